Source: an optimization exercise on an open RTL-to-GDS flow (aim: small area and a short achievable clock period). Production flows keep margins and buffers that such runs may drop.
Where RTL was checked, it was by simulation tests only, not by an equivalence proof against the original.
Order is by start time. A run may have started before the one above it ended, and the first run may already hold edits.
Some runs may be left out. An edit can pass the tests and still lose a function that they never use.
Only the layout flow was run in runs 2 to 7, 13 to 23, 25, 26, 28, 30, 48, 50, 52, 54, 57, 62, 68, 69, 71 and 72; the RTL was not checked for function there.
Power and IR drop assume default switching activity.

`design.v`:
```
`timescale 1ns / 1ps
module fixedFloatConversion(
  input wire clk, 
  input wire rst , 
  input wire[31:0] targetnumber, 
  input wire[4:0] fixpointpos , 
  input wire opcode , 
  output reg[31:0] result );
reg [31:0] floatresult ; 
reg [31:0] fixresult ; 
reg [1:0] signBit;
reg [31:0] targetnumberCopy;
reg[7:0] exponent; 
integer index;
integer first1Pos;
reg [22:0] fraction; 
integer foundFirstOne;
reg sign;
integer exp2;
reg [31:0] temp; 
always @(*) begin 
	floatresult= 32'h0;
	fixresult=32'h0;
	signBit = 2'b0;
	targetnumberCopy = 32'h0;
	exponent = 8'h0;
	index = 0;
	first1Pos = 0;
	fraction = 23'h0;
	foundFirstOne = 0;
	sign = 1'b0;
	exp2 = 0;
	temp = 32'h0;
	case (opcode) 
	1'b00: begin
		foundFirstOne = 0;
		first1Pos = 999;
		targetnumberCopy = targetnumber;
		signBit = targetnumberCopy[31];
		if (signBit == 1) begin
			targetnumberCopy = (~targetnumberCopy) + 1;
		end
		for(index = 30; index >= 0; index = index - 1) begin
			if (targetnumberCopy[index] == 1 && foundFirstOne == 0) begin
				exponent = index - fixpointpos + 127;
				first1Pos = index;
				foundFirstOne = 1;
			end
		end
		if(first1Pos == 999) begin
			signBit = 0;
			exponent = 0;
			fraction = 0;
		end
		else begin
			targetnumberCopy = targetnumberCopy << (31-first1Pos);
			fraction = targetnumberCopy[31:8];		
		end
		floatresult = {signBit, exponent, fraction};
	end
	1'b01: begin 
		sign = targetnumber[31];
		exp2 = targetnumber[30:23] - 127;
		temp = 1;
		temp[23] = 1;
		temp[22:0] = targetnumber[22:0];
		temp = temp >> (23 - (fixpointpos + exp2));
		if (sign == 1'b1) begin 
			temp=-temp;
		end
		fixresult= temp; 
  end 
  endcase
  end
always @ ( posedge clk ) begin 
    result <= opcode == 1 ?  fixresult : floatresult ;
end 
endmodule
```
`run.sh`:
```
#!/bin/bash
# synth_recipe.tcl (not shown) runs the flow's synth.tcl, then flattens the netlist and writes it again
# the make line also repeats each setting of config.mk as NAME=value (left out here)
make -C /OpenROAD-flow-scripts/flow DESIGN_CONFIG=/design/flow/config.mk WORK_HOME=/design/flow/orfs CLKGATE_MAP_FILE= SYNTH_SCRIPT=/design/flow/synth_recipe.tcl finish
```
`config.mk`:
```
export PLATFORM = sky130hd
export DESIGN_NAME = fixedFloatConversion
export DESIGN_NICKNAME = fixedFloatConversion
export VERILOG_FILES = /design/flow/design.v
export SDC_FILE = /design/flow/constraint.sdc
export NUM_CORES = 4
export LEC_CHECK = 0
export CAP_MARGIN = 20
export CORE_MARGIN = 2
export CORE_UTILIZATION = 40
export SLEW_MARGIN = 20
```
`constraint.sdc`:
```
create_clock -name core_clock -period 9.0 [get_ports {clk}]
set_input_delay 1.8000 -clock core_clock [delete_from_list [all_inputs] [get_ports {clk}]]
set_output_delay 1.8000 -clock core_clock [all_outputs]
set_load 0.01 [all_outputs]
```
==> flow_summary.toml, run 1 <==
[status]
result_of_the_run = "timing/DRC/antenna clean"

[placement]
place.gp.congestion = 1.017
buffers_added_on_ports = 70
post-dp-hpwl_um = 41360

[floorplan]
core_area_um2 = 28550
fp-row-count = 62
io_pins = 72
die_height_um = 173.7
floorplan.die_area_um2 = 30170
chip_width_um = 173.7
start_util_pct = 40.35

[critical_path]
start_kind = "input port"
critical_path.max_fanout = 15
critical_path_required_ns = 9.13
cp.arrival_ns = 8.46
crit_start = "targetnumber[23]"
critical_path.endpoint = "result[17]"
worstSetupEndpointType = "flip-flop"
cell_type_of_the_slowest_stage_on_the_worst_timing_path = "sky130_fd_sc_hd__clkdlybuf4s50_1"
timing.setup.critical_path_class = "input port to flip-flop"
cp_slowest_stage_delay_ns = 0.69

[synth]
synth_seq_cells = 32
total_standard_cell_area_after_synthesis_um2 = 11520
fraction_of_the_yosys_area_taken_by_sequential_cells_pct = 5.561
postSynthAreaPerCell_um2 = 6.780
yosys.area.top_type = "sky130_fd_sc_hd__nand2_1"
synth_edf_count = 0
synthesis.nets = 1787
synth-main-ff-cell = "sky130_fd_sc_hd__dfxtp_1"
synthesis.yosys.warnings = 1
synth.lib_cells_used.distinct = 97
synth.area.top_cells = "sky130_fd_sc_hd__nand2_1 (7.2%), sky130_fd_sc_hd__xnor2_1 (6.4%), sky130_fd_sc_hd__mux2i_1 (6.3%), sky130_fd_sc_hd__dfxtp_1 (5.6%), sky130_fd_sc_hd__ha_1 (5.0%)"
ys_async_sr_fraction_pct = 0
synth_largest_type_area_fraction_pct = 7.201
synthCells = 1699

[sta]
period_share_pct = 92.57
slew_headroom_pct = 29.12
report.final.hold_viol_count = 0
final.hold.worst_slack_ns = 2.305
finalCriticalPeriod_ns = 8.332
worst-slew-pin-transition_ns = 1.063
fmaxAchievable_ghz = 0.1200
rsz0062_at_grt = "false"
setup_violations = 0
finalSetupTns_ns = 0
timing.final.max_slew_violations = 0

[global_routing]
grt_pass1_vias = 12700
use_met3_pct = 6.360
grt_first_pass_wirelength_um = 78110
number_of_antenna_violations_at_the_first_check_in_global_routing = 0
grt_overflow = 0
grt_start_max_net_pins = 74
gr-usage-met1_pct = 47.60
grt-busiest-layer = "met2"
globalRouteTotalUtil_pct = 32.94
globalRouteMet2Util_pct = 48.75

[detailed_routing]
remaining_drc_errors = 0
dr_total_vias = 14240
routed_wirelength_um = 51680
detail_route.wl_per_cell_um = 24.55
drtAntennaViolNets = 0
drtIter0Drc = 2134
drtPass1Iterations = 6
via_count_normalized_by_instance_count = 6.765

[cells_and_area]
area.growth.synth_to_final_pct = 11.72
finalNetCount = 1808
antenna_cells = 0
layout_top_registers = "result (32)"
largest_register_ff_count = 32
post_route_cells_drive_above_1_share_pct = 9.123
max_flop_register = "result"

[flow_run]
drv.max_cap_violation_count = 0

[power_and_ir_drop]
peakVddDrop_uv = 65.67
power_report.internal_total_w = 0.0007100
p_switching_w = 0.0007543
pwr-share-clk_pct = 12.9
fraction_of_power_consumed_by_sequential_logic_pct = 12.0
power_per_cell_area_nw_per_um2 = 113.8
leakagePower_nw = 4.662
comb_power_share_pct = 75.1
switching_share_pct = 51.51

[worst_hold_path]
hold_path_class = "input port to flip-flop"

[clocking]
clock_path_buffers = 2
clock_edge_transition_at_the_registers_on_the_reported_setup_and_hold_paths_ns = 0.05
cts_buffers = 5
post_cts_resized = 0
clock-root-buffer = "sky130_fd_sc_hd__clkbuf_16"
ctsHoldBuffers = 0
post_cts.repair.setup_buffers = 0
cts_tree = "yes"
clock_tree.htree_level_count = 2
clock_sinks = 32
[power by group through the flow]
stage | sequential, W | combinational, W | clock, W
2_1_floorplan | 0.000195 | 0.000691 | 0
3_3_place_gp | 0.000179 | 0.00106 | 0
3_5_place_dp | 0.000180 | 0.00106 | 0
4_1_cts | 0.000177 | 0.00106 | 0.000193
5_1_grt | 0.000180 | 0.00117 | 0.000200
6_report | 0.000176 | 0.00110 | 0.000189
[routing by layer]
layer	vias to the layer above	part of all wire [%]
met5	-	0
met4	0	3.9
met3	125	11
met2	909	41
met1	6755	44
li1	6451	-
[logic make-up (layout without fill, tap and decap cells)]
| family | count (synthesis) | after routing | synth area share [%] |
|---|---|---|---|
| AO/OA/AOI/OAI | 503 | 503 | 29.95 |
| XOR/XNOR | 135 | 135 | 10.33 |
| adder cells (fa/ha/maj) | 48 | 48 | 5.344 |
| buffers and inverters | 170 | 192 | 6.267 |
| flip-flops | 32 | 32 | 5.561 |
| multiplexers | 105 | 105 | 11.33 |
| AND/OR/NAND/NOR | 706 | 706 | 31.23 |
[through the flow]
step | instances | power [W] | util [%] | instance area, um^2 | worst slack (ns)
global placement | 2097 | 0.001236 | 44.46 | 12690 | 0.5219
finish | 2105 | 0.001464 | 45.08 | 12870 | 0.6684
CTS | 2105 | 0.001431 | 45.05 | 12860 | 0.6997
detailed placement | 2097 | 0.001237 | 44.46 | 12690 | 0.4211
floorplan | 1699 | 0.0008857 | - | 11520 | 1.730
global route | 2105 | 0.001549 | 45.08 | 12870 | 0.1983
[worst max-delay path: cells and delay by family]
family / cells / cell delay (ns)
adders and majority gates: 4 / 1.38
AOI/OAI and AO/OA: 11 / 2.10
muxes: 1 / 0.26
buffers and inverters: 3 / 1.01
and+or+nand+nor: 8 / 1.72
xor gates and xnor gates: 1 / 0.15
[cell type report]
type | count | area [um^2]
Clock buffer | 5 | 125.1
Clock inverter | 3 | 42.54
Fill cell | 3059 | 15680
Inverter | 45 | 168.9
Multi-Input combinational cell | 1497 | 10170
Sequential cell | 32 | 640.6
Tap cell | 384 | 480.5
Timing Repair Buffer | 139 | 1239
[synth_stat cells, drive strengths merged, types with 18 or more instances]
cell and n:
nand2 221, a31oi 27, and3 18, mux2i 73
dfxtp 32, xnor2 84, nand2b 19, o211ai 23
inv 42, a211oi 20, nor2 138, o21ai 105
a21oi 102, o31ai 24, nor2b 22, nand4 28
nand3 66, buf 41, mux4 19, ha 46
or3 27, xor2 51, clkbuf 84, nor4 32
nor3 64, o22ai 21
[worst min-delay path by stage]
stage,startpoint,to,cells past startpoint
6_report,targetnumber[31],result[31],3
5_1_grt,targetnumber[31],result[31],3
4_1_cts,targetnumber[31],result[31],3
3_5_place_dp,result[17],result[17],1
3_3_place_gp,result[20],result[20],1
2_1_floorplan,opcode,result[11],2
[layout by cell type, fill, tap and decap left out, types with 25 or more instances in the layout]
cell type and instances:
sky130_fd_sc_hd__nor4_1 25, sky130_fd_sc_hd__nor3_1 61, sky130_fd_sc_hd__buf_4 67, sky130_fd_sc_hd__a21oi_1 102, sky130_fd_sc_hd__clkdlybuf4s50_1 69, sky130_fd_sc_hd__or3_1 27
sky130_fd_sc_hd__xor2_1 50, sky130_fd_sc_hd__ha_1 45, sky130_fd_sc_hd__nand3_1 66, sky130_fd_sc_hd__nand2_1 221, sky130_fd_sc_hd__dfxtp_1 32, sky130_fd_sc_hd__nor2_1 136
sky130_fd_sc_hd__inv_1 42, sky130_fd_sc_hd__o21ai_0 96, sky130_fd_sc_hd__mux2i_1 73, sky130_fd_sc_hd__a31oi_1 27, sky130_fd_sc_hd__nand4_1 27, sky130_fd_sc_hd__xnor2_1 83
==> run 2, diff against run 1 <==
==> design.v (replaced) <==
`timescale 1ns / 1ps
module fixedFloatConversion(
  input wire clk,
  input wire rst,
  input wire[31:0] targetnumber,
  input wire[4:0] fixpointpos,
  input wire opcode,
  output reg[31:0] result);
wire        s  = targetnumber[31];
wire [30:0] t  = targetnumber[30:0];
wire [30:0] mag = s ? (~t + 31'd1) : t;
wire        nz  = |t;
wire [9:0] d     = 10'd150 - {5'd0, fixpointpos} - {2'd0, targetnumber[30:23]};
wire       valid = (d[9:5] == 5'd0);
wire [4:0] amt   = d[4:0];
wire [23:0] m = {1'b1, targetnumber[22:0]};
wire [30:0] revm;
genvar g;
generate
  for (g = 0; g < 24; g = g + 1) begin : rv
    assign revm[30-g] = m[g];
  end
endgenerate
assign revm[6:0] = 7'd0;
wire [30:0] x0 = opcode ? revm : mag;
wire z16 = opcode ? amt[4] : ~|x0[30:15];
wire [30:0] x1 = z16 ? {x0[14:0], 16'd0} : x0;
wire z8  = opcode ? amt[3] : ~|x1[30:23];
wire [30:0] x2 = z8 ? {x1[22:0], 8'd0} : x1;
wire z4  = opcode ? amt[2] : ~|x2[30:27];
wire [30:0] x3 = z4 ? {x2[26:0], 4'd0} : x2;
wire z2  = opcode ? amt[1] : ~|x3[30:29];
wire [30:0] x4 = z2 ? {x3[28:0], 2'd0} : x3;
wire z1  = opcode ? amt[0] : ~x4[30];
wire [30:0] y  = z1 ? {x4[29:0], 1'd0} : x4;
wire [4:0]  lz = {z16, z8, z4, z2, z1};
wire [7:0]  e  = 8'd157 - {3'd0, lz} - {3'd0, fixpointpos};
wire [31:0] fres = nz ? {s, e, y[29:7]} : 32'd0;
wire [23:0] v;
generate
  for (g = 0; g < 24; g = g + 1) begin : rb
    assign v[g] = y[30-g] & valid;
  end
endgenerate
wire [31:0] xres = s ? -{8'd0, v} : {8'd0, v};
always @(posedge clk) begin
  result <= opcode ? xres : fres;
end
endmodule
==> run 2 against run 1 <==
Die area down 48%. Sequential cell count unchanged. Power decreased by 5.3%. Cell count is 50% lower. Sequential power increased by 19%. Global-route usage is 4.3 points lower. Largest cell class unchanged. Highest routed layer unchanged.
==> flow_summary.toml, run 2 <==
[critical_path]
critical_path_required_ns = 9.17
crit_start = "targetnumber[15]"
cp_slowest_stage_delay_ns = 0.67
start_kind = "input port"
worstSetupEndpointType = "flip-flop"
critical_path_buf_inv_count = 6

[sta]
finalCriticalPeriod_ns = 8.391
finalSetupTns_ns = 0
timing.final.max_slew_violations = 0
setup_violations = 0
worst-slew-pin-transition_ns = 0.9176
slew_headroom_pct = 38.42

[synth]
total_standard_cell_area_after_synthesis_um2 = 5858
synth_seq_cells = 32
postSynthAreaPerCell_um2 = 7.259
synth.area.top_cells = "sky130_fd_sc_hd__dfxtp_1 (11%), sky130_fd_sc_hd__mux2_2 (5.8%), sky130_fd_sc_hd__mux2i_1 (5.6%), sky130_fd_sc_hd__o21ai_0 (4.5%), sky130_fd_sc_hd__nand2_1 (4.2%)"

[detailed_routing]
remaining_drc_errors = 0
drtPass1Iterations = 6
dr_total_vias = 6861

[placement]
post-dp-hpwl_um = 18200
place.gp.congestion = 0.9801
buffers_added_on_ports = 70
dpl-instance-area_um2 = 6888

[cells_and_area]
num-fill-cells = 1453
layout.cells.largest_class = "multi-input combinational cells"
area.growth.synth_to_final_pct = 20.44
buf_share_pct = 15.32
antenna_cells = 0
layout_top_registers = "result (32)"
seq-cell-share_pct = 9.080
post_route_cells_drive_above_1_share_pct = 14.74
multi_input_area_um2 = 4822

[clocking]
cts_buffers = 5
clock-root-buffer = "sky130_fd_sc_hd__clkbuf_16"
clock_edge_transition_at_the_registers_on_the_reported_setup_and_hold_paths_ns = 0.05

[power_and_ir_drop]
leakagePower_nw = 2.718
comb_cell_power_w = 0.000981
comb_power_share_pct = 70.7
power_report.internal_total_w = 0.0007503
power.largest_group = "combinational logic"

[floorplan]
floorplan.die_area_um2 = 15630
io_pins = 72
die_height_um = 125.0

[status]
result_of_the_run = "timing/DRC/antenna clean"

[global_routing]
grt-busiest-layer = "met2"
globalRouteMet2Util_pct = 44.88
grt_start_max_net_pins = 52
number_of_antenna_violations_at_the_first_check_in_global_routing = 0
grt_pass1_vias = 6486
## run 2: cell families after synthesis
| family | synth area share [%] |
|---|---|
| mux | 12.28 |
| fa+ha+maj | 4.742 |
| flops | 10.94 |
| compound gates | 31.91 |
| xor+xnor | 6.130 |
| simple gates | 27.08 |
| buf+inv | 6.920 |
## run 2: per-stage QoR
step | utilization, % | cells | worst slack (ns) | total power (W) | hold slack [ns]
after floorplan | - | 807 | 1.371 | 0.0008322 | 2.032
after global placement | 47.75 | 1051 | 0.5079 | 0.001156 | 2.473
after detailed placement | 47.75 | 1051 | 0.4227 | 0.001171 | 2.437
after CTS | 48.92 | 1059 | 0.7109 | 0.001373 | 2.164
after global routing | 48.92 | 1059 | 0.2668 | 0.001476 | 2.202
final | 48.92 | 1059 | 0.6092 | 0.001386 | 2.177
## run 2: layer usage
layer / share of wire [%] / vias to the layer above / wire length (um)
li1: - / 3214 / -
met1: 47 / 3239 / 10610
met2: 44 / 374 / 9974
met3: 8.0 / 34 / 1819
met4: 1.6 / 0 / 360
met5: 0 / - / 0
## run 2: worst min-delay path by stage
stage | to | slack, ns | depth (start not counted) | from
floorplan | result[23] | 2.03 | 2 | fixpointpos[0]
global placement | result[31] | 2.47 | 3 | targetnumber[31]
global route | result[31] | 2.20 | 3 | targetnumber[31]
CTS | result[31] | 2.16 | 3 | targetnumber[31]
detailed placement | result[31] | 2.44 | 3 | targetnumber[31]
finish | result[31] | 2.18 | 3 | targetnumber[31]
==> run 3, diff against run 2 <==
--- a/config.mk
+++ b/config.mk
@@ -7,2 +7,3 @@
 export LEC_CHECK = 0
+export ABC_AREA = 1
 export CAP_MARGIN = 20
@@ -10,2 +11,3 @@
 export CORE_UTILIZATION = 40
+export SETUP_SLACK_MARGIN = 4
 export SLEW_MARGIN = 20
==> run 3 against run 2 <==
Still clean on timing, DRC and antenna. Setup slack gained 1.9 ns. Power grew 26%. Critical path depth grew 19. Critical path type unchanged. Largest cell class unchanged. Highest routed layer unchanged.
==> flow_summary.toml, run 3 <==
[status]
result_of_the_run = "timing/DRC/antenna clean"

[worst_hold_path]
hold_depth = 4

[critical_path]
timing.setup.critical_path_class = "input port to flip-flop"
cp_slowest_stage_delay_ns = 0.28
worstSetupEndpointType = "flip-flop"
cp.arrival_ns = 6.72
critical_path.max_fanout = 8

[sta]
setup_violations = 0
rsz0062_at_grt = "true"
finalCriticalPeriod_ns = 6.501
slew_headroom_pct = 30.21
smallest_setup_slack_after_layout_ns = 2.499
worst-slew-pin-transition_ns = 1.040
timing.final.max_slew_violations = 0
report.final.hold_viol_count = 0

[synth]
synth_top_family_by_area = "simple AND/OR/NAND/NOR gates"
synth_largest_type_area_fraction_pct = 24.78
synth.lib_cells_used.distinct = 44
synth_mux_area_share_pct = 1.643
yosys.cell_count.top_type = "sky130_fd_sc_hd__nand2_1"
yosys.area.top_type = "sky130_fd_sc_hd__nand2_1"
synth-main-ff-cell = "sky130_fd_sc_hd__dfxtp_1"
synth-compound-area-share_pct = 13.40

[power_and_ir_drop]
power_per_cell_area_nw_per_um2 = 195.9
power.sequential.total_w = 0.000210
comb_cell_power_w = 0.00136
switching_share_pct = 51.24
power_report.internal_total_w = 0.0008490
fraction_of_power_consumed_by_sequential_logic_pct = 12.0
comb_power_share_pct = 78.0
fin_total_pwr_w = 0.001741

[cells_and_area]
antenna_cells = 0
finalInstanceArea_um2 = 8886
layout.cells.most_common = "sky130_fd_sc_hd__nand2_1"

[placement]
buffers_added_on_ports = 70

[global_routing]
grt_start_max_net_pins = 43
grt_pass1_vias = 6769
grt_overflow = 0

[clocking]
clock_sinks = 32
cts_tree = "yes"
clock_path_buffers = 2

[floorplan]
floorplan.die_area_um2 = 14660
start_util_pct = 41.24
die_height_um = 121.1

[detailed_routing]
drtPass1Iterations = 5
drtIter0Drc = 870
via_count_normalized_by_instance_count = 5.620
dr_total_vias = 7694
detail_route.wl_per_cell_um = 16.82
-- run 3: layer usage --
| metal | GRT usage (%) | wire length, um | part of all wire [%] | vias up |
|---|---|---|---|---|
| met4 | 5.233 | 626 | 2.7 | 0 |
| met1 | 42.59 | 10040 | 44 | 3526 |
| li1 | - | - | - | 3699 |
| met2 | 45.15 | 10160 | 44 | 396 |
| met3 | 7.284 | 2187 | 9.5 | 73 |
| met5 | 0 | 0 | 0 | - |
-- run 3: final cells by class --
cell class,count,area share [%]
flip-flops and latches,32,7.209
repair buffers,187,18.25
inverters,93,4.280
multi-input cells,873,66.09
clock inverters,1,0.08448
well taps,176,2.478
clock buffers,7,1.605
-- run 3: timing repair --
action,4_1_cts,5_1_grt
pin swaps,102,66
cloned,11,2
setup buffers,74,35
resized for setup,275,195
setup endpoints to repair,32,32
-- run 3: worst paths after layout --
| kind | startpoint | endpoint | slack [ns] |
|---|---|---|---|
| setup / recovery | targetnumber[1] | result[8] | 2.50 |
| hold / removal | fixpointpos[0] | result[23] | 2.02 |
-- run 3: critical path, delay by kind of cell --
family	cells	cell delay, ns
adder cells (fa/ha/maj)	1	0.14
AND/OR/NAND/NOR	31	3.37
AO/OA/AOI/OAI	4	0.65
buffers and inverters	6	0.72
==> run 4, diff against run 3 <==
--- a/config.mk
+++ b/config.mk
@@ -11,3 +11,2 @@
 export CORE_UTILIZATION = 40
-export SETUP_SLACK_MARGIN = 4
 export SLEW_MARGIN = 20
==> run 4 against run 3 <==
Hold slack improved by 0.39 ns. Global-route usage shrank 5.2 points. Clock-buffer cell count did not move. Via count decreased by 15%. Fmax shrank 20%. Clock power increased by 17%. Wire length shrank 24%. Sequential share of layout area is 2.8 points higher. Combinational power down 36%.
==> flow_summary.toml, run 4 <==
[cells_and_area]
layout_top_registers = "result (32)"
post_route_cells_drive_above_1_share_pct = 7.369
num-fill-cells = 1433
finalInstanceArea_um2 = 6399

[global_routing]
grt-busiest-layer = "met2"
gr-usage-met1_pct = 36.77
globalRouteMet2Util_pct = 37.29
grt_first_pass_wirelength_um = 28990
grt_start_max_net_pins = 42
grt_pass1_vias = 5803
globalRouteTotalUtil_pct = 24.47
use_met3_pct = 3.900

[power_and_ir_drop]
fraction_of_power_consumed_by_sequential_logic_pct = 16.3

[synth]
synth_mux_area_share_pct = 1.643
synth_edf_count = 0
post_synth_fa_ha_maj_area_fraction_pct = 5.066
synthesis.nets = 1089
ys_top_cells_by_count = "sky130_fd_sc_hd__nand2_1 (362), sky130_fd_sc_hd__nand3_1 (138), sky130_fd_sc_hd__nor2_1 (103), sky130_fd_sc_hd__inv_1 (88), sky130_fd_sc_hd__o21ai_0 (67)"
synthesis.yosys.warnings = 1
fraction_of_the_yosys_area_taken_by_sequential_cells_pct = 11.68
synth_largest_type_area_fraction_pct = 24.78
yosys.cell_count.top_type = "sky130_fd_sc_hd__nand2_1"
synth-compound-area-share_pct = 13.40
total_standard_cell_area_after_synthesis_um2 = 5483

[clocking]
clock-root-buffer = "sky130_fd_sc_hd__clkbuf_16"
post_cts.repair.setup_buffers = 0
post_cts_resized = 0
ctsHoldBuffers = 0
clock_path_buffers = 2
clock_sinks = 32
clock_edge_transition_at_the_registers_on_the_reported_setup_and_hold_paths_ns = 0.05

[placement]
place.gp.congestion = 0.9260
dpl-instance-area_um2 = 6216
buffers_added_on_ports = 70

[sta]
rsz0062_at_grt = "false"
period_share_pct = 90.49
finalCriticalPeriod_ns = 8.144

[critical_path]
cp.arrival_ns = 8.30
worstSetupEndpointType = "flip-flop"
crit_start = "targetnumber[0]"
critical_path.endpoint = "result[28]"

[detailed_routing]
wl_met1_um = 8757
dr_total_vias = 6578

[worst_hold_path]
hold_depth = 4
hold_path_class = "input port to flip-flop"

[floorplan]
floorplan.die_area_um2 = 14660
fp-row-count = 42
chip_width_um = 121.1

[status]
result_of_the_run = "timing/DRC/antenna clean"
run 4: cell counts after synthesis:
Identical to the previous run, type by type.
run 4: logic make-up (layout without fill, tap and decap cells):
| kind of cell | Yosys count | in the layout |
|---|---|---|
| AOI/OAI and AO/OA | 137 | 137 |
| xor gates and xnor gates | 5 | 5 |
| DFF | 32 | 32 |
| and+or+nand+nor | 689 | 689 |
| buffers and inverters | 135 | 179 |
| muxes | 9 | 9 |
| adders and majority gates | 21 | 21 |
run 4: metrics by stage:
stage	hold WS, ns	util (%)
2_1_floorplan	2.074	-
3_3_place_gp	2.534	46.75
3_5_place_dp	2.533	46.75
4_1_cts	2.396	48.13
5_1_grt	2.451	48.13
6_report	2.403	48.13
run 4: area by class of cell:
| class | count | area (um^2) | share of cell area (%) |
|---|---|---|---|
| multi-input combinational | 861 | 4250 | 66.43 |
| tap | 176 | 220.2 | 3.442 |
| clock buffer | 7 | 152.6 | 2.386 |
| inverter | 93 | 349.1 | 5.456 |
| timing repair buffer | 78 | 755.7 | 11.81 |
| clock inverter | 1 | 30.03 | 0.4693 |
| sequential | 32 | 640.6 | 10.01 |
run 4: power by group through the flow:
stage	Sequential, W	Combinational, W	Clock [W]
after floorplan	0.000241	0.000577	0
after global placement	0.000211	0.000862	0
after detailed placement	0.000212	0.000860	0
after CTS	0.000210	0.000865	0.000206
after global routing	0.000214	0.000983	0.000214
final	0.000209	0.000874	0.000202
==> run 5, diff against run 4 <==
--- a/config.mk
+++ b/config.mk
@@ -11,2 +11,3 @@
 export CORE_UTILIZATION = 40
+export SETUP_SLACK_MARGIN = 2
 export SLEW_MARGIN = 20
==> run 5 against run 4 <==
Utilization is 11 points higher. Global-route usage is 0.77 points higher. Power grew 24%. Final area is 22% higher. Combinational power is 35% higher. Fmax increased by 19%. Clock power is essentially flat. Critical path depth grew 1. Die area unchanged. Synthesized cell count stayed put. Largest cell class unchanged. Synthesized area did not move.
==> flow_summary.toml, run 5 <==
[cells_and_area]
final_cell_mix = "sky130_fd_sc_hd__nand2_1 (327), sky130_fd_sc_hd__nand3_1 (103), sky130_fd_sc_hd__inv_1 (85)"
final_util_pct = 58.81
finalNetCount = 1199
num-fill-cells = 1265
register_area_um2 = 640.6

[worst_hold_path]
holdCritStartpoint = "fixpointpos[0]"
hold_path_class = "input port to flip-flop"
hold_depth = 4
worst_hold_path.endpoint = "result[23]"

[critical_path]
cp_slowest_stage_delay_ns = 0.41
crit_start = "targetnumber[0]"
worstSetupEndpointType = "flip-flop"

[flow_run]
drv.max_cap_violation_count = 0

[clocking]
post_cts_resized = 25
clock-root-buffer = "sky130_fd_sc_hd__clkbuf_16"
cts_tree = "yes"

[global_routing]
grt_overflow = 0
gr-usage-met1_pct = 38.34
grt-busiest-layer = "met1"
globalRouteTotalUtil_pct = 25.24
grt_start_max_net_pins = 42

[sta]
fmaxAchievable_ghz = 0.1459
setup_violations = 0

[floorplan]
io_pins = 72
fp-row-count = 42
start_util_pct = 41.24
floorplan.die_area_um2 = 14660
die_height_um = 121.1
core_area_um2 = 13300

[power_and_ir_drop]
power_per_cell_area_nw_per_um2 = 202.9
peakVddDrop_uv = 108.9

[synth]
synth.lib_cells_used.distinct = 44
yosys.cell_count.top_type = "sky130_fd_sc_hd__nand2_1"
ys_top_cells_by_count = "sky130_fd_sc_hd__nand2_1 (362), sky130_fd_sc_hd__nand3_1 (138), sky130_fd_sc_hd__nor2_1 (103), sky130_fd_sc_hd__inv_1 (88), sky130_fd_sc_hd__o21ai_0 (67)"
synthCells = 1028
synth-main-ff-cell = "sky130_fd_sc_hd__dfxtp_1"
synth_largest_type_area_fraction_pct = 24.78
synth_mux_area_share_pct = 1.643
post_synth_fa_ha_maj_area_fraction_pct = 5.066
synth_edf_count = 0
synth-compound-area-share_pct = 13.40
synthesis.nets = 1089
synth.area.top_cells = "sky130_fd_sc_hd__nand2_1 (25%), sky130_fd_sc_hd__nand3_1 (13%), sky130_fd_sc_hd__dfxtp_1 (12%), sky130_fd_sc_hd__nor2_1 (7.1%), sky130_fd_sc_hd__o21ai_0 (6.1%)"
ys_async_sr_fraction_pct = 0

[status]
result_of_the_run = "timing/DRC/antenna clean"

[detailed_routing]
dr_total_vias = 7166
drtAntennaViolNets = 0
routed_wirelength_um = 20300
drtIter0Drc = 735
-- run 5: per-stage QoR --
stage	worst slack [ns]	cell area (um^2)	hold slack, ns	power [W]	cells
after floorplan	2.768	5483	2.074	0.0008188	1028
after global placement	0.6559	6216	2.534	0.001073	1240
after detailed placement	0.6838	6216	2.533	0.001073	1240
after CTS	2.017	6664	2.396	0.001331	1263
after global routing	1.776	7819	2.118	0.001708	1315
final	2.145	7819	2.068	0.001587	1315
-- run 5: critical path, delay by kind of cell --
family          cells  cell delay (ns)
simple gates       36             3.84
buf+inv             4             0.82
fa+ha+maj           1             0.14
compound gates      1             0.38
-- run 5: logic make-up (layout without fill, tap and decap cells) --
family / Yosys count / count (layout)
mux: 9 / 9
compound gates: 137 / 137
xor+xnor: 5 / 5
flops: 32 / 32
fa+ha+maj: 21 / 21
buf+inv: 135 / 236
simple gates: 689 / 699
-- run 5: power breakdown --
group	total (W)	switching [W]	internal (W)
sequential	0.000209	0.0000126	0.000196
clock	0.000202	0.0000571	0.000145
combinational	0.00118	0.000700	0.000475
total	0.00159	0.000770	0.000817
-- run 5: area by class of cell --
class                   count  area share, %
clock buffers               7          1.952
clock inverters             1         0.3841
inverters                  93          4.497
multi-input cells         871          65.29
flip-flops and latches     32          8.193
well taps                 176          2.816
repair buffers            135          16.87
-- run 5: metal layers --
metal	routed length [um]	share of wire (%)
met5	0	0
met1	9256	46
met3	1699	8.4
met4	319	1.6
met2	9020	44
==> run 6, diff against run 5 <==
--- a/config.mk
+++ b/config.mk
@@ -10,4 +10,4 @@
 export CORE_MARGIN = 2
-export CORE_UTILIZATION = 40
-export SETUP_SLACK_MARGIN = 2
+export CORE_UTILIZATION = 70
+export PLACE_DENSITY = 0.8
 export SLEW_MARGIN = 20
==> run 6 against run 5 <==
Still clean on timing, DRC and antenna. Final area down 20%. Synthesized area did not move. Critical path depth shrank 1. Synthesized cell count did not move. Power fell by 21%. Critical endpoint is now result[28]. Highest routed layer unchanged.
==> flow_summary.toml, run 6 <==
[floorplan]
core_area_um2 = 7647
start_util_pct = 71.70
io_pins = 72
floorplan.die_area_um2 = 8556

[power_and_ir_drop]
leakagePower_nw = 3.157
comb_power_share_pct = 71.2
pwr-share-clk_pct = 12.0
switching_share_pct = 50.70
p_switching_w = 0.0006375

[synth]
synthCells = 1028
synth-main-ff-cell = "sky130_fd_sc_hd__dfxtp_1"
yosys.cell_count.top_type = "sky130_fd_sc_hd__nand2_1"
synth_edf_count = 0
postSynthAreaPerCell_um2 = 5.333
fraction_of_the_yosys_area_taken_by_sequential_cells_pct = 11.68
synth.lib_cells_used.distinct = 44

[cells_and_area]
largest_register_ff_count = 32
area.growth.synth_to_final_pct = 13.94
final_cell_mix = "sky130_fd_sc_hd__nand2_1 (362), sky130_fd_sc_hd__nand3_1 (138), sky130_fd_sc_hd__nor2_1 (103)"
num-fill-cells = 616
register_area_um2 = 640.6
antenna_cells = 0
layout.cells.most_common = "sky130_fd_sc_hd__nand2_1"
finalNetCount = 1130
layout_top_registers = "result (32)"

[global_routing]
number_of_antenna_violations_at_the_first_check_in_global_routing = 0
globalRouteTotalUtil_pct = 40.94

[clocking]
clock_tree.htree_level_count = 2
cts_tree = "yes"
clock_edge_transition_at_the_registers_on_the_reported_setup_and_hold_paths_ns = 0.07
clock_sinks = 32
clock-root-buffer = "sky130_fd_sc_hd__clkbuf_8"

[detailed_routing]
dr_total_vias = 7017
drtPass1Iterations = 7
drtIter0Drc = 977
detail_route.wl_per_cell_um = 14.71

[critical_path]
cp_slowest_stage_delay_ns = 0.40
timing.critical_path.max_delay_family = "simple AND/OR/NAND/NOR gates"
critical_path_buf_inv_count = 2
critical_path_required_ns = 9.16
worstSetupEndpointType = "flip-flop"
timing.setup.critical_path_class = "input port to flip-flop"

[sta]
worst-slew-pin-transition_ns = 0.7279
rsz0062_at_grt = "false"

[placement]
place_ws_ns = 0.8103
post-dp-hpwl_um = 13380
dpl-instance-area_um2 = 6121

[status]
result_of_the_run = "timing/DRC/antenna clean"

[worst_hold_path]
holdCritStartpoint = "targetnumber[31]"
-- run 6: cell counts after synthesis --
Identical to the previous run, type by type.
-- run 6: path summary, 6_finish.rpt --
check / end / slack, ns / cells past startpoint
worst max-delay path: result[28] / 0.76 / 41
worst min-delay path: result[31] / 2.38 / 4
-- run 6: area by class of cell --
cell class / count / share of cell area, %
Sequential cell: 32 / 10.25
Tap cell: 102 / 2.043
Clock buffer: 7 / 1.542
Inverter: 93 / 5.588
Clock inverter: 1 / 0.4807
Timing Repair Buffer: 76 / 12.06
Multi-Input combinational cell: 861 / 68.04
-- run 6: per-layer routing --
metal / GRT usage (%) / share of wire (%)
met5: 0 / 0
met4: 9.204 / 2.6
met3: 10.50 / 13
met2: 64.90 / 43
met1: 55.86 / 40
-- run 6: cell families (layout without fill, tap and decap cells) --
group | count (synthesis) | after routing | synth area share (%)
simple gates | 689 | 689 | 56.62
mux | 9 | 9 | 1.643
compound gates | 137 | 137 | 13.40
xor+xnor | 5 | 5 | 0.7989
buf+inv | 135 | 177 | 10.79
fa+ha+maj | 21 | 21 | 5.066
flops | 32 | 32 | 11.68
-- run 6: power by group through the flow --
stage	Sequential [W]	Combinational [W]	Clock, W
2_1_floorplan	0.000241	0.000577	0
3_3_place_gp	0.000211	0.000836	0
3_5_place_dp	0.000214	0.000856	0
4_1_cts	0.000212	0.000868	0.000149
5_1_grt	0.000215	0.000988	0.000158
6_report	0.000211	0.000895	0.000151
==> run 7, diff against run 6 <==
==> design.v (replaced) <==
`timescale 1ns / 1ps
module fixedFloatConversion(
  input wire clk,
  input wire rst,
  input wire[31:0] targetnumber,
  input wire[4:0] fixpointpos,
  input wire opcode,
  output reg[31:0] result);
genvar g;
wire        s  = targetnumber[31];
wire [30:0] t  = targetnumber[30:0];
wire [30:0] mag = s ? (~t + 31'd1) : t;
wire        nz  = |t;
wire [4:0] lz;
lzc32 ulz (.w({mag, 1'b1}), .lz(lz));
wire [9:0] d     = 10'd150 - {5'd0, fixpointpos} - {2'd0, targetnumber[30:23]};
wire       valid = (d[9:5] == 5'd0);
wire [23:0] m = {1'b1, targetnumber[22:0]};
wire [30:0] revm;
generate
  for (g = 0; g < 24; g = g + 1) begin : rv
    assign revm[30-g] = m[g];
  end
endgenerate
assign revm[6:0] = 7'd0;
wire [30:0] x0 = opcode ? revm : mag;
wire [4:0]  sh = opcode ? d[4:0] : lz;
wire [30:0] x1 = sh[4] ? {x0[14:0], 16'd0} : x0;
wire [30:0] x2 = sh[3] ? {x1[22:0], 8'd0} : x1;
wire [30:0] x3 = sh[2] ? {x2[26:0], 4'd0} : x2;
wire [30:0] x4 = sh[1] ? {x3[28:0], 2'd0} : x3;
wire [30:0] y  = sh[0] ? {x4[29:0], 1'd0} : x4;
wire [7:0]  e  = 8'd157 - {3'd0, fixpointpos} - {3'd0, lz};
wire [31:0] fres = nz ? {s, e, y[29:7]} : 32'd0;
wire [23:0] v;
generate
  for (g = 0; g < 24; g = g + 1) begin : rb
    assign v[g] = y[30-g] & valid;
  end
endgenerate
wire [31:0] xres = s ? -{8'd0, v} : {8'd0, v};
always @(posedge clk) begin
  result <= opcode ? xres : fres;
end
endmodule
module lzc32 (
  input  wire [31:0] w,
  output wire [4:0]  lz);
  wire [15:0] z1; wire [15:0] c1;
  wire [7:0]  z2; wire [15:0] c2;
  wire [3:0]  z3; wire [11:0] c3;
  wire [1:0]  z4; wire [7:0]  c4;
  genvar i;
  generate
    for (i = 0; i < 16; i = i + 1) begin : l1
      assign z1[i] = ~(w[2*i+1] | w[2*i]);
      assign c1[i] = ~w[2*i+1];
    end
    for (i = 0; i < 8; i = i + 1) begin : l2
      assign z2[i] = z1[2*i+1] & z1[2*i];
      assign c2[2*i+1:2*i] = z1[2*i+1] ? {1'b1, c1[2*i]} : {1'b0, c1[2*i+1]};
    end
    for (i = 0; i < 4; i = i + 1) begin : l3
      assign z3[i] = z2[2*i+1] & z2[2*i];
      assign c3[3*i+2:3*i] = z2[2*i+1] ? {1'b1, c2[4*i+1:4*i]} : {1'b0, c2[4*i+3:4*i+2]};
    end
    for (i = 0; i < 2; i = i + 1) begin : l4
      assign z4[i] = z3[2*i+1] & z3[2*i];
      assign c4[4*i+3:4*i] = z3[2*i+1] ? {1'b1, c3[6*i+2:6*i]} : {1'b0, c3[6*i+5:6*i+3]};
    end
  endgenerate
  assign lz = z4[1] ? {1'b1, c4[3:0]} : {1'b0, c4[7:4]};
endmodule
--- a/config.mk
+++ b/config.mk
@@ -10,4 +10,3 @@
 export CORE_MARGIN = 2
-export CORE_UTILIZATION = 70
-export PLACE_DENSITY = 0.8
+export CORE_UTILIZATION = 40
 export SLEW_MARGIN = 20
==> run 7 against run 6 <==
Still clean on timing, DRC and antenna. Utilization down 34 points. Cell count is 13% higher. Sequential share of layout area down 1.0 points. Via count rose by 3.5%. Highest routed layer unchanged.
==> flow_summary.toml, run 7 <==
[status]
result_of_the_run = "timing/DRC/antenna clean"

[detailed_routing]
dr_total_vias = 7265
route.met3.wl_um = 1432
wl_met1_um = 9737
remaining_drc_errors = 0
drtPass1Iterations = 6

[power_and_ir_drop]
power_per_cell_area_nw_per_um2 = 160.7
leakagePower_nw = 3.537

[clocking]
clock_edge_transition_at_the_registers_on_the_reported_setup_and_hold_paths_ns = 0.06
clock_tree.htree_level_count = 2
cts_tree = "yes"
clock_path_buffers = 2
post_cts_resized = 0
clock-root-buffer = "sky130_fd_sc_hd__clkbuf_16"
clock_sinks = 32

[placement]
place.gp.congestion = 0.9225
buffers_added_on_ports = 70

[global_routing]
number_of_antenna_violations_at_the_first_check_in_global_routing = 0
grt_pass1_vias = 6468
grt_overflow = 0

[synth]
synthesis.yosys.warnings = 1
synth_edf_count = 0
synth.lib_cells_used.distinct = 49
fraction_of_the_yosys_area_taken_by_sequential_cells_pct = 10.57
ys_async_sr_fraction_pct = 0
postSynthAreaPerCell_um2 = 5.460
synthesis.nets = 1172
total_standard_cell_area_after_synthesis_um2 = 6061
yosys.area.top_type = "sky130_fd_sc_hd__nand2_1"

[floorplan]
chip_width_um = 127.1
die_height_um = 127.1
floorplan.die_area_um2 = 16150

[critical_path]
start_kind = "input port"
crit_start = "targetnumber[0]"
cp_slowest_stage_delay_ns = 0.77
timing.critical_path.max_delay_family = "simple AND/OR/NAND/NOR gates"
critical_path.max_fanout = 31
cp_num_cells = 28
critical_path_buf_inv_count = 3

[cells_and_area]
antenna_cells = 0
multi_input_area_um2 = 4741
max_flop_register = "result"
post_route_cells_drive_above_1_share_pct = 11.17
area.growth.synth_to_final_pct = 14.35

[sta]
finalCriticalPeriod_ns = 6.559
finalSetupTns_ns = 0

[flow_run]
drv.max_cap_violation_count = 0

[worst_hold_path]
worst_hold_path.endpoint = "result[23]"
hold_depth = 4
run 7: cell types whose count changed after synthesis, sizes merged, moves of 8 or more:
| cell | previous run | this run |
|---|---|---|
| xor2 | 2 | 13 |
| a21oi | 27 | 13 |
| nand2 | 384 | 373 |
| mux2i | 9 | 0 |
| inv | 91 | 111 |
| nand3 | 151 | 260 |
| o21ai | 94 | 84 |
| nor2 | 114 | 106 |
run 7: kinds of logic (layout without fill, tap and decap cells):
family	Yosys count	after routing	synth area share (%)
AOI/OAI and AO/OA	111	111	10.07
xor gates and xnor gates	14	14	2.023
adders and majority gates	22	22	4.789
buffers and inverters	159	195	11.31
DFF	32	32	10.57
and+or+nand+nor	772	772	61.23
run 7: area by class of cell:
type,instances,share of cell area [%]
multi-input cells,919,68.41
repair buffers,73,10.36
flip-flops and latches,32,9.244
inverters,114,6.192
well taps,184,3.322
clock buffers,5,1.805
clock inverters,3,0.6680
run 7: power by group:
group / switching (W) / total [W] / internal, W
Sequential: 0.0000102 / 0.000197 / 0.000187
Clock: 0.0000617 / 0.000193 / 0.000131
Combinational: 0.000454 / 0.000724 / 0.000269
run 7: metal layers:
metal	up-vias	GRT usage, %
met3	14	2.848
met5	-	0
met1	3289	38.19
met2	263	40.23
met4	0	2.004
li1	3699	-
run 7: stage by stage:
stage                     utilization, %  std cells
after floorplan                        -       1110
after global placement             46.16       1322
after detailed placement           46.16       1322
after CTS                          47.33       1330
after global routing               47.33       1330
final                              47.33       1330
==> run 8, diff against run 7 <==
--- a/design.v
+++ b/design.v
@@ -37,6 +37,6 @@
   for (g = 0; g < 24; g = g + 1) begin : rb
-    assign v[g] = y[30-g] & valid;
+    assign v[g] = y[30-g];
   end
 endgenerate
-wire [31:0] xres = s ? -{8'd0, v} : {8'd0, v};
+wire [31:0] xres = valid ? (s ? -{8'd0, v} : {8'd0, v}) : 32'd0;
 always @(posedge clk) begin
==> run 8 against run 7 <==
Sequential share of layout area rose by 0.38 points. Power fell by 11%. Critical path depth rose by 1. Critical endpoint is now result[6]. Global-route usage fell by 0.85 points. Final area fell by 3.9%. First-iteration DRC count fell by 29%.
==> flow_summary.toml, run 8 <==
[cells_and_area]
post_route_cells_drive_above_1_share_pct = 7.225
final_cell_mix = "sky130_fd_sc_hd__nand2_1 (348), sky130_fd_sc_hd__nand3_1 (246), sky130_fd_sc_hd__nor2_1 (102)"
num-fill-cells = 1632
layout.cells.most_common = "sky130_fd_sc_hd__nand2_1"
register_area_um2 = 640.6
finalNetCount = 1197
area.growth.synth_to_final_pct = 13.96

[floorplan]
core_area_um2 = 14420
floorplan.die_area_um2 = 15590
start_util_pct = 40.50

[global_routing]
number_of_antenna_violations_at_the_first_check_in_global_routing = 0
grt_first_pass_wirelength_um = 31680
grt_pass1_vias = 6379
globalRouteTotalUtil_pct = 24.43
grt-busiest-layer = "met2"

[critical_path]
cp.arrival_ns = 6.73
cell_type_of_the_slowest_stage_on_the_worst_timing_path = "sky130_fd_sc_hd__nand2_1"
worstSetupEndpointType = "flip-flop"
critical_path_required_ns = 9.12

[placement]
place_ws_ns = 2.222
dpl-instance-area_um2 = 6505

[synth]
ys_async_sr_fraction_pct = 0
post_synth_fa_ha_maj_area_fraction_pct = 4.969
yosys.cell_count.top_type = "sky130_fd_sc_hd__nand2_1"
ys_top_cells_by_count = "sky130_fd_sc_hd__nand2_1 (348), sky130_fd_sc_hd__nand3_1 (246), sky130_fd_sc_hd__nor2_1 (102), sky130_fd_sc_hd__inv_1 (91), sky130_fd_sc_hd__o21ai_0 (42)"
fraction_of_the_yosys_area_taken_by_sequential_cells_pct = 10.97
synth-main-ff-cell = "sky130_fd_sc_hd__dfxtp_1"
synthesis.nets = 1160
synth_largest_type_area_fraction_pct = 22.36

[clocking]
clock_edge_transition_at_the_registers_on_the_reported_setup_and_hold_paths_ns = 0.05
cts_tree = "yes"
cts_buffers = 5

[worst_hold_path]
holdCritStartpoint = "targetnumber[31]"
hold_path_class = "input port to flip-flop"

[detailed_routing]
wl_met1_um = 8990
routed_wirelength_um = 19260
drtPass1Iterations = 5
route.met3.wl_um = 776
via_count_normalized_by_instance_count = 5.393

[status]
result_of_the_run = "timing/DRC/antenna clean"

[sta]
fmaxAchievable_ghz = 0.1513
finalSetupTns_ns = 0
setup_violations = 0
period_share_pct = 73.42
rsz0062_at_grt = "false"
slew_headroom_pct = 30.94

[power_and_ir_drop]
peakVddDrop_uv = 76.35
power_per_cell_area_nw_per_um2 = 148.9

[flow_run]
drv.max_cap_violation_count = 0
-- run 8: where the power goes --
group	internal [W]	leakage [nW]	total (W)	switching, W
clock	0.000116	0.0760	0.000171	0.0000551
combinational	0.000222	2.90	0.000640	0.000418
sequential	0.000173	0.267	0.000181	0.00000747
total	0.000511	3.25	0.000991	0.000480
-- run 8: how the worst max path moves through the flow --
stage                          from    endpoint  slack, ns  cells after the start
global route        targetnumber[0]   result[6]       1.91                     29
CTS                 targetnumber[0]   result[6]       2.48                     29
finish              targetnumber[0]   result[6]       2.39                     29
global placement    targetnumber[0]  result[30]       2.24                     27
detailed placement  targetnumber[0]   result[6]       2.22                     29
floorplan           targetnumber[0]  result[30]       4.22                     27
-- run 8: stage by stage --
stage | std cells | total power [W] | util (%)
6_report | 1319 | 0.0009912 | 46.16
5_1_grt | 1319 | 0.001084 | 46.16
4_1_cts | 1319 | 0.0009910 | 46.16
3_5_place_dp | 1312 | 0.0008160 | 45.10
3_3_place_gp | 1312 | 0.0008137 | 45.10
2_1_floorplan | 1098 | 0.0006366 | -
-- run 8: critical path, delay by kind of cell --
family / cells / cell delay (ns)
adder cells (fa/ha/maj): 2 / 0.45
buffers and inverters: 2 / 0.57
AND/OR/NAND/NOR: 22 / 3.53
AO/OA/AOI/OAI: 3 / 0.34
-- run 8: final cells by class --
cell class	count	share of cell area, %
Timing Repair Buffer	73	10.79
Inverter	95	5.431
Sequential cell	32	9.622
Tap cell	184	3.458
Multi-Input combinational cell	928	68.41
Clock buffer	7	2.293
==> run 9, diff against run 8 <==
==> flow/run.sh (new file) <==
#!/bin/bash
# Standard layout, with the port buffers made of the smallest buffer cell.
set -euo pipefail
export BUFFER_PORTS_ARGS="-buffer_cell sky130_fd_sc_hd__buf_1"
bash standard.sh > standard.log 2>&1
==> standard.sh (new file) <==
#!/bin/bash
# synth_recipe.tcl (not shown) runs the flow's synth.tcl, then flattens the netlist and writes it again
# the make line also repeats each setting of config.mk as NAME=value (left out here)
make -C /OpenROAD-flow-scripts/flow DESIGN_CONFIG=/design/flow/config.mk WORK_HOME=/design/flow/orfs CLKGATE_MAP_FILE= SYNTH_SCRIPT=/design/flow/synth_recipe.tcl "${@:-finish}"
removed: run.sh
==> run 9 against run 8 <==
Wire length shrank 1.3%. Critical path depth shrank 6. Cell count is essentially flat. Global-route usage shrank 0.31 points. Largest power group unchanged. Power shrank 3.0%. Combinational power shrank 7.7%.
==> flow_summary.toml, run 9 <==
[clocking]
clock_tree.htree_level_count = 2
clock_sinks = 32
ctsHoldBuffers = 0
clock-root-buffer = "sky130_fd_sc_hd__clkbuf_16"
clock_edge_transition_at_the_registers_on_the_reported_setup_and_hold_paths_ns = 0.05
cts_buffers = 5
cts_tree = "yes"
post_cts_resized = 0

[cells_and_area]
nNonClkBuffers = 73
seq-cell-share_pct = 10.26
layout.cells.largest_class = "multi-input combinational cells"
seq_cell_count = 32
num-fill-cells = 1671
num-clock-buffers = 5
layout_top_registers = "result (32)"
area_share_clock_buf_inv_pct = 2.686
register_area_um2 = 640.6

[detailed_routing]
drtPass1Iterations = 7
detail_route.wl_per_cell_um = 14.40
via_count_normalized_by_instance_count = 5.405
route.met3.wl_um = 1028
drtIter0Drc = 590
routed.top_layer = "met4"
drtAntennaViolNets = 0
met2WireLength_um = 8670
wl_met1_um = 8569
remaining_drc_errors = 0

[critical_path]
critical_path.endpoint = "result[30]"
crit_start = "targetnumber[31]"
timing.critical_path.max_delay_family = "simple AND/OR/NAND/NOR gates"
worstSetupEndpointType = "flip-flop"
start_kind = "input port"
critical_path.max_fanout = 44
cp.arrival_ns = 7.02
cell_type_of_the_slowest_stage_on_the_worst_timing_path = "sky130_fd_sc_hd__clkbuf_2"
cp_slowest_stage_delay_ns = 0.65

[synth]
synth_edf_count = 0
ys_async_sr_fraction_pct = 0
synth.area.top_cells = "sky130_fd_sc_hd__nand2_1 (22%), sky130_fd_sc_hd__nand3_1 (21%), sky130_fd_sc_hd__dfxtp_1 (11%), sky130_fd_sc_hd__nor2_1 (6.6%), sky130_fd_sc_hd__inv_1 (5.8%)"
postSynthAreaPerCell_um2 = 5.320
synth_seq_cells = 32
yosys.area.top_type = "sky130_fd_sc_hd__nand2_1"
fraction_of_the_yosys_area_taken_by_sequential_cells_pct = 10.97
synthesis.nets = 1160
synth_largest_type_area_fraction_pct = 22.36

[global_routing]
gr-usage-met1_pct = 32.16
use_met3_pct = 2.405
globalRouteTotalUtil_pct = 24.12
grt_first_pass_wirelength_um = 31270
number_of_antenna_violations_at_the_first_check_in_global_routing = 0

[worst_hold_path]
hold_path_class = "input port to flip-flop"

[placement]
buffers_added_on_ports = 70
place.gp.congestion = 0.9594
post-dp-hpwl_um = 15000

[power_and_ir_drop]
fin_total_pwr_w = 0.0009612
peakVddDrop_uv = 79.42
leakagePower_nw = 3.070

[sta]
finalCriticalPeriod_ns = 6.878
final.hold.worst_slack_ns = 2.058
period_share_pct = 76.42
rsz0062_at_grt = "false"
report.final.hold_viol_count = 0
setup_violations = 0

[status]
result_of_the_run = "timing/DRC/antenna clean"

[floorplan]
chip_width_um = 124.9
start_util_pct = 40.50
core_area_um2 = 14420
well_tap_count = 184
fp-row-count = 44
io_pins = 72

[flow_run]
drv.max_cap_violation_count = 0
## run 9: cell counts after synthesis
Identical to the previous run, type by type.
## run 9: cells by family (layout without fill, tap and decap cells)
logic type / count (synthesis) / after routing / share of synthesized area [%]
simple gates: 775 / 775 / 60.10
xor+xnor: 11 / 11 / 1.649
compound gates: 120 / 120 / 11.24
fa+ha+maj: 22 / 22 / 4.969
buf+inv: 138 / 176 / 11.07
flops: 32 / 32 / 10.97
## run 9: worst min-delay path: cells and delay by family
| family | cells | cell delay, ns |
|---|---|---|
| simple gates | 2 | 0.14 |
| buf+inv | 1 | 0.19 |
| fa+ha+maj | 1 | 0.17 |
## run 9: report_power, final
group / internal [W] / switching, W
clock network: 0.000130 / 0.0000607
logic: 0.000174 / 0.000417
registers: 0.000173 / 0.00000710
total: 0.000477 / 0.000484
## run 9: how the worst min path moves through the flow
stage                         from          to
floorplan           fixpointpos[0]  result[23]
global placement        result[14]  result[14]
detailed placement      result[10]  result[10]
CTS                 fixpointpos[0]  result[23]
global route        fixpointpos[0]  result[23]
finish              fixpointpos[0]  result[23]
## run 9: through the flow
stage          std cells  setup WS (ns)  instance area, um^2  util [%]
2_1_floorplan       1098          4.220                 5842         -
5_1_grt             1320          1.662                 6241     43.27
3_3_place_gp        1312          2.019                 6073     42.11
6_report            1320          2.122                 6241     43.27
4_1_cts             1320          2.219                 6241     43.27
3_5_place_dp        1312          1.951                 6073     42.11
==> run 10, diff against run 9 <==
==> run.sh (new file) <==
#!/bin/bash
# synth_recipe.tcl (not shown) runs the flow's synth.tcl, then flattens the netlist and writes it again
# the make line also repeats each setting of config.mk as NAME=value (left out here)
make -C /OpenROAD-flow-scripts/flow DESIGN_CONFIG=/design/flow/config.mk WORK_HOME=/design/flow/orfs CLKGATE_MAP_FILE= SYNTH_SCRIPT=/design/flow/synth_recipe.tcl finish
--- a/config.mk
+++ b/config.mk
@@ -11,2 +11,4 @@
 export CORE_UTILIZATION = 40
+export SETUP_SLACK_MARGIN = 3
 export SLEW_MARGIN = 20
+export TNS_END_PERCENT = 0
removed: flow/run.sh
removed: standard.sh
==> run 10 against run 9 <==
Synthesized cell count is the same. Critical path depth decreased by 7. Clock power is 11% lower. Global-route usage increased by 0.34 points. Clock-buffer cell count is 2 higher. Critical path type unchanged.
==> flow_summary.toml, run 10 <==
[status]
result_of_the_run = "timing/DRC/antenna clean"

[sta]
period_share_pct = 64.86
setup_violations = 0
fmaxAchievable_ghz = 0.1713
worst-slew-pin-transition_ns = 0.7881
smallest_setup_slack_after_layout_ns = 3.163
timing.final.max_slew_violations = 0
finalCriticalPeriod_ns = 5.837

[detailed_routing]
routed.top_layer = "met4"
routed_wirelength_um = 21410
route.met3.wl_um = 1421
drtAntennaViolNets = 0
met2WireLength_um = 9718
via_count_normalized_by_instance_count = 5.565
dr_total_vias = 7446

[floorplan]
floorplan.die_area_um2 = 15590
fp-row-count = 44
core_area_um2 = 14420

[global_routing]
globalRouteMet2Util_pct = 40.37
gr-usage-met1_pct = 33.32
grt_pass1_vias = 6379
number_of_antenna_violations_at_the_first_check_in_global_routing = 0
grt-busiest-layer = "met2"

[critical_path]
worstSetupEndpointType = "flip-flop"
critical_path_buf_inv_count = 3
critical_path_required_ns = 9.14
critical_path.max_fanout = 63

[cells_and_area]
antenna_cells = 0
register_area_um2 = 640.6
largest_register_ff_count = 32
layout_top_registers = "result (32)"
finalNetCount = 1216

[power_and_ir_drop]
peakVddDrop_uv = 76.36
fin_total_pwr_w = 0.001060

[clocking]
clock-root-buffer = "sky130_fd_sc_hd__clkbuf_16"
cts_tree = "yes"
clock_tree.htree_level_count = 2

[synth]
ys_top_cells_by_count = "sky130_fd_sc_hd__nand2_1 (348), sky130_fd_sc_hd__nand3_1 (246), sky130_fd_sc_hd__nor2_1 (102), sky130_fd_sc_hd__inv_1 (91), sky130_fd_sc_hd__o21ai_0 (42)"
synth_seq_cells = 32
synthCells = 1098
synth_edf_count = 0
synthesis.nets = 1160
synth-main-ff-cell = "sky130_fd_sc_hd__dfxtp_1"
yosys.area.top_type = "sky130_fd_sc_hd__nand2_1"
synth.lib_cells_used.distinct = 42

[placement]
place_ws_ns = 2.222
dpl-instance-area_um2 = 6505

[worst_hold_path]
hold_path_class = "input port to flip-flop"
holdCritStartpoint = "targetnumber[31]"
-- run 10: layout make-up --
class,count,area share [%]
Multi-Input combinational cell,939,69.88
Clock buffer,7,2.118
Timing Repair Buffer,81,10.90
Inverter,95,5.017
Sequential cell,32,8.889
Tap cell,184,3.194
-- run 10: cell families (layout without fill, tap and decap cells) --
group / count (synthesis) / in the layout / share of synthesized area, %
XOR/XNOR: 11 / 11 / 1.649
flip-flops: 32 / 32 / 10.97
buffers and inverters: 138 / 183 / 11.07
AO/OA/AOI/OAI: 120 / 121 / 11.24
adder cells (fa/ha/maj): 22 / 22 / 4.969
AND/OR/NAND/NOR: 775 / 785 / 60.10
-- run 10: timing repair --
item / in CTS / in global routing
resized for setup: 9 / 68
setup buffers: 0 / 8
cloned: 0 / 11
endpoints found under the setup margin: 31 / 31
pin swaps: 0 / 18
-- run 10: worst paths after layout --
path                      to  slack (ns)  depth (start not counted)
setup / recovery  result[29]        3.16                         16
hold / removal    result[23]        2.05                          4
-- run 10: metrics by stage --
stage | std cells | hold slack [ns]
global route | 1338 | 2.083
CTS | 1319 | 2.051
floorplan | 1098 | 2.074
detailed placement | 1312 | 2.331
finish | 1338 | 2.054
global placement | 1312 | 2.341
-- run 10: power breakdown --
part / switching (W) / internal [W]
combinational: 0.000464 / 0.000245
sequential: 0.00000747 / 0.000173
clock: 0.0000542 / 0.000116
==> run 11, diff against run 10 <==
--- a/config.mk
+++ b/config.mk
@@ -11,3 +11,3 @@
 export CORE_UTILIZATION = 40
-export SETUP_SLACK_MARGIN = 3
+export SETUP_SLACK_MARGIN = 4
 export SLEW_MARGIN = 20
==> run 11 against run 10 <==
Setup slack gained 0.60 ns. Combinational power grew about 50%. Still clean on timing, DRC and antenna. Wire length grew 22%. Global-route usage grew 5.8 points. Critical path depth grew 5. Utilization grew 16 points. Clock-buffer cell count is the same. Largest power group unchanged. Critical path type unchanged. Synthesized cell count is the same. Hold slack lost 0.12 ns. Power grew 33%. Cell count grew 5.9%. Sequential cell count is the same.
==> flow_summary.toml, run 11 <==
[floorplan]
chip_width_um = 124.9
start_util_pct = 40.50
floorplan.die_area_um2 = 15590

[status]
result_of_the_run = "timing/DRC/antenna clean"

[sta]
finalCriticalPeriod_ns = 5.235
worst-slew-pin-transition_ns = 0.7870
period_share_pct = 58.17
fmaxAchievable_ghz = 0.1910
report.final.hold_viol_count = 0

[placement]
place.gp.congestion = 0.9500
buffers_added_on_ports = 70
post-dp-hpwl_um = 15460

[synth]
synthesis.yosys.warnings = 1
synth_largest_type_area_fraction_pct = 22.36
synth-main-ff-cell = "sky130_fd_sc_hd__dfxtp_1"
post_synth_fa_ha_maj_area_fraction_pct = 4.969
synth_top_family_by_area = "simple AND/OR/NAND/NOR gates"
synth-xor-area-share_pct = 1.649
synth.lib_cells_used.distinct = 42
synth_seq_cells = 32
synthesis.nets = 1160

[power_and_ir_drop]
leakagePower_nw = 4.285
power.sequential.total_w = 0.000181
fraction_of_power_consumed_by_sequential_logic_pct = 12.8
pwr.group.clock_w = 0.000171
comb_cell_power_w = 0.00106
peakVddDrop_uv = 77.03
power_report.internal_total_w = 0.0006781

[clocking]
ctsHoldBuffers = 0
cts_tree = "yes"
clock_tree.htree_level_count = 2
clock-root-buffer = "sky130_fd_sc_hd__clkbuf_16"
post_cts.repair.setup_buffers = 55
clock_path_buffers = 2

[cells_and_area]
max_flop_register = "result"
layout.cells.most_common = "sky130_fd_sc_hd__nand2_1"
final_cell_mix = "sky130_fd_sc_hd__nand2_1 (276), sky130_fd_sc_hd__nand3_2 (111), sky130_fd_sc_hd__nand3_1 (109)"
antenna_cells = 0
area.growth.synth_to_final_pct = 62.52
largest_register_ff_count = 32

[global_routing]
gr-usage-met1_pct = 38.19
grt_overflow = 0
use_met3_pct = 5.842

[critical_path]
critical_path.max_fanout = 18
worstSetupEndpointType = "flip-flop"

[detailed_routing]
drtPass1Iterations = 13
met2WireLength_um = 12060
drtIter0Drc = 900

[worst_hold_path]
worst_hold_path.endpoint = "result[23]"
run 11: cell type report:
| cell class | instances | area [um^2] | area share (%) |
|---|---|---|---|
| multi-input combinational | 949 | 6769 | 71.30 |
| inverter | 95 | 381.6 | 4.020 |
| sequential | 32 | 640.6 | 6.747 |
| clock buffer | 7 | 152.6 | 1.608 |
| tap | 184 | 230.2 | 2.425 |
| timing repair buffer | 150 | 1320 | 13.90 |
run 11: cells by family (layout without fill, tap and decap cells):
| kind of cell | after synthesis | count (layout) |
|---|---|---|
| AND/OR/NAND/NOR | 775 | 794 |
| buffers and inverters | 138 | 252 |
| AO/OA/AOI/OAI | 120 | 122 |
| flip-flops | 32 | 32 |
| adder cells (fa/ha/maj) | 22 | 22 |
| XOR/XNOR | 11 | 11 |
run 11: through the flow:
step                      setup slack (ns)  cell area, um^2  total power, W  cells
final                                3.765             9494        0.001408   1417
after global routing                 3.649             9494        0.001487   1417
after CTS                            3.827             8479        0.001232   1393
after detailed placement             2.222             6505       0.0008160   1312
after global placement               2.241             6505       0.0008137   1312
after floorplan                      4.220             5842       0.0006366   1098
run 11: how the worst max path moves through the flow:
stage	endpoint	startpoint	depth (start not counted)	slack [ns]
4_1_cts	result[30]	targetnumber[1]	26	3.83
6_report	result[29]	targetnumber[31]	21	3.77
3_3_place_gp	result[30]	targetnumber[0]	27	2.24
2_1_floorplan	result[30]	targetnumber[0]	27	4.22
5_1_grt	result[29]	targetnumber[31]	21	3.65
3_5_place_dp	result[6]	targetnumber[0]	29	2.22
==> run 12, diff against run 11 <==
==> flow/run.sh (new file) <==
#!/bin/bash
# Standard layout, with the port buffers made of the smallest buffer cell.
set -euo pipefail
export BUFFER_PORTS_ARGS="-buffer_cell sky130_fd_sc_hd__buf_1"
bash standard.sh > standard.log 2>&1
==> standard.sh (new file) <==
#!/bin/bash
# synth_recipe.tcl (not shown) runs the flow's synth.tcl, then flattens the netlist and writes it again
# the make line also repeats each setting of config.mk as NAME=value (left out here)
make -C /OpenROAD-flow-scripts/flow DESIGN_CONFIG=/design/flow/config.mk WORK_HOME=/design/flow/orfs CLKGATE_MAP_FILE= SYNTH_SCRIPT=/design/flow/synth_recipe.tcl "${@:-finish}"
--- a/config.mk
+++ b/config.mk
@@ -11,3 +11,3 @@
 export CORE_UTILIZATION = 40
-export SETUP_SLACK_MARGIN = 4
+export SETUP_SLACK_MARGIN = 3
 export SLEW_MARGIN = 20
removed: run.sh
==> run 12 against run 11 <==
Still clean on timing, DRC and antenna. Critical path depth increased by 6. Sequential cell count unchanged. Sequential power about the same. Synthesized area unchanged. Combinational power decreased by 43%. Global-route usage decreased by 6.0 points. Utilization decreased by 21 points. Sequential share of layout area increased by 3.2 points. Die area unchanged. Cell count decreased by 6.1%. Clock power increased by 11%. Critical path type unchanged. Largest cell class unchanged. Highest routed layer unchanged.
==> flow_summary.toml, run 12 <==
[status]
result_of_the_run = "timing/DRC/antenna clean"

[cells_and_area]
layout_top_registers = "result (32)"
post_route_cells_drive_above_1_share_pct = 8.726
layout.cells.most_common = "sky130_fd_sc_hd__nand2_1"
final_util_pct = 44.67

[global_routing]
grt_start_max_net_pins = 66
globalRouteTotalUtil_pct = 24.24
number_of_antenna_violations_at_the_first_check_in_global_routing = 0
grt_pass1_vias = 6434
grt_overflow = 0

[detailed_routing]
drtAntennaViolNets = 0
dr_total_vias = 7249
detail_route.wl_per_cell_um = 14.67
drtIter0Drc = 607
routed_wirelength_um = 19510

[critical_path]
timing.setup.critical_path_class = "input port to flip-flop"
worstSetupEndpointType = "flip-flop"
critical_path_buf_inv_count = 4
timing.critical_path.max_delay_family = "simple AND/OR/NAND/NOR gates"
start_kind = "input port"

[synth]
synthesis.nets = 1160
yosys.cell_count.top_type = "sky130_fd_sc_hd__nand2_1"
synth.lib_cells_used.distinct = 42
total_standard_cell_area_after_synthesis_um2 = 5842
synth.area.top_cells = "sky130_fd_sc_hd__nand2_1 (22%), sky130_fd_sc_hd__nand3_1 (21%), sky130_fd_sc_hd__dfxtp_1 (11%), sky130_fd_sc_hd__nor2_1 (6.6%), sky130_fd_sc_hd__inv_1 (5.8%)"
synth_seq_cells = 32

[placement]
dpl-instance-area_um2 = 6073

[sta]
slew_headroom_pct = 44.76
smallest_setup_slack_after_layout_ns = 3.366
report.final.hold_viol_count = 0
fmaxAchievable_ghz = 0.1775
final.hold.worst_slack_ns = 1.974
period_share_pct = 62.59
worst-slew-pin-transition_ns = 0.8230

[clocking]
clock-root-buffer = "sky130_fd_sc_hd__clkbuf_16"
clock_tree.htree_level_count = 2
clock_sinks = 32
ctsHoldBuffers = 0
clock_path_buffers = 2

[floorplan]
die_height_um = 124.9
io_pins = 72
core_area_um2 = 14420

[power_and_ir_drop]
peakVddDrop_uv = 79.41
power.largest_group = "combinational logic"
comb_cell_power_w = 0.000608
p_switching_w = 0.0004942
fraction_of_power_consumed_by_sequential_logic_pct = 18.4
comb_power_share_pct = 62.2

[worst_hold_path]
hold_path_class = "input port to flip-flop"
-- run 12: changes by cell type in the layout (fill, tap and decap cells not counted), sizes merged, moves of 2 or more --
cell and change:
clkdlybuf4s50 -34, clkbuf -23, nand2 -15, dlygate4sd2 -6, clkdlybuf4s15 -4, buf -3, dlymetal6s2s -2, nand3 -2
-- run 12: area by class of cell --
class	count	area, um^2
inverters	95	365.4
fillers	1646	7980
clock buffers	5	125.1
flip-flops and latches	32	640.6
multi-input cells	931	4691
clock inverters	3	42.54
repair buffers	80	349.1
well taps	184	230.2
-- run 12: path summary, 6_finish.rpt --
kind | start | endpoint | slack [ns] | depth (start not counted)
max | targetnumber[0] | result[30] | 3.37 | 27
min | targetnumber[31] | result[23] | 1.97 | 4
-- run 12: metal layers --
| layer | up-vias | track usage (%) | part of all wire [%] |
|---|---|---|---|
| li1 | 3703 | - | - |
| met1 | 3160 | 32.37 | 43 |
| met2 | 324 | 40.28 | 45 |
| met3 | 62 | 2.448 | 7.2 |
| met4 | 0 | 9.346 | 4.6 |
| met5 | - | 0 | 0 |
-- run 12: timing repair --
action / CTS / global route
resized for setup: 7 / 16
buffers inserted: 5 / 2
pin swaps: 0 / 8
setup endpoints to repair: 31 / 31
gates cloned: 0 / 3
-- run 12: cell families (layout without fill, tap and decap cells) --
group	after synthesis	count (layout)	share of synthesized area [%]
buf+inv	138	183	11.07
compound gates	120	121	11.24
fa+ha+maj	22	22	4.969
flops	32	32	10.97
simple gates	775	777	60.10
xor+xnor	11	11	1.649
==> run 13, diff against run 12 <==
--- a/design.v
+++ b/design.v
@@ -8,7 +8,8 @@
   output reg[31:0] result);
-genvar g;
 wire        s  = targetnumber[31];
 wire [30:0] t  = targetnumber[30:0];
-wire [30:0] mag = s ? (~t + 31'd1) : t;
-wire        nz  = |t;
+wire [30:0] tp;                  
+prefix_or #(.N(31)) pa (.a(t), .y(tp));
+wire [30:0] mag = t ^ ({31{s}} & {tp[29:0], 1'b0});
+wire        nz  = tp[30];
 wire [4:0] lz;
@@ -17,28 +18,20 @@
 wire       valid = (d[9:5] == 5'd0);
-wire [23:0] m = {1'b1, targetnumber[22:0]};
-wire [30:0] revm;
-generate
-  for (g = 0; g < 24; g = g + 1) begin : rv
-    assign revm[30-g] = m[g];
-  end
-endgenerate
-assign revm[6:0] = 7'd0;
-wire [30:0] x0 = opcode ? revm : mag;
-wire [4:0]  sh = opcode ? d[4:0] : lz;
-wire [30:0] x1 = sh[4] ? {x0[14:0], 16'd0} : x0;
-wire [30:0] x2 = sh[3] ? {x1[22:0], 8'd0} : x1;
-wire [30:0] x3 = sh[2] ? {x2[26:0], 4'd0} : x2;
-wire [30:0] x4 = sh[1] ? {x3[28:0], 2'd0} : x3;
-wire [30:0] y  = sh[0] ? {x4[29:0], 1'd0} : x4;
+wire [4:0] bsh   = ~d[4:0];
+wire [54:0] x0 = opcode ? {31'd0, 1'b1, t[22:0]} : {mag, 24'd0};
+wire [4:0]  sh = opcode ? bsh : lz;
+wire [54:16] x1 = sh[4] ? x0[38:0]  : x0[54:16];
+wire [54:24] x2 = sh[3] ? x1[46:16] : x1[54:24];
+wire [54:28] x3 = sh[2] ? x2[50:24] : x2[54:28];
+wire [54:30] x4 = sh[1] ? x3[52:28] : x3[54:30];
+wire [54:31] y  = sh[0] ? x4[53:30] : x4[54:31];
+wire [23:0] vp;                  
+prefix_or #(.N(24)) pb (.a(y[54:31]), .y(vp));
+wire        sb = opcode & s;
+wire        keep = opcode ? valid : nz;
+wire [23:0] low = y[54:31] ^ ({24{sb}} & {vp[22:0], 1'b0});
 wire [7:0]  e  = 8'd157 - {3'd0, fixpointpos} - {3'd0, lz};
-wire [31:0] fres = nz ? {s, e, y[29:7]} : 32'd0;
-wire [23:0] v;
-generate
-  for (g = 0; g < 24; g = g + 1) begin : rb
-    assign v[g] = y[30-g];
-  end
-endgenerate
-wire [31:0] xres = valid ? (s ? -{8'd0, v} : {8'd0, v}) : 32'd0;
 always @(posedge clk) begin
-  result <= opcode ? xres : fres;
+  result[22:0]  <= keep ? low[22:0] : 23'd0;
+  result[30:23] <= keep ? (opcode ? {{7{sb & vp[23]}}, low[23]} : e) : 8'd0;
+  result[31]    <= keep & s & (~opcode | vp[23]);
 end
@@ -73 +66,20 @@
 endmodule
+module prefix_or #(parameter N = 32) (
+  input  wire [N-1:0] a,
+  output wire [N-1:0] y);
+  localparam L = $clog2(N);
+  wire [N-1:0] p [0:L];
+  assign p[0] = a;
+  genvar k, i;
+  generate
+    for (k = 0; k < L; k = k + 1) begin : lv
+      for (i = 0; i < N; i = i + 1) begin : bt
+        if ((i >> k) & 1)
+          assign p[k+1][i] = p[k][i] | p[k][((i >> k) << k) - 1];
+        else
+          assign p[k+1][i] = p[k][i];
+      end
+    end
+  endgenerate
+  assign y = p[L];
+endmodule
==> flow/run.sh (replaced) <==
#!/bin/bash
# Standard layout with two changes:
#  - synthesis maps with the ABC script flow/map.abc (registers untouched:
#    abc runs without -dff, so the standard synthesis's flip-flops remain);
#  - the port buffers are the smallest buffer cell.
set -euo pipefail
W=$(pwd)
export BUFFER_PORTS_ARGS="-buffer_cell sky130_fd_sc_hd__buf_1"
{
  echo 'proc abc {args} {'
  echo '  set i [lsearch $args -script]'
  echo "  if {\$i >= 0} { lset args [expr {\$i+1}] $W/flow/map.abc }"
  echo '  yosys abc {*}$args'
  echo '}'
  cat "$W/synth_recipe.tcl"
} > "$W/my_synth.tcl"
sed -E "s#'?SYNTH_SCRIPT=[^ ']*'?#SYNTH_SCRIPT=$W/my_synth.tcl#" "$W/standard.sh" > "$W/my_standard.sh"
grep -q "SYNTH_SCRIPT=$W/my_synth.tcl" "$W/my_standard.sh"
bash "$W/my_standard.sh" > "$W/standard.log" 2>&1
==> flow/map.abc (new file) <==
strash
dch -f
map -B 0.9
topo
stime -c
buffer -c
upsize -c
dnsize -c
==> run 13 against run 12 <==
Still clean on timing, DRC and antenna. Cell count down 5.9%. Sequential cell count unchanged. Clock power shrank about 10%.
==> flow_summary.toml, run 13 <==
[synth]
ys_async_sr_fraction_pct = 0
synth_mux_area_share_pct = 0
synth_largest_type_area_fraction_pct = 25.25
yosys.area.top_type = "sky130_fd_sc_hd__nand2_1"
synth_edf_count = 0
synth-xor-area-share_pct = 1.964
ys_top_cells_by_count = "sky130_fd_sc_hd__nand2_1 (360), sky130_fd_sc_hd__nand3_1 (195), sky130_fd_sc_hd__inv_1 (107), sky130_fd_sc_hd__nor2_1 (90), sky130_fd_sc_hd__a21oi_1 (48)"
synth_simple_gate_area_share_pct = 58.43
synth-compound-area-share_pct = 10.15
fraction_of_the_yosys_area_taken_by_sequential_cells_pct = 11.97
post_synth_fa_ha_maj_area_fraction_pct = 4.957
total_standard_cell_area_after_synthesis_um2 = 5351
synthesis.yosys.warnings = 3

[global_routing]
globalRouteMet2Util_pct = 37.39
grt_start_max_net_pins = 45
grt_pass1_vias = 5576
grt-busiest-layer = "met2"

[floorplan]
chip_width_um = 119.7
io_pins = 72
floorplan.die_area_um2 = 14320
fp-row-count = 42

[sta]
worst-slew-pin-transition_ns = 0.6335
finalSetupTns_ns = 0
setup_violations = 0
report.final.hold_viol_count = 0

[clocking]
cts_buffers = 5
clock_edge_transition_at_the_registers_on_the_reported_setup_and_hold_paths_ns = 0.05
cts_tree = "yes"
clock_tree.htree_level_count = 2
clock-root-buffer = "sky130_fd_sc_hd__clkbuf_16"

[power_and_ir_drop]
leakagePower_nw = 3.085
peakVddDrop_uv = 74.94

[cells_and_area]
antenna_cells = 0
max_flop_register = "result"
final_cell_mix = "sky130_fd_sc_hd__nand2_1 (356), sky130_fd_sc_hd__nand3_1 (195), sky130_fd_sc_hd__inv_1 (107)"
final_util_pct = 45.10
largest_register_ff_count = 32
area.growth.synth_to_final_pct = 10.73

[critical_path]
critical_path.max_fanout = 23
cp.arrival_ns = 5.72
timing.critical_path.max_delay_family = "simple AND/OR/NAND/NOR gates"

[placement]
dpl-instance-area_um2 = 5623
place.gp.congestion = 0.9914

[detailed_routing]
detail_route.wl_per_cell_um = 12.75
drtAntennaViolNets = 0

[worst_hold_path]
hold_depth = 5
worst_hold_path.endpoint = "result[23]"
holdCritStartpoint = "fixpointpos[0]"

[status]
result_of_the_run = "timing/DRC/antenna clean"
run 13: cell types whose count changed after synthesis, sizes merged, moves of 4 or more:
cell	change
or2	-5
nor2	-14
inv	+17
o21ai	-39
nand2	-4
nand3b	+4
nand3	-54
a21oi	+23
run 13: stage by stage:
stage	setup WS, ns	hold WS (ns)
global route	3.012	2.098
global placement	2.373	2.185
CTS	3.090	2.055
floorplan	4.034	2.062
finish	3.453	2.046
detailed placement	2.344	2.185
run 13: area by class of cell:
cell class	count	area (um^2)	share of cell area, %
clock buffer	5	125.1	2.111
sequential	32	640.6	10.81
clock inverter	3	23.77	0.4012
multi-input combinational	839	4126	69.64
timing repair buffer	84	369.1	6.229
tap	176	220.2	3.716
inverter	112	420.4	7.095
run 13: how the worst max path moves through the flow:
stage	end	slack, ns	cells after the start
after detailed placement	result[26]	2.34	25
after global placement	result[24]	2.37	25
final	result[11]	3.45	27
after floorplan	result[24]	4.03	23
after global routing	result[11]	3.01	28
after CTS	result[26]	3.09	27
run 13: report_power, final:
group          internal (W)  switching [W]  leakage, nW
Clock              0.000103      0.0000682       0.0660
Combinational      0.000148       0.000324         2.75
Sequential         0.000169     0.00000570        0.267
run 13: layer usage:
metal | share of wire (%) | wire length [um]
met2 | 45 | 7212
met3 | 5.1 | 809
met5 | 0 | 0
met1 | 48 | 7662
met4 | 1.6 | 259
==> run 14, diff against run 13 <==
==> flow/map.abc (replaced) <==
strash
dch -f
map -A 0.5 -B 0.9
topo
stime -c
buffer -c
upsize -c
dnsize -c
==> run 14 against run 13 <==
Critical path type unchanged. Die area rose by 2.0%. Still clean. Synthesized area rose by 2.1%. Non-clock buffer count fell by 1.
==> flow_summary.toml, run 14 <==
[sta]
timing.final.max_slew_violations = 0
finalCriticalPeriod_ns = 5.573
report.final.hold_viol_count = 0

[detailed_routing]
drtIter0Drc = 527
remaining_drc_errors = 0
wl_met1_um = 7838
routed_wirelength_um = 16490
dr_total_vias = 6484
drtPass1Iterations = 5
via_count_normalized_by_instance_count = 5.085

[clocking]
ctsHoldBuffers = 0
clock_sinks = 32
cts_tree = "yes"
cts_buffers = 5
clock_tree.htree_level_count = 2

[placement]
place.gp.congestion = 0.9197
buffers_added_on_ports = 70

[cells_and_area]
largest_register_ff_count = 32
multi_input_area_um2 = 4220
finalNetCount = 1158
num-fill-cells = 1531
finalInstanceArea_um2 = 6050
layout.cells.most_common = "sky130_fd_sc_hd__nand2_1"
max_flop_register = "result"
layout_top_registers = "result (32)"
antenna_cells = 0

[floorplan]
die_height_um = 120.9
start_util_pct = 41.10
io_pins = 72
fp-row-count = 42

[power_and_ir_drop]
power_per_cell_area_nw_per_um2 = 142.4
leakagePower_nw = 3.200
peakVddDrop_uv = 72.57

[synth]
synth_mux_area_share_pct = 0
total_standard_cell_area_after_synthesis_um2 = 5464
synthesis.yosys.warnings = 3
synth-compound-area-share_pct = 8.312
synthesis.nets = 1105
yosys.cell_count.top_type = "sky130_fd_sc_hd__nand2_1"
synth_seq_cells = 32
synth_top_family_by_area = "simple AND/OR/NAND/NOR gates"

[critical_path]
start_kind = "input port"
critical_path_required_ns = 9.15
worstSetupEndpointType = "flip-flop"
cell_type_of_the_slowest_stage_on_the_worst_timing_path = "sky130_fd_sc_hd__nor2_4"

[global_routing]
globalRouteTotalUtil_pct = 21.94
grt-busiest-layer = "met2"
grt_start_max_net_pins = 45

[status]
result_of_the_run = "timing/DRC/antenna clean"
[run 14: what timing repair did]
item,in CTS,in global routing
buffers inserted,0,11
endpoints found under the setup margin,13,29
endpoints found under the hold margin,0,0
pin swaps,0,4
resized for setup,2,13
gates cloned,0,5
[run 14: per-stage QoR]
stage	cells	power (W)	worst slack, ns
2_1_floorplan	1045	0.0005538	4.259
3_5_place_dp	1251	0.0006548	2.601
6_report	1275	0.0008617	3.427
5_1_grt	1275	0.0009431	2.974
3_3_place_gp	1251	0.0006516	2.634
4_1_cts	1259	0.0008432	3.020
[run 14: where the power goes]
| part | internal (W) | switching, W |
|---|---|---|
| clock network | 0.000130 | 0.0000551 |
| registers | 0.000171 | 0.00000605 |
| logic | 0.000156 | 0.000343 |
[run 14: critical path, delay by kind of cell]
family          cells  cell delay [ns]
compound gates      2             0.33
simple gates       23             2.92
buf+inv             4             0.65
[run 14: final timing paths]
check                  startpoint    endpoint  depth (start not counted)
setup / recovery  targetnumber[0]   result[9]                         29
hold / removal     fixpointpos[0]  result[23]                          5
[run 14: cell type report]
cell class / instances / share of cell area [%]
Clock buffer: 6 / 2.130
Clock inverter: 2 / 0.5791
Inverter: 115 / 7.260
Multi-Input combinational cell: 861 / 69.76
Sequential cell: 32 / 10.59
Tap cell: 176 / 3.640
Timing Repair Buffer: 83 / 6.039
==> run 15, diff against run 14 <==
==> flow/map.abc (replaced) <==
strash
dch -f
amap
topo
stime -c
buffer -c
upsize -c
dnsize -c
==> run 15 against run 14 <==
Global-route usage grew 3.0 points. Synthesized area is 21% lower. Power decreased by 8.4%. Cell count down 31%. Largest cell class unchanged. Non-clock buffer count increased by 32. Clock power shrank 26%. Final area fell by 9.4%. Die area shrank 21%. Utilization is 7.4 points higher. Still clean. First-iteration DRC count shrank 12%. Fmax shrank 19%.
==> flow_summary.toml, run 15 <==
[floorplan]
io_pins = 72
floorplan.die_area_um2 = 11590

[cells_and_area]
buf_share_pct = 12.19
area.growth.synth_to_final_pct = 27.61
area_share_clock_buf_inv_pct = 2.031
finalInstanceArea_um2 = 5483
multi_input_area_share_pct = 64.49
register_area_um2 = 640.6
seq_cell_count = 32
number_of_standard_cells_in_the_final_layout_excluding_fillers = 877

[sta]
finalSetupTns_ns = 0
smallest_setup_slack_after_layout_ns = 2.130
finalCriticalPeriod_ns = 6.870
worst-slew-pin-transition_ns = 0.7296
final.hold.worst_slack_ns = 1.971

[synth]
total_standard_cell_area_after_synthesis_um2 = 4297
synth.lib_cells_used.distinct = 63
synth_top_family_by_area = "compound AO/OA/AOI/OAI gates"
synthesis.yosys.warnings = 3
synth_mux_area_share_pct = 0
yosys.area.top_type = "sky130_fd_sc_hd__dfxtp_1"
synth_edf_count = 0
synth_largest_type_area_fraction_pct = 14.91

[placement]
dpl-instance-area_um2 = 4644
buffers_added_on_ports = 70

[clocking]
cts_buffers = 5
clock-root-buffer = "sky130_fd_sc_hd__clkbuf_8"
post_cts_resized = 76
clock_path_buffers = 2
ctsHoldBuffers = 0
clock_edge_transition_at_the_registers_on_the_reported_setup_and_hold_paths_ns = 0.07

[critical_path]
start_kind = "input port"
cell_type_of_the_slowest_stage_on_the_worst_timing_path = "sky130_fd_sc_hd__nor4_4"
timing.setup.critical_path_class = "input port to flip-flop"
worstSetupEndpointType = "flip-flop"
cp_slowest_stage_delay_ns = 0.35

[power_and_ir_drop]
leakagePower_nw = 2.266
fraction_of_power_consumed_by_sequential_logic_pct = 22.4
power_per_cell_area_nw_per_um2 = 143.9

[global_routing]
globalRouteMet2Util_pct = 41.64
use_met3_pct = 2.179
number_of_antenna_violations_at_the_first_check_in_global_routing = 0
gr-usage-met1_pct = 33.04
grt_start_max_net_pins = 44

[detailed_routing]
routed.top_layer = "met4"
detail_route.wl_per_cell_um = 16.63
drtAntennaViolNets = 0

[status]
result_of_the_run = "timing/DRC/antenna clean"

[worst_hold_path]
hold_path_class = "input port to flip-flop"
==> run 15: cell types whose count changed after synthesis, moves of 12 or more <==
cell	delta
sky130_fd_sc_hd__a211oi_1	+13
sky130_fd_sc_hd__a21oi_1	+15
sky130_fd_sc_hd__clkbuf_1	+12
sky130_fd_sc_hd__inv_1	-37
sky130_fd_sc_hd__nand2_1	-345
sky130_fd_sc_hd__nand2_2	-24
sky130_fd_sc_hd__nand3_1	-181
sky130_fd_sc_hd__o21ai_0	+18
sky130_fd_sc_hd__o22a_1	+64
sky130_fd_sc_hd__o22ai_1	+37
sky130_fd_sc_hd__o32ai_1	+13
==> run 15: power groups by stage <==
stage               Clock [W]  Sequential, W  Combinational [W]
global placement            0       0.000180           0.000397
finish               0.000137       0.000177           0.000475
CTS                  0.000140       0.000178           0.000463
floorplan                   0       0.000195           0.000294
global route         0.000143       0.000179           0.000523
detailed placement          0       0.000180           0.000404
==> run 15: how the worst max path moves through the flow <==
stage	from	end	slack, ns
2_1_floorplan	targetnumber[1]	result[29]	2.44
3_3_place_gp	targetnumber[1]	result[22]	1.00
3_5_place_dp	targetnumber[1]	result[22]	0.89
4_1_cts	targetnumber[3]	result[29]	2.16
5_1_grt	targetnumber[16]	result[21]	1.73
6_report	targetnumber[16]	result[29]	2.13
==> run 15: worst max-delay path: cells and delay by family <==
family                 cells  cell delay (ns)
buffers and inverters      7             0.90
AO/OA/AOI/OAI              9             1.83
AND/OR/NAND/NOR           15             2.51
==> run 16, diff against run 15 <==
==> flow/map.abc (replaced) <==
strash
dch -f
map -B 0.9
topo
stime -c
buffer -c
upsize -c
dnsize -c
--- a/config.mk
+++ b/config.mk
@@ -11,3 +11,3 @@
 export CORE_UTILIZATION = 40
-export SETUP_SLACK_MARGIN = 3
+export SETUP_SLACK_MARGIN = 3.5
 export SLEW_MARGIN = 20
==> run 16 against run 15 <==
Sequential cell count stayed put. Sequential power hardly changed. Non-clock buffer count is 20 lower. Global-route usage is 2.5 points lower. Setup slack better by 1.7 ns. Critical endpoint is now result[24]. Critical path type unchanged. Die area is 24% higher. Synthesized cell count is 57% higher. Clock-buffer cell count stayed put. Via count is 28% higher. Cell count is 45% higher.
==> flow_summary.toml, run 16 <==
[detailed_routing]
routed_wirelength_um = 17140
remaining_drc_errors = 0
dr_total_vias = 6718

[synth]
synth_largest_type_area_fraction_pct = 25.25
postSynthAreaPerCell_um2 = 5.231
synth-main-ff-cell = "sky130_fd_sc_hd__dfxtp_1"
synth_edf_count = 0
synthesis.nets = 1083
synth.area.top_cells = "sky130_fd_sc_hd__nand2_1 (25%), sky130_fd_sc_hd__nand3_1 (18%), sky130_fd_sc_hd__dfxtp_1 (12%), sky130_fd_sc_hd__inv_1 (7.5%), sky130_fd_sc_hd__nor2_1 (6.3%)"
synth_seq_cells = 32
synthCells = 1023
ys_async_sr_fraction_pct = 0
yosys.cell_count.top_type = "sky130_fd_sc_hd__nand2_1"
ys_top_cells_by_count = "sky130_fd_sc_hd__nand2_1 (360), sky130_fd_sc_hd__nand3_1 (195), sky130_fd_sc_hd__inv_1 (107), sky130_fd_sc_hd__nor2_1 (90), sky130_fd_sc_hd__a21oi_1 (48)"

[sta]
period_share_pct = 57.50
slew_headroom_pct = 57.64
finalCriticalPeriod_ns = 5.175
rsz0062_at_grt = "false"
worst-slew-pin-transition_ns = 0.6354

[clocking]
clock_edge_transition_at_the_registers_on_the_reported_setup_and_hold_paths_ns = 0.05
cts_buffers = 5
clock-root-buffer = "sky130_fd_sc_hd__clkbuf_16"
clock_sinks = 32

[power_and_ir_drop]
leakagePower_nw = 3.235
pwr-share-clk_pct = 19.9
power_report.internal_total_w = 0.0004420
power.sequential.total_w = 0.000174
comb_cell_power_w = 0.000515
switching_share_pct = 48.69

[global_routing]
grt_first_pass_wirelength_um = 26810
globalRouteTotalUtil_pct = 22.44
grt-busiest-layer = "met2"
number_of_antenna_violations_at_the_first_check_in_global_routing = 0
use_met3_pct = 2.281

[floorplan]
die_height_um = 119.7
core_area_um2 = 13140
well_tap_count = 176
floorplan.die_area_um2 = 14320

[critical_path]
cp.arrival_ns = 5.31
cell_type_of_the_slowest_stage_on_the_worst_timing_path = "sky130_fd_sc_hd__fa_2"

[status]
result_of_the_run = "timing/DRC/antenna clean"

[cells_and_area]
multi_input_area_share_pct = 69.17
seq-cell-share_pct = 10.14
buf_share_pct = 8.018
max_flop_register = "result"
register_area_um2 = 640.6
layout_top_registers = "result (32)"
finalInstanceArea_um2 = 6320

[worst_hold_path]
hold_depth = 5
[run 16: changes by cell type in the layout (fill, tap and decap cells not counted), sizes merged, moves of 8 or more]
cell and change:
o22a -64, inv +26, buf -18, a21oi -9
nand2 +341, o21ai -19, o22ai -37, xor2 +10
a211oi -13, nand3 +190, o32ai -13, or2 -8
[run 16: cell families after synthesis]
group | synth area share [%]
XOR/XNOR | 1.964
AND/OR/NAND/NOR | 58.43
AO/OA/AOI/OAI | 10.15
flip-flops | 11.97
adder cells (fa/ha/maj) | 4.957
buffers and inverters | 12.53
[run 16: layer usage]
metal / vias up / wire, um / part of all wire, %
li1: 3436 / - / -
met1: 2983 / 7876 / 46
met2: 267 / 7626 / 44
met3: 32 / 1189 / 6.9
met4: 0 / 448 / 2.6
met5: - / 0 / 0
[run 16: metrics by stage]
step | hold slack (ns) | std cells | total power [W] | util (%)
3_3_place_gp | 2.185 | 1231 | 0.0006299 | 42.80
4_1_cts | 2.055 | 1245 | 0.0008133 | 44.69
6_report | 2.046 | 1269 | 0.0008613 | 48.10
3_5_place_dp | 2.185 | 1231 | 0.0006315 | 42.80
5_1_grt | 2.098 | 1269 | 0.0009385 | 48.10
2_1_floorplan | 2.062 | 1023 | 0.0005356 | -
[run 16: repair_timing]
action                                  4_1_cts  5_1_grt
gates resized for setup                      10       54
setup buffers                                 4       16
endpoints found under the setup margin       31       29
endpoints found under the hold margin         0        0
cloned                                        2        8
pin swaps                                     4       20
==> run 17, diff against run 16 <==
--- a/design.v
+++ b/design.v
@@ -10,8 +10,5 @@
 wire [30:0] t  = targetnumber[30:0];
-wire [30:0] tp;                  
-prefix_or #(.N(31)) pa (.a(t), .y(tp));
-wire [30:0] mag = t ^ ({31{s}} & {tp[29:0], 1'b0});
-wire        nz  = tp[30];
+wire        nz = |t;
 wire [4:0] lz;
-lzc32 ulz (.w({mag, 1'b1}), .lz(lz));
+lzc32 ulz (.w({t ^ {31{s}}, 1'b1}), .lz(lz));
 wire [9:0] d     = 10'd150 - {5'd0, fixpointpos} - {2'd0, targetnumber[30:23]};
@@ -19,3 +16,3 @@
 wire [4:0] bsh   = ~d[4:0];
-wire [54:0] x0 = opcode ? {31'd0, 1'b1, t[22:0]} : {mag, 24'd0};
+wire [54:0] x0 = opcode ? {31'd0, 1'b1, t[22:0]} : {t, 24'd0};
 wire [4:0]  sh = opcode ? bsh : lz;
@@ -26,12 +23,15 @@
 wire [54:31] y  = sh[0] ? x4[53:30] : x4[54:31];
-wire [23:0] vp;                  
-prefix_or #(.N(24)) pb (.a(y[54:31]), .y(vp));
-wire        sb = opcode & s;
-wire        keep = opcode ? valid : nz;
-wire [23:0] low = y[54:31] ^ ({24{sb}} & {vp[22:0], 1'b0});
-wire [7:0]  e  = 8'd157 - {3'd0, fixpointpos} - {3'd0, lz};
+wire st = (~sh[4] & |x0[15:0]) | (~sh[3] & |x1[23:16]) | (~sh[2] & |x2[27:24])
+        | (~sh[1] & |x3[29:28]) | (~sh[0] & x4[30]);
+wire        cin = ~opcode & st;
+wire [24:0] vp;                  
+prefix_or #(.N(25)) pb (.a({y[54:31], cin}), .y(vp));
+wire [23:0] low = y[54:31] ^ ({24{s}} & vp[23:0]);
+wire [7:0]  e0 = 8'd157 - {3'd0, fixpointpos} - {3'd0, lz};
+wire [7:0]  e  = (s & ~vp[24]) ? e0 + 8'd1 : e0;
+wire keep = opcode ? valid : nz;
 always @(posedge clk) begin
   result[22:0]  <= keep ? low[22:0] : 23'd0;
-  result[30:23] <= keep ? (opcode ? {{7{sb & vp[23]}}, low[23]} : e) : 8'd0;
-  result[31]    <= keep & s & (~opcode | vp[23]);
+  result[30:23] <= keep ? (opcode ? {{7{s & vp[24]}}, low[23]} : e) : 8'd0;
+  result[31]    <= keep & s & (~opcode | vp[24]);
 end
--- a/config.mk
+++ b/config.mk
@@ -11,3 +11,3 @@
 export CORE_UTILIZATION = 40
-export SETUP_SLACK_MARGIN = 3.5
+export SETUP_SLACK_MARGIN = 3
 export SLEW_MARGIN = 20
==> run 17 against run 16 <==
Clock power is essentially flat. Final area shrank 6.4%. Still clean. Cell count shrank 3.6%. Largest cell class unchanged. Combinational power shrank 4.3%. Utilization shrank 5.0 points. Power shrank 2.4%. Largest power group unchanged. Setup slack lost 0.35 ns. Critical path type unchanged. Fmax shrank 6.3%.
==> flow_summary.toml, run 17 <==
[status]
result_of_the_run = "timing/DRC/antenna clean"

[critical_path]
timing.critical_path.max_delay_family = "simple AND/OR/NAND/NOR gates"
timing.setup.critical_path_class = "input port to flip-flop"
start_kind = "input port"
critical_path_required_ns = 9.14
cell_type_of_the_slowest_stage_on_the_worst_timing_path = "sky130_fd_sc_hd__nand2_2"
critical_path_buf_inv_count = 1
cp_slowest_stage_delay_ns = 0.46

[clocking]
cts_buffers = 5
clock_path_buffers = 2
clock-root-buffer = "sky130_fd_sc_hd__clkbuf_16"
clock_sinks = 32
post_cts_resized = 0

[detailed_routing]
detail_route.wl_per_cell_um = 13.23
drtIter0Drc = 533
via_count_normalized_by_instance_count = 5.329
drtAntennaViolNets = 0
remaining_drc_errors = 0

[cells_and_area]
final_cell_mix = "sky130_fd_sc_hd__nand2_1 (319), sky130_fd_sc_hd__nand3_1 (236), sky130_fd_sc_hd__inv_1 (94)"
seq_cell_count = 32
final_util_pct = 43.13
largest_register_ff_count = 32
finalNetCount = 1104
multi_input_area_share_pct = 70.42
nNonClkBuffers = 75
finalInstanceArea_um2 = 5917
post_route_cells_drive_above_1_share_pct = 7.862
max_flop_register = "result"
layout.cells.most_common = "sky130_fd_sc_hd__nand2_1"

[synth]
synthesis.nets = 1072
ys_top_cells_by_count = "sky130_fd_sc_hd__nand2_1 (319), sky130_fd_sc_hd__nand3_1 (236), sky130_fd_sc_hd__inv_1 (95), sky130_fd_sc_hd__a21oi_1 (45), sky130_fd_sc_hd__nor2_1 (44)"
fraction_of_the_yosys_area_taken_by_sequential_cells_pct = 11.56
synth-main-ff-cell = "sky130_fd_sc_hd__dfxtp_1"
synth_edf_count = 0
synthesis.yosys.warnings = 2
synth.area.top_cells = "sky130_fd_sc_hd__nand2_1 (22%), sky130_fd_sc_hd__nand3_1 (21%), sky130_fd_sc_hd__dfxtp_1 (12%), sky130_fd_sc_hd__inv_1 (6.4%), sky130_fd_sc_hd__ha_1 (4.3%)"

[floorplan]
floorplan.die_area_um2 = 14810
core_area_um2 = 13720
well_tap_count = 180
fp-row-count = 43
io_pins = 72

[global_routing]
number_of_antenna_violations_at_the_first_check_in_global_routing = 0
globalRouteTotalUtil_pct = 22.33
grt_start_max_net_pins = 38
grt_first_pass_wirelength_um = 27330

[placement]
numPlacedInstances = 1215

[worst_hold_path]
hold_path_class = "input port to flip-flop"

[sta]
final.hold.worst_slack_ns = 2.108
setup_violations = 0
-- run 17: cell count changes after synthesis, sizes merged, moves of 3 or more --
cell,delta
a21oi,-5
buf,+11
clkbuf,-3
inv,-7
nand2,-33
nand3,+45
nand4,+12
nor2,-45
nor4,+5
o21a,+4
or2,+5
-- run 17: logic make-up (layout without fill, tap and decap cells) --
kind of cell	Yosys count	after routing	synth area share, %
and+or+nand+nor	691	691	58.25
DFF	32	32	11.56
xor gates and xnor gates	12	12	1.897
adders and majority gates	21	21	5.012
buffers and inverters	156	188	13.34
AOI/OAI and AO/OA	99	99	9.935
-- run 17: where the power goes --
part	total [W]	internal, W	switching, W
Clock	0.000172	0.000116	0.0000559
Combinational	0.000493	0.000158	0.000335
Sequential	0.000176	0.000170	0.00000591
-- run 17: path summary, 6_finish.rpt --
path,startpoint,to,slack (ns),cells past startpoint
worst min-delay path,targetnumber[31],result[31],2.11,4
worst max-delay path,fixpointpos[0],result[25],3.48,22
-- run 17: tightest hold or removal path: cells and delay by family --
| family | cells | cell delay (ns) |
|---|---|---|
| compound gates | 1 | 0.11 |
| buf+inv | 3 | 0.40 |
-- run 17: layer usage --
layer / track usage [%] / part of all wire [%] / vias to the layer above
met4: 4.095 / 1.4 / 0
met2: 39.71 / 49 / 165
met3: 2.247 / 4.4 / 25
li1: - / - / 3401
met5: 0 / 0 / -
met1: 29.51 / 45 / 2926
==> run 18, diff against run 17 <==
--- a/flow/map.abc
+++ b/flow/map.abc
@@ -1 +1,4 @@
+strash
+dch -f
+map -B 0.9
 strash
==> run 18 against run 17 <==
Final area grew 2.1%. Non-clock buffer count grew 6. Synthesized cell count up 4.1%. Critical path depth up 4. Sequential share of layout area shrank 0.22 points. Power is 1.1% higher. Cell count rose by 3.5%. Fmax grew 0.73%. Die area up 0.94%.
==> flow_summary.toml, run 18 <==
[status]
result_of_the_run = "timing/DRC/antenna clean"

[critical_path]
cell_type_of_the_slowest_stage_on_the_worst_timing_path = "sky130_fd_sc_hd__buf_6"
critical_path_buf_inv_count = 5
worstSetupEndpointType = "flip-flop"
cp_slowest_stage_delay_ns = 0.33
cp.arrival_ns = 5.62
timing.setup.critical_path_class = "input port to flip-flop"

[global_routing]
grt-busiest-layer = "met2"
grt_first_pass_wirelength_um = 28170
gr-usage-met1_pct = 30.31
number_of_antenna_violations_at_the_first_check_in_global_routing = 0
globalRouteMet2Util_pct = 38.61
globalRouteTotalUtil_pct = 23.03

[cells_and_area]
max_flop_register = "result"
num-fill-cells = 1618
finalNetCount = 1146
post_route_cells_drive_above_1_share_pct = 6.538
final_util_pct = 43.84

[detailed_routing]
detail_route.wl_per_cell_um = 13.26
route.met3.wl_um = 827
routed_wirelength_um = 16780
drtPass1Iterations = 5
met2WireLength_um = 7863
via_count_normalized_by_instance_count = 5.339

[synth]
ys_async_sr_fraction_pct = 0
synth_edf_count = 0
synthesis.nets = 1113
postSynthAreaPerCell_um2 = 5.319

[power_and_ir_drop]
peakVddDrop_uv = 74.78
leakagePower_nw = 3.079

[clocking]
clock_edge_transition_at_the_registers_on_the_reported_setup_and_hold_paths_ns = 0.05
clock_path_buffers = 2
cts_buffers = 5

[floorplan]
chip_width_um = 122.3
io_pins = 72
start_util_pct = 40.62

[flow_run]
drv.max_cap_violation_count = 0

[sta]
rsz0062_at_grt = "false"
setup_violations = 0
final.hold.worst_slack_ns = 2.102
slew_headroom_pct = 38.07
finalCriticalPeriod_ns = 5.482
period_share_pct = 60.91
fmaxAchievable_ghz = 0.1824
smallest_setup_slack_after_layout_ns = 3.518
worst-slew-pin-transition_ns = 0.9290

[placement]
dpl-instance-area_um2 = 5783
buffers_added_on_ports = 70

[worst_hold_path]
hold_path_class = "input port to flip-flop"
[run 18: area by class of cell]
| cell class | instances | share of cell area (%) |
|---|---|---|
| multi-input cells | 864 | 70.76 |
| clock buffers | 6 | 2.300 |
| flip-flops and latches | 32 | 10.61 |
| inverters | 101 | 6.361 |
| clock inverters | 2 | 0.1658 |
| well taps | 180 | 3.730 |
| repair buffers | 81 | 6.071 |
[run 18: power by group]
part / total, W / switching [W] / internal [W]
combinational: 0.000507 / 0.000346 / 0.000161
sequential: 0.000177 / 0.00000637 / 0.000171
clock: 0.000166 / 0.0000574 / 0.000109
total: 0.000850 / 0.000409 / 0.000440
[run 18: path summary, 6_finish.rpt]
path	from	end	slack, ns
hold / removal	fixpointpos[0]	result[23]	2.10
setup / recovery	targetnumber[31]	result[26]	3.52
[run 18: kinds of logic (layout without fill, tap and decap cells)]
kind of cell	count (synthesis)	in the layout	share of synthesized area, %
simple gates	715	715	56.93
buf+inv	156	190	12.72
compound gates	112	112	11.43
flops	32	32	11.45
fa+ha+maj	21	21	4.964
xor+xnor	16	16	2.505
[run 18: tightest hold or removal path, stage by stage]
cell and delay [ns]:
sky130_fd_sc_hd__buf_1 0.16, sky130_fd_sc_hd__ha_1 0.19, sky130_fd_sc_hd__nand2_1 0.06, sky130_fd_sc_hd__nand3_1 0.07
sky130_fd_sc_hd__a21oi_1 0.05
[run 18: timing repair]
action / CTS / global route
setup buffers: 0 / 7
resized for setup: 4 / 7
pin swaps: 0 / 2
endpoints found under the setup margin: 21 / 26
==> run 19, diff against run 18 <==
==> flow/map.abc (replaced) <==
strash
dch -f
map -B 0.9
==> run 19 against run 18 <==
Clock-buffer cell count unchanged. Setup slack got worse by 0.096 ns. Non-clock buffer count increased by 1. Hold slack improved by 0.012 ns. Highest routed layer unchanged. Power decreased by 0.64%.
==> flow_summary.toml, run 19 <==
[status]
result_of_the_run = "timing/DRC/antenna clean"

[critical_path]
cell_type_of_the_slowest_stage_on_the_worst_timing_path = "sky130_fd_sc_hd__fa_1"
critical_path.max_fanout = 19
timing.setup.critical_path_class = "input port to flip-flop"
cp_slowest_stage_delay_ns = 0.44
crit_start = "targetnumber[31]"

[global_routing]
grt_first_pass_wirelength_um = 26870
globalRouteMet2Util_pct = 40.74
grt_overflow = 0
grt_pass1_vias = 5776
globalRouteTotalUtil_pct = 24.26
use_met3_pct = 3.374

[synth]
synth-main-ff-cell = "sky130_fd_sc_hd__dfxtp_1"
synth_seq_cells = 32
synth-xor-area-share_pct = 2.118
synthesis.nets = 1021
ys_async_sr_fraction_pct = 0
post_synth_fa_ha_maj_area_fraction_pct = 5.598

[floorplan]
die_height_um = 115.4
fp-row-count = 40
core_area_um2 = 12060
start_util_pct = 41.14
floorplan.die_area_um2 = 13310
chip_width_um = 115.4

[detailed_routing]
routed.top_layer = "met4"
detail_route.wl_per_cell_um = 13.20
via_count_normalized_by_instance_count = 5.390

[placement]
numPlacedInstances = 1206

[sta]
rsz0062_at_grt = "true"
finalCriticalPeriod_ns = 5.578
fmaxAchievable_ghz = 0.1793
slew_headroom_pct = 61.04

[clocking]
clock_path_buffers = 2
clock_edge_transition_at_the_registers_on_the_reported_setup_and_hold_paths_ns = 0.05
clock_sinks = 32
cts_buffers = 5

[power_and_ir_drop]
power_report.internal_total_w = 0.0004553
pwr.group.clock_w = 0.000186
comb_power_share_pct = 57.1
power.sequential.total_w = 0.000176
comb_cell_power_w = 0.000482
fraction_of_power_consumed_by_sequential_logic_pct = 20.8

[worst_hold_path]
hold_path_class = "input port to flip-flop"
hold_depth = 5
holdCritStartpoint = "fixpointpos[0]"

[cells_and_area]
area.growth.synth_to_final_pct = 18.18
number_of_standard_cells_in_the_final_layout_excluding_fillers = 1220
antenna_cells = 0

[flow_run]
drv.max_cap_violation_count = 0
==> run 19: cell count changes after synthesis, sizes merged, moves of 11 or more <==
| cell | previous run | this run |
|---|---|---|
| clkinv | 2 | 105 |
| clkbuf | 14 | 0 |
| inv | 99 | 0 |
| o21ai | 49 | 38 |
| buf | 41 | 0 |
| nand2 | 386 | 342 |
==> run 19: worst min path at each step <==
stage,end
2_1_floorplan,result[31]
3_3_place_gp,result[10]
3_5_place_dp,result[6]
4_1_cts,result[23]
5_1_grt,result[8]
6_report,result[23]
==> run 19: critical path, delay by kind of cell <==
family	cells	cell delay, ns
buf+inv	10	1.14
simple gates	16	1.65
compound gates	2	0.26
fa+ha+maj	3	0.92
==> run 19: cell type report <==
class | instances | area, um^2 | area share, %
flip-flops and latches | 32 | 640.6 | 10.92
repair buffers | 82 | 394.1 | 6.721
clock buffers | 6 | 128.9 | 2.198
inverters | 105 | 407.9 | 6.955
multi-input cells | 824 | 4043 | 68.94
repair inverters | 1 | 5.005 | 0.08534
clock inverters | 2 | 35.03 | 0.5974
well taps | 168 | 210.2 | 3.584
==> run 19: through the flow <==
step	hold WS [ns]	util (%)	worst slack, ns	power (W)	instance area [um^2]
after detailed placement	2.185	45.84	1.693	0.0006464	5529
final	2.114	48.62	3.422	0.0008444	5864
after global placement	2.185	45.84	1.779	0.0006443	5529
after floorplan	1.942	-	3.002	0.0005249	4995
after CTS	2.118	47.63	3.059	0.0008406	5746
after global routing	2.128	48.62	2.996	0.0009324	5864
==> run 20, diff against run 19 <==
==> flow/map.abc (replaced) <==
strash
dch -f
map -a
topo
stime -c
buffer -c
upsize -c
dnsize -c
==> run 20 against run 19 <==
Die area about the same. Clock-buffer cell count did not move. Global-route usage is 3.3 points lower. Setup slack worse by 0.18 ns. Sequential share of layout area increased by 0.096 points. Power increased by 0.46%. Via count decreased by 15%. Sequential cell count stayed put. Fmax is 3.2% lower. Clock power down 18%. Combinational power is 7.3% higher. Wire length fell by 9.7%. Critical path type unchanged. Critical endpoint is now result[24]. Largest cell class unchanged. Largest power group unchanged.
==> flow_summary.toml, run 20 <==
[clocking]
cts_tree = "yes"
clock_sinks = 32
clock-root-buffer = "sky130_fd_sc_hd__clkbuf_16"

[synth]
fraction_of_the_yosys_area_taken_by_sequential_cells_pct = 12.90
synth.area.top_cells = "sky130_fd_sc_hd__nand2_1 (14%), sky130_fd_sc_hd__dfxtp_1 (13%), sky130_fd_sc_hd__nor2_1 (6.6%), sky130_fd_sc_hd__inv_1 (6.1%), sky130_fd_sc_hd__o21ai_1 (5.8%)"
synth_largest_type_area_fraction_pct = 13.83
synth_simple_gate_area_share_pct = 30.98
synth_top_family_by_area = "simple AND/OR/NAND/NOR gates"
yosys.area.top_type = "sky130_fd_sc_hd__nand2_1"
synth.lib_cells_used.distinct = 65
synth_edf_count = 0
ys_top_cells_by_count = "sky130_fd_sc_hd__nand2_1 (183), sky130_fd_sc_hd__nor2_1 (87), sky130_fd_sc_hd__inv_1 (81), sky130_fd_sc_hd__o21ai_1 (58), sky130_fd_sc_hd__a21oi_1 (57)"
synthCells = 827
synth_seq_cells = 32
synth-main-ff-cell = "sky130_fd_sc_hd__dfxtp_1"
synth-xor-area-share_pct = 6.121
synthesis.nets = 888

[power_and_ir_drop]
comb_power_share_pct = 61.0
power.largest_group = "combinational logic"
switching_share_pct = 46.56
p_switching_w = 0.0003949
peakVddDrop_uv = 67.41
power_per_cell_area_nw_per_um2 = 145.9
power.sequential.total_w = 0.000178
fraction_of_power_consumed_by_sequential_logic_pct = 21.0

[sta]
report.final.hold_viol_count = 0
fmaxAchievable_ghz = 0.1736
period_share_pct = 64.00

[cells_and_area]
finalInstanceArea_um2 = 5813
post_route_cells_drive_above_1_share_pct = 16.00
number_of_standard_cells_in_the_final_layout_excluding_fillers = 1062
antenna_cells = 0
max_flop_register = "result"

[floorplan]
start_util_pct = 41.18
die_height_um = 115.4
core_area_um2 = 12060
io_pins = 72
fp-row-count = 40

[critical_path]
timing.setup.critical_path_class = "input port to flip-flop"
start_kind = "input port"
critical_path_buf_inv_count = 7
cell_type_of_the_slowest_stage_on_the_worst_timing_path = "sky130_fd_sc_hd__fa_2"

[global_routing]
grt_pass1_vias = 4740
grt_first_pass_wirelength_um = 22840

[worst_hold_path]
hold_depth = 3
holdCritStartpoint = "targetnumber[31]"

[detailed_routing]
routed_wirelength_um = 14550
dr_total_vias = 5568

[status]
result_of_the_run = "timing/DRC/antenna clean"
-- run 20: layer usage --
metal / part of all wire [%] / GRT usage, % / vias up
li1: - / - / 2889
met1: 48 / 29.59 / 2483
met2: 45 / 33.96 / 179
met3: 5.8 / 2.406 / 17
met4: 1.4 / 5.622 / 0
met5: 0 / 0 / -
-- run 20: worst max path at each step --
stage,from,end,slack [ns],cells after the start
after CTS,fixpointpos[0],result[24],3.00,33
after detailed placement,targetnumber[31],result[24],2.28,35
after floorplan,fixpointpos[0],result[24],3.60,29
final,fixpointpos[0],result[24],3.24,29
after global routing,fixpointpos[1],result[23],2.94,34
after global placement,targetnumber[31],result[23],2.21,35
-- run 20: logic make-up after synthesis --
kind of cell	count (synthesis)
and+or+nand+nor	346
AOI/OAI and AO/OA	239
buffers and inverters	150
xor gates and xnor gates	33
DFF	32
adders and majority gates	21
muxes	6
-- run 20: timing repair --
action,4_1_cts,5_1_grt
setup buffers,3,16
cloned,3,5
hold buffers,0,0
pin swaps,3,17
endpoints found under the setup margin,25,26
resized for setup,6,68
-- run 20: layout make-up --
type                    count  share of cell area, %
repair inverters            1                 0.1291
clock inverters             1                0.08610
flip-flops and latches     32                  11.02
multi-input cells         650                  66.01
repair buffers             96                  9.255
inverters                 108                  7.662
well taps                 168                  3.616
clock buffers               6                  2.217
==> run 21, diff against run 20 <==
==> flow/map.abc (replaced) <==
strash
&get -n
&dch -f
&nf -R 1000
&put
topo
stime -c
buffer -c
upsize -c
dnsize -c
==> run 21 against run 20 <==
Still clean on timing, DRC and antenna. Die area fell by 8.7%. Sequential cell count unchanged. Largest cell class unchanged. Hold slack improved by 0.024 ns. Critical endpoint is now result[27].
==> flow_summary.toml, run 21 <==
[status]
result_of_the_run = "timing/DRC/antenna clean"

[placement]
post-dp-hpwl_um = 9840
place.gp.congestion = 0.9534

[clocking]
cts_tree = "yes"
clock_tree.htree_level_count = 2
clock_edge_transition_at_the_registers_on_the_reported_setup_and_hold_paths_ns = 0.04
cts_buffers = 5
clock_sinks = 32

[cells_and_area]
layout_top_registers = "result (32)"
final_cell_mix = "sky130_fd_sc_hd__nor2_1 (80), sky130_fd_sc_hd__nand2_1 (71), sky130_fd_sc_hd__buf_4 (64)"
antenna_cells = 0
number_of_standard_cells_in_the_final_layout_excluding_fillers = 924
final_util_pct = 56.93
post_route_cells_drive_above_1_share_pct = 25.13

[worst_hold_path]
hold_depth = 6

[floorplan]
fp-row-count = 38
start_util_pct = 41.32
die_height_um = 110.3

[synth]
ys_async_sr_fraction_pct = 0
total_standard_cell_area_after_synthesis_um2 = 4518
synthesis.yosys.warnings = 2
synth.lib_cells_used.distinct = 62
synthCells = 659
yosys.area.top_type = "sky130_fd_sc_hd__dfxtp_1"
synth_largest_type_area_fraction_pct = 14.18
synth_edf_count = 0

[power_and_ir_drop]
comb_cell_power_w = 0.000727
pwr.group.clock_w = 0.000164
power.largest_group = "combinational logic"
peakVddDrop_uv = 185.3
fraction_of_power_consumed_by_sequential_logic_pct = 17.5
p_switching_w = 0.0004696
comb_power_share_pct = 67.3

[sta]
finalCriticalPeriod_ns = 6.200
rsz0062_at_grt = "true"
final.hold.worst_slack_ns = 2.165
worst-slew-pin-transition_ns = 0.8670
report.final.hold_viol_count = 0
finalSetupTns_ns = 0

[critical_path]
crit_start = "fixpointpos[2]"
cell_type_of_the_slowest_stage_on_the_worst_timing_path = "sky130_fd_sc_hd__or4_4"
start_kind = "input port"
cp_slowest_stage_delay_ns = 0.46
timing.setup.critical_path_class = "input port to flip-flop"
cp.arrival_ns = 6.31

[detailed_routing]
dr_total_vias = 5165
drtAntennaViolNets = 0

[global_routing]
grt_pass1_vias = 4706

[flow_run]
drv.max_cap_violation_count = 0
[run 21: routing by layer]
layer	vias up	share of wire [%]	track usage, %
met5	-	0	0
met4	0	2.8	9.196
met3	39	5.5	1.293
met2	197	48	41.19
met1	2353	44	31.75
li1	2576	-	-
[run 21: cells by family (layout without fill, tap and decap cells)]
kind of cell | count (synthesis) | in the layout | synth area share (%)
multiplexers | 53 | 53 | 11.82
buffers and inverters | 64 | 181 | 6.591
flip-flops | 32 | 32 | 14.18
AO/OA/AOI/OAI | 184 | 192 | 23.62
XOR/XNOR | 62 | 62 | 12.02
AND/OR/NAND/NOR | 243 | 243 | 25.62
adder cells (fa/ha/maj) | 21 | 21 | 6.148
[run 21: layout make-up]
| cell class | count | area [um^2] |
|---|---|---|
| multi-input cells | 571 | 4172 |
| well taps | 140 | 175.2 |
| flip-flops and latches | 32 | 640.6 |
| fillers | 1055 | 4710 |
| clock buffers | 7 | 152.6 |
| repair buffers | 148 | 984.7 |
| inverters | 26 | 101.3 |
[run 21: timing repair]
item	CTS	global route
cloned	9	1
endpoints found under the setup margin	32	25
pin swaps	27	37
setup buffers	52	17
hold endpoints to repair	0	0
gates resized for setup	56	75
[run 21: metrics by stage]
stage               cell area (um^2)   power, W
finish                          6226   0.001081
global route                    6226   0.001166
CTS                             5746  0.0009970
detailed placement              4876  0.0007356
global placement                4868  0.0007254
floorplan                       4549  0.0006135
==> run 22, diff against run 21 <==
==> flow/map.abc (replaced) <==
strash
dch -f
map -a
==> run 22 against run 21 <==
Still clean. Non-clock buffer count is 32 lower. Via count increased by 15%. Die area shrank 1.9%. Utilization shrank 1.3 points. Clock power decreased by 9%. Synthesized cell count up 19%. Cell count up 15%. Largest power group unchanged. Highest routed layer unchanged.
==> flow_summary.toml, run 22 <==
[synth]
yosys.area.top_type = "sky130_fd_sc_hd__nand2_1"
synth_seq_cells = 32
synth-main-ff-cell = "sky130_fd_sc_hd__dfxtp_1"
ys_async_sr_fraction_pct = 0
fraction_of_the_yosys_area_taken_by_sequential_cells_pct = 14.47
postSynthAreaPerCell_um2 = 5.639
synth.area.top_cells = "sky130_fd_sc_hd__nand2_1 (16%), sky130_fd_sc_hd__dfxtp_1 (14%), sky130_fd_sc_hd__o21ai_0 (13%), sky130_fd_sc_hd__clkinv_1 (9.2%), sky130_fd_sc_hd__nor2_1 (8.6%)"

[power_and_ir_drop]
pwr.group.clock_w = 0.000150
power_report.internal_total_w = 0.0004670
leakagePower_nw = 2.470
fin_total_pwr_w = 0.0008830
power_per_cell_area_nw_per_um2 = 146.3
fraction_of_power_consumed_by_sequential_logic_pct = 20.2

[detailed_routing]
drtIter0Drc = 393
drtAntennaViolNets = 0
routed.top_layer = "met4"
remaining_drc_errors = 0
route.met3.wl_um = 1072
via_count_normalized_by_instance_count = 5.591

[cells_and_area]
finalNetCount = 980
final_util_pct = 55.68
multi_input_area_um2 = 3854
layout_top_registers = "result (32)"
antenna_cells = 0
post_route_cells_drive_above_1_share_pct = 18.70
layout.cells.most_common = "sky130_fd_sc_hd__nand2_1"

[status]
result_of_the_run = "timing/DRC/antenna clean"

[critical_path]
worstSetupEndpointType = "flip-flop"
critical_path_required_ns = 9.16
cell_type_of_the_slowest_stage_on_the_worst_timing_path = "sky130_fd_sc_hd__fa_2"

[sta]
setup_violations = 0
worst-slew-pin-transition_ns = 0.5663
finalSetupTns_ns = 0
timing.final.max_slew_violations = 0
slew_headroom_pct = 62.25
fmaxAchievable_ghz = 0.1696
report.final.hold_viol_count = 0

[clocking]
cts_buffers = 5
ctsHoldBuffers = 0
clock_edge_transition_at_the_registers_on_the_reported_setup_and_hold_paths_ns = 0.07

[floorplan]
core_area_um2 = 10840
io_pins = 72
die_height_um = 109.2

[global_routing]
globalRouteMet2Util_pct = 42.15
grt_pass1_vias = 5077
grt_overflow = 0
grt_start_max_net_pins = 44

[placement]
numPlacedInstances = 998
place.gp.congestion = 0.9589
## run 22: changes by cell type after synthesis, sizes merged, moves of 8 or more
cell    change
nand3       +8
inv        -25
clkbuf     -14
buf        -24
o21ai      +57
nor2       +12
clkinv    +107
xnor2      -24
a21oi      -19
o21bai     +14
nand2     +112
mux2i      -44
nor2b      -10
## run 22: path summary, 6_finish.rpt
path	from	endpoint	cells past startpoint
setup / recovery	fixpointpos[0]	result[26]	32
hold / removal	targetnumber[31]	result[31]	3
## run 22: cell type report
class,instances,area share [%]
Sequential cell,32,10.61
Timing Repair inverter,3,0.4353
Inverter,108,7.815
Multi-Input combinational cell,653,63.85
Clock inverter,1,0.4975
Tap cell,140,2.902
Clock buffer,7,1.596
Timing Repair Buffer,116,12.29
## run 22: timing repair
item                                    CTS  global route
gates cloned                              6             8
buffers inserted                          9            31
endpoints found under the setup margin   31            27
gates resized for setup                  39           132
pin swaps                                10            41
## run 22: critical path, delay by kind of cell
kind / cells / cell delay, ns
adder cells (fa/ha/maj): 2 / 0.55
AO/OA/AOI/OAI: 11 / 1.41
AND/OR/NAND/NOR: 8 / 0.92
buffers and inverters: 10 / 1.11
multiplexers: 1 / 0.26
## run 22: cells by family after synthesis
logic type      share of synthesized area (%)
simple gates                            31.66
compound gates                          30.55
buf+inv                                 9.158
xor+xnor                                6.529
flops                                   14.47
fa+ha+maj                               6.275
mux                                     1.357
==> run 23, diff against run 22 <==
--- a/design.v
+++ b/design.v
@@ -18,9 +18,29 @@
 wire [4:0]  sh = opcode ? bsh : lz;
-wire [54:16] x1 = sh[4] ? x0[38:0]  : x0[54:16];
-wire [54:24] x2 = sh[3] ? x1[46:16] : x1[54:24];
-wire [54:28] x3 = sh[2] ? x2[50:24] : x2[54:28];
-wire [54:30] x4 = sh[1] ? x3[52:28] : x3[54:30];
-wire [54:31] y  = sh[0] ? x4[53:30] : x4[54:31];
-wire st = (~sh[4] & |x0[15:0]) | (~sh[3] & |x1[23:16]) | (~sh[2] & |x2[27:24])
-        | (~sh[1] & |x3[29:28]) | (~sh[0] & x4[30]);
+wire [4:0]  shn = ~sh;
+wire [54:16] n1;                 
+wire [54:24] x2;
+wire [54:28] n3;                 
+wire [54:30] x4;
+wire [54:31] ny;                 
+genvar g;
+generate
+  for (g = 16; g <= 54; g = g + 1) begin : l1
+    mux_ao m (.a(x0[g-16]), .b(x0[g]), .s(sh[4]), .sn(shn[4]), .y(n1[g]));
+  end
+  for (g = 24; g <= 54; g = g + 1) begin : l2
+    mux_oa m (.a(n1[g-8]), .b(n1[g]), .s(sh[3]), .sn(shn[3]), .y(x2[g]));
+  end
+  for (g = 28; g <= 54; g = g + 1) begin : l3
+    mux_ao m (.a(x2[g-4]), .b(x2[g]), .s(sh[2]), .sn(shn[2]), .y(n3[g]));
+  end
+  for (g = 30; g <= 54; g = g + 1) begin : l4
+    mux_oa m (.a(n3[g-2]), .b(n3[g]), .s(sh[1]), .sn(shn[1]), .y(x4[g]));
+  end
+  for (g = 31; g <= 54; g = g + 1) begin : l5
+    mux_ao m (.a(x4[g-1]), .b(x4[g]), .s(sh[0]), .sn(shn[0]), .y(ny[g]));
+  end
+endgenerate
+wire [54:31] y = ~ny;
+wire st = (shn[4] & |x0[15:0]) | (shn[3] & ~&n1[23:16]) | (shn[2] & |x2[27:24])
+        | (shn[1] & ~&n3[29:28]) | (shn[0] & x4[30]);
 wire        cin = ~opcode & st;
@@ -85 +105,11 @@
 endmodule
+module mux_ao (
+  input  wire a, b, s, sn,
+  output wire y);
+  assign y = ~((a & s) | (b & sn));
+endmodule
+module mux_oa (
+  input  wire a, b, s, sn,
+  output wire y);
+  assign y = ~((a | sn) & (b | s));
+endmodule
--- a/config.mk
+++ b/config.mk
@@ -13,2 +13,4 @@
 export SLEW_MARGIN = 20
+export SYNTH_HIERARCHICAL = 1
+export SYNTH_MINIMUM_KEEP_SIZE = 0
 export TNS_END_PERCENT = 0
==> run 23 against run 22 <==
Sequential cell count unchanged. Wire length down 4.8%. Synthesized area down 2.8%. Sequential share of layout area down 0.35 points. Cell count down 8.4%. Largest cell class unchanged. Sequential power about the same. Via count down 4.8%. Largest power group unchanged. Combinational power up 27%. Still clean. Utilization up 4.5 points. Clock power down 8%.
==> flow_summary.toml, run 23 <==
[detailed_routing]
remaining_drc_errors = 0
routed_wirelength_um = 15470
drtIter0Drc = 454
drtPass1Iterations = 5
dr_total_vias = 5639
detail_route.wl_per_cell_um = 15.93

[floorplan]
core_area_um2 = 10370
die_height_um = 107.7
chip_width_um = 107.7
fp-row-count = 37
floorplan.die_area_um2 = 11600
start_util_pct = 41.49

[critical_path]
start_kind = "input port"
cp_slowest_stage_delay_ns = 0.31
cp.arrival_ns = 7.01
critical_path_required_ns = 9.17
critical_path_buf_inv_count = 12
timing.critical_path.max_delay_family = "simple AND/OR/NAND/NOR gates"
timing.setup.critical_path_class = "input port to flip-flop"

[sta]
finalSetupTns_ns = 0
worst-slew-pin-transition_ns = 0.5394
report.final.hold_viol_count = 0
period_share_pct = 76.01
smallest_setup_slack_after_layout_ns = 2.159
setup_violations = 0
timing.final.max_slew_violations = 0
slew_headroom_pct = 63.81
fmaxAchievable_ghz = 0.1462

[power_and_ir_drop]
peakVddDrop_uv = 72.36
p_switching_w = 0.0004780
pwr-share-clk_pct = 13.5
switching_share_pct = 46.90
power.largest_group = "combinational logic"
leakagePower_nw = 2.319
fraction_of_power_consumed_by_sequential_logic_pct = 17.7
comb_cell_power_w = 0.000702
pwr.group.clock_w = 0.000138
power_report.internal_total_w = 0.0005412
power_per_cell_area_nw_per_um2 = 163.3

[clocking]
clock_tree.htree_level_count = 2
post_cts.repair.setup_buffers = 39
clock_sinks = 32
cts_tree = "yes"
cts_buffers = 5
post_cts_resized = 68

[placement]
post-dp-hpwl_um = 10520
place_ws_ns = 0.8730
place.gp.congestion = 0.9380
buffers_added_on_ports = 70
numPlacedInstances = 899

[global_routing]
globalRouteTotalUtil_pct = 25.31
grt_start_max_net_pins = 43
grt_first_pass_wirelength_um = 23920
grt_pass1_vias = 5028

[worst_hold_path]
hold_depth = 4
hold_path_class = "input port to flip-flop"
worst_hold_path.endpoint = "result[30]"

[cells_and_area]
antenna_cells = 0
max_flop_register = "result"
post_route_cells_drive_above_1_share_pct = 26.23
final_cell_mix = "sky130_fd_sc_hd__nor2_1 (118), sky130_fd_sc_hd__clkinv_1 (96), sky130_fd_sc_hd__buf_4 (62)"
number_of_standard_cells_in_the_final_layout_excluding_fillers = 971
layout.cells.most_common = "sky130_fd_sc_hd__nor2_1"
layout_top_registers = "result (32)"
finalNetCount = 895

[synth]
synthCells = 677
total_standard_cell_area_after_synthesis_um2 = 4303
synthesis.yosys.warnings = 8
postSynthAreaPerCell_um2 = 6.356

[flow_run]
drv.max_cap_violation_count = 0

[status]
result_of_the_run = "timing/DRC/antenna clean"
-- run 23: how the worst max path moves through the flow --
| stage | from | end | cells past startpoint |
|---|---|---|---|
| 5_1_grt | fixpointpos[2] | result[29] | 36 |
| 2_1_floorplan | fixpointpos[0] | result[28] | 34 |
| 6_report | fixpointpos[2] | result[29] | 35 |
| 3_3_place_gp | targetnumber[31] | result[28] | 39 |
| 4_1_cts | targetnumber[31] | result[28] | 43 |
| 3_5_place_dp | targetnumber[31] | result[28] | 40 |
-- run 23: metal layers --
| metal | up-vias | GRT usage (%) | wire length (um) |
|---|---|---|---|
| li1 | 2725 | - | - |
| met2 | 254 | 41.46 | 7224 |
| met5 | - | 0 | 0 |
| met4 | 0 | 9.707 | 550 |
| met1 | 2610 | 34.06 | 6743 |
| met3 | 50 | 2.663 | 950 |
-- run 23: area by class of cell --
class	count	area (um^2)	share of cell area [%]
sequential	32	640.6	10.26
tap	136	170.2	2.727
clock inverter	3	42.54	0.6816
timing repair inverter	3	26.28	0.4210
multi-input combinational	530	3812	61.09
inverter	115	467.9	7.498
timing repair buffer	147	1012	16.22
clock buffer	5	68.82	1.103
-- run 23: stage by stage --
stage	total power (W)	util [%]	hold slack (ns)	area [um^2]
after floorplan	0.0005853	-	1.899	4404
after global placement	0.0007097	47.90	2.186	4967
after detailed placement	0.0007190	47.90	2.187	4967
after CTS	0.0009360	54.93	2.136	5697
after global routing	0.001096	60.18	2.211	6241
final	0.001019	60.18	2.177	6241
==> run 24, diff against run 23 <==
--- a/design.v
+++ b/design.v
@@ -18,29 +18,9 @@
 wire [4:0]  sh = opcode ? bsh : lz;
-wire [4:0]  shn = ~sh;
-wire [54:16] n1;                 
-wire [54:24] x2;
-wire [54:28] n3;                 
-wire [54:30] x4;
-wire [54:31] ny;                 
-genvar g;
-generate
-  for (g = 16; g <= 54; g = g + 1) begin : l1
-    mux_ao m (.a(x0[g-16]), .b(x0[g]), .s(sh[4]), .sn(shn[4]), .y(n1[g]));
-  end
-  for (g = 24; g <= 54; g = g + 1) begin : l2
-    mux_oa m (.a(n1[g-8]), .b(n1[g]), .s(sh[3]), .sn(shn[3]), .y(x2[g]));
-  end
-  for (g = 28; g <= 54; g = g + 1) begin : l3
-    mux_ao m (.a(x2[g-4]), .b(x2[g]), .s(sh[2]), .sn(shn[2]), .y(n3[g]));
-  end
-  for (g = 30; g <= 54; g = g + 1) begin : l4
-    mux_oa m (.a(n3[g-2]), .b(n3[g]), .s(sh[1]), .sn(shn[1]), .y(x4[g]));
-  end
-  for (g = 31; g <= 54; g = g + 1) begin : l5
-    mux_ao m (.a(x4[g-1]), .b(x4[g]), .s(sh[0]), .sn(shn[0]), .y(ny[g]));
-  end
-endgenerate
-wire [54:31] y = ~ny;
-wire st = (shn[4] & |x0[15:0]) | (shn[3] & ~&n1[23:16]) | (shn[2] & |x2[27:24])
-        | (shn[1] & ~&n3[29:28]) | (shn[0] & x4[30]);
+wire [54:16] x1 = sh[4] ? x0[38:0]  : x0[54:16];
+wire [54:24] x2 = sh[3] ? x1[46:16] : x1[54:24];
+wire [54:28] x3 = sh[2] ? x2[50:24] : x2[54:28];
+wire [54:30] x4 = sh[1] ? x3[52:28] : x3[54:30];
+wire [54:31] y  = sh[0] ? x4[53:30] : x4[54:31];
+wire st = (~sh[4] & |x0[15:0]) | (~sh[3] & |x1[23:16]) | (~sh[2] & |x2[27:24])
+        | (~sh[1] & |x3[29:28]) | (~sh[0] & x4[30]);
 wire        cin = ~opcode & st;
@@ -89,3 +69,3 @@
   output wire [N-1:0] y);
-  localparam L = $clog2(N);
+  localparam L = 5;               
   wire [N-1:0] p [0:L];
@@ -105,11 +85 @@
 endmodule
-module mux_ao (
-  input  wire a, b, s, sn,
-  output wire y);
-  assign y = ~((a & s) | (b & sn));
-endmodule
-module mux_oa (
-  input  wire a, b, s, sn,
-  output wire y);
-  assign y = ~((a | sn) & (b | s));
-endmodule
==> flow/map.abc (replaced) <==
strash
dch -f
map -B 0.9
--- a/config.mk
+++ b/config.mk
@@ -13,4 +13,2 @@
 export SLEW_MARGIN = 20
-export SYNTH_HIERARCHICAL = 1
-export SYNTH_MINIMUM_KEEP_SIZE = 0
 export TNS_END_PERCENT = 0
==> run 24 against run 23 <==
Synthesized cell count is 42% higher. Critical path type unchanged. Sequential cell count did not move. Critical path depth fell by 4. Largest cell class unchanged. First-iteration DRC count increased by 4.2%. Non-clock buffer count down 65.
==> flow_summary.toml, run 24 <==
[clocking]
clock_sinks = 32
clock_edge_transition_at_the_registers_on_the_reported_setup_and_hold_paths_ns = 0.05
clock-root-buffer = "sky130_fd_sc_hd__clkbuf_16"
cts_buffers = 5
clock_path_buffers = 2
ctsHoldBuffers = 0
cts_tree = "yes"

[floorplan]
die_height_um = 115.4
chip_width_um = 115.4
start_util_pct = 41.14
core_area_um2 = 12060

[sta]
worst-slew-pin-transition_ns = 0.5838
report.final.hold_viol_count = 0
smallest_setup_slack_after_layout_ns = 3.422
timing.final.max_slew_violations = 0

[synth]
ys_top_cells_by_count = "sky130_fd_sc_hd__nand2_1 (342), sky130_fd_sc_hd__nand3_1 (244), sky130_fd_sc_hd__clkinv_1 (105), sky130_fd_sc_hd__nor2_1 (61), sky130_fd_sc_hd__a21oi_1 (45)"
synth.lib_cells_used.distinct = 24
synthesis.yosys.warnings = 2
postSynthAreaPerCell_um2 = 5.169
synth_edf_count = 0
yosys.area.top_type = "sky130_fd_sc_hd__nand2_1"

[cells_and_area]
finalNetCount = 1112
multi_input_area_um2 = 4043
antenna_cells = 0
layout.cells.most_common = "sky130_fd_sc_hd__nand2_1"
largest_register_ff_count = 32
max_flop_register = "result"

[critical_path]
worstSetupEndpointType = "flip-flop"
critical_path.max_fanout = 19

[global_routing]
grt_start_max_net_pins = 61
grt_pass1_vias = 5776
gr-usage-met1_pct = 32.71
grt-busiest-layer = "met2"
grt_first_pass_wirelength_um = 26870
use_met3_pct = 3.374

[placement]
place.gp.congestion = 0.9185
post-dp-hpwl_um = 12140
dpl-instance-area_um2 = 5529

[detailed_routing]
routed_wirelength_um = 16110
drtPass1Iterations = 9
remaining_drc_errors = 0
via_count_normalized_by_instance_count = 5.390
detail_route.wl_per_cell_um = 13.20
drtIter0Drc = 473

[worst_hold_path]
hold_path_class = "input port to flip-flop"

[flow_run]
drv.max_cap_violation_count = 0

[status]
result_of_the_run = "timing/DRC/antenna clean"

[power_and_ir_drop]
fin_total_pwr_w = 0.0008444
power_per_cell_area_nw_per_um2 = 144.0
-- run 24: logic make-up after synthesis --
group	after synthesis	synth area share, %
DFF	32	12.91
adders and majority gates	21	5.598
AOI/OAI and AO/OA	99	10.77
and+or+nand+nor	691	60.67
buffers and inverters	105	7.943
xor gates and xnor gates	12	2.118
-- run 24: layout make-up --
cell class	instances	area share, %
clock inverters	2	0.5974
repair inverters	1	0.08534
flip-flops and latches	32	10.92
repair buffers	82	6.721
inverters	105	6.955
well taps	168	3.584
multi-input cells	824	68.94
clock buffers	6	2.198
-- run 24: where the power goes --
part / internal, W / total (W) / switching (W) / leakage (nW)
sequential: 0.000170 / 0.000176 / 0.00000589 / 0.267
combinational: 0.000156 / 0.000482 / 0.000327 / 2.29
clock: 0.000130 / 0.000186 / 0.0000565 / 0.0808
-- run 24: path summary, 6_finish.rpt --
check,startpoint,to,slack (ns),cells after the start
max,targetnumber[31],result[30],3.42,31
min,fixpointpos[0],result[23],2.11,5
-- run 24: layer usage --
layer,wire length (um),part of all wire [%]
met3,832,5.2
met1,7475,46
met5,0,0
met2,7350,46
met4,449,2.8
-- run 24: critical path: cells and delay by family --
kind | cells | cell delay (ns)
AO/OA/AOI/OAI | 2 | 0.26
adder cells (fa/ha/maj) | 3 | 0.92
buffers and inverters | 10 | 1.14
AND/OR/NAND/NOR | 16 | 1.65
==> run 25, diff against run 24 <==
--- a/design.v
+++ b/design.v
@@ -16,5 +16,11 @@
 wire [4:0] bsh   = ~d[4:0];
-wire [54:0] x0 = opcode ? {31'd0, 1'b1, t[22:0]} : {t, 24'd0};
+wire [54:0] xa = {t, 24'd0};
+wire [54:0] xb = {31'd0, 1'b1, t[22:0]};
 wire [4:0]  sh = opcode ? bsh : lz;
-wire [54:16] x1 = sh[4] ? x0[38:0]  : x0[54:16];
+wire pa1 = ~opcode & lz[4];
+wire pa0 = ~opcode & ~lz[4];
+wire pb1 = opcode & bsh[4];
+wire pb0 = opcode & ~bsh[4];
+wire [54:16] x1 = ({39{pa1}} & xa[38:0]) | ({39{pa0}} & xa[54:16])
+                | ({39{pb1}} & xb[38:0]) | ({39{pb0}} & xb[54:16]);
 wire [54:24] x2 = sh[3] ? x1[46:16] : x1[54:24];
@@ -23,4 +29,3 @@
 wire [54:31] y  = sh[0] ? x4[53:30] : x4[54:31];
-wire st = (~sh[4] & |x0[15:0]) | (~sh[3] & |x1[23:16]) | (~sh[2] & |x2[27:24])
-        | (~sh[1] & |x3[29:28]) | (~sh[0] & x4[30]);
+wire st = (~sh[2] & |x2[27:24]) | (~sh[1] & |x3[29:28]) | (~sh[0] & x4[30]);
 wire        cin = ~opcode & st;
==> flow/map.abc (replaced) <==
strash
dch -f
map -B 0.9
topo
stime -c
buffer -c
upsize -c
dnsize -c
==> run 25 against run 24 <==
Sequential cell count stayed put. Global-route usage down 1.5 points. First-iteration DRC count rose by 11%. Via count is 3.7% lower. Critical path depth fell by 13. Sequential share of layout area increased by 0.35 points. Hold slack better by 0.020 ns. Combinational power grew 2%. Largest power group unchanged.
==> flow_summary.toml, run 25 <==
[status]
result_of_the_run = "timing/DRC/antenna clean"

[cells_and_area]
number_of_standard_cells_in_the_final_layout_excluding_fillers = 1202
max_flop_register = "result"
finalNetCount = 1090
num-fill-cells = 1490
finalInstanceArea_um2 = 5680
final_util_pct = 44.65

[global_routing]
grt-busiest-layer = "met2"
number_of_antenna_violations_at_the_first_check_in_global_routing = 0
grt_pass1_vias = 5785
globalRouteMet2Util_pct = 40.88
gr-usage-met1_pct = 29.44

[detailed_routing]
met2WireLength_um = 7642
routed_wirelength_um = 15720
wl_met1_um = 7047
detail_route.wl_per_cell_um = 13.08
drtIter0Drc = 523
dr_total_vias = 6333
route.met3.wl_um = 894

[power_and_ir_drop]
fin_total_pwr_w = 0.0008322
power_per_cell_area_nw_per_um2 = 146.5
leakagePower_nw = 2.889

[worst_hold_path]
hold_depth = 4
worst_hold_path.endpoint = "result[31]"

[critical_path]
worstSetupEndpointType = "flip-flop"
cp_slowest_stage_delay_ns = 0.61
cp.arrival_ns = 5.69

[synth]
synth.area.top_cells = "sky130_fd_sc_hd__nand2_1 (26%), sky130_fd_sc_hd__nand3_1 (19%), sky130_fd_sc_hd__dfxtp_1 (12%), sky130_fd_sc_hd__inv_1 (6.7%), sky130_fd_sc_hd__ha_1 (4.5%)"
yosys.area.top_type = "sky130_fd_sc_hd__nand2_1"
synthCells = 990
synthesis.yosys.warnings = 2
synth_seq_cells = 32
synth_largest_type_area_fraction_pct = 26.22
synth-main-ff-cell = "sky130_fd_sc_hd__dfxtp_1"
synthesis.nets = 1051
postSynthAreaPerCell_um2 = 5.321
synth.lib_cells_used.distinct = 46

[sta]
report.final.hold_viol_count = 0
setup_violations = 0
smallest_setup_slack_after_layout_ns = 3.452
period_share_pct = 61.65
finalSetupTns_ns = 0
slew_headroom_pct = 44.26

[clocking]
cts_buffers = 5

[placement]
dpl-instance-area_um2 = 5497
post-dp-hpwl_um = 12130

[floorplan]
core_area_um2 = 12720
io_pins = 72
floorplan.die_area_um2 = 14100
[run 25: area by class of cell]
cell class,instances,area [um^2],share of cell area (%)
tap,172,215.2,3.789
timing repair inverter,1,5.005,0.08811
clock buffer,8,146.4,2.577
sequential,32,640.6,11.28
multi-input combinational,818,3999,70.40
timing repair buffer,75,305.3,5.374
inverter,96,369.1,6.498
[run 25: worst max-delay path, delay by kind of cell]
| kind | cells | cell delay, ns |
|---|---|---|
| buf+inv | 3 | 1.38 |
| compound gates | 1 | 0.11 |
| simple gates | 14 | 2.38 |
[run 25: report_power, final]
part	leakage, nW	internal (W)	switching [W]
clock	0.0712	0.000110	0.0000540
combinational	2.55	0.000156	0.000335
sequential	0.267	0.000171	0.00000650
[run 25: repair_timing]
item                                    4_1_cts  5_1_grt
buffers inserted                              0        1
gates resized for setup                       0        8
endpoints found under the setup margin        0       22
[run 25: worst max path at each step]
stage	cells past startpoint	startpoint	slack, ns	end
floorplan	24	fixpointpos[0]	4.08	result[16]
global placement	18	opcode	2.78	result[27]
detailed placement	18	opcode	2.76	result[29]
CTS	18	opcode	3.06	result[25]
global route	18	opcode	3.01	result[24]
finish	18	opcode	3.45	result[25]
[run 25: logic make-up (layout without fill, tap and decap cells)]
logic type      Yosys count  count (layout)  synth area share (%)
simple gates            680             680                 57.29
buf+inv                 140             180                 12.16
compound gates          110             110                 11.95
flops                    32              32                 12.16
fa+ha+maj                21              21                 5.273
xor+xnor                  7               7                 1.164
==> run 26, diff against run 25 <==
==> flow/map.abc (replaced) <==
strash
dch -f
map -B 0.9
==> run 26 against run 25 <==
Setup slack worse by 0.13 ns. Sequential cell count stayed put. Largest power group unchanged. Sequential share of layout area is 0.23 points higher. Wire length is 1.8% lower. Clock-buffer cell count is 1 lower. Hold slack worse by 0.026 ns. Critical endpoint is now result[30]. Clock power is 5% higher. Power is 0.28% lower. Synthesized area is 8.4% lower. Die area is 8.1% lower. Utilization is 2.1 points higher.
==> flow_summary.toml, run 26 <==
[critical_path]
cell_type_of_the_slowest_stage_on_the_worst_timing_path = "sky130_fd_sc_hd__fa_1"
critical_path_buf_inv_count = 6
critical_path_required_ns = 9.19
start_kind = "input port"
critical_path.max_fanout = 58
timing.setup.critical_path_class = "input port to flip-flop"

[worst_hold_path]
hold_depth = 4
hold_path_class = "input port to flip-flop"

[cells_and_area]
multi_input_area_um2 = 3885
layout_top_registers = "result (32)"
finalInstanceArea_um2 = 5567
finalNetCount = 1093
final_cell_mix = "sky130_fd_sc_hd__nand2_1 (376), sky130_fd_sc_hd__nand3_1 (206), sky130_fd_sc_hd__clkinv_1 (93)"
post_route_cells_drive_above_1_share_pct = 3.876

[floorplan]
start_util_pct = 40.51
die_height_um = 113.8
chip_width_um = 113.8

[synth]
synth.lib_cells_used.distinct = 27
yosys.area.top_type = "sky130_fd_sc_hd__nand2_1"
synthesis.yosys.warnings = 2
synth_edf_count = 0
synth-main-ff-cell = "sky130_fd_sc_hd__dfxtp_1"
ys_async_sr_fraction_pct = 0
yosys.cell_count.top_type = "sky130_fd_sc_hd__nand2_1"
synthCells = 946

[power_and_ir_drop]
leakagePower_nw = 2.532
pwr-share-clk_pct = 20.7
comb_cell_power_w = 0.000481
power.sequential.total_w = 0.000177
power_per_cell_area_nw_per_um2 = 149.1

[detailed_routing]
detail_route.wl_per_cell_um = 13.10
dr_total_vias = 6263
routed_wirelength_um = 15440
remaining_drc_errors = 0

[placement]
place_ws_ns = 1.791
place.gp.congestion = 0.9197

[sta]
worst-slew-pin-transition_ns = 0.8801
smallest_setup_slack_after_layout_ns = 3.320
setup_violations = 0
fmaxAchievable_ghz = 0.1761
timing.final.max_slew_violations = 0

[clocking]
clock_edge_transition_at_the_registers_on_the_reported_setup_and_hold_paths_ns = 0.05
cts_tree = "yes"
cts_buffers = 5

[status]
result_of_the_run = "timing/DRC/antenna clean"

[global_routing]
grt_overflow = 0
globalRouteTotalUtil_pct = 24.58
grt_first_pass_wirelength_um = 26360
number_of_antenna_violations_at_the_first_check_in_global_routing = 0
==> run 26: per-layer routing <==
| layer | vias up | GRT usage (%) | wire, um |
|---|---|---|---|
| met4 | 0 | 4.797 | 197 |
| met5 | - | 0 | 0 |
| met3 | 17 | 3.348 | 884 |
| met2 | 182 | 43.83 | 7285 |
| li1 | 3343 | - | - |
| met1 | 2721 | 31.81 | 7073 |
==> run 26: cell families after synthesis <==
kind of cell	Yosys count	share of synthesized area, %
and+or+nand+nor	680	59.71
AOI/OAI and AO/OA	110	12.52
adders and majority gates	21	5.756
buffers and inverters	96	7.467
DFF	32	13.27
xor gates and xnor gates	7	1.270
==> run 26: cell type report <==
type / instances / area share [%]
clock buffer: 7 / 2.742
inverter: 96 / 6.631
multi-input combinational: 818 / 69.79
sequential: 32 / 11.51
tap: 147 / 3.304
timing repair buffer: 79 / 6.024
==> run 26: stage by stage <==
step                       power, W  instances  utilization, %
after floorplan           0.0005283        946               -
after global placement    0.0006499       1169           44.65
after detailed placement  0.0006511       1169           44.65
after CTS                 0.0008277       1176           46.10
after global routing      0.0009186       1179           46.73
final                     0.0008299       1179           46.73
==> run 26: worst max path at each step <==
stage,startpoint,to,depth (start not counted)
global route,targetnumber[31],result[30],23
global placement,targetnumber[31],result[24],23
CTS,targetnumber[31],result[24],20
detailed placement,targetnumber[31],result[24],23
floorplan,targetnumber[31],result[24],21
finish,targetnumber[31],result[30],23
==> run 27, diff against run 26 <==
--- a/design.v
+++ b/design.v
@@ -34,4 +34,4 @@
 wire [23:0] low = y[54:31] ^ ({24{s}} & vp[23:0]);
-wire [7:0]  e0 = 8'd157 - {3'd0, fixpointpos} - {3'd0, lz};
-wire [7:0]  e  = (s & ~vp[24]) ? e0 + 8'd1 : e0;
+wire        pow2 = s & (&(t[30:1] | ~t[29:0]));
+wire [7:0]  e  = 8'd157 - {3'd0, fixpointpos} - {3'd0, lz} + {7'd0, pow2};
 wire keep = opcode ? valid : nz;
==> flow/map.abc (replaced) <==
strash
dch -f
map -B 0.9
topo
stime -c
buffer -c
upsize -c
dnsize -c
==> run 27 against run 26 <==
Wire length is 2.8% higher. Critical path depth rose by 1. Via count hardly changed. Fmax grew 1.9%. Sequential cell count did not move. Combinational power grew 3%. Power grew 0.98%. Synthesized cell count increased by 2.7%. Synthesized area grew 7.3%. Die area is 7.0% higher. Final area shrank 0.18%. Hold slack lost 0.047 ns. Critical endpoint is now result[24]. Largest power group unchanged. Highest routed layer unchanged.
==> flow_summary.toml, run 27 <==
[synth]
total_standard_cell_area_after_synthesis_um2 = 5177
synth-main-ff-cell = "sky130_fd_sc_hd__dfxtp_1"
synth_edf_count = 0
synth.area.top_cells = "sky130_fd_sc_hd__nand2_1 (27%), sky130_fd_sc_hd__nand3_1 (15%), sky130_fd_sc_hd__dfxtp_1 (12%), sky130_fd_sc_hd__nor2_1 (5.7%), sky130_fd_sc_hd__inv_1 (5.5%)"
yosys.area.top_type = "sky130_fd_sc_hd__nand2_1"
yosys.cell_count.top_type = "sky130_fd_sc_hd__nand2_1"
ys_top_cells_by_count = "sky130_fd_sc_hd__nand2_1 (372), sky130_fd_sc_hd__nand3_1 (156), sky130_fd_sc_hd__nor2_1 (79), sky130_fd_sc_hd__inv_1 (76), sky130_fd_sc_hd__a21oi_1 (50)"
synthesis.nets = 1033

[cells_and_area]
final_util_pct = 44.03
antenna_cells = 0
layout.cells.most_common = "sky130_fd_sc_hd__nand2_1"
max_flop_register = "result"
finalNetCount = 1071
final_cell_mix = "sky130_fd_sc_hd__nand2_1 (371), sky130_fd_sc_hd__nand3_1 (156), sky130_fd_sc_hd__nor2_1 (78)"
post_route_cells_drive_above_1_share_pct = 6.330
layout_top_registers = "result (32)"
num-fill-cells = 1493

[sta]
timing.final.max_slew_violations = 0
setup_violations = 0
fmaxAchievable_ghz = 0.1794
finalCriticalPeriod_ns = 5.575
finalSetupTns_ns = 0
period_share_pct = 61.94

[power_and_ir_drop]
power_per_cell_area_nw_per_um2 = 150.8
pwr-share-clk_pct = 19.6

[detailed_routing]
drtAntennaViolNets = 0
remaining_drc_errors = 0

[clocking]
clock_sinks = 32
cts_tree = "yes"
clock-root-buffer = "sky130_fd_sc_hd__clkbuf_16"
clock_tree.htree_level_count = 2
post_cts_resized = 0
clock_path_buffers = 2
cts_buffers = 5

[status]
result_of_the_run = "timing/DRC/antenna clean"

[worst_hold_path]
hold_depth = 4

[critical_path]
timing.critical_path.max_delay_family = "simple AND/OR/NAND/NOR gates"
start_kind = "input port"
critical_path_buf_inv_count = 4
critical_path_required_ns = 9.16
timing.setup.critical_path_class = "input port to flip-flop"

[floorplan]
fp-row-count = 41
chip_width_um = 117.8
die_height_um = 117.8
floorplan.die_area_um2 = 13870

[placement]
post-dp-hpwl_um = 12540

[global_routing]
number_of_antenna_violations_at_the_first_check_in_global_routing = 0
grt_overflow = 0
globalRouteTotalUtil_pct = 22.83
[run 27: power groups by stage]
stage	sequential (W)	clock [W]	combinational (W)
final	0.000177	0.000164	0.000496
after global routing	0.000181	0.000175	0.000567
after CTS	0.000177	0.000168	0.000491
after detailed placement	0.000180	0	0.000489
after global placement	0.000180	0	0.000485
after floorplan	0.000197	0	0.000372
[run 27: logic make-up after synthesis]
family,after synthesis,share of synthesized area [%]
flops,32,12.37
buf+inv,123,11.55
fa+ha+maj,21,5.365
xor+xnor,7,1.184
compound gates,118,12.66
simple gates,671,56.86
[run 27: layer usage]
layer	GRT usage [%]	wire (um)
met2	36.41	6909
met5	0	0
met4	5.949	326
met1	33.14	7674
met3	1.696	967
[run 27: metrics by stage]
stage               hold WS, ns  area [um^2]  worst slack [ns]  instances
CTS                       2.053         5535             3.049       1183
finish                    2.061         5557             3.425       1183
detailed placement        2.185         5389             2.778       1175
floorplan                 2.103         5177             4.204        972
global placement          2.185         5389             2.758       1175
global route              2.120         5557             3.000       1183
[run 27: final cells by class]
class | instances | area (um^2) | share of cell area, %
inverter | 81 | 312.8 | 5.629
tap | 172 | 215.2 | 3.873
sequential | 32 | 640.6 | 11.53
timing repair buffer | 73 | 292.8 | 5.269
clock buffer | 8 | 146.4 | 2.635
multi-input combinational | 817 | 3949 | 71.07
[run 27: path summary, 6_finish.rpt]
check  slack (ns)    endpoint        startpoint
min          2.06  result[24]            opcode
max          3.43  result[24]  targetnumber[31]
==> run 28, diff against run 27 <==
--- a/design.v
+++ b/design.v
@@ -19,6 +19,8 @@
 wire [4:0]  sh = opcode ? bsh : lz;
-wire pa1 = ~opcode & lz[4];
-wire pa0 = ~opcode & ~lz[4];
-wire pb1 = opcode & bsh[4];
-wire pb0 = opcode & ~bsh[4];
+wire ka  = ~opcode & nz;        
+wire kb  = opcode & valid;
+wire pa1 = ka & lz[4];
+wire pa0 = ka & ~lz[4];
+wire pb1 = kb & bsh[4];
+wire pb0 = kb & ~bsh[4];
 wire [54:16] x1 = ({39{pa1}} & xa[38:0]) | ({39{pa0}} & xa[54:16])
@@ -36,7 +38,6 @@
 wire [7:0]  e  = 8'd157 - {3'd0, fixpointpos} - {3'd0, lz} + {7'd0, pow2};
-wire keep = opcode ? valid : nz;
 always @(posedge clk) begin
-  result[22:0]  <= keep ? low[22:0] : 23'd0;
-  result[30:23] <= keep ? (opcode ? {{7{s & vp[24]}}, low[23]} : e) : 8'd0;
-  result[31]    <= keep & s & (~opcode | vp[24]);
+  result[22:0]  <= low[22:0];
+  result[30:23] <= opcode ? {{7{s & vp[24]}}, low[23]} : (nz ? e : 8'd0);
+  result[31]    <= s & (opcode ? vp[24] : nz);
 end
==> run 28 against run 27 <==
Still clean. Global-route usage is 0.61 points lower. Setup slack better by 0.0061 ns. Combinational power is 2% lower. Non-clock buffer count is 4 higher. Sequential cell count stayed put.
==> flow_summary.toml, run 28 <==
[global_routing]
grt_start_max_net_pins = 45
grt_first_pass_wirelength_um = 26080
grt_pass1_vias = 5312

[synth]
ys_top_cells_by_count = "sky130_fd_sc_hd__nand3_1 (230), sky130_fd_sc_hd__nand2_1 (218), sky130_fd_sc_hd__inv_1 (87), sky130_fd_sc_hd__nor2_1 (56), sky130_fd_sc_hd__nand4_1 (40)"
total_standard_cell_area_after_synthesis_um2 = 5230
postSynthAreaPerCell_um2 = 5.811
synth.lib_cells_used.distinct = 47
synthesis.nets = 961
yosys.cell_count.top_type = "sky130_fd_sc_hd__nand3_1"
synth_edf_count = 0
synth_simple_gate_area_share_pct = 54.45
synth_largest_type_area_fraction_pct = 22.01
fraction_of_the_yosys_area_taken_by_sequential_cells_pct = 12.25
synth_mux_area_share_pct = 0
synthCells = 900
synth-xor-area-share_pct = 4.689
synth-main-ff-cell = "sky130_fd_sc_hd__dfxtp_1"

[power_and_ir_drop]
peakVddDrop_uv = 62.05
fin_total_pwr_w = 0.0008751
power_per_cell_area_nw_per_um2 = 155.1

[clocking]
clock_path_buffers = 2
post_cts_resized = 2
cts_tree = "yes"

[detailed_routing]
via_count_normalized_by_instance_count = 5.374
remaining_drc_errors = 0
drtPass1Iterations = 5
drtIter0Drc = 661
routed_wirelength_um = 15560

[sta]
period_share_pct = 61.87
finalCriticalPeriod_ns = 5.569
rsz0062_at_grt = "false"
setup_violations = 0
fmaxAchievable_ghz = 0.1796
slew_headroom_pct = 38.06
report.final.hold_viol_count = 0

[cells_and_area]
antenna_cells = 0
largest_register_ff_count = 32
area.growth.synth_to_final_pct = 7.847

[floorplan]
core_area_um2 = 12670
start_util_pct = 41.28

[critical_path]
timing.critical_path.max_delay_family = "simple AND/OR/NAND/NOR gates"
cp_slowest_stage_delay_ns = 0.35
critical_path_required_ns = 9.15

[placement]
place_ws_ns = 2.558
dpl-instance-area_um2 = 5450

[status]
result_of_the_run = "timing/DRC/antenna clean"

[worst_hold_path]
hold_path_class = "input port to flip-flop"
hold_depth = 3

[flow_run]
drv.max_cap_violation_count = 0
==> run 28: layer usage <==
metal / wire length [um] / part of all wire, %
met5: 0 / 0
met4: 318 / 2.0
met3: 901 / 5.8
met2: 6820 / 44
met1: 7520 / 48
==> run 28: cell families after synthesis <==
group,count (synthesis)
AO/OA/AOI/OAI,86
XOR/XNOR,28
adder cells (fa/ha/maj),21
buffers and inverters,139
flip-flops,32
AND/OR/NAND/NOR,594
==> run 28: cell type report <==
type | count | area (um^2)
clock buffers | 5 | 125.1
clock inverters | 3 | 42.54
fillers | 1436 | 7030
inverters | 94 | 365.4
multi-input cells | 729 | 3929
flip-flops and latches | 32 | 640.6
well taps | 172 | 215.2
repair buffers | 77 | 322.8
==> run 28: power by group <==
part	switching (W)	internal, W	total (W)	leakage, nW
registers	0.00000952	0.000186	0.000195	0.270
clock network	0.0000625	0.000130	0.000192	0.0798
logic	0.000330	0.000157	0.000488	2.32
==> run 28: worst max-delay path by stage <==
| stage | from | endpoint | slack [ns] |
|---|---|---|---|
| after floorplan | fixpointpos[0] | result[14] | 4.12 |
| after global placement | targetnumber[31] | result[26] | 2.59 |
| after detailed placement | targetnumber[31] | result[26] | 2.56 |
| after CTS | targetnumber[31] | result[26] | 3.09 |
| after global routing | targetnumber[31] | result[24] | 3.00 |
| final | targetnumber[31] | result[26] | 3.43 |
==> run 28: worst min-delay path: cells and delay by family <==
kind / cells / cell delay (ns)
buffers and inverters: 1 / 0.19
and+or+nand+nor: 2 / 0.17
==> run 29, diff against run 28 <==
--- a/design.v
+++ b/design.v
@@ -19,8 +19,6 @@
 wire [4:0]  sh = opcode ? bsh : lz;
-wire ka  = ~opcode & nz;        
-wire kb  = opcode & valid;
-wire pa1 = ka & lz[4];
-wire pa0 = ka & ~lz[4];
-wire pb1 = kb & bsh[4];
-wire pb0 = kb & ~bsh[4];
+wire pa1 = ~opcode & lz[4];
+wire pa0 = ~opcode & ~lz[4];
+wire pb1 = opcode & bsh[4];
+wire pb0 = opcode & ~bsh[4];
 wire [54:16] x1 = ({39{pa1}} & xa[38:0]) | ({39{pa0}} & xa[54:16])
@@ -38,6 +36,7 @@
 wire [7:0]  e  = 8'd157 - {3'd0, fixpointpos} - {3'd0, lz} + {7'd0, pow2};
+wire keep = opcode ? valid : nz;
 always @(posedge clk) begin
-  result[22:0]  <= low[22:0];
-  result[30:23] <= opcode ? {{7{s & vp[24]}}, low[23]} : (nz ? e : 8'd0);
-  result[31]    <= s & (opcode ? vp[24] : nz);
+  result[22:0]  <= keep ? low[22:0] : 23'd0;
+  result[30:23] <= keep ? (opcode ? {{7{s & vp[24]}}, low[23]} : e) : 8'd0;
+  result[31]    <= keep & s & (~opcode | vp[24]);
 end
==> flow/map.abc (replaced) <==
strash
dch -f
map -B 0.9
==> run 29 against run 28 <==
Final area down 3.5%. Hold slack improved by 0.089 ns. Wire length shrank 1.9%. Global-route usage grew 2.4 points. Sequential cell count unchanged. Critical endpoint is now result[13]. Highest routed layer unchanged.
==> flow_summary.toml, run 29 <==
[global_routing]
grt_start_max_net_pins = 60
grt_first_pass_wirelength_um = 25830
number_of_antenna_violations_at_the_first_check_in_global_routing = 0
grt_pass1_vias = 5470
globalRouteTotalUtil_pct = 24.60

[critical_path]
crit_start = "fixpointpos[0]"
timing.setup.critical_path_class = "input port to flip-flop"
start_kind = "input port"
critical_path.max_fanout = 17
critical_path.endpoint = "result[13]"
timing.critical_path.max_delay_family = "simple AND/OR/NAND/NOR gates"
cp_num_cells = 29
critical_path_required_ns = 9.15
worstSetupEndpointType = "flip-flop"
cp.arrival_ns = 5.69

[sta]
worst-slew-pin-transition_ns = 0.5607
setup_violations = 0
finalCriticalPeriod_ns = 5.548
fmaxAchievable_ghz = 0.1802
timing.final.max_slew_violations = 0
rsz0062_at_grt = "false"

[cells_and_area]
largest_register_ff_count = 32
multi_input_area_share_pct = 69.55
layout_top_registers = "result (32)"
layout.cells.largest_class = "multi-input combinational cells"
multi_input_area_um2 = 3784
area_share_clock_buf_inv_pct = 3.358
buf_share_pct = 6.164
layout.cells.most_common = "sky130_fd_sc_hd__nand2_1"
final.signal_inverter_count = 82
num-fill-cells = 1307
finalNetCount = 1078
area.growth.synth_to_final_pct = 15.67
antenna_cells = 0
register_area_um2 = 640.6
post_route_cells_drive_above_1_share_pct = 3.340
seq-cell-share_pct = 11.78
layout.comb_gates.multi_input = 817
max_flop_register = "result"

[detailed_routing]
via_count_normalized_by_instance_count = 5.323
remaining_drc_errors = 0
dr_total_vias = 6180
routed_wirelength_um = 15260
drtIter0Drc = 499

[clocking]
clock_path_buffers = 2
ctsHoldBuffers = 0
cts_tree = "yes"
clock-root-buffer = "sky130_fd_sc_hd__clkbuf_16"
post_cts.repair.setup_buffers = 0
cts_buffers = 5

[synth]
synthesis.nets = 991
ys_top_cells_by_count = "sky130_fd_sc_hd__nand2_1 (393), sky130_fd_sc_hd__nand3_1 (164), sky130_fd_sc_hd__nor2_1 (92), sky130_fd_sc_hd__clkinv_1 (81), sky130_fd_sc_hd__a21oi_1 (50)"
postSynthAreaPerCell_um2 = 5.057
synth_edf_count = 0
yosys.cell_count.top_type = "sky130_fd_sc_hd__nand2_1"
synthesis.yosys.warnings = 2
total_standard_cell_area_after_synthesis_um2 = 4703

[flow_run]
drv.max_cap_violation_count = 0

[floorplan]
die_height_um = 112.4
core_area_um2 = 11470
floorplan.die_area_um2 = 12640
fp-row-count = 39

[power_and_ir_drop]
fin_total_pwr_w = 0.0008586
power_per_cell_area_nw_per_um2 = 157.8
peakVddDrop_uv = 104.2

[worst_hold_path]
hold_depth = 4
holdCritStartpoint = "opcode"

[placement]
place_ws_ns = 2.772
post-dp-hpwl_um = 11740
buffers_added_on_ports = 70

[status]
result_of_the_run = "timing/DRC/antenna clean"
==> run 29: changes by cell type after synthesis, sizes merged, moves of 31 or more <==
| cell | before | now |
|---|---|---|
| a21oi | 14 | 50 |
| buf | 31 | 0 |
| clkinv | 2 | 81 |
| inv | 92 | 0 |
| nand2 | 239 | 393 |
| nand3 | 241 | 164 |
| nand4 | 40 | 8 |
==> run 29: metal layers <==
layer,up-vias,share of wire (%),GRT usage (%)
met2,194,45,40.40
li1,3264,-,-
met3,25,6.1,4.104
met1,2697,47,33.52
met5,-,0,0
met4,0,2.1,6.667
==> run 29: cell families after synthesis <==
group	count (synthesis)	share of synthesized area, %
xor gates and xnor gates	7	1.304
DFF	32	13.62
buffers and inverters	81	6.464
and+or+nand+nor	671	59.08
adders and majority gates	21	5.906
AOI/OAI and AO/OA	118	13.62
==> run 29: where the power goes <==
part           leakage, nW  switching (W)  total (W)  internal (W)
registers            0.267     0.00000679   0.000178      0.000171
clock network       0.0901      0.0000591   0.000204      0.000145
logic                 2.17       0.000325   0.000476      0.000150
==> run 29: per-stage QoR <==
stage | hold slack, ns | std cells | cell area (um^2) | util (%)
3_5_place_dp | 2.184 | 1151 | 5206 | 45.40
5_1_grt | 2.073 | 1161 | 5440 | 47.44
6_report | 2.032 | 1161 | 5440 | 47.44
3_3_place_gp | 2.186 | 1151 | 5206 | 45.40
4_1_cts | 2.015 | 1159 | 5389 | 46.99
2_1_floorplan | 1.934 | 930 | 4703 | -
==> run 30, diff against run 29 <==
--- a/design.v
+++ b/design.v
@@ -19,6 +19,8 @@
 wire [4:0]  sh = opcode ? bsh : lz;
-wire pa1 = ~opcode & lz[4];
-wire pa0 = ~opcode & ~lz[4];
-wire pb1 = opcode & bsh[4];
-wire pb0 = opcode & ~bsh[4];
+wire ka  = ~opcode & nz;        
+wire kb  = opcode & valid;
+wire pa1 = ka & lz[4];
+wire pa0 = ka & ~lz[4];
+wire pb1 = kb & bsh[4];
+wire pb0 = kb & ~bsh[4];
 wire [54:16] x1 = ({39{pa1}} & xa[38:0]) | ({39{pa0}} & xa[54:16])
@@ -36,7 +38,6 @@
 wire [7:0]  e  = 8'd157 - {3'd0, fixpointpos} - {3'd0, lz} + {7'd0, pow2};
-wire keep = opcode ? valid : nz;
 always @(posedge clk) begin
-  result[22:0]  <= keep ? low[22:0] : 23'd0;
-  result[30:23] <= keep ? (opcode ? {{7{s & vp[24]}}, low[23]} : e) : 8'd0;
-  result[31]    <= keep & s & (~opcode | vp[24]);
+  result[22:0]  <= low[22:0];
+  result[30:23] <= opcode ? {{7{s & vp[24]}}, low[23]} : (nz ? e : 8'd0);
+  result[31]    <= s & (opcode ? vp[24] : nz);
 end
==> run 30 against run 29 <==
Still clean. First-iteration DRC count fell by 1.6%. Sequential share of layout area is 0.097 points lower. Fmax rose by 0.41%. Clock power shrank 5%. Critical path type unchanged.
==> flow_summary.toml, run 30 <==
[status]
result_of_the_run = "timing/DRC/antenna clean"

[critical_path]
cp_num_cells = 21
worstSetupEndpointType = "flip-flop"
timing.setup.critical_path_class = "input port to flip-flop"
start_kind = "input port"
critical_path.endpoint = "result[28]"
timing.critical_path.max_delay_family = "compound AO/OA/AOI/OAI gates"

[floorplan]
chip_width_um = 111.7
floorplan.die_area_um2 = 12470

[sta]
setup_violations = 0
timing.final.max_slew_violations = 0
fmaxAchievable_ghz = 0.1810
rsz0062_at_grt = "false"
report.final.hold_viol_count = 0
finalCriticalPeriod_ns = 5.526

[cells_and_area]
final_util_pct = 48.24
max_flop_register = "result"
num-fill-cells = 1286
antenna_cells = 0
area.growth.synth_to_final_pct = 18.26
final_cell_mix = "sky130_fd_sc_hd__nand3_1 (240), sky130_fd_sc_hd__nand2_1 (236), sky130_fd_sc_hd__clkinv_1 (89)"

[power_and_ir_drop]
p_switching_w = 0.0003938
power_report.internal_total_w = 0.0004709
power_per_cell_area_nw_per_um2 = 157.6
leakagePower_nw = 2.338
fin_total_pwr_w = 0.0008647
power.sequential.total_w = 0.000195
switching_share_pct = 45.54
comb_power_share_pct = 55.1

[synth]
synthCells = 855
total_standard_cell_area_after_synthesis_um2 = 4638
yosys.cell_count.top_type = "sky130_fd_sc_hd__nand3_1"
synth_largest_type_area_fraction_pct = 26.00
synth-main-ff-cell = "sky130_fd_sc_hd__dfxtp_1"
ys_async_sr_fraction_pct = 0
postSynthAreaPerCell_um2 = 5.425
synth.area.top_cells = "sky130_fd_sc_hd__nand3_1 (26%), sky130_fd_sc_hd__nand2_1 (19%), sky130_fd_sc_hd__dfxtp_1 (14%), sky130_fd_sc_hd__clkinv_1 (7.6%), sky130_fd_sc_hd__o21ai_0 (5.8%)"

[detailed_routing]
remaining_drc_errors = 0
drtAntennaViolNets = 0
drtPass1Iterations = 5

[global_routing]
number_of_antenna_violations_at_the_first_check_in_global_routing = 0
globalRouteTotalUtil_pct = 24.83
grt_pass1_vias = 5363

[clocking]
clock_edge_transition_at_the_registers_on_the_reported_setup_and_hold_paths_ns = 0.05
clock-root-buffer = "sky130_fd_sc_hd__clkbuf_16"
clock_path_buffers = 2
cts_tree = "yes"

[flow_run]
drv.max_cap_violation_count = 0

[worst_hold_path]
hold_path_class = "input port to flip-flop"
[run 30: worst min path at each step]
stage | depth (start not counted) | startpoint | endpoint | slack (ns)
floorplan | 2 | targetnumber[31] | result[31] | 1.91
global placement | 1 | result[31] | result[31] | 2.19
detailed placement | 1 | result[24] | result[24] | 2.18
CTS | 3 | opcode | result[23] | 2.01
global route | 3 | opcode | result[23] | 2.08
finish | 3 | opcode | result[23] | 2.02
[run 30: layout make-up]
class | instances | area share, %
sequential | 32 | 11.68
clock inverter | 2 | 0.6387
multi-input combinational | 729 | 68.52
inverter | 94 | 6.843
clock buffer | 6 | 2.349
timing repair buffer | 83 | 6.706
tap | 143 | 3.262
[run 30: logic make-up (layout without fill, tap and decap cells)]
kind of cell	count (synthesis)	count (layout)	share of synthesized area, %
xor gates and xnor gates	28	28	5.287
buffers and inverters	94	185	7.607
and+or+nand+nor	594	594	57.05
adders and majority gates	21	21	5.989
DFF	32	32	13.81
AOI/OAI and AO/OA	86	86	10.25
[run 30: routing by layer]
metal,vias up,part of all wire [%],wire [um],track usage (%)
met5,-,0,0,0
met4,0,2.4,376,7.490
met3,28,6.6,1014,2.994
met2,210,44,6852,40.24
met1,2744,47,7177,34.58
li1,3128,-,-,-
[run 30: repair_timing]
item                       CTS  global route
gates resized for setup     12            20
setup endpoints to repair   32            26
buffers inserted             0             2
pin swaps                    0             3
hold buffers                 0             0
==> run 31, diff against run 30 <==
--- a/design.v
+++ b/design.v
@@ -19,8 +19,6 @@
 wire [4:0]  sh = opcode ? bsh : lz;
-wire ka  = ~opcode & nz;        
-wire kb  = opcode & valid;
-wire pa1 = ka & lz[4];
-wire pa0 = ka & ~lz[4];
-wire pb1 = kb & bsh[4];
-wire pb0 = kb & ~bsh[4];
+wire pa1 = ~opcode & lz[4];
+wire pa0 = ~opcode & ~lz[4];
+wire pb1 = opcode & bsh[4];
+wire pb0 = opcode & ~bsh[4];
 wire [54:16] x1 = ({39{pa1}} & xa[38:0]) | ({39{pa0}} & xa[54:16])
@@ -38,6 +36,7 @@
 wire [7:0]  e  = 8'd157 - {3'd0, fixpointpos} - {3'd0, lz} + {7'd0, pow2};
+wire keep = opcode ? valid : nz;
 always @(posedge clk) begin
-  result[22:0]  <= low[22:0];
-  result[30:23] <= opcode ? {{7{s & vp[24]}}, low[23]} : (nz ? e : 8'd0);
-  result[31]    <= s & (opcode ? vp[24] : nz);
+  result[22:0]  <= keep ? low[22:0] : 23'd0;
+  result[30:23] <= keep ? (opcode ? {{7{s & vp[24]}}, low[23]} : e) : 8'd0;
+  result[31]    <= keep & s & (~opcode | vp[24]);
 end
==> flow/map.abc (replaced) <==
strash
dch -f
map
==> run 31 against run 30 <==
First-iteration DRC count up 35%. Critical path depth down 1. Critical path type unchanged. Still clean. Largest cell class unchanged. Utilization up 0.32 points.
==> flow_summary.toml, run 31 <==
[status]
result_of_the_run = "timing/DRC/antenna clean"

[detailed_routing]
dr_total_vias = 6766
via_count_normalized_by_instance_count = 6.030
met2WireLength_um = 8093
routed.top_layer = "met4"
route.met3.wl_um = 1437
drtPass1Iterations = 6
drtAntennaViolNets = 0

[sta]
final.hold.worst_slack_ns = 2.052
worst-slew-pin-transition_ns = 0.6383
fmaxAchievable_ghz = 0.1768
period_share_pct = 62.84
finalSetupTns_ns = 0

[clocking]
clock_tree.htree_level_count = 2
clock_edge_transition_at_the_registers_on_the_reported_setup_and_hold_paths_ns = 0.05

[global_routing]
grt_start_max_net_pins = 87
grt_overflow = 0
grt_pass1_vias = 5887
grt_first_pass_wirelength_um = 28730
globalRouteTotalUtil_pct = 26.55

[synth]
total_standard_cell_area_after_synthesis_um2 = 5001
synthesis.nets = 919
synth-compound-area-share_pct = 29.87
yosys.area.top_type = "sky130_fd_sc_hd__nand3_1"
synth_simple_gate_area_share_pct = 44.23
postSynthAreaPerCell_um2 = 5.829
post_synth_fa_ha_maj_area_fraction_pct = 5.554
fraction_of_the_yosys_area_taken_by_sequential_cells_pct = 12.81
synth-main-ff-cell = "sky130_fd_sc_hd__dfxtp_1"
synth.lib_cells_used.distinct = 37
synth_edf_count = 0

[cells_and_area]
register_area_um2 = 640.6
max_flop_register = "result"
largest_register_ff_count = 32
area.growth.synth_to_final_pct = 17.61
final_util_pct = 48.56

[placement]
buffers_added_on_ports = 70
place_ws_ns = 2.063

[power_and_ir_drop]
fin_total_pwr_w = 0.0009052
leakagePower_nw = 2.241
power_report.internal_total_w = 0.0004635
p_switching_w = 0.0004417

[critical_path]
crit_start = "fixpointpos[0]"
cp.arrival_ns = 5.82
worstSetupEndpointType = "flip-flop"
cp_num_cells = 20

[worst_hold_path]
hold_depth = 3
holdCritStartpoint = "targetnumber[31]"

[floorplan]
io_pins = 72
run 31: changes by cell type in the layout (fill, tap and decap cells not counted), sizes merged, moves of 12 or more:
cell	before	now
a21oi	14	68
clkinv	90	77
nand2	239	177
nand3	241	167
o211ai	4	49
o21ai	54	42
xor2	14	2
run 31: path summary, 6_finish.rpt:
path	slack [ns]	endpoint
worst min-delay path	2.05	result[31]
worst max-delay path	3.34	result[25]
run 31: cells by family (layout without fill, tap and decap cells):
| logic type | Yosys count | count (layout) |
|---|---|---|
| compound gates | 233 | 234 |
| xor+xnor | 10 | 10 |
| fa+ha+maj | 21 | 21 |
| buf+inv | 77 | 172 |
| flops | 32 | 32 |
| simple gates | 485 | 485 |
run 31: what timing repair did:
| action | CTS | global route |
|---|---|---|
| buffers inserted | 1 | 2 |
| setup endpoints to repair | 14 | 20 |
| gates cloned | 1 | 0 |
| hold endpoints to repair | 0 | 0 |
| pin swaps | 2 | 2 |
| gates resized for setup | 5 | 11 |
run 31: power groups by stage:
stage	Clock (W)	Combinational (W)	Sequential [W]
final	0.000170	0.000558	0.000177
after global routing	0.000183	0.000628	0.000180
after CTS	0.000176	0.000545	0.000177
after detailed placement	0	0.000538	0.000180
after global placement	0	0.000533	0.000181
after floorplan	0	0.000371	0.000197
run 31: layout make-up:
type                       instances  area share [%]
clock buffer                       6           2.361
clock inverter                     2          0.2553
inverter                          77           4.956
multi-input combinational        750           71.09
sequential                        32           10.89
tap                              168           3.574
timing repair buffer              87           6.871
==> run 32, diff against run 31 <==
==> flow/map.abc (replaced) <==
strash
dch -f
map -B 0.5
==> run 32 against run 31 <==
Critical path depth increased by 2. Sequential share of layout area increased by 0.49 points. Utilization increased by 0.50 points.
==> flow_summary.toml, run 32 <==
[power_and_ir_drop]
comb_cell_power_w = 0.000505
fin_total_pwr_w = 0.0008892
peakVddDrop_uv = 94.43
power.largest_group = "combinational logic"
pwr.group.clock_w = 0.000206
comb_power_share_pct = 56.8
pwr-share-clk_pct = 23.2
fraction_of_power_consumed_by_sequential_logic_pct = 20.1
leakagePower_nw = 2.406

[detailed_routing]
drtAntennaViolNets = 0
drtPass1Iterations = 5
detail_route.wl_per_cell_um = 14.57
dr_total_vias = 6333
routed_wirelength_um = 16140
via_count_normalized_by_instance_count = 5.716
remaining_drc_errors = 0

[cells_and_area]
antenna_cells = 0
largest_register_ff_count = 32
number_of_standard_cells_in_the_final_layout_excluding_fillers = 1108
max_flop_register = "result"
final_util_pct = 49.07

[critical_path]
critical_path_required_ns = 9.14
cp.arrival_ns = 5.70
cp_slowest_stage_delay_ns = 0.32
start_kind = "input port"
crit_start = "targetnumber[31]"

[global_routing]
number_of_antenna_violations_at_the_first_check_in_global_routing = 0
grt_first_pass_wirelength_um = 26680
grt_overflow = 0

[synth]
synthCells = 863
synth.area.top_cells = "sky130_fd_sc_hd__nand3_1 (23%), sky130_fd_sc_hd__nand2_1 (19%), sky130_fd_sc_hd__dfxtp_1 (14%), sky130_fd_sc_hd__clkinv_1 (6.8%), sky130_fd_sc_hd__a21oi_1 (6.3%)"
synthesis.nets = 924
synth_largest_type_area_fraction_pct = 23.46
postSynthAreaPerCell_um2 = 5.463
synth.lib_cells_used.distinct = 28

[sta]
fmaxAchievable_ghz = 0.1799
finalSetupTns_ns = 0
report.final.hold_viol_count = 0
finalCriticalPeriod_ns = 5.560
smallest_setup_slack_after_layout_ns = 3.440

[clocking]
clock_sinks = 32
clock-root-buffer = "sky130_fd_sc_hd__clkbuf_16"
cts_buffers = 5
clock_tree.htree_level_count = 2
clock_edge_transition_at_the_registers_on_the_reported_setup_and_hold_paths_ns = 0.05

[placement]
place.gp.congestion = 0.9375

[floorplan]
die_height_um = 112.6

[worst_hold_path]
hold_path_class = "input port to flip-flop"

[status]
result_of_the_run = "timing/DRC/antenna clean"
run 32: cell types whose count changed after synthesis, sizes merged, moves of 9 or more:
cell    previous run  this run
a21oi             68        59
nand2            177       242
nor2              72        46
nand3            167       221
o211ai            49         3
run 32: worst max-delay path, delay by kind of cell:
kind	cells	cell delay [ns]
AND/OR/NAND/NOR	13	2.04
AO/OA/AOI/OAI	3	0.63
buffers and inverters	6	1.20
run 32: cell families after synthesis:
group           after synthesis  share of synthesized area, %
xor+xnor                     14                         2.601
fa+ha+maj                    21                         5.892
simple gates                567                         54.19
compound gates              144                         16.96
flops                        32                         13.59
buf+inv                      85                         6.768
run 32: per-layer routing:
metal  vias to the layer above  track usage, %  share of wire [%]
li1                       3241               -                  -
met1                      2840           34.99                 46
met2                       215           41.28                 46
met3                        37           3.456                6.3
met4                         0           6.667                2.6
met5                         -               0                  0
run 32: area by class of cell:
class | instances | area [um^2]
Multi-Input combinational cell | 747 | 3857
Timing Repair Buffer | 93 | 444.2
Clock buffer | 7 | 152.6
Inverter | 85 | 322.8
Tap cell | 143 | 178.9
Sequential cell | 32 | 640.6
Fill cell | 1296 | 5841
Clock inverter | 1 | 30.03
run 32: final timing paths:
path | end | depth (start not counted)
hold / removal | result[23] | 3
setup / recovery | result[26] | 22
run 32: repair_timing:
action / CTS / global route
setup endpoints to repair: 28 / 27
resized for setup: 9 / 11
pin swaps: 0 / 4
cloned: 0 / 1
buffers inserted: 0 / 13
==> run 33, diff against run 32 <==
==> flow/map.abc (replaced) <==
strash
dch -f
map -B 0.9 -A 0.9
==> run 33 against run 32 <==
Utilization shrank 2.1 points. Global-route usage decreased by 0.87 points. Critical endpoint unchanged. Power fell by 6.0%. Die area up 2.9%. First-iteration DRC count fell by 24%. Synthesized area up 3.0%. Critical path depth grew 4. Fmax grew 2.7%. Sequential cell count is the same. Critical path type unchanged. Synthesized cell count grew 17%. Cell count increased by 13%. Non-clock buffer count shrank 14.
==> flow_summary.toml, run 33 <==
[critical_path]
crit_start = "fixpointpos[0]"
cp.arrival_ns = 5.62
critical_path_required_ns = 9.21
timing.critical_path.max_delay_family = "simple AND/OR/NAND/NOR gates"
cell_type_of_the_slowest_stage_on_the_worst_timing_path = "sky130_fd_sc_hd__ha_1"
worstSetupEndpointType = "flip-flop"
critical_path_buf_inv_count = 4

[cells_and_area]
multi_input_area_um2 = 3909
finalNetCount = 1161
final.signal_inverter_count = 94
seq-cell-share_pct = 11.45
final_cell_mix = "sky130_fd_sc_hd__nand2_1 (488), sky130_fd_sc_hd__nor2_1 (138), sky130_fd_sc_hd__nand3_1 (119)"
nNonClkBuffers = 79
layout.comb_gates.multi_input = 888
num-fill-cells = 1409
area_share_clock_buf_inv_pct = 2.685
number_of_standard_cells_in_the_final_layout_excluding_fillers = 1248

[power_and_ir_drop]
fraction_of_power_consumed_by_sequential_logic_pct = 21.6
pwr.group.clock_w = 0.000173
p_switching_w = 0.0003982

[synth]
synthesis.nets = 1073
synth_edf_count = 0
synthCells = 1012
fraction_of_the_yosys_area_taken_by_sequential_cells_pct = 13.20
synth-main-ff-cell = "sky130_fd_sc_hd__dfxtp_1"

[floorplan]
core_area_um2 = 11910
chip_width_um = 114.2

[sta]
fmaxAchievable_ghz = 0.1848
timing.final.max_slew_violations = 0
final.hold.worst_slack_ns = 2.033
rsz0062_at_grt = "false"
report.final.hold_viol_count = 0
worst-slew-pin-transition_ns = 0.5937

[placement]
dpl-instance-area_um2 = 5358
post-dp-hpwl_um = 11490

[detailed_routing]
drtIter0Drc = 471
drtAntennaViolNets = 0
via_count_normalized_by_instance_count = 5.084
routed_wirelength_um = 15260

[status]
result_of_the_run = "timing/DRC/antenna clean"

[global_routing]
number_of_antenna_violations_at_the_first_check_in_global_routing = 0
globalRouteTotalUtil_pct = 24.39
grt_overflow = 0
grt_start_max_net_pins = 50

[clocking]
post_cts_resized = 8

[worst_hold_path]
hold_path_class = "input port to flip-flop"
holdCritStartpoint = "opcode"
worst_hold_path.endpoint = "result[24]"
hold_depth = 4
run 33: cell count changes in the layout (fill, tap and decap cells not counted), moves of 4 or more:
cell,delta
sky130_fd_sc_hd__nor3_1,+5
sky130_fd_sc_hd__a22oi_1,-5
sky130_fd_sc_hd__buf_4,-14
sky130_fd_sc_hd__nand2_1,+250
sky130_fd_sc_hd__nand4_1,-43
sky130_fd_sc_hd__nor2_1,+95
sky130_fd_sc_hd__a21oi_1,-18
sky130_fd_sc_hd__o21a_1,-8
sky130_fd_sc_hd__nand3_1,-100
sky130_fd_sc_hd__nor4_1,-4
sky130_fd_sc_hd__clkinv_1,+5
sky130_fd_sc_hd__a31oi_1,-7
run 33: cell families (layout without fill, tap and decap cells):
group / Yosys count / count (layout)
xor gates and xnor gates: 10 / 10
DFF: 32 / 32
AOI/OAI and AO/OA: 89 / 89
buffers and inverters: 92 / 181
adders and majority gates: 21 / 21
and+or+nand+nor: 768 / 768
run 33: routing by layer:
metal	wire length [um]	GRT usage [%]	share of wire, %
met1	7108	32.33	47
met2	6774	40.60	44
met3	974	3.017	6.4
met4	403	9.024	2.6
met5	0	0	0
run 33: how the worst max path moves through the flow:
stage                      end  slack (ns)  cells after the start
CTS                 result[24]        3.05                     29
global route        result[17]        3.05                     31
finish              result[26]        3.59                     26
floorplan           result[16]        3.26                     21
global placement    result[17]        1.53                     25
detailed placement  result[17]        1.50                     25
==> run 34, diff against run 33 <==
==> flow/map.abc (replaced) <==
strash
dch -f
map -B 0.9
topo
stime -c
buffer -c
==> run 34 against run 33 <==
Still clean. Clock-buffer cell count fell by 1. Die area grew 9.0%. Combinational power is essentially flat. Cell count shrank 4.6%. First-iteration DRC count grew 32%. Sequential cell count is the same. Synthesized area is 9.3% higher. Non-clock buffer count shrank 4. Final area fell by 2.1%. Hold slack gained 0.012 ns. Sequential share of layout area is 0.24 points higher. Critical endpoint is now result[31]. Largest cell class unchanged.
==> flow_summary.toml, run 34 <==
[cells_and_area]
largest_register_ff_count = 32
post_route_cells_drive_above_1_share_pct = 3.353
final_cell_mix = "sky130_fd_sc_hd__nand2_1 (387), sky130_fd_sc_hd__nand3_1 (164), sky130_fd_sc_hd__nor2_1 (87)"
max_flop_register = "result"
area.growth.synth_to_final_pct = 3.206
register_area_um2 = 640.6
layout.cells.most_common = "sky130_fd_sc_hd__nand2_1"
multi_input_area_um2 = 3810
final_util_pct = 41.86

[sta]
final.hold.worst_slack_ns = 2.045
finalCriticalPeriod_ns = 5.485
slew_headroom_pct = 36.74
finalSetupTns_ns = 0
report.final.hold_viol_count = 0
period_share_pct = 60.94

[clocking]
clock-root-buffer = "sky130_fd_sc_hd__clkbuf_16"
cts_tree = "yes"
clock_path_buffers = 2

[floorplan]
start_util_pct = 40.56
io_pins = 72
floorplan.die_area_um2 = 14210

[critical_path]
critical_path_buf_inv_count = 4
crit_start = "fixpointpos[0]"
timing.critical_path.max_delay_family = "simple AND/OR/NAND/NOR gates"
cp_num_cells = 26
start_kind = "input port"
cp_slowest_stage_delay_ns = 0.32

[detailed_routing]
remaining_drc_errors = 0

[power_and_ir_drop]
comb_power_share_pct = 56.6
power_per_cell_area_nw_per_um2 = 154.6
p_switching_w = 0.0003957
power.sequential.total_w = 0.000178
pwr.group.clock_w = 0.000190
comb_cell_power_w = 0.000479
pwr-share-clk_pct = 22.5
power.largest_group = "combinational logic"
leakagePower_nw = 2.772
fin_total_pwr_w = 0.0008471

[synth]
total_standard_cell_area_after_synthesis_um2 = 5308
synth_edf_count = 0
synth.lib_cells_used.distinct = 35
fraction_of_the_yosys_area_taken_by_sequential_cells_pct = 12.07
synthesis.nets = 1033

[placement]
numPlacedInstances = 1180

[global_routing]
grt_pass1_vias = 5509
gr-usage-met1_pct = 29.76
number_of_antenna_violations_at_the_first_check_in_global_routing = 0

[status]
result_of_the_run = "timing/DRC/antenna clean"

[flow_run]
drv.max_cap_violation_count = 0
-- run 34: worst min path at each step --
stage / from / endpoint / slack [ns]
6_report: opcode / result[24] / 2.05
3_5_place_dp: result[16] / result[16] / 2.19
2_1_floorplan: fixpointpos[4] / result[29] / 2.10
3_3_place_gp: result[17] / result[17] / 2.18
5_1_grt: opcode / result[24] / 2.06
4_1_cts: opcode / result[24] / 2.04
-- run 34: cell families (layout without fill, tap and decap cells) --
| family | after synthesis | count (layout) | synth area share (%) |
|---|---|---|---|
| and+or+nand+nor | 671 | 671 | 52.50 |
| xor gates and xnor gates | 7 | 7 | 1.155 |
| AOI/OAI and AO/OA | 118 | 118 | 12.14 |
| adders and majority gates | 21 | 21 | 5.233 |
| buffers and inverters | 123 | 165 | 16.90 |
| DFF | 32 | 32 | 12.07 |
-- run 34: metal layers --
layer / up-vias / share of wire (%)
li1: 3245 / -
met1: 2755 / 45
met2: 183 / 46
met3: 35 / 5.4
met4: 0 / 2.9
met5: - / 0
-- run 34: timing repair --
action                                  CTS  global route
setup buffers                             0             1
hold buffers                              0             0
cloned                                    0             1
resized for setup                         4            17
endpoints found under the setup margin   24            27
pin swaps                                 0             0
-- run 34: area by class of cell --
type	instances	area share (%)
clock buffers	6	2.353
clock inverters	2	0.6396
inverters	81	5.779
multi-input cells	817	69.55
flip-flops and latches	32	11.69
well taps	176	4.020
repair buffers	75	5.870
repair inverters	1	0.09137
==> run 35, diff against run 34 <==
==> flow/map.abc (replaced) <==
strash
dch -f
map -B 0.9
topo
dnsize -c
==> run 35 against run 34 <==
Still clean on timing, DRC and antenna. Critical path type unchanged. Synthesized area down 11%. Largest power group unchanged. Utilization rose by 5.8 points. Clock power rose by 8%. Clock-buffer cell count up 1.
==> flow_summary.toml, run 35 <==
[power_and_ir_drop]
power_per_cell_area_nw_per_um2 = 158.4

[detailed_routing]
dr_total_vias = 6208
drtIter0Drc = 444
drtAntennaViolNets = 0
remaining_drc_errors = 0

[placement]
place.gp.congestion = 0.9679
dpl-instance-area_um2 = 5195
buffers_added_on_ports = 70
post-dp-hpwl_um = 11630

[cells_and_area]
area.growth.synth_to_final_pct = 15.71
num-fill-cells = 1403
register_area_um2 = 640.6
layout.cells.most_common = "sky130_fd_sc_hd__nand2_1"
finalInstanceArea_um2 = 5438
largest_register_ff_count = 32
number_of_standard_cells_in_the_final_layout_excluding_fillers = 1160
post_route_cells_drive_above_1_share_pct = 3.147
antenna_cells = 0

[synth]
total_standard_cell_area_after_synthesis_um2 = 4700
fraction_of_the_yosys_area_taken_by_sequential_cells_pct = 13.63
synthCells = 930
yosys.area.top_type = "sky130_fd_sc_hd__nand2_1"
postSynthAreaPerCell_um2 = 5.053
synthesis.nets = 991
synth-main-ff-cell = "sky130_fd_sc_hd__dfxtp_1"
synth_seq_cells = 32
yosys.cell_count.top_type = "sky130_fd_sc_hd__nand2_1"
synth_edf_count = 0

[status]
result_of_the_run = "timing/DRC/antenna clean"

[sta]
setup_violations = 0
rsz0062_at_grt = "true"
finalCriticalPeriod_ns = 5.591
final.hold.worst_slack_ns = 2.029
slew_headroom_pct = 51.69
period_share_pct = 62.12

[critical_path]
cell_type_of_the_slowest_stage_on_the_worst_timing_path = "sky130_fd_sc_hd__ha_1"
start_kind = "input port"
timing.setup.critical_path_class = "input port to flip-flop"
cp.arrival_ns = 5.76
critical_path_buf_inv_count = 5

[floorplan]
fp-row-count = 39
die_height_um = 112.4
floorplan.die_area_um2 = 12630

[global_routing]
globalRouteTotalUtil_pct = 24.89
number_of_antenna_violations_at_the_first_check_in_global_routing = 0
grt_pass1_vias = 5537
grt_first_pass_wirelength_um = 26160

[worst_hold_path]
hold_path_class = "input port to flip-flop"

[flow_run]
drv.max_cap_violation_count = 0
==> run 35: cell families (layout without fill, tap and decap cells) <==
group,after synthesis,count (layout),share of synthesized area [%]
and+or+nand+nor,671,671,59.05
AOI/OAI and AO/OA,118,118,13.63
xor gates and xnor gates,7,7,1.305
DFF,32,32,13.63
buffers and inverters,81,168,6.470
adders and majority gates,21,21,5.911
==> run 35: final cells by class <==
cell class / count / area share (%)
clock buffers: 7 / 2.807
multi-input cells: 817 / 69.42
clock inverters: 1 / 0.5522
well taps: 143 / 3.290
flip-flops and latches: 32 / 11.78
repair inverters: 1 / 0.1381
inverters: 81 / 5.752
repair buffers: 78 / 6.259
==> run 35: worst paths after layout <==
check	start	endpoint	slack [ns]	depth (start not counted)
hold / removal	opcode	result[24]	2.03	4
setup / recovery	fixpointpos[0]	result[11]	3.41	28
==> run 35: timing repair <==
item / CTS / global route
resized for setup: 2 / 11
gates cloned: 0 / 1
setup endpoints to repair: 14 / 26
setup buffers: 0 / 1
==> run 35: per-layer routing <==
| metal | GRT usage (%) | vias up | wire [um] |
|---|---|---|---|
| li1 | - | 3266 | - |
| met1 | 33.85 | 2731 | 7224 |
| met2 | 41.53 | 182 | 6892 |
| met3 | 4.104 | 29 | 1017 |
| met4 | 5.610 | 0 | 282 |
| met5 | 0 | - | 0 |
==> run 35: power breakdown <==
part	switching, W	internal, W
clock	0.0000595	0.000145
combinational	0.000326	0.000152
sequential	0.00000678	0.000171
==> run 36, diff against run 35 <==
==> flow/map.abc (replaced) <==
strash
dch -f
map -B 0.9
--- a/config.mk
+++ b/config.mk
@@ -11,3 +11,3 @@
 export CORE_UTILIZATION = 40
-export SETUP_SLACK_MARGIN = 3
+export SETUP_SLACK_MARGIN = 2.7
 export SLEW_MARGIN = 20
==> run 36 against run 35 <==
Still clean on timing, DRC and antenna. Sequential cell count unchanged. Combinational power is 1% lower. Utilization is 0.40 points lower. First-iteration DRC count increased by 4.7%. Via count fell by 0.77%. Global-route usage is 0.28 points lower. Final area is 0.41% lower. Largest cell class unchanged. Highest routed layer unchanged.
==> flow_summary.toml, run 36 <==
[synth]
synth_largest_type_area_fraction_pct = 31.36
synth.area.top_cells = "sky130_fd_sc_hd__nand2_1 (31%), sky130_fd_sc_hd__nand3_1 (17%), sky130_fd_sc_hd__dfxtp_1 (14%), sky130_fd_sc_hd__nor2_1 (7.3%), sky130_fd_sc_hd__clkinv_1 (6.5%)"
synthesis.yosys.warnings = 2
synthCells = 930
synth_seq_cells = 32
synthesis.nets = 991

[clocking]
cts_tree = "yes"
cts_buffers = 5
clock_sinks = 32
clock_tree.htree_level_count = 2
post_cts.repair.setup_buffers = 0

[placement]
post-dp-hpwl_um = 11740
buffers_added_on_ports = 70

[floorplan]
core_area_um2 = 11470
fp-row-count = 39

[detailed_routing]
route.met3.wl_um = 998
drtPass1Iterations = 5
detail_route.wl_per_cell_um = 13.08
via_count_normalized_by_instance_count = 5.315
wl_met1_um = 7147

[cells_and_area]
post_route_cells_drive_above_1_share_pct = 2.756
final_cell_mix = "sky130_fd_sc_hd__nand2_1 (391), sky130_fd_sc_hd__nand3_1 (164), sky130_fd_sc_hd__nor2_1 (90)"
layout.cells.most_common = "sky130_fd_sc_hd__nand2_1"
antenna_cells = 0
area.growth.synth_to_final_pct = 15.14
layout_top_registers = "result (32)"

[power_and_ir_drop]
switching_share_pct = 45.45
fraction_of_power_consumed_by_sequential_logic_pct = 20.9
pwr-share-clk_pct = 23.9
power_per_cell_area_nw_per_um2 = 157.7
power.largest_group = "combinational logic"
comb_power_share_pct = 55.2
p_switching_w = 0.0003882
leakagePower_nw = 2.522
comb_cell_power_w = 0.000471

[critical_path]
critical_path_required_ns = 9.17
cp_slowest_stage_delay_ns = 0.63
critical_path_buf_inv_count = 3
cell_type_of_the_slowest_stage_on_the_worst_timing_path = "sky130_fd_sc_hd__nand2_1"

[global_routing]
globalRouteMet2Util_pct = 40.40
gr-usage-met1_pct = 33.52
use_met3_pct = 4.104
grt-busiest-layer = "met2"
grt_overflow = 0

[sta]
rsz0062_at_grt = "false"
worst-slew-pin-transition_ns = 0.9881
finalCriticalPeriod_ns = 5.823

[worst_hold_path]
hold_depth = 4

[status]
result_of_the_run = "timing/DRC/antenna clean"
[run 36: kinds of logic after synthesis]
kind of cell / Yosys count / synth area share, %
AND/OR/NAND/NOR: 671 / 59.08
AO/OA/AOI/OAI: 118 / 13.62
buffers and inverters: 81 / 6.464
flip-flops: 32 / 13.62
adder cells (fa/ha/maj): 21 / 5.906
XOR/XNOR: 7 / 1.304
[run 36: final cells by class]
cell class                      instances  area, um^2
Inverter                               81       311.5
Timing Repair Buffer                   78       327.8
Clock inverter                          1       30.03
Fill cell                            1307        6052
Sequential cell                        32       640.6
Clock buffer                            7       152.6
Multi-Input combinational cell        817        3774
Tap cell                              143       178.9
[run 36: stage by stage]
step | cells | hold slack, ns | power (W) | setup WS [ns]
finish | 1159 | 2.031 | 0.0008541 | 3.177
global route | 1159 | 2.073 | 0.0009384 | 2.705
CTS | 1159 | 2.015 | 0.0008569 | 3.061
detailed placement | 1151 | 2.184 | 0.0006464 | 2.772
global placement | 1151 | 2.186 | 0.0006446 | 2.776
floorplan | 930 | 1.934 | 0.0005207 | 3.433
[run 36: what timing repair did]
| action | 4_1_cts | 5_1_grt |
|---|---|---|
| setup endpoints to repair | 0 | 22 |
| gates resized for setup | 0 | 8 |
| hold endpoints to repair | 0 | 0 |
| hold buffers | 0 | 0 |
[run 36: final timing paths]
kind | startpoint | endpoint | slack (ns)
worst max-delay path | targetnumber[31] | result[17] | 3.18
worst min-delay path | opcode | result[25] | 2.03
==> run 37, diff against run 36 <==
--- a/config.mk
+++ b/config.mk
@@ -11,3 +11,3 @@
 export CORE_UTILIZATION = 40
-export SETUP_SLACK_MARGIN = 2.7
+export SETUP_SLACK_MARGIN = 3.3
 export SLEW_MARGIN = 20
==> run 37 against run 36 <==
Final area grew 0.90%. Clock power about the same. Clock-buffer cell count is the same. Critical path depth shrank 2. Critical endpoint is now result[13]. Largest cell class unchanged.
==> flow_summary.toml, run 37 <==
[floorplan]
die_height_um = 112.4
start_util_pct = 41.01
core_area_um2 = 11470

[detailed_routing]
dr_total_vias = 6131
drtPass1Iterations = 5
routed.top_layer = "met4"
detail_route.wl_per_cell_um = 13.11
met2WireLength_um = 6799
route.met3.wl_um = 998

[power_and_ir_drop]
fin_total_pwr_w = 0.0008596
leakagePower_nw = 2.552

[clocking]
clock_sinks = 32
clock_path_buffers = 2
clock_tree.htree_level_count = 2

[placement]
buffers_added_on_ports = 70

[cells_and_area]
largest_register_ff_count = 32
number_of_standard_cells_in_the_final_layout_excluding_fillers = 1159
area.growth.synth_to_final_pct = 16.17
max_flop_register = "result"
finalNetCount = 1076
layout_top_registers = "result (32)"
final_util_pct = 47.65
layout.cells.most_common = "sky130_fd_sc_hd__nand2_1"

[sta]
smallest_setup_slack_after_layout_ns = 3.755
fmaxAchievable_ghz = 0.1907
finalSetupTns_ns = 0
slew_headroom_pct = 62.15
period_share_pct = 58.28
rsz0062_at_grt = "true"
report.final.hold_viol_count = 0
finalCriticalPeriod_ns = 5.245
worst-slew-pin-transition_ns = 0.5657

[synth]
postSynthAreaPerCell_um2 = 5.057
synthesis.yosys.warnings = 2
synthesis.nets = 991
ys_top_cells_by_count = "sky130_fd_sc_hd__nand2_1 (393), sky130_fd_sc_hd__nand3_1 (164), sky130_fd_sc_hd__nor2_1 (92), sky130_fd_sc_hd__clkinv_1 (81), sky130_fd_sc_hd__a21oi_1 (50)"
total_standard_cell_area_after_synthesis_um2 = 4703
synth.area.top_cells = "sky130_fd_sc_hd__nand2_1 (31%), sky130_fd_sc_hd__nand3_1 (17%), sky130_fd_sc_hd__dfxtp_1 (14%), sky130_fd_sc_hd__nor2_1 (7.3%), sky130_fd_sc_hd__clkinv_1 (6.5%)"
ys_async_sr_fraction_pct = 0
fraction_of_the_yosys_area_taken_by_sequential_cells_pct = 13.62

[critical_path]
timing.critical_path.max_delay_family = "simple AND/OR/NAND/NOR gates"
critical_path_buf_inv_count = 3
timing.setup.critical_path_class = "input port to flip-flop"
worstSetupEndpointType = "flip-flop"
start_kind = "input port"

[global_routing]
globalRouteTotalUtil_pct = 24.63
number_of_antenna_violations_at_the_first_check_in_global_routing = 0

[status]
result_of_the_run = "timing/DRC/antenna clean"

[flow_run]
drv.max_cap_violation_count = 0
-- run 37: cell counts after synthesis --
Identical to the previous run, type by type.
-- run 37: cell type report --
| class | count | area (um^2) |
|---|---|---|
| Fill cell | 1303 | 6003 |
| Tap cell | 143 | 178.9 |
| Clock inverter | 1 | 30.03 |
| Timing Repair Buffer | 78 | 331.6 |
| Sequential cell | 32 | 640.6 |
| Multi-Input combinational cell | 817 | 3815 |
| Clock buffer | 7 | 152.6 |
| Inverter | 81 | 315.3 |
-- run 37: logic make-up after synthesis --
kind of cell / after synthesis / synth area share (%)
buffers and inverters: 81 / 6.464
AOI/OAI and AO/OA: 118 / 13.62
and+or+nand+nor: 671 / 59.08
adders and majority gates: 21 / 5.906
xor gates and xnor gates: 7 / 1.304
DFF: 32 / 13.62
-- run 37: where the power goes --
group          switching (W)  internal (W)
sequential        0.00000679      0.000171
clock              0.0000589      0.000145
combinational       0.000326      0.000151
-- run 37: path summary, 6_finish.rpt --
path                        startpoint  slack, ns          to  depth (start not counted)
worst min-delay path            opcode       2.03  result[25]                          4
worst max-delay path  targetnumber[24]       3.75  result[13]                         23
-- run 37: repair_timing --
action | 4_1_cts | 5_1_grt
endpoints found under the hold margin | 0 | 0
resized for setup | 8 | 19
setup endpoints to repair | 22 | 25
pin swaps | 0 | 0
-- run 37: metal layers --
metal | vias up | GRT usage, %
met2 | 211 | 40.48
met1 | 2640 | 33.52
li1 | 3257 | -
met3 | 23 | 4.104
met5 | - | 0
met4 | 0 | 6.667
==> run 38, diff against run 37 <==
==> flow/map.abc (replaced) <==
strash
dch -f
map -a
topo
stime -c
buffer -c
upsize -c
dnsize -c
--- a/config.mk
+++ b/config.mk
@@ -11,3 +11,3 @@
 export CORE_UTILIZATION = 40
-export SETUP_SLACK_MARGIN = 3.3
+export SETUP_SLACK_MARGIN = 2.5
 export SLEW_MARGIN = 20
==> run 38 against run 37 <==
Still clean on timing, DRC and antenna. Sequential share of layout area grew 0.95 points. Final area down 7.5%. Critical path depth rose by 7. Fmax is 14% lower. Clock-buffer cell count decreased by 1. First-iteration DRC count decreased by 26%. Hold slack gained 0.011 ns. Via count shrank 13%. Clock power down 8%. Setup slack worse by 0.85 ns. Critical endpoint is now result[25]. Largest cell class unchanged. Largest power group unchanged.
==> flow_summary.toml, run 38 <==
[sta]
rsz0062_at_grt = "false"
slew_headroom_pct = 52.49
final.hold.worst_slack_ns = 2.044
finalSetupTns_ns = 0
report.final.hold_viol_count = 0
period_share_pct = 67.76
fmaxAchievable_ghz = 0.1640
worst-slew-pin-transition_ns = 0.6946

[critical_path]
timing.critical_path.max_delay_family = "compound AO/OA/AOI/OAI gates"
cell_type_of_the_slowest_stage_on_the_worst_timing_path = "sky130_fd_sc_hd__a21oi_4"
critical_path.endpoint = "result[25]"
critical_path_required_ns = 9.20
cp_slowest_stage_delay_ns = 0.32
cp.arrival_ns = 6.30
worstSetupEndpointType = "flip-flop"
critical_path_buf_inv_count = 7
cp_num_cells = 30

[global_routing]
number_of_antenna_violations_at_the_first_check_in_global_routing = 0
globalRouteTotalUtil_pct = 23.47
grt_start_max_net_pins = 47
grt_first_pass_wirelength_um = 22900

[cells_and_area]
num-fill-cells = 1241
final_cell_mix = "sky130_fd_sc_hd__nand2_1 (154), sky130_fd_sc_hd__nor2_1 (113), sky130_fd_sc_hd__inv_1 (77)"
largest_register_ff_count = 32
layout_top_registers = "result (32)"
layout.cells.most_common = "sky130_fd_sc_hd__nand2_1"
max_flop_register = "result"

[synth]
synth_largest_type_area_fraction_pct = 14.17
synth.lib_cells_used.distinct = 52
synthesis.yosys.warnings = 2
synth-main-ff-cell = "sky130_fd_sc_hd__dfxtp_1"
synthesis.nets = 834
fraction_of_the_yosys_area_taken_by_sequential_cells_pct = 14.17
ys_async_sr_fraction_pct = 0

[placement]
place.gp.congestion = 0.9386

[detailed_routing]
drtPass1Iterations = 5
via_count_normalized_by_instance_count = 5.496
remaining_drc_errors = 0
dr_total_vias = 5342
drtIter0Drc = 374

[power_and_ir_drop]
peakVddDrop_uv = 103.8

[clocking]
clock-root-buffer = "sky130_fd_sc_hd__clkbuf_16"
clock_tree.htree_level_count = 2
ctsHoldBuffers = 0

[floorplan]
io_pins = 72
start_util_pct = 41.35

[flow_run]
drv.max_cap_violation_count = 0

[worst_hold_path]
hold_path_class = "input port to flip-flop"

[status]
result_of_the_run = "timing/DRC/antenna clean"
[run 38: metal layers]
layer / track usage, % / up-vias / wire length [um]
met3: 2.822 / 24 / 827
met1: 32.11 / 2429 / 6772
li1: - / 2717 / -
met2: 39.00 / 172 / 6574
met4: 6.161 / 0 / 287
met5: 0 / - / 0
[run 38: cell families (layout without fill, tap and decap cells)]
kind of cell / after synthesis / in the layout / synth area share [%]
fa+ha+maj: 21 / 21 / 6.143
simple gates: 322 / 323 / 30.05
xor+xnor: 22 / 22 / 4.427
compound gates: 241 / 242 / 31.21
buf+inv: 132 / 189 / 13.34
mux: 3 / 3 / 0.6641
flops: 32 / 32 / 14.17
[run 38: cell type report]
type / instances / area (um^2) / share of cell area [%]
Tap cell: 140 / 175.2 / 3.465
Inverter: 98 / 379.1 / 7.500
Multi-Input combinational cell: 611 / 3319 / 65.67
Sequential cell: 32 / 640.6 / 12.67
Timing Repair Buffer: 83 / 376.6 / 7.450
Clock inverter: 2 / 35.03 / 0.6931
Clock buffer: 6 / 128.9 / 2.550
[run 38: power by group]
part / switching, W / internal [W] / total, W
clock: 0.0000580 / 0.000130 / 0.000188
combinational: 0.000329 / 0.000162 / 0.000490
sequential: 0.00000675 / 0.000175 / 0.000182
total: 0.000393 / 0.000467 / 0.000860
[run 38: timing repair]
| action | in CTS | in global routing |
|---|---|---|
| buffers inserted | 0 | 11 |
| gates resized for setup | 2 | 7 |
| pin swaps | 0 | 3 |
| endpoints found under the setup margin | 22 | 22 |
| gates cloned | 0 | 2 |
==> run 39, diff against run 38 <==
--- a/config.mk
+++ b/config.mk
@@ -11,3 +11,3 @@
 export CORE_UTILIZATION = 40
-export SETUP_SLACK_MARGIN = 2.5
+export SETUP_SLACK_MARGIN = 3
 export SLEW_MARGIN = 20
==> run 39 against run 38 <==
Global-route usage grew 0.71 points. Largest power group unchanged. Largest cell class unchanged. Utilization up 0.86 points. Still clean. Combinational power is 2% higher.
==> flow_summary.toml, run 39 <==
[status]
result_of_the_run = "timing/DRC/antenna clean"

[synth]
synth-main-ff-cell = "sky130_fd_sc_hd__dfxtp_1"
total_standard_cell_area_after_synthesis_um2 = 4522
postSynthAreaPerCell_um2 = 5.850
ys_async_sr_fraction_pct = 0
synth_edf_count = 0
synth_seq_cells = 32

[detailed_routing]
dr_total_vias = 5436
met2WireLength_um = 6776
via_count_normalized_by_instance_count = 5.564
routed.top_layer = "met4"
drtPass1Iterations = 5
wl_met1_um = 6639

[cells_and_area]
antenna_cells = 0
area.growth.synth_to_final_pct = 13.86
post_route_cells_drive_above_1_share_pct = 11.35
max_flop_register = "result"
finalInstanceArea_um2 = 5149

[clocking]
cts_tree = "yes"
clock_edge_transition_at_the_registers_on_the_reported_setup_and_hold_paths_ns = 0.05
clock_tree.htree_level_count = 2

[floorplan]
start_util_pct = 41.35
fp-row-count = 38
io_pins = 72
die_height_um = 110.3
core_area_um2 = 10940

[global_routing]
use_met3_pct = 2.822
globalRouteTotalUtil_pct = 24.18
grt_overflow = 0
number_of_antenna_violations_at_the_first_check_in_global_routing = 0
grt-busiest-layer = "met2"
gr-usage-met1_pct = 32.47
grt_first_pass_wirelength_um = 23530
grt_start_max_net_pins = 47

[critical_path]
critical_path.endpoint = "result[25]"
crit_start = "targetnumber[31]"
cp.arrival_ns = 5.83
worstSetupEndpointType = "flip-flop"
timing.setup.critical_path_class = "input port to flip-flop"

[sta]
smallest_setup_slack_after_layout_ns = 3.315
fmaxAchievable_ghz = 0.1759
finalCriticalPeriod_ns = 5.685

[power_and_ir_drop]
power_per_cell_area_nw_per_um2 = 169.3
leakagePower_nw = 2.298

[worst_hold_path]
hold_depth = 3
hold_path_class = "input port to flip-flop"

[placement]
numPlacedInstances = 951
post-dp-hpwl_um = 11270
dpl-instance-area_um2 = 4746
[run 39: cell count changes in the layout (fill, tap and decap cells not counted), sizes merged]
cell,delta
inv,-1
buf,+2
clkbuf,+2
clkinvlp,+2
[run 39: timing repair]
item,in CTS,in global routing
buffers inserted,4,11
endpoints found under the setup margin,31,26
gates resized for setup,9,21
cloned,2,1
pin swaps,3,4
[run 39: final cells by class]
cell class	instances	area [um^2]	share of cell area (%)
multi-input cells	611	3369	65.44
flip-flops and latches	32	640.6	12.44
clock inverters	2	35.03	0.6804
clock buffers	6	128.9	2.503
repair buffers	87	404.1	7.849
inverters	98	390.4	7.582
well taps	140	175.2	3.402
repair inverters	1	5.005	0.09721
[run 39: critical path, delay by kind of cell]
family	cells	cell delay (ns)
AO/OA/AOI/OAI	5	0.65
buffers and inverters	7	0.82
AND/OR/NAND/NOR	18	2.51
[run 39: cells by family after synthesis]
family | Yosys count | share of synthesized area [%]
mux | 3 | 0.6641
flops | 32 | 14.17
fa+ha+maj | 21 | 6.143
buf+inv | 132 | 13.34
simple gates | 322 | 30.05
compound gates | 241 | 31.21
xor+xnor | 22 | 4.427
[run 39: power by group]
part	internal, W	leakage [nW]	switching, W	total, W
clock	0.000130	0.0808	0.0000584	0.000188
sequential	0.000175	0.267	0.00000679	0.000182
combinational	0.000167	1.95	0.000335	0.000502
==> run 40, diff against run 39 <==
==> flow/map.abc (replaced) <==
strash
dch -f
map -D 3000
==> run 40 against run 39 <==
Still clean. Power fell by 7.1%. Die area fell by 9.3%. Setup slack got worse by 0.14 ns. Synthesized cell count fell by 7.0%. Wire length rose by 1.9%. Via count rose by 0.66%. Global-route usage rose by 2.3 points. Critical path depth fell by 5. Critical path type unchanged. Highest routed layer unchanged.
==> flow_summary.toml, run 40 <==
[global_routing]
grt_start_max_net_pins = 32
grt_first_pass_wirelength_um = 24140
number_of_antenna_violations_at_the_first_check_in_global_routing = 0
globalRouteTotalUtil_pct = 26.49
grt_pass1_vias = 5019
grt_overflow = 0

[critical_path]
timing.setup.critical_path_class = "input port to flip-flop"
critical_path_buf_inv_count = 5
crit_start = "targetnumber[31]"

[worst_hold_path]
hold_path_class = "input port to flip-flop"
holdCritStartpoint = "targetnumber[31]"
worst_hold_path.endpoint = "result[1]"

[clocking]
clock-root-buffer = "sky130_fd_sc_hd__clkbuf_8"
clock_path_buffers = 2
ctsHoldBuffers = 0
cts_tree = "yes"
clock_edge_transition_at_the_registers_on_the_reported_setup_and_hold_paths_ns = 0.07

[synth]
synth_edf_count = 0
post_synth_fa_ha_maj_area_fraction_pct = 6.797
ys_async_sr_fraction_pct = 0
synth.area.top_cells = "sky130_fd_sc_hd__nand2_1 (16%), sky130_fd_sc_hd__dfxtp_1 (16%), sky130_fd_sc_hd__o21ai_0 (14%), sky130_fd_sc_hd__a21oi_1 (8.5%), sky130_fd_sc_hd__nor2_1 (8.4%)"
synth_seq_cells = 32
synth_top_family_by_area = "compound AO/OA/AOI/OAI gates"
synth_simple_gate_area_share_pct = 29.33
postSynthAreaPerCell_um2 = 5.683
yosys.cell_count.top_type = "sky130_fd_sc_hd__nand2_1"
fraction_of_the_yosys_area_taken_by_sequential_cells_pct = 15.68

[cells_and_area]
area.growth.synth_to_final_pct = 29.30
post_route_cells_drive_above_1_share_pct = 14.73
largest_register_ff_count = 32
max_flop_register = "result"

[sta]
fmaxAchievable_ghz = 0.1718
timing.final.max_slew_violations = 0
slew_headroom_pct = 50.80

[detailed_routing]
dr_total_vias = 5472
drtAntennaViolNets = 0
route.met3.wl_um = 1160
routed_wirelength_um = 14890
drtPass1Iterations = 5
drtIter0Drc = 403

[power_and_ir_drop]
p_switching_w = 0.0003957
peakVddDrop_uv = 84.08
comb_power_share_pct = 63.4
fin_total_pwr_w = 0.0008098
power_per_cell_area_nw_per_um2 = 153.3

[floorplan]
chip_width_um = 105.1

[status]
result_of_the_run = "timing/DRC/antenna clean"

[placement]
post-dp-hpwl_um = 10910
buffers_added_on_ports = 70
[run 40: timing repair]
action,4_1_cts,5_1_grt
setup endpoints to repair,31,30
cloned,6,0
pin swaps,8,15
resized for setup,32,73
buffers inserted,8,14
[run 40: worst max path at each step]
stage | to | slack [ns]
6_report | result[21] | 3.18
5_1_grt | result[20] | 2.92
4_1_cts | result[23] | 2.98
3_5_place_dp | result[20] | 1.52
3_3_place_gp | result[20] | 1.65
2_1_floorplan | result[20] | 3.01
[run 40: layer usage]
layer,GRT usage (%),up-vias
li1,-,2734
met1,36.11,2463
met2,43.41,243
met3,4.242,32
met4,6.667,0
met5,0,-
[run 40: per-stage QoR]
step	setup slack, ns	instances	instance area, um^2
2_1_floorplan	3.014	719	4194
3_3_place_gp	1.650	925	4647
3_5_place_dp	1.517	925	4647
4_1_cts	2.981	947	4977
5_1_grt	2.924	961	5284
6_report	3.178	961	5284
[run 40: power groups by stage]
stage	clock (W)	sequential (W)	combinational (W)
floorplan	0	0.000203	0.000304
global placement	0	0.000184	0.000433
detailed placement	0	0.000185	0.000439
CTS	0.000118	0.000182	0.000467
global route	0.000124	0.000185	0.000577
finish	0.000115	0.000181	0.000513
[run 40: cell type report]
cell class / count / area [um^2]
clock buffers: 7 / 86.33
repair buffers: 95 / 501.7
inverters: 85 / 356.6
clock inverters: 1 / 7.507
repair inverters: 1 / 5.005
well taps: 133 / 166.4
fillers: 1053 / 4581
multi-input cells: 607 / 3520
flip-flops and latches: 32 / 640.6
==> run 41, diff against run 40 <==
==> flow/map.abc (replaced) <==
strash
dch -f
map -D 3000
topo
stime -c
buffer -c
==> run 41 against run 40 <==
Global-route usage decreased by 5.1 points. Critical endpoint is now result[28]. Wire length decreased by 2.5%. Utilization decreased by 3.2 points. Via count unchanged. Combinational power increased by 9.2%. Critical path type unchanged. Setup slack improved by 0.024 ns. Sequential share of layout area decreased by 0.84 points. Clock-buffer cell count decreased by 1. Largest cell class unchanged. Synthesized area increased by 12%. Critical path depth increased by 6.
==> flow_summary.toml, run 41 <==
[status]
result_of_the_run = "timing/DRC/antenna clean"

[cells_and_area]
post_route_cells_drive_above_1_share_pct = 16.57
multi_input_area_um2 = 3477
number_of_standard_cells_in_the_final_layout_excluding_fillers = 1000
final_cell_mix = "sky130_fd_sc_hd__nand2_1 (167), sky130_fd_sc_hd__nor2_1 (83), sky130_fd_sc_hd__inv_1 (75)"
layout.cells.most_common = "sky130_fd_sc_hd__nand2_1"
max_flop_register = "result"
num-fill-cells = 1196

[sta]
fmaxAchievable_ghz = 0.1725
report.final.hold_viol_count = 0
smallest_setup_slack_after_layout_ns = 3.202
finalSetupTns_ns = 0
worst-slew-pin-transition_ns = 0.9048
slew_headroom_pct = 39.68
timing.final.max_slew_violations = 0
period_share_pct = 64.42
setup_violations = 0
rsz0062_at_grt = "false"

[critical_path]
cell_type_of_the_slowest_stage_on_the_worst_timing_path = "sky130_fd_sc_hd__a2111oi_4"
cp_num_cells = 31
crit_start = "targetnumber[31]"
critical_path.max_fanout = 12
start_kind = "input port"
critical_path.endpoint = "result[28]"
cp.arrival_ns = 5.93
worstSetupEndpointType = "flip-flop"

[worst_hold_path]
hold_depth = 4
holdCritStartpoint = "fixpointpos[4]"

[synth]
yosys.cell_count.top_type = "sky130_fd_sc_hd__nand2_1"
synth_seq_cells = 32
synthCells = 755
synth.lib_cells_used.distinct = 36
synth.area.top_cells = "sky130_fd_sc_hd__nand2_1 (14%), sky130_fd_sc_hd__dfxtp_1 (14%), sky130_fd_sc_hd__o21ai_0 (12%), sky130_fd_sc_hd__clkbuf_8 (10%), sky130_fd_sc_hd__nor2_1 (7.5%)"
synth_largest_type_area_fraction_pct = 14.29
synthesis.nets = 816
total_standard_cell_area_after_synthesis_um2 = 4572
synth_edf_count = 0

[power_and_ir_drop]
leakagePower_nw = 2.556
peakVddDrop_uv = 148.8

[placement]
place.gp.congestion = 0.8862
numPlacedInstances = 938
place_ws_ns = 1.456

[clocking]
clock_tree.htree_level_count = 2
clock_sinks = 32

[global_routing]
grt_pass1_vias = 4576
number_of_antenna_violations_at_the_first_check_in_global_routing = 0

[floorplan]
floorplan.die_area_um2 = 12300
io_pins = 72

[detailed_routing]
routed_wirelength_um = 14520
==> run 41: area by class of cell <==
| cell class | instances | area share, % |
|---|---|---|
| Multi-Input combinational cell | 603 | 61.27 |
| Timing Repair Buffer | 128 | 15.70 |
| Sequential cell | 32 | 11.29 |
| Inverter | 85 | 6.019 |
| Tap cell | 143 | 3.153 |
| Clock buffer | 6 | 2.271 |
| Timing Repair inverter | 2 | 0.2205 |
| Clock inverter | 1 | 0.08818 |
==> run 41: per-layer routing <==
metal	part of all wire (%)	routed length [um]	vias to the layer above	track usage (%)
met3	7.1	1037	42	2.023
met4	3.3	477	0	6.917
met2	46	6659	254	35.50
met5	0	0	-	0
met1	44	6349	2396	29.11
li1	-	-	2780	-
==> run 41: logic make-up after synthesis <==
group	share of synthesized area, %
xor+xnor	3.640
buf+inv	17.46
compound gates	31.01
mux	1.533
simple gates	26.27
fa+ha+maj	6.076
flops	14.01
==> run 41: power breakdown <==
| part | switching [W] | internal [W] |
|---|---|---|
| clock | 0.0000526 | 0.0000999 |
| combinational | 0.000343 | 0.000217 |
| sequential | 0.00000662 | 0.000175 |
==> run 41: repair_timing <==
| action | 4_1_cts | 5_1_grt |
|---|---|---|
| pin swaps | 8 | 18 |
| gates resized for setup | 43 | 92 |
| cloned | 7 | 4 |
| hold buffers | 0 | 0 |
| buffers inserted | 17 | 27 |
| setup endpoints to repair | 30 | 25 |
==> run 42, diff against run 41 <==
==> flow/map.abc (replaced) <==
strash
dch -f
map -B 0.9
--- a/config.mk
+++ b/config.mk
@@ -11,3 +11,3 @@
 export CORE_UTILIZATION = 40
-export SETUP_SLACK_MARGIN = 3
+export SETUP_SLACK_MARGIN = 3.9
 export SLEW_MARGIN = 20
==> run 42 against run 41 <==
Still clean. Power increased by 2.7%. Clock-buffer cell count increased by 1. Fmax increased by 17%. Highest routed layer unchanged. Largest power group unchanged. Critical path type unchanged.
==> flow_summary.toml, run 42 <==
[status]
result_of_the_run = "timing/DRC/antenna clean"

[detailed_routing]
remaining_drc_errors = 0
via_count_normalized_by_instance_count = 5.408

[cells_and_area]
layout_top_registers = "result (32)"
register_area_um2 = 640.6
finalInstanceArea_um2 = 5863
area.growth.synth_to_final_pct = 24.66
multi_input_area_um2 = 4045
number_of_standard_cells_in_the_final_layout_excluding_fillers = 1175
final_cell_mix = "sky130_fd_sc_hd__nand2_1 (376), sky130_fd_sc_hd__nand3_1 (154), sky130_fd_sc_hd__nor2_1 (82)"
layout.cells.most_common = "sky130_fd_sc_hd__nand2_1"

[critical_path]
cp.arrival_ns = 5.13
critical_path_buf_inv_count = 1
crit_start = "fixpointpos[0]"
cell_type_of_the_slowest_stage_on_the_worst_timing_path = "sky130_fd_sc_hd__ha_1"
critical_path.max_fanout = 8

[synth]
synth.area.top_cells = "sky130_fd_sc_hd__nand2_1 (31%), sky130_fd_sc_hd__nand3_1 (17%), sky130_fd_sc_hd__dfxtp_1 (14%), sky130_fd_sc_hd__nor2_1 (7.3%), sky130_fd_sc_hd__clkinv_1 (6.5%)"
ys_top_cells_by_count = "sky130_fd_sc_hd__nand2_1 (393), sky130_fd_sc_hd__nand3_1 (164), sky130_fd_sc_hd__nor2_1 (92), sky130_fd_sc_hd__clkinv_1 (81), sky130_fd_sc_hd__a21oi_1 (50)"
synth_largest_type_area_fraction_pct = 31.36
synthCells = 930
synth.lib_cells_used.distinct = 27
yosys.cell_count.top_type = "sky130_fd_sc_hd__nand2_1"
synthesis.nets = 991
postSynthAreaPerCell_um2 = 5.057

[floorplan]
chip_width_um = 112.4
core_area_um2 = 11470
floorplan.die_area_um2 = 12640

[power_and_ir_drop]
fraction_of_power_consumed_by_sequential_logic_pct = 19.5
power.largest_group = "combinational logic"
leakagePower_nw = 2.711
power_per_cell_area_nw_per_um2 = 156.5
comb_power_share_pct = 57.9

[clocking]
ctsHoldBuffers = 0
cts_tree = "yes"
clock_edge_transition_at_the_registers_on_the_reported_setup_and_hold_paths_ns = 0.05
clock_tree.htree_level_count = 2
clock-root-buffer = "sky130_fd_sc_hd__clkbuf_16"

[global_routing]
grt_start_max_net_pins = 60
use_met3_pct = 5.238
grt_first_pass_wirelength_um = 26430
gr-usage-met1_pct = 33.43

[sta]
finalSetupTns_ns = 0
worst-slew-pin-transition_ns = 0.5758
setup_violations = 0
final.hold.worst_slack_ns = 2.034
rsz0062_at_grt = "true"
timing.final.max_slew_violations = 0

[worst_hold_path]
hold_path_class = "input port to flip-flop"

[placement]
place_ws_ns = 2.677
==> run 42: cell types whose count changed after synthesis, moves of 4 or more <==
cell,delta
sky130_fd_sc_hd__mux2i_1,-7
sky130_fd_sc_hd__inv_1,-84
sky130_fd_sc_hd__o22ai_1,-24
sky130_fd_sc_hd__a21oi_1,-18
sky130_fd_sc_hd__nand3_1,+147
sky130_fd_sc_hd__xor2_1,-9
sky130_fd_sc_hd__nand2_1,+219
sky130_fd_sc_hd__clkinv_1,+80
sky130_fd_sc_hd__a31oi_1,-9
sky130_fd_sc_hd__o21a_1,+4
sky130_fd_sc_hd__o21ai_0,-65
sky130_fd_sc_hd__clkbuf_8,-34
sky130_fd_sc_hd__a22oi_1,-9
==> run 42: cell type report <==
type                       count  share of cell area [%]
timing repair buffer          90                   8.216
sequential                    32                   10.93
inverter                      81                   5.591
tap                          143                   3.052
timing repair inverter         1                  0.1067
clock buffer                   7                   2.603
clock inverter                 1                  0.5122
multi-input combinational    820                   68.99
==> run 42: per-layer routing <==
layer  vias to the layer above  share of wire [%]
met5                         -                  0
met4                         0                1.9
met3                        27                7.7
met2                       237                 46
met1                      2790                 44
li1                       3300                  -
==> run 42: cell families (layout without fill, tap and decap cells) <==
logic type	after synthesis	count (layout)	share of synthesized area, %
and+or+nand+nor	671	674	59.08
AOI/OAI and AO/OA	118	118	13.62
adders and majority gates	21	21	5.906
buffers and inverters	81	180	6.464
DFF	32	32	13.62
xor gates and xnor gates	7	7	1.304
==> run 43, diff against run 42 <==
==> flow/map.abc (replaced) <==
strash
dch -f
map -B 0.9
topo
stime -c
buffer -c
--- a/config.mk
+++ b/config.mk
@@ -11,3 +11,3 @@
 export CORE_UTILIZATION = 40
-export SETUP_SLACK_MARGIN = 3.9
+export SETUP_SLACK_MARGIN = 3.3
 export SLEW_MARGIN = 20
==> run 43 against run 42 <==
Sequential power about the same. Cell count up 1.7%. Global-route usage down 2.8 points. Setup slack worse by 0.34 ns. First-iteration DRC count up 27%. Combinational power down 8.6%. Fmax down 6.5%. Synthesized cell count up 4.5%. Hold slack better by 0.017 ns. Critical endpoint is now result[30]. Largest power group unchanged.
==> flow_summary.toml, run 43 <==
[detailed_routing]
routed_wirelength_um = 16010
drtAntennaViolNets = 0
drtPass1Iterations = 6
route.met3.wl_um = 894
via_count_normalized_by_instance_count = 5.249
routed.top_layer = "met4"

[synth]
ys_top_cells_by_count = "sky130_fd_sc_hd__nand2_1 (391), sky130_fd_sc_hd__nand3_1 (164), sky130_fd_sc_hd__nor2_1 (91), sky130_fd_sc_hd__inv_1 (77), sky130_fd_sc_hd__a21oi_1 (50)"
synth_largest_type_area_fraction_pct = 27.65
synth_seq_cells = 32
yosys.area.top_type = "sky130_fd_sc_hd__nand2_1"
synthesis.yosys.warnings = 2
synth.area.top_cells = "sky130_fd_sc_hd__nand2_1 (28%), sky130_fd_sc_hd__nand3_1 (15%), sky130_fd_sc_hd__dfxtp_1 (12%), sky130_fd_sc_hd__clkbuf_8 (10%), sky130_fd_sc_hd__nor2_1 (6.4%)"
postSynthAreaPerCell_um2 = 5.460
fraction_of_the_yosys_area_taken_by_sequential_cells_pct = 12.07
yosys.cell_count.top_type = "sky130_fd_sc_hd__nand2_1"
synth-main-ff-cell = "sky130_fd_sc_hd__dfxtp_1"

[global_routing]
grt_start_max_net_pins = 60
gr-usage-met1_pct = 29.70
use_met3_pct = 2.826
grt_pass1_vias = 5529
number_of_antenna_violations_at_the_first_check_in_global_routing = 0

[critical_path]
critical_path.max_fanout = 31
cell_type_of_the_slowest_stage_on_the_worst_timing_path = "sky130_fd_sc_hd__ha_1"
timing.critical_path.max_delay_family = "simple AND/OR/NAND/NOR gates"
cp.arrival_ns = 5.46
critical_path_required_ns = 9.16

[worst_hold_path]
worst_hold_path.endpoint = "result[24]"
hold_path_class = "input port to flip-flop"

[status]
result_of_the_run = "timing/DRC/antenna clean"

[sta]
period_share_pct = 58.87
rsz0062_at_grt = "true"
smallest_setup_slack_after_layout_ns = 3.702
finalCriticalPeriod_ns = 5.298
setup_violations = 0
timing.final.max_slew_violations = 0

[clocking]
cts_tree = "yes"
clock-root-buffer = "sky130_fd_sc_hd__clkbuf_16"

[placement]
place.gp.congestion = 0.9676
buffers_added_on_ports = 70

[flow_run]
drv.max_cap_violation_count = 0

[cells_and_area]
number_of_standard_cells_in_the_final_layout_excluding_fillers = 1195
layout_top_registers = "result (32)"
final_cell_mix = "sky130_fd_sc_hd__nand2_1 (386), sky130_fd_sc_hd__nand3_1 (164), sky130_fd_sc_hd__nor2_1 (85)"
largest_register_ff_count = 32
antenna_cells = 0
post_route_cells_drive_above_1_share_pct = 4.122
max_flop_register = "result"

[power_and_ir_drop]
leakagePower_nw = 2.831

[floorplan]
start_util_pct = 40.56
## run 43: where the power goes
group	internal, W	switching, W	leakage, nW
logic	0.000154	0.000332	2.48
clock network	0.000130	0.0000604	0.0808
registers	0.000171	0.00000629	0.267
## run 43: worst max-delay path by stage
stage / slack [ns] / startpoint / cells past startpoint / to
floorplan: 4.07 / fixpointpos[0] / 24 / result[16]
global placement: 2.30 / targetnumber[31] / 23 / result[30]
detailed placement: 2.30 / targetnumber[31] / 21 / result[31]
CTS: 3.24 / targetnumber[31] / 26 / result[17]
global route: 3.29 / targetnumber[31] / 26 / result[16]
finish: 3.70 / fixpointpos[0] / 23 / result[30]
## run 43: timing repair
item | 4_1_cts | 5_1_grt
hold buffers | 0 | 0
resized for setup | 8 | 23
setup buffers | 0 | 5
cloned | 0 | 2
hold endpoints to repair | 0 | 0
pin swaps | 0 | 2
endpoints found under the setup margin | 24 | 25
## run 43: area by class of cell
class,count,area [um^2]
multi-input combinational,817,3832
fill,1480,7533
clock buffer,6,128.9
tap,176,220.2
sequential,32,640.6
inverter,81,317.8
clock inverter,2,35.03
timing repair buffer,80,369.1
timing repair inverter,1,7.507
## run 43: kinds of logic after synthesis
kind of cell	synth area share, %
fa+ha+maj	5.233
flops	12.07
buf+inv	16.90
simple gates	52.50
xor+xnor	1.155
compound gates	12.14
==> run 44, diff against run 43 <==
--- a/config.mk
+++ b/config.mk
@@ -11,3 +11,3 @@
 export CORE_UTILIZATION = 40
-export SETUP_SLACK_MARGIN = 3.3
+export SETUP_SLACK_MARGIN = 3.6
 export SLEW_MARGIN = 20
==> run 44 against run 43 <==
Die area stayed put. Critical path depth is 2 higher. Combinational power is 2% higher. Sequential share of layout area is 0.15 points lower. Highest routed layer unchanged. Sequential cell count stayed put. First-iteration DRC count is 18% lower. Utilization is 0.55 points higher.
==> flow_summary.toml, run 44 <==
[placement]
numPlacedInstances = 1180
place.gp.congestion = 0.9676
place_ws_ns = 2.299
dpl-instance-area_um2 = 5229

[sta]
final.hold.worst_slack_ns = 2.055
fmaxAchievable_ghz = 0.1968
finalCriticalPeriod_ns = 5.082
report.final.hold_viol_count = 0
period_share_pct = 56.47
setup_violations = 0

[power_and_ir_drop]
power.largest_group = "combinational logic"
leakagePower_nw = 2.847
fin_total_pwr_w = 0.0008659
comb_cell_power_w = 0.000498
pwr.group.clock_w = 0.000190
peakVddDrop_uv = 68.12
power_per_cell_area_nw_per_um2 = 154.0
power_report.internal_total_w = 0.0004589

[synth]
fraction_of_the_yosys_area_taken_by_sequential_cells_pct = 12.07
synth_edf_count = 0
ys_top_cells_by_count = "sky130_fd_sc_hd__nand2_1 (391), sky130_fd_sc_hd__nand3_1 (164), sky130_fd_sc_hd__nor2_1 (91), sky130_fd_sc_hd__inv_1 (77), sky130_fd_sc_hd__a21oi_1 (50)"
synthesis.nets = 1033
yosys.cell_count.top_type = "sky130_fd_sc_hd__nand2_1"
synth_largest_type_area_fraction_pct = 27.65
synthCells = 972

[cells_and_area]
post_route_cells_drive_above_1_share_pct = 5.000
number_of_standard_cells_in_the_final_layout_excluding_fillers = 1196
finalNetCount = 1080
final_util_pct = 42.97
layout_top_registers = "result (32)"
layout.cells.largest_class = "multi-input combinational cells"
final.signal_inverter_count = 82
multi_input_area_share_pct = 69.27
buf_share_pct = 6.653

[global_routing]
grt_first_pass_wirelength_um = 26450
number_of_antenna_violations_at_the_first_check_in_global_routing = 0
grt_pass1_vias = 5532

[status]
result_of_the_run = "timing/DRC/antenna clean"

[clocking]
clock_path_buffers = 2
clock-root-buffer = "sky130_fd_sc_hd__clkbuf_16"
cts_buffers = 5
clock_sinks = 32

[floorplan]
chip_width_um = 119.2
start_util_pct = 40.56

[critical_path]
timing.setup.critical_path_class = "input port to flip-flop"
critical_path_buf_inv_count = 3

[detailed_routing]
remaining_drc_errors = 0
drtPass1Iterations = 6

[worst_hold_path]
hold_path_class = "input port to flip-flop"
==> run 44: worst min-delay path: stages <==
cell and delay (ns):
sky130_fd_sc_hd__buf_1 0.07, sky130_fd_sc_hd__buf_4 0.23, sky130_fd_sc_hd__nor2_1 0.13, sky130_fd_sc_hd__nor2_1 0.05
==> run 44: what timing repair did <==
action,4_1_cts,5_1_grt
setup buffers,0,5
setup endpoints to repair,30,31
cloned,1,2
hold endpoints to repair,0,0
pin swaps,0,3
resized for setup,20,24
==> run 44: worst paths after layout <==
| kind | endpoint | start | slack [ns] | cells after the start |
|---|---|---|---|---|
| setup / recovery | result[23] | fixpointpos[0] | 3.92 | 25 |
| hold / removal | result[24] | opcode | 2.05 | 4 |
==> run 44: cells by family (layout without fill, tap and decap cells) <==
family	after synthesis	after routing	synth area share (%)
buffers and inverters	123	170	16.90
flip-flops	32	32	12.07
adder cells (fa/ha/maj)	21	21	5.233
AND/OR/NAND/NOR	671	672	52.50
AO/OA/AOI/OAI	118	118	12.14
XOR/XNOR	7	7	1.155
==> run 44: per-layer routing <==
metal | up-vias | share of wire (%) | GRT usage (%)
met4 | 0 | 3.1 | 7.887
met5 | - | 0 | 0
li1 | 3252 | - | -
met2 | 206 | 46 | 38.11
met1 | 2848 | 44 | 29.94
met3 | 40 | 6.2 | 2.778
==> run 45, diff against run 44 <==
==> flow/map.abc (replaced) <==
strash
dch -f
map -a
topo
stime -c
buffer -c
upsize -c
dnsize -c
--- a/config.mk
+++ b/config.mk
@@ -11,3 +11,3 @@
 export CORE_UTILIZATION = 40
-export SETUP_SLACK_MARGIN = 3.6
+export SETUP_SLACK_MARGIN = 3.3
 export SLEW_MARGIN = 20
==> run 45 against run 44 <==
Sequential cell count did not move. Combinational power rose by 14%. Utilization rose by 8.7 points. Global-route usage rose by 1.7 points. Via count fell by 12%. Final area rose by 0.42%. Hold slack got worse by 0.19 ns.
==> flow_summary.toml, run 45 <==
[status]
result_of_the_run = "timing/DRC/antenna clean"

[floorplan]
io_pins = 72
start_util_pct = 41.35
chip_width_um = 110.3

[clocking]
cts_tree = "yes"
cts_buffers = 5
ctsHoldBuffers = 0
clock_edge_transition_at_the_registers_on_the_reported_setup_and_hold_paths_ns = 0.05
clock_tree.htree_level_count = 2
post_cts_resized = 15
clock_path_buffers = 2

[power_and_ir_drop]
fraction_of_power_consumed_by_sequential_logic_pct = 19.4
power_per_cell_area_nw_per_um2 = 165.7
power_report.internal_total_w = 0.0005023
pwr.group.clock_w = 0.000187
power.sequential.total_w = 0.000182
comb_cell_power_w = 0.000567

[synth]
yosys.area.top_type = "sky130_fd_sc_hd__dfxtp_1"
synth_top_family_by_area = "compound AO/OA/AOI/OAI gates"
synth-xor-area-share_pct = 4.427
synth_largest_type_area_fraction_pct = 14.17
synth-main-ff-cell = "sky130_fd_sc_hd__dfxtp_1"
synth.lib_cells_used.distinct = 52
synth_seq_cells = 32
total_standard_cell_area_after_synthesis_um2 = 4522
synth_simple_gate_area_share_pct = 30.05
ys_top_cells_by_count = "sky130_fd_sc_hd__nand2_1 (154), sky130_fd_sc_hd__nor2_1 (114), sky130_fd_sc_hd__inv_1 (78), sky130_fd_sc_hd__a21oi_1 (68), sky130_fd_sc_hd__o21ai_0 (52)"

[critical_path]
critical_path_buf_inv_count = 6
cp.arrival_ns = 5.70
cp_slowest_stage_delay_ns = 0.35
start_kind = "input port"

[cells_and_area]
final_util_pct = 51.64
post_route_cells_drive_above_1_share_pct = 19.15
finalNetCount = 911
antenna_cells = 0
layout.cells.most_common = "sky130_fd_sc_hd__nand2_1"
layout_top_registers = "result (32)"
largest_register_ff_count = 32
max_flop_register = "result"

[detailed_routing]
drtPass1Iterations = 5
remaining_drc_errors = 0

[sta]
smallest_setup_slack_after_layout_ns = 3.443
final.hold.worst_slack_ns = 1.869
finalCriticalPeriod_ns = 5.557
period_share_pct = 61.75

[global_routing]
grt_pass1_vias = 4935
grt_first_pass_wirelength_um = 23730

[placement]
buffers_added_on_ports = 70
place_ws_ns = 1.948
run 45: cell count changes after synthesis, moves of 18 or more:
cell	change
sky130_fd_sc_hd__o22ai_1	+24
sky130_fd_sc_hd__nand2_1	-237
sky130_fd_sc_hd__nor2_1	+23
sky130_fd_sc_hd__o21ai_1	+44
sky130_fd_sc_hd__clkbuf_8	-40
sky130_fd_sc_hd__nand3_1	-145
sky130_fd_sc_hd__a21oi_1	+18
run 45: per-layer routing:
metal / vias to the layer above / share of wire (%) / global-route usage [%] / wire length, um
li1: 2772 / - / - / -
met1: 2575 / 45 / 32.93 / 7099
met5: - / 0 / 0 / 0
met3: 27 / 5.5 / 2.234 / 856
met4: 0 / 2.2 / 6.875 / 345
met2: 215 / 47 / 41.37 / 7331
run 45: stage by stage:
stage               cells  total power (W)
floorplan             773        0.0005543
global placement      951        0.0006403
detailed placement    951        0.0006507
CTS                   968        0.0008596
global route          991         0.001014
finish                991        0.0009356
run 45: area by class of cell:
class                           instances  area, um^2
Fill cell                            1178        5289
Multi-Input combinational cell        613        3672
Sequential cell                        32       640.6
Timing Repair Buffer                   99       586.8
Inverter                               98       400.4
Tap cell                              140       175.2
Clock buffer                            6       128.9
Clock inverter                          2       35.03
Timing Repair inverter                  1       7.507
run 45: final timing paths:
| kind | startpoint | to | cells after the start |
|---|---|---|---|
| worst max-delay path | fixpointpos[2] | result[23] | 28 |
| worst min-delay path | targetnumber[31] | result[31] | 3 |
==> run 46, diff against run 45 <==
--- a/config.mk
+++ b/config.mk
@@ -11,3 +11,3 @@
 export CORE_UTILIZATION = 40
-export SETUP_SLACK_MARGIN = 3.3
+export SETUP_SLACK_MARGIN = 3.6
 export SLEW_MARGIN = 20
==> run 46 against run 45 <==
Wire length is 6.1% higher. Combinational power is 15% higher. Synthesized area stayed put. Die area stayed put. Critical path type unchanged. Largest cell class unchanged.
==> flow_summary.toml, run 46 <==
[cells_and_area]
post_route_cells_drive_above_1_share_pct = 27.58
max_flop_register = "result"
num-fill-cells = 1080
final_util_pct = 56.68
layout_top_registers = "result (32)"
finalNetCount = 941

[power_and_ir_drop]
switching_share_pct = 46.47
fin_total_pwr_w = 0.001022
fraction_of_power_consumed_by_sequential_logic_pct = 17.8

[sta]
finalSetupTns_ns = 0
final.hold.worst_slack_ns = 1.895
report.final.hold_viol_count = 0
rsz0062_at_grt = "true"
slew_headroom_pct = 55.69
fmaxAchievable_ghz = 0.1852
setup_violations = 0

[synth]
synth-main-ff-cell = "sky130_fd_sc_hd__dfxtp_1"
synth_edf_count = 0
synth-compound-area-share_pct = 31.21
synth_largest_type_area_fraction_pct = 14.17
post_synth_fa_ha_maj_area_fraction_pct = 6.143
synth_top_family_by_area = "compound AO/OA/AOI/OAI gates"
fraction_of_the_yosys_area_taken_by_sequential_cells_pct = 14.17
postSynthAreaPerCell_um2 = 5.850
synth_seq_cells = 32
ys_top_cells_by_count = "sky130_fd_sc_hd__nand2_1 (154), sky130_fd_sc_hd__nor2_1 (114), sky130_fd_sc_hd__inv_1 (78), sky130_fd_sc_hd__a21oi_1 (68), sky130_fd_sc_hd__o21ai_0 (52)"
synthesis.yosys.warnings = 2
yosys.cell_count.top_type = "sky130_fd_sc_hd__nand2_1"

[placement]
dpl-instance-area_um2 = 4746
buffers_added_on_ports = 70
numPlacedInstances = 951

[critical_path]
worstSetupEndpointType = "flip-flop"
critical_path_required_ns = 9.16
cp.arrival_ns = 5.56
timing.critical_path.max_delay_family = "compound AO/OA/AOI/OAI gates"
timing.setup.critical_path_class = "input port to flip-flop"
critical_path.max_fanout = 10

[global_routing]
number_of_antenna_violations_at_the_first_check_in_global_routing = 0
grt_start_max_net_pins = 32
grt-busiest-layer = "met2"
globalRouteMet2Util_pct = 44.92
grt_first_pass_wirelength_um = 25800

[detailed_routing]
drtIter0Drc = 352
drtAntennaViolNets = 0

[floorplan]
die_height_um = 110.3
fp-row-count = 38

[clocking]
clock-root-buffer = "sky130_fd_sc_hd__clkbuf_16"
cts_tree = "yes"

[status]
result_of_the_run = "timing/DRC/antenna clean"
run 46: routing by layer:
metal  vias to the layer above  routed length [um]
met1                      2700                7051
met2                       239                7880
met3                        45                1118
li1                       2836                   -
met5                         -                   0
met4                         0                 539
run 46: final cells by class:
class / instances / area (um^2) / share of cell area, %
clock buffers: 6 / 128.9 / 2.079
clock inverters: 2 / 35.03 / 0.5652
inverters: 98 / 421.7 / 6.803
multi-input cells: 615 / 3963 / 63.93
flip-flops and latches: 32 / 640.6 / 10.34
well taps: 140 / 175.2 / 2.826
repair buffers: 126 / 815.8 / 13.16
repair inverters: 2 / 18.77 / 0.3028
run 46: path summary, 6_finish.rpt:
| path | start | to | slack (ns) | depth (start not counted) |
|---|---|---|---|---|
| min | targetnumber[31] | result[31] | 1.90 | 3 |
| max | fixpointpos[1] | result[16] | 3.60 | 29 |
run 46: power by group through the flow:
| stage | combinational, W | clock (W) | sequential (W) |
|---|---|---|---|
| after floorplan | 0.000351 | 0 | 0.000204 |
| after global placement | 0.000456 | 0 | 0.000184 |
| after detailed placement | 0.000466 | 0 | 0.000185 |
| after CTS | 0.000552 | 0.000191 | 0.000182 |
| after global routing | 0.000720 | 0.000196 | 0.000185 |
| final | 0.000652 | 0.000187 | 0.000182 |
run 46: timing repair:
| action | CTS | global route |
|---|---|---|
| cloned | 8 | 2 |
| setup buffers | 33 | 19 |
| setup endpoints to repair | 32 | 31 |
| resized for setup | 70 | 116 |
| pin swaps | 24 | 27 |
==> run 47, diff against run 46 <==
==> flow/map.abc (replaced) <==
strash
dch -f
map -B 0.9
==> run 47 against run 46 <==
Synthesized cell count up 20%. First-iteration DRC count is 33% higher. Wire length fell by 6.8%. Largest cell class unchanged. Synthesized area increased by 4.0%. Die area is 3.9% higher. Hold slack improved by 0.15 ns. Global-route usage is 2.6 points lower. Critical path depth is 3 lower.
==> flow_summary.toml, run 47 <==
[global_routing]
globalRouteTotalUtil_pct = 24.06
grt_first_pass_wirelength_um = 25250
number_of_antenna_violations_at_the_first_check_in_global_routing = 0

[synth]
synth.lib_cells_used.distinct = 27
synth.area.top_cells = "sky130_fd_sc_hd__nand2_1 (31%), sky130_fd_sc_hd__nand3_1 (17%), sky130_fd_sc_hd__dfxtp_1 (14%), sky130_fd_sc_hd__nor2_1 (7.3%), sky130_fd_sc_hd__clkinv_1 (6.5%)"
synth-compound-area-share_pct = 13.62
yosys.cell_count.top_type = "sky130_fd_sc_hd__nand2_1"
ys_async_sr_fraction_pct = 0
ys_top_cells_by_count = "sky130_fd_sc_hd__nand2_1 (393), sky130_fd_sc_hd__nand3_1 (164), sky130_fd_sc_hd__nor2_1 (92), sky130_fd_sc_hd__clkinv_1 (81), sky130_fd_sc_hd__a21oi_1 (50)"
synth_seq_cells = 32
synth-main-ff-cell = "sky130_fd_sc_hd__dfxtp_1"
synth_top_family_by_area = "simple AND/OR/NAND/NOR gates"
synth_simple_gate_area_share_pct = 59.08
total_standard_cell_area_after_synthesis_um2 = 4703
yosys.area.top_type = "sky130_fd_sc_hd__nand2_1"
synth_mux_area_share_pct = 0

[detailed_routing]
detail_route.wl_per_cell_um = 13.24
drtAntennaViolNets = 0
dr_total_vias = 6259

[cells_and_area]
post_route_cells_drive_above_1_share_pct = 5.371
num-fill-cells = 1308
largest_register_ff_count = 32
layout.cells.most_common = "sky130_fd_sc_hd__nand2_1"
final_cell_mix = "sky130_fd_sc_hd__nand2_1 (385), sky130_fd_sc_hd__nand3_1 (163), sky130_fd_sc_hd__nor2_1 (86)"
layout_top_registers = "result (32)"
finalInstanceArea_um2 = 5618
final_util_pct = 48.99

[floorplan]
start_util_pct = 41.01
io_pins = 72

[clocking]
clock_sinks = 32
clock_edge_transition_at_the_registers_on_the_reported_setup_and_hold_paths_ns = 0.05
clock_path_buffers = 2

[critical_path]
worstSetupEndpointType = "flip-flop"
timing.critical_path.max_delay_family = "simple AND/OR/NAND/NOR gates"
timing.setup.critical_path_class = "input port to flip-flop"

[placement]
dpl-instance-area_um2 = 5206
post-dp-hpwl_um = 11740
buffers_added_on_ports = 70
place.gp.congestion = 0.9269

[flow_run]
drv.max_cap_violation_count = 0

[sta]
report.final.hold_viol_count = 0
finalSetupTns_ns = 0
smallest_setup_slack_after_layout_ns = 3.955
rsz0062_at_grt = "true"
period_share_pct = 56.06
finalCriticalPeriod_ns = 5.045
timing.final.max_slew_violations = 0
slew_headroom_pct = 63.18

[status]
result_of_the_run = "timing/DRC/antenna clean"
[run 47: layer usage]
metal / vias up / GRT usage, % / wire length, um
met3: 26 / 4.860 / 1129
met4: 0 / 5.041 / 308
li1: 3280 / - / -
met2: 187 / 40.44 / 6961
met5: - / 0 / 0
met1: 2766 / 32.09 / 7057
[run 47: layout make-up]
cell class	instances	area (um^2)	area share (%)
tap	143	178.9	3.185
sequential	32	640.6	11.40
clock buffer	7	152.6	2.717
inverter	81	321.6	5.724
timing repair buffer	86	421.7	7.506
multi-input combinational	817	3872	68.93
clock inverter	1	30.03	0.5345
[run 47: power breakdown]
part | leakage (nW) | total (W) | internal [W] | switching, W
Clock | 0.0901 | 0.000206 | 0.000145 | 0.0000605
Sequential | 0.267 | 0.000179 | 0.000171 | 0.00000721
Combinational | 2.27 | 0.000490 | 0.000157 | 0.000333
[run 47: repair_timing]
action | CTS | global route
cloned | 0 | 1
pin swaps | 0 | 5
gates resized for setup | 15 | 33
buffers inserted | 0 | 7
hold buffers | 0 | 0
setup endpoints to repair | 25 | 32
[run 47: cells by family after synthesis]
group                      count (synthesis)
and+or+nand+nor                          671
AOI/OAI and AO/OA                        118
DFF                                       32
xor gates and xnor gates                   7
adders and majority gates                 21
buffers and inverters                     81
[run 47: worst paths after layout]
| kind | depth (start not counted) | to | slack [ns] |
|---|---|---|---|
| setup / recovery | 26 | result[28] | 3.95 |
| hold / removal | 4 | result[25] | 2.05 |
==> run 48, diff against run 47 <==
--- a/design.v
+++ b/design.v
@@ -19,6 +19,8 @@
 wire [4:0]  sh = opcode ? bsh : lz;
-wire pa1 = ~opcode & lz[4];
-wire pa0 = ~opcode & ~lz[4];
-wire pb1 = opcode & bsh[4];
-wire pb0 = opcode & ~bsh[4];
+wire ka  = ~opcode & nz;        
+wire kb  = opcode & valid;
+wire pa1 = ka & lz[4];
+wire pa0 = ka & ~lz[4];
+wire pb1 = kb & bsh[4];
+wire pb0 = kb & ~bsh[4];
 wire [54:16] x1 = ({39{pa1}} & xa[38:0]) | ({39{pa0}} & xa[54:16])
@@ -36,7 +38,6 @@
 wire [7:0]  e  = 8'd157 - {3'd0, fixpointpos} - {3'd0, lz} + {7'd0, pow2};
-wire keep = opcode ? valid : nz;
 always @(posedge clk) begin
-  result[22:0]  <= keep ? low[22:0] : 23'd0;
-  result[30:23] <= keep ? (opcode ? {{7{s & vp[24]}}, low[23]} : e) : 8'd0;
-  result[31]    <= keep & s & (~opcode | vp[24]);
+  result[22:0]  <= low[22:0];
+  result[30:23] <= opcode ? {{7{s & vp[24]}}, low[23]} : (nz ? e : 8'd0);
+  result[31]    <= s & (opcode ? vp[24] : nz);
 end
==> run 48 against run 47 <==
Synthesized area decreased by 1.4%. Clock power decreased by 7%. Sequential share of layout area decreased by 0.53 points. Critical endpoint is now result[26]. Largest cell class unchanged. First-iteration DRC count increased by 41%. Via count increased by 2.2%. Sequential power increased by 9%. Critical path type unchanged. Hold slack got worse by 0.11 ns.
==> flow_summary.toml, run 48 <==
[cells_and_area]
post_route_cells_drive_above_1_share_pct = 9.812
num-fill-cells = 1243
layout.cells.most_common = "sky130_fd_sc_hd__nand3_1"
antenna_cells = 0
finalNetCount = 1018
largest_register_ff_count = 32
max_flop_register = "result"

[synth]
synth.lib_cells_used.distinct = 25
synthesis.nets = 916
yosys.cell_count.top_type = "sky130_fd_sc_hd__nand3_1"
synthCells = 855
fraction_of_the_yosys_area_taken_by_sequential_cells_pct = 13.81
synth_seq_cells = 32
synth.area.top_cells = "sky130_fd_sc_hd__nand3_1 (26%), sky130_fd_sc_hd__nand2_1 (19%), sky130_fd_sc_hd__dfxtp_1 (14%), sky130_fd_sc_hd__clkinv_1 (7.6%), sky130_fd_sc_hd__o21ai_0 (5.8%)"
synth_edf_count = 0

[clocking]
ctsHoldBuffers = 0
clock_edge_transition_at_the_registers_on_the_reported_setup_and_hold_paths_ns = 0.05
cts_buffers = 5
clock_sinks = 32
clock_tree.htree_level_count = 2

[detailed_routing]
drtPass1Iterations = 6
remaining_drc_errors = 0

[sta]
finalCriticalPeriod_ns = 5.172
rsz0062_at_grt = "true"
timing.final.max_slew_violations = 0
worst-slew-pin-transition_ns = 0.7311

[floorplan]
io_pins = 72
start_util_pct = 40.79
floorplan.die_area_um2 = 12470

[power_and_ir_drop]
pwr-share-clk_pct = 20.7
fin_total_pwr_w = 0.0009289
peakVddDrop_uv = 122.3
comb_power_share_pct = 58.3
power.sequential.total_w = 0.000195
comb_cell_power_w = 0.000542
power_per_cell_area_nw_per_um2 = 157.6
switching_share_pct = 46.79
p_switching_w = 0.0004347

[global_routing]
grt_pass1_vias = 5543

[critical_path]
cp.arrival_ns = 5.32
cp_slowest_stage_delay_ns = 0.35
critical_path.max_fanout = 16
timing.setup.critical_path_class = "input port to flip-flop"
cell_type_of_the_slowest_stage_on_the_worst_timing_path = "sky130_fd_sc_hd__ha_1"

[placement]
numPlacedInstances = 1072
place.gp.congestion = 0.9836

[status]
result_of_the_run = "timing/DRC/antenna clean"

[worst_hold_path]
hold_path_class = "input port to flip-flop"

[flow_run]
drv.max_cap_violation_count = 0
==> run 48: metrics by stage <==
stage | setup WS [ns] | hold WS [ns] | utilization, %
4_1_cts | 3.604 | 1.907 | 49.55
3_5_place_dp | 1.821 | 2.184 | 45.52
5_1_grt | 3.549 | 1.959 | 51.83
2_1_floorplan | 3.570 | 1.911 | -
6_report | 3.828 | 1.937 | 51.83
3_3_place_gp | 1.828 | 2.185 | 45.52
==> run 48: final timing paths <==
check                       startpoint    endpoint  slack (ns)  cells after the start
worst min-delay path  targetnumber[31]  result[31]        1.94                      3
worst max-delay path    fixpointpos[0]  result[26]        3.83                     25
==> run 48: per-layer routing <==
metal / track usage (%) / routed length (um) / vias to the layer above
li1: - / - / 3164
met1: 36.98 / 7436 / 2880
met2: 41.82 / 7627 / 299
met3: 3.919 / 1589 / 54
met4: 8.477 / 546 / 0
met5: 0 / 0 / -
==> run 48: layout make-up <==
type                    instances  area, um^2  area share [%]
multi-input cells             735        4035           68.47
flip-flops and latches         32       640.6           10.87
repair buffers                 89       475.5           8.068
inverters                      94       399.1           6.773
well taps                     143       178.9           3.036
clock buffers                   6       128.9           2.187
clock inverters                 2       35.03          0.5945
==> run 48: cells by family after synthesis <==
family          Yosys count  synth area share, %
buf+inv                  94                7.607
flops                    32                13.81
xor+xnor                 28                5.287
fa+ha+maj                21                5.989
simple gates            594                57.05
compound gates           86                10.25
==> run 49, diff against run 48 <==
--- a/design.v
+++ b/design.v
@@ -13,5 +13,5 @@
 lzc32 ulz (.w({t ^ {31{s}}, 1'b1}), .lz(lz));
-wire [9:0] d     = 10'd150 - {5'd0, fixpointpos} - {2'd0, targetnumber[30:23]};
-wire       valid = (d[9:5] == 5'd0);
-wire [4:0] bsh   = ~d[4:0];
+wire [8:0] sum   = {4'd0, fixpointpos} + {1'd0, targetnumber[30:23]} + 9'd9;
+wire       valid = (sum[8:5] == 4'b0100);
+wire [4:0] bsh   = sum[4:0];
 wire [54:0] xa = {t, 24'd0};
@@ -19,8 +19,6 @@
 wire [4:0]  sh = opcode ? bsh : lz;
-wire ka  = ~opcode & nz;        
-wire kb  = opcode & valid;
-wire pa1 = ka & lz[4];
-wire pa0 = ka & ~lz[4];
-wire pb1 = kb & bsh[4];
-wire pb0 = kb & ~bsh[4];
+wire pa1 = ~opcode & lz[4];
+wire pa0 = ~opcode & ~lz[4];
+wire pb1 = opcode & bsh[4];
+wire pb0 = opcode & ~bsh[4];
 wire [54:16] x1 = ({39{pa1}} & xa[38:0]) | ({39{pa0}} & xa[54:16])
@@ -38,6 +36,7 @@
 wire [7:0]  e  = 8'd157 - {3'd0, fixpointpos} - {3'd0, lz} + {7'd0, pow2};
+wire keep = opcode ? valid : nz;
 always @(posedge clk) begin
-  result[22:0]  <= low[22:0];
-  result[30:23] <= opcode ? {{7{s & vp[24]}}, low[23]} : (nz ? e : 8'd0);
-  result[31]    <= s & (opcode ? vp[24] : nz);
+  result[22:0]  <= keep ? low[22:0] : 23'd0;
+  result[30:23] <= keep ? (opcode ? {{7{s & vp[24]}}, low[23]} : e) : 8'd0;
+  result[31]    <= keep & s & (~opcode | vp[24]);
 end
==> run 49 against run 48 <==
Global-route usage down 1.6 points. Utilization down 2.7 points. Cell count up 4.8%. Synthesized area about the same. Die area about the same. Fmax up 1.9%. Setup slack better by 0.096 ns. Non-clock buffer count up 3. Combinational power down 18%. Sequential share of layout area up 0.60 points. Still clean on timing, DRC and antenna. Sequential cell count unchanged. Sequential power down 8%.
==> flow_summary.toml, run 49 <==
[cells_and_area]
post_route_cells_drive_above_1_share_pct = 5.737
final_util_pct = 49.14
multi_input_area_um2 = 3825
area.growth.synth_to_final_pct = 20.42
number_of_standard_cells_in_the_final_layout_excluding_fillers = 1154

[floorplan]
io_pins = 72
start_util_pct = 40.81
core_area_um2 = 11370

[power_and_ir_drop]
p_switching_w = 0.0003674
fin_total_pwr_w = 0.0008320
power.sequential.total_w = 0.000179
switching_share_pct = 44.16
leakagePower_nw = 2.608
power.largest_group = "combinational logic"

[synth]
synth-xor-area-share_pct = 1.510
ys_async_sr_fraction_pct = 0
postSynthAreaPerCell_um2 = 5.093
synth_largest_type_area_fraction_pct = 30.91
total_standard_cell_area_after_synthesis_um2 = 4639
synth_simple_gate_area_share_pct = 60.30
synth_seq_cells = 32
synthesis.yosys.warnings = 2
synth-compound-area-share_pct = 12.14

[worst_hold_path]
hold_path_class = "input port to flip-flop"

[detailed_routing]
wl_met1_um = 7024
drtAntennaViolNets = 0
met2WireLength_um = 6996
route.met3.wl_um = 1102
routed.top_layer = "met4"
drtIter0Drc = 503
via_count_normalized_by_instance_count = 5.383
drtPass1Iterations = 5

[global_routing]
globalRouteMet2Util_pct = 41.66
use_met3_pct = 4.409
number_of_antenna_violations_at_the_first_check_in_global_routing = 0
grt-busiest-layer = "met2"
grt_overflow = 0

[clocking]
clock-root-buffer = "sky130_fd_sc_hd__clkbuf_16"
ctsHoldBuffers = 0

[critical_path]
start_kind = "input port"
worstSetupEndpointType = "flip-flop"
timing.setup.critical_path_class = "input port to flip-flop"
critical_path_buf_inv_count = 3

[status]
result_of_the_run = "timing/DRC/antenna clean"

[placement]
place_ws_ns = 2.385

[sta]
setup_violations = 0
timing.final.max_slew_violations = 0
period_share_pct = 56.40

[flow_run]
drv.max_cap_violation_count = 0
==> run 49: cell count changes in the layout (fill, tap and decap cells not counted), sizes merged, moves of 11 or more <==
cell / previous run / this run
a21oi: 14 / 47
o21ai: 54 / 40
nand4: 40 / 4
nand3: 241 / 181
nor2: 71 / 82
xor2: 15 / 4
clkinv: 91 / 72
nand2: 241 / 382
==> run 49: repair_timing <==
action,4_1_cts,5_1_grt
gates resized for setup,15,28
buffers inserted,1,10
endpoints found under the setup margin,29,26
pin swaps,1,5
==> run 49: path summary, 6_finish.rpt <==
| path | depth (start not counted) | endpoint | startpoint | slack (ns) |
|---|---|---|---|---|
| hold / removal | 4 | result[29] | fixpointpos[4] | 2.01 |
| setup / recovery | 22 | result[30] | targetnumber[23] | 3.92 |
==> run 49: final cells by class <==
| class | count | share of cell area (%) |
|---|---|---|
| clock buffer | 7 | 2.732 |
| clock inverter | 1 | 0.5375 |
| inverter | 74 | 5.375 |
| multi-input combinational | 805 | 68.47 |
| sequential | 32 | 11.47 |
| tap | 143 | 3.203 |
| timing repair buffer | 92 | 8.219 |
==> run 49: cell families (layout without fill, tap and decap cells) <==
kind of cell | after synthesis | in the layout
and+or+nand+nor | 670 | 670
AOI/OAI and AO/OA | 105 | 105
buffers and inverters | 74 | 174
DFF | 32 | 32
adders and majority gates | 22 | 22
xor gates and xnor gates | 8 | 8
==> run 50, diff against run 49 <==
--- a/design.v
+++ b/design.v
@@ -13,5 +13,5 @@
 lzc32 ulz (.w({t ^ {31{s}}, 1'b1}), .lz(lz));
-wire [8:0] sum   = {4'd0, fixpointpos} + {1'd0, targetnumber[30:23]} + 9'd9;
-wire       valid = (sum[8:5] == 4'b0100);
-wire [4:0] bsh   = sum[4:0];
+wire [9:0] d     = 10'd150 - {5'd0, fixpointpos} - {2'd0, targetnumber[30:23]};
+wire       valid = (d[9:5] == 5'd0);
+wire [4:0] bsh   = ~d[4:0];
 wire [54:0] xa = {t, 24'd0};
@@ -35,3 +35,4 @@
 wire        pow2 = s & (&(t[30:1] | ~t[29:0]));
-wire [7:0]  e  = 8'd157 - {3'd0, fixpointpos} - {3'd0, lz} + {7'd0, pow2};
+wire [7:0]  ek = 8'd126 - {3'd0, fixpointpos} + {7'd0, pow2};
+wire [7:0]  e  = ek + {3'd0, ~lz};
 wire keep = opcode ? valid : nz;
==> run 50 against run 49 <==
First-iteration DRC count decreased by 10%. Setup slack improved by 0.0018 ns. Die area increased by 1.4%. Hold slack got worse by 0.10 ns. Critical path type unchanged. Critical endpoint is now result[24]. Largest power group unchanged. Highest routed layer unchanged.
==> flow_summary.toml, run 50 <==
[status]
result_of_the_run = "timing/DRC/antenna clean"

[detailed_routing]
dr_total_vias = 6182
routed.top_layer = "met4"
wl_met1_um = 7046
detail_route.wl_per_cell_um = 13.14
routed_wirelength_um = 15080
drtAntennaViolNets = 0
drtIter0Drc = 451
met2WireLength_um = 6838
via_count_normalized_by_instance_count = 5.385

[floorplan]
start_util_pct = 41.05
io_pins = 72
floorplan.die_area_um2 = 12650
core_area_um2 = 11470
die_height_um = 112.5
fp-row-count = 39

[critical_path]
timing.setup.critical_path_class = "input port to flip-flop"
cp.arrival_ns = 5.24
worstSetupEndpointType = "flip-flop"
critical_path_required_ns = 9.16
start_kind = "input port"

[sta]
worst-slew-pin-transition_ns = 0.5665
timing.final.max_slew_violations = 0
period_share_pct = 56.38
setup_violations = 0
rsz0062_at_grt = "true"
report.final.hold_viol_count = 0

[clocking]
clock_edge_transition_at_the_registers_on_the_reported_setup_and_hold_paths_ns = 0.05
clock_tree.htree_level_count = 2
clock_path_buffers = 2
clock_sinks = 32
cts_buffers = 5
post_cts.repair.setup_buffers = 0

[cells_and_area]
num-fill-cells = 1312
finalNetCount = 1065
max_flop_register = "result"
layout.cells.most_common = "sky130_fd_sc_hd__nand2_1"
final_util_pct = 48.13
final_cell_mix = "sky130_fd_sc_hd__nand2_1 (387), sky130_fd_sc_hd__nand3_1 (162), sky130_fd_sc_hd__clkinv_1 (75)"
multi_input_area_um2 = 3869
number_of_standard_cells_in_the_final_layout_excluding_fillers = 1148
layout_top_registers = "result (32)"
post_route_cells_drive_above_1_share_pct = 4.378

[power_and_ir_drop]
peakVddDrop_uv = 123.6
leakagePower_nw = 2.579

[global_routing]
globalRouteMet2Util_pct = 40.32
grt_pass1_vias = 5455
globalRouteTotalUtil_pct = 24.44
grt_overflow = 0
grt-busiest-layer = "met2"
grt_start_max_net_pins = 40

[synth]
synth_largest_type_area_fraction_pct = 31.50
ys_async_sr_fraction_pct = 0
synthesis.yosys.warnings = 2
synth_edf_count = 0
synth-xor-area-share_pct = 2.791
postSynthAreaPerCell_um2 = 5.111
yosys.area.top_type = "sky130_fd_sc_hd__nand2_1"
post_synth_fa_ha_maj_area_fraction_pct = 5.901
total_standard_cell_area_after_synthesis_um2 = 4707
synth_simple_gate_area_share_pct = 58.43
synthesis.nets = 982
synth_top_family_by_area = "simple AND/OR/NAND/NOR gates"
synth.lib_cells_used.distinct = 26
fraction_of_the_yosys_area_taken_by_sequential_cells_pct = 13.61

[placement]
numPlacedInstances = 1140
place_ws_ns = 2.017
place.gp.congestion = 0.9769
post-dp-hpwl_um = 11760
buffers_added_on_ports = 70

[worst_hold_path]
hold_path_class = "input port to flip-flop"
==> run 50: cell types whose count changed after synthesis, sizes merged, moves of 2 or more <==
| cell | previous run | this run |
|---|---|---|
| a31oi | 4 | 2 |
| nor2 | 82 | 74 |
| nand3 | 181 | 163 |
| clkinv | 74 | 80 |
| o22ai | 3 | 6 |
| o21ai | 40 | 45 |
| nand4 | 4 | 12 |
| nor3 | 10 | 8 |
| xor2 | 4 | 10 |
| nand2 | 382 | 395 |
==> run 50: final timing paths <==
check             slack [ns]         end  cells past startpoint
setup / recovery        3.93  result[24]                     23
hold / removal          1.91  result[31]                      3
==> run 50: cell type report <==
type,instances,area share [%]
clock buffers,7,2.766
clock inverters,1,0.5441
inverters,80,5.758
multi-input cells,809,70.10
flip-flops and latches,32,11.61
well taps,143,3.242
repair buffers,76,5.985
==> run 50: critical path: cells and delay by family <==
kind | cells | cell delay, ns
compound gates | 1 | 0.20
simple gates | 17 | 2.12
xor+xnor | 2 | 0.41
fa+ha+maj | 2 | 0.60
buf+inv | 1 | 0.12
==> run 50: power breakdown <==
group / internal [W] / total [W] / leakage, nW / switching, W
Sequential: 0.000172 / 0.000179 / 0.268 / 0.00000710
Combinational: 0.000156 / 0.000490 / 2.22 / 0.000334
Clock: 0.000145 / 0.000205 / 0.0901 / 0.0000593
Total: 0.000473 / 0.000873 / 2.58 / 0.000400
==> run 50: repair_timing <==
item | CTS | global route
gates cloned | 0 | 0
setup endpoints to repair | 32 | 32
resized for setup | 16 | 27
pin swaps | 0 | 2
==> run 51, diff against run 50 <==
--- a/design.v
+++ b/design.v
@@ -35,4 +35,3 @@
 wire        pow2 = s & (&(t[30:1] | ~t[29:0]));
-wire [7:0]  ek = 8'd126 - {3'd0, fixpointpos} + {7'd0, pow2};
-wire [7:0]  e  = ek + {3'd0, ~lz};
+wire [7:0]  e  = 8'd157 - {3'd0, fixpointpos} - {3'd0, lz} + {7'd0, pow2};
 wire keep = opcode ? valid : nz;
--- a/config.mk
+++ b/config.mk
@@ -10,3 +10,4 @@
 export CORE_MARGIN = 2
-export CORE_UTILIZATION = 40
+export CORE_UTILIZATION = 60
+export PLACE_DENSITY = 0.75
 export SETUP_SLACK_MARGIN = 3.6
==> run 51 against run 50 <==
Clock power down 34%. Utilization is 22 points higher. Still clean on timing, DRC and antenna. Cell count fell by 2.7%. First-iteration DRC count grew 17%. Final area is 2.6% lower. Via count is 2.2% higher.
==> flow_summary.toml, run 51 <==
[status]
result_of_the_run = "timing/DRC/antenna clean"

[detailed_routing]
detail_route.wl_per_cell_um = 12.77
dr_total_vias = 6315
drtAntennaViolNets = 0

[synth]
ys_top_cells_by_count = "sky130_fd_sc_hd__nand2_1 (393), sky130_fd_sc_hd__nand3_1 (164), sky130_fd_sc_hd__nor2_1 (92), sky130_fd_sc_hd__clkinv_1 (81), sky130_fd_sc_hd__a21oi_1 (50)"
fraction_of_the_yosys_area_taken_by_sequential_cells_pct = 13.62
synthesis.yosys.warnings = 2
yosys.cell_count.top_type = "sky130_fd_sc_hd__nand2_1"
synth.lib_cells_used.distinct = 27
synth-main-ff-cell = "sky130_fd_sc_hd__dfxtp_1"
synth-compound-area-share_pct = 13.62
total_standard_cell_area_after_synthesis_um2 = 4703
synth_seq_cells = 32
synth_largest_type_area_fraction_pct = 31.36
postSynthAreaPerCell_um2 = 5.057

[critical_path]
critical_path_required_ns = 9.20
crit_start = "targetnumber[31]"
worstSetupEndpointType = "flip-flop"
cp.arrival_ns = 5.34
cp_num_cells = 26

[cells_and_area]
max_flop_register = "result"
nNonClkBuffers = 77
multi_input_area_um2 = 3859
seq-cell-share_pct = 11.91
final_cell_mix = "sky130_fd_sc_hd__nand2_1 (387), sky130_fd_sc_hd__nand3_1 (163), sky130_fd_sc_hd__nor2_1 (85)"
multi_input_area_share_pct = 71.75
area.growth.synth_to_final_pct = 14.34
post_route_cells_drive_above_1_share_pct = 3.941
layout.cells.most_common = "sky130_fd_sc_hd__nand2_1"
finalNetCount = 1075
num-fill-cells = 806

[global_routing]
grt_pass1_vias = 5674
grt_first_pass_wirelength_um = 24960
grt_overflow = 0
number_of_antenna_violations_at_the_first_check_in_global_routing = 0

[clocking]
ctsHoldBuffers = 0
clock_path_buffers = 2
cts_tree = "yes"

[floorplan]
core_area_um2 = 7647

[sta]
slew_headroom_pct = 63.03
period_share_pct = 57.08
timing.final.max_slew_violations = 0
report.final.hold_viol_count = 0
setup_violations = 0

[power_and_ir_drop]
pwr-share-clk_pct = 17.0
comb_cell_power_w = 0.000486
fin_total_pwr_w = 0.0007993

[placement]
place.gp.congestion = 1.022

[worst_hold_path]
hold_path_class = "input port to flip-flop"
==> run 51: cell types whose count changed after synthesis, sizes merged, moves of 2 or more <==
| cell | before | now |
|---|---|---|
| a21oi | 46 | 50 |
| nor2 | 74 | 92 |
| or2 | 4 | 2 |
| o211ai | 1 | 3 |
| nand4 | 12 | 8 |
| nor3 | 8 | 5 |
| xor2 | 10 | 3 |
| nand2 | 395 | 393 |
==> run 51: repair_timing <==
item / CTS / global route
endpoints found under the setup margin: 27 / 30
resized for setup: 12 / 27
pin swaps: 0 / 2
==> run 51: how the worst min path moves through the flow <==
stage	cells after the start	to	slack [ns]	start
final	4	result[24]	2.04	opcode
after global routing	4	result[25]	2.05	opcode
after CTS	4	result[24]	2.02	opcode
after detailed placement	1	result[13]	2.19	result[13]
after global placement	1	result[25]	2.19	result[25]
after floorplan	2	result[24]	1.93	opcode
==> run 51: routing by layer <==
| metal | global-route usage, % | part of all wire [%] |
|---|---|---|
| met2 | 60.46 | 45 |
| met5 | 0 | 0 |
| met1 | 44.76 | 44 |
| met4 | 8.706 | 2.3 |
| met3 | 6.672 | 8.4 |
==> run 51: metrics by stage <==
stage / instances / instance area (um^2) / setup slack [ns]
global placement: 1109 / 5147 / 2.785
detailed placement: 1109 / 5147 / 2.728
finish: 1117 / 5378 / 3.863
global route: 1117 / 5378 / 3.565
CTS: 1117 / 5280 / 3.523
floorplan: 930 / 4703 / 3.658
==> run 52, diff against run 51 <==
--- a/design.v
+++ b/design.v
@@ -35,3 +35,4 @@
 wire        pow2 = s & (&(t[30:1] | ~t[29:0]));
-wire [7:0]  e  = 8'd157 - {3'd0, fixpointpos} - {3'd0, lz} + {7'd0, pow2};
+wire [7:0]  ek = 8'd126 - {3'd0, fixpointpos} + {7'd0, pow2};
+wire [7:0]  e  = ek + {3'd0, ~lz};
 wire keep = opcode ? valid : nz;
--- a/flow/run.sh
+++ b/flow/run.sh
@@ -4,3 +4,4 @@
 #    abc runs without -dff, so the standard synthesis's flip-flops remain);
-#  - the port buffers are the smallest buffer cell.
+#  - the port buffers are the smallest buffer cell;
+#  - no adder cells (ADDER_MAP_FILE empty): abc maps the adders as logic.
 set -euo pipefail
@@ -8,2 +9,4 @@
 export BUFFER_PORTS_ARGS="-buffer_cell sky130_fd_sc_hd__buf_1"
+# no half/full adder cells: the adders are left to abc as plain logic
+export ADDER_MAP_FILE=""
 {
--- a/config.mk
+++ b/config.mk
@@ -10,4 +10,3 @@
 export CORE_MARGIN = 2
-export CORE_UTILIZATION = 60
-export PLACE_DENSITY = 0.75
+export CORE_UTILIZATION = 40
 export SETUP_SLACK_MARGIN = 3.6
==> run 52 against run 51 <==
Still clean. Via count decreased by 2.9%. Sequential cell count unchanged. Sequential power about the same. Critical path depth decreased by 2. Die area increased by 39%. Sequential share of layout area increased by 0.11 points. Fmax increased by 0.42%. Wire length increased by 11%. Largest cell class unchanged.
==> flow_summary.toml, run 52 <==
[synth]
synthCells = 838
synth_seq_cells = 32
synth.area.top_cells = "sky130_fd_sc_hd__nand3_1 (27%), sky130_fd_sc_hd__nand2_1 (21%), sky130_fd_sc_hd__dfxtp_1 (15%), sky130_fd_sc_hd__nor2_1 (6.9%), sky130_fd_sc_hd__clkinv_1 (5.8%)"
synth.lib_cells_used.distinct = 25
yosys.area.top_type = "sky130_fd_sc_hd__nand3_1"

[detailed_routing]
drtIter0Drc = 555
via_count_normalized_by_instance_count = 5.714
drtAntennaViolNets = 0
dr_total_vias = 6131

[cells_and_area]
antenna_cells = 0
number_of_standard_cells_in_the_final_layout_excluding_fillers = 1073
post_route_cells_drive_above_1_share_pct = 6.860
final_util_pct = 49.37
area.growth.synth_to_final_pct = 20.96
largest_register_ff_count = 32
layout.cells.most_common = "sky130_fd_sc_hd__nand3_1"
layout_top_registers = "result (32)"

[global_routing]
globalRouteTotalUtil_pct = 26.25
grt_overflow = 0
grt_start_max_net_pins = 63
grt_pass1_vias = 5244

[critical_path]
critical_path.max_fanout = 26
cp_slowest_stage_delay_ns = 0.32
timing.critical_path.max_delay_family = "simple AND/OR/NAND/NOR gates"
cp.arrival_ns = 5.30

[sta]
rsz0062_at_grt = "false"
setup_violations = 0
finalCriticalPeriod_ns = 5.116
worst-slew-pin-transition_ns = 1.001
smallest_setup_slack_after_layout_ns = 3.884
finalSetupTns_ns = 0
fmaxAchievable_ghz = 0.1955

[power_and_ir_drop]
peakVddDrop_uv = 83.81
fin_total_pwr_w = 0.0007680
power_per_cell_area_nw_per_um2 = 144.1
leakagePower_nw = 2.220

[clocking]
clock_path_buffers = 2
clock_edge_transition_at_the_registers_on_the_reported_setup_and_hold_paths_ns = 0.08
clock-root-buffer = "sky130_fd_sc_hd__clkbuf_8"
cts_tree = "yes"

[floorplan]
core_area_um2 = 10790
floorplan.die_area_um2 = 11870
fp-row-count = 38
die_height_um = 108.9

[placement]
post-dp-hpwl_um = 11420
place_ws_ns = 2.352
buffers_added_on_ports = 70

[status]
result_of_the_run = "timing/DRC/antenna clean"

[worst_hold_path]
hold_path_class = "input port to flip-flop"
run 52: changes by cell type after synthesis, moves of 13 or more:
cell	before	now
sky130_fd_sc_hd__nand3_1	164	235
sky130_fd_sc_hd__o211ai_1	3	16
sky130_fd_sc_hd__nand2_1	393	242
sky130_fd_sc_hd__ha_1	19	0
sky130_fd_sc_hd__clkinv_1	81	68
run 52: final cells by class:
type,instances,area [um^2],area share (%)
Multi-Input combinational cell,741,3664,68.75
Sequential cell,32,640.6,12.02
Timing Repair Buffer,84,451.7,8.476
Inverter,68,286.5,5.377
Tap cell,140,175.2,3.287
Clock buffer,5,68.82,1.291
Clock inverter,3,42.54,0.7983
run 52: routing by layer:
metal | GRT usage, % | up-vias | share of wire [%]
met1 | 33.95 | 2713 | 43
met2 | 43.97 | 266 | 46
met4 | 8.700 | 0 | 3.0
met3 | 4.603 | 48 | 8.3
li1 | - | 3104 | -
met5 | 0 | - | 0
run 52: worst paths after layout:
check,to,cells after the start
hold / removal,result[0],4
setup / recovery,result[18],24
run 52: where the power goes:
part | switching [W] | total (W) | internal, W
Clock | 0.0000603 | 0.000142 | 0.0000819
Combinational | 0.000303 | 0.000450 | 0.000147
Sequential | 0.00000607 | 0.000176 | 0.000170
run 52: logic make-up (layout without fill, tap and decap cells):
group	after synthesis	in the layout	synth area share, %
compound gates	120	120	15.42
xor+xnor	25	25	4.970
buf+inv	68	160	5.794
flops	32	32	14.54
simple gates	593	596	59.27
==> run 53, diff against run 52 <==
--- a/design.v
+++ b/design.v
@@ -35,4 +35,3 @@
 wire        pow2 = s & (&(t[30:1] | ~t[29:0]));
-wire [7:0]  ek = 8'd126 - {3'd0, fixpointpos} + {7'd0, pow2};
-wire [7:0]  e  = ek + {3'd0, ~lz};
+wire [7:0]  e  = 8'd157 - {3'd0, fixpointpos} - {3'd0, lz} + {7'd0, pow2};
 wire keep = opcode ? valid : nz;
==> run 53 against run 52 <==
Sequential cell count unchanged. Fmax grew 1.1%. Wire length is 1.9% lower. Synthesized area increased by 0.77%. Setup slack improved by 0.057 ns. Power shrank 1.4%. Sequential power about the same. Clock-buffer cell count unchanged. Non-clock buffer count did not move. First-iteration DRC count grew 17%. Synthesized cell count is 2.3% higher.
==> flow_summary.toml, run 53 <==
[floorplan]
chip_width_um = 109.3

[critical_path]
cell_type_of_the_slowest_stage_on_the_worst_timing_path = "sky130_fd_sc_hd__or2_2"
worstSetupEndpointType = "flip-flop"
timing.critical_path.max_delay_family = "simple AND/OR/NAND/NOR gates"

[cells_and_area]
finalInstanceArea_um2 = 5359
area.growth.synth_to_final_pct = 20.72
num-fill-cells = 1223
largest_register_ff_count = 32
max_flop_register = "result"
final_util_pct = 49.43

[power_and_ir_drop]
switching_share_pct = 47.66
power_per_cell_area_nw_per_um2 = 141.4
fin_total_pwr_w = 0.0007575
power.sequential.total_w = 0.000177
p_switching_w = 0.0003610
pwr.group.clock_w = 0.000138
comb_power_share_pct = 58.4

[synth]
yosys.cell_count.top_type = "sky130_fd_sc_hd__nand3_1"
synth_top_family_by_area = "simple AND/OR/NAND/NOR gates"
fraction_of_the_yosys_area_taken_by_sequential_cells_pct = 14.43
synth_seq_cells = 32
synth-compound-area-share_pct = 16.35
synth-main-ff-cell = "sky130_fd_sc_hd__dfxtp_1"
synth_mux_area_share_pct = 0
synth_largest_type_area_fraction_pct = 27.28
synthesis.nets = 897
synth-xor-area-share_pct = 3.354
post_synth_fa_ha_maj_area_fraction_pct = 0
synth.lib_cells_used.distinct = 27
synthesis.yosys.warnings = 2

[clocking]
clock_sinks = 32
cts_tree = "yes"
clock_tree.htree_level_count = 2
clock-root-buffer = "sky130_fd_sc_hd__clkbuf_8"

[placement]
numPlacedInstances = 1074
post-dp-hpwl_um = 11630
dpl-instance-area_um2 = 4935

[sta]
fmaxAchievable_ghz = 0.1977
report.final.hold_viol_count = 0
timing.final.max_slew_violations = 0
slew_headroom_pct = 56.09
worst-slew-pin-transition_ns = 0.6526

[detailed_routing]
dr_total_vias = 6249
drtPass1Iterations = 5
drtIter0Drc = 652

[global_routing]
number_of_antenna_violations_at_the_first_check_in_global_routing = 0
globalRouteTotalUtil_pct = 25.82

[worst_hold_path]
hold_path_class = "input port to flip-flop"

[status]
result_of_the_run = "timing/DRC/antenna clean"
[run 53: final cells by class]
| class | instances | area (um^2) | area share (%) |
|---|---|---|---|
| inverters | 83 | 330.3 | 6.164 |
| clock buffers | 5 | 68.82 | 1.284 |
| multi-input cells | 746 | 3651 | 68.13 |
| clock inverters | 3 | 42.54 | 0.7938 |
| well taps | 140 | 175.2 | 3.269 |
| flip-flops and latches | 32 | 640.6 | 11.95 |
| repair buffers | 84 | 450.4 | 8.405 |
[run 53: worst paths after layout]
check              from         end  slack, ns  depth (start not counted)
max    targetnumber[31]  result[27]       3.94                         25
min    targetnumber[31]  result[31]       1.86                          3
[run 53: kinds of logic (layout without fill, tap and decap cells)]
family / after synthesis / count (layout)
and+or+nand+nor: 594 / 598
DFF: 32 / 32
buffers and inverters: 83 / 175
xor gates and xnor gates: 17 / 17
AOI/OAI and AO/OA: 131 / 131
[run 53: what timing repair did]
action                                 in CTS  in global routing
setup buffers                               0                  5
pin swaps                                   0                  6
setup endpoints to repair                  32                 29
resized for setup                          19                 39
endpoints found under the hold margin       0                  0
gates cloned                                0                  6
[run 53: layer usage]
layer / part of all wire, % / routed length (um) / vias up / global-route usage (%)
li1: - / - / 3159 / -
met1: 44 / 6836 / 2762 / 34.83
met2: 44 / 6940 / 290 / 42.11
met3: 9.1 / 1414 / 38 / 5.276
met4: 2.6 / 406 / 0 / 6.329
met5: 0 / 0 / - / 0
==> run 54, diff against run 53 <==
--- a/design.v
+++ b/design.v
@@ -13,5 +13,5 @@
 lzc32 ulz (.w({t ^ {31{s}}, 1'b1}), .lz(lz));
-wire [9:0] d     = 10'd150 - {5'd0, fixpointpos} - {2'd0, targetnumber[30:23]};
-wire       valid = (d[9:5] == 5'd0);
-wire [4:0] bsh   = ~d[4:0];
+wire [8:0] sum   = {4'd0, fixpointpos} + {1'd0, targetnumber[30:23]} + 9'd9;
+wire       valid = (sum[8:5] == 4'b0100);
+wire [4:0] bsh   = sum[4:0];
 wire [54:0] xa = {t, 24'd0};
@@ -35,3 +35,4 @@
 wire        pow2 = s & (&(t[30:1] | ~t[29:0]));
-wire [7:0]  e  = 8'd157 - {3'd0, fixpointpos} - {3'd0, lz} + {7'd0, pow2};
+wire [7:0]  ek = 8'd126 - {3'd0, fixpointpos} + {7'd0, pow2};
+wire [7:0]  e  = ek + {3'd0, ~lz};
 wire keep = opcode ? valid : nz;
==> run 54 against run 53 <==
Power shrank 2.1%. Combinational power decreased by 6.5%. Largest cell class unchanged. Utilization is 0.33 points higher. Largest power group unchanged. Highest routed layer unchanged. Sequential power barely moved.
==> flow_summary.toml, run 54 <==
[cells_and_area]
finalNetCount = 1013
area.growth.synth_to_final_pct = 21.16
layout_top_registers = "result (32)"
antenna_cells = 0
largest_register_ff_count = 32
post_route_cells_drive_above_1_share_pct = 5.852
layout.cells.most_common = "sky130_fd_sc_hd__nand2_1"

[sta]
report.final.hold_viol_count = 0
smallest_setup_slack_after_layout_ns = 3.841
setup_violations = 0
timing.final.max_slew_violations = 0
finalSetupTns_ns = 0

[synth]
synth.lib_cells_used.distinct = 20
synth-main-ff-cell = "sky130_fd_sc_hd__dfxtp_1"
yosys.cell_count.top_type = "sky130_fd_sc_hd__nand2_1"
fraction_of_the_yosys_area_taken_by_sequential_cells_pct = 14.39
synth_edf_count = 0
total_standard_cell_area_after_synthesis_um2 = 4453
synthesis.nets = 919

[global_routing]
grt_overflow = 0
grt_pass1_vias = 5477
globalRouteTotalUtil_pct = 27.14

[detailed_routing]
drtPass1Iterations = 6
via_count_normalized_by_instance_count = 5.538
drtIter0Drc = 512
wl_met1_um = 7153

[clocking]
cts_buffers = 5
clock_path_buffers = 2
cts_tree = "yes"
clock_sinks = 32
clock_edge_transition_at_the_registers_on_the_reported_setup_and_hold_paths_ns = 0.07

[worst_hold_path]
hold_path_class = "input port to flip-flop"
holdCritStartpoint = "opcode"
worst_hold_path.endpoint = "result[23]"

[critical_path]
cp.arrival_ns = 5.34
start_kind = "input port"
timing.setup.critical_path_class = "input port to flip-flop"
cp_slowest_stage_delay_ns = 0.27
crit_start = "targetnumber[25]"
worstSetupEndpointType = "flip-flop"
timing.critical_path.max_delay_family = "simple AND/OR/NAND/NOR gates"

[floorplan]
chip_width_um = 109.5
floorplan.die_area_um2 = 11990
core_area_um2 = 10840
io_pins = 72

[placement]
place_ws_ns = 2.255
dpl-instance-area_um2 = 4955

[status]
result_of_the_run = "timing/DRC/antenna clean"

[power_and_ir_drop]
fraction_of_power_consumed_by_sequential_logic_pct = 23.5
## run 54: worst min-delay path: stages
cell and delay (ns):
sky130_fd_sc_hd__buf_1 0.07, sky130_fd_sc_hd__buf_4 0.25, sky130_fd_sc_hd__nand3_1 0.14, sky130_fd_sc_hd__a21oi_1 0.05
## run 54: power groups by stage
stage	Clock, W	Sequential [W]	Combinational [W]
2_1_floorplan	0	0.000193	0.000259
3_3_place_gp	0	0.000178	0.000379
3_5_place_dp	0	0.000178	0.000382
4_1_cts	0.000157	0.000175	0.000395
5_1_grt	0.000164	0.000178	0.000474
6_report	0.000154	0.000174	0.000414
## run 54: area by class of cell
type	instances	area, um^2
Inverter	62	252.7
Timing Repair Buffer	84	405.4
Clock inverter	1	30.03
Fill cell	1218	5445
Tap cell	140	175.2
Multi-Input combinational cell	788	3795
Clock buffer	7	96.34
Sequential cell	32	640.6
## run 54: kinds of logic after synthesis
logic type / synth area share, %
AND/OR/NAND/NOR: 65.33
buffers and inverters: 5.226
XOR/XNOR: 2.754
flip-flops: 14.39
AO/OA/AOI/OAI: 12.31
## run 54: repair_timing
action	CTS	global route
hold buffers	0	0
pin swaps	3	7
endpoints found under the setup margin	29	31
resized for setup	26	29
setup buffers	1	6
gates cloned	1	2
## run 54: per-layer routing
metal | vias up | global-route usage [%]
li1 | 3214 | -
met5 | - | 0
met3 | 39 | 4.268
met4 | 0 | 8.861
met2 | 204 | 44.36
met1 | 2712 | 36.40
==> run 55, diff against run 54 <==
--- a/design.v
+++ b/design.v
@@ -13,5 +13,5 @@
 lzc32 ulz (.w({t ^ {31{s}}, 1'b1}), .lz(lz));
-wire [8:0] sum   = {4'd0, fixpointpos} + {1'd0, targetnumber[30:23]} + 9'd9;
-wire       valid = (sum[8:5] == 4'b0100);
-wire [4:0] bsh   = sum[4:0];
+wire [9:0] d     = 10'd150 - {5'd0, fixpointpos} - {2'd0, targetnumber[30:23]};
+wire       valid = (d[9:5] == 5'd0);
+wire [4:0] bsh   = ~d[4:0];
 wire [54:0] xa = {t, 24'd0};
@@ -35,4 +35,3 @@
 wire        pow2 = s & (&(t[30:1] | ~t[29:0]));
-wire [7:0]  ek = 8'd126 - {3'd0, fixpointpos} + {7'd0, pow2};
-wire [7:0]  e  = ek + {3'd0, ~lz};
+wire [7:0]  e  = 8'd157 - {3'd0, fixpointpos} - {3'd0, lz} + {7'd0, pow2};
 wire keep = opcode ? valid : nz;
--- a/config.mk
+++ b/config.mk
@@ -10,3 +10,4 @@
 export CORE_MARGIN = 2
-export CORE_UTILIZATION = 40
+export CORE_UTILIZATION = 60
+export PLACE_DENSITY = 0.75
 export SETUP_SLACK_MARGIN = 3.6
==> run 55 against run 54 <==
Sequential share of layout area grew 0.33 points. Die area shrank 32%. Critical path depth is 3 lower. First-iteration DRC count rose by 100%. Final area shrank 2.7%. Sequential cell count unchanged. Non-clock buffer count down 1. Combinational power up 13%. Critical endpoint unchanged. Largest cell class unchanged.
==> flow_summary.toml, run 55 <==
[status]
result_of_the_run = "timing/DRC/antenna clean"

[synth]
synth_seq_cells = 32
yosys.area.top_type = "sky130_fd_sc_hd__nand3_1"
synthCells = 857
synth_top_family_by_area = "simple AND/OR/NAND/NOR gates"

[power_and_ir_drop]
leakagePower_nw = 2.208
switching_share_pct = 49.35
pwr-share-clk_pct = 17.7
fin_total_pwr_w = 0.0007871
comb_power_share_pct = 59.6
peakVddDrop_uv = 139.4

[critical_path]
critical_path.max_fanout = 27
timing.setup.critical_path_class = "input port to flip-flop"
cp_slowest_stage_delay_ns = 0.30
worstSetupEndpointType = "flip-flop"
cp.arrival_ns = 5.40
critical_path_required_ns = 9.18

[sta]
period_share_pct = 58.06
finalCriticalPeriod_ns = 5.226
setup_violations = 0
final.hold.worst_slack_ns = 2.007
worst-slew-pin-transition_ns = 0.7953

[detailed_routing]
routed_wirelength_um = 16790
drtIter0Drc = 1049
drtPass1Iterations = 7
via_count_normalized_by_instance_count = 6.481
drtAntennaViolNets = 0
detail_route.wl_per_cell_um = 16.00

[clocking]
ctsHoldBuffers = 0
clock_sinks = 32
post_cts_resized = 23
clock_tree.htree_level_count = 2
clock_path_buffers = 2

[cells_and_area]
num-clock-buffers = 6
layout.comb_gates.multi_input = 744
finalNetCount = 989
max_flop_register = "result"
largest_register_ff_count = 32
nNonClkBuffers = 83
seq_cell_count = 32
antenna_cells = 0
layout.cells.most_common = "sky130_fd_sc_hd__nand3_1"
multi_input_area_um2 = 3631
post_route_cells_drive_above_1_share_pct = 6.316

[global_routing]
grt_first_pass_wirelength_um = 26960
number_of_antenna_violations_at_the_first_check_in_global_routing = 0
grt_pass1_vias = 5981

[floorplan]
io_pins = 72
chip_width_um = 90.02
==> run 55: path summary, 6_finish.rpt <==
kind             start          to  slack (ns)  cells after the start
max   targetnumber[11]  result[18]        3.77                     22
min     fixpointpos[4]  result[30]        2.01                      6
==> run 55: power groups by stage <==
stage | Clock (W) | Sequential, W | Combinational [W]
global route | 0.000144 | 0.000180 | 0.000514
detailed placement | 0 | 0.000181 | 0.000416
global placement | 0 | 0.000180 | 0.000400
finish | 0.000139 | 0.000179 | 0.000469
CTS | 0.000137 | 0.000178 | 0.000430
floorplan | 0 | 0.000197 | 0.000283
==> run 55: layer usage <==
layer | vias up | routed length (um) | share of wire [%] | global-route usage [%]
met3 | 153 | 1903 | 11 | 6.454
met1 | 2921 | 6371 | 38 | 48.69
met2 | 572 | 7500 | 45 | 66.10
met4 | 0 | 1009 | 6.0 | 21.28
li1 | 3153 | - | - | -
met5 | - | 0 | 0 | 0
==> run 55: worst min-delay path, stage by stage <==
cell,delay (ns)
sky130_fd_sc_hd__buf_1,0.12
sky130_fd_sc_hd__clkinv_1,0.07
sky130_fd_sc_hd__nor2_1,0.07
sky130_fd_sc_hd__clkinv_1,0.06
sky130_fd_sc_hd__a21oi_1,0.06
sky130_fd_sc_hd__nor2_1,0.09
==> run 55: through the flow <==
stage               util (%)  worst slack (ns)  instances
CTS                    70.22             3.562       1041
floorplan                  -             3.633        857
global placement       67.48             1.854       1031
global route           72.79             3.564       1049
detailed placement     67.48             1.571       1031
finish                 72.79             3.774       1049
==> run 56, diff against run 55 <==
--- a/config.mk
+++ b/config.mk
@@ -10,5 +10,4 @@
 export CORE_MARGIN = 2
-export CORE_UTILIZATION = 60
-export PLACE_DENSITY = 0.75
-export SETUP_SLACK_MARGIN = 3.6
+export CORE_UTILIZATION = 40
+export SETUP_SLACK_MARGIN = 3.9
 export SLEW_MARGIN = 20
==> run 56 against run 55 <==
Sequential share of layout area shrank 0.92 points. Wire length is 2.3% lower. Largest cell class unchanged. Synthesized cell count unchanged. Cell count rose by 5.7%. Critical path depth is 3 higher. Power is 3.2% higher. Fmax grew 7.5%. Highest routed layer unchanged. Die area rose by 48%. Synthesized area is the same.
==> flow_summary.toml, run 56 <==
[floorplan]
core_area_um2 = 10840
io_pins = 72
start_util_pct = 40.95
fp-row-count = 38
floorplan.die_area_um2 = 11960

[sta]
slew_headroom_pct = 49.14
finalSetupTns_ns = 0
final.hold.worst_slack_ns = 2.015
rsz0062_at_grt = "false"
worst-slew-pin-transition_ns = 0.7559
setup_violations = 0
finalCriticalPeriod_ns = 4.860
timing.final.max_slew_violations = 0

[detailed_routing]
remaining_drc_errors = 0
via_count_normalized_by_instance_count = 5.673
drtAntennaViolNets = 0
drtPass1Iterations = 5
routed_wirelength_um = 16400
dr_total_vias = 6291
routed.top_layer = "met4"
wl_met1_um = 7150

[status]
result_of_the_run = "timing/DRC/antenna clean"

[synth]
synthesis.nets = 897
synthesis.yosys.warnings = 2
synth-main-ff-cell = "sky130_fd_sc_hd__dfxtp_1"
total_standard_cell_area_after_synthesis_um2 = 4439
yosys.cell_count.top_type = "sky130_fd_sc_hd__nand3_1"
fraction_of_the_yosys_area_taken_by_sequential_cells_pct = 14.43
synth.lib_cells_used.distinct = 27

[cells_and_area]
layout_top_registers = "result (32)"
antenna_cells = 0
layout.cells.most_common = "sky130_fd_sc_hd__nand3_1"
num-fill-cells = 1174

[placement]
post-dp-hpwl_um = 11430
place_ws_ns = 2.393
place.gp.congestion = 0.9519

[clocking]
clock_path_buffers = 2
cts_buffers = 5
ctsHoldBuffers = 0
clock_tree.htree_level_count = 2

[power_and_ir_drop]
fraction_of_power_consumed_by_sequential_logic_pct = 21.8
switching_share_pct = 46.63
power.sequential.total_w = 0.000177
power_per_cell_area_nw_per_um2 = 143.0

[critical_path]
cp_slowest_stage_delay_ns = 0.26
critical_path_required_ns = 9.19

[global_routing]
number_of_antenna_violations_at_the_first_check_in_global_routing = 0
globalRouteMet2Util_pct = 42.02
grt_first_pass_wirelength_um = 24830
==> run 56: cell counts after synthesis <==
No cell type changed its count.
==> run 56: timing repair <==
action,4_1_cts,5_1_grt
resized for setup,34,68
pin swaps,7,14
gates cloned,5,5
setup endpoints to repair,32,29
buffers inserted,2,17
==> run 56: area by class of cell <==
class,count,area share [%]
repair inverters,1,0.1543
clock inverters,1,0.5289
clock buffers,7,1.697
multi-input cells,747,67.06
inverters,83,5.950
flip-flops and latches,32,11.28
well taps,140,3.085
repair buffers,98,10.25
==> run 56: critical path: cells and delay by family <==
family / cells / cell delay (ns)
buffers and inverters: 4 / 0.72
AOI/OAI and AO/OA: 1 / 0.08
and+or+nand+nor: 20 / 2.44
==> run 56: kinds of logic (layout without fill, tap and decap cells) <==
| kind of cell | count (synthesis) | in the layout | synth area share (%) |
|---|---|---|---|
| AO/OA/AOI/OAI | 131 | 131 | 16.35 |
| XOR/XNOR | 17 | 17 | 3.354 |
| AND/OR/NAND/NOR | 594 | 599 | 58.85 |
| buffers and inverters | 83 | 190 | 7.018 |
| flip-flops | 32 | 32 | 14.43 |
==> run 56: path summary, 6_finish.rpt <==
path | startpoint | to | cells after the start
worst min-delay path | fixpointpos[4] | result[30] | 6
worst max-delay path | targetnumber[11] | result[27] | 25
==> run 56: through the flow <==
step | cells | total power, W
final | 1109 | 0.0008120
after global routing | 1109 | 0.0008841
after CTS | 1087 | 0.0007673
after detailed placement | 1072 | 0.0005910
after global placement | 1072 | 0.0005892
after floorplan | 857 | 0.0004803
==> run 57, diff against run 56 <==
--- a/design.v
+++ b/design.v
@@ -35,3 +35,4 @@
 wire        pow2 = s & (&(t[30:1] | ~t[29:0]));
-wire [7:0]  e  = 8'd157 - {3'd0, fixpointpos} - {3'd0, lz} + {7'd0, pow2};
+wire [7:0]  ek = 8'd126 - {3'd0, fixpointpos} + {7'd0, pow2};
+wire [7:0]  e  = ek + {3'd0, ~lz};
 wire keep = opcode ? valid : nz;
--- a/config.mk
+++ b/config.mk
@@ -10,4 +10,5 @@
 export CORE_MARGIN = 2
-export CORE_UTILIZATION = 40
-export SETUP_SLACK_MARGIN = 3.9
+export CORE_UTILIZATION = 60
+export PLACE_DENSITY = 0.75
+export SETUP_SLACK_MARGIN = 3.6
 export SLEW_MARGIN = 20
==> run 57 against run 56 <==
Via count rose by 5.7%. Die area fell by 33%. Critical path type unchanged. Combinational power fell by 4%. Global-route usage is 13 points higher. Synthesized cell count decreased by 2.2%. Still clean on timing, DRC and antenna.
==> flow_summary.toml, run 57 <==
[synth]
synthCells = 838
ys_async_sr_fraction_pct = 0
total_standard_cell_area_after_synthesis_um2 = 4405
synthesis.yosys.warnings = 2
synthesis.nets = 878
synth-main-ff-cell = "sky130_fd_sc_hd__dfxtp_1"
synth_mux_area_share_pct = 0
synth_simple_gate_area_share_pct = 59.27

[global_routing]
globalRouteTotalUtil_pct = 38.99
grt_overflow = 0

[floorplan]
start_util_pct = 61.39
die_height_um = 89.69

[detailed_routing]
drtIter0Drc = 896
via_count_normalized_by_instance_count = 6.418
routed_wirelength_um = 16610
detail_route.wl_per_cell_um = 16.03
drtPass1Iterations = 6

[cells_and_area]
layout_top_registers = "result (32)"
area.growth.synth_to_final_pct = 20.42
num-fill-cells = 627
final_util_pct = 73.93
multi_input_area_um2 = 3685

[placement]
numPlacedInstances = 1010
place_ws_ns = 2.240
buffers_added_on_ports = 70
post-dp-hpwl_um = 11390

[sta]
report.final.hold_viol_count = 0
finalCriticalPeriod_ns = 5.261
smallest_setup_slack_after_layout_ns = 3.739
final.hold.worst_slack_ns = 2.049
timing.final.max_slew_violations = 0

[critical_path]
cp_slowest_stage_delay_ns = 0.25
start_kind = "input port"
cp_num_cells = 24
timing.critical_path.max_delay_family = "simple AND/OR/NAND/NOR gates"
critical_path.max_fanout = 29

[clocking]
post_cts.repair.setup_buffers = 3
clock_edge_transition_at_the_registers_on_the_reported_setup_and_hold_paths_ns = 0.07
clock-root-buffer = "sky130_fd_sc_hd__clkbuf_8"
cts_tree = "yes"
cts_buffers = 5

[power_and_ir_drop]
fraction_of_power_consumed_by_sequential_logic_pct = 22.6
fin_total_pwr_w = 0.0007824
power.sequential.total_w = 0.000177
comb_power_share_pct = 59.2
pwr.group.clock_w = 0.000143
peakVddDrop_uv = 102.7

[flow_run]
drv.max_cap_violation_count = 0

[status]
result_of_the_run = "timing/DRC/antenna clean"
## run 57: cell count changes in the layout (fill, tap and decap cells not counted), moves of 6 or more
cell	change
sky130_fd_sc_hd__clkinv_1	-15
sky130_fd_sc_hd__nand2_1	+14
sky130_fd_sc_hd__nand2_2	-10
sky130_fd_sc_hd__o21ai_0	-10
sky130_fd_sc_hd__o211ai_1	+6
sky130_fd_sc_hd__xnor2_1	+6
## run 57: tightest hold or removal path: cells and delay by family
| family | cells | cell delay, ns |
|---|---|---|
| AOI/OAI and AO/OA | 1 | 0.13 |
| buffers and inverters | 3 | 0.24 |
| and+or+nand+nor | 2 | 0.13 |
## run 57: area by class of cell
type / instances / area share (%)
inverters: 68 / 5.401
repair buffers: 88 / 8.632
flip-flops and latches: 32 / 12.08
clock buffers: 5 / 1.297
well taps: 99 / 2.335
clock inverters: 3 / 0.8019
multi-input cells: 741 / 69.46
## run 57: worst min path at each step
stage,start,to,cells past startpoint
global placement,result[4],result[4],1
finish,fixpointpos[4],result[30],6
CTS,fixpointpos[4],result[30],6
detailed placement,result[19],result[19],1
global route,fixpointpos[4],result[30],6
floorplan,opcode,result[25],2
## run 57: metal layers
| layer | routed length (um) | vias up | global-route usage, % |
|---|---|---|---|
| met5 | 0 | - | 0 |
| met4 | 766 | 0 | 16.15 |
| li1 | - | 3126 | - |
| met2 | 7532 | 503 | 64.51 |
| met1 | 6379 | 2919 | 50.60 |
| met3 | 1930 | 101 | 5.576 |
==> run 58, diff against run 57 <==
--- a/design.v
+++ b/design.v
@@ -35,4 +35,3 @@
 wire        pow2 = s & (&(t[30:1] | ~t[29:0]));
-wire [7:0]  ek = 8'd126 - {3'd0, fixpointpos} + {7'd0, pow2};
-wire [7:0]  e  = ek + {3'd0, ~lz};
+wire [7:0]  e  = 8'd157 - {3'd0, fixpointpos} - {3'd0, lz} + {7'd0, pow2};
 wire keep = opcode ? valid : nz;
--- a/flow/run.sh
+++ b/flow/run.sh
@@ -1,3 +1,3 @@
 #!/bin/bash
-# Standard layout with two changes:
+# Standard layout with three changes:
 #  - synthesis maps with the ABC script flow/map.abc (registers untouched:
--- a/config.mk
+++ b/config.mk
@@ -10,4 +10,3 @@
 export CORE_MARGIN = 2
-export CORE_UTILIZATION = 60
-export PLACE_DENSITY = 0.75
+export CORE_UTILIZATION = 40
 export SETUP_SLACK_MARGIN = 3.6
==> run 58 against run 57 <==
Combinational power down 4.3%. Clock-buffer cell count unchanged. Critical path depth is 1 higher. Power down 3.2%. Synthesized cell count grew 2.3%. Sequential power about the same. Utilization decreased by 24 points. Sequential share of layout area shrank 0.12 points. Hold slack got worse by 0.19 ns.
==> flow_summary.toml, run 58 <==
[cells_and_area]
largest_register_ff_count = 32
post_route_cells_drive_above_1_share_pct = 5.981
register_area_um2 = 640.6
layout.cells.most_common = "sky130_fd_sc_hd__nand3_1"
num-fill-cells = 1223
multi_input_area_um2 = 3651

[detailed_routing]
routed_wirelength_um = 15600
dr_total_vias = 6249
drtPass1Iterations = 5
drtIter0Drc = 652

[sta]
worst-slew-pin-transition_ns = 0.6526
report.final.hold_viol_count = 0
slew_headroom_pct = 56.09
finalCriticalPeriod_ns = 5.059
finalSetupTns_ns = 0
timing.final.max_slew_violations = 0

[synth]
ys_async_sr_fraction_pct = 0
synthesis.yosys.warnings = 2
total_standard_cell_area_after_synthesis_um2 = 4439
synthCells = 857
synthesis.nets = 897
synth_edf_count = 0
ys_top_cells_by_count = "sky130_fd_sc_hd__nand3_1 (242), sky130_fd_sc_hd__nand2_1 (235), sky130_fd_sc_hd__nor2_1 (87), sky130_fd_sc_hd__clkinv_1 (83), sky130_fd_sc_hd__o21ai_0 (58)"
synth-main-ff-cell = "sky130_fd_sc_hd__dfxtp_1"
synth.lib_cells_used.distinct = 27

[placement]
place_ws_ns = 2.324
place.gp.congestion = 0.9604
buffers_added_on_ports = 70

[global_routing]
grt_start_max_net_pins = 51
number_of_antenna_violations_at_the_first_check_in_global_routing = 0

[clocking]
post_cts.repair.setup_buffers = 0
clock_path_buffers = 2
cts_buffers = 5
post_cts_resized = 19
ctsHoldBuffers = 0
clock-root-buffer = "sky130_fd_sc_hd__clkbuf_8"

[power_and_ir_drop]
fin_total_pwr_w = 0.0007575
power_per_cell_area_nw_per_um2 = 141.4

[floorplan]
fp-row-count = 38
io_pins = 72
die_height_um = 109.3
floorplan.die_area_um2 = 11960
core_area_um2 = 10840
chip_width_um = 109.3

[critical_path]
start_kind = "input port"
timing.critical_path.max_delay_family = "simple AND/OR/NAND/NOR gates"
worstSetupEndpointType = "flip-flop"

[status]
result_of_the_run = "timing/DRC/antenna clean"

[worst_hold_path]
hold_path_class = "input port to flip-flop"
## run 58: cell families after synthesis
| kind of cell | Yosys count | share of synthesized area (%) |
|---|---|---|
| simple gates | 594 | 58.85 |
| compound gates | 131 | 16.35 |
| buf+inv | 83 | 7.018 |
| flops | 32 | 14.43 |
| xor+xnor | 17 | 3.354 |
## run 58: power breakdown
part	switching [W]	leakage, nW	internal, W
registers	0.00000626	0.268	0.000171
logic	0.000299	1.89	0.000144
clock network	0.0000561	0.0541	0.0000818
total	0.000361	2.22	0.000397
## run 58: worst min-delay path by stage
stage	startpoint	cells past startpoint	slack, ns	to
2_1_floorplan	opcode	2	1.92	result[27]
3_3_place_gp	result[29]	1	2.18	result[29]
3_5_place_dp	result[20]	1	2.19	result[20]
4_1_cts	targetnumber[31]	3	1.87	result[31]
5_1_grt	targetnumber[31]	3	1.88	result[6]
6_report	targetnumber[31]	3	1.86	result[31]
## run 58: cell type report
class	count	area share [%]
inverter	83	6.164
clock buffer	5	1.284
sequential	32	11.95
multi-input combinational	746	68.13
timing repair buffer	84	8.405
clock inverter	3	0.7938
tap	140	3.269
## run 58: metal layers
metal / track usage [%] / vias up / share of wire [%]
li1: - / 3159 / -
met5: 0 / - / 0
met2: 42.11 / 290 / 44
met1: 34.83 / 2762 / 44
met4: 6.329 / 0 / 2.6
met3: 5.276 / 38 / 9.1
==> run 59, diff against run 58 <==
==> flow/map.abc (replaced) <==
strash
dch -f
map -B 0.9
topo
stime -c
buffer -c
==> run 59 against run 58 <==
Still clean on timing, DRC and antenna. Sequential share of layout area down 0.16 points. Via count fell by 1.4%. Power is 6.5% higher. Clock-buffer cell count up 1. Critical path type unchanged.
==> flow_summary.toml, run 59 <==
[status]
result_of_the_run = "timing/DRC/antenna clean"

[power_and_ir_drop]
p_switching_w = 0.0003648
fraction_of_power_consumed_by_sequential_logic_pct = 22.0
fin_total_pwr_w = 0.0008069
pwr.group.clock_w = 0.000188
switching_share_pct = 45.21
pwr-share-clk_pct = 23.3
leakagePower_nw = 2.506
power.largest_group = "combinational logic"

[worst_hold_path]
hold_path_class = "input port to flip-flop"
holdCritStartpoint = "targetnumber[31]"
hold_depth = 4
worst_hold_path.endpoint = "result[31]"

[detailed_routing]
drtAntennaViolNets = 0
route.met3.wl_um = 1234
wl_met1_um = 7507
drtPass1Iterations = 5
routed_wirelength_um = 16060

[clocking]
clock_sinks = 32
post_cts.repair.setup_buffers = 4
post_cts_resized = 18

[floorplan]
die_height_um = 116.6
start_util_pct = 40.52

[critical_path]
cell_type_of_the_slowest_stage_on_the_worst_timing_path = "sky130_fd_sc_hd__o21ai_0"
start_kind = "input port"
timing.setup.critical_path_class = "input port to flip-flop"
critical_path_buf_inv_count = 5
cp_slowest_stage_delay_ns = 0.36
cp.arrival_ns = 5.22

[global_routing]
grt-busiest-layer = "met2"
grt_overflow = 0
globalRouteMet2Util_pct = 36.98
number_of_antenna_violations_at_the_first_check_in_global_routing = 0
grt_start_max_net_pins = 51

[synth]
postSynthAreaPerCell_um2 = 5.623
yosys.area.top_type = "sky130_fd_sc_hd__nand3_1"
synth_seq_cells = 32
synth-main-ff-cell = "sky130_fd_sc_hd__dfxtp_1"
synth.lib_cells_used.distinct = 37
synthesis.nets = 942
synth_largest_type_area_fraction_pct = 23.78

[placement]
place.gp.congestion = 0.9672
post-dp-hpwl_um = 11890

[sta]
finalSetupTns_ns = 0
setup_violations = 0

[cells_and_area]
layout_top_registers = "result (32)"
area.growth.synth_to_final_pct = 7.104
antenna_cells = 0
post_route_cells_drive_above_1_share_pct = 5.672
[run 59: kinds of logic (layout without fill, tap and decap cells)]
| logic type | count (synthesis) | after routing | synth area share (%) |
|---|---|---|---|
| AO/OA/AOI/OAI | 131 | 131 | 14.31 |
| buffers and inverters | 128 | 174 | 18.38 |
| XOR/XNOR | 17 | 17 | 2.935 |
| flip-flops | 32 | 32 | 12.63 |
| AND/OR/NAND/NOR | 594 | 598 | 51.75 |
[run 59: area by class of cell]
class	instances	area, um^2
inverter	83	326.6
clock buffer	6	128.9
fill	1438	7084
sequential	32	640.6
multi-input combinational	746	3669
timing repair buffer	81	402.9
timing repair inverter	2	15.01
tap	172	215.2
clock inverter	2	35.03
[run 59: worst max path at each step]
stage	start	end	slack (ns)	depth (start not counted)
final	targetnumber[13]	result[18]	3.93	23
after global routing	targetnumber[31]	result[21]	3.60	24
after CTS	targetnumber[31]	result[22]	3.61	25
after detailed placement	targetnumber[31]	result[22]	2.44	23
after global placement	targetnumber[31]	result[27]	2.43	23
after floorplan	targetnumber[18]	result[10]	3.89	22
[run 59: stage by stage]
stage          worst slack (ns)  hold slack, ns  cells  area [um^2]
2_1_floorplan             3.890           2.104    902         5072
3_3_place_gp              2.428           2.185   1103         4976
3_5_place_dp              2.436           2.187   1103         4976
4_1_cts                   3.608           2.053   1117         5241
5_1_grt                   3.596           2.073   1124         5433
6_report                  3.935           2.052   1124         5433
==> run 60, diff against run 59 <==
==> flow/map.abc (replaced) <==
strash
dch -f
map -B 0.9
topo
stime -c
buffer -c
upsize -c
dnsize -c
==> run 60 against run 59 <==
Critical path depth fell by 1. Final area fell by 0.62%. Via count fell by 1.4%. Fmax barely moved. Power fell by 2.7%. Clock-buffer cell count did not move. Cell count fell by 1.3%. Utilization rose by 1.2 points. First-iteration DRC count fell by 31%. Synthesized area fell by 1.5%. Clock power fell by 9.6%. Global-route usage rose by 0.38 points. Largest cell class unchanged.
==> flow_summary.toml, run 60 <==
[placement]
post-dp-hpwl_um = 12080
place_ws_ns = 3.047

[synth]
synth.lib_cells_used.distinct = 50
synth_edf_count = 0
total_standard_cell_area_after_synthesis_um2 = 4997
synthesis.nets = 942
synth.area.top_cells = "sky130_fd_sc_hd__nand3_1 (23%), sky130_fd_sc_hd__nand2_1 (16%), sky130_fd_sc_hd__dfxtp_1 (13%), sky130_fd_sc_hd__nor2_1 (5.6%), sky130_fd_sc_hd__inv_1 (5.6%)"
yosys.cell_count.top_type = "sky130_fd_sc_hd__nand3_1"
postSynthAreaPerCell_um2 = 5.540
ys_async_sr_fraction_pct = 0
ys_top_cells_by_count = "sky130_fd_sc_hd__nand3_1 (233), sky130_fd_sc_hd__nand2_1 (219), sky130_fd_sc_hd__nor2_1 (75), sky130_fd_sc_hd__inv_1 (74), sky130_fd_sc_hd__a21oi_1 (45)"

[clocking]
clock_edge_transition_at_the_registers_on_the_reported_setup_and_hold_paths_ns = 0.05
cts_buffers = 5
post_cts.repair.setup_buffers = 0
ctsHoldBuffers = 0

[global_routing]
globalRouteTotalUtil_pct = 23.56
grt_first_pass_wirelength_um = 25620
number_of_antenna_violations_at_the_first_check_in_global_routing = 0
grt_overflow = 0
grt_pass1_vias = 5324
grt_start_max_net_pins = 51

[cells_and_area]
number_of_standard_cells_in_the_final_layout_excluding_fillers = 1109
area.growth.synth_to_final_pct = 8.037
largest_register_ff_count = 32
antenna_cells = 0

[detailed_routing]
dr_total_vias = 6073
route.met3.wl_um = 951
remaining_drc_errors = 0
routed_wirelength_um = 15420
drtIter0Drc = 507

[power_and_ir_drop]
peakVddDrop_uv = 67.85
fin_total_pwr_w = 0.0007848
power_per_cell_area_nw_per_um2 = 145.4

[sta]
period_share_pct = 56.34
fmaxAchievable_ghz = 0.1972
smallest_setup_slack_after_layout_ns = 3.929
rsz0062_at_grt = "false"

[floorplan]
chip_width_um = 115.8
start_util_pct = 41.26
die_height_um = 115.8
fp-row-count = 40

[status]
result_of_the_run = "timing/DRC/antenna clean"

[worst_hold_path]
hold_depth = 6
hold_path_class = "input port to flip-flop"
holdCritStartpoint = "fixpointpos[4]"

[critical_path]
critical_path_required_ns = 9.17
start_kind = "input port"
cp.arrival_ns = 5.24
timing.critical_path.max_delay_family = "simple AND/OR/NAND/NOR gates"
==> run 60: how the worst max path moves through the flow <==
stage / start / slack [ns] / endpoint
floorplan: targetnumber[31] / 4.57 / result[27]
global placement: targetnumber[31] / 3.07 / result[27]
detailed placement: targetnumber[31] / 3.05 / result[27]
CTS: targetnumber[31] / 3.65 / result[27]
global route: targetnumber[31] / 3.59 / result[28]
finish: targetnumber[31] / 3.93 / result[27]
==> run 60: logic make-up after synthesis <==
| logic type | synth area share, % |
|---|---|
| AO/OA/AOI/OAI | 15.60 |
| flip-flops | 12.82 |
| AND/OR/NAND/NOR | 55.78 |
| XOR/XNOR | 3.130 |
| buffers and inverters | 12.67 |
==> run 60: power by group <==
| part | switching (W) | internal [W] |
|---|---|---|
| clock | 0.0000602 | 0.000110 |
| combinational | 0.000299 | 0.000138 |
| sequential | 0.00000698 | 0.000171 |
==> run 60: area by class of cell <==
type,instances,area [um^2],area share [%]
well taps,168,210.2,3.893
multi-input cells,742,3745,69.36
flip-flops and latches,32,640.6,11.87
repair buffers,76,332.8,6.165
inverters,83,316.6,5.863
clock inverters,2,15.01,0.2781
clock buffers,6,138.9,2.572
==> run 60: layer usage <==
layer  global-route usage [%]  up-vias
li1                         -     3120
met1                    31.66     2710
met2                    39.18      213
met3                    3.609       30
met4                    6.825        0
met5                        0        -
==> run 61, diff against run 60 <==
==> flow/map.abc (replaced) <==
strash
dch -f
map -B 0.9 -A 0.9
==> run 61 against run 60 <==
Power grew 8.6%. Sequential power grew 2%. Utilization grew 8.1 points. Critical path type unchanged.
==> flow_summary.toml, run 61 <==
[critical_path]
start_kind = "input port"
timing.critical_path.max_delay_family = "simple AND/OR/NAND/NOR gates"
crit_start = "targetnumber[31]"
critical_path.endpoint = "result[29]"
cp.arrival_ns = 5.31
cp_slowest_stage_delay_ns = 0.32
critical_path_buf_inv_count = 6

[cells_and_area]
layout.cells.most_common = "sky130_fd_sc_hd__nand2_1"
largest_register_ff_count = 32
multi_input_area_share_pct = 66.26
final_cell_mix = "sky130_fd_sc_hd__nand2_1 (308), sky130_fd_sc_hd__nand3_1 (202), sky130_fd_sc_hd__nor2_1 (105)"
layout_top_registers = "result (32)"
max_flop_register = "result"
num-fill-cells = 1217
number_of_standard_cells_in_the_final_layout_excluding_fillers = 1159
seq-cell-share_pct = 11.07
multi_input_area_um2 = 3835

[placement]
place.gp.congestion = 0.9497
numPlacedInstances = 1129

[synth]
ys_async_sr_fraction_pct = 0
fraction_of_the_yosys_area_taken_by_sequential_cells_pct = 14.04
synth_top_family_by_area = "simple AND/OR/NAND/NOR gates"
synth_largest_type_area_fraction_pct = 26.25
synthesis.nets = 953
yosys.cell_count.top_type = "sky130_fd_sc_hd__nand2_1"

[clocking]
clock_sinks = 32
clock_path_buffers = 2
post_cts_resized = 26

[floorplan]
io_pins = 72
well_tap_count = 140
fp-row-count = 38
die_height_um = 110.8

[global_routing]
grt_start_max_net_pins = 47
grt_first_pass_wirelength_um = 25990

[sta]
timing.final.max_slew_violations = 0
period_share_pct = 57.23
final.hold.worst_slack_ns = 1.883
report.final.hold_viol_count = 0

[power_and_ir_drop]
comb_power_share_pct = 58.6
leakagePower_nw = 2.562
switching_share_pct = 46.13
peakVddDrop_uv = 126.2
comb_cell_power_w = 0.000499

[worst_hold_path]
holdCritStartpoint = "targetnumber[31]"
hold_path_class = "input port to flip-flop"

[detailed_routing]
detail_route.wl_per_cell_um = 14.05
dr_total_vias = 6221

[flow_run]
drv.max_cap_violation_count = 0

[status]
result_of_the_run = "timing/DRC/antenna clean"
## run 61: cell count changes after synthesis, moves of 17 or more
cell and change:
sky130_fd_sc_hd__nand3_1 -23, sky130_fd_sc_hd__a21oi_1 -20, sky130_fd_sc_hd__o21ai_0 +17, sky130_fd_sc_hd__nand2_1 +100
sky130_fd_sc_hd__clkinv_1 +94, sky130_fd_sc_hd__nor2_1 +39, sky130_fd_sc_hd__inv_1 -74
## run 61: tightest hold or removal path: stages
cell                     delay, ns
sky130_fd_sc_hd__buf_6        0.14
sky130_fd_sc_hd__inv_8        0.10
sky130_fd_sc_hd__nor3_1       0.06
## run 61: routing by layer
layer | routed length, um | share of wire (%) | GRT usage (%) | up-vias
met1 | 7176 | 44 | 34.08 | 2707
li1 | - | - | - | 3218
met5 | 0 | 0 | 0 | -
met4 | 479 | 2.9 | 6.917 | 0
met2 | 7234 | 44 | 41.19 | 253
met3 | 1398 | 8.6 | 3.937 | 43
## run 61: stage by stage
step / util (%) / worst slack (ns) / instance area (um^2)
floorplan: - / 3.687 / 4587
global placement: 46.18 / 2.373 / 5072
detailed placement: 46.18 / 2.363 / 5072
CTS: 49.21 / 3.613 / 5405
global route: 52.70 / 3.540 / 5788
finish: 52.70 / 3.849 / 5788
==> run 62, diff against run 61 <==
--- a/design.v
+++ b/design.v
@@ -19,6 +19,8 @@
 wire [4:0]  sh = opcode ? bsh : lz;
-wire pa1 = ~opcode & lz[4];
-wire pa0 = ~opcode & ~lz[4];
-wire pb1 = opcode & bsh[4];
-wire pb0 = opcode & ~bsh[4];
+wire ka  = ~opcode & nz;        
+wire kb  = opcode & valid;
+wire pa1 = ka & lz[4];
+wire pa0 = ka & ~lz[4];
+wire pb1 = kb & bsh[4];
+wire pb0 = kb & ~bsh[4];
 wire [54:16] x1 = ({39{pa1}} & xa[38:0]) | ({39{pa0}} & xa[54:16])
@@ -36,7 +38,6 @@
 wire [7:0]  e  = 8'd157 - {3'd0, fixpointpos} - {3'd0, lz} + {7'd0, pow2};
-wire keep = opcode ? valid : nz;
 always @(posedge clk) begin
-  result[22:0]  <= keep ? low[22:0] : 23'd0;
-  result[30:23] <= keep ? (opcode ? {{7{s & vp[24]}}, low[23]} : e) : 8'd0;
-  result[31]    <= keep & s & (~opcode | vp[24]);
+  result[22:0]  <= low[22:0];
+  result[30:23] <= opcode ? {{7{s & vp[24]}}, low[23]} : (nz ? e : 8'd0);
+  result[31]    <= s & (opcode ? vp[24] : nz);
 end
==> flow/map.abc (replaced) <==
strash
dch -f
map -B 0.9
==> run 62 against run 61 <==
Still clean on timing, DRC and antenna. First-iteration DRC count decreased by 0.90%. Final area decreased by 3.6%. Wire length increased by 2.0%. Highest routed layer unchanged. Global-route usage increased by 3.3 points.
==> flow_summary.toml, run 62 <==
[power_and_ir_drop]
fraction_of_power_consumed_by_sequential_logic_pct = 23.3
peakVddDrop_uv = 97.75
comb_power_share_pct = 59.8
pwr.group.clock_w = 0.000141
p_switching_w = 0.0003973
switching_share_pct = 47.64
power.largest_group = "combinational logic"

[synth]
synth-main-ff-cell = "sky130_fd_sc_hd__dfxtp_1"
synth-compound-area-share_pct = 14.40
yosys.area.top_type = "sky130_fd_sc_hd__nand3_1"
total_standard_cell_area_after_synthesis_um2 = 4370
synth_mux_area_share_pct = 0
synthCells = 819
synth.lib_cells_used.distinct = 26
synthesis.nets = 859
synth-xor-area-share_pct = 5.812
synth_seq_cells = 32

[global_routing]
globalRouteTotalUtil_pct = 28.43
grt-busiest-layer = "met2"
number_of_antenna_violations_at_the_first_check_in_global_routing = 0
globalRouteMet2Util_pct = 42.37

[critical_path]
start_kind = "input port"
critical_path_buf_inv_count = 2
timing.critical_path.max_delay_family = "simple AND/OR/NAND/NOR gates"
worstSetupEndpointType = "flip-flop"
cell_type_of_the_slowest_stage_on_the_worst_timing_path = "sky130_fd_sc_hd__nor4_4"

[sta]
period_share_pct = 57.43
timing.final.max_slew_violations = 0
setup_violations = 0
final.hold.worst_slack_ns = 1.831

[detailed_routing]
drtPass1Iterations = 6
drtIter0Drc = 661
dr_total_vias = 6173
via_count_normalized_by_instance_count = 5.764

[cells_and_area]
largest_register_ff_count = 32
area.growth.synth_to_final_pct = 27.71
num-fill-cells = 1203
max_flop_register = "result"
final_cell_mix = "sky130_fd_sc_hd__nand2_1 (220), sky130_fd_sc_hd__nand3_1 (216), sky130_fd_sc_hd__nor2_1 (71)"
antenna_cells = 0

[clocking]
post_cts_resized = 32

[status]
result_of_the_run = "timing/DRC/antenna clean"

[flow_run]
drv.max_cap_violation_count = 0

[placement]
place.gp.congestion = 0.9976
post-dp-hpwl_um = 11670
dpl-instance-area_um2 = 4923

[floorplan]
die_height_um = 108.5
io_pins = 72

[worst_hold_path]
hold_depth = 3
==> run 62: cell count changes after synthesis, sizes merged, moves of 4 or more <==
cell / delta
nor2: -35
nand4: +31
o22ai: +4
clkinv: -30
nand3: +10
xnor2: -11
o211ai: +11
xor2: +5
nand2: -90
==> run 62: cell type report <==
class | count | area (um^2) | area share [%]
Clock buffer | 6 | 72.57 | 1.300
Sequential cell | 32 | 640.6 | 11.48
Clock inverter | 2 | 35.03 | 0.6277
Timing Repair Buffer | 100 | 615.6 | 11.03
Timing Repair inverter | 1 | 8.758 | 0.1569
Multi-Input combinational cell | 725 | 3757 | 67.32
Inverter | 65 | 276.5 | 4.954
Tap cell | 140 | 175.2 | 3.138
==> run 62: worst min-delay path by stage <==
| stage | to | slack (ns) |
|---|---|---|
| 2_1_floorplan | result[28] | 1.91 |
| 3_3_place_gp | result[26] | 2.18 |
| 3_5_place_dp | result[28] | 2.18 |
| 4_1_cts | result[31] | 1.89 |
| 5_1_grt | result[31] | 1.83 |
| 6_report | result[31] | 1.83 |
==> run 62: cell families after synthesis <==
family / count (synthesis)
AO/OA/AOI/OAI: 110
AND/OR/NAND/NOR: 583
buffers and inverters: 65
XOR/XNOR: 29
flip-flops: 32
==> run 62: metal layers <==
layer	up-vias	part of all wire [%]	wire length [um]
met3	54	10	1711
li1	3121	-	-
met4	0	3.2	535
met2	304	41	6879
met5	-	0	0
met1	2694	45	7484
==> run 63, diff against run 62 <==
--- a/design.v
+++ b/design.v
@@ -19,8 +19,6 @@
 wire [4:0]  sh = opcode ? bsh : lz;
-wire ka  = ~opcode & nz;        
-wire kb  = opcode & valid;
-wire pa1 = ka & lz[4];
-wire pa0 = ka & ~lz[4];
-wire pb1 = kb & bsh[4];
-wire pb0 = kb & ~bsh[4];
+wire pa1 = ~opcode & lz[4];
+wire pa0 = ~opcode & ~lz[4];
+wire pb1 = opcode & bsh[4];
+wire pb0 = opcode & ~bsh[4];
 wire [54:16] x1 = ({39{pa1}} & xa[38:0]) | ({39{pa0}} & xa[54:16])
@@ -38,6 +36,7 @@
 wire [7:0]  e  = 8'd157 - {3'd0, fixpointpos} - {3'd0, lz} + {7'd0, pow2};
+wire keep = opcode ? valid : nz;
 always @(posedge clk) begin
-  result[22:0]  <= low[22:0];
-  result[30:23] <= opcode ? {{7{s & vp[24]}}, low[23]} : (nz ? e : 8'd0);
-  result[31]    <= s & (opcode ? vp[24] : nz);
+  result[22:0]  <= keep ? low[22:0] : 23'd0;
+  result[30:23] <= keep ? (opcode ? {{7{s & vp[24]}}, low[23]} : e) : 8'd0;
+  result[31]    <= keep & s & (~opcode | vp[24]);
 end
==> flow/map.abc (replaced) <==
strash
dc2
dch -f
map -B 0.9
==> run 63 against run 62 <==
Via count rose by 4.7%. Sequential cell count did not move. Wire length rose by 10%. Largest cell class unchanged. Clock-buffer cell count rose by 1. Final area rose by 23%. Still clean on timing, DRC and antenna. Synthesized area fell by 4.0%.
==> flow_summary.toml, run 63 <==
[status]
result_of_the_run = "timing/DRC/antenna clean"

[power_and_ir_drop]
fin_total_pwr_w = 0.0008864
power_per_cell_area_nw_per_um2 = 129.5
power.sequential.total_w = 0.000175
comb_power_share_pct = 62.7
power.largest_group = "combinational logic"
leakagePower_nw = 3.036
fraction_of_power_consumed_by_sequential_logic_pct = 19.8

[critical_path]
timing.setup.critical_path_class = "input port to flip-flop"
critical_path_buf_inv_count = 20
start_kind = "input port"
critical_path.max_fanout = 13

[clocking]
cts_tree = "yes"
clock-root-buffer = "sky130_fd_sc_hd__clkbuf_8"
clock_tree.htree_level_count = 2

[detailed_routing]
drtIter0Drc = 601
drtAntennaViolNets = 0
remaining_drc_errors = 0
drtPass1Iterations = 8

[cells_and_area]
antenna_cells = 0
final_util_pct = 66.89
number_of_standard_cells_in_the_final_layout_excluding_fillers = 1162
area.growth.synth_to_final_pct = 63.19
nNonClkBuffers = 196
layout.cells.largest_class = "multi-input combinational cells"
layout_top_registers = "result (32)"
finalNetCount = 1065

[synth]
synth_largest_type_area_fraction_pct = 24.88
synth.lib_cells_used.distinct = 27
total_standard_cell_area_after_synthesis_um2 = 4194
ys_top_cells_by_count = "sky130_fd_sc_hd__nand2_1 (278), sky130_fd_sc_hd__o21ai_0 (128), sky130_fd_sc_hd__clkinv_1 (110), sky130_fd_sc_hd__nand3_1 (82), sky130_fd_sc_hd__nor2_1 (55)"
synth_edf_count = 0
synthCells = 814

[global_routing]
number_of_antenna_violations_at_the_first_check_in_global_routing = 0
grt_pass1_vias = 5702

[sta]
worst-slew-pin-transition_ns = 0.6271
setup_violations = 0
fmaxAchievable_ghz = 0.1720
timing.final.max_slew_violations = 0

[floorplan]
start_util_pct = 40.99
io_pins = 72
fp-row-count = 37
core_area_um2 = 10230
die_height_um = 106.4

[placement]
post-dp-hpwl_um = 11010
place_ws_ns = 1.425
buffers_added_on_ports = 70

[flow_run]
drv.max_cap_violation_count = 0

[worst_hold_path]
hold_path_class = "input port to flip-flop"
run 63: changes by cell type in the layout (fill, tap and decap cells not counted), sizes merged, moves of 7 or more:
cell	before	now
nand3	220	82
buf	91	181
o21ai	57	130
nand2	229	280
clkinv	61	105
nor2	79	56
nand4	41	19
o22ai	4	18
a21oi	26	38
xnor2	12	4
xor2	17	9
o211ai	11	4
run 63: cell families (layout without fill, tap and decap cells):
family / after synthesis / in the layout / share of synthesized area [%]
mux: 6 / 6 / 1.432
buf+inv: 110 / 317 / 9.845
simple gates: 450 / 453 / 44.66
flops: 32 / 32 / 15.27
fa+ha+maj: 1 / 1 / 0.2387
compound gates: 202 / 204 / 25.84
xor+xnor: 13 / 13 / 2.715
run 63: per-layer routing:
layer  wire [um]  part of all wire, %  vias up  GRT usage, %
li1            -                    -     3183             -
met1        7556                   41     2914         40.48
met2        8578                   47      315         50.60
met3        1622                  8.9       54         4.108
met4         523                  2.9        0         10.81
met5           0                    0        -             0
run 63: worst paths after layout:
check / from / end / depth (start not counted)
worst max-delay path: targetnumber[31] / result[2] / 36
worst min-delay path: fixpointpos[4] / result[30] / 4
run 63: what timing repair did:
| item | in CTS | in global routing |
|---|---|---|
| pin swaps | 46 | 59 |
| setup buffers | 83 | 31 |
| hold buffers | 0 | 0 |
| resized for setup | 180 | 102 |
| gates cloned | 11 | 1 |
| endpoints found under the setup margin | 29 | 25 |
==> run 64, diff against run 63 <==
==> flow/map.abc (replaced) <==
strash
dch -f
map -B 0.9
strash
dch -f
map -B 0.9
==> run 64 against run 63 <==
Largest cell class unchanged. Still clean on timing, DRC and antenna. Utilization fell by 18 points. Clock power fell by about 10%. Critical path type unchanged. Die area rose by 5.5%. Final area fell by 22%. Via count fell by 3.0%. Cell count fell by 3.8%. Combinational power fell by 24%. Setup slack improved by 0.74 ns. Power fell by 16%. Non-clock buffer count fell by 109.
==> flow_summary.toml, run 64 <==
[clocking]
cts_tree = "yes"
clock-root-buffer = "sky130_fd_sc_hd__clkbuf_8"
clock_tree.htree_level_count = 2

[sta]
finalCriticalPeriod_ns = 5.075
slew_headroom_pct = 62.57
report.final.hold_viol_count = 0
worst-slew-pin-transition_ns = 0.5594
period_share_pct = 56.39
rsz0062_at_grt = "false"

[synth]
yosys.area.top_type = "sky130_fd_sc_hd__nand3_1"
synth-main-ff-cell = "sky130_fd_sc_hd__dfxtp_1"
total_standard_cell_area_after_synthesis_um2 = 4434
fraction_of_the_yosys_area_taken_by_sequential_cells_pct = 14.45
synth_simple_gate_area_share_pct = 61.88
synth.area.top_cells = "sky130_fd_sc_hd__nand3_1 (27%), sky130_fd_sc_hd__nand2_1 (24%), sky130_fd_sc_hd__dfxtp_1 (14%), sky130_fd_sc_hd__o21ai_0 (7.6%), sky130_fd_sc_hd__nor2_1 (7.1%)"
post_synth_fa_ha_maj_area_fraction_pct = 0
synth.lib_cells_used.distinct = 24
synth_edf_count = 0
yosys.cell_count.top_type = "sky130_fd_sc_hd__nand2_1"
synthesis.nets = 921
synth_mux_area_share_pct = 0.2257

[placement]
dpl-instance-area_um2 = 4962
post-dp-hpwl_um = 12310

[cells_and_area]
num-fill-cells = 1251
antenna_cells = 0
post_route_cells_drive_above_1_share_pct = 7.464
finalInstanceArea_um2 = 5339
final_cell_mix = "sky130_fd_sc_hd__nand2_1 (276), sky130_fd_sc_hd__nand3_1 (236), sky130_fd_sc_hd__nor2_1 (79)"
area.growth.synth_to_final_pct = 20.40
layout.cells.most_common = "sky130_fd_sc_hd__nand2_1"

[floorplan]
floorplan.die_area_um2 = 11940
start_util_pct = 40.90
chip_width_um = 109.3
io_pins = 72

[status]
result_of_the_run = "timing/DRC/antenna clean"

[global_routing]
grt-busiest-layer = "met2"
globalRouteMet2Util_pct = 46.89
grt_overflow = 0
gr-usage-met1_pct = 37.54

[detailed_routing]
dr_total_vias = 6275
remaining_drc_errors = 0
met2WireLength_um = 7373

[power_and_ir_drop]
switching_share_pct = 47.45
pwr-share-clk_pct = 18.8
fraction_of_power_consumed_by_sequential_logic_pct = 23.9

[critical_path]
timing.critical_path.max_delay_family = "simple AND/OR/NAND/NOR gates"
worstSetupEndpointType = "flip-flop"
timing.setup.critical_path_class = "input port to flip-flop"

[worst_hold_path]
hold_path_class = "input port to flip-flop"
[run 64: changes by cell type after synthesis, sizes merged, moves of 6 or more]
cell,previous run,this run
o22ai,18,4
clkinv,110,80
o21ai,128,67
nor2,55,84
nand3,82,239
nand4,19,7
nand2,278,284
[run 64: cell type report]
cell class	count	area (um^2)	area share, %
Clock buffer	6	72.57	1.359
Clock inverter	2	35.03	0.6562
Multi-Input combinational cell	771	3640	68.17
Sequential cell	32	640.6	12.00
Inverter	80	321.6	6.023
Timing Repair Buffer	87	454.2	8.507
Tap cell	140	175.2	3.281
[run 64: kinds of logic after synthesis]
logic type | Yosys count
multiplexers | 1
flip-flops | 32
buffers and inverters | 80
AND/OR/NAND/NOR | 635
AO/OA/AOI/OAI | 125
XOR/XNOR | 8
[run 64: power groups by stage]
| stage | combinational [W] | sequential [W] | clock [W] |
|---|---|---|---|
| global placement | 0.000397 | 0.000180 | 0 |
| finish | 0.000424 | 0.000177 | 0.000139 |
| floorplan | 0.000268 | 0.000197 | 0 |
| detailed placement | 0.000400 | 0.000181 | 0 |
| global route | 0.000485 | 0.000180 | 0.000149 |
| CTS | 0.000408 | 0.000178 | 0.000143 |
[run 64: worst paths after layout]
| check | start | endpoint | slack [ns] | cells past startpoint |
|---|---|---|---|---|
| max | targetnumber[31] | result[25] | 3.92 | 26 |
| min | targetnumber[31] | result[31] | 1.87 | 3 |
==> run 65, diff against run 64 <==
--- a/design.v
+++ b/design.v
@@ -13,5 +13,5 @@
 lzc32 ulz (.w({t ^ {31{s}}, 1'b1}), .lz(lz));
-wire [9:0] d     = 10'd150 - {5'd0, fixpointpos} - {2'd0, targetnumber[30:23]};
-wire       valid = (d[9:5] == 5'd0);
-wire [4:0] bsh   = ~d[4:0];
+wire [8:0] sum   = {4'd0, fixpointpos} + {1'd0, targetnumber[30:23]} + 9'd9;
+wire       valid = (sum[8:5] == 4'b0100);
+wire [4:0] bsh   = sum[4:0];
 wire [54:0] xa = {t, 24'd0};
==> flow/map.abc (replaced) <==
strash
dch -f
map -B 0.9
==> run 65 against run 64 <==
Still clean. Sequential share of layout area rose by 0.16 points. Global-route usage decreased by 0.89 points. Power fell by 7.3%. Hold slack gained 0.15 ns. Wire length decreased by 3.4%. Combinational power is 4% lower. Clock-buffer cell count unchanged. Synthesized cell count fell by 0.57%. Critical endpoint is now result[18]. Highest routed layer unchanged.
==> flow_summary.toml, run 65 <==
[sta]
period_share_pct = 56.29
slew_headroom_pct = 49.43
worst-slew-pin-transition_ns = 0.7516
finalSetupTns_ns = 0
report.final.hold_viol_count = 0
timing.final.max_slew_violations = 0

[cells_and_area]
area.growth.synth_to_final_pct = 18.31
final_cell_mix = "sky130_fd_sc_hd__nand2_1 (302), sky130_fd_sc_hd__nand3_1 (241), sky130_fd_sc_hd__nor2_1 (73)"
num-clock-buffers = 6
layout.comb_gates.multi_input = 780
number_of_standard_cells_in_the_final_layout_excluding_fillers = 1104
largest_register_ff_count = 32
nNonClkBuffers = 80
register_area_um2 = 640.6
layout.cells.largest_class = "multi-input combinational cells"

[clocking]
clock_path_buffers = 2
post_cts_resized = 14
clock_edge_transition_at_the_registers_on_the_reported_setup_and_hold_paths_ns = 0.06
clock-root-buffer = "sky130_fd_sc_hd__clkbuf_8"

[flow_run]
drv.max_cap_violation_count = 0

[detailed_routing]
detail_route.wl_per_cell_um = 14.24
drtIter0Drc = 538
drtAntennaViolNets = 0
remaining_drc_errors = 0

[critical_path]
cp.arrival_ns = 5.25
cp_slowest_stage_delay_ns = 0.56
start_kind = "input port"
critical_path_required_ns = 9.19
crit_start = "targetnumber[31]"
critical_path.max_fanout = 18
timing.critical_path.max_delay_family = "compound AO/OA/AOI/OAI gates"

[placement]
buffers_added_on_ports = 70

[status]
result_of_the_run = "timing/DRC/antenna clean"

[synth]
ys_top_cells_by_count = "sky130_fd_sc_hd__nand2_1 (308), sky130_fd_sc_hd__nand3_1 (242), sky130_fd_sc_hd__nor2_1 (80), sky130_fd_sc_hd__clkinv_1 (65), sky130_fd_sc_hd__a21oi_1 (44)"
postSynthAreaPerCell_um2 = 5.085
synth_mux_area_share_pct = 0
synth-main-ff-cell = "sky130_fd_sc_hd__dfxtp_1"
synthesis.yosys.warnings = 2
synthCells = 876
synth_top_family_by_area = "simple AND/OR/NAND/NOR gates"
synth_seq_cells = 32
ys_async_sr_fraction_pct = 0
post_synth_fa_ha_maj_area_fraction_pct = 0

[global_routing]
grt_first_pass_wirelength_um = 25710
grt_start_max_net_pins = 68

[floorplan]
start_util_pct = 41.09
fp-row-count = 38

[power_and_ir_drop]
power.largest_group = "combinational logic"
comb_cell_power_w = 0.000407
-- run 65: changes by cell type after synthesis, moves of 5 or more --
cell | previous run | this run
sky130_fd_sc_hd__o21ai_0 | 67 | 41
sky130_fd_sc_hd__nand2_1 | 284 | 308
sky130_fd_sc_hd__clkinv_1 | 80 | 65
sky130_fd_sc_hd__xnor2_1 | 3 | 11
sky130_fd_sc_hd__a21oi_1 | 38 | 44
sky130_fd_sc_hd__o211ai_1 | 8 | 2
sky130_fd_sc_hd__xor2_1 | 5 | 10
-- run 65: worst min path at each step --
stage / start / endpoint / slack [ns] / depth (start not counted)
after floorplan: opcode / result[26] / 1.93 / 2
after global placement: result[24] / result[24] / 2.19 / 1
after detailed placement: result[27] / result[27] / 2.19 / 1
after CTS: fixpointpos[0] / result[24] / 2.02 / 5
after global routing: opcode / result[23] / 2.07 / 4
final: fixpointpos[0] / result[24] / 2.03 / 5
-- run 65: per-stage QoR --
step	util (%)	setup WS [ns]	total power (W)
after global placement	45.75	2.350	0.0005553
final	48.62	3.934	0.0006860
after detailed placement	45.75	2.319	0.0005569
after floorplan	-	3.615	0.0004512
after global routing	48.62	3.594	0.0007571
after CTS	47.21	3.606	0.0006739
-- run 65: routing by layer --
metal,up-vias,share of wire (%),global-route usage [%]
met4,0,3.4,8.047
met5,-,0,0
met3,40,7.0,4.149
li1,3161,-,-
met1,2710,46,37.13
met2,203,43,43.78
==> run 66, diff against run 65 <==
--- a/config.mk
+++ b/config.mk
@@ -11,3 +11,3 @@
 export CORE_UTILIZATION = 40
-export SETUP_SLACK_MARGIN = 3.6
+export SETUP_SLACK_MARGIN = 3.4
 export SLEW_MARGIN = 20
==> run 66 against run 65 <==
Still clean. Setup slack worse by 0.058 ns. Fmax decreased by 1.1%. Critical path depth rose by 6. Sequential share of layout area increased by 0.15 points. Utilization is 0.60 points lower. Combinational power is 3% lower. Non-clock buffer count is 1 higher. First-iteration DRC count unchanged. Cell count is 0.18% higher. Synthesized cell count unchanged. Synthesized area stayed put. Via count shrank 0.88%. Critical path type unchanged. Critical endpoint is now result[22]. Largest power group unchanged.
==> flow_summary.toml, run 66 <==
[clocking]
cts_tree = "yes"
clock_edge_transition_at_the_registers_on_the_reported_setup_and_hold_paths_ns = 0.07
clock_path_buffers = 2
ctsHoldBuffers = 0

[sta]
report.final.hold_viol_count = 0
slew_headroom_pct = 42.37
timing.final.max_slew_violations = 0
setup_violations = 0
fmaxAchievable_ghz = 0.1952
rsz0062_at_grt = "false"

[worst_hold_path]
hold_path_class = "input port to flip-flop"

[global_routing]
number_of_antenna_violations_at_the_first_check_in_global_routing = 0
grt_start_max_net_pins = 43

[placement]
buffers_added_on_ports = 70
post-dp-hpwl_um = 11610
place_ws_ns = 1.535
dpl-instance-area_um2 = 4970

[floorplan]
fp-row-count = 38
start_util_pct = 41.09
chip_width_um = 109.5

[synth]
yosys.area.top_type = "sky130_fd_sc_hd__nand3_1"
synth_seq_cells = 32
synth.area.top_cells = "sky130_fd_sc_hd__nand3_1 (27%), sky130_fd_sc_hd__nand2_1 (26%), sky130_fd_sc_hd__dfxtp_1 (14%), sky130_fd_sc_hd__nor2_1 (6.7%), sky130_fd_sc_hd__clkinv_1 (5.5%)"
synthCells = 876
synthesis.nets = 916
ys_async_sr_fraction_pct = 0
postSynthAreaPerCell_um2 = 5.085
synth_largest_type_area_fraction_pct = 27.19
synth-main-ff-cell = "sky130_fd_sc_hd__dfxtp_1"
ys_top_cells_by_count = "sky130_fd_sc_hd__nand2_1 (308), sky130_fd_sc_hd__nand3_1 (242), sky130_fd_sc_hd__nor2_1 (80), sky130_fd_sc_hd__clkinv_1 (65), sky130_fd_sc_hd__a21oi_1 (44)"
synthesis.yosys.warnings = 2

[detailed_routing]
via_count_normalized_by_instance_count = 5.479
remaining_drc_errors = 0
detail_route.wl_per_cell_um = 13.87

[cells_and_area]
num-fill-cells = 1236
final_util_pct = 48.01
finalNetCount = 1005
post_route_cells_drive_above_1_share_pct = 4.348
layout_top_registers = "result (32)"
max_flop_register = "result"

[critical_path]
timing.setup.critical_path_class = "input port to flip-flop"
critical_path_required_ns = 9.19
critical_path.max_fanout = 32
cp_slowest_stage_delay_ns = 0.30

[power_and_ir_drop]
pwr-share-clk_pct = 21.2
power.largest_group = "combinational logic"
peakVddDrop_uv = 93.87
fin_total_pwr_w = 0.0007213

[status]
result_of_the_run = "timing/DRC/antenna clean"
==> run 66: cell types whose count changed in the layout (fill, tap and decap cells not counted), sizes merged <==
cell | previous run | this run
clkinvlp | 0 | 1
clkbuf | 8 | 7
buf | 78 | 81
bufinv | 0 | 1
inv | 2 | 0
==> run 66: routing by layer <==
layer / vias to the layer above / global-route usage [%] / share of wire [%]
met2: 211 / 44.53 / 44
met4: 0 / 8.409 / 2.6
met1: 2639 / 36.99 / 47
met5: - / 0 / 0
li1: 3174 / - / -
met3: 36 / 3.912 / 6.7
==> run 66: cell type report <==
cell class	instances	area, um^2	area share, %
timing repair buffer	81	369.1	7.091
tap	140	175.2	3.365
inverter	65	257.7	4.952
sequential	32	640.6	12.31
clock inverter	1	30.03	0.5769
multi-input combinational	780	3636	69.86
clock buffer	7	96.34	1.851
==> run 66: what timing repair did <==
action / CTS / global route
pin swaps: 2 / 0
buffers inserted: 3 / 0
setup endpoints to repair: 32 / 28
gates cloned: 1 / 0
resized for setup: 9 / 11
==> run 66: cell families after synthesis <==
kind of cell | count (synthesis) | synth area share [%]
AO/OA/AOI/OAI | 101 | 12.30
buffers and inverters | 65 | 5.477
AND/OR/NAND/NOR | 657 | 63.71
XOR/XNOR | 21 | 4.129
flip-flops | 32 | 14.38
==> run 66: path summary, 6_finish.rpt <==
kind / to / slack, ns / depth (start not counted)
setup / recovery: result[22] / 3.88 / 25
hold / removal: result[0] / 2.03 / 4
==> run 67, diff against run 66 <==
--- a/config.mk
+++ b/config.mk
@@ -11,3 +11,3 @@
 export CORE_UTILIZATION = 40
-export SETUP_SLACK_MARGIN = 3.4
+export SETUP_SLACK_MARGIN = 3.8
 export SLEW_MARGIN = 20
==> run 67 against run 66 <==
Still clean. Sequential power hardly changed. Combinational power increased by 6.6%. First-iteration DRC count rose by 16%. Critical path type unchanged. Largest cell class unchanged. Largest power group unchanged. Highest routed layer unchanged.
==> flow_summary.toml, run 67 <==
[status]
result_of_the_run = "timing/DRC/antenna clean"

[global_routing]
globalRouteTotalUtil_pct = 26.94
grt_overflow = 0
number_of_antenna_violations_at_the_first_check_in_global_routing = 0
grt_start_max_net_pins = 38

[placement]
place_ws_ns = 2.428
numPlacedInstances = 1092

[cells_and_area]
layout_top_registers = "result (32)"
final_cell_mix = "sky130_fd_sc_hd__nand2_1 (298), sky130_fd_sc_hd__nand3_1 (239), sky130_fd_sc_hd__nor2_1 (71)"
max_flop_register = "result"
layout.cells.most_common = "sky130_fd_sc_hd__nand2_1"
post_route_cells_drive_above_1_share_pct = 8.111
antenna_cells = 0

[sta]
final.hold.worst_slack_ns = 2.028
finalCriticalPeriod_ns = 5.007
setup_violations = 0
slew_headroom_pct = 45.90
report.final.hold_viol_count = 0
fmaxAchievable_ghz = 0.1997

[detailed_routing]
dr_total_vias = 6176
drtAntennaViolNets = 0
drtPass1Iterations = 5
remaining_drc_errors = 0
via_count_normalized_by_instance_count = 5.544

[floorplan]
io_pins = 72
core_area_um2 = 10840
start_util_pct = 41.09
fp-row-count = 38

[worst_hold_path]
hold_path_class = "input port to flip-flop"
holdCritStartpoint = "targetnumber[31]"

[power_and_ir_drop]
leakagePower_nw = 2.404
pwr.group.clock_w = 0.000154
power_report.internal_total_w = 0.0004005
power.sequential.total_w = 0.000172

[critical_path]
cp_slowest_stage_delay_ns = 0.33
critical_path_buf_inv_count = 5
critical_path_required_ns = 9.19
worstSetupEndpointType = "flip-flop"
cp.arrival_ns = 5.19

[synth]
synth-main-ff-cell = "sky130_fd_sc_hd__dfxtp_1"
postSynthAreaPerCell_um2 = 5.085
synth.area.top_cells = "sky130_fd_sc_hd__nand3_1 (27%), sky130_fd_sc_hd__nand2_1 (26%), sky130_fd_sc_hd__dfxtp_1 (14%), sky130_fd_sc_hd__nor2_1 (6.7%), sky130_fd_sc_hd__clkinv_1 (5.5%)"
fraction_of_the_yosys_area_taken_by_sequential_cells_pct = 14.38
ys_top_cells_by_count = "sky130_fd_sc_hd__nand2_1 (308), sky130_fd_sc_hd__nand3_1 (242), sky130_fd_sc_hd__nor2_1 (80), sky130_fd_sc_hd__clkinv_1 (65), sky130_fd_sc_hd__a21oi_1 (44)"
synth_seq_cells = 32
synthesis.nets = 916
total_standard_cell_area_after_synthesis_um2 = 4454
synth.lib_cells_used.distinct = 28

[clocking]
clock-root-buffer = "sky130_fd_sc_hd__clkbuf_8"
run 67: cell counts after synthesis:
Identical to the previous run, type by type.
run 67: path summary, 6_finish.rpt:
path	end	slack (ns)	cells after the start
min	result[0]	2.03	4
max	result[18]	3.99	25
run 67: per-stage QoR:
stage                      power, W  cell area [um^2]
final                     0.0007491              5475
after CTS                 0.0007255              5245
after floorplan           0.0004525              4492
after global placement    0.0005560              4976
after detailed placement  0.0005576              4976
after global routing      0.0008152              5475
run 67: per-layer routing:
layer / track usage (%) / up-vias
li1: - / 3188
met1: 36.86 / 2701
met2: 43.52 / 246
met3: 3.853 / 41
met4: 8.499 / 0
met5: 0 / -
run 67: logic make-up after synthesis:
kind of cell              synth area share [%]
AOI/OAI and AO/OA                        12.30
DFF                                      14.38
buffers and inverters                    5.477
xor gates and xnor gates                 4.129
and+or+nand+nor                          63.71
run 67: cell type report:
class	count	area [um^2]	share of cell area (%)
well taps	140	175.2	3.199
clock buffers	7	96.34	1.760
clock inverters	1	30.03	0.5484
inverters	65	256.5	4.685
repair buffers	85	457.9	8.364
multi-input cells	783	3812	69.63
flip-flops and latches	32	640.6	11.70
repair inverters	1	6.256	0.1143
run 67: repair_timing:
action / CTS / global route
setup endpoints to repair: 31 / 28
cloned: 2 / 6
hold endpoints to repair: 0 / 0
gates resized for setup: 19 / 42
buffers inserted: 2 / 4
pin swaps: 2 / 7
==> run 68, diff against run 67 <==
==> design.v (replaced) <==
`timescale 1ns / 1ps
module fixedFloatConversion(
  input wire clk,
  input wire rst,
  input wire[31:0] targetnumber,
  input wire[4:0] fixpointpos,
  input wire opcode,
  output reg[31:0] result);
wire        s  = targetnumber[31];
wire [30:0] t  = targetnumber[30:0];
wire        nz = |t;
wire [31:0] w = {t ^ {31{s}}, 1'b1};
wire [15:0] z1; wire [15:0] c1;    
wire [7:0]  z2; wire [15:0] c2;    
wire [3:0]  z3; wire [11:0] c3;
wire [1:0]  z4; wire [7:0]  c4;
genvar i;
generate
  for (i = 0; i < 16; i = i + 1) begin : l1
    assign z1[i] = ~(w[2*i+1] | w[2*i]);
    assign c1[i] = ~w[2*i+1];
  end
  for (i = 0; i < 8; i = i + 1) begin : l2
    assign z2[i] = z1[2*i+1] & z1[2*i];
    assign c2[2*i+1:2*i] = z1[2*i+1] ? {1'b1, c1[2*i]} : {1'b0, c1[2*i+1]};
  end
  for (i = 0; i < 4; i = i + 1) begin : l3
    assign z3[i] = z2[2*i+1] & z2[2*i];
    assign c3[3*i+2:3*i] = z2[2*i+1] ? {1'b1, c2[4*i+1:4*i]} : {1'b0, c2[4*i+3:4*i+2]};
  end
  for (i = 0; i < 2; i = i + 1) begin : l4
    assign z4[i] = z3[2*i+1] & z3[2*i];
    assign c4[4*i+3:4*i] = z3[2*i+1] ? {1'b1, c3[6*i+2:6*i]} : {1'b0, c3[6*i+5:6*i+3]};
  end
endgenerate
wire [4:0] lz = z4[1] ? {1'b1, c4[3:0]} : {1'b0, c4[7:4]};
wire [8:0] sum   = {4'd0, fixpointpos} + {1'd0, targetnumber[30:23]} + 9'd9;
wire       valid = (sum[8:5] == 4'b0100);
wire [4:0] bsh   = sum[4:0];
wire [54:0] xa = {t, 24'd0};
wire [54:0] xb = {31'd0, 1'b1, t[22:0]};
wire [4:0]  sh = opcode ? bsh : lz;
wire pa1 = ~opcode & lz[4];
wire pa0 = ~opcode & ~lz[4];
wire pb1 = opcode & bsh[4];
wire pb0 = opcode & ~bsh[4];
wire [54:16] x1 = ({39{pa1}} & xa[38:0]) | ({39{pa0}} & xa[54:16])
                | ({39{pb1}} & xb[38:0]) | ({39{pb0}} & xb[54:16]);
wire [4:0]  shn = ~sh;
wire [54:24] n2;                 
wire [54:28] x3;
wire [54:30] n4;                 
wire [54:31] y;
generate
  for (i = 24; i <= 54; i = i + 1) begin : m2
    mux_ao m (.a(x1[i-8]), .b(x1[i]), .s(sh[3]), .sn(shn[3]), .y(n2[i]));
  end
  for (i = 28; i <= 54; i = i + 1) begin : m3
    mux_oa m (.a(n2[i-4]), .b(n2[i]), .s(sh[2]), .sn(shn[2]), .y(x3[i]));
  end
  for (i = 30; i <= 54; i = i + 1) begin : m4
    mux_ao m (.a(x3[i-2]), .b(x3[i]), .s(sh[1]), .sn(shn[1]), .y(n4[i]));
  end
  for (i = 31; i <= 54; i = i + 1) begin : m5
    mux_oa m (.a(n4[i-1]), .b(n4[i]), .s(sh[0]), .sn(shn[0]), .y(y[i]));
  end
endgenerate
wire st = (shn[2] & ~&n2[27:24]) | (shn[1] & |x3[29:28]) | (shn[0] & ~n4[30]);
wire        cin = ~opcode & st;
wire [24:0] vp;                  
wire [24:0] pp [0:5];
assign pp[0] = {y[54:31], cin};
genvar k;
generate
  for (k = 0; k < 5; k = k + 1) begin : pl
    for (i = 0; i < 25; i = i + 1) begin : pbit
      if ((i >> k) & 1)
        assign pp[k+1][i] = pp[k][i] | pp[k][((i >> k) << k) - 1];
      else
        assign pp[k+1][i] = pp[k][i];
    end
  end
endgenerate
assign vp = pp[5];
wire [23:0] low = y[54:31] ^ ({24{s}} & vp[23:0]);
wire        pow2 = s & (&(t[30:1] | ~t[29:0]));
wire [7:0]  e  = 8'd157 - {3'd0, fixpointpos} - {3'd0, lz} + {7'd0, pow2};
wire keep = opcode ? valid : nz;
always @(posedge clk) begin
  result[22:0]  <= keep ? low[22:0] : 23'd0;
  result[30:23] <= keep ? (opcode ? {{7{s & vp[24]}}, low[23]} : e) : 8'd0;
  result[31]    <= keep & s & (~opcode | vp[24]);
end
endmodule
module mux_ao (
  input  wire a, b, s, sn,
  output wire y);
  assign y = ~((a & s) | (b & sn));
endmodule
module mux_oa (
  input  wire a, b, s, sn,
  output wire y);
  assign y = ~((a | sn) & (b | s));
endmodule
==> flow/run.sh (replaced) <==
#!/bin/bash
# Standard layout with three changes:
#  - synthesis maps the multiplexer modules (mux_ao, mux_oa) with the
#    area-only ABC script flow/map_cell.abc and the rest with flow/map.abc
#    (registers untouched: abc runs without -dff, so the standard
#    synthesis's flip-flops remain);
#  - the port buffers are the smallest buffer cell;
#  - no adder cells (ADDER_MAP_FILE empty): abc maps the adders as logic.
set -euo pipefail
W=$(pwd)
export BUFFER_PORTS_ARGS="-buffer_cell sky130_fd_sc_hd__buf_1"
export ADDER_MAP_FILE=""
{
  echo 'proc abc {args} {'
  echo '  set i [lsearch $args -script]'
  echo '  set a1 $args'
  echo "  lset a1 [expr {\$i+1}] $W/flow/map_cell.abc"
  echo '  yosys abc {*}$a1 mux_ao mux_oa'
  echo '  set a2 $args'
  echo "  lset a2 [expr {\$i+1}] $W/flow/map.abc"
  echo '  yosys abc {*}$a2 fixedFloatConversion'
  echo '}'
  cat "$W/synth_recipe.tcl"
} > "$W/my_synth.tcl"
sed -E "s#'?SYNTH_SCRIPT=[^ ']*'?#SYNTH_SCRIPT=$W/my_synth.tcl#" "$W/standard.sh" > "$W/my_standard.sh"
grep -q "SYNTH_SCRIPT=$W/my_synth.tcl" "$W/my_standard.sh"
bash "$W/my_standard.sh" > "$W/standard.log" 2>&1
==> flow/map_cell.abc (new file) <==
strash
map -a
--- a/config.mk
+++ b/config.mk
@@ -11,4 +11,6 @@
 export CORE_UTILIZATION = 40
-export SETUP_SLACK_MARGIN = 3.8
+export SETUP_SLACK_MARGIN = 3.6
 export SLEW_MARGIN = 20
+export SYNTH_HIERARCHICAL = 1
+export SYNTH_MINIMUM_KEEP_SIZE = 0
 export TNS_END_PERCENT = 0
==> run 68 against run 67 <==
Largest cell class unchanged. Highest routed layer unchanged. Critical endpoint is now result[25]. Cell count fell by 8.4%. Synthesized area fell by 9.8%. Die area fell by 9.5%. Fmax fell by 5.8%. Setup slack got worse by 0.31 ns. Sequential share of layout area fell by 1.1 points.
==> flow_summary.toml, run 68 <==
[critical_path]
cell_type_of_the_slowest_stage_on_the_worst_timing_path = "sky130_fd_sc_hd__a22oi_2"
critical_path_required_ns = 9.18

[clocking]
post_cts.repair.setup_buffers = 10
clock_sinks = 32
cts_buffers = 5
ctsHoldBuffers = 0

[cells_and_area]
finalInstanceArea_um2 = 6066
seq_cell_count = 32
buf_share_pct = 13.28
area.growth.synth_to_final_pct = 50.98
num-fill-cells = 972
post_route_cells_drive_above_1_share_pct = 26.16
register_area_um2 = 640.6
finalNetCount = 926
layout_top_registers = "result (32)"
layout.cells.largest_class = "multi-input combinational cells"
antenna_cells = 0
num-clock-buffers = 6
layout.comb_gates.multi_input = 632
number_of_standard_cells_in_the_final_layout_excluding_fillers = 1020

[floorplan]
core_area_um2 = 9774
die_height_um = 104.2
fp-row-count = 36
floorplan.die_area_um2 = 10860

[synth]
yosys.cell_count.top_type = "sky130_fd_sc_hd__nand2_1"
synth.lib_cells_used.distinct = 24
synth-xor-area-share_pct = 1.744
synth.area.top_cells = "sky130_fd_sc_hd__nand2_1 (22%), sky130_fd_sc_hd__dfxtp_1 (16%), sky130_fd_sc_hd__o22ai_1 (14%), sky130_fd_sc_hd__a22oi_1 (10%), sky130_fd_sc_hd__clkinv_1 (8.0%)"
ys_top_cells_by_count = "sky130_fd_sc_hd__nand2_1 (237), sky130_fd_sc_hd__o22ai_1 (88), sky130_fd_sc_hd__clkinv_1 (86), sky130_fd_sc_hd__nor2_1 (75), sky130_fd_sc_hd__a22oi_1 (56)"
synth_top_family_by_area = "simple AND/OR/NAND/NOR gates"
total_standard_cell_area_after_synthesis_um2 = 4018

[global_routing]
grt_start_max_net_pins = 36
grt_pass1_vias = 4963
grt_overflow = 0

[detailed_routing]
drtAntennaViolNets = 0
drtPass1Iterations = 5
detail_route.wl_per_cell_um = 17.18
via_count_normalized_by_instance_count = 6.096

[sta]
smallest_setup_slack_after_layout_ns = 3.682
setup_violations = 0
finalCriticalPeriod_ns = 5.318

[placement]
numPlacedInstances = 945
dpl-instance-area_um2 = 4503
post-dp-hpwl_um = 10720

[status]
result_of_the_run = "timing/DRC/antenna clean"

[power_and_ir_drop]
p_switching_w = 0.0003916
switching_share_pct = 47.25
power_per_cell_area_nw_per_um2 = 136.6
fraction_of_power_consumed_by_sequential_logic_pct = 21.3
-- run 68: changes by cell type in the layout (fill, tap and decap cells not counted), sizes merged, moves of 6 or more --
cell and change:
buf +44, xor2 -6, nand3 -195, o21ai -6, a22oi +56, nand2 -66, inv +21, o22ai +87
xnor2 -7
-- run 68: path summary, 6_finish.rpt --
kind | from | endpoint | slack [ns] | cells after the start
max | targetnumber[31] | result[25] | 3.68 | 30
min | fixpointpos[4] | result[30] | 1.96 | 4
-- run 68: modules after synthesis, one instance, submodules excluded --
module,cells,flops+latches
fixedFloatConversion,632,32
mux_ao,1,0
mux_oa,1,0
-- run 68: power groups by stage --
stage          Combinational (W)  Sequential (W)  Clock [W]
5_1_grt                 0.000563        0.000179   0.000144
4_1_cts                 0.000413        0.000177   0.000138
3_3_place_gp            0.000356        0.000179          0
3_5_place_dp            0.000361        0.000180          0
2_1_floorplan           0.000249        0.000196          0
6_report                0.000518        0.000176   0.000135
-- run 68: layer usage --
metal / routed length [um] / GRT usage, %
met1: 7179 / 37.96
met2: 7679 / 43.00
met3: 2000 / 3.008
met4: 664 / 8.301
met5: 0 / 0
-- run 68: stage by stage --
step | power (W) | hold slack (ns)
3_5_place_dp | 0.0005404 | 2.185
3_3_place_gp | 0.0005351 | 2.187
6_report | 0.0008289 | 1.956
5_1_grt | 0.0008859 | 1.987
2_1_floorplan | 0.0004445 | 1.931
4_1_cts | 0.0007275 | 1.963
==> run 69, diff against run 68 <==
--- a/config.mk
+++ b/config.mk
@@ -11,3 +11,3 @@
 export CORE_UTILIZATION = 40
-export SETUP_SLACK_MARGIN = 3.6
+export SETUP_SLACK_MARGIN = 3.0
 export SLEW_MARGIN = 20
==> run 69 against run 68 <==
Still clean. First-iteration DRC count decreased by 22%. Utilization shrank 10 points. Synthesized cell count stayed put. Via count down 9.4%. Synthesized area did not move. Final area fell by 17%. Clock-buffer cell count is the same. Cell count decreased by 4.7%. Largest cell class unchanged.
==> flow_summary.toml, run 69 <==
[status]
result_of_the_run = "timing/DRC/antenna clean"

[cells_and_area]
num-fill-cells = 1065
num-clock-buffers = 6
layout.comb_gates.multi_input = 624
multi_input_area_um2 = 3301
buf_share_pct = 9.211
final_cell_mix = "sky130_fd_sc_hd__nand2_1 (228), sky130_fd_sc_hd__o22ai_1 (87), sky130_fd_sc_hd__clkinv_1 (78)"
max_flop_register = "result"
area.growth.synth_to_final_pct = 25.44
layout.cells.most_common = "sky130_fd_sc_hd__nand2_1"
layout_top_registers = "result (32)"

[global_routing]
grt_start_max_net_pins = 62
grt_overflow = 0
globalRouteTotalUtil_pct = 24.68

[floorplan]
chip_width_um = 104.2
die_height_um = 104.2

[power_and_ir_drop]
leakagePower_nw = 1.997
power_report.internal_total_w = 0.0003896
power_per_cell_area_nw_per_um2 = 144.1

[critical_path]
cp.arrival_ns = 5.78
critical_path_required_ns = 9.17
cp_num_cells = 26
critical_path.max_fanout = 28
critical_path_buf_inv_count = 6

[clocking]
clock_sinks = 32
cts_buffers = 5
post_cts.repair.setup_buffers = 0
clock_path_buffers = 2
ctsHoldBuffers = 0
clock_edge_transition_at_the_registers_on_the_reported_setup_and_hold_paths_ns = 0.07

[synth]
synthesis.nets = 779
ys_async_sr_fraction_pct = 0
synth-main-ff-cell = "sky130_fd_sc_hd__dfxtp_1"
fraction_of_the_yosys_area_taken_by_sequential_cells_pct = 15.95
ys_top_cells_by_count = "sky130_fd_sc_hd__nand2_1 (237), sky130_fd_sc_hd__o22ai_1 (88), sky130_fd_sc_hd__clkinv_1 (86), sky130_fd_sc_hd__nor2_1 (75), sky130_fd_sc_hd__a22oi_1 (56)"
synth_largest_type_area_fraction_pct = 22.14
synth.area.top_cells = "sky130_fd_sc_hd__nand2_1 (22%), sky130_fd_sc_hd__dfxtp_1 (16%), sky130_fd_sc_hd__o22ai_1 (14%), sky130_fd_sc_hd__a22oi_1 (10%), sky130_fd_sc_hd__clkinv_1 (8.0%)"
synthesis.yosys.warnings = 7

[sta]
fmaxAchievable_ghz = 0.1783
period_share_pct = 62.30
slew_headroom_pct = 51.22

[detailed_routing]
drtIter0Drc = 567
drtPass1Iterations = 6
remaining_drc_errors = 0

[placement]
buffers_added_on_ports = 70

[worst_hold_path]
worst_hold_path.endpoint = "result[30]"
hold_path_class = "input port to flip-flop"
holdCritStartpoint = "fixpointpos[4]"
hold_depth = 4
## run 69: per-stage QoR
step	util [%]	total power, W	setup WS [ns]
floorplan	-	0.0004422	3.143
global route	51.56	0.0007827	2.941
global placement	45.95	0.0005347	1.809
CTS	47.76	0.0006886	3.004
finish	51.56	0.0007264	3.393
detailed placement	45.95	0.0005416	1.666
## run 69: modules after synthesis, one instance, submodules excluded
module	area, um^2	copies in the design	cells inside	flip-flops and latches
fixedFloatConversion	3278	1	632	32
mux_ao	7.507	56	1	0
mux_oa	6.256	51	1	0
## run 69: kinds of logic (layout without fill, tap and decap cells)
logic type / after synthesis / count (layout) / synth area share (%)
DFF: 32 / 32 / 15.95
AOI/OAI and AO/OA: 234 / 234 / 36.06
and+or+nand+nor: 379 / 382 / 38.21
buffers and inverters: 86 / 183 / 8.035
xor gates and xnor gates: 8 / 8 / 1.744
## run 69: power groups by stage
stage          registers [W]  clock network, W  logic, W
2_1_floorplan       0.000196                 0  0.000247
5_1_grt             0.000179          0.000145  0.000459
3_3_place_gp        0.000179                 0  0.000355
3_5_place_dp        0.000180                 0  0.000362
4_1_cts             0.000177          0.000140  0.000372
6_report            0.000176          0.000137  0.000413
## run 69: metal layers
layer | track usage [%] | routed length [um] | up-vias | share of wire, %
li1 | - | - | 2840 | -
met1 | 33.55 | 6602 | 2555 | 45
met2 | 40.93 | 6661 | 216 | 46
met3 | 3.571 | 1110 | 24 | 7.6
met4 | 6.371 | 255 | 0 | 1.7
met5 | 0 | 0 | - | 0
==> run 70, diff against run 69 <==
==> design.v: back to that of run 49 <==
==> flow/run.sh (replaced) <==
#!/bin/bash
# Standard layout with three changes:
#  - synthesis maps with the ABC script flow/map.abc (registers untouched:
#    abc runs without -dff, so the standard synthesis's flip-flops remain);
#  - the port buffers are the smallest buffer cell;
#  - no adder cells (ADDER_MAP_FILE empty): abc maps the adders as logic.
set -euo pipefail
W=$(pwd)
export BUFFER_PORTS_ARGS="-buffer_cell sky130_fd_sc_hd__buf_1"
# no half/full adder cells: the adders are left to abc as plain logic
export ADDER_MAP_FILE=""
{
  echo 'proc abc {args} {'
  echo '  set i [lsearch $args -script]'
  echo "  if {\$i >= 0} { lset args [expr {\$i+1}] $W/flow/map.abc }"
  echo '  yosys abc {*}$args'
  echo '}'
  cat "$W/synth_recipe.tcl"
} > "$W/my_synth.tcl"
sed -E "s#'?SYNTH_SCRIPT=[^ ']*'?#SYNTH_SCRIPT=$W/my_synth.tcl#" "$W/standard.sh" > "$W/my_standard.sh"
grep -q "SYNTH_SCRIPT=$W/my_synth.tcl" "$W/my_standard.sh"
bash "$W/my_standard.sh" > "$W/standard.log" 2>&1
--- a/config.mk
+++ b/config.mk
@@ -11,6 +11,5 @@
 export CORE_UTILIZATION = 40
-export SETUP_SLACK_MARGIN = 3.0
+export CTS_BUF_LIST = sky130_fd_sc_hd__clkbuf_8
+export SETUP_SLACK_MARGIN = 3.6
 export SLEW_MARGIN = 20
-export SYNTH_HIERARCHICAL = 1
-export SYNTH_MINIMUM_KEEP_SIZE = 0
 export TNS_END_PERCENT = 0
removed: flow/map_cell.abc
==> run 70 against run 69 <==
Still clean. Utilization fell by 2.9 points. Synthesized cell count rose by 19%. Global-route usage rose by 2.4 points. Cell count rose by 14%. Power fell by 5.7%. Setup slack improved by 0.54 ns. Clock-buffer cell count fell by 1. Final area rose by 4.6%. Critical path type unchanged. Largest power group unchanged. Highest routed layer unchanged.
==> flow_summary.toml, run 70 <==
[status]
result_of_the_run = "timing/DRC/antenna clean"

[power_and_ir_drop]
p_switching_w = 0.0003364
switching_share_pct = 49.11
comb_power_share_pct = 59.4

[global_routing]
grt_pass1_vias = 5295
grt_overflow = 0
grt-busiest-layer = "met2"
grt_start_max_net_pins = 68

[sta]
timing.final.max_slew_violations = 0
slew_headroom_pct = 49.40
finalSetupTns_ns = 0
fmaxAchievable_ghz = 0.1974
worst-slew-pin-transition_ns = 0.7521

[floorplan]
chip_width_um = 109.5
fp-row-count = 38
die_height_um = 109.5
core_area_um2 = 10840

[cells_and_area]
layout.cells.most_common = "sky130_fd_sc_hd__nand2_1"
finalNetCount = 1004
register_area_um2 = 640.6
antenna_cells = 0
number_of_standard_cells_in_the_final_layout_excluding_fillers = 1104
post_route_cells_drive_above_1_share_pct = 5.290

[placement]
place_ws_ns = 2.319
post-dp-hpwl_um = 11550

[clocking]
clock_path_buffers = 2
clock_tree.htree_level_count = 2
clock-root-buffer = "sky130_fd_sc_hd__clkbuf_8"

[synth]
yosys.area.top_type = "sky130_fd_sc_hd__nand3_1"
postSynthAreaPerCell_um2 = 5.085
synth_seq_cells = 32
fraction_of_the_yosys_area_taken_by_sequential_cells_pct = 14.38
synth_edf_count = 0
synthesis.nets = 916
synth_largest_type_area_fraction_pct = 27.19
synthCells = 876
synth-main-ff-cell = "sky130_fd_sc_hd__dfxtp_1"

[detailed_routing]
drtPass1Iterations = 6
routed.top_layer = "met4"
detail_route.wl_per_cell_um = 14.25
route.met3.wl_um = 1112

[critical_path]
critical_path.max_fanout = 18
critical_path_required_ns = 9.19
worstSetupEndpointType = "flip-flop"
critical_path_buf_inv_count = 4
timing.setup.critical_path_class = "input port to flip-flop"

[worst_hold_path]
hold_path_class = "input port to flip-flop"
hold_depth = 5
holdCritStartpoint = "fixpointpos[0]"
## run 70: area by class of cell
class                           instances  share of cell area [%]
Multi-Input combinational cell        780                   70.54
Sequential cell                        32                   12.16
Timing Repair Buffer                   80                   7.716
Inverter                               65                   4.796
Tap cell                              140                   3.324
Clock buffer                            5                   1.306
Clock inverter                          2                  0.1662
## run 70: how the worst max path moves through the flow
| stage | start | endpoint | slack (ns) | cells past startpoint |
|---|---|---|---|---|
| after floorplan | targetnumber[31] | result[22] | 3.61 | 22 |
| after global placement | targetnumber[31] | result[22] | 2.35 | 19 |
| after detailed placement | targetnumber[31] | result[28] | 2.32 | 21 |
| after CTS | targetnumber[31] | result[28] | 3.61 | 23 |
| after global routing | targetnumber[22] | result[18] | 3.59 | 27 |
| final | targetnumber[31] | result[18] | 3.93 | 19 |
## run 70: cell families (layout without fill, tap and decap cells)
family | count (synthesis) | in the layout | share of synthesized area [%]
flip-flops | 32 | 32 | 14.38
buffers and inverters | 65 | 152 | 5.477
XOR/XNOR | 21 | 21 | 4.129
AND/OR/NAND/NOR | 657 | 657 | 63.71
AO/OA/AOI/OAI | 101 | 102 | 12.30
## run 70: repair_timing
item | CTS | global route
endpoints found under the setup margin | 31 | 28
cloned | 1 | 2
gates resized for setup | 14 | 29
hold endpoints to repair | 0 | 0
buffers inserted | 2 | 0
pin swaps | 2 | 1
hold buffers | 0 | 0
==> run 71, diff against run 70 <==
==> design.v: back to that of run 68 <==
==> flow/run.sh (replaced) <==
#!/bin/bash
# Standard layout with three changes:
#  - synthesis maps the multiplexer modules (mux_ao, mux_oa) with the
#    area-only ABC script flow/map_cell.abc and the rest with flow/map.abc
#    (registers untouched: abc runs without -dff, so the standard
#    synthesis's flip-flops remain);
#  - the port buffers are the smallest buffer cell;
#  - no adder cells (ADDER_MAP_FILE empty): abc maps the adders as logic.
set -euo pipefail
W=$(pwd)
export BUFFER_PORTS_ARGS="-buffer_cell sky130_fd_sc_hd__buf_1"
export ADDER_MAP_FILE=""
{
  echo 'proc abc {args} {'
  echo '  set i [lsearch $args -script]'
  echo '  set a1 $args'
  echo "  lset a1 [expr {\$i+1}] $W/flow/map_cell.abc"
  echo '  yosys abc {*}$a1 mux_ao mux_oa'
  echo '  set a2 $args'
  echo "  lset a2 [expr {\$i+1}] $W/flow/map.abc"
  echo '  yosys abc {*}$a2 fixedFloatConversion'
  echo '}'
  cat "$W/synth_recipe.tcl"
} > "$W/my_synth.tcl"
sed -E "s#'?SYNTH_SCRIPT=[^ ']*'?#SYNTH_SCRIPT=$W/my_synth.tcl#" "$W/standard.sh" > "$W/my_standard.sh"
grep -q "SYNTH_SCRIPT=$W/my_synth.tcl" "$W/my_standard.sh"
bash "$W/my_standard.sh" > "$W/standard.log" 2>&1
==> flow/map_cell.abc (new file) <==
strash
map -a
--- a/config.mk
+++ b/config.mk
@@ -11,5 +11,6 @@
 export CORE_UTILIZATION = 40
-export CTS_BUF_LIST = sky130_fd_sc_hd__clkbuf_8
-export SETUP_SLACK_MARGIN = 3.6
+export SETUP_SLACK_MARGIN = 3.3
 export SLEW_MARGIN = 20
+export SYNTH_HIERARCHICAL = 1
+export SYNTH_MINIMUM_KEEP_SIZE = 0
 export TNS_END_PERCENT = 0
==> run 71 against run 70 <==
Setup slack got worse by 0.38 ns. Combinational power increased by about 10%. Non-clock buffer count increased by 15. Largest cell class unchanged. Still clean. Critical path depth increased by 8. Clock power about the same.
==> flow_summary.toml, run 71 <==
[synth]
ys_top_cells_by_count = "sky130_fd_sc_hd__nand2_1 (237), sky130_fd_sc_hd__o22ai_1 (88), sky130_fd_sc_hd__clkinv_1 (86), sky130_fd_sc_hd__nor2_1 (75), sky130_fd_sc_hd__a22oi_1 (56)"
synth_largest_type_area_fraction_pct = 22.14
synth.lib_cells_used.distinct = 24
fraction_of_the_yosys_area_taken_by_sequential_cells_pct = 15.95
synth_seq_cells = 32
synthesis.yosys.warnings = 7
synthesis.nets = 779
synth-main-ff-cell = "sky130_fd_sc_hd__dfxtp_1"
synth_edf_count = 0

[global_routing]
grt_pass1_vias = 4793
grt_start_max_net_pins = 36
grt_overflow = 0

[cells_and_area]
num-fill-cells = 1054
area.growth.synth_to_final_pct = 31.58
largest_register_ff_count = 32
number_of_standard_cells_in_the_final_layout_excluding_fillers = 981

[critical_path]
critical_path.max_fanout = 33
timing.setup.critical_path_class = "input port to flip-flop"
cp.arrival_ns = 5.61
critical_path.endpoint = "result[26]"
critical_path_required_ns = 9.16
cell_type_of_the_slowest_stage_on_the_worst_timing_path = "sky130_fd_sc_hd__nor3_4"
worstSetupEndpointType = "flip-flop"

[sta]
report.final.hold_viol_count = 0
timing.final.max_slew_violations = 0
setup_violations = 0
finalSetupTns_ns = 0
fmaxAchievable_ghz = 0.1837

[detailed_routing]
remaining_drc_errors = 0
via_count_normalized_by_instance_count = 5.860
drtIter0Drc = 511
routed_wirelength_um = 15270

[worst_hold_path]
hold_path_class = "input port to flip-flop"
holdCritStartpoint = "fixpointpos[4]"

[floorplan]
chip_width_um = 104.2
die_height_um = 104.2
core_area_um2 = 9774
io_pins = 72
floorplan.die_area_um2 = 10860

[clocking]
clock-root-buffer = "sky130_fd_sc_hd__clkbuf_8"
clock_tree.htree_level_count = 2
clock_path_buffers = 2
cts_tree = "yes"

[placement]
post-dp-hpwl_um = 10710
numPlacedInstances = 948
buffers_added_on_ports = 70

[power_and_ir_drop]
peakVddDrop_uv = 98.62
power_per_cell_area_nw_per_um2 = 137.8

[status]
result_of_the_run = "timing/DRC/antenna clean"
==> run 71: layout make-up <==
cell class	instances	area [um^2]	share of cell area (%)
multi-input combinational	627	3502	66.25
sequential	32	640.6	12.12
timing repair buffer	95	525.5	9.941
inverter	86	365.4	6.911
tap	133	166.4	3.148
clock buffer	6	72.57	1.373
timing repair inverter	1	8.758	0.1657
clock inverter	1	5.005	0.09467
==> run 71: critical path: cells and delay by family <==
kind,cells,cell delay (ns)
buffers and inverters,6,0.84
AND/OR/NAND/NOR,15,2.02
AO/OA/AOI/OAI,6,0.89
==> run 71: power breakdown <==
| part | internal [W] | switching [W] | total (W) | leakage, nW |
|---|---|---|---|---|
| combinational | 0.000152 | 0.000296 | 0.000448 | 1.81 |
| sequential | 0.000170 | 0.00000620 | 0.000176 | 0.268 |
| clock | 0.0000525 | 0.0000520 | 0.000104 | 0.0410 |
| total | 0.000375 | 0.000354 | 0.000728 | 2.12 |
==> run 71: logic make-up after synthesis <==
group / count (synthesis) / synth area share [%]
compound gates: 234 / 36.06
xor+xnor: 8 / 1.744
simple gates: 379 / 38.21
buf+inv: 86 / 8.035
flops: 32 / 15.95
==> run 71: what timing repair did <==
item | in CTS | in global routing
buffers inserted | 0 | 18
gates resized for setup | 32 | 84
cloned | 1 | 7
endpoints found under the setup margin | 32 | 28
pin swaps | 1 | 25
hold buffers | 0 | 0
==> run 71: per-layer routing <==
metal	wire (um)	track usage (%)
met5	0	0
met4	402	5.212
met1	6625	34.36
met3	1502	4.386
met2	6737	41.12
==> run 72, diff against run 71 <==
--- a/config.mk
+++ b/config.mk
@@ -11,3 +11,3 @@
 export CORE_UTILIZATION = 40
-export SETUP_SLACK_MARGIN = 3.3
+export SETUP_SLACK_MARGIN = 3.2
 export SLEW_MARGIN = 20
==> run 72 against run 71 <==
Critical endpoint is now result[30]. Critical path type unchanged. Largest power group unchanged. Largest cell class unchanged. Wire length fell by 1.1%. Sequential power hardly changed. Highest routed layer unchanged. Cell count down 1.4%.
==> flow_summary.toml, run 72 <==
[global_routing]
grt_pass1_vias = 4840
number_of_antenna_violations_at_the_first_check_in_global_routing = 0
globalRouteTotalUtil_pct = 24.90
grt_overflow = 0

[cells_and_area]
layout.cells.most_common = "sky130_fd_sc_hd__nand2_1"
antenna_cells = 0
largest_register_ff_count = 32
finalNetCount = 873
layout_top_registers = "result (32)"

[placement]
post-dp-hpwl_um = 10590

[critical_path]
timing.setup.critical_path_class = "input port to flip-flop"
crit_start = "fixpointpos[2]"
timing.critical_path.max_delay_family = "simple AND/OR/NAND/NOR gates"
critical_path.max_fanout = 11
cp.arrival_ns = 5.70
critical_path_buf_inv_count = 3
critical_path_required_ns = 9.16

[worst_hold_path]
holdCritStartpoint = "fixpointpos[4]"
hold_depth = 4

[synth]
ys_async_sr_fraction_pct = 0
yosys.area.top_type = "sky130_fd_sc_hd__nand2_1"
synth-main-ff-cell = "sky130_fd_sc_hd__dfxtp_1"
ys_top_cells_by_count = "sky130_fd_sc_hd__nand2_1 (237), sky130_fd_sc_hd__o22ai_1 (88), sky130_fd_sc_hd__clkinv_1 (86), sky130_fd_sc_hd__nor2_1 (75), sky130_fd_sc_hd__a22oi_1 (56)"
synth_seq_cells = 32
fraction_of_the_yosys_area_taken_by_sequential_cells_pct = 15.95
synth.area.top_cells = "sky130_fd_sc_hd__nand2_1 (22%), sky130_fd_sc_hd__dfxtp_1 (16%), sky130_fd_sc_hd__o22ai_1 (14%), sky130_fd_sc_hd__a22oi_1 (10%), sky130_fd_sc_hd__clkinv_1 (8.0%)"
synth_largest_type_area_fraction_pct = 22.14
synth.lib_cells_used.distinct = 24

[sta]
period_share_pct = 61.52
smallest_setup_slack_after_layout_ns = 3.463
rsz0062_at_grt = "true"
finalCriticalPeriod_ns = 5.537
final.hold.worst_slack_ns = 1.934

[status]
result_of_the_run = "timing/DRC/antenna clean"

[detailed_routing]
remaining_drc_errors = 0
drtAntennaViolNets = 0
drtIter0Drc = 473
dr_total_vias = 5644
met2WireLength_um = 6801

[power_and_ir_drop]
power_report.internal_total_w = 0.0003900
leakagePower_nw = 2.014
fraction_of_power_consumed_by_sequential_logic_pct = 24.0

[clocking]
clock_sinks = 32
clock_tree.htree_level_count = 2
clock_edge_transition_at_the_registers_on_the_reported_setup_and_hold_paths_ns = 0.07
clock_path_buffers = 2

[floorplan]
die_height_um = 104.2
core_area_um2 = 9774
io_pins = 72
## run 72: cell count changes in the layout (fill, tap and decap cells not counted), sizes merged, moves of 4 or more
cell    before  now
clkbuf      16   11
buf         85   75
clkinv      78   74
inv          9   13
## run 72: area by class of cell
cell class                 instances  area share [%]
timing repair inverter             2          0.2719
multi-input combinational        626           66.63
inverter                          86           7.244
timing repair buffer              80           7.787
sequential                        32           12.66
tap                              133           3.288
clock inverter                     2          0.6922
clock buffer                       6           1.434
## run 72: logic make-up (layout without fill, tap and decap cells)
logic type,count (synthesis),count (layout),synth area share [%]
xor+xnor,8,8,1.744
compound gates,234,234,36.06
flops,32,32,15.95
simple gates,379,384,38.21
buf+inv,86,176,8.035
## run 72: repair_timing
action,4_1_cts,5_1_grt
endpoints found under the setup margin,32,28
pin swaps,0,10
setup buffers,0,5
gates resized for setup,22,70
gates cloned,0,9
## run 72: modules after synthesis, one instance, submodules excluded
module                times used  flops+latches
mux_ao                        56              0
mux_oa                        51              0
fixedFloatConversion           1             32
## run 72: power groups by stage
stage	clock, W	combinational [W]	sequential, W
2_1_floorplan	0	0.000247	0.000196
3_3_place_gp	0	0.000354	0.000179
3_5_place_dp	0	0.000360	0.000180
4_1_cts	0.000139	0.000372	0.000177
5_1_grt	0.000147	0.000467	0.000179
6_report	0.000136	0.000421	0.000177
## run 72: metal layers
metal  vias to the layer above  track usage (%)
li1                       2836                -
met1                      2537            33.84
met2                       249            39.99
met3                        22            5.388
met4                         0            6.371
met5                         -                0
==> run 73, diff against run 72 <==
==> design.v: back to that of run 49 <==
==> flow/run.sh (replaced) <==
#!/bin/bash
# Standard layout with three changes:
#  - synthesis maps with the ABC script flow/map.abc (registers untouched:
#    abc runs without -dff, so the standard synthesis's flip-flops remain);
#  - the port buffers are the smallest buffer cell;
#  - no adder cells (ADDER_MAP_FILE empty): abc maps the adders as logic.
set -euo pipefail
W=$(pwd)
export BUFFER_PORTS_ARGS="-buffer_cell sky130_fd_sc_hd__buf_1"
# no half/full adder cells: the adders are left to abc as plain logic
export ADDER_MAP_FILE=""
{
  echo 'proc abc {args} {'
  echo '  set i [lsearch $args -script]'
  echo "  if {\$i >= 0} { lset args [expr {\$i+1}] $W/flow/map.abc }"
  echo '  yosys abc {*}$args'
  echo '}'
  cat "$W/synth_recipe.tcl"
} > "$W/my_synth.tcl"
sed -E "s#'?SYNTH_SCRIPT=[^ ']*'?#SYNTH_SCRIPT=$W/my_synth.tcl#" "$W/standard.sh" > "$W/my_standard.sh"
grep -q "SYNTH_SCRIPT=$W/my_synth.tcl" "$W/my_standard.sh"
bash "$W/my_standard.sh" > "$W/standard.log" 2>&1
--- a/config.mk
+++ b/config.mk
@@ -11,6 +11,5 @@
 export CORE_UTILIZATION = 40
-export SETUP_SLACK_MARGIN = 3.2
+export PLACE_DENSITY = 0.75
+export SETUP_SLACK_MARGIN = 3.6
 export SLEW_MARGIN = 20
-export SYNTH_HIERARCHICAL = 1
-export SYNTH_MINIMUM_KEEP_SIZE = 0
 export TNS_END_PERCENT = 0
removed: flow/map_cell.abc
==> run 73 against run 72 <==
Die area up 10%. Critical path type unchanged. First-iteration DRC count up 53%. Sequential power down 2%. Largest power group unchanged. Critical endpoint is now result[16]. Wire length up 3.0%. Cell count up 14%. Utilization down 3.4 points.
==> flow_summary.toml, run 73 <==
[cells_and_area]
area_share_clock_buf_inv_pct = 2.122
final_cell_mix = "sky130_fd_sc_hd__nand2_1 (302), sky130_fd_sc_hd__nand3_1 (241), sky130_fd_sc_hd__nor2_1 (75)"
layout_top_registers = "result (32)"
antenna_cells = 0
layout.cells.largest_class = "multi-input combinational cells"
layout.cells.most_common = "sky130_fd_sc_hd__nand2_1"
finalInstanceArea_um2 = 5248
area.growth.synth_to_final_pct = 17.81
post_route_cells_drive_above_1_share_pct = 5.285
layout.comb_gates.multi_input = 780
largest_register_ff_count = 32
num-clock-buffers = 5
register_area_um2 = 640.6
nNonClkBuffers = 80
final_util_pct = 48.41
multi_input_area_um2 = 3680

[clocking]
post_cts.repair.setup_buffers = 3
cts_tree = "yes"
cts_buffers = 5
clock_sinks = 32
ctsHoldBuffers = 0
clock_path_buffers = 2
clock-root-buffer = "sky130_fd_sc_hd__clkbuf_8"

[critical_path]
start_kind = "input port"
timing.setup.critical_path_class = "input port to flip-flop"
worstSetupEndpointType = "flip-flop"
critical_path.endpoint = "result[16]"
critical_path_required_ns = 9.20
critical_path.max_fanout = 34
cp.arrival_ns = 5.31

[worst_hold_path]
worst_hold_path.endpoint = "result[24]"
hold_path_class = "input port to flip-flop"
holdCritStartpoint = "fixpointpos[0]"
hold_depth = 5

[power_and_ir_drop]
switching_share_pct = 47.51
p_switching_w = 0.0003411
pwr-share-clk_pct = 19.6
power_per_cell_area_nw_per_um2 = 136.8
leakagePower_nw = 2.288
power_report.internal_total_w = 0.0003767
comb_power_share_pct = 56.4
comb_cell_power_w = 0.000405

[detailed_routing]
drtAntennaViolNets = 0
remaining_drc_errors = 0
drtIter0Drc = 726
drtPass1Iterations = 6
via_count_normalized_by_instance_count = 5.650

[floorplan]
chip_width_um = 109.5
core_area_um2 = 10840
fp-row-count = 38
die_height_um = 109.5
io_pins = 72

[global_routing]
globalRouteTotalUtil_pct = 26.39
use_met3_pct = 4.505
grt-busiest-layer = "met2"
grt_first_pass_wirelength_um = 25310
globalRouteMet2Util_pct = 42.59

[synth]
fraction_of_the_yosys_area_taken_by_sequential_cells_pct = 14.38
synthCells = 876
synthesis.yosys.warnings = 2
total_standard_cell_area_after_synthesis_um2 = 4454
synthesis.nets = 916
synth.lib_cells_used.distinct = 28
ys_top_cells_by_count = "sky130_fd_sc_hd__nand2_1 (308), sky130_fd_sc_hd__nand3_1 (242), sky130_fd_sc_hd__nor2_1 (80), sky130_fd_sc_hd__clkinv_1 (65), sky130_fd_sc_hd__a21oi_1 (44)"
yosys.cell_count.top_type = "sky130_fd_sc_hd__nand2_1"
post_synth_fa_ha_maj_area_fraction_pct = 0

[status]
result_of_the_run = "timing/DRC/antenna clean"

[sta]
report.final.hold_viol_count = 0
finalCriticalPeriod_ns = 5.112
rsz0062_at_grt = "true"
fmaxAchievable_ghz = 0.1956
run 73: changes by cell type in the layout (fill, tap and decap cells not counted), moves of 8 or more:
| cell | before | now |
|---|---|---|
| sky130_fd_sc_hd__nand3_1 | 42 | 241 |
| sky130_fd_sc_hd__o22ai_1 | 86 | 1 |
| sky130_fd_sc_hd__nand2_1 | 223 | 302 |
| sky130_fd_sc_hd__a22oi_1 | 44 | 0 |
| sky130_fd_sc_hd__a22oi_2 | 12 | 0 |
| sky130_fd_sc_hd__clkinv_1 | 71 | 61 |
| sky130_fd_sc_hd__inv_2 | 9 | 1 |
run 73: per-layer routing:
layer  vias up  share of wire [%]
li1       3177                  -
met1      2749                 44
met2       275                 45
met3        42                8.1
met4         0                3.4
met5         -                  0
run 73: through the flow:
step | total power, W | setup WS [ns] | std cells | hold slack, ns
3_3_place_gp | 0.0005493 | 2.419 | 1092 | 2.186
3_5_place_dp | 0.0005552 | 2.341 | 1092 | 2.187
6_report | 0.0007178 | 3.888 | 1105 | 2.032
4_1_cts | 0.0007052 | 3.659 | 1104 | 2.026
5_1_grt | 0.0007841 | 3.586 | 1105 | 2.078
2_1_floorplan | 0.0004512 | 3.615 | 876 | 1.932
run 73: kinds of logic (layout without fill, tap and decap cells):
logic type,after synthesis,in the layout
xor+xnor,21,21
compound gates,101,102
buf+inv,65,153
flops,32,32
simple gates,657,657
==> run 74, diff against run 73 <==
--- a/config.mk
+++ b/config.mk
@@ -11,3 +11,3 @@
 export CORE_UTILIZATION = 40
-export PLACE_DENSITY = 0.75
+export PLACE_DENSITY = 0.5
 export SETUP_SLACK_MARGIN = 3.6
==> run 74 against run 73 <==
Clock power barely moved. Critical path depth unchanged. Wire length is 9.1% higher. Global-route usage is 2.6 points higher. Combinational power increased by 3%. Fmax grew 0.26%. Sequential power about the same. Via count grew 0.54%. Cell count rose by 0.54%. Sequential share of layout area fell by 0.21 points. Critical endpoint is now result[11]. Highest routed layer unchanged.
==> flow_summary.toml, run 74 <==
[synth]
synth.lib_cells_used.distinct = 28
total_standard_cell_area_after_synthesis_um2 = 4454
ys_async_sr_fraction_pct = 0
synth.area.top_cells = "sky130_fd_sc_hd__nand3_1 (27%), sky130_fd_sc_hd__nand2_1 (26%), sky130_fd_sc_hd__dfxtp_1 (14%), sky130_fd_sc_hd__nor2_1 (6.7%), sky130_fd_sc_hd__clkinv_1 (5.5%)"
synth_top_family_by_area = "simple AND/OR/NAND/NOR gates"
post_synth_fa_ha_maj_area_fraction_pct = 0
synth-compound-area-share_pct = 12.30
yosys.area.top_type = "sky130_fd_sc_hd__nand3_1"

[detailed_routing]
drtAntennaViolNets = 0
met2WireLength_um = 7606
detail_route.wl_per_cell_um = 15.26
remaining_drc_errors = 0
drtIter0Drc = 582
route.met3.wl_um = 1221

[placement]
place.gp.congestion = 0.9464

[global_routing]
grt_first_pass_wirelength_um = 27470
grt_overflow = 0
use_met3_pct = 4.683
number_of_antenna_violations_at_the_first_check_in_global_routing = 0
gr-usage-met1_pct = 37.83
grt-busiest-layer = "met2"

[clocking]
clock_tree.htree_level_count = 2
clock-root-buffer = "sky130_fd_sc_hd__clkbuf_8"

[cells_and_area]
num-clock-buffers = 6
multi_input_area_share_pct = 69.86
layout_top_registers = "result (32)"
seq_cell_count = 32
multi_input_area_um2 = 3730
post_route_cells_drive_above_1_share_pct = 6.076
register_area_um2 = 640.6
number_of_standard_cells_in_the_final_layout_excluding_fillers = 1111
buf_share_pct = 8.109
finalNetCount = 1010

[worst_hold_path]
hold_depth = 5
hold_path_class = "input port to flip-flop"

[critical_path]
timing.critical_path.max_delay_family = "simple AND/OR/NAND/NOR gates"
cp_slowest_stage_delay_ns = 0.29

[power_and_ir_drop]
peakVddDrop_uv = 132.7
power_per_cell_area_nw_per_um2 = 135.7
fraction_of_power_consumed_by_sequential_logic_pct = 23.7
switching_share_pct = 47.43
leakagePower_nw = 2.328

[sta]
worst-slew-pin-transition_ns = 0.7688
slew_headroom_pct = 48.27
finalSetupTns_ns = 0
setup_violations = 0
period_share_pct = 56.65

[floorplan]
chip_width_um = 109.5

[status]
result_of_the_run = "timing/DRC/antenna clean"
==> run 74: cell types whose count changed in the layout (fill, tap and decap cells not counted), sizes merged <==
cell,delta
inv,-1
buf,+5
nand2,+1
clkinvlp,-1
clkbuf,+1
clkinv,+1
==> run 74: power by group through the flow <==
| stage | clock network [W] | logic, W | registers (W) |
|---|---|---|---|
| after floorplan | 0 | 0.000262 | 0.000189 |
| after global placement | 0 | 0.000384 | 0.000175 |
| after detailed placement | 0 | 0.000390 | 0.000175 |
| after CTS | 0.000141 | 0.000399 | 0.000172 |
| after global routing | 0.000147 | 0.000473 | 0.000175 |
| final | 0.000137 | 0.000416 | 0.000172 |
==> run 74: what timing repair did <==
action,CTS,global route
hold endpoints to repair,0,0
hold buffers,0,0
buffers inserted,4,2
endpoints found under the setup margin,31,27
gates cloned,1,3
gates resized for setup,16,26
pin swaps,2,4
==> run 74: metrics by stage <==
| stage | utilization (%) | area [um^2] | hold slack (ns) | power [W] | worst slack [ns] |
|---|---|---|---|---|---|
| 3_5_place_dp | 45.82 | 4967 | 2.185 | 0.0005651 | 2.303 |
| 3_3_place_gp | 45.82 | 4967 | 2.187 | 0.0005592 | 2.448 |
| 2_1_floorplan | - | 4476 | 1.932 | 0.0004512 | 3.615 |
| 4_1_cts | 47.67 | 5167 | 2.026 | 0.0007123 | 3.731 |
| 5_1_grt | 49.25 | 5339 | 2.078 | 0.0007953 | 3.584 |
| 6_report | 49.25 | 5339 | 2.039 | 0.0007246 | 3.901 |
==> run 75, diff against run 74 <==
--- a/config.mk
+++ b/config.mk
@@ -9,5 +9,6 @@
 export CAP_MARGIN = 20
+export CELL_PAD_IN_SITES_DETAIL_PLACEMENT = 0
+export CELL_PAD_IN_SITES_GLOBAL_PLACEMENT = 0
 export CORE_MARGIN = 2
 export CORE_UTILIZATION = 40
-export PLACE_DENSITY = 0.5
 export SETUP_SLACK_MARGIN = 3.6
==> run 75 against run 74 <==
Utilization down 0.63 points. Die area unchanged. Final area down 1.3%. Non-clock buffer count down 5. Critical path depth down 5. Via count down 2.6%. Critical path type unchanged. Critical endpoint is now result[18]. Highest routed layer unchanged.
==> flow_summary.toml, run 75 <==
[cells_and_area]
finalNetCount = 1004
max_flop_register = "result"
largest_register_ff_count = 32
post_route_cells_drive_above_1_share_pct = 5.290
layout.cells.most_common = "sky130_fd_sc_hd__nand2_1"
final_cell_mix = "sky130_fd_sc_hd__nand2_1 (302), sky130_fd_sc_hd__nand3_1 (241), sky130_fd_sc_hd__nor2_1 (73)"
number_of_standard_cells_in_the_final_layout_excluding_fillers = 1104
area.growth.synth_to_final_pct = 18.31
num-fill-cells = 1231

[global_routing]
grt_overflow = 0
grt_first_pass_wirelength_um = 25710

[synth]
synthesis.nets = 916
synth_edf_count = 0
total_standard_cell_area_after_synthesis_um2 = 4454
synth_seq_cells = 32

[power_and_ir_drop]
power.sequential.total_w = 0.000172
fin_total_pwr_w = 0.0006860
peakVddDrop_uv = 69.14
power_per_cell_area_nw_per_um2 = 130.2
comb_power_share_pct = 59.3

[sta]
setup_violations = 0
rsz0062_at_grt = "false"
slew_headroom_pct = 49.43
report.final.hold_viol_count = 0
timing.final.max_slew_violations = 0

[critical_path]
worstSetupEndpointType = "flip-flop"
cp.arrival_ns = 5.25
critical_path_required_ns = 9.19
cell_type_of_the_slowest_stage_on_the_worst_timing_path = "sky130_fd_sc_hd__a21oi_1"
timing.setup.critical_path_class = "input port to flip-flop"
cp_slowest_stage_delay_ns = 0.56
cp_num_cells = 19

[clocking]
clock_tree.htree_level_count = 2
clock_sinks = 32
clock-root-buffer = "sky130_fd_sc_hd__clkbuf_8"

[detailed_routing]
dr_total_vias = 6114
detail_route.wl_per_cell_um = 14.24
drtIter0Drc = 538
remaining_drc_errors = 0
routed_wirelength_um = 15720

[worst_hold_path]
hold_depth = 5
hold_path_class = "input port to flip-flop"

[floorplan]
floorplan.die_area_um2 = 12000
chip_width_um = 109.5
die_height_um = 109.5
fp-row-count = 38

[placement]
numPlacedInstances = 1092

[status]
result_of_the_run = "timing/DRC/antenna clean"

[flow_run]
drv.max_cap_violation_count = 0
==> run 75: kinds of logic (layout without fill, tap and decap cells) <==
kind of cell	count (synthesis)	after routing	share of synthesized area, %
AO/OA/AOI/OAI	101	102	12.30
XOR/XNOR	21	21	4.129
buffers and inverters	65	152	5.477
flip-flops	32	32	14.38
AND/OR/NAND/NOR	657	657	63.71
==> run 75: metal layers <==
layer  vias up  track usage (%)  share of wire [%]  wire length, um
met5         -                0                  0                0
met4         0            8.047                3.4              531
met3        40            4.149                7.0             1098
met2       203            43.78                 43             6798
met1      2710            37.13                 46             7295
li1       3161                -                  -                -
==> run 75: path summary, 6_finish.rpt <==
kind,slack [ns],start,endpoint
setup / recovery,3.93,targetnumber[31],result[18]
hold / removal,2.03,fixpointpos[0],result[24]
==> run 75: cell type report <==
cell class	count	area [um^2]	share of cell area, %
clock buffers	6	72.57	1.377
clock inverters	1	5.005	0.09497
inverters	65	252.7	4.796
multi-input cells	780	3717	70.54
flip-flops and latches	32	640.6	12.16
well taps	140	175.2	3.324
repair buffers	80	406.6	7.716
==> run 75: per-stage QoR <==
step	cell area [um^2]	setup slack (ns)
after floorplan	4476	3.615
final	5270	3.934
after global placement	4960	2.350
after CTS	5117	3.606
after detailed placement	4960	2.319
after global routing	5270	3.594
==> run 75: what timing repair did <==
item                                    4_1_cts  5_1_grt
endpoints found under the setup margin       31       28
setup buffers                                 2        0
gates cloned                                  1        2
pin swaps                                     2        1
hold buffers                                  0        0
resized for setup                            14       29
==> run 76, diff against run 75 <==
--- a/config.mk
+++ b/config.mk
@@ -9,7 +9,5 @@
 export CAP_MARGIN = 20
-export CELL_PAD_IN_SITES_DETAIL_PLACEMENT = 0
-export CELL_PAD_IN_SITES_GLOBAL_PLACEMENT = 0
 export CORE_MARGIN = 2
 export CORE_UTILIZATION = 40
-export SETUP_SLACK_MARGIN = 3.6
+export SETUP_SLACK_MARGIN = 3.7
 export SLEW_MARGIN = 20
==> run 76 against run 75 <==
Still clean on timing, DRC and antenna. Wire length shrank 1.9%. Synthesized area is the same. Non-clock buffer count grew 1. Synthesized cell count is the same. Power grew 6.5%. Utilization grew 0.45 points. Clock-buffer cell count grew 1. Combinational power shrank 1%. Cell count grew 0.18%. Largest power group unchanged. Highest routed layer unchanged.
==> flow_summary.toml, run 76 <==
[status]
result_of_the_run = "timing/DRC/antenna clean"

[detailed_routing]
drtAntennaViolNets = 0
via_count_normalized_by_instance_count = 5.470
met2WireLength_um = 6807
wl_met1_um = 7165
routed_wirelength_um = 15430

[synth]
synthesis.nets = 916
synth_edf_count = 0
yosys.area.top_type = "sky130_fd_sc_hd__nand3_1"
total_standard_cell_area_after_synthesis_um2 = 4454
synth-main-ff-cell = "sky130_fd_sc_hd__dfxtp_1"
postSynthAreaPerCell_um2 = 5.085
yosys.cell_count.top_type = "sky130_fd_sc_hd__nand2_1"
synth.lib_cells_used.distinct = 28
fraction_of_the_yosys_area_taken_by_sequential_cells_pct = 14.38

[cells_and_area]
final_cell_mix = "sky130_fd_sc_hd__nand2_1 (303), sky130_fd_sc_hd__nand3_1 (241), sky130_fd_sc_hd__nor2_1 (73)"
number_of_standard_cells_in_the_final_layout_excluding_fillers = 1106
layout_top_registers = "result (32)"

[global_routing]
grt_start_max_net_pins = 68
number_of_antenna_violations_at_the_first_check_in_global_routing = 0
grt-busiest-layer = "met2"
globalRouteTotalUtil_pct = 26.82
globalRouteMet2Util_pct = 42.86

[flow_run]
drv.max_cap_violation_count = 0

[placement]
numPlacedInstances = 1092
place.gp.congestion = 0.9699

[sta]
period_share_pct = 55.17
fmaxAchievable_ghz = 0.2014
slew_headroom_pct = 45.42
rsz0062_at_grt = "true"
setup_violations = 0
finalCriticalPeriod_ns = 4.965

[power_and_ir_drop]
comb_cell_power_w = 0.000403
fraction_of_power_consumed_by_sequential_logic_pct = 23.6
p_switching_w = 0.0003361
pwr.group.clock_w = 0.000156
leakagePower_nw = 2.326
switching_share_pct = 45.99

[critical_path]
critical_path.max_fanout = 16
timing.setup.critical_path_class = "input port to flip-flop"
start_kind = "input port"
timing.critical_path.max_delay_family = "simple AND/OR/NAND/NOR gates"

[floorplan]
chip_width_um = 109.5
core_area_um2 = 10840

[clocking]
post_cts_resized = 17
clock_path_buffers = 2
ctsHoldBuffers = 0
clock-root-buffer = "sky130_fd_sc_hd__clkbuf_8"
cts_buffers = 5
[run 76: cell counts after synthesis]
Identical to the previous run, type by type.
[run 76: logic make-up after synthesis]
family                 count (synthesis)  synth area share [%]
XOR/XNOR                              21                 4.129
buffers and inverters                 65                 5.477
AO/OA/AOI/OAI                        101                 12.30
AND/OR/NAND/NOR                      657                 63.71
flip-flops                            32                 14.38
[run 76: final timing paths]
path	from	end	slack, ns	cells past startpoint
worst max-delay path	targetnumber[13]	result[18]	4.03	25
worst min-delay path	fixpointpos[0]	result[24]	2.03	5
[run 76: cell type report]
cell class | instances | area, um^2
repair buffers | 81 | 420.4
clock inverters | 1 | 30.03
flip-flops and latches | 32 | 640.6
clock buffers | 7 | 96.34
multi-input cells | 780 | 3704
well taps | 140 | 175.2
inverters | 65 | 252.7
fillers | 1243 | 5522
[run 76: per-stage QoR]
stage	worst slack, ns	utilization, %	hold slack, ns	cell area (um^2)
2_1_floorplan	3.721	-	1.932	4479
3_3_place_gp	2.338	45.79	2.185	4964
3_5_place_dp	2.278	45.79	2.185	4964
4_1_cts	3.753	47.90	2.013	5192
5_1_grt	3.678	49.07	2.084	5319
6_report	4.035	49.07	2.025	5319
[run 76: worst min-delay path: stages]
cell                      delay, ns
sky130_fd_sc_hd__buf_1         0.11
sky130_fd_sc_hd__nand3_1       0.09
sky130_fd_sc_hd__nand2_1       0.06
sky130_fd_sc_hd__xor2_1        0.13
sky130_fd_sc_hd__a21oi_1       0.07
==> run 77, diff against run 76 <==
--- a/config.mk
+++ b/config.mk
@@ -11,3 +11,3 @@
 export CORE_UTILIZATION = 40
-export SETUP_SLACK_MARGIN = 3.7
+export SETUP_SLACK_MARGIN = 3.5
 export SLEW_MARGIN = 20
==> run 77 against run 76 <==
Still clean. Fmax fell by 2.4%. Synthesized area did not move. Sequential power barely moved. Hold slack improved by 0.0042 ns. Utilization fell by 0.91 points. Clock-buffer cell count fell by 1. Power fell by 7.0%. Sequential cell count did not move. Setup slack got worse by 0.12 ns. Critical path depth did not move. Highest routed layer unchanged.
==> flow_summary.toml, run 77 <==
[power_and_ir_drop]
comb_power_share_pct = 59.0
fraction_of_power_consumed_by_sequential_logic_pct = 25.3

[placement]
post-dp-hpwl_um = 11550
place_ws_ns = 2.319
dpl-instance-area_um2 = 4960

[sta]
rsz0062_at_grt = "true"
finalCriticalPeriod_ns = 5.089
slew_headroom_pct = 43.93
worst-slew-pin-transition_ns = 0.8334
fmaxAchievable_ghz = 0.1965
report.final.hold_viol_count = 0
setup_violations = 0

[clocking]
clock_edge_transition_at_the_registers_on_the_reported_setup_and_hold_paths_ns = 0.06
clock_tree.htree_level_count = 2
cts_buffers = 5
post_cts.repair.setup_buffers = 2

[critical_path]
cell_type_of_the_slowest_stage_on_the_worst_timing_path = "sky130_fd_sc_hd__buf_4"
cp_slowest_stage_delay_ns = 0.25
critical_path.endpoint = "result[18]"
worstSetupEndpointType = "flip-flop"
cp.arrival_ns = 5.28
critical_path.max_fanout = 23

[floorplan]
io_pins = 72
core_area_um2 = 10840
floorplan.die_area_um2 = 12000
chip_width_um = 109.5

[detailed_routing]
detail_route.wl_per_cell_um = 14.17
drtIter0Drc = 579
via_count_normalized_by_instance_count = 5.537
remaining_drc_errors = 0

[global_routing]
grt_overflow = 0
gr-usage-met1_pct = 37.13
grt-busiest-layer = "met2"
grt_first_pass_wirelength_um = 25710

[status]
result_of_the_run = "timing/DRC/antenna clean"

[synth]
synthesis.yosys.warnings = 2
synth-main-ff-cell = "sky130_fd_sc_hd__dfxtp_1"
synth.lib_cells_used.distinct = 28
synth_simple_gate_area_share_pct = 63.71
synth.area.top_cells = "sky130_fd_sc_hd__nand3_1 (27%), sky130_fd_sc_hd__nand2_1 (26%), sky130_fd_sc_hd__dfxtp_1 (14%), sky130_fd_sc_hd__nor2_1 (6.7%), sky130_fd_sc_hd__clkinv_1 (5.5%)"
ys_top_cells_by_count = "sky130_fd_sc_hd__nand2_1 (308), sky130_fd_sc_hd__nand3_1 (242), sky130_fd_sc_hd__nor2_1 (80), sky130_fd_sc_hd__clkinv_1 (65), sky130_fd_sc_hd__a21oi_1 (44)"
postSynthAreaPerCell_um2 = 5.085
ys_async_sr_fraction_pct = 0
synth_edf_count = 0

[cells_and_area]
final_cell_mix = "sky130_fd_sc_hd__nand2_1 (302), sky130_fd_sc_hd__nand3_1 (241), sky130_fd_sc_hd__nor2_1 (75)"
number_of_standard_cells_in_the_final_layout_excluding_fillers = 1104
finalNetCount = 1004

[worst_hold_path]
hold_path_class = "input port to flip-flop"
hold_depth = 5
[run 77: cell counts after synthesis]
Identical to the previous run, type by type.
[run 77: power by group through the flow]
stage | sequential, W | combinational (W) | clock [W]
after floorplan | 0.000189 | 0.000262 | 0
after CTS | 0.000173 | 0.000390 | 0.000111
after detailed placement | 0.000176 | 0.000381 | 0
after global placement | 0.000176 | 0.000379 | 0
final | 0.000172 | 0.000401 | 0.000106
after global routing | 0.000175 | 0.000459 | 0.000118
[run 77: metal layers]
layer / share of wire, % / wire (um) / vias up
met5: 0 / 0 / -
met4: 2.5 / 384 / 0
met3: 7.6 / 1184 / 29
met2: 44 / 6866 / 241
met1: 46 / 7214 / 2677
li1: - / - / 3166
[run 77: kinds of logic (layout without fill, tap and decap cells)]
| logic type | after synthesis | in the layout |
|---|---|---|
| simple gates | 657 | 657 |
| compound gates | 101 | 102 |
| buf+inv | 65 | 152 |
| flops | 32 | 32 |
| xor+xnor | 21 | 21 |
[run 77: layout make-up]
| type | instances | area (um^2) | share of cell area (%) |
|---|---|---|---|
| tap | 140 | 175.2 | 3.356 |
| multi-input combinational | 780 | 3675 | 70.40 |
| inverter | 65 | 252.7 | 4.842 |
| timing repair buffer | 80 | 399.1 | 7.646 |
| sequential | 32 | 640.6 | 12.27 |
| clock inverter | 1 | 5.005 | 0.09588 |
| clock buffer | 6 | 72.57 | 1.390 |

==> static timing again, ports no longer ideal <==
Ports are ideal in the flow. The routed layouts listed here were re-timed in OpenROAD. Step 1: set_driving_cell puts a clkbuf_16 on clk and a buf_2 on each other input, an assumption about the parent block. Step 2 times the ports against the registers' clock, not the clock port: input delays grow and output delays shrink by t, the midpoint of the rising clock arrivals with the driver on. Three values: no drivers, after step 1, after step 2; two values: the first two.
run | shift t [ns] | slack for setup (ns) | hold slack, ns | worst register clock-pin slew, ns
run 1 | 0.308 | 0.668 / 0.682 / 0.374 | 2.305 / 2.291 / 2.552 | 0.05 / 0.05
run 2 | 0.325 | 0.609 / 0.624 / 0.300 | 2.177 / 2.159 / 2.483 | 0.05 / 0.05
run 3 | 0.315 | 2.499 / 2.485 / 2.170 | 2.016 / 2.007 / 2.322 | 0.06 / 0.06
run 4 | 0.309 | 0.856 / 0.871 / 0.561 | 2.403 / 2.388 / 2.548 | 0.05 / 0.05
run 5 | 0.310 | 2.145 / 2.159 / 1.849 | 2.068 / 2.053 / 2.363 | 0.05 / 0.05
run 6 | 0.310 | 0.761 / 0.768 / 0.457 | 2.382 / 2.372 / 2.552 | 0.07 / 0.07
run 7 | 0.310 | 2.441 / 2.448 / 2.138 | 2.413 / 2.406 / 2.547 | 0.06 / 0.06
run 8 | 0.306 | 2.392 / 2.406 / 2.100 | 2.055 / 2.038 / 2.344 | 0.05 / 0.05
run 9 | 0.311 | 2.122 / 2.137 / 1.826 | 2.058 / 2.048 / 2.202 | 0.05 / 0.05
run 10 | 0.305 | 3.163 / 3.176 / 2.871 | 2.054 / 2.038 / 2.343 | 0.05 / 0.05
run 11 | 0.309 | 3.765 / 3.753 / 3.444 | 1.938 / 1.938 / 2.247 | 0.05 / 0.05
run 12 | 0.309 | 3.366 / 3.376 / 3.067 | 1.974 / 1.978 / 2.202 | 0.05 / 0.05
run 13 | 0.312 | 3.453 / 3.463 / 3.151 | 2.046 / 2.049 / 2.202 | 0.06 / 0.06
run 14 | 0.304 | 3.427 / 3.440 / 3.136 | 2.076 / 2.063 / 2.201 | 0.05 / 0.05
run 15 | 0.315 | 2.130 / 2.138 / 1.823 | 1.971 / 1.964 / 2.210 | 0.07 / 0.07
run 16 | 0.315 | 3.825 / 3.830 / 3.515 | 2.046 / 2.047 / 2.202 | 0.06 / 0.06
run 17 | 0.302 | 3.478 / 3.474 / 3.172 | 2.108 / 2.109 / 2.201 | 0.05 / 0.05
run 18 | 0.309 | 3.518 / 3.530 / 3.221 | 2.102 / 2.090 / 2.201 | 0.05 / 0.05
run 19 | 0.305 | 3.422 / 3.433 / 3.128 | 2.114 / 2.100 / 2.200 | 0.05 / 0.05
run 20 | 0.300 | 3.240 / 3.255 / 2.954 | 2.141 / 2.130 / 2.199 | 0.05 / 0.05
run 21 | 0.294 | 2.800 / 2.727 / 2.432 | 2.165 / 2.166 / 2.200 | 0.05 / 0.05
run 22 | 0.311 | 3.103 / 3.115 / 2.804 | 1.928 / 1.927 / 2.203 | 0.07 / 0.07
run 23 | 0.318 | 2.159 / 2.123 / 1.806 | 2.177 / 2.167 / 2.205 | 0.07 / 0.07
run 24 | 0.305 | 3.422 / 3.433 / 3.128 | 2.114 / 2.100 / 2.200 | 0.05 / 0.05
run 25 | 0.305 | 3.452 / 3.462 / 3.156 | 2.134 / 2.121 / 2.199 | 0.05 / 0.05
run 26 | 0.310 | 3.320 / 3.331 / 3.021 | 2.108 / 2.097 / 2.198 | 0.05 / 0.05
run 27 | 0.306 | 3.425 / 3.443 / 3.136 | 2.061 / 2.043 / 2.198 | 0.05 / 0.05
run 28 | 0.310 | 3.431 / 3.446 / 3.136 | 1.942 / 1.934 / 2.202 | 0.06 / 0.06
run 29 | 0.314 | 3.452 / 3.462 / 3.148 | 2.032 / 2.017 / 2.199 | 0.05 / 0.05
run 30 | 0.312 | 3.474 / 3.461 / 3.148 | 2.019 / 2.003 / 2.199 | 0.06 / 0.06
run 31 | 0.312 | 3.344 / 3.356 / 3.044 | 2.052 / 2.046 / 2.202 | 0.05 / 0.05
run 32 | 0.308 | 3.440 / 3.453 / 3.145 | 1.975 / 1.963 / 2.199 | 0.05 / 0.05
run 33 | 0.312 | 3.588 / 3.601 / 3.288 | 2.033 / 2.020 / 2.199 | 0.06 / 0.06
run 34 | 0.314 | 3.515 / 3.530 / 3.216 | 2.045 / 2.027 / 2.202 | 0.05 / 0.05
run 35 | 0.312 | 3.409 / 3.421 / 3.109 | 2.029 / 2.014 / 2.203 | 0.05 / 0.05
run 36 | 0.314 | 3.177 / 3.189 / 2.876 | 2.031 / 2.016 / 2.199 | 0.05 / 0.05
run 37 | 0.314 | 3.755 / 3.760 / 3.447 | 2.033 / 2.018 / 2.199 | 0.05 / 0.05
run 38 | 0.307 | 2.901 / 2.917 / 2.610 | 2.044 / 2.029 / 2.197 | 0.06 / 0.06
run 39 | 0.307 | 3.315 / 3.313 / 3.005 | 1.918 / 1.920 / 2.198 | 0.06 / 0.06
run 40 | 0.311 | 3.178 / 3.162 / 2.851 | 2.048 / 2.080 / 2.205 | 0.07 / 0.07
run 41 | 0.299 | 3.202 / 3.214 / 2.915 | 2.082 / 2.074 / 2.199 | 0.05 / 0.05
run 42 | 0.321 | 4.046 / 4.058 / 3.737 | 2.034 / 2.017 / 2.199 | 0.05 / 0.05
run 43 | 0.315 | 3.702 / 3.718 / 3.403 | 2.051 / 2.034 / 2.201 | 0.05 / 0.05
run 44 | 0.313 | 3.918 / 3.933 / 3.620 | 2.055 / 2.037 / 2.201 | 0.05 / 0.05
run 45 | 0.307 | 3.443 / 3.454 / 3.147 | 1.869 / 1.949 / 2.198 | 0.06 / 0.06
run 46 | 0.305 | 3.601 / 3.539 / 3.234 | 1.895 / 1.950 / 2.198 | 0.05 / 0.05
run 47 | 0.313 | 3.955 / 3.967 / 3.654 | 2.047 / 2.035 / 2.200 | 0.05 / 0.05
run 48 | 0.311 | 3.828 / 3.838 / 3.527 | 1.937 / 1.930 / 2.200 | 0.06 / 0.06
run 49 | 0.316 | 3.924 / 3.939 / 3.623 | 2.014 / 2.000 / 2.202 | 0.05 / 0.05
run 50 | 0.315 | 3.926 / 3.936 / 3.621 | 1.913 / 1.909 / 2.198 | 0.05 / 0.05
run 51 | 0.314 | 3.863 / 3.870 / 3.556 | 2.042 / 2.034 / 2.206 | 0.07 / 0.07
run 52 | 0.322 | 3.884 / 3.892 / 3.570 | 2.038 / 2.027 / 2.206 | 0.08 / 0.08
run 53 | 0.321 | 3.941 / 3.923 / 3.602 | 1.857 / 1.864 / 2.185 | 0.07 / 0.07
run 54 | 0.324 | 3.841 / 3.850 / 3.526 | 2.079 / 2.070 / 2.205 | 0.07 / 0.07
run 55 | 0.326 | 3.774 / 3.785 / 3.460 | 2.007 / 1.993 / 2.209 | 0.07 / 0.07
run 56 | 0.328 | 4.140 / 4.153 / 3.825 | 2.015 / 2.002 / 2.202 | 0.07 / 0.07
run 57 | 0.325 | 3.739 / 3.753 / 3.428 | 2.049 / 2.038 / 2.207 | 0.08 / 0.08
run 58 | 0.321 | 3.941 / 3.923 / 3.602 | 1.857 / 1.864 / 2.185 | 0.07 / 0.07
run 59 | 0.302 | 3.935 / 3.910 / 3.608 | 2.052 / 2.063 / 2.203 | 0.05 / 0.05
run 60 | 0.310 | 3.929 / 3.929 / 3.619 | 2.044 / 2.031 / 2.202 | 0.05 / 0.05
run 61 | 0.320 | 3.849 / 3.853 / 3.533 | 1.883 / 1.875 / 2.194 | 0.05 / 0.05
run 62 | 0.322 | 3.831 / 3.840 / 3.518 | 1.831 / 1.843 / 2.165 | 0.08 / 0.08
run 63 | 0.322 | 3.186 / 3.078 / 2.757 | 1.945 / 1.942 / 2.208 | 0.07 / 0.07
run 64 | 0.324 | 3.925 / 3.917 / 3.593 | 1.872 / 1.880 / 2.204 | 0.07 / 0.07
run 65 | 0.334 | 3.934 / 3.950 / 3.616 | 2.027 / 2.020 / 2.207 | 0.06 / 0.06
run 66 | 0.323 | 3.876 / 3.869 / 3.547 | 2.027 / 2.028 / 2.206 | 0.07 / 0.07
run 67 | 0.329 | 3.993 / 4.001 / 3.673 | 2.028 / 2.017 / 2.205 | 0.07 / 0.07
run 68 | 0.315 | 3.682 / 3.619 / 3.304 | 1.956 / 1.947 / 2.203 | 0.07 / 0.07
run 69 | 0.315 | 3.393 / 3.402 / 3.088 | 1.952 / 1.943 / 2.205 | 0.07 / 0.07
run 70 | 0.334 | 3.934 / 3.950 / 3.616 | 2.027 / 2.020 / 2.207 | 0.07 / 0.07
run 71 | 0.312 | 3.557 / 3.533 / 3.220 | 1.936 / 1.927 / 2.201 | 0.07 / 0.07
run 72 | 0.314 | 3.463 / 3.470 / 3.156 | 1.934 / 1.929 / 2.201 | 0.07 / 0.07
run 73 | 0.333 | 3.888 / 3.896 / 3.563 | 2.032 / 2.024 / 2.211 | 0.07 / 0.07
run 74 | 0.326 | 3.901 / 3.911 / 3.585 | 2.039 / 2.032 / 2.204 | 0.07 / 0.07
run 75 | 0.334 | 3.934 / 3.950 / 3.616 | 2.027 / 2.020 / 2.207 | 0.06 / 0.06
run 76 | 0.329 | 4.035 / 4.043 / 3.714 | 2.025 / 2.025 / 2.207 | 0.07 / 0.07
run 77 | 0.330 | 3.911 / 3.925 / 3.595 | 2.029 / 2.022 / 2.207 | 0.06 / 0.06
After both steps setup and hold are still met in every run listed. For run 63, which loses most, drivers alone change the setup slack by -0.108 ns; drivers and shift together by -0.429 ns.
